Background: an optimization exercise with open tools, aiming at small area, a short achievable clock period and few clock cycles. Do not read the settings as production practice. Where RTL was checked, it was by simulation tests only, not by an equivalence proof against the original. Runs are listed by start time; runs that overlapped did not see each other's results, and the first one shown may already differ from the original design. The series may have gaps, and a smaller design here may also do less where the tests do not look. No functional check of the RTL was part of runs 1, 3 to 5, 16, 17, 20 and 31. Power figures rest on the tool's default switching activity, not on a simulated workload.

===== design/flow/run.sh =====
#!/bin/bash
# synth_recipe.tcl (not shown) runs the flow's synth.tcl, then flattens the netlist and writes it again
# the make line also repeats each setting of config.mk as NAME=value (left out here)
make -C /OpenROAD-flow-scripts/flow DESIGN_CONFIG=/design/flow/config.mk WORK_HOME=/design/flow/orfs CLKGATE_MAP_FILE= SYNTH_SCRIPT=/design/flow/synth_recipe.tcl finish

===== design/flow/config.mk =====
export PLATFORM = sky130hd
export DESIGN_NAME = cpu_design
export DESIGN_NICKNAME = cpu_design
export VERILOG_FILES = /design/flow/design.v
export SDC_FILE = /design/flow/constraint.sdc
export NUM_CORES = 4
export LEC_CHECK = 0
export CAP_MARGIN = 20
export CORE_MARGIN = 2
export CORE_UTILIZATION = 40
export SLEW_MARGIN = 20

===== design/flow/constraint.sdc =====
create_clock -name core_clock -period 8.0 [get_ports {clock}]
set_input_delay 1.6000 -clock core_clock [delete_from_list [all_inputs] [get_ports {clock}]]
set_output_delay 1.6000 -clock core_clock [all_outputs]
set_load 0.01 [all_outputs]

===== design/flow/design.v =====
module cpu_design (reset, clock, write_read, M_address, M_data_in, M_data_out,overflow,status);
input reset,clock;
input[7:0] M_data_in;
output reg write_read,overflow;
output reg [7:0] M_data_out;
output reg[11:0] M_address;
reg[15:0] IR;
reg[7:0] MDR;
reg[11:0] MAR,PC;
reg [7:0]R0;
reg [7:0]R1;
reg [7:0]R2;
reg [7:0]R3;
reg [7:0]A;
reg [8:0]F;
output reg[2:0] status;
parameter idle=4'b0000, load=4'b0001, move=4'b0010, add=4'b0011, sub=4'b0100, AND=4'b0101;
parameter OR=4'b0110, XOR=4'b0111, shrp=4'b1000, shlp=4'b1001, swap=4'b1010, jmp=4'b1011;
parameter jz=4'b1100, read=4'b1101, write=4'b1110, stop=4'b1111; 
always@(*)  
begin
	if((reset==1)&&(status==3)&&(IR[15:12]==write)) 
		write_read=1'b1; 
	else
		write_read=1'b0; 
	M_address=MAR;
	M_data_out=MDR;
	overflow=F[8]^F[7];
 end
always @(negedge clock or negedge reset) 
begin
	if(reset==1'b0)
	begin
		MAR<=12'b000000000000;
		status<=3'b000; 
	end
	else  
		case (status)
			3'b000: begin
						status<=3'b001;
						MAR<=PC;
						case(IR[9:8])
							2'b00: A<=R0;
							2'b01: A<=R1;
							2'b10: A<=R2;
							2'b11: A<=R3;
						endcase
					end
			3'b001: begin
						if(IR[15:12]==stop)status<=1;
						else if (IR[15:12]==swap|| (IR[15:12]==jmp)|| IR[15:12]==jz || IR[15:12]==read || IR[15:12]==write) 
							status<=3'b010;
						else
							status<=3'b000;
					end
			3'b010:begin 
						if(IR[15:12]==swap)
							status <= 3'b000;
						else if ((IR[15:12]==jmp)||(IR[15:12]==read)||(IR[15:12]==write))
						begin
							MAR <= IR[11:0];
							status <= 3'b011;
						end
						else if((IR[15:12]==jz)&& (R0[7:0] == 8'b0000_0000)) 
						begin
							MAR <= IR[11:0];
							status <= 3'b011;
						end
						else
						begin
							MAR <= PC;
							status <= 3'b011;
						end
					end
			3'b011:begin
						if((IR[15:12]==write) || (IR[15:12]==read))
						begin
							MAR<=PC;
							status<=3'b100;
						end
						else
							status<=3'b000;
					 end
			3'b100:begin
						status<=3'b000;
					 end
			default:status<=3'b000;
		endcase
end
always@(posedge clock or negedge reset) 
begin
	if(reset==1'b0) 
	begin
		IR<=16'h0000;
		PC<=12'b000000000000;
		MDR<=8'b00000000;
		R0<=8'b00000000;
		R1<=8'b00000000;
		R2<=8'b00000000;
		F=9'b000000000;
		R3<=8'b00000000; 
	end
	else
	begin
		case (status)
			3'b000: begin
						IR[15:8]<=M_data_in;
						IR[7:0]<=8'b00000000; 
						PC<=PC+12'b000000000001; 
					end  
			3'b001: begin  
						case(IR[15:12]) 
							load: R0<={4'b0000,IR[11:8]}; 
							swap:begin
									case(IR[11:10])
										2'b00:begin
													case(IR[9:8])
														2'b00:R0<=R0;
														2'b01:R1<=R0;
														2'b10:R2<=R0;
														2'b11:R3<=R0;
													endcase
												end
										2'b01:begin
													case(IR[9:8])
														2'b00:R0<=R1;
														2'b01:R1<=R1;
														2'b10:R2<=R1;
														2'b11:R3<=R1;
													endcase
												end
										2'b10:begin
													case(IR[9:8])
														2'b00:R0<=R2;
														2'b01:R1<=R2;
														2'b10:R2<=R2;
														2'b11:R3<=R2;
													endcase
												end
										2'b11:begin
													case(IR[9:8])
														2'b00:R0<=R3;
														2'b01:R1<=R3;
														2'b10:R2<=R3;
														2'b11:R3<=R3;
													endcase
												end
									endcase
								  end
							shlp:begin 
									case(IR[11:10]) 
										2'b00:R0<=R0<<1;
										2'b01:R1<=R1<<1;
										2'b10:R2<=R2<<1;
										2'b11:R3<=R3<<1;
									endcase
								  end
							shrp:begin
									case(IR[11:10]) 
										2'b00:R0<=R0>>1;
										2'b01:R1<=R1>>1;
										2'b10:R2<=R2>>1;
										2'b11:R3<=R3>>1;
									endcase
								  end
							add:begin
									case(IR[11:10])
										2'b00:begin
													F=A+R0;
													R0<=F[7:0];
												end
										2'b01:begin
													F=A+R1;
													R1<=F[7:0];
												end
										2'b10:begin
													F=A+R2;
													R2<=F[7:0];
												end
										2'b11:begin
													F=A+R3;
													R3<=F[7:0];
												end
									endcase
								 end
							sub:begin
									case(IR[11:10])
										2'b00:begin
													F=R0-A;
													R0<=F[7:0];
												end
										2'b01:begin
													F=R1-A;
													R1<=F[7:0];
												end
										2'b10:begin
													F=R2-A;
													R2<=F[7:0];
												end
										2'b11:begin
													F=R3-A;
													R3<=F[7:0];
												end
									endcase
								 end
							move:begin
										case(IR[11:10])
											2'b00:R0<=A;
											2'b01:R1<=A;
											2'b10:R2<=A;
											2'b11:R3<=A;
										endcase
								  end
							AND:begin
									case(IR[11:10])
										2'b00:R0=R0 & A;
										2'b01:R1=R1 & A;
										2'b10:R2=R2 & A;
										2'b11:R3=R3 & A;
									endcase
								 end
							OR:begin
									case(IR[11:10])
										2'b00:R0=R0 | A;
										2'b01:R1=R1 | A;
										2'b10:R2=R2 | A;
										2'b11:R3=R3 | A;
									endcase
								end
							XOR:begin
									case(IR[11:10])
										2'b00:R0=R0 ^ A;
										2'b01:R1=R1 ^ A;
										2'b10:R2=R2 ^ A;
										2'b11:R3=R3 ^ A;
									endcase
								 end
							default:;
						endcase
					end 
			3'b010:begin
						case(IR[15:12])
							swap:begin
									case(IR[11:10])
										2'b00:R0<=A;
										2'b01:R1<=A;
										2'b10:R2<=A;
										2'b11:R3<=A;
									endcase
								  end
							read:begin
									IR[7:0]<=M_data_in;
									PC<=PC+12'b000000000001;
								  end
							write:begin
										IR[7:0]<=M_data_in;
										PC<=PC+12'b000000000001;
										MDR<=R0;
									end
							jmp:begin
									IR[7:0]<=M_data_in;
									PC<=PC+12'b000000000001;
								 end
							jz:begin
									IR[7:0]<=M_data_in;
									PC<=PC+12'b000000000001;
								end
						endcase
					 end
			3'b011:begin
						case(IR[15:12])
							jmp:begin
										PC<=IR[11:0];
									end
							jz:begin
									if(R0==8'b00000000)
										PC<=IR[11:0];
								end
							read:begin
									R0<=M_data_in;
								end
							default:;
						endcase
					 end
			3'b100:begin
					 end
			default:; 
		endcase
	end
end 
endmodule

==> results of run 1 <==
-- registers in the layout, summed over array words and instances (netlist names) --
| register | cells |
|---|---|
| status | 3 |
| A | 8 |
| IR | 16 |
| MDR | 8 |
| R3 | 8 |
| MAR | 12 |
| PC | 12 |
| F | 2 |
| R2 | 8 |
| R1 | 8 |
| R0 | 8 |
-- layout make-up --
class / count / area (um2) / share of cell area [%]
Inverter: 74 / 278 / 2.34
Clock inverter: 15 / 101 / 0.854
Tap cell: 341 / 427 / 3.59
Timing Repair Buffer: 81 / 691 / 5.82
Clock buffer: 9 / 225 / 1.90
Sequential cell: 93 / 2370 / 20.0
Multi-Input combinational cell: 1097 / 7780 / 65.5
-- metrics by stage --
step                area (um2)  instances
floorplan                10900       1375
global placement         11500       1687
detailed placement       11500       1687
CTS                      11900       1710
global route             11900       1710
finish                   11900       1710
-- path summary, 6_finish.rpt --
check	startpoint	endpoint	slack (ns)	cells past startpoint
max	status[1]	write_read	0.34	4
min	MAR[5]	MAR[5]	0.42	2
max reg2reg	A[3]	F[7]	0.71	8
min reg2reg	MAR[5]	MAR[5]	0.42	2
max in group asynchronous	reset	MAR[9]	1.74	2
min in group asynchronous	reset	R0[7]	1.20	1
-- cells in the mapped netlist (32+ instances only) --
master	count	area, um2
a21oi_1	140	701
buf_2	35	175
clkbuf_1	58	218
dfrtp_1	70	1750
ha_1	107	1340
inv_1	73	274
mux2i_1	62	621
nand2_1	135	507
nand3_1	32	160
nor2_1	99	372
o21ai_0	90	450
o22ai_1	35	219
-- cell families after synthesis --
| group | count (synthesis) |
|---|---|
| multiplexers | 84 |
| adder cells (fa/ha/maj) | 115 |
| AND/OR/NAND/NOR | 392 |
| flip-flops | 93 |
| XOR/XNOR | 25 |
| buffers and inverters | 185 |
| AO/OA/AOI/OAI | 481 |
-- worst min-delay path: stages, from the launching register on --
cell	delay (ns)
dfrtn_1	0.41
nand2_1	0.04
o21ai_0	0.06
-- routing by layer --
| layer | up-vias | GRT usage [%] |
|---|---|---|
| li1 | 5039 | - |
| met5 | - | 0 |
| met3 | 146 | 5.05 |
| met4 | 0 | 13.9 |
| met2 | 714 | 48.4 |
| met1 | 5408 | 40.4 |
==> metrics.csv, run 1 <==
metric,value,unit
class_of_the_most_critical_hold_timing_path,reg2reg,
route.antenna.remaining_nets,0,
cts.repair.resized,0,
cts_setup_buffers,0,
mappedNetlistArea,10900,um2
critPathRequiredTime,6.40,ns
mostFrequentLayoutCell,a21oi_1,
whs,0.424,ns
cp_data_arrival_time,6.06,ns
path_buf_inv,1,
clk_pin_slew,0.06,ns
place_congestion,0.985,
post_synth_and_or_nand_nor_area_fraction,17.1,%
place_hpwl,30800,um
synth-async-reset-ratio,91.4,%
endpoint_kind,output pin,
cts_buffers,9,
finalSetupViolCount,0,
num_rows,60,
crit_path_max_incr_delay,0.57,ns
cap_viol_max_count,0,
synthXorXnorAreaFrac,2.08,%
clk_path_buf_depth,2,
yosys.area_share.adder,13.8,%
fillers,2713,
grt_pass1_vias,10800,
number_of_enable_type_register_cells_in_the_synthesized_netlist,8,
grt_first_pass_wirelength,66300,um
finalCoreUtilization,44.2,%
die-height,169,um
finalWirelength,43900,um
average_footprint_of_a_synthesized_cell,7.92,um2
die_area,28600,um2
dieWidth,169,um
ys.flop_type,dfrtp_1,
dr.first_iter.drc_count,1396,
seq_area_frac_synth,21.7,%
grt_setup_unrepaired,false,
fraction_of_synthesized_area_in_multiplexers,8.80,%
routed_wire_length_per_instance,25.6,um
layout_common_cells,"a21oi_1 (140), nand2_1 (135), ha_1 (107)",
num_antenna_cells,0,
startpoint_type,register,
finalWorstSetupSlack,0.343,ns
port_buffers,34,
post-route-drc-count,0,
slew_headroom,22.2,%
grt_usage,30.4,%
pre_repair_dr_iteration_count,7,
cts_root_buffer,clkbuf_16,
actual_transition_at_the_worst_max_transition_pin,1.16,ns
max_slew_violation_count,0,
number_of_top_level_pins,35,
finalHoldViolCount,0,
ctsHtreeMaxLevel,3,
synth_compound_area_share,29.3,%
maxUsedRoutingLayer,met4,
detailroute.wirelength.met2,19700,um
outcome,no timing/DRC/antenna violations,
clock_latency_on_the_worst_skew_pair,0.43,ns
area_delta_synth_final,9.01,%
worst_path_dominant_cell_family,simple AND/OR/NAND/NOR gates,
dpl_worst_slack,0.738,ns
criticalPathCategory,reg2out,
vias,11300,
tritoncts_num_sinks,93,
cts_tree,built,
synth_top_family_by_area,compound AO/OA/AOI/OAI gates,
nets,1489,
number_of_antenna_violations_at_the_first_check_in_global_routing,0,
globalRoute.totalOverflow,0,
met3RoutedLength,4530,um
setup_tns,0,ns
finalClockSkew,0.0703,ns
initial_utilization,40.5,%
core_area,26900,um2
worstPathMaxFanout,10,
grt_start_max_net_pins,60,
synthCells,1375,
cts_hold_buf,0,
detail_route.wirelength.met1,17600,um
viasPerCell,6.61,
drive_gt1_share,8.77,%
timing.critical_path.cells,nand2b_1 > nor2_1 > and3_1 > clkdlybuf4s50_1,
synth_warnings,1,
netlist-cell-type-count,93,
yosys_register_bits,93,
critical-path-slowest-cell,dfrtn_1,
Power of run 1 is not shown: the default activity estimate is doubtful for this run.
==> run 2, diff against run 1 <==
==> design/flow/design.v (replaced) <==
module cpu_design (reset, clock, write_read, M_address, M_data_in, M_data_out, overflow, status);
input reset, clock;
input [7:0] M_data_in;
output write_read, overflow;
output [7:0] M_data_out;
output [11:0] M_address;
output [2:0] status;
reg [11:0] PC;
reg [7:0] IR, LO;
reg [7:0] R0, R1, R2, R3;
reg ovf;
reg st_e, st_t, st_h;
wire [3:0] op = IR[7:4];
wire [1:0] rd_i = IR[3:2];
wire [1:0] rs_i = IR[1:0];
wire op_ld   = op == 4'd1;
wire op_add  = op == 4'd3;
wire op_sub  = op == 4'd4;
wire op_swap = op == 4'd10;
wire op_jmp  = op == 4'd11;
wire op_jz   = op == 4'd12;
wire op_rd   = op == 4'd13;
wire op_wr   = op == 4'd14;
wire op_stop = op == 4'd15;
wire op_two  = op[3] & (op[2] | op[1] & op[0]) & ~op_stop;   
wire op_alu  = (op >= 4'd2) && (op <= 4'd10);
reg [7:0] rd, rs;
always @(*) begin
	case (rd_i)
		2'd0: rd = R0;
		2'd1: rd = R1;
		2'd2: rd = R2;
		default: rd = R3;
	endcase
	case (rs_i)
		2'd0: rs = R0;
		2'd1: rs = R1;
		2'd2: rs = R2;
		default: rs = R3;
	endcase
end
wire [8:0] sum = {1'b0, rd} + {1'b0, rs ^ {8{op_sub}}} + {8'd0, op_sub};
wire f8 = sum[8] ^ op_sub;
wire f7 = sum[7];
reg [7:0] res;
always @(*) begin
	case (op)
		4'd3, 4'd4: res = sum[7:0];
		4'd5: res = rd & rs;
		4'd6: res = rd | rs;
		4'd7: res = rd ^ rs;
		4'd8: res = {1'b0, rd[7:1]};
		4'd9: res = {rd[6:0], 1'b0};
		default: res = rs;   
	endcase
end
wire r0z = (R0 == 8'd0);
wire [11:0] tgt = {IR[3:0], LO};
wire [11:0] addr = st_t ? tgt : PC;
wire t_fetch = st_t & (op_jmp | op_jz);       
wire fetch = (~st_e & ~st_t & ~st_h) | (st_e & ~op_two & ~op_stop) | t_fetch;
assign M_address = addr;
assign M_data_out = R0;
assign write_read = st_t & op_wr;
assign overflow = ovf;
assign status = {1'b0, write_read, write_read | st_h};
wire ex = st_e;
wire wr_alu = ex & op_alu;
wire wr_sw  = ex & op_swap;
always @(posedge clock or negedge reset) begin
	if (!reset) begin
		PC <= 12'd0;
		st_e <= 1'b0;
		st_t <= 1'b0;
		st_h <= 1'b0;
		ovf <= 1'b0;
		R0 <= 8'd0;
		R1 <= 8'd0;
		R2 <= 8'd0;
		R3 <= 8'd0;
	end else begin
		if (fetch | (st_e & op_two))
			PC <= addr + 12'd1;
		st_e <= fetch;
		st_t <= st_e & op_two & ~(op_jz & ~r0z);
		if (st_e & op_stop)
			st_h <= 1'b1;
		if (ex & (op_add | op_sub))
			ovf <= f8 ^ f7;
		if (st_t & op_rd) R0 <= M_data_in;
		else if (ex & op_ld) R0 <= {4'd0, IR[3:0]};
		else if (wr_alu & (rd_i == 2'd0)) R0 <= res;
		else if (wr_sw & (rs_i == 2'd0)) R0 <= rd;
		if (wr_alu & (rd_i == 2'd1)) R1 <= res;
		else if (wr_sw & (rs_i == 2'd1)) R1 <= rd;
		if (wr_alu & (rd_i == 2'd2)) R2 <= res;
		else if (wr_sw & (rs_i == 2'd2)) R2 <= rd;
		if (wr_alu & (rd_i == 2'd3)) R3 <= res;
		else if (wr_sw & (rs_i == 2'd3)) R3 <= rd;
	end
end
always @(posedge clock) begin
	if (fetch)
		IR <= M_data_in;
	if (st_e & op_two)
		LO <= M_data_in;
end
endmodule
==> metrics.csv, run 2 <==
metric,value,unit,change
outcome,no timing/DRC/antenna violations,,
max_reg_flops,12,,-4
criticalPathCategory,reg2out,,
synth_warnings,1,,unchanged
mostFrequentLayoutCell,nand2_1,,
grt_first_pass_wirelength,23000,um,-65%
cts_tree,built,,
netlist-cell-type-count,71,,-24%
ys.flop_type,dfrtp_1,,
yosys_register_bits,64,,-31%
cts_hold_buf,0,,unchanged
actual_transition_at_the_worst_max_transition_pin,1.12,ns,-0.0415 ns
place_hpwl,10700,um,-65%
synthTopCellsByCount,"nand2_1 (58), dfrtp_1 (48), a21oi_1 (38)",,
mappedNetlistArea,5020,um2,-54%
ctsHtreeMaxLevel,3,,unchanged
average_footprint_of_a_synthesized_cell,9.31,um2,+18%
final_cell_count_no_fill,731,,-57%
yosys-top-cells-area,"dfrtp_1 (24%), edfxtp_1 (9.6%), mux4_2 (6.7%)",,
initial_utilization,41.4,%,+0.90 points
core_area,12100,um2,-55%
dr.first_iter.drc_count,394,,-72%
class_of_the_most_critical_hold_timing_path,reg2reg,,
layout_common_cells,"nand2_1 (58), dfrtp_1 (48), a21oi_1 (38)",,
post-synth-top-count-cell,nand2_1,,
cts_buffers,9,,unchanged
grt_pass1_vias,4162,,-62%
cts_root_buffer,clkbuf_16,,
num_antenna_cells,0,,unchanged
synthCells,539,,-61%
cp_data_arrival_time,2.68,ns,-3.38 ns
worstPathMaxFanout,31,,+21
critical-path-slowest-cell,edfxtp_1,,
fillers,1155,,-57%
cts.repair.resized,0,,unchanged
clk_path_buf_depth,2,,unchanged
number_of_top_level_pins,35,,unchanged
dieWidth,116,um,-31%
number_of_enable_type_register_cells_in_the_synthesized_netlist,16,,+8
num_rows,40,,-33%
place_congestion,0.937,,-4.9%
max_slew_violation_count,0,,unchanged
worst_path_dominant_cell_family,flip-flops,,
cap_viol_max_count,0,,unchanged
critPathRequiredTime,6.40,ns,about the same
seq_area_frac_synth,33.5,%,+12 points
vias,4378,,-61%
clk_pin_slew,0.05,ns,about the same
viasPerCell,5.99,,-9.4%
pre_repair_dr_iteration_count,6,,-1
number_of_antenna_violations_at_the_first_check_in_global_routing,0,,unchanged
cts_setup_buffers,0,,unchanged
globalRoute.totalOverflow,0,,unchanged
post-route-drc-count,0,,unchanged
post-place-cells,715,,-58%
die_area,13500,um2,-53%
min_period,4.28,ns,
setup_tns,0,ns,unchanged
grt_usage,22.8,%,-7.6 points
synthDominantCellAreaShare,23.9,%,+7.9 points
slew_headroom,25.4,%,+3.2 points
crit_path_max_incr_delay,0.98,ns,+0.41 ns
finalClockSkew,0.00787,ns,-0.0624 ns
route.antenna.remaining_nets,0,,unchanged
path_buf_inv,2,,+1
finalHoldViolCount,0,,unchanged
finalWirelength,14400,um,-67%
routed_wire_length_per_instance,19.7,um,-23%
achievable-frequency,234,MHz,
tritoncts_num_sinks,64,,-31%
layout_worst_path_cycle_share,53.5,%,
final-seq-area,1680,um2,-29%
area_used_by_multi_input_combinational_logic,3080,um2,-60%
timing.critical_path.cells,inv_1 > nor3_1 > or2_2 > clkdlybuf4s50_1,,
grt_start_max_net_pins,49,,-18%
nets,593,,-60%
endpoint_kind,output pin,,
clock_latency_on_the_worst_skew_pair,0.34,ns,-0.09 ns
finalSetupViolCount,0,,unchanged
grt_setup_unrepaired,false,,
synth_area_leader_cell,dfrtp_1,,
startpoint_type,register,,
area_delta_synth_final,15.1,%,
synth-async-reset-ratio,75.0,%,-16 points
regMostFlops,PC,,
die-height,116,um,-31%
drive_gt1_share,12.6,%,+3.8 points
port_buffers,33,,-2.9%
==> run 2: layer usage <==
metal  routed length, um  vias up  share of wire [%]  GRT usage [%]
met4                 272        0                1.9           8.41
met2                6490      177                 45           34.0
met5                   0        -                  0              0
met3                1020       26                7.1           5.39
li1                    -     2042                  -              -
met1                6640     2133                 46           32.4
==> run 2: metrics by stage <==
step | hold slack (ns) | util, % | instance area [um2] | setup slack (ns)
after CTS | 0.485 | 47.7 | 5770 | 3.72
after floorplan | 0.442 | - | 5020 | 4.71
final | 0.480 | 47.7 | 5770 | 3.72
after detailed placement | 0.470 | 45.0 | 5450 | 4.05
after global placement | 0.461 | 45.0 | 5450 | 4.14
after global routing | 0.528 | 47.7 | 5770 | 3.49
==> run 2: final timing paths <==
check / to / slack, ns / depth (start not counted) / from
min in group asynchronous: R0[6] / 1.38 / 2 / reset
min reg2reg: ovf / 0.48 / 2 / ovf
min: ovf / 0.48 / 2 / ovf
max reg2reg: R0[2] / 3.99 / 10 / IR[5]
max in group asynchronous: R3[3] / 6.18 / 2 / reset
max: status[0] / 3.72 / 4 / IR[5]
==> run 2: logic make-up after synthesis <==
family,synth area share (%)
fa+ha+maj,6.39
flops,33.5
xor+xnor,3.32
compound gates,19.5
buf+inv,5.16
mux,15.6
simple gates,16.5
other cells,0.0748
==> run 2: cell type report <==
class                      count  area share (%)
sequential                    64            29.1
timing repair buffer          41            6.68
inverter                      26            1.69
tap                          168            3.64
multi-input combinational    416            53.3
clock inverter                 7            1.67
clock buffer                   9            3.90
==> run 2: worst min-delay path, stage by stage, from the launching register on <==
cell	delay, ns
dfrtp_1	0.34
nand2_1	0.05
o21ai_1	0.06
Testbench counts for the RTL of run 2, summed over its fixed seeds: cycles 256,524.
Power of run 2 is not shown: the default activity estimate is doubtful for this run.
==> run 3, diff against run 2 <==
--- a/design/flow/design.v
+++ b/design/flow/design.v
@@ -5,11 +5,11 @@
 output [7:0] M_data_out;
 output [11:0] M_address;
 output [2:0] status;
-reg [11:0] PC;
-reg [7:0] IR, LO;
+reg [11:0] MAR, PC;
+reg [7:0] IR;
 reg [7:0] R0, R1, R2, R3;
 reg ovf;
-reg st_e, st_t, st_h;
+reg st_e, st_tj, st_tr, st_tw, st_h;
 wire [3:0] op = IR[7:4];
 wire [1:0] rd_i = IR[3:2];
 wire [1:0] rs_i = IR[1:0];
@@ -22,7 +22,7 @@
 wire op_rd   = op == 4'd13;
 wire op_wr   = op == 4'd14;
 wire op_stop = op == 4'd15;
-wire op_two  = op[3] & (op[2] | op[1] & op[0]) & ~op_stop;   
+wire op_two  = op_jmp | op_jz | op_rd | op_wr;
 wire op_alu  = (op >= 4'd2) && (op <= 4'd10);
 reg [7:0] rd, rs;
 always @(*) begin
@@ -55,23 +55,25 @@
 	endcase
 end
 wire r0z = (R0 == 8'd0);
-wire [11:0] tgt = {IR[3:0], LO};
-wire [11:0] addr = st_t ? tgt : PC;
-wire t_fetch = st_t & (op_jmp | op_jz);       
-wire fetch = (~st_e & ~st_t & ~st_h) | (st_e & ~op_two & ~op_stop) | t_fetch;
-assign M_address = addr;
+wire st_b = ~(st_e | st_tj | st_tr | st_tw | st_h);
+wire e_two = st_e & op_two;
+wire go_t = e_two & ~(op_jz & ~r0z);
+wire fetch = st_b | (st_e & ~op_two & ~op_stop) | st_tj;
+wire [11:0] mar_inc = MAR + 12'd1;
+assign M_address = MAR;
 assign M_data_out = R0;
-assign write_read = st_t & op_wr;
+assign write_read = st_tw;
 assign overflow = ovf;
-assign status = {1'b0, write_read, write_read | st_h};
-wire ex = st_e;
-wire wr_alu = ex & op_alu;
-wire wr_sw  = ex & op_swap;
+assign status = {1'b0, st_tw, st_tw | st_h};
+wire wr_alu = st_e & op_alu;
+wire wr_sw  = st_e & op_swap;
 always @(posedge clock or negedge reset) begin
 	if (!reset) begin
-		PC <= 12'd0;
+		MAR <= 12'd0;
 		st_e <= 1'b0;
-		st_t <= 1'b0;
+		st_tj <= 1'b0;
+		st_tr <= 1'b0;
+		st_tw <= 1'b0;
 		st_h <= 1'b0;
 		ovf <= 1'b0;
 		R0 <= 8'd0;
@@ -79,16 +81,22 @@
 		R2 <= 8'd0;
 		R3 <= 8'd0;
 	end else begin
-		if (fetch | (st_e & op_two))
-			PC <= addr + 12'd1;
+		if (go_t)
+			MAR <= {IR[3:0], M_data_in};
+		else if (st_tr | st_tw)
+			MAR <= PC;
+		else
+			MAR <= mar_inc;
 		st_e <= fetch;
-		st_t <= st_e & op_two & ~(op_jz & ~r0z);
+		st_tj <= go_t & (op_jmp | op_jz);
+		st_tr <= go_t & op_rd;
+		st_tw <= go_t & op_wr;
 		if (st_e & op_stop)
 			st_h <= 1'b1;
-		if (ex & (op_add | op_sub))
+		if (st_e & (op_add | op_sub))
 			ovf <= f8 ^ f7;
-		if (st_t & op_rd) R0 <= M_data_in;
-		else if (ex & op_ld) R0 <= {4'd0, IR[3:0]};
+		if (st_tr) R0 <= M_data_in;
+		else if (st_e & op_ld) R0 <= {4'd0, IR[3:0]};
 		else if (wr_alu & (rd_i == 2'd0)) R0 <= res;
 		else if (wr_sw & (rs_i == 2'd0)) R0 <= rd;
 		if (wr_alu & (rd_i == 2'd1)) R1 <= res;
@@ -100,9 +108,8 @@
 	end
 end
 always @(posedge clock) begin
-	if (fetch)
-		IR <= M_data_in;
-	if (st_e & op_two)
-		LO <= M_data_in;
+	IR <= M_data_in;
+	if (e_two)
+		PC <= mar_inc;
 end
 endmodule
==> metrics.csv, run 3 <==
metric,value,unit,change
cap_viol_max_count,0,,unchanged
pre_repair_dr_iteration_count,5,,-1
post-route-drc-count,0,,unchanged
viasPerCell,6.03,,+0.74%
area_delta_synth_final,14.8,%,
ff2ff_setup_slack,3.83,ns,-0.16 ns
yosys-top-cells-area,"dfrtp_1 (25%), edfxtp_1 (7.2%), mux4_2 (6.3%)",,
vias,4356,,-0.50%
drive_gt1_share,11.0,%,-1.6 points
core_area,12100,um2,unchanged
power_leakage,2.39,nW,
finalHoldViolCount,0,,unchanged
powerDensity,391,nW/um2,
timing.critical_path.from,IR[6],,
hold-path-cell-count,2,,unchanged
die_area,13400,um2,-0.16%
clk_path_buf_depth,2,,unchanged
critPathRequiredTime,8.27,ns,+1.87 ns
yosys_register_bits,70,,+9.4%
cts_buffers,9,,unchanged
routed_wire_length_per_instance,20.5,um,+3.9%
max_slew_violation_count,0,,unchanged
grt_first_pass_wirelength,23400,um,+1.8%
area_used_by_multi_input_combinational_logic,3000,um2,-2.4%
nets,584,,-1.5%
outcome,no timing/DRC/antenna violations,,
criticalPathCategory,reg2reg,,
place_hpwl,10200,um,-4.8%
fillers,1179,,+2.1%
ys.flop_type,dfrtp_1,,
finalWirelength,14800,um,+2.7%
final-seq-area,1770,um2,+5.4%
grt_pass1_vias,4103,,-1.4%
globalRoute.totalOverflow,0,,unchanged
cts.repair.resized,0,,unchanged
num_antenna_cells,0,,unchanged
synthTopCellsByCount,"dfrtp_1 (50), nor2_1 (49), nand2_1 (47)",,
startpoint_type,register,,
number_of_enable_type_register_cells_in_the_synthesized_netlist,12,,-4
max-vdd-ir-drop,0.142,mV,
dieWidth,116,um,about the same
min_to,st_e,,
clock_latency_on_the_worst_skew_pair,0.35,ns,about the same
clk_pin_slew,0.06,ns,about the same
synth-async-reset-ratio,71.4,%,-3.6 points
min_period,4.17,ns,-0.113 ns
seq_area_frac_synth,35.4,%,+1.9 points
layout_common_cells,"dfrtp_1 (50), nor2_1 (49), nand2_1 (47)",,
dr.first_iter.drc_count,379,,-3.8%
actual_transition_at_the_worst_max_transition_pin,1.10,ns,-0.0209 ns
finalClockSkew,0.0144,ns,+0.00656 ns
finalSetupViolCount,0,,unchanged
slew_headroom,26.5,%,+1.1 points
cts_tree,built,,
r2r.worst_path.cells,10,,unchanged
setup_tns,0,ns,unchanged
finalWorstSetupSlack,3.83,ns,+0.113 ns
rr_endpoint,R0[6],,
mostFrequentLayoutCell,dfrtp_1,,
synthDominantCellAreaShare,25.0,%,+1.0 points
cts_root_buffer,clkbuf_16,,
tritoncts_num_sinks,70,,+9.4%
cp_data_arrival_time,4.43,ns,+1.75 ns
dpl_worst_slack,3.94,ns,-0.107 ns
post-synth-top-count-cell,dfrtp_1,,
grt_usage,23.0,%,+0.25 points
port_buffers,33,,unchanged
num_rows,40,,unchanged
place_congestion,1.01,,+7.4%
route.antenna.remaining_nets,0,,unchanged
cts_setup_buffers,0,,unchanged
timing.rr.start,IR[6],,
initial_utilization,41.3,%,-0.072 points
synth_area_leader_cell,dfrtp_1,,
die-height,116,um,about the same
synth_warnings,1,,unchanged
synthCells,532,,-1.3%
hold_start,st_tj,,
reg_top3,"MAR: 12 flops, PC: 12 flops",,
number_of_top_level_pins,35,,unchanged
grt_setup_unrepaired,false,,
grt_start_max_net_pins,51,,+4.1%
class_of_the_most_critical_hold_timing_path,reg2reg,,
number_of_antenna_violations_at_the_first_check_in_global_routing,0,,unchanged
endpoint_kind,register,,
achievable-frequency,240,MHz,+2.7%
average_footprint_of_a_synthesized_cell,9.41,um2,+1.1%
layout_worst_path_cycle_share,52.1,%,-1.4 points
worstPathMaxFanout,22,,-29%
netlist-cell-type-count,70,,-1.4%
ctsHtreeMaxLevel,3,,unchanged
cts_hold_buf,0,,unchanged
mappedNetlistArea,5010,um2,-0.17%
run 3: cells by family (layout without fill, tap and decap cells):
logic type	Yosys count	in the layout	share of synthesized area, %
mux	48	48	14.4
flops	70	70	35.4
other cells	1	1	0.0749
xor+xnor	21	21	3.67
buf+inv	56	78	4.82
compound gates	144	144	18.8
fa+ha+maj	25	25	6.40
simple gates	167	167	16.5
run 3: power breakdown:
part	total (mW)	internal [mW]	switching, mW
sequential	0.646	0.507	0.139
clock	0.423	0.246	0.177
combinational	1.18	0.536	0.643
total	2.25	1.29	0.959
run 3: per-stage QoR:
| stage | hold slack, ns | total power [mW] | instance area, um2 | utilization, % | instances |
|---|---|---|---|---|---|
| after detailed placement | 0.433 | 1.81 | 5440 | 44.9 | 706 |
| after global routing | 0.468 | 2.41 | 5750 | 47.5 | 722 |
| after global placement | 0.428 | 1.78 | 5440 | 44.9 | 706 |
| after CTS | 0.449 | 2.24 | 5750 | 47.5 | 722 |
| final | 0.445 | 2.25 | 5750 | 47.5 | 722 |
| after floorplan | 0.416 | 1.43 | 5010 | - | 532 |
run 3: cell type report:
class	instances	area share (%)
clock buffer	9	3.92
multi-input combinational	406	52.2
tap	168	3.66
clock inverter	7	1.41
sequential	70	30.8
inverter	23	1.50
timing repair buffer	39	6.44
run 3: how the worst max path moves through the flow:
stage / slack (ns) / to / depth (start not counted)
detailed placement: 3.94 / R0[6] / 10
global route: 3.53 / R0[6] / 10
global placement: 4.11 / R0[6] / 10
CTS: 3.95 / R0[6] / 10
finish: 3.83 / R0[6] / 10
floorplan: 5.01 / R0[6] / 11
run 3: worst max-delay path, cell delays in order (launching register included):
cell       delay, ns
dfxtp_1         0.77
nor4b_4         1.01
xor2_1          0.25
inv_1           0.08
fa_1            0.43
nor2b_1         0.18
o2111ai_1       0.20
and3b_1         0.22
o32ai_1         0.59
a221oi_1        0.17
a21oi_1         0.18
run 3: per-layer routing:
layer	vias to the layer above	routed length, um	global-route usage [%]
li1	1988	-	-
met1	2151	6780	33.7
met2	193	6650	33.7
met3	24	1070	5.28
met4	0	312	7.78
met5	-	0	0
==> run 4, diff against run 3 <==
--- a/design/flow/design.v
+++ b/design/flow/design.v
@@ -39,7 +39,8 @@
 		default: rs = R3;
 	endcase
 end
-wire [8:0] sum = {1'b0, rd} + {1'b0, rs ^ {8{op_sub}}} + {8'd0, op_sub};
+wire [9:0] sum_c = {1'b0, rd, 1'b1} + {1'b0, rs ^ {8{op_sub}}, op_sub};
+wire [8:0] sum = sum_c[9:1];
 wire f8 = sum[8] ^ op_sub;
 wire f7 = sum[7];
 reg [7:0] res;
@@ -109,7 +110,6 @@
 end
 always @(posedge clock) begin
 	IR <= M_data_in;
-	if (e_two)
-		PC <= mar_inc;
+	PC <= mar_inc;   
 end
 endmodule
--- a/design/flow/config.mk
+++ b/design/flow/config.mk
@@ -5,7 +5,9 @@
 export SDC_FILE = /design/flow/constraint.sdc
 export NUM_CORES = 4
 export LEC_CHECK = 0
+export ABC_CLOCK_PERIOD_IN_PS = 2500
 export CAP_MARGIN = 20
 export CORE_MARGIN = 2
 export CORE_UTILIZATION = 40
+export SETUP_SLACK_MARGIN = 5
 export SLEW_MARGIN = 20
==> metrics.csv, run 4 <==
metric,value,unit,change
finalSetupViolCount,0,,unchanged
place_congestion,0.955,,-5.2%
final_cell_count_no_fill,787,,+9.0%
cts_tree,built,,
layout_common_cells,"nor2_1 (55), dfrtp_1 (45), a21oi_1 (43)",,
min_period,3.00,ns,-1.17 ns
yosys-top-cells-area,"dfrtp_1 (25%), dfxtp_1 (7.9%), mux2i_1 (7.5%)",,
clock_latency_on_the_worst_skew_pair,0.36,ns,about the same
post-place-cells,739,,+4.7%
seq_area_frac_synth,32.6,%,-2.8 points
synth_area_leader_cell,dfrtp_1,,
drive_gt1_share,20.5,%,+9.5 points
number_of_antenna_violations_at_the_first_check_in_global_routing,0,,unchanged
ctsHtreeMaxLevel,3,,unchanged
max_slew_violation_count,0,,unchanged
post_detailed_placement_cell_area,5510,um2,+1.3%
grt_setup_unrepaired,true,,
yosys_register_bits,70,,unchanged
globalRoute.totalOverflow,0,,unchanged
dpl_worst_slack,4.52,ns,+0.577 ns
whs,0.468,ns,+0.0229 ns
actual_transition_at_the_worst_max_transition_pin,0.923,ns,-0.175 ns
powerDensity,409,nW/um2,+4.6%
path_buf_inv,1,,unchanged
cts_buffers,9,,unchanged
synthCells,565,,+6.2%
dr.first_iter.drc_count,432,,+14%
number_of_enable_type_register_cells_in_the_synthesized_netlist,0,,-12
mappedNetlistArea,5070,um2,+1.3%
worstPathMaxFanout,5,,-77%
worst_path_dominant_cell_family,buffers and inverters,,
crit_path_max_incr_delay,0.58,ns,-0.43 ns
timing.critical_path.cells,clkdlybuf4s50_1,,
critical-path-slowest-cell,clkdlybuf4s50_1,,
clockPowerShare,16.1,%,-2.7 points
ys.flop_type,dfrtp_1,,
cts_root_buffer,clkbuf_16,,
grt_first_pass_wirelength,24000,um,+2.8%
dieWidth,117,um,+0.63%
number_of_top_level_pins,35,,unchanged
class_of_the_most_critical_hold_timing_path,reg2reg,,
nets,642,,+9.9%
clk_pin_slew,0.06,ns,about the same
place_hpwl,10900,um,+6.8%
reg_top3,"MAR: 12 flops, PC: 12 flops",,
synth-async-reset-ratio,71.4,%,unchanged
post-synth-top-count-cell,nor2_1,,
finalWirelength,15800,um,+6.4%
seq_power_share,25.7,%,-3.0 points
endpoint_kind,output pin,,
startpoint_type,register,,
setup_tns,0,ns,unchanged
post-route-drc-count,0,,unchanged
critPathRequiredTime,6.40,ns,-1.87 ns
power_leakage,2.78,nW,+16%
criticalPathCategory,reg2out,,
core_area,12500,um2,+3.3%
cp_data_arrival_time,1.40,ns,-3.03 ns
synth_warnings,1,,unchanged
path_depth,1,,-9
die-height,117,um,+0.63%
share_comb_of_total_power,58.2,%,+5.8 points
post-route-cell-area,6270,um2,+9.0%
clk_path_buf_depth,2,,unchanged
initial_utilization,40.5,%,-0.82 points
power.share.switching,42.6,%,-0.085 points
cts_hold_buf,0,,unchanged
synthTopCellsByCount,"nor2_1 (55), dfrtp_1 (50), a21oi_1 (45)",,
finalCoreUtilization,50.1,%,+2.6 points
grt_pass1_vias,4368,,+6.5%
tritoncts_num_sinks,70,,unchanged
pre_repair_dr_iteration_count,7,,+2
viasPerCell,5.98,,-0.95%
die_area,13600,um2,+1.3%
synthDominantCellAreaShare,24.7,%,-0.32 points
outcome,no timing/DRC/antenna violations,,
finalClockSkew,0.0123,ns,-0.00215 ns
hold-path-cell-count,1,,-1
average_footprint_of_a_synthesized_cell,8.98,um2,-4.6%
power,2.57,mW,+14%
layout_worst_path_cycle_share,37.5,%,-15 points
achievable-frequency,333,MHz,+39%
cap_viol_max_count,0,,unchanged
max-vdd-ir-drop,0.189,mV,+33%
finalWorstSetupSlack,5.00,ns,+1.17 ns
internal_power,1.47,mW,+14%
netlist-cell-type-count,66,,-5.7%
finalHoldViolCount,0,,unchanged
port_buffers,33,,unchanged
route.antenna.remaining_nets,0,,unchanged
num_antenna_cells,0,,unchanged
slew_headroom,38.3,%,+12 points
vias,4703,,+8.0%
switchingPower,1.09,mW,+14%
num_rows,41,,+2.5%
routed_wire_length_per_instance,20.0,um,-2.3%
r2r.worst_path.cells,11,,+1
area_delta_synth_final,23.5,%,
mostFrequentLayoutCell,nor2_1,,
grt_usage,23.3,%,+0.30 points
grt_start_max_net_pins,51,,unchanged
-- run 4: changes by cell type after synthesis, sizes merged, moves of 7 or more --
cell	before	now
mux2i	20	39
nand2b	9	2
edfxtp	12	0
mux2	12	3
a211oi	10	17
nor3	12	4
inv	23	37
dfxtp	8	20
nand2	48	37
o21ai	45	29
a31oi	0	11
-- run 4: routing by layer --
layer / up-vias / routed length (um) / part of all wire [%] / track usage, %
li1: 2158 / - / - / -
met1: 2281 / 6730 / 43 / 32.4
met2: 217 / 7210 / 46 / 36.0
met3: 47 / 1360 / 8.6 / 4.41
met4: 0 / 454 / 2.9 / 9.49
met5: - / 0 / 0 / 0
-- run 4: power groups by stage --
stage | clock [mW] | sequential, mW | combinational (mW)
after CTS | 0.416 | 0.656 | 1.34
after global routing | 0.428 | 0.679 | 1.63
after global placement | 0 | 0.657 | 1.24
after floorplan | 0 | 0.628 | 0.939
after detailed placement | 0 | 0.665 | 1.27
final | 0.413 | 0.660 | 1.49
-- run 4: what timing repair did --
item | in CTS | in global routing
setup endpoints to repair | 34 | 33
resized for setup | 21 | 24
setup buffers | 16 | 16
pin swaps | 4 | 9
-- run 4: area by class of cell --
type,count,area (um2)
Inverter,37,139
Clock inverter,5,57.6
Tap cell,172,215
Multi-Input combinational cell,422,3310
Sequential cell,70,1680
Fill cell,1176,6250
Timing Repair Buffer,70,619
Clock buffer,11,243
-- run 4: path summary, 6_finish.rpt --
check,from,to,slack (ns)
max,R0[7],M_data_out[7],5.00
min,st_tj,st_e,0.47
max reg2reg,IR[2],R0[0],5.00
min reg2reg,st_tj,st_e,0.47
max in group asynchronous,reset,MAR[3],6.11
min in group asynchronous,reset,R2[4],1.37
-- run 4: logic make-up after synthesis --
kind of cell | synth area share, %
simple gates | 16.1
compound gates | 20.4
buf+inv | 5.80
flops | 32.6
mux | 15.6
fa+ha+maj | 5.43
xor+xnor | 4.00
other cells | 0.0739
==> run 5, diff against run 4 <==
--- a/design/flow/config.mk
+++ b/design/flow/config.mk
@@ -5,7 +5,6 @@
 export SDC_FILE = /design/flow/constraint.sdc
 export NUM_CORES = 4
 export LEC_CHECK = 0
-export ABC_CLOCK_PERIOD_IN_PS = 2500
 export CAP_MARGIN = 20
 export CORE_MARGIN = 2
 export CORE_UTILIZATION = 40
==> metrics.csv, run 5 <==
metric,value,unit,change
outcome,no timing/DRC/antenna violations,,
grt_first_pass_wirelength,24000,um,unchanged
actual_transition_at_the_worst_max_transition_pin,0.923,ns,unchanged
grt_setup_unrepaired,true,,
place_congestion,0.955,,unchanged
mappedNetlistArea,5070,um2,unchanged
initial_utilization,40.5,%,unchanged
criticalPathCategory,reg2out,,
worstPathMaxFanout,5,,unchanged
vias,4703,,unchanged
port_buffers,33,,unchanged
finalHoldViolCount,0,,unchanged
number_of_top_level_pins,35,,unchanged
clk_path_buf_depth,2,,unchanged
path_buf_inv,1,,unchanged
post_detailed_placement_cell_area,5510,um2,unchanged
grt_start_max_net_pins,51,,unchanged
finalSetupViolCount,0,,unchanged
clock_latency_on_the_worst_skew_pair,0.36,ns,about the same
startpoint_type,register,,
critical-path-slowest-cell,clkdlybuf4s50_1,,
internal_power,1.47,mW,unchanged
critPathRequiredTime,6.40,ns,about the same
crit_path_max_incr_delay,0.58,ns,about the same
switchingPower,1.09,mW,unchanged
cts_hold_buf,0,,unchanged
ys.flop_type,dfrtp_1,,
finalCoreUtilization,50.1,%,unchanged
layout_worst_path_cycle_share,37.5,%,unchanged
dieWidth,117,um,unchanged
netlist-cell-type-count,66,,unchanged
pre_repair_dr_iteration_count,7,,unchanged
synthTopCellsByCount,"nor2_1 (55), dfrtp_1 (50), a21oi_1 (45)",,
synth-async-reset-ratio,71.4,%,unchanged
nets,642,,unchanged
number_of_antenna_violations_at_the_first_check_in_global_routing,0,,unchanged
dpl_worst_slack,4.52,ns,unchanged
core_area,12500,um2,unchanged
routed_wire_length_per_instance,20.0,um,unchanged
worst_path_dominant_cell_family,buffers and inverters,,
die-height,117,um,unchanged
num_rows,41,,unchanged
number_of_enable_type_register_cells_in_the_synthesized_netlist,0,,unchanged
post-route-drc-count,0,,unchanged
seq_power_share,25.7,%,about the same
synth_area_leader_cell,dfrtp_1,,
min_period,3.00,ns,unchanged
timing.rr.start,IR[2],,
reg_top3,"MAR: 12 flops, PC: 12 flops",,
area_delta_synth_final,23.5,%,unchanged
setup_tns,0,ns,unchanged
route.antenna.remaining_nets,0,,unchanged
post-synth-top-count-cell,nor2_1,,
layout_common_cells,"nor2_1 (55), dfrtp_1 (45), a21oi_1 (43)",,
grt_pass1_vias,4368,,unchanged
power.share.switching,42.6,%,unchanged
die_area,13600,um2,unchanged
ctsHtreeMaxLevel,3,,unchanged
seq_area_frac_synth,32.6,%,unchanged
timing.critical_path.cells,clkdlybuf4s50_1,,
finalWirelength,15800,um,unchanged
whs,0.468,ns,unchanged
cts_buffers,9,,unchanged
drive_gt1_share,20.5,%,unchanged
viasPerCell,5.98,,unchanged
max_slew_violation_count,0,,unchanged
finalClockSkew,0.0123,ns,unchanged
clk_pin_slew,0.06,ns,about the same
class_of_the_most_critical_hold_timing_path,reg2reg,,
powerDensity,409,nW/um2,unchanged
cts_tree,built,,
achievable-frequency,333,MHz,unchanged
cap_viol_max_count,0,,unchanged
hold_start,st_tj,,
max-vdd-ir-drop,0.189,mV,unchanged
yosys_register_bits,70,,unchanged
fillers,1176,,unchanged
average_footprint_of_a_synthesized_cell,8.98,um2,unchanged
power,2.57,mW,unchanged
mostFrequentLayoutCell,nor2_1,,
power_leakage,2.78,nW,unchanged
synth_warnings,1,,unchanged
cp_data_arrival_time,1.40,ns,about the same
tritoncts_num_sinks,70,,unchanged
share_comb_of_total_power,58.2,%,about the same
synthCells,565,,unchanged
post-place-cells,739,,unchanged
endpoint_kind,output pin,,
clockPowerShare,16.1,%,about the same
globalRoute.totalOverflow,0,,unchanged
timing.critical_path.from,R0[7],,
slew_headroom,38.3,%,unchanged
place_hpwl,10900,um,unchanged
grt_usage,23.3,%,unchanged
final_cell_count_no_fill,787,,unchanged
yosys-top-cells-area,"dfrtp_1 (25%), dfxtp_1 (7.9%), mux2i_1 (7.5%)",,
cts_root_buffer,clkbuf_16,,
post-route-cell-area,6270,um2,unchanged
dr.first_iter.drc_count,432,,unchanged
num_antenna_cells,0,,unchanged
synthDominantCellAreaShare,24.7,%,unchanged
finalWorstSetupSlack,5.00,ns,unchanged
-- run 5: cell counts in the layout (fill, tap and decap cells not counted) --
No cell type changed its count.
-- run 5: layout make-up --
cell class | count | area (um2) | area share, %
clock inverters | 5 | 57.6 | 0.919
repair buffers | 70 | 619 | 9.88
flip-flops and latches | 70 | 1680 | 26.9
well taps | 172 | 215 | 3.43
inverters | 37 | 139 | 2.22
clock buffers | 11 | 243 | 3.87
multi-input cells | 422 | 3310 | 52.8
-- run 5: final timing paths --
check	to	slack, ns	depth (start not counted)
setup / recovery	M_data_out[7]	5.00	1
min in group asynchronous	R2[4]	1.37	2
max in group asynchronous	MAR[3]	6.11	2
hold / removal	st_e	0.47	1
setup reg to reg	R0[0]	5.00	11
hold reg to reg	st_e	0.47	1
-- run 5: power by group through the flow --
stage / clock network (mW) / logic [mW] / registers [mW]
final: 0.413 / 1.49 / 0.660
after CTS: 0.416 / 1.34 / 0.656
after floorplan: 0 / 0.939 / 0.628
after global placement: 0 / 1.24 / 0.657
after detailed placement: 0 / 1.27 / 0.665
after global routing: 0.428 / 1.63 / 0.679
-- run 5: worst reg2reg max path, cell delays in order, from the launching register on --
cell	delay, ns
dfxtp_4	0.47
buf_4	0.16
mux4_2	0.64
inv_1	0.27
ha_1	0.29
nand2_1	0.07
nand3_1	0.07
a21oi_1	0.23
o211ai_1	0.16
a21oi_1	0.17
o31ai_1	0.11
a31o_2	0.25
-- run 5: logic make-up after synthesis --
group / Yosys count / synth area share (%)
fa+ha+maj: 22 / 5.43
xor+xnor: 21 / 4.00
flops: 70 / 32.6
compound gates: 154 / 20.4
buf+inv: 73 / 5.80
other cells: 1 / 0.0739
mux: 58 / 15.6
simple gates: 166 / 16.1
-- run 5: layer usage --
layer | track usage [%] | vias up | share of wire, %
li1 | - | 2158 | -
met1 | 32.4 | 2281 | 43
met2 | 36.0 | 217 | 46
met3 | 4.41 | 47 | 8.6
met4 | 9.49 | 0 | 2.9
met5 | 0 | - | 0
-- run 5: repair_timing --
item,CTS,global route
endpoints found under the setup margin,34,33
cloned,0,0
setup buffers,16,16
pin swaps,4,9
hold endpoints to repair,0,0
gates resized for setup,21,24
==> run 6, diff against run 5 <==
--- a/design/flow/design.v
+++ b/design/flow/design.v
@@ -60,7 +60,15 @@
 wire e_two = st_e & op_two;
 wire go_t = e_two & ~(op_jz & ~r0z);
 wire fetch = st_b | (st_e & ~op_two & ~op_stop) | st_tj;
-wire [11:0] mar_inc = MAR + 12'd1;
+wire wr0 = st_tr | st_e & (op_ld | op_alu & (rd_i == 2'd0) | op_swap & (rs_i == 2'd0));
+wire r0_nz_next = ~wr0 & ~r0z
+	| st_e & op_ld & (|IR[3:0])
+	| st_e & (op == 4'd8) & (rd_i == 2'd0) & (|R0[7:1])
+	| st_e & (op == 4'd9) & (rd_i == 2'd0) & (|R0[6:0]);
+wire skip = fetch & r0_nz_next & (M_data_in[7:4] == 4'd12);
+wire [10:0] mar_hi_inc = MAR[11:1] + 11'd1;
+wire [11:0] mar_inc = {MAR[0] ? mar_hi_inc : MAR[11:1], ~MAR[0]};
+wire [11:0] mar_next = {(MAR[0] | skip) ? mar_hi_inc : MAR[11:1], MAR[0] ^ ~skip};
 assign M_address = MAR;
 assign M_data_out = R0;
 assign write_read = st_tw;
@@ -87,8 +95,8 @@
 		else if (st_tr | st_tw)
 			MAR <= PC;
 		else
-			MAR <= mar_inc;
-		st_e <= fetch;
+			MAR <= mar_next;
+		st_e <= fetch & ~skip;
 		st_tj <= go_t & (op_jmp | op_jz);
 		st_tr <= go_t & op_rd;
 		st_tw <= go_t & op_wr;
==> metrics.csv, run 6 <==
metric,value,unit,change
cts_buffers,9,,unchanged
synthCells,560,,-0.88%
post-route-drc-count,0,,unchanged
pre_repair_dr_iteration_count,6,,-1
viasPerCell,5.80,,-3.0%
cts_root_buffer,clkbuf_16,,
finalWirelength,15300,um,-2.7%
clk_path_buf_depth,2,,unchanged
globalRoute.totalOverflow,0,,unchanged
number_of_top_level_pins,35,,unchanged
area_delta_synth_final,26.4,%,
average_footprint_of_a_synthesized_cell,8.98,um2,about the same
finalWorstSetupSlack,4.92,ns,-0.0836 ns
place_congestion,0.854,,-11%
num_rows,40,,-2.4%
cp_data_arrival_time,3.31,ns,+1.91 ns
synthDominantCellAreaShare,24.9,%,+0.20 points
layout_worst_path_cycle_share,38.5,%,+1.0 points
min_period,3.08,ns,+0.0836 ns
drive_gt1_share,27.7,%,+7.2 points
cts_hold_buf,0,,unchanged
synthTopCellsByCount,"nand2_1 (53), dfrtp_1 (50), a21oi_1 (40)",,
finalHoldViolCount,0,,unchanged
place_hpwl,9900,um,-9.2%
cts_tree,built,,
netlist-cell-type-count,63,,-4.5%
port_buffers,33,,unchanged
seq_area_frac_synth,32.8,%,+0.27 points
grt_start_max_net_pins,51,,unchanged
grt_pass1_vias,4275,,-2.1%
initial_utilization,41.4,%,+0.84 points
worstPathMaxFanout,6,,+1
post_detailed_placement_cell_area,5420,um2,-1.7%
mostFrequentLayoutCell,nand2_1,,
route.antenna.remaining_nets,0,,unchanged
endpoint_kind,register,,
outcome,no timing/DRC/antenna violations,,
dpl_worst_slack,4.24,ns,-0.282 ns
ys.flop_type,dfrtp_1,,
power_leakage,2.63,nW,-5.4%
max_slew_violation_count,0,,unchanged
routed_wire_length_per_instance,19.4,um,-3.1%
finalClockSkew,0.00643,ns,-0.00585 ns
core_area,12200,um2,-2.8%
die_area,13500,um2,-0.79%
number_of_antenna_violations_at_the_first_check_in_global_routing,0,,unchanged
fillers,1147,,-2.5%
synth_warnings,1,,unchanged
mappedNetlistArea,5030,um2,-0.81%
vias,4581,,-2.6%
grt_usage,23.3,%,-0.032 points
yosys_register_bits,70,,unchanged
powerDensity,433,nW/um2,+5.7%
post-synth-top-count-cell,nand2_1,,
critPathRequiredTime,8.23,ns,+1.83 ns
whs,0.516,ns,+0.0477 ns
setup_tns,0,ns,unchanged
num_antenna_cells,0,,unchanged
nets,650,,+1.2%
cap_viol_max_count,0,,unchanged
grt_setup_unrepaired,true,,
actual_transition_at_the_worst_max_transition_pin,0.815,ns,-0.108 ns
clock_latency_on_the_worst_skew_pair,0.35,ns,about the same
startpoint_type,register,,
max-vdd-ir-drop,0.178,mV,-5.6%
slew_headroom,45.6,%,+7.3 points
achievable-frequency,324,MHz,-2.7%
synth-async-reset-ratio,71.4,%,unchanged
dr.first_iter.drc_count,547,,+27%
criticalPathCategory,reg2reg,,
finalSetupViolCount,0,,unchanged
clk_pin_slew,0.06,ns,about the same
class_of_the_most_critical_hold_timing_path,reg2reg,,
layout_common_cells,"nand2_1 (52), buf_4 (50), dfrtp_1 (37)",,
dieWidth,116,um,-0.39%
grt_first_pass_wirelength,23800,um,-1.1%
ctsHtreeMaxLevel,3,,unchanged
number_of_enable_type_register_cells_in_the_synthesized_netlist,0,,unchanged
reg_top3,"MAR: 12 flops, PC: 12 flops",,
post-route-cell-area,6360,um2,+1.5%
synth_area_leader_cell,dfrtp_1,,
die-height,116,um,-0.39%
tritoncts_num_sinks,70,,unchanged
yosys-top-cells-area,"dfrtp_1 (25%), dfxtp_1 (8.0%), mux4_2 (7.2%)",,
-- run 6: changes by cell type after synthesis, moves of 12 or more --
cell | before | now
nand2_1 | 37 | 53
inv_1 | 37 | 24
mux2i_1 | 38 | 11
nor2b_1 | 4 | 26
o21ai_0 | 24 | 36
nor2_1 | 55 | 25
-- run 6: area by class of cell --
type / count / area (um2) / share of cell area [%]
clock buffer: 10 / 229 / 3.60
clock inverter: 6 / 71.3 / 1.12
inverter: 25 / 93.8 / 1.48
multi-input combinational: 422 / 3300 / 51.9
sequential: 70 / 1700 / 26.7
tap: 168 / 210 / 3.31
timing repair buffer: 89 / 756 / 11.9
-- run 6: metal layers --
layer / share of wire [%] / vias up / global-route usage (%)
met5: 0 / - / 0
met4: 1.6 / 0 / 7.06
met3: 8.3 / 17 / 5.97
met2: 46 / 186 / 34.7
met1: 44 / 2245 / 33.6
li1: - / 2133 / -
-- run 6: worst max-delay path: stages (launching register included) --
cell and delay (ns):
dfxtp_4 0.42, buf_6 0.16, mux4_2 0.58, inv_1 0.13
ha_1 0.24, a21o_1 0.19, a21oi_2 0.14, o21ai_0 0.09
a222oi_1 0.41, buf_4 0.20, a211oi_1 0.07, a211oi_1 0.23
o21ai_1 0.10
-- run 6: cell families after synthesis --
family,Yosys count,synth area share (%)
adders and majority gates,23,5.72
other,1,0.0745
muxes,39,12.0
DFF,70,32.8
buffers and inverters,68,5.67
and+or+nand+nor,160,16.4
xor gates and xnor gates,36,6.79
AOI/OAI and AO/OA,163,20.4
-- run 6: per-stage QoR --
| step | util, % | total power [mW] | std cells |
|---|---|---|---|
| floorplan | - | 1.62 | 560 |
| global placement | 44.6 | 1.97 | 722 |
| detailed placement | 44.6 | 2.00 | 722 |
| CTS | 49.8 | 2.57 | 770 |
| global route | 52.3 | 2.94 | 790 |
| finish | 52.3 | 2.75 | 790 |
-- run 6: worst paths after layout --
check	slack, ns	endpoint	cells past startpoint	startpoint
max in group asynchronous	6.12	R0[7]	2	reset
min in group asynchronous	1.37	MAR[2]	2	reset
worst max register to register	4.92	R0[0]	12	IR[2]
worst min register to register	0.52	MAR[1]	2	PC[1]
worst min-delay path	0.52	MAR[1]	2	PC[1]
worst max-delay path	4.92	R0[0]	12	IR[2]
-- run 6: report_power, final --
group	switching, mW	internal (mW)	leakage (nW)
registers	0.155	0.513	0.753
logic	0.828	0.847	1.73
clock network	0.165	0.243	0.139
-- run 6: timing repair --
action | in CTS | in global routing
setup buffers | 32 | 20
endpoints found under the setup margin | 52 | 46
endpoints found under the hold margin | 0 | 0
gates resized for setup | 53 | 39
pin swaps | 13 | 15
Testbench counts for the RTL of run 6, summed over its fixed seeds: cycles 245,097.
==> run 7, diff against run 6 <==
==> design/flow/flow/run.sh (new file) <==
#!/bin/bash
set -euo pipefail
here=$(cd "$(dirname "$0")" && pwd)
source "$here/params.sh"
bash standard.sh SETUP_SLACK_MARGIN=$MARGIN \
  "BUFFER_PORTS_ARGS=-buffer_cell $PORT_BUF" finish > make.log 2>&1
==> design/flow/flow/params.sh (new file) <==
MARGIN=6.2
PORT_BUF=sky130_fd_sc_hd__buf_2
==> design/flow/standard.sh (new file) <==
#!/bin/bash
# synth_recipe.tcl (not shown) runs the flow's synth.tcl, then flattens the netlist and writes it again
# the make line also repeats each setting of config.mk as NAME=value (left out here)
make -C /OpenROAD-flow-scripts/flow DESIGN_CONFIG=/design/flow/config.mk WORK_HOME=/design/flow/orfs CLKGATE_MAP_FILE= SYNTH_SCRIPT=/design/flow/synth_recipe.tcl "${@:-finish}"
removed: design/flow/run.sh
==> metrics.csv, run 7 <==
metric,value,unit,change
num_antenna_cells,0,,unchanged
area_delta_synth_final,33.6,%,
post-route-drc-count,0,,unchanged
slew_headroom,45.3,%,-0.27 points
core_area,12200,um2,unchanged
dr.first_iter.drc_count,537,,-1.8%
crit_path_max_incr_delay,0.53,ns,-0.05 ns
worstPathMaxFanout,5,,-1
routed_wire_length_per_instance,19.1,um,-1.4%
achievable-frequency,332,MHz,+2.4%
number_of_enable_type_register_cells_in_the_synthesized_netlist,0,,unchanged
average_footprint_of_a_synthesized_cell,8.98,um2,unchanged
die_area,13500,um2,unchanged
powerDensity,439,nW/um2,+1.4%
place_congestion,0.906,,+6.1%
clock_latency_on_the_worst_skew_pair,0.34,ns,about the same
number_of_top_level_pins,35,,unchanged
initial_utilization,41.4,%,unchanged
synthTopCellsByCount,"nand2_1 (53), dfrtp_1 (50), a21oi_1 (40)",,
grt_usage,24.0,%,+0.72 points
dieWidth,116,um,unchanged
mappedNetlistArea,5030,um2,unchanged
path_buf_inv,1,,-2
critical-path-slowest-cell,mux4_2,,
cap_viol_max_count,0,,unchanged
ys.flop_type,dfrtp_1,,
max-vdd-ir-drop,0.179,mV,+0.34%
mostFrequentLayoutCell,buf_4,,
grt_setup_unrepaired,true,,
cts_root_buffer,clkbuf_16,,
globalRoute.totalOverflow,0,,unchanged
cp_data_arrival_time,3.21,ns,-0.10 ns
layout_common_cells,"buf_4 (62), nand2_1 (52), dfrtp_1 (36)",,
timing.critical_path.cells,mux4_2 > xor2_1 > ha_1 > a21oi_2 > o21bai_1 > a21o_1 > or3_1 > and4b_4 > a21boi_4 > buf_4 > o21ai_1,,
clk_path_buf_depth,2,,unchanged
worst_path_dominant_cell_family,compound AO/OA/AOI/OAI gates,,
power_leakage,2.85,nW,+8.3%
place_hpwl,9820,um,-0.79%
grt_start_max_net_pins,51,,unchanged
grt_pass1_vias,4447,,+4.0%
nets,670,,+3.1%
synth-async-reset-ratio,71.4,%,unchanged
synth_area_leader_cell,dfrtp_1,,
number_of_antenna_violations_at_the_first_check_in_global_routing,0,,unchanged
post-synth-top-count-cell,nand2_1,,
finalHoldViolCount,0,,unchanged
actual_transition_at_the_worst_max_transition_pin,0.818,ns,+0.00260 ns
finalWorstSetupSlack,4.99,ns,+0.0722 ns
port_buffers,33,,unchanged
netlist-cell-type-count,63,,unchanged
die-height,116,um,unchanged
critPathRequiredTime,8.20,ns,-0.03 ns
dpl_worst_slack,4.22,ns,-0.0220 ns
cts_buffers,9,,unchanged
max_slew_violation_count,0,,unchanged
finalClockSkew,0.00986,ns,+0.00344 ns
seq_area_frac_synth,32.8,%,unchanged
num_rows,40,,unchanged
finalSetupViolCount,0,,unchanged
vias,4716,,+2.9%
yosys_register_bits,70,,unchanged
setup_tns,0,ns,unchanged
grt_first_pass_wirelength,24500,um,+3.1%
route.antenna.remaining_nets,0,,unchanged
endpoint_kind,register,,
synthDominantCellAreaShare,24.9,%,unchanged
layout_worst_path_cycle_share,37.6,%,-0.90 points
drive_gt1_share,38.3,%,+11 points
pre_repair_dr_iteration_count,8,,+2
finalWirelength,15500,um,+1.1%
clk_pin_slew,0.06,ns,about the same
min_period,3.01,ns,-0.0722 ns
tritoncts_num_sinks,70,,unchanged
viasPerCell,5.82,,+0.41%
startpoint_type,register,,
class_of_the_most_critical_hold_timing_path,reg2reg,,
synthCells,560,,unchanged
synth_warnings,1,,unchanged
cts_tree,built,,
outcome,no timing/DRC/antenna violations,,
yosys-top-cells-area,"dfrtp_1 (25%), dfxtp_1 (8.0%), mux4_2 (7.2%)",,
reg_top3,"MAR: 12 flops, PC: 12 flops",,
criticalPathCategory,reg2reg,,
cts_hold_buf,0,,unchanged
ctsHtreeMaxLevel,3,,unchanged
-- run 7: routing by layer --
layer	GRT usage (%)	vias up	part of all wire (%)
met4	7.54	0	1.9
met5	0	-	0
met3	3.89	25	7.0
li1	-	2179	-
met2	37.3	206	46
met1	34.7	2306	45
-- run 7: tightest hold or removal path: cells and delay by family (launching register included) --
kind,cells,cell delay (ns)
flops,1,0.30
compound gates,2,0.15
-- run 7: worst paths after layout --
kind	slack, ns	start	end	cells past startpoint
min	0.50	PC[0]	MAR[0]	2
max in group asynchronous	6.34	reset	MAR[5]	2
max reg2reg	4.99	R0[4]	R3[7]	11
max	4.99	R0[4]	R3[7]	11
min reg2reg	0.50	PC[0]	MAR[0]	2
min in group asynchronous	1.29	reset	MAR[2]	2
-- run 7: final cells by class --
class	instances	area, um2
multi-input cells	422	3500
fillers	1057	5440
well taps	168	210
clock buffers	11	243
repair buffers	109	913
clock inverters	5	58.8
flip-flops and latches	70	1700
inverters	25	96.3
-- run 7: timing repair --
action                     CTS  global route
resized for setup          108            30
setup endpoints to repair  121            73
setup buffers               65             7
pin swaps                   36            25
-- run 7: stage by stage --
stage          hold slack [ns]  area [um2]  utilization, %  instances  total power, mW
2_1_floorplan            0.468        5190               -        560             1.69
3_3_place_gp             0.490        5340            43.9        722             1.96
3_5_place_dp             0.502        5340            43.9        722             2.00
4_1_cts                  0.506        6550            53.8        803             2.83
5_1_grt                  0.539        6720            55.3        810             3.14
6_report                 0.498        6720            55.3        810             2.95
-- run 7: power breakdown --
part | leakage [nW] | internal, mW | switching (mW)
Sequential | 0.752 | 0.514 | 0.132
Clock | 0.142 | 0.250 | 0.155
Combinational | 1.95 | 0.965 | 0.933
-- run 7: logic make-up after synthesis --
group	count (synthesis)	share of synthesized area [%]
xor+xnor	36	6.79
buf+inv	68	5.67
simple gates	160	16.4
other cells	1	0.0745
flops	70	32.8
compound gates	163	20.4
mux	39	12.0
fa+ha+maj	23	5.72
==> run 8, diff against run 7 <==
==> design/flow/flow/params.sh (replaced) <==
MARGIN=5.6
PORT_BUF=sky130_fd_sc_hd__buf_2
==> metrics.csv, run 8 <==
metric,value,unit,change
vias,4787,,+1.5%
cts_hold_buf,0,,unchanged
achievable-frequency,327,MHz,-1.5%
worstPathMaxFanout,7,,+2
route.antenna.remaining_nets,0,,unchanged
hold-path-cell-count,2,,unchanged
class_of_the_most_critical_hold_timing_path,reg2reg,,
post-synth-top-count-cell,nand2_1,,
die-height,116,um,unchanged
criticalPathCategory,reg2reg,,
ctsHtreeMaxLevel,3,,unchanged
globalRoute.totalOverflow,0,,unchanged
yosys-top-cells-area,"dfrtp_1 (25%), dfxtp_1 (8.0%), mux4_2 (7.2%)",,
grt_setup_unrepaired,true,,
initial_utilization,41.4,%,unchanged
post_detailed_placement_cell_area,5330,um2,-0.14%
num_rows,40,,unchanged
endpoint_kind,register,,
setup_tns,0,ns,unchanged
core_area,12200,um2,unchanged
cts_root_buffer,clkbuf_16,,
synth_warnings,1,,unchanged
post-route-drc-count,0,,unchanged
startpoint_type,register,,
slew_headroom,45.2,%,-0.17 points
dr.first_iter.drc_count,546,,+1.7%
reg_top3,"MAR: 12 flops, PC: 12 flops",,
finalSetupViolCount,0,,unchanged
dieWidth,116,um,unchanged
cap_viol_max_count,0,,unchanged
average_footprint_of_a_synthesized_cell,8.98,um2,unchanged
viasPerCell,5.80,,-0.34%
netlist-cell-type-count,63,,unchanged
synthCells,560,,unchanged
number_of_enable_type_register_cells_in_the_synthesized_netlist,0,,unchanged
nets,685,,+2.2%
number_of_antenna_violations_at_the_first_check_in_global_routing,0,,unchanged
critPathRequiredTime,8.23,ns,+0.03 ns
cts_tree,built,,
grt_first_pass_wirelength,25600,um,+4.5%
grt_start_max_net_pins,51,,unchanged
drive_gt1_share,40.3,%,+2.0 points
final-seq-area,1700,um2,about the same
r2r.worst_path.cells,11,,unchanged
area_delta_synth_final,37.0,%,
place_hpwl,9760,um,-0.66%
mappedNetlistArea,5030,um2,unchanged
cp_data_arrival_time,3.28,ns,+0.07 ns
die_area,13500,um2,unchanged
clock_latency_on_the_worst_skew_pair,0.34,ns,about the same
routed_wire_length_per_instance,19.8,um,+3.3%
actual_transition_at_the_worst_max_transition_pin,0.821,ns,+0.00391 ns
powerDensity,441,nW/um2,+0.58%
synthTopCellsByCount,"nand2_1 (53), dfrtp_1 (50), a21oi_1 (40)",,
synth_area_leader_cell,dfrtp_1,,
mostFrequentLayoutCell,buf_4,,
grt_pass1_vias,4645,,+4.5%
power_leakage,2.95,nW,+3.6%
max_slew_violation_count,0,,unchanged
synthDominantCellAreaShare,24.9,%,unchanged
outcome,no timing/DRC/antenna violations,,
finalClockSkew,0.00365,ns,-0.00621 ns
area_used_by_multi_input_combinational_logic,3520,um2,+0.46%
layout_worst_path_cycle_share,38.2,%,+0.57 points
ys.flop_type,dfrtp_1,,
min_period,3.06,ns,+0.0454 ns
yosys_register_bits,70,,unchanged
max-vdd-ir-drop,0.169,mV,-5.6%
clk_pin_slew,0.06,ns,about the same
layout_common_cells,"buf_4 (76), nand2_1 (52), dfrtp_1 (37)",,
tritoncts_num_sinks,70,,unchanged
synth-async-reset-ratio,71.4,%,unchanged
num_antenna_cells,0,,unchanged
finalHoldViolCount,0,,unchanged
fillers,1023,,-3.2%
post-route-cell-area,6890,um2,+2.5%
cts_buffers,9,,unchanged
place_congestion,0.898,,-0.80%
finalWirelength,16300,um,+5.3%
pre_repair_dr_iteration_count,5,,-3
grt_usage,24.9,%,+0.84 points
port_buffers,33,,unchanged
clk_path_buf_depth,2,,unchanged
seq_area_frac_synth,32.8,%,unchanged
number_of_top_level_pins,35,,unchanged
## run 8: cell counts after synthesis
Identical to the previous run, type by type.
## run 8: area by class of cell
type,instances,share of cell area [%]
well taps,168,3.05
flip-flops and latches,70,24.6
multi-input cells,422,51.1
clock inverters,6,1.36
inverters,25,1.51
repair buffers,124,15.1
clock buffers,10,3.32
## run 8: repair_timing
| item | in CTS | in global routing |
|---|---|---|
| setup endpoints to repair | 70 | 69 |
| gates resized for setup | 116 | 36 |
| buffers inserted | 71 | 16 |
| endpoints found under the hold margin | 0 | 0 |
| cloned | 0 | 0 |
| pin swaps | 44 | 28 |
## run 8: layer usage
| metal | global-route usage [%] | wire length, um | share of wire, % | vias to the layer above |
|---|---|---|---|---|
| met5 | 0 | 0 | 0 | - |
| met4 | 8.33 | 311 | 1.9 | 0 |
| met3 | 5.50 | 1320 | 8.1 | 35 |
| met2 | 38.2 | 7470 | 46 | 238 |
| met1 | 35.0 | 7210 | 44 | 2308 |
| li1 | - | - | - | 2206 |
## run 8: report_power, final
| group | switching, mW | internal (mW) | total (mW) |
|---|---|---|---|
| logic | 0.960 | 0.995 | 1.96 |
| clock network | 0.165 | 0.275 | 0.440 |
| registers | 0.132 | 0.513 | 0.645 |
| total | 1.26 | 1.78 | 3.04 |
## run 8: cell families after synthesis
logic type / synth area share, %
XOR/XNOR: 6.79
flip-flops: 32.8
multiplexers: 12.0
other: 0.0745
AND/OR/NAND/NOR: 16.4
adder cells (fa/ha/maj): 5.72
buffers and inverters: 5.67
AO/OA/AOI/OAI: 20.4
## run 8: final timing paths
kind / endpoint / slack (ns) / from
setup / recovery: R0[7] / 4.94 / IR[0]
hold / removal: MAR[0] / 0.53 / PC[0]
setup reg to reg: R0[7] / 4.94 / IR[0]
hold reg to reg: MAR[0] / 0.53 / PC[0]
max in group asynchronous: MAR[5] / 6.08 / reset
min in group asynchronous: MAR[3] / 1.38 / reset
## run 8: worst max-delay path, cell delays in order, from the launching register on
cell and delay (ns):
dfxtp_4 0.43, mux4_2 0.60, xor2_1 0.17, ha_1 0.29, a21oi_2 0.20, o21bai_1 0.07, a21o_1 0.19, or3_1 0.32
and4b_4 0.23, a21boi_4 0.21, o211ai_1 0.11, o21a_1 0.11
## run 8: metrics by stage
step           hold WS [ns]  setup slack [ns]  std cells  power (mW)  utilization, %
2_1_floorplan         0.459              4.94        560        1.68               -
3_3_place_gp          0.489              4.38        722        1.95            43.8
3_5_place_dp          0.492              4.25        722        1.98            43.8
4_1_cts               0.518              4.96        809        2.86            54.3
5_1_grt               0.571              4.85        825        3.23            56.7
6_report              0.528              4.94        825        3.04            56.7
==> run 9, diff against run 8 <==
==> design/flow/run.sh (new file) <==
#!/bin/bash
# synth_recipe.tcl (not shown) runs the flow's synth.tcl, then flattens the netlist and writes it again
# the make line also repeats each setting of config.mk as NAME=value (left out here)
make -C /OpenROAD-flow-scripts/flow DESIGN_CONFIG=/design/flow/config.mk WORK_HOME=/design/flow/orfs CLKGATE_MAP_FILE= SYNTH_SCRIPT=/design/flow/synth_recipe.tcl finish
--- a/design/flow/config.mk
+++ b/design/flow/config.mk
@@ -8,5 +8,7 @@
 export CAP_MARGIN = 20
 export CORE_MARGIN = 2
 export CORE_UTILIZATION = 40
+export CTS_BUF_LIST = sky130_fd_sc_hd__clkbuf_8
+export CTS_CLUSTER_SIZE = 30
 export SETUP_SLACK_MARGIN = 5
 export SLEW_MARGIN = 20
removed: design/flow/flow/run.sh
removed: design/flow/flow/params.sh
removed: design/flow/standard.sh
==> metrics.csv, run 9 <==
metric,value,unit,change
power_leakage,2.57,nW,-13%
ctsHtreeMaxLevel,3,,unchanged
finalSetupViolCount,0,,unchanged
cap_viol_max_count,0,,unchanged
grt_start_max_net_pins,51,,unchanged
dr.first_iter.drc_count,460,,-16%
clk_path_buf_depth,2,,unchanged
dieWidth,116,um,unchanged
synth-async-reset-ratio,71.4,%,unchanged
criticalPathCategory,reg2reg,,
max_slew_violation_count,0,,unchanged
port_buffers,33,,unchanged
grt_usage,23.2,%,-1.6 points
nets,649,,-5.3%
layout_common_cells,"nand2_1 (52), buf_4 (50), dfrtp_1 (36)",,
ys.flop_type,dfrtp_1,,
ff2ff_setup_slack,4.98,ns,+0.03 ns
cts_buffers,9,,unchanged
crit_path_max_incr_delay,0.59,ns,about the same
post_detailed_placement_cell_area,5420,um2,+1.6%
worst_path_dominant_cell_family,multiplexers,,
finalWirelength,15200,um,-6.6%
actual_transition_at_the_worst_max_transition_pin,0.757,ns,-0.0640 ns
pre_repair_dr_iteration_count,6,,+1
critical_path.most_common_cell,xnor2_2,,
cp_data_arrival_time,3.25,ns,-0.03 ns
vias,4611,,-3.7%
switchingPower,1.12,mW,-11%
netlist-cell-type-count,63,,unchanged
initial_utilization,41.4,%,unchanged
rr_endpoint,ovf,,
synthTopCellsByCount,"nand2_1 (53), dfrtp_1 (50), a21oi_1 (40)",,
routed_wire_length_per_instance,19.3,um,-2.4%
setup_tns,0,ns,unchanged
post-route-drc-count,0,,unchanged
internal_power,1.48,mW,-17%
clk_pin_slew,0.08,ns,+0.02 ns
synthDominantCellAreaShare,24.9,%,unchanged
timing.critical_path.cells,buf_4 > mux4_2 > xor2_1 > ha_1 > a21o_1 > a41o_1 > nor4_1 > and4b_4 > xnor2_2 > xnor2_2 > a31oi_1,,
finalHoldViolCount,0,,unchanged
cts_tree,built,,
max-vdd-ir-drop,0.183,mV,+8.3%
num_rows,40,,unchanged
area_delta_synth_final,23.2,%,
worstPathMaxFanout,5,,-2
synth_area_leader_cell,dfrtp_1,,
mostFrequentLayoutCell,nand2_1,,
power.share.switching,43.1,%,+1.7 points
average_footprint_of_a_synthesized_cell,8.98,um2,unchanged
grt_setup_unrepaired,true,,
cts_root_buffer,clkbuf_8,,
powerDensity,418,nW/um2,-5.2%
whs,0.525,ns,-0.00356 ns
r2r.worst_path.cells,11,,unchanged
min_to,PC[3],,
achievable-frequency,331,MHz,+1.0%
timing.rr.start,IR[0],,
viasPerCell,5.84,,+0.72%
yosys_register_bits,70,,unchanged
hold_start,MAR[3],,
share_comb_of_total_power,63.4,%,-0.9 points
fillers,1160,,+13%
seq_power_share,25.2,%,+4.0 points
die-height,116,um,unchanged
critPathRequiredTime,8.23,ns,about the same
place_hpwl,9900,um,+1.5%
grt_pass1_vias,4266,,-8.2%
min_period,3.02,ns,-0.0313 ns
synth_warnings,1,,unchanged
path_buf_inv,1,,+1
number_of_top_level_pins,35,,unchanged
clock_latency_on_the_worst_skew_pair,0.37,ns,+0.03 ns
die_area,13500,um2,unchanged
class_of_the_most_critical_hold_timing_path,reg2reg,,
power,2.59,mW,-15%
reg_top3,"MAR: 12 flops, PC: 12 flops",,
mappedNetlistArea,5030,um2,unchanged
seq_area_frac_synth,32.8,%,unchanged
layout_worst_path_cycle_share,37.8,%,-0.39 points
startpoint_type,register,,
post-synth-top-count-cell,nand2_1,,
clockPowerShare,11.4,%,-3.1 points
yosys-top-cells-area,"dfrtp_1 (25%), dfxtp_1 (8.0%), mux4_2 (7.2%)",,
globalRoute.totalOverflow,0,,unchanged
post-route-cell-area,6200,um2,-10%
endpoint_kind,register,,
outcome,no timing/DRC/antenna violations,,
finalClockSkew,0.00973,ns,+0.00608 ns
final_cell_count_no_fill,789,,-4.4%
route.antenna.remaining_nets,0,,unchanged
slew_headroom,49.4,%,+4.3 points
synthCells,560,,unchanged
critical-path-slowest-cell,mux4_2,,
post-place-cells,722,,unchanged
drive_gt1_share,26.9,%,-13 points
tritoncts_num_sinks,70,,unchanged
number_of_antenna_violations_at_the_first_check_in_global_routing,0,,unchanged
core_area,12200,um2,unchanged
num_antenna_cells,0,,unchanged
grt_first_pass_wirelength,23700,um,-7.2%
hold-path-cell-count,1,,-1
number_of_enable_type_register_cells_in_the_synthesized_netlist,0,,unchanged
place_congestion,0.854,,-5.0%
run 9: timing repair:
action,in CTS,in global routing
setup endpoints to repair,61,47
pin swaps,11,14
hold buffers,0,0
buffers inserted,32,19
gates cloned,0,0
resized for setup,57,30
run 9: cell type report:
type,instances,area (um2),share of cell area (%)
clock buffers,9,124,2.00
flip-flops and latches,70,1700,27.4
repair buffers,88,746,12.0
multi-input cells,422,3250,52.5
inverters,25,93.8,1.51
clock inverters,7,75.1,1.21
well taps,168,210,3.39
run 9: kinds of logic after synthesis:
kind of cell / Yosys count / synth area share [%]
flip-flops: 70 / 32.8
AO/OA/AOI/OAI: 163 / 20.4
XOR/XNOR: 36 / 6.79
adder cells (fa/ha/maj): 23 / 5.72
other: 1 / 0.0745
buffers and inverters: 68 / 5.67
multiplexers: 39 / 12.0
AND/OR/NAND/NOR: 160 / 16.4
run 9: power groups by stage:
| stage | Sequential, mW | Combinational, mW | Clock (mW) |
|---|---|---|---|
| 2_1_floorplan | 0.632 | 0.983 | 0 |
| 3_3_place_gp | 0.671 | 1.30 | 0 |
| 3_5_place_dp | 0.679 | 1.32 | 0 |
| 4_1_cts | 0.659 | 1.50 | 0.299 |
| 5_1_grt | 0.678 | 1.78 | 0.313 |
| 6_report | 0.654 | 1.65 | 0.295 |
run 9: worst max-delay path by stage:
stage                     slack, ns  depth (start not counted)  endpoint    startpoint
final                          4.98                         11       ovf         IR[0]
after global routing           4.85                         11       ovf         IR[0]
after CTS                      4.94                         10       ovf         IR[0]
after detailed placement       4.24                         10     R0[0]         IR[2]
after global placement         4.24                         10     R0[0]         IR[2]
after floorplan                4.94                          9   MAR[10]  M_data_in[4]
run 9: per-layer routing:
layer / up-vias / global-route usage, % / wire length [um]
met5: - / 0 / 0
met4: 0 / 6.83 / 279
met3: 24 / 5.19 / 1220
met2: 220 / 34.6 / 7020
met1: 2239 / 34.0 / 6710
li1: 2128 / - / -
run 9: stage by stage:
stage	utilization [%]	setup slack, ns
3_3_place_gp	44.6	4.24
4_1_cts	49.0	4.94
6_report	51.0	4.98
2_1_floorplan	-	4.94
3_5_place_dp	44.6	4.24
5_1_grt	51.0	4.85
==> run 10, diff against run 9 <==
==> design/flow/flow/run.sh (new file) <==
#!/bin/bash
set -euo pipefail
here=$(cd "$(dirname "$0")" && pwd)
source "$here/params.sh"
bash standard.sh SETUP_SLACK_MARGIN=$MARGIN \
  "BUFFER_PORTS_ARGS=-buffer_cell $PORT_BUF" finish > make.log 2>&1
==> design/flow/flow/params.sh (new file) <==
MARGIN=5
PORT_BUF=sky130_fd_sc_hd__buf_1
==> design/flow/standard.sh (new file) <==
#!/bin/bash
# synth_recipe.tcl (not shown) runs the flow's synth.tcl, then flattens the netlist and writes it again
# the make line also repeats each setting of config.mk as NAME=value (left out here)
make -C /OpenROAD-flow-scripts/flow DESIGN_CONFIG=/design/flow/config.mk WORK_HOME=/design/flow/orfs CLKGATE_MAP_FILE= SYNTH_SCRIPT=/design/flow/synth_recipe.tcl "${@:-finish}"
--- a/design/flow/config.mk
+++ b/design/flow/config.mk
@@ -8,7 +8,5 @@
 export CAP_MARGIN = 20
 export CORE_MARGIN = 2
 export CORE_UTILIZATION = 40
-export CTS_BUF_LIST = sky130_fd_sc_hd__clkbuf_8
-export CTS_CLUSTER_SIZE = 30
 export SETUP_SLACK_MARGIN = 5
 export SLEW_MARGIN = 20
removed: design/flow/run.sh
==> metrics.csv, run 10 <==
metric,value,unit,change
initial_utilization,41.4,%,unchanged
power,2.57,mW,-1.0%
seq_power_share,26.5,%,+1.3 points
seq_area_frac_synth,32.8,%,unchanged
finalSetupViolCount,0,,unchanged
cts_buffers,9,,unchanged
switchingPower,1.11,mW,-0.99%
port_buffers,33,,unchanged
globalRoute.totalOverflow,0,,unchanged
yosys-top-cells-area,"dfrtp_1 (25%), dfxtp_1 (8.0%), mux4_2 (7.2%)",,
final_cell_count_no_fill,776,,-1.6%
pre_repair_dr_iteration_count,5,,-1
reg_top3,"MAR: 12 flops, PC: 12 flops",,
netlist-cell-type-count,63,,unchanged
finalWirelength,15000,um,-1.4%
grt_pass1_vias,4146,,-2.8%
vias,4563,,-1.0%
grt_setup_unrepaired,true,,
num_antenna_cells,0,,unchanged
timing.critical_path.cells,buf_4 > mux4_2 > xor2_1 > ha_1 > a31oi_1 > a21boi_1 > o41ai_2 > xnor2_1 > a21oi_2 > a21oi_1,,
startpoint_type,register,,
grt_usage,22.3,%,-0.95 points
max-vdd-ir-drop,0.153,mV,-16%
grt_start_max_net_pins,51,,unchanged
outcome,no timing/DRC/antenna violations,,
crit_path_max_incr_delay,0.57,ns,-0.02 ns
finalClockSkew,0.00769,ns,-0.00204 ns
share_comb_of_total_power,58.1,%,-5.3 points
core_area,12200,um2,unchanged
slew_headroom,50.4,%,+0.96 points
endpoint_kind,register,,
critPathRequiredTime,8.18,ns,-0.05 ns
min_period,3.02,ns,-0.00834 ns
max_slew_violation_count,0,,unchanged
setup_tns,0,ns,unchanged
place_hpwl,9890,um,about the same
area_delta_synth_final,20.1,%,
number_of_enable_type_register_cells_in_the_synthesized_netlist,0,,unchanged
timing.critical_path.from,IR[0],,
route.antenna.remaining_nets,0,,unchanged
achievable-frequency,332,MHz,+0.28%
cts_root_buffer,clkbuf_16,,
place_congestion,0.926,,+8.5%
synthTopCellsByCount,"nand2_1 (53), dfrtp_1 (50), a21oi_1 (40)",,
dieWidth,116,um,unchanged
power.share.switching,43.1,%,about the same
clockPowerShare,15.5,%,+4.1 points
actual_transition_at_the_worst_max_transition_pin,0.743,ns,-0.0143 ns
post_detailed_placement_cell_area,5220,um2,-3.7%
dpl_worst_slack,3.88,ns,-0.358 ns
power_leakage,2.47,nW,-4.2%
finalCoreUtilization,49.7,%,-1.3 points
finalWorstSetupSlack,4.98,ns,+0.00834 ns
clk_path_buf_depth,2,,unchanged
mostFrequentLayoutCell,nand2_1,,
whs,0.521,ns,-0.00385 ns
class_of_the_most_critical_hold_timing_path,reg2reg,,
ys.flop_type,dfrtp_1,,
nets,636,,-2.0%
finalHoldViolCount,0,,unchanged
tritoncts_num_sinks,70,,unchanged
synth-async-reset-ratio,71.4,%,unchanged
clk_pin_slew,0.06,ns,-0.02 ns
synth_warnings,1,,unchanged
hold_start,PC[1],,
synthDominantCellAreaShare,24.9,%,unchanged
drive_gt1_share,23.4,%,-3.5 points
cap_viol_max_count,0,,unchanged
mappedNetlistArea,5030,um2,unchanged
worstPathMaxFanout,6,,+1
layout_worst_path_cycle_share,37.7,%,-0.10 points
post-place-cells,722,,unchanged
die_area,13500,um2,unchanged
viasPerCell,5.88,,+0.62%
worst_path_dominant_cell_family,compound AO/OA/AOI/OAI gates,,
number_of_top_level_pins,35,,unchanged
layout_common_cells,"nand2_1 (52), dfrtp_1 (48), buf_4 (38)",,
cp_data_arrival_time,3.19,ns,-0.06 ns
grt_first_pass_wirelength,23000,um,-3.3%
yosys_register_bits,70,,unchanged
dr.first_iter.drc_count,376,,-18%
average_footprint_of_a_synthesized_cell,8.98,um2,unchanged
synth_area_leader_cell,dfrtp_1,,
critical-path-slowest-cell,mux4_2,,
routed_wire_length_per_instance,19.4,um,+0.25%
clock_latency_on_the_worst_skew_pair,0.34,ns,-0.03 ns
post-synth-top-count-cell,nand2_1,,
die-height,116,um,unchanged
ctsHtreeMaxLevel,3,,unchanged
criticalPathCategory,reg2reg,,
path_buf_inv,1,,unchanged
synthCells,560,,unchanged
timing.rr.start,IR[0],,
number_of_antenna_violations_at_the_first_check_in_global_routing,0,,unchanged
cts_tree,built,,
num_rows,40,,unchanged
powerDensity,425,nW/um2,+1.6%
post-route-drc-count,0,,unchanged
cts_hold_buf,0,,unchanged
internal_power,1.46,mW,-1.1%
post-route-cell-area,6040,um2,-2.6%
-- run 10: cell counts after synthesis --
No cell type changed its count.
-- run 10: repair_timing --
item,4_1_cts,5_1_grt
hold endpoints to repair,0,0
gates resized for setup,26,42
setup endpoints to repair,46,35
buffers inserted,15,23
pin swaps,2,14
-- run 10: worst paths after layout --
kind,to,slack (ns),cells past startpoint
setup / recovery,R1[6],4.98,10
hold / removal,MAR[1],0.52,2
setup reg to reg,R1[6],4.98,10
hold reg to reg,MAR[1],0.52,2
max in group asynchronous,R0[4],6.09,2
min in group asynchronous,MAR[3],1.37,2
-- run 10: power by group through the flow --
stage                     logic, mW  clock network [mW]  registers [mW]
after global routing           1.62               0.420           0.700
after CTS                      1.32               0.402           0.676
final                          1.49               0.398           0.679
after detailed placement       1.23                   0           0.683
after global placement         1.21                   0           0.672
after floorplan               0.983                   0           0.632
-- run 10: logic make-up after synthesis --
group                    synth area share (%)
flip-flops                               32.8
AO/OA/AOI/OAI                            20.4
buffers and inverters                    5.67
XOR/XNOR                                 6.79
other                                  0.0745
AND/OR/NAND/NOR                          16.4
multiplexers                             12.0
adder cells (fa/ha/maj)                  5.72
-- run 10: tightest hold or removal path, cell delays in order (launching register included) --
cell	delay, ns
dfxtp_1	0.30
a21oi_1	0.11
a21oi_1	0.07
-- run 10: area by class of cell --
class / instances / area, um2
clock buffers: 11 / 233
flip-flops and latches: 70 / 1680
clock inverters: 5 / 58.8
well taps: 168 / 210
repair buffers: 75 / 454
multi-input cells: 422 / 3310
fillers: 1117 / 6120
inverters: 25 / 93.8
-- run 10: per-layer routing --
metal	vias up	share of wire, %	GRT usage [%]
met5	-	0	0
met4	0	2.8	8.73
met3	29	7.1	4.15
met2	201	46	34.0
met1	2229	44	31.5
li1	2104	-	-
==> run 11, diff against run 10 <==
--- a/design/flow/config.mk
+++ b/design/flow/config.mk
@@ -8,5 +8,7 @@
 export CAP_MARGIN = 20
 export CORE_MARGIN = 2
 export CORE_UTILIZATION = 40
+export CTS_BUF_LIST = sky130_fd_sc_hd__clkbuf_8
+export CTS_CLUSTER_SIZE = 30
 export SETUP_SLACK_MARGIN = 5
 export SLEW_MARGIN = 20
==> metrics.csv, run 11 <==
metric,value,unit,change
layout_worst_path_cycle_share,37.5,%,-0.22 points
finalHoldViolCount,0,,unchanged
num_rows,40,,unchanged
tritoncts_num_sinks,70,,unchanged
post_detailed_placement_cell_area,5220,um2,unchanged
vias,4529,,-0.75%
cts_buffers,9,,unchanged
reg_top3,"MAR: 12 flops, PC: 12 flops",,
cts_tree,built,,
drive_gt1_share,22.9,%,-0.43 points
netlist-cell-type-count,63,,unchanged
cap_viol_max_count,0,,unchanged
finalWirelength,15000,um,-0.44%
place_congestion,0.926,,unchanged
finalSetupViolCount,0,,unchanged
critPathRequiredTime,8.26,ns,+0.08 ns
dieWidth,116,um,unchanged
ys.flop_type,dfrtp_1,,
yosys-top-cells-area,"dfrtp_1 (25%), dfxtp_1 (8.0%), mux4_2 (7.2%)",,
internal_power,1.37,mW,-6.4%
outcome,no timing/DRC/antenna violations,,
whs,0.521,ns,+0.000660 ns
layout_common_cells,"nand2_1 (52), dfrtp_1 (48), buf_4 (44)",,
worst_path_dominant_cell_family,compound AO/OA/AOI/OAI gates,,
setup_tns,0,ns,unchanged
number_of_antenna_violations_at_the_first_check_in_global_routing,0,,unchanged
yosys_register_bits,70,,unchanged
clk_path_buf_depth,2,,unchanged
max-vdd-ir-drop,0.151,mV,-1.5%
synth_area_leader_cell,dfrtp_1,,
viasPerCell,5.78,,-1.6%
area_delta_synth_final,18.4,%,
class_of_the_most_critical_hold_timing_path,reg2reg,,
grt_usage,22.1,%,-0.24 points
grt_first_pass_wirelength,22900,um,-0.48%
mostFrequentLayoutCell,nand2_1,,
seq_power_share,27.7,%,+1.2 points
post-place-cells,722,,unchanged
initial_utilization,41.4,%,unchanged
cp_data_arrival_time,3.26,ns,+0.07 ns
clk_pin_slew,0.08,ns,+0.02 ns
grt_setup_unrepaired,true,,
share_comb_of_total_power,60.6,%,+2.5 points
finalCoreUtilization,49.0,%,-0.71 points
synth_warnings,1,,unchanged
critical-path-slowest-cell,mux4_2,,
power.share.switching,44.3,%,+1.2 points
timing.rr.start,R0[4],,
die-height,116,um,unchanged
slew_headroom,49.4,%,-1.0 points
post-route-cell-area,5950,um2,-1.4%
ctsHtreeMaxLevel,3,,unchanged
nets,643,,+1.1%
pre_repair_dr_iteration_count,5,,unchanged
cts_root_buffer,clkbuf_8,,
die_area,13500,um2,unchanged
synthTopCellsByCount,"nand2_1 (53), dfrtp_1 (50), a21oi_1 (40)",,
actual_transition_at_the_worst_max_transition_pin,0.748,ns,+0.00516 ns
grt_start_max_net_pins,51,,unchanged
num_antenna_cells,0,,unchanged
number_of_top_level_pins,35,,unchanged
routed_wire_length_per_instance,19.1,um,-1.3%
worstPathMaxFanout,7,,+1
number_of_enable_type_register_cells_in_the_synthesized_netlist,0,,unchanged
synthCells,560,,unchanged
switchingPower,1.09,mW,-1.8%
port_buffers,33,,unchanged
seq_area_frac_synth,32.8,%,unchanged
average_footprint_of_a_synthesized_cell,8.98,um2,unchanged
grt_pass1_vias,4094,,-1.3%
endpoint_kind,register,,
clockPowerShare,11.7,%,-3.8 points
mappedNetlistArea,5030,um2,unchanged
startpoint_type,register,,
final_cell_count_no_fill,783,,+0.90%
timing.critical_path.from,R0[4],,
cts_hold_buf,0,,unchanged
power_leakage,2.46,nW,-0.39%
hold_start,PC[1],,
post-synth-top-count-cell,nand2_1,,
achievable-frequency,333,MHz,+0.58%
dr.first_iter.drc_count,398,,+5.9%
globalRoute.totalOverflow,0,,unchanged
synthDominantCellAreaShare,24.9,%,unchanged
min_period,3.00,ns,-0.0175 ns
finalClockSkew,0.0125,ns,+0.00479 ns
route.antenna.remaining_nets,0,,unchanged
synth-async-reset-ratio,71.4,%,unchanged
core_area,12200,um2,unchanged
max_slew_violation_count,0,,unchanged
post-route-drc-count,0,,unchanged
crit_path_max_incr_delay,0.54,ns,-0.03 ns
criticalPathCategory,reg2reg,,
powerDensity,412,nW/um2,-3.1%
timing.critical_path.cells,mux4_2 > xor2_2 > ha_4 > a21oi_4 > o21bai_1 > a21o_1 > or3_1 > and4b_4 > a21boi_4 > o211ai_1 > o21a_1,,
place_hpwl,9890,um,unchanged
clock_latency_on_the_worst_skew_pair,0.36,ns,+0.02 ns
path_buf_inv,0,,-1
[run 11: cell counts after synthesis]
No cell type changed its count.
[run 11: worst paths after layout]
path / endpoint / slack [ns] / cells past startpoint
worst max register to register: R0[7] / 5.00 / 11
worst min register to register: MAR[1] / 0.52 / 2
worst max-delay path: R0[7] / 5.00 / 11
min in group asynchronous: MAR[3] / 1.36 / 2
max in group asynchronous: R0[4] / 6.15 / 2
worst min-delay path: MAR[1] / 0.52 / 2
[run 11: layout make-up]
| type | count | area, um2 |
|---|---|---|
| Fill cell | 1130 | 6210 |
| Multi-Input combinational cell | 423 | 3290 |
| Sequential cell | 70 | 1680 |
| Timing Repair Buffer | 81 | 493 |
| Tap cell | 168 | 210 |
| Clock buffer | 9 | 124 |
| Inverter | 25 | 93.8 |
| Clock inverter | 7 | 66.3 |
[run 11: metrics by stage]
step	total power, mW	setup slack (ns)
global placement	1.89	3.88
CTS	2.28	5.00
global route	2.62	4.89
detailed placement	1.92	3.88
floorplan	1.62	4.94
finish	2.45	5.00
[run 11: cell families after synthesis]
| family | synth area share, % |
|---|---|
| muxes | 12.0 |
| other | 0.0745 |
| xor gates and xnor gates | 6.79 |
| AOI/OAI and AO/OA | 20.4 |
| and+or+nand+nor | 16.4 |
| DFF | 32.8 |
| buffers and inverters | 5.67 |
| adders and majority gates | 5.72 |
[run 11: what timing repair did]
item                                    4_1_cts  5_1_grt
pin swaps                                     2       11
gates cloned                                  0        1
endpoints found under the setup margin       46       32
resized for setup                            24       28
buffers inserted                             16       28
[run 11: worst register-to-register path: stages (launching register included)]
cell	delay, ns
dfrtp_2	0.46
mux4_2	0.54
xor2_2	0.21
ha_4	0.26
a21oi_4	0.17
o21bai_1	0.07
a21o_1	0.19
or3_1	0.32
and4b_4	0.24
a21boi_4	0.20
o211ai_1	0.12
o21a_1	0.11
[run 11: layer usage]
layer	share of wire, %	wire, um	vias up	GRT usage (%)
met4	2.3	337	0	6.90
met2	45	6790	175	33.9
met1	45	6790	2204	32.0
met3	6.9	1030	27	3.58
li1	-	-	2123	-
met5	0	0	-	0
[run 11: power by group through the flow]
stage	clock network (mW)	logic (mW)	registers (mW)
floorplan	0	0.983	0.632
global placement	0	1.21	0.672
detailed placement	0	1.23	0.683
CTS	0.289	1.31	0.674
global route	0.307	1.61	0.700
finish	0.287	1.49	0.680
==> run 12, diff against run 11 <==
--- a/design/flow/design.v
+++ b/design/flow/design.v
@@ -43,17 +43,26 @@
 wire [8:0] sum = sum_c[9:1];
 wire f8 = sum[8] ^ op_sub;
 wire f7 = sum[7];
-reg [7:0] res;
+reg [3:0] lut;
 always @(*) begin
 	case (op)
-		4'd3, 4'd4: res = sum[7:0];
-		4'd5: res = rd & rs;
-		4'd6: res = rd | rs;
-		4'd7: res = rd ^ rs;
-		4'd8: res = {1'b0, rd[7:1]};
-		4'd9: res = {rd[6:0], 1'b0};
-		default: res = rs;   
+		4'd5: lut = 4'b1000;
+		4'd6: lut = 4'b1110;
+		4'd7: lut = 4'b0110;
+		default: lut = 4'b1010;   
 	endcase
+end
+wire sel_sum = op_add | op_sub;
+wire sel_shr = op == 4'd8;
+wire sel_shl = op == 4'd9;
+reg [7:0] res;
+integer bi;
+always @(*) begin
+	for (bi = 0; bi < 8; bi = bi + 1)
+		res[bi] = lut[{rd[bi], rs[bi]}];
+	if (sel_shr) res = {1'b0, rd[7:1]};
+	if (sel_shl) res = {rd[6:0], 1'b0};
+	if (sel_sum) res = sum[7:0];
 end
 wire r0z = (R0 == 8'd0);
 wire st_b = ~(st_e | st_tj | st_tr | st_tw | st_h);
==> metrics.csv, run 12 <==
metric,value,unit,change
synthCells,536,,-4.3%
outcome,no timing/DRC/antenna violations,,
grt_first_pass_wirelength,23000,um,+0.52%
achievable-frequency,326,MHz,-2.3%
cp_data_arrival_time,3.32,ns,+0.06 ns
path_depth,9,,-2
nets,595,,-7.5%
reg_top3,"MAR: 12 flops, PC: 12 flops",,
finalHoldViolCount,0,,unchanged
die-height,115,um,-0.72%
synthTopCellsByCount,"dfrtp_1 (50), nand2_1 (47), nor2_1 (38)",,
slew_headroom,53.1,%,+3.7 points
number_of_antenna_violations_at_the_first_check_in_global_routing,0,,unchanged
yosys_register_bits,70,,unchanged
synth-async-reset-ratio,71.4,%,unchanged
die_area,13300,um2,-1.4%
worstPathMaxFanout,5,,-2
num_antenna_cells,0,,unchanged
synth_top_family_by_area,multiplexers,,
startpoint_type,register,,
routed_wire_length_per_instance,19.9,um,+4.3%
num_rows,40,,unchanged
number_of_top_level_pins,35,,unchanged
mostFrequentLayoutCell,dfrtp_1,,
dieWidth,115,um,-0.72%
worst_path_dominant_cell_family,multiplexers,,
setup_tns,0,ns,unchanged
clock_latency_on_the_worst_skew_pair,0.36,ns,about the same
powerDensity,404,nW/um2,-1.9%
place_hpwl,10000,um,+1.6%
ys.flop_type,dfrtp_1,,
synth_compound_area_share,16.4,%,-4.1 points
netlist-cell-type-count,71,,+13%
initial_utilization,41.1,%,-0.28 points
drive_gt1_share,25.2,%,+2.3 points
max-vdd-ir-drop,0.138,mV,-8.6%
dpl_worst_slack,4.40,ns,+0.517 ns
grt_usage,22.7,%,+0.66 points
grt_pass1_vias,4185,,+2.2%
hold-path-cell-count,2,,unchanged
post-route-drc-count,0,,unchanged
synthDominantCellAreaShare,25.2,%,+0.38 points
synth_area_leader_cell,dfrtp_1,,
average_footprint_of_a_synthesized_cell,9.25,um2,+2.9%
cap_viol_max_count,0,,unchanged
place_congestion,0.922,,-0.45%
finalWirelength,14900,um,-0.45%
area_delta_synth_final,17.3,%,
clk_pin_slew,0.08,ns,about the same
number_of_enable_type_register_cells_in_the_synthesized_netlist,0,,unchanged
finalSetupViolCount,0,,unchanged
seq_area_frac_synth,33.3,%,+0.50 points
cts_root_buffer,clkbuf_8,,
yosys.area_share.adder,2.93,%,-2.8 points
timing.critical_path.cells,mux4_2 > xnor2_1 > ha_1 > and3_1 > a221o_1 > a21oi_2 > o21ai_2 > xnor3_1 > mux2_2,,
layout_common_cells,"dfrtp_1 (49), nand2_1 (47), nor2_1 (35)",,
r2r.worst_path.cells,9,,-2
post-synth-top-count-cell,dfrtp_1,,
grt_setup_unrepaired,true,,
dr.first_iter.drc_count,431,,+8.3%
grt_start_max_net_pins,51,,unchanged
critPathRequiredTime,8.25,ns,about the same
viasPerCell,6.02,,+4.1%
fraction_of_synthesized_area_in_multiplexers,18.1,%,+6.0 points
fillers,1152,,+1.9%
ctsHtreeMaxLevel,3,,unchanged
critical-path-slowest-cell,mux4_2,,
path_buf_inv,0,,unchanged
min_period,3.07,ns,+0.0694 ns
finalWorstSetupSlack,4.93,ns,-0.0694 ns
max_slew_violation_count,0,,unchanged
class_of_the_most_critical_hold_timing_path,reg2reg,,
finalClockSkew,0.0175,ns,+0.00497 ns
route.antenna.remaining_nets,0,,unchanged
vias,4497,,-0.71%
globalRoute.totalOverflow,0,,unchanged
criticalPathCategory,reg2reg,,
actual_transition_at_the_worst_max_transition_pin,0.704,ns,-0.0448 ns
yosys-top-cells-area,"dfrtp_1 (25%), dfxtp_1 (8.1%), mux4_2 (7.3%)",,
power_leakage,2.29,nW,-6.7%
core_area,12100,um2,-0.82%
port_buffers,33,,unchanged
endpoint_kind,register,,
clk_path_buf_depth,2,,unchanged
crit_path_max_incr_delay,0.58,ns,+0.04 ns
cts_tree,built,,
cts_buffers,9,,unchanged
post_synth_and_or_nand_nor_area_fraction,17.4,%,+0.96 points
layout_worst_path_cycle_share,38.4,%,+0.87 points
tritoncts_num_sinks,70,,unchanged
pre_repair_dr_iteration_count,5,,unchanged
synth_warnings,1,,unchanged
cts_hold_buf,0,,unchanged
synthXorXnorAreaFrac,6.11,%,-0.68 points
mappedNetlistArea,4960,um2,-1.5%
[run 12: routing by layer]
| layer | vias to the layer above | part of all wire [%] | wire length, um | global-route usage, % |
|---|---|---|---|---|
| met5 | - | 0 | 0 | 0 |
| met4 | 0 | 2.8 | 424 | 8.92 |
| met3 | 39 | 6.8 | 1010 | 3.48 |
| met2 | 230 | 46 | 6920 | 34.9 |
| met1 | 2191 | 44 | 6530 | 32.3 |
| li1 | 2037 | - | - | - |
[run 12: cell type report]
cell class | instances | area [um2] | area share (%)
Multi-Input combinational cell | 410 | 3240 | 55.8
Clock inverter | 7 | 90.1 | 1.55
Inverter | 14 | 52.6 | 0.904
Timing Repair Buffer | 69 | 414 | 7.12
Tap cell | 168 | 210 | 3.62
Clock buffer | 9 | 124 | 2.13
Sequential cell | 70 | 1680 | 28.9
[run 12: repair_timing]
item / 4_1_cts / 5_1_grt
cloned: 1 / 0
resized for setup: 23 / 28
endpoints found under the setup margin: 39 / 26
buffers inserted: 17 / 17
pin swaps: 7 / 12
endpoints found under the hold margin: 0 / 0
[run 12: worst paths after layout]
check | from | endpoint | slack, ns
hold / removal | PC[1] | MAR[1] | 0.45
setup reg to reg | R0[2] | ovf | 4.93
max in group asynchronous | reset | R0[0] | 6.13
hold reg to reg | PC[1] | MAR[1] | 0.45
min in group asynchronous | reset | MAR[7] | 1.37
setup / recovery | R0[2] | ovf | 4.93
[run 12: logic make-up (layout without fill, tap and decap cells)]
| kind of cell | Yosys count | count (layout) |
|---|---|---|
| adder cells (fa/ha/maj) | 11 | 11 |
| AO/OA/AOI/OAI | 128 | 128 |
| XOR/XNOR | 33 | 33 |
| other | 1 | 1 |
| multiplexers | 66 | 66 |
| AND/OR/NAND/NOR | 170 | 171 |
| buffers and inverters | 57 | 99 |
| flip-flops | 70 | 70 |
[run 12: tightest hold or removal path: cells and delay by family (launching register included)]
family	cells	cell delay [ns]
AOI/OAI and AO/OA	1	0.07
DFF	1	0.30
and+or+nand+nor	1	0.05
[run 12: stage by stage]
stage               total power [mW]  hold slack [ns]  util [%]  cell area, um2  cells
detailed placement              1.82            0.450      42.6            5140    696
CTS                             2.22            0.461      46.1            5560    730
floorplan                       1.53            0.429         -            5040    536
global route                    2.50            0.505      48.2            5810    747
finish                          2.35            0.455      48.2            5810    747
global placement                1.78            0.435      42.6            5140    696
[run 12: power by group]
group	switching, mW	internal [mW]
clock	0.145	0.174
sequential	0.176	0.507
combinational	0.715	0.631
total	1.04	1.31
Testbench counts for the RTL of run 12, summed over its fixed seeds: cycles 245,097.
==> run 13, diff against run 12 <==
--- a/design/flow/config.mk
+++ b/design/flow/config.mk
@@ -7,7 +7,7 @@
 export LEC_CHECK = 0
 export CAP_MARGIN = 20
 export CORE_MARGIN = 2
-export CORE_UTILIZATION = 40
+export CORE_UTILIZATION = 65
 export CTS_BUF_LIST = sky130_fd_sc_hd__clkbuf_8
 export CTS_CLUSTER_SIZE = 30
 export SETUP_SLACK_MARGIN = 5
==> metrics.csv, run 13 <==
metric,value,unit,change
num_rows,31,,-23%
timing.rr.start,IR[7],,
viasPerCell,6.87,,+14%
grt_usage,37.2,%,+14 points
synthTopCellsByCount,"dfrtp_1 (50), nand2_1 (47), nor2_1 (38)",,
seq_power_share,29.3,%,+0.2 points
cts_tree,built,,
r2r.worst_path.cells,10,,+1
core_area,7330,um2,-39%
vias,4632,,+3.0%
place_congestion,0.983,,+6.6%
routed_wire_length_per_instance,21.9,um,+10%
clk_pin_slew,0.09,ns,about the same
cap_viol_max_count,0,,unchanged
globalRoute.totalOverflow,0,,unchanged
layout_common_cells,"dfrtp_1 (48), nand2_1 (47), nor2_1 (36)",,
synth_warnings,1,,unchanged
actual_transition_at_the_worst_max_transition_pin,0.775,ns,+0.0718 ns
worst_path_dominant_cell_family,simple AND/OR/NAND/NOR gates,,
yosys_register_bits,70,,unchanged
port_buffers,33,,unchanged
setup_tns,0,ns,unchanged
ys.flop_type,dfrtp_1,,
synthDominantCellAreaShare,25.2,%,unchanged
clockPowerShare,14.1,%,+0.5 points
synth-async-reset-ratio,71.4,%,unchanged
ff2ff_setup_slack,4.96,ns,+0.03 ns
startpoint_type,register,,
max_slew_violation_count,0,,unchanged
critical-path-slowest-cell,or4b_4,,
hold-path-cell-count,2,,unchanged
grt_start_max_net_pins,51,,unchanged
dpl_worst_slack,4.45,ns,+0.0535 ns
rr_endpoint,ovf,,
slew_headroom,48.2,%,-4.9 points
class_of_the_most_critical_hold_timing_path,reg2reg,,
outcome,no timing/DRC/antenna violations,,
dr.first_iter.drc_count,644,,+49%
clk_path_buf_depth,2,,unchanged
synthCells,536,,unchanged
post-route-drc-count,0,,unchanged
pre_repair_dr_iteration_count,5,,unchanged
number_of_antenna_violations_at_the_first_check_in_global_routing,0,,unchanged
yosys-top-cells-area,"dfrtp_1 (25%), dfxtp_1 (8.1%), mux4_2 (7.3%)",,
number_of_enable_type_register_cells_in_the_synthesized_netlist,0,,unchanged
finalWorstSetupSlack,4.96,ns,+0.0317 ns
seq_area_frac_synth,33.3,%,unchanged
clock_latency_on_the_worst_skew_pair,0.36,ns,about the same
path_buf_inv,1,,+1
power_leakage,2.28,nW,-0.63%
tritoncts_num_sinks,70,,unchanged
finalWirelength,14800,um,-0.69%
die_area,8340,um2,-37%
cts_hold_buf,0,,unchanged
grt_pass1_vias,4500,,+7.5%
route.antenna.remaining_nets,0,,unchanged
grt_first_pass_wirelength,24100,um,+5.0%
nets,591,,-0.67%
mostFrequentLayoutCell,dfrtp_1,,
synth_area_leader_cell,dfrtp_1,,
powerDensity,410,nW/um2,+1.5%
layout_worst_path_cycle_share,38.0,%,-0.40 points
num_antenna_cells,0,,unchanged
min_to,MAR[1],,
die-height,91.3,um,-21%
cts_root_buffer,clkbuf_8,,
area_delta_synth_final,14.6,%,
endpoint_kind,register,,
netlist-cell-type-count,71,,unchanged
timing.critical_path.cells,or4b_4 > buf_4 > xnor2_1 > ha_2 > or3_1 > a21oi_1 > o31a_1 > xnor2_2 > xnor3_1 > mux2_2,,
initial_utilization,67.6,%,+27 points
switchingPower,1.04,mW,+0.12%
critPathRequiredTime,8.25,ns,about the same
reg_top3,"MAR: 12 flops, PC: 12 flops",,
finalHoldViolCount,0,,unchanged
share_comb_of_total_power,56.5,%,-0.8 points
crit_path_max_incr_delay,0.63,ns,+0.05 ns
criticalPathCategory,reg2reg,,
worstPathMaxFanout,7,,+2
number_of_top_level_pins,35,,unchanged
power.share.switching,44.5,%,+0.40 points
internal_power,1.29,mW,-1.5%
achievable-frequency,329,MHz,+1.0%
min_period,3.04,ns,-0.0317 ns
hold_start,PC[1],,
ctsHtreeMaxLevel,3,,unchanged
dieWidth,91.3,um,-21%
mappedNetlistArea,4960,um2,unchanged
drive_gt1_share,25.0,%,-0.17 points
finalClockSkew,0.0135,ns,-0.00398 ns
cts_buffers,9,,unchanged
average_footprint_of_a_synthesized_cell,9.25,um2,unchanged
max-vdd-ir-drop,0.201,mV,+46%
grt_setup_unrepaired,true,,
place_hpwl,9530,um,-5.2%
post-synth-top-count-cell,dfrtp_1,,
cp_data_arrival_time,3.29,ns,-0.03 ns
finalSetupViolCount,0,,unchanged
-- run 13: cell counts after synthesis --
Identical to the previous run, type by type.
-- run 13: repair_timing --
item                       CTS  global route
buffers inserted            27             4
setup endpoints to repair   37            26
gates resized for setup     21            27
pin swaps                    5            10
gates cloned                 0             0
-- run 13: layer usage --
metal	track usage [%]	vias to the layer above	routed length, um
li1	-	2035	-
met1	53.4	2197	5970
met2	54.5	330	6610
met3	9.13	70	1630
met4	14.1	0	569
met5	0	-	0
-- run 13: how the worst max path moves through the flow --
stage	start	end	cells past startpoint
final	IR[7]	ovf	10
after global routing	IR[0]	ovf	10
after CTS	IR[4]	ovf	9
after detailed placement	IR[5]	MAR[8]	10
after global placement	IR[0]	ovf	9
after floorplan	M_data_in[4]	MAR[8]	8
-- run 13: final cells by class --
| cell class | count | area, um2 |
|---|---|---|
| clock inverters | 7 | 96.3 |
| fillers | 515 | 1650 |
| flip-flops and latches | 70 | 1680 |
| multi-input cells | 409 | 3220 |
| well taps | 99 | 124 |
| clock buffers | 9 | 124 |
| repair buffers | 66 | 389 |
| inverters | 14 | 52.6 |
-- run 13: per-stage QoR --
stage	power [mW]	std cells	instance area [um2]	hold slack [ns]	utilization [%]
finish	2.33	674	5680	0.464	77.5
global route	2.47	674	5680	0.515	77.5
CTS	2.22	670	5550	0.462	75.7
detailed placement	1.80	627	5050	0.442	68.9
global placement	1.76	627	5050	0.440	68.9
floorplan	1.53	536	5040	0.429	-
-- run 13: power groups by stage --
stage               Combinational, mW  Clock [mW]  Sequential, mW
floorplan                       0.898           0           0.636
global placement                 1.09           0           0.676
detailed placement               1.12           0           0.687
CTS                              1.21       0.331           0.675
global route                     1.41       0.346           0.704
finish                           1.32       0.329           0.684
-- run 13: logic make-up (layout without fill, tap and decap cells) --
| family | Yosys count | after routing | synth area share [%] |
|---|---|---|---|
| other | 1 | 1 | 0.0757 |
| adder cells (fa/ha/maj) | 11 | 11 | 2.93 |
| flip-flops | 70 | 70 | 33.3 |
| XOR/XNOR | 33 | 33 | 6.11 |
| AND/OR/NAND/NOR | 170 | 170 | 17.4 |
| AO/OA/AOI/OAI | 128 | 128 | 16.4 |
| multiplexers | 66 | 66 | 18.1 |
| buffers and inverters | 57 | 96 | 5.76 |
-- run 13: tightest hold or removal path, stage by stage, from the launching register on --
cell	delay, ns
dfxtp_1	0.30
nand2_1	0.05
a31oi_1	0.08
==> run 14, diff against run 13 <==
==> design/flow/flow/params.sh (replaced) <==
MARGIN=4.5
PORT_BUF=sky130_fd_sc_hd__buf_1
==> metrics.csv, run 14 <==
metric,value,unit,change
post_detailed_placement_cell_area,4980,um2,-1.4%
routed_wire_length_per_instance,20.8,um,-5.1%
number_of_antenna_violations_at_the_first_check_in_global_routing,0,,unchanged
cp_data_arrival_time,3.59,ns,+0.30 ns
core_area,7330,um2,unchanged
layout_worst_path_cycle_share,42.0,%,+4.0 points
timing.rr.start,IR[2],,
criticalPathCategory,reg2reg,,
synthDominantCellAreaShare,25.2,%,unchanged
finalHoldViolCount,0,,unchanged
finalWorstSetupSlack,4.64,ns,-0.323 ns
timing.critical_path.from,IR[2],,
clock_latency_on_the_worst_skew_pair,0.35,ns,about the same
power_leakage,2.06,nW,-9.5%
worstPathMaxFanout,14,,+7
grt_pass1_vias,4019,,-11%
route.antenna.remaining_nets,0,,unchanged
ctsHtreeMaxLevel,3,,unchanged
achievable-frequency,298,MHz,-9.6%
yosys_register_bits,70,,unchanged
post-route-drc-count,0,,unchanged
synth_area_leader_cell,dfrtp_1,,
max-vdd-ir-drop,0.246,mV,+22%
num_antenna_cells,0,,unchanged
globalRoute.totalOverflow,0,,unchanged
mostFrequentLayoutCell,dfrtp_1,,
seq_area_frac_synth,33.3,%,unchanged
synth_warnings,1,,unchanged
initial_utilization,67.6,%,unchanged
reg_top3,"MAR: 12 flops, PC: 12 flops",,
dpl_worst_slack,4.20,ns,-0.246 ns
finalClockSkew,0.0131,ns,-0.000338 ns
grt_usage,33.2,%,-4.0 points
min_period,3.36,ns,+0.323 ns
cts_tree,built,,
grt_setup_unrepaired,false,,
ys.flop_type,dfrtp_1,,
grt_start_max_net_pins,51,,unchanged
fillers,569,,+10%
place_congestion,0.980,,-0.29%
max_slew_violation_count,0,,unchanged
hold_start,PC[1],,
setup_tns,0,ns,unchanged
cts_hold_buf,0,,unchanged
layout_common_cells,"dfrtp_1 (50), nand2_1 (47), nor2_1 (38)",,
cts_root_buffer,clkbuf_8,,
mappedNetlistArea,4960,um2,unchanged
synthTopCellsByCount,"dfrtp_1 (50), nand2_1 (47), nor2_1 (38)",,
endpoint_kind,register,,
final_cell_count_no_fill,646,,-4.2%
place_hpwl,9410,um,-1.2%
pre_repair_dr_iteration_count,6,,+1
cap_viol_max_count,0,,unchanged
finalWirelength,13400,um,-9.1%
startpoint_type,register,,
post-place-cells,626,,-0.16%
post-route-cell-area,5260,um2,-7.5%
cts_buffers,9,,unchanged
outcome,no timing/DRC/antenna violations,,
dr.first_iter.drc_count,486,,-25%
die-height,91.3,um,unchanged
area_delta_synth_final,6.03,%,
grt_first_pass_wirelength,21600,um,-11%
synth-async-reset-ratio,71.4,%,unchanged
critPathRequiredTime,8.23,ns,-0.02 ns
drive_gt1_share,15.2,%,-9.9 points
class_of_the_most_critical_hold_timing_path,reg2reg,,
synthCells,536,,unchanged
port_buffers,33,,unchanged
die_area,8340,um2,unchanged
slew_headroom,52.3,%,+4.1 points
clk_path_buf_depth,2,,unchanged
actual_transition_at_the_worst_max_transition_pin,0.715,ns,-0.0599 ns
netlist-cell-type-count,71,,unchanged
viasPerCell,6.69,,-2.7%
post-synth-top-count-cell,dfrtp_1,,
number_of_top_level_pins,35,,unchanged
whs,0.458,ns,-0.00563 ns
nets,563,,-4.7%
number_of_enable_type_register_cells_in_the_synthesized_netlist,0,,unchanged
dieWidth,91.3,um,unchanged
powerDensity,407,nW/um2,-0.80%
clk_pin_slew,0.08,ns,about the same
tritoncts_num_sinks,70,,unchanged
ff2ff_setup_slack,4.64,ns,-0.32 ns
yosys-top-cells-area,"dfrtp_1 (25%), dfxtp_1 (8.1%), mux4_2 (7.3%)",,
vias,4320,,-6.7%
average_footprint_of_a_synthesized_cell,9.25,um2,unchanged
finalSetupViolCount,0,,unchanged
num_rows,31,,unchanged
## run 14: area by class of cell
type | instances | area, um2 | share of cell area [%]
Multi-Input combinational cell | 409 | 3030 | 57.6
Timing Repair Buffer | 38 | 163 | 3.10
Clock buffer | 10 | 138 | 2.62
Inverter | 14 | 52.6 | 1.00
Tap cell | 99 | 124 | 2.36
Sequential cell | 70 | 1670 | 31.7
Clock inverter | 6 | 86.3 | 1.64
## run 14: per-layer routing
layer / vias to the layer above / track usage (%) / wire length (um)
met5: - / 0 / 0
met4: 0 / 12.1 / 270
met3: 36 / 7.22 / 1400
met2: 225 / 47.4 / 6010
met1: 2087 / 49.8 / 5750
li1: 1972 / - / -
## run 14: through the flow
step	total power, mW	utilization (%)
2_1_floorplan	1.50	-
3_3_place_gp	1.75	67.9
3_5_place_dp	1.78	67.9
4_1_cts	2.11	71.2
5_1_grt	2.28	71.7
6_report	2.14	71.7
## run 14: final timing paths
check,end,cells past startpoint
max in group asynchronous,R2[5],2
hold / removal,MAR[1],2
setup reg to reg,ovf,8
min in group asynchronous,MAR[3],2
hold reg to reg,MAR[1],2
setup / recovery,ovf,8
## run 14: power by group
| part | switching, mW | internal (mW) | total, mW |
|---|---|---|---|
| sequential | 0.178 | 0.507 | 0.685 |
| combinational | 0.618 | 0.511 | 1.13 |
| clock | 0.140 | 0.184 | 0.325 |
## run 14: what timing repair did
action	CTS	global route
setup endpoints to repair	20	16
endpoints found under the hold margin	0	0
resized for setup	5	6
setup buffers	1	3
pin swaps	1	1
## run 14: critical path: stages, from the launching register on
cell and delay, ns:
dfxtp_2 0.57, mux4_2 0.70, fa_1 0.51, a211o_1 0.32
a21oi_1 0.15, o31a_1 0.15, xnor2_1 0.20, xnor3_1 0.38
mux2_2 0.26
## run 14: kinds of logic (layout without fill, tap and decap cells)
group / count (synthesis) / count (layout) / share of synthesized area [%]
and+or+nand+nor: 170 / 170 / 17.4
DFF: 70 / 70 / 33.3
other: 1 / 1 / 0.0757
muxes: 66 / 66 / 18.1
adders and majority gates: 11 / 11 / 2.93
xor gates and xnor gates: 33 / 33 / 6.11
buffers and inverters: 57 / 68 / 5.76
AOI/OAI and AO/OA: 128 / 128 / 16.4
==> run 15, diff against run 14 <==
==> design/flow/flow/params.sh (replaced) <==
MARGIN=5.4
PORT_BUF=sky130_fd_sc_hd__buf_1
==> metrics.csv, run 15 <==
metric,value,unit,change
cap_viol_max_count,0,,unchanged
number_of_antenna_violations_at_the_first_check_in_global_routing,0,,unchanged
cts_buffers,9,,unchanged
endpoint_kind,register,,
dr.first_iter.drc_count,1027,,+110%
drive_gt1_share,37.8,%,+23 points
power_leakage,2.55,nW,+24%
synth-async-reset-ratio,71.4,%,unchanged
setup_tns,0,ns,unchanged
seq_area_frac_synth,33.3,%,unchanged
die_area,8340,um2,unchanged
grt_setup_unrepaired,true,,
synth_area_leader_cell,dfrtp_1,,
mostFrequentLayoutCell,buf_4,,
cts_root_buffer,clkbuf_8,,
criticalPathCategory,reg2reg,,
hold-path-cell-count,2,,unchanged
synthDominantCellAreaShare,25.2,%,unchanged
dieWidth,91.3,um,unchanged
clock_latency_on_the_worst_skew_pair,0.37,ns,+0.02 ns
number_of_enable_type_register_cells_in_the_synthesized_netlist,0,,unchanged
cp_data_arrival_time,3.43,ns,-0.16 ns
startpoint_type,register,,
num_rows,31,,unchanged
rr_endpoint,ovf,,
layout_common_cells,"buf_4 (57), nand2_1 (45), nor2_1 (34)",,
ff2ff_setup_slack,4.83,ns,+0.19 ns
synthTopCellsByCount,"dfrtp_1 (50), nand2_1 (47), nor2_1 (38)",,
pre_repair_dr_iteration_count,8,,+2
max-vdd-ir-drop,0.234,mV,-5.0%
port_buffers,33,,unchanged
initial_utilization,67.6,%,unchanged
cts_tree,built,,
slew_headroom,50.6,%,-1.7 points
routed_wire_length_per_instance,24.7,um,+19%
timing.rr.start,IR[6],,
number_of_top_level_pins,35,,unchanged
hold_start,PC[1],,
grt_start_max_net_pins,51,,unchanged
powerDensity,438,nW/um2,+7.7%
yosys_register_bits,70,,unchanged
grt_first_pass_wirelength,25000,um,+16%
tritoncts_num_sinks,70,,unchanged
synth_warnings,1,,unchanged
power,2.77,mW,+30%
grt_usage,38.9,%,+5.7 points
synthCells,536,,unchanged
globalRoute.totalOverflow,0,,unchanged
route.antenna.remaining_nets,0,,unchanged
ctsHtreeMaxLevel,3,,unchanged
num_antenna_cells,0,,unchanged
dpl_worst_slack,4.36,ns,+0.150 ns
yosys-top-cells-area,"dfrtp_1 (25%), dfxtp_1 (8.1%), mux4_2 (7.3%)",,
place_hpwl,9470,um,+0.63%
average_footprint_of_a_synthesized_cell,9.25,um2,unchanged
max_slew_violation_count,0,,unchanged
actual_transition_at_the_worst_max_transition_pin,0.740,ns,+0.0250 ns
achievable-frequency,316,MHz,+6.0%
outcome,no timing/DRC/antenna violations,,
finalWirelength,17600,um,+31%
r2r.worst_path.cells,9,,+1
post-synth-top-count-cell,dfrtp_1,,
finalSetupViolCount,0,,unchanged
grt_pass1_vias,4531,,+13%
finalClockSkew,0.0244,ns,+0.0113 ns
place_congestion,0.990,,+0.98%
class_of_the_most_critical_hold_timing_path,reg2reg,,
netlist-cell-type-count,71,,unchanged
finalHoldViolCount,0,,unchanged
die-height,91.3,um,unchanged
reg_top3,"MAR: 12 flops, PC: 12 flops",,
ys.flop_type,dfrtp_1,,
worstPathMaxFanout,10,,-4
layout_worst_path_cycle_share,39.6,%,-2.4 points
core_area,7330,um2,unchanged
nets,629,,+12%
min_period,3.17,ns,-0.191 ns
vias,5092,,+18%
mappedNetlistArea,4960,um2,unchanged
fillers,364,,-36%
clk_path_buf_depth,2,,unchanged
clk_pin_slew,0.09,ns,about the same
area_delta_synth_final,27.6,%,
viasPerCell,7.15,,+6.9%
min_to,MAR[1],,
critPathRequiredTime,8.26,ns,+0.03 ns
finalWorstSetupSlack,4.83,ns,+0.191 ns
post-route-drc-count,0,,unchanged
-- run 15: power breakdown --
part	switching [mW]	internal [mW]	total [mW]
Clock	0.152	0.152	0.304
Sequential	0.154	0.515	0.669
Combinational	0.939	0.861	1.80
Total	1.24	1.53	2.77
-- run 15: worst max path at each step --
stage / from / to / slack (ns) / depth (start not counted)
floorplan: M_data_in[4] / MAR[8] / 4.93 / 8
global placement: IR[4] / MAR[8] / 4.36 / 10
detailed placement: IR[4] / MAR[8] / 4.36 / 10
CTS: IR[5] / R0[7] / 5.02 / 11
global route: IR[0] / ovf / 4.84 / 9
finish: IR[6] / ovf / 4.83 / 9
-- run 15: logic make-up after synthesis --
kind of cell             share of synthesized area, %
flip-flops                                       33.3
XOR/XNOR                                         6.11
buffers and inverters                            5.76
adder cells (fa/ha/maj)                          2.93
AND/OR/NAND/NOR                                  17.4
AO/OA/AOI/OAI                                    16.4
multiplexers                                     18.1
other                                          0.0757
-- run 15: metrics by stage --
stage          util (%)  instance area [um2]  hold slack (ns)  instances
6_report           86.3                 6320            0.459        712
5_1_grt            86.3                 6320            0.494        712
4_1_cts            81.0                 5940            0.457        689
3_5_place_dp       69.4                 5090            0.453        627
3_3_place_gp       69.4                 5090            0.441        627
2_1_floorplan         -                 5080            0.429        536
-- run 15: per-layer routing --
layer	global-route usage (%)	vias to the layer above	share of wire, %
met5	0	-	0
met4	15.2	0	5.6
met3	9.13	119	14
met2	57.8	488	43
met1	55.5	2382	37
li1	-	2103	-
-- run 15: repair_timing --
item	4_1_cts	5_1_grt
resized for setup	88	48
setup endpoints to repair	55	59
setup buffers	46	23
hold buffers	0	0
pin swaps	34	25
-- run 15: worst max-delay path, cell delays in order (launching register included) --
cell	delay (ns)
dfxtp_4	0.42
or4b_4	0.61
xnor2_4	0.19
ha_4	0.23
a21o_1	0.20
a221o_1	0.45
a21oi_2	0.27
o21ai_2	0.09
xnor3_1	0.33
mux2_2	0.27
-- run 15: layout make-up --
class / count / area [um2] / share of cell area [%]
multi-input combinational: 409 / 3470 / 54.8
sequential: 70 / 1700 / 26.9
tap: 99 / 124 / 1.96
timing repair buffer: 104 / 777 / 12.3
clock buffer: 10 / 138 / 2.18
inverter: 14 / 52.6 / 0.831
clock inverter: 6 / 63.8 / 1.01
==> run 16, diff against run 15 <==
--- a/design/flow/design.v
+++ b/design/flow/design.v
@@ -75,9 +75,9 @@
 	| st_e & (op == 4'd8) & (rd_i == 2'd0) & (|R0[7:1])
 	| st_e & (op == 4'd9) & (rd_i == 2'd0) & (|R0[6:0]);
 wire skip = fetch & r0_nz_next & (M_data_in[7:4] == 4'd12);
-wire [10:0] mar_hi_inc = MAR[11:1] + 11'd1;
-wire [11:0] mar_inc = {MAR[0] ? mar_hi_inc : MAR[11:1], ~MAR[0]};
-wire [11:0] mar_next = {(MAR[0] | skip) ? mar_hi_inc : MAR[11:1], MAR[0] ^ ~skip};
+wire [11:0] base = (st_tr | st_tw) ? PC : MAR;
+wire [10:0] base_hi_inc = base[11:1] + 11'd1;
+wire [11:0] seq_next = {(base[0] | skip) ? base_hi_inc : base[11:1], base[0] ^ ~skip};
 assign M_address = MAR;
 assign M_data_out = R0;
 assign write_read = st_tw;
@@ -101,10 +101,8 @@
 	end else begin
 		if (go_t)
 			MAR <= {IR[3:0], M_data_in};
-		else if (st_tr | st_tw)
-			MAR <= PC;
 		else
-			MAR <= mar_next;
+			MAR <= seq_next;
 		st_e <= fetch & ~skip;
 		st_tj <= go_t & (op_jmp | op_jz);
 		st_tr <= go_t & op_rd;
@@ -127,6 +125,6 @@
 end
 always @(posedge clock) begin
 	IR <= M_data_in;
-	PC <= mar_inc;   
+	PC <= MAR;   
 end
 endmodule
==> design/flow/flow/run.sh (replaced) <==
#!/bin/bash
set -euo pipefail
here=$(cd "$(dirname "$0")" && pwd)
source "$here/params.sh"
args=(SETUP_SLACK_MARGIN=$MARGIN "BUFFER_PORTS_ARGS=-buffer_cell $PORT_BUF")
if [[ -n "${CTS_ARGS:-}" ]]; then args+=("CTS_ARGS=$CTS_ARGS"); fi
bash standard.sh "${args[@]}" finish > make.log 2>&1
==> design/flow/flow/params.sh (replaced) <==
MARGIN=5
PORT_BUF=sky130_fd_sc_hd__buf_1
CTS_ARGS="-sink_clustering_enable -repair_clock_nets -sink_clustering_size 30 -buf_list sky130_fd_sc_hd__clkbuf_8 -dont_use_dummy_load"
==> metrics.csv, run 16 <==
metric,value,unit,change
routed_wire_length_per_instance,22.2,um,-10%
criticalPathCategory,reg2reg,,
num_rows,31,,unchanged
die-height,90.8,um,-0.56%
clk_pin_slew,0.08,ns,about the same
num_antenna_cells,0,,unchanged
drive_gt1_share,30.2,%,-7.7 points
seq_area_frac_synth,33.7,%,+0.39 points
final_cell_count_no_fill,669,,-6.0%
synth_area_leader_cell,dfrtp_1,,
number_of_enable_type_register_cells_in_the_synthesized_netlist,0,,unchanged
grt_setup_unrepaired,true,,
synthCells,509,,-5.0%
finalWirelength,14900,um,-16%
max_slew_violation_count,0,,unchanged
ff2ff_setup_slack,4.90,ns,+0.07 ns
cts_hold_buf,0,,unchanged
dr.first_iter.drc_count,613,,-40%
cp_data_arrival_time,3.33,ns,-0.10 ns
core_area,7290,um2,-0.53%
number_of_top_level_pins,35,,unchanged
power_leakage,2.48,nW,-2.8%
critPathRequiredTime,8.24,ns,-0.02 ns
max-vdd-ir-drop,0.188,mV,-20%
timing.critical_path.cells,mux4_2 > xor2_2 > ha_1 > and3_1 > a221o_1 > a2111o_1 > o211ai_1 > nor2_2 > o21ai_1,,
startpoint_type,register,,
finalClockSkew,0.0257,ns,+0.00129 ns
yosys-top-cells-area,"dfrtp_1 (26%), dfxtp_1 (8.2%), mux4_2 (7.4%)",,
synthTopCellsByCount,"dfrtp_1 (50), nor2_1 (50), a21oi_1 (35)",,
actual_transition_at_the_worst_max_transition_pin,1.03,ns,+0.292 ns
grt_start_max_net_pins,51,,unchanged
layout_worst_path_cycle_share,38.7,%,-0.91 points
pre_repair_dr_iteration_count,6,,-2
vias,4549,,-11%
worstPathMaxFanout,7,,-3
cts_tree,built,,
die_area,8250,um2,-1.1%
initial_utilization,67.2,%,-0.43 points
nets,593,,-5.7%
grt_first_pass_wirelength,23200,um,-7.2%
area_delta_synth_final,19.0,%,
netlist-cell-type-count,75,,+5.6%
viasPerCell,6.80,,-4.9%
reg_top3,"MAR: 12 flops, PC: 12 flops",,
outcome,no timing/DRC/antenna violations,,
route.antenna.remaining_nets,0,,unchanged
post-route-drc-count,0,,unchanged
average_footprint_of_a_synthesized_cell,9.62,um2,+4.1%
setup_tns,0,ns,unchanged
mappedNetlistArea,4900,um2,-1.2%
power,2.26,mW,-19%
critical-path-slowest-cell,mux4_2,,
post-place-cells,607,,-3.2%
cts_root_buffer,clkbuf_8,,
finalSetupViolCount,0,,unchanged
cap_viol_max_count,0,,unchanged
class_of_the_most_critical_hold_timing_path,reg2reg,,
clock_latency_on_the_worst_skew_pair,0.36,ns,about the same
grt_pass1_vias,4321,,-4.6%
grt_usage,36.3,%,-2.6 points
synth_warnings,1,,unchanged
achievable-frequency,323,MHz,+2.4%
synth-async-reset-ratio,71.4,%,unchanged
clk_path_buf_depth,2,,unchanged
slew_headroom,30.9,%,-20 points
crit_path_max_incr_delay,0.61,ns,about the same
tritoncts_num_sinks,70,,unchanged
layout_common_cells,"dfrtp_1 (48), buf_4 (48), nor2_1 (45)",,
globalRoute.totalOverflow,0,,unchanged
powerDensity,387,nW/um2,-12%
ctsHtreeMaxLevel,3,,unchanged
cts_buffers,9,,unchanged
number_of_antenna_violations_at_the_first_check_in_global_routing,0,,unchanged
min_period,3.10,ns,-0.0728 ns
synthDominantCellAreaShare,25.5,%,+0.30 points
port_buffers,33,,unchanged
dieWidth,90.8,um,-0.56%
endpoint_kind,register,,
finalHoldViolCount,0,,unchanged
yosys_register_bits,70,,unchanged
place_congestion,0.953,,-3.7%
place_hpwl,9400,um,-0.78%
ys.flop_type,dfrtp_1,,
run 16: cell types whose count changed after synthesis, sizes merged, moves of 8 or more:
cell and delta:
xnor2 -23, nand2 -19, xor2 +17, nor2 +11
inv -8
run 16: where the power goes:
group | switching (mW) | total [mW] | leakage [nW] | internal, mW
clock network | 0.120 | 0.221 | 0.0647 | 0.100
logic | 0.739 | 1.40 | 1.65 | 0.660
registers | 0.135 | 0.639 | 0.763 | 0.504
total | 0.994 | 2.26 | 2.48 | 1.26
run 16: worst paths after layout:
| check | start | to | cells after the start |
|---|---|---|---|
| max in group asynchronous | reset | st_tr | 2 |
| setup / recovery | R0[0] | R3[4] | 9 |
| min in group asynchronous | reset | R0[6] | 2 |
| hold reg to reg | MAR[10] | PC[10] | 0 |
| hold / removal | MAR[10] | PC[10] | 0 |
| setup reg to reg | R0[0] | R3[4] | 9 |
run 16: what timing repair did:
item / in CTS / in global routing
pin swaps: 21 / 21
hold endpoints to repair: 0 / 0
endpoints found under the setup margin: 43 / 27
resized for setup: 41 / 19
gates cloned: 1 / 0
setup buffers: 38 / 14
run 16: routing by layer:
layer / share of wire, % / up-vias / track usage [%]
met5: 0 / - / 0
met4: 3.2 / 0 / 10.7
met3: 11 / 61 / 12.0
met2: 45 / 299 / 54.2
met1: 41 / 2186 / 50.7
li1: - / 2003 / -
run 16: cell type report:
type	count	area, um2
clock buffer	9	124
fill	510	1460
inverter	6	22.5
multi-input combinational	395	3210
sequential	70	1680
tap	99	124
timing repair buffer	90	668
run 16: kinds of logic (layout without fill, tap and decap cells):
kind of cell | after synthesis | count (layout) | synth area share [%]
mux | 72 | 72 | 19.6
fa+ha+maj | 11 | 11 | 2.96
buf+inv | 44 | 105 | 4.55
xor+xnor | 26 | 26 | 4.65
simple gates | 157 | 157 | 16.8
other cells | 1 | 1 | 0.0766
flops | 70 | 70 | 33.7
compound gates | 128 | 128 | 17.7
run 16: through the flow:
| step | utilization, % | hold slack, ns | setup slack, ns | instance area (um2) |
|---|---|---|---|---|
| finish | 79.9 | 0.397 | 4.90 | 5830 |
| global route | 79.9 | 0.406 | 4.82 | 5830 |
| CTS | 77.4 | 0.399 | 4.90 | 5640 |
| detailed placement | 69.3 | 0.374 | 4.24 | 5050 |
| global placement | 69.3 | 0.369 | 4.32 | 5050 |
| floorplan | - | 0.428 | 4.88 | 4970 |
run 16: worst max-delay path, delay by kind of cell (launching register included):
kind            cells  cell delay [ns]
mux                 1             0.61
flops               1             0.47
simple gates        2             0.27
compound gates      4             1.14
fa+ha+maj           1             0.30
xor+xnor            1             0.20
==> run 17, diff against run 16 <==
--- a/design/flow/config.mk
+++ b/design/flow/config.mk
@@ -7,7 +7,7 @@
 export LEC_CHECK = 0
 export CAP_MARGIN = 20
 export CORE_MARGIN = 2
-export CORE_UTILIZATION = 65
+export CORE_UTILIZATION = 75
 export CTS_BUF_LIST = sky130_fd_sc_hd__clkbuf_8
 export CTS_CLUSTER_SIZE = 30
 export SETUP_SLACK_MARGIN = 5
==> metrics.csv, run 17 <==
metric,value,unit,change
outcome,no timing/DRC/antenna violations,,
place_congestion,0.950,,-0.34%
maxUsedRoutingLayer,met4,,
ff2ff_setup_slack,4.82,ns,-0.08 ns
final-seq-area,1680,um2,+0.30%
finalHoldViolCount,0,,unchanged
clk_path_buf_depth,2,,unchanged
cts_tree,built,,
actual_transition_at_the_worst_max_transition_pin,1.09,ns,+0.0584 ns
max-vdd-ir-drop,0.423,mV,+130%
critPathRequiredTime,8.18,ns,-0.06 ns
number_of_antenna_violations_at_the_first_check_in_global_routing,0,,unchanged
layout_common_cells,"dfrtp_1 (48), nor2_1 (47), buf_4 (47)",,
dr.first_iter.drc_count,763,,+24%
hold-path-cell-count,0,,unchanged
synth_area_leader_cell,dfrtp_1,,
cp_data_arrival_time,3.36,ns,+0.03 ns
globalRoute.totalOverflow,0,,unchanged
core_area,6350,um2,-13%
ys.flop_type,dfrtp_1,,
drive_gt1_share,29.0,%,-1.1 points
grt_start_max_net_pins,51,,unchanged
yosys-top-cells-area,"dfrtp_1 (26%), dfxtp_1 (8.2%), mux4_2 (7.4%)",,
synthDominantCellAreaShare,25.5,%,unchanged
timing.critical_path.from,IR[0],,
route.antenna.remaining_nets,0,,unchanged
mappedNetlistArea,4900,um2,unchanged
slew_headroom,27.0,%,-3.9 points
detailroute.wirelength.met2,7030,um,+5.9%
area_used_by_multi_input_combinational_logic,3200,um2,-0.31%
grt_setup_unrepaired,true,,
criticalPathCategory,reg2reg,,
grt_first_pass_wirelength,22800,um,-1.7%
max_slew_violation_count,0,,unchanged
mostFrequentLayoutCell,dfrtp_1,,
viasPerCell,7.70,,+13%
min_period,3.18,ns,+0.0796 ns
synthTopCellsByCount,"dfrtp_1 (50), nor2_1 (50), a21oi_1 (35)",,
clock_latency_on_the_worst_skew_pair,0.37,ns,about the same
layout_worst_path_cycle_share,39.7,%,+0.99 points
tritoncts_num_sinks,70,,unchanged
grt_usage,40.6,%,+4.3 points
startpoint_type,register,,
pre_repair_dr_iteration_count,7,,+1
powerDensity,392,nW/um2,+1.3%
met3RoutedLength,2230,um,+33%
post_detailed_placement_cell_area,5020,um2,-0.69%
endpoint_kind,register,,
num_antenna_cells,0,,unchanged
synth_warnings,1,,unchanged
power_leakage,2.41,nW,-2.6%
port_buffers,33,,unchanged
achievable-frequency,315,MHz,-2.5%
seq_area_frac_synth,33.7,%,unchanged
die_area,7190,um2,-13%
worstPathMaxFanout,7,,unchanged
post-route-cell-area,5680,um2,-2.6%
finalClockSkew,0.0342,ns,+0.00845 ns
place_hpwl,8980,um,-4.5%
setup_tns,0,ns,unchanged
number_of_enable_type_register_cells_in_the_synthesized_netlist,0,,unchanged
area_delta_synth_final,16.0,%,
reg_top3,"MAR: 12 flops, PC: 12 flops",,
dieWidth,84.8,um,-6.6%
netlist-cell-type-count,75,,unchanged
average_footprint_of_a_synthesized_cell,9.62,um2,unchanged
grt_pass1_vias,4399,,+1.8%
whs,0.378,ns,-0.0197 ns
cts_hold_buf,0,,unchanged
num_rows,29,,-6.5%
rr_endpoint,R2[5],,
finalWirelength,16200,um,+9.2%
cts_root_buffer,clkbuf_8,,
synth-async-reset-ratio,71.4,%,unchanged
class_of_the_most_critical_hold_timing_path,reg2reg,,
cp-endpoint,R2[5],,
post-route-drc-count,0,,unchanged
detail_route.wirelength.met1,5720,um,-5.6%
power,2.23,mW,-1.3%
fillers,279,,-45%
clk_pin_slew,0.08,ns,about the same
finalSetupViolCount,0,,unchanged
number_of_top_level_pins,35,,unchanged
vias,4945,,+8.7%
initial_utilization,77.1,%,+10 points
cts_buffers,9,,unchanged
yosys_register_bits,70,,unchanged
routed_wire_length_per_instance,25.3,um,+14%
dpl_worst_slack,4.23,ns,-0.0130 ns
nets,588,,-0.84%
finalWorstSetupSlack,4.82,ns,-0.0796 ns
die-height,84.8,um,-6.6%
timing.rr.start,IR[0],,
cap_viol_max_count,0,,unchanged
ctsHtreeMaxLevel,3,,unchanged
synthCells,509,,unchanged
r2r.worst_path.cells,11,,+2
-- run 17: routing by layer --
| metal | GRT usage [%] | vias to the layer above |
|---|---|---|
| li1 | - | 2004 |
| met1 | 58.1 | 2281 |
| met2 | 59.8 | 500 |
| met3 | 10.8 | 160 |
| met4 | 15.4 | 0 |
| met5 | 0 | - |
-- run 17: kinds of logic after synthesis --
kind of cell,after synthesis,share of synthesized area [%]
buf+inv,44,4.55
xor+xnor,26,4.65
simple gates,157,16.8
mux,72,19.6
other cells,1,0.0766
fa+ha+maj,11,2.96
compound gates,128,17.7
flops,70,33.7
-- run 17: repair_timing --
item	in CTS	in global routing
endpoints found under the setup margin	43	29
pin swaps	10	24
gates resized for setup	31	25
setup buffers	32	17
-- run 17: power by group --
part / switching [mW] / internal, mW / total, mW
Clock: 0.124 / 0.100 / 0.225
Sequential: 0.145 / 0.504 / 0.650
Combinational: 0.758 / 0.597 / 1.35
Total: 1.03 / 1.20 / 2.23
-- run 17: layout make-up --
type / count / area share (%)
multi-input cells: 395 / 56.4
flip-flops and latches: 70 / 29.6
repair buffers: 85 / 9.71
clock buffers: 9 / 2.18
well taps: 77 / 1.70
inverters: 6 / 0.396
-- run 17: worst min-delay path by stage --
stage	startpoint	endpoint	slack (ns)
2_1_floorplan	MAR[0]	PC[0]	0.43
3_3_place_gp	MAR[0]	PC[0]	0.37
3_5_place_dp	MAR[0]	PC[0]	0.38
4_1_cts	MAR[9]	PC[9]	0.37
5_1_grt	MAR[9]	PC[9]	0.38
6_report	MAR[9]	PC[9]	0.38
-- run 17: per-stage QoR --
step / std cells / util (%)
after global routing: 642 / 89.5
after global placement: 584 / 79.0
after detailed placement: 584 / 79.0
after CTS: 625 / 85.8
after floorplan: 509 / -
final: 642 / 89.5
-- run 17: worst max-delay path, stage by stage, from the launching register on --
cell      delay [ns]
dfxtp_4         0.40
buf_6           0.14
mux4_2          0.57
xor2_1          0.19
ha_2            0.42
o21ai_0         0.11
nor2_1          0.25
o22ai_1         0.16
xnor2_1         0.18
a221oi_2        0.32
buf_4           0.20
mux2i_1         0.07
==> run 18, diff against run 17 <==
--- a/design/flow/design.v
+++ b/design/flow/design.v
@@ -75,9 +75,9 @@
 	| st_e & (op == 4'd8) & (rd_i == 2'd0) & (|R0[7:1])
 	| st_e & (op == 4'd9) & (rd_i == 2'd0) & (|R0[6:0]);
 wire skip = fetch & r0_nz_next & (M_data_in[7:4] == 4'd12);
-wire [11:0] base = (st_tr | st_tw) ? PC : MAR;
-wire [10:0] base_hi_inc = base[11:1] + 11'd1;
-wire [11:0] seq_next = {(base[0] | skip) ? base_hi_inc : base[11:1], base[0] ^ ~skip};
+wire [10:0] mar_hi_inc = MAR[11:1] + 11'd1;
+wire [11:0] mar_inc = {MAR[0] ? mar_hi_inc : MAR[11:1], ~MAR[0]};
+wire [11:0] mar_next = {(MAR[0] | skip) ? mar_hi_inc : MAR[11:1], MAR[0] ^ ~skip};
 assign M_address = MAR;
 assign M_data_out = R0;
 assign write_read = st_tw;
@@ -101,8 +101,10 @@
 	end else begin
 		if (go_t)
 			MAR <= {IR[3:0], M_data_in};
+		else if (st_tr | st_tw)
+			MAR <= PC;
 		else
-			MAR <= seq_next;
+			MAR <= mar_next;
 		st_e <= fetch & ~skip;
 		st_tj <= go_t & (op_jmp | op_jz);
 		st_tr <= go_t & op_rd;
@@ -125,6 +127,6 @@
 end
 always @(posedge clock) begin
 	IR <= M_data_in;
-	PC <= MAR;   
+	PC <= mar_inc;   
 end
 endmodule
--- a/design/flow/config.mk
+++ b/design/flow/config.mk
@@ -7,7 +7,7 @@
 export LEC_CHECK = 0
 export CAP_MARGIN = 20
 export CORE_MARGIN = 2
-export CORE_UTILIZATION = 75
+export CORE_UTILIZATION = 65
 export CTS_BUF_LIST = sky130_fd_sc_hd__clkbuf_8
 export CTS_CLUSTER_SIZE = 30
 export SETUP_SLACK_MARGIN = 5
==> metrics.csv, run 18 <==
metric,value,unit,change
mostFrequentLayoutCell,dfrtp_1,,
dr.first_iter.drc_count,917,,+20%
layout_worst_path_cycle_share,38.2,%,-1.5 points
outcome,no timing/DRC/antenna violations,,
cts_root_buffer,clkbuf_8,,
clk_pin_slew,0.07,ns,about the same
post_detailed_placement_cell_area,5050,um2,+0.67%
grt_start_max_net_pins,51,,unchanged
final-seq-area,1680,um2,-0.30%
finalWirelength,14900,um,-8.2%
yosys_register_bits,70,,unchanged
port_buffers,33,,unchanged
cts_buffers,9,,unchanged
yosys-top-cells-area,"dfrtp_1 (25%), dfxtp_1 (8.1%), mux4_2 (7.3%)",,
endpoint_kind,register,,
viasPerCell,6.97,,-9.6%
cts_hold_buf,0,,unchanged
post-route-cell-area,5630,um2,-0.82%
synthCells,536,,+5.3%
setup_tns,0,ns,unchanged
synth_warnings,1,,unchanged
power_leakage,2.24,nW,-7.3%
synthDominantCellAreaShare,25.2,%,-0.30 points
post-synth-top-count-cell,dfrtp_1,,
r2r.worst_path.cells,9,,-2
place_hpwl,9530,um,+6.1%
drive_gt1_share,25.2,%,-3.8 points
hold-path-cell-count,2,,+2
startpoint_type,register,,
netlist-cell-type-count,71,,-5.3%
fillers,537,,+92%
globalRoute.totalOverflow,0,,unchanged
clk_path_buf_depth,2,,unchanged
initial_utilization,67.6,%,-9.5 points
grt_setup_unrepaired,true,,
area_delta_synth_final,13.7,%,
die_area,8340,um2,+16%
clock_latency_on_the_worst_skew_pair,0.37,ns,about the same
worstPathMaxFanout,6,,-1
reg_top3,"MAR: 12 flops, PC: 12 flops",,
max_slew_violation_count,0,,unchanged
synth-async-reset-ratio,71.4,%,unchanged
actual_transition_at_the_worst_max_transition_pin,0.791,ns,-0.299 ns
cp_data_arrival_time,3.29,ns,-0.07 ns
finalClockSkew,0.0212,ns,-0.0130 ns
number_of_enable_type_register_cells_in_the_synthesized_netlist,0,,unchanged
grt_pass1_vias,4336,,-1.4%
class_of_the_most_critical_hold_timing_path,reg2reg,,
number_of_antenna_violations_at_the_first_check_in_global_routing,0,,unchanged
pre_repair_dr_iteration_count,6,,-1
seq_area_frac_synth,33.3,%,-0.39 points
post-route-drc-count,0,,unchanged
die-height,91.3,um,+7.7%
dieWidth,91.3,um,+7.7%
route.antenna.remaining_nets,0,,unchanged
finalWorstSetupSlack,4.94,ns,+0.118 ns
finalHoldViolCount,0,,unchanged
achievable-frequency,327,MHz,+3.9%
mappedNetlistArea,4960,um2,+1.2%
place_congestion,0.983,,+3.5%
ctsHtreeMaxLevel,3,,unchanged
vias,4639,,-6.2%
average_footprint_of_a_synthesized_cell,9.25,um2,-3.9%
number_of_top_level_pins,35,,unchanged
core_area,7330,um2,+15%
routed_wire_length_per_instance,22.4,um,-11%
power,2.27,mW,+1.9%
synth_area_leader_cell,dfrtp_1,,
min_period,3.06,ns,-0.118 ns
slew_headroom,47.2,%,+20 points
ys.flop_type,dfrtp_1,,
num_antenna_cells,0,,unchanged
powerDensity,403,nW/um2,+2.8%
nets,590,,+0.34%
max-vdd-ir-drop,0.189,mV,-55%
criticalPathCategory,reg2reg,,
cts_tree,built,,
synthTopCellsByCount,"dfrtp_1 (50), nand2_1 (47), nor2_1 (38)",,
finalSetupViolCount,0,,unchanged
grt_first_pass_wirelength,23700,um,+3.6%
dpl_worst_slack,4.45,ns,+0.222 ns
critPathRequiredTime,8.23,ns,+0.05 ns
grt_usage,36.4,%,-4.2 points
tritoncts_num_sinks,70,,unchanged
num_rows,31,,+6.9%
cap_viol_max_count,0,,unchanged
area_used_by_multi_input_combinational_logic,3270,um2,+2.3%
layout_common_cells,"dfrtp_1 (48), nand2_1 (47), nor2_1 (35)",,
## run 18: cell types whose count changed in the layout (fill, tap and decap cells not counted), sizes merged, moves of 7 or more
cell | previous run | this run
a31oi | 12 | 5
nand2 | 28 | 47
xnor2 | 4 | 27
buf | 83 | 62
xor2 | 22 | 5
inv | 6 | 14
nor2 | 50 | 39
o21ai | 27 | 34
## run 18: final cells by class
cell class                 instances  area share (%)
sequential                        70            29.8
tap                               99            2.20
multi-input combinational        409            58.1
timing repair buffer              65            6.75
clock buffer                       9            2.20
inverter                          14           0.933
## run 18: per-stage QoR
step	cells	hold slack, ns	util [%]
2_1_floorplan	536	0.429	-
3_3_place_gp	627	0.440	68.9
3_5_place_dp	627	0.442	68.9
4_1_cts	658	0.461	73.7
5_1_grt	666	0.514	76.9
6_report	666	0.461	76.9
## run 18: final timing paths
check,slack [ns],from,end
setup / recovery,4.94,R0[0],ovf
hold / removal,0.46,PC[1],MAR[1]
setup reg to reg,4.94,R0[0],ovf
hold reg to reg,0.46,PC[1],MAR[1]
max in group asynchronous,6.15,reset,R0[0]
min in group asynchronous,1.37,reset,MAR[4]
## run 18: power breakdown
group          total, mW  leakage, nW  switching (mW)  internal [mW]
sequential         0.685        0.769           0.177          0.508
combinational       1.36         1.40           0.729          0.631
clock              0.227       0.0647           0.127          0.100
total               2.27         2.24            1.03           1.24
## run 18: worst max-delay path, stage by stage, from the launching register on
cell and delay, ns:
dfrtp_2 0.47, mux4_2 0.57, xnor2_4 0.19, ha_1 0.30
and3_1 0.18, a221o_1 0.34, a21oi_2 0.21, o21ai_2 0.08
xnor3_1 0.33, mux2_2 0.26
## run 18: kinds of logic (layout without fill, tap and decap cells)
family / count (synthesis) / count (layout) / share of synthesized area (%)
compound gates: 128 / 128 / 16.4
xor+xnor: 33 / 33 / 6.11
fa+ha+maj: 11 / 11 / 2.93
buf+inv: 57 / 88 / 5.76
flops: 70 / 70 / 33.3
mux: 66 / 66 / 18.1
other cells: 1 / 1 / 0.0757
simple gates: 170 / 170 / 17.4
## run 18: per-layer routing
metal  track usage (%)  part of all wire (%)  vias up
met3              7.47                    12       58
met2              53.5                    45      346
met5                 0                     0        -
li1                  -                     -     2028
met4              14.0                   3.0        0
met1              53.0                    40     2207
## run 18: repair_timing
item	CTS	global route
endpoints found under the setup margin	37	24
pin swaps	5	13
gates resized for setup	21	38
buffers inserted	22	8
Testbench counts for the RTL of run 18, summed over its fixed seeds: cycles 245,097.
==> run 19, diff against run 18 <==
--- a/design/flow/config.mk
+++ b/design/flow/config.mk
@@ -5,6 +5,7 @@
 export SDC_FILE = /design/flow/constraint.sdc
 export NUM_CORES = 4
 export LEC_CHECK = 0
+export ABC_AREA = 1
 export CAP_MARGIN = 20
 export CORE_MARGIN = 2
 export CORE_UTILIZATION = 65
==> metrics.csv, run 19 <==
metric,value,unit,change
cts_hold_buf,0,,unchanged
grt_first_pass_wirelength,24800,um,+4.8%
ff2ff_setup_slack,5.09,ns,+0.15 ns
number_of_enable_type_register_cells_in_the_synthesized_netlist,0,,unchanged
vias,5456,,+18%
critPathRequiredTime,8.23,ns,about the same
cap_viol_max_count,0,,unchanged
tritoncts_num_sinks,70,,unchanged
fillers,612,,+14%
seq_area_frac_synth,33.5,%,+0.14 points
hold-path-cell-count,2,,unchanged
rr_endpoint,R1[6],,
synthDominantCellAreaShare,25.3,%,+0.10 points
initial_utilization,67.7,%,+0.085 points
r2r.worst_path.cells,17,,+8
layout_common_cells,"nand2_1 (196), inv_1 (66), o21ai_0 (58)",,
slew_headroom,34.6,%,-13 points
core_area,7290,um2,-0.53%
share_comb_of_total_power,51.9,%,-7.9 points
powerDensity,342,nW/um2,-15%
worst_path_dominant_cell_family,simple AND/OR/NAND/NOR gates,,
clk_path_buf_depth,2,,unchanged
mostFrequentLayoutCell,nand2_1,,
synth_compound_area_share,20.7,%,+4.3 points
power_leakage,2.52,nW,+13%
clockPowerShare,11.9,%,+1.9 points
hold_start,st_h,,
timing.critical_path.cells,buf_4 > inv_2 > nand3_1 > nand3_1 > nand2_1 > xor2_1 > ha_1 > nand2_1 > o21ai_0 > nor2_1 > o21bai_1 > or2_2 > nand3_1 > nand2_1 > nand2_1 > nand2_1 > nand2_1,,
finalSetupViolCount,0,,unchanged
outcome,no timing/DRC/antenna violations,,
netlist-cell-type-count,46,,-35%
synth_top_family_by_area,simple AND/OR/NAND/NOR gates,,
num_rows,31,,unchanged
cts_tree,built,,
criticalPathCategory,reg2reg,,
synth_warnings,1,,unchanged
nets,793,,+34%
max-vdd-ir-drop,0.234,mV,+24%
finalCoreUtilization,74.3,%,-2.5 points
grt_start_max_net_pins,51,,unchanged
mappedNetlistArea,4940,um2,-0.40%
setup_tns,0,ns,unchanged
synthXorXnorAreaFrac,3.02,%,-3.1 points
power.share.switching,49.1,%,+3.6 points
dr.first_iter.drc_count,735,,-20%
ctsHtreeMaxLevel,3,,unchanged
critical_path.most_common_cell,nand2_1,,
number_of_top_level_pins,35,,unchanged
synth_area_leader_cell,dfrtp_1,,
area_delta_synth_final,9.78,%,
place_hpwl,11400,um,+20%
yosys_register_bits,70,,unchanged
layout_worst_path_cycle_share,36.4,%,-1.8 points
timing.rr.start,IR[1],,
startpoint_type,register,,
finalWirelength,15800,um,+5.9%
yosys-top-cells-area,"dfrtp_1 (25%), nand2_1 (15%), dfxtp_1 (8.1%)",,
critical-path-slowest-cell,dfxtp_4,,
synthTopCellsByCount,"nand2_1 (203), inv_1 (66), o21ai_0 (58)",,
post-place-cells,842,,+34%
grt_usage,37.8,%,+1.3 points
seq_power_share,36.2,%,+6.0 points
routed_wire_length_per_instance,18.2,um,-19%
globalRoute.totalOverflow,0,,unchanged
class_of_the_most_critical_hold_timing_path,reg2reg,,
cts_buffers,9,,unchanged
actual_transition_at_the_worst_max_transition_pin,0.977,ns,+0.186 ns
post-route-drc-count,0,,unchanged
min_period,2.91,ns,-0.147 ns
cts_root_buffer,clkbuf_8,,
ys.flop_type,dfrtp_1,,
port_buffers,33,,unchanged
number_of_antenna_violations_at_the_first_check_in_global_routing,0,,unchanged
die-height,91.1,um,-0.20%
grt_pass1_vias,4861,,+12%
achievable-frequency,344,MHz,+5.0%
synth-async-reset-ratio,71.4,%,unchanged
viasPerCell,6.28,,-9.9%
fraction_of_synthesized_area_in_multiplexers,0,%,-18 points
crit_path_max_incr_delay,0.41,ns,-0.16 ns
die_area,8310,um2,-0.39%
synthCells,729,,+36%
power,1.85,mW,-18%
place_congestion,1.03,,+5.0%
route.antenna.remaining_nets,0,,unchanged
finalHoldViolCount,0,,unchanged
dieWidth,91.1,um,-0.20%
reg_top3,"MAR: 12 flops, PC: 12 flops",,
max_slew_violation_count,0,,unchanged
post-synth-top-count-cell,nand2_1,,
worstPathMaxFanout,12,,+6
internal_power,0.944,mW,-24%
num_antenna_cells,0,,unchanged
clock_latency_on_the_worst_skew_pair,0.35,ns,-0.02 ns
post_synth_and_or_nand_nor_area_fraction,30.5,%,+13 points
min_to,st_h,,
endpoint_kind,register,,
clk_pin_slew,0.08,ns,about the same
cp_data_arrival_time,3.14,ns,-0.15 ns
grt_setup_unrepaired,true,,
yosys.area_share.adder,2.94,%,+0.012 points
finalClockSkew,0.0212,ns,-0.0000451 ns
average_footprint_of_a_synthesized_cell,6.77,um2,-27%
final_cell_count_no_fill,869,,+30%
switchingPower,0.910,mW,-12%
path_buf_inv,2,,+2
drive_gt1_share,13.1,%,-12 points
pre_repair_dr_iteration_count,6,,unchanged
## run 19: repair_timing
item / 4_1_cts / 5_1_grt
buffers inserted: 0 / 17
pin swaps: 0 / 6
cloned: 0 / 1
resized for setup: 10 / 19
setup endpoints to repair: 38 / 32
## run 19: cells by family after synthesis
kind of cell / after synthesis
compound gates: 173
flops: 70
other cells: 1
simple gates: 346
xor+xnor: 17
fa+ha+maj: 11
buf+inv: 111
## run 19: tightest hold or removal path, stage by stage, from the launching register on
cell and delay, ns:
dfrtp_1 0.37, inv_1 0.05, o31ai_1 0.06
## run 19: worst max-delay path by stage
stage | startpoint | end | slack (ns) | cells after the start
detailed placement | M_data_in[7] | MAR[9] | 4.65 | 10
floorplan | M_data_in[5] | MAR[6] | 5.33 | 9
finish | IR[1] | R1[6] | 5.09 | 17
global placement | M_data_in[7] | MAR[9] | 4.76 | 10
CTS | IR[1] | R1[6] | 5.00 | 15
global route | IR[5] | MAR[3] | 4.97 | 18
## run 19: layout make-up
class	instances	area [um2]	share of cell area [%]
flip-flops and latches	70	1670	30.8
inverters	90	338	6.23
clock buffers	9	124	2.29
repair buffers	52	263	4.85
multi-input cells	549	2900	53.5
well taps	99	124	2.29
## run 19: stage by stage
stage	hold slack [ns]	setup slack [ns]	instance area (um2)
after global placement	0.495	4.76	5080
final	0.510	5.09	5420
after floorplan	0.451	5.33	4940
after detailed placement	0.483	4.65	5080
after CTS	0.502	5.00	5220
after global routing	0.533	4.97	5420
## run 19: per-layer routing
layer	track usage (%)	vias to the layer above	wire length, um
met4	13.0	0	569
met3	8.96	69	1890
met1	53.1	2485	6410
li1	-	2508	-
met5	0	-	0
met2	57.2	394	6910
## run 19: power groups by stage
| stage | Sequential [mW] | Clock [mW] | Combinational [mW] |
|---|---|---|---|
| 4_1_cts | 0.660 | 0.221 | 0.893 |
| 6_report | 0.670 | 0.221 | 0.962 |
| 2_1_floorplan | 0.632 | 0 | 0.646 |
| 3_5_place_dp | 0.664 | 0 | 0.885 |
| 3_3_place_gp | 0.662 | 0 | 0.858 |
| 5_1_grt | 0.686 | 0.236 | 1.07 |
==> run 20, diff against run 19 <==
--- a/design/flow/design.v
+++ b/design/flow/design.v
@@ -39,10 +39,11 @@
 		default: rs = R3;
 	endcase
 end
-wire [9:0] sum_c = {1'b0, rd, 1'b1} + {1'b0, rs ^ {8{op_sub}}, op_sub};
-wire [8:0] sum = sum_c[9:1];
-wire f8 = sum[8] ^ op_sub;
-wire f7 = sum[7];
+wire [7:0] bb = rs ^ {8{op_sub}};
+wire [8:0] lo_c = {1'b0, rd[6:0], 1'b1} + {1'b0, bb[6:0], op_sub};
+wire c7 = lo_c[8];
+wire [7:0] sum = {rd[7] ^ bb[7] ^ c7, lo_c[7:1]};
+wire ovf_f = op_sub ^ (c7 ? ~(rd[7] & bb[7]) : (rd[7] | bb[7]));
 reg [3:0] lut;
 always @(*) begin
 	case (op)
@@ -75,9 +76,9 @@
 	| st_e & (op == 4'd8) & (rd_i == 2'd0) & (|R0[7:1])
 	| st_e & (op == 4'd9) & (rd_i == 2'd0) & (|R0[6:0]);
 wire skip = fetch & r0_nz_next & (M_data_in[7:4] == 4'd12);
-wire [10:0] mar_hi_inc = MAR[11:1] + 11'd1;
-wire [11:0] mar_inc = {MAR[0] ? mar_hi_inc : MAR[11:1], ~MAR[0]};
-wire [11:0] mar_next = {(MAR[0] | skip) ? mar_hi_inc : MAR[11:1], MAR[0] ^ ~skip};
+wire [11:0] base = (st_tr | st_tw) ? PC : MAR;
+wire [10:0] base_hi_inc = base[11:1] + 11'd1;
+wire [11:0] seq_next = {(base[0] | skip) ? base_hi_inc : base[11:1], base[0] ^ ~skip};
 assign M_address = MAR;
 assign M_data_out = R0;
 assign write_read = st_tw;
@@ -101,10 +102,8 @@
 	end else begin
 		if (go_t)
 			MAR <= {IR[3:0], M_data_in};
-		else if (st_tr | st_tw)
-			MAR <= PC;
 		else
-			MAR <= mar_next;
+			MAR <= seq_next;
 		st_e <= fetch & ~skip;
 		st_tj <= go_t & (op_jmp | op_jz);
 		st_tr <= go_t & op_rd;
@@ -112,7 +111,7 @@
 		if (st_e & op_stop)
 			st_h <= 1'b1;
 		if (st_e & (op_add | op_sub))
-			ovf <= f8 ^ f7;
+			ovf <= ovf_f;
 		if (st_tr) R0 <= M_data_in;
 		else if (st_e & op_ld) R0 <= {4'd0, IR[3:0]};
 		else if (wr_alu & (rd_i == 2'd0)) R0 <= res;
@@ -127,6 +126,6 @@
 end
 always @(posedge clock) begin
 	IR <= M_data_in;
-	PC <= mar_inc;   
+	PC <= MAR;   
 end
 endmodule
==> metrics.csv, run 20 <==
metric,value,unit,change
outcome,no timing/DRC/antenna violations,,
cts_root_buffer,clkbuf_8,,
grt_pass1_vias,4865,,+0.082%
clk_path_buf_depth,2,,unchanged
dr.first_iter.drc_count,856,,+16%
ctsHtreeMaxLevel,3,,unchanged
setup_tns,0,ns,unchanged
finalWorstSetupSlack,4.63,ns,-0.463 ns
reg_top3,"MAR: 12 flops, PC: 12 flops",,
power_leakage,2.67,nW,+6.1%
area_used_by_multi_input_combinational_logic,2870,um2,-0.99%
synth_warnings,1,,unchanged
critPathRequiredTime,8.22,ns,about the same
vias,5636,,+3.3%
grt_usage,43.5,%,+5.7 points
dpl_worst_slack,4.12,ns,-0.526 ns
post_detailed_placement_cell_area,4910,um2,-3.3%
cts_tree,built,,
tritoncts_num_sinks,70,,unchanged
grt_start_max_net_pins,51,,unchanged
finalWirelength,18600,um,+18%
place_hpwl,11700,um,+2.6%
netlist-cell-type-count,53,,+15%
place_congestion,1.07,,+3.5%
powerDensity,348,nW/um2,+1.6%
clock_latency_on_the_worst_skew_pair,0.36,ns,about the same
ys.flop_type,dfrtp_1,,
synth-async-reset-ratio,71.4,%,unchanged
mappedNetlistArea,4700,um2,-4.7%
r2r.worst_path.cells,20,,+3
achievable-frequency,296,MHz,-14%
startpoint_type,register,,
core_area,7140,um2,-2.1%
number_of_antenna_violations_at_the_first_check_in_global_routing,0,,unchanged
worstPathMaxFanout,7,,-5
synthTopCellsByCount,"nand2_1 (190), inv_1 (80), o21ai_0 (58)",,
pre_repair_dr_iteration_count,9,,+3
nets,768,,-3.2%
min_period,3.37,ns,+0.463 ns
number_of_top_level_pins,35,,unchanged
finalHoldViolCount,0,,unchanged
drive_gt1_share,17.5,%,+4.4 points
layout_worst_path_cycle_share,42.2,%,+5.8 points
slew_headroom,52.1,%,+17 points
route.antenna.remaining_nets,0,,unchanged
initial_utilization,65.9,%,-1.8 points
cts_buffers,9,,unchanged
synthDominantCellAreaShare,26.6,%,+1.3 points
max-vdd-ir-drop,0.170,mV,-27%
yosys_register_bits,70,,unchanged
finalClockSkew,0.0294,ns,+0.00828 ns
num_rows,31,,unchanged
grt_first_pass_wirelength,25400,um,+2.6%
cp_data_arrival_time,3.60,ns,+0.46 ns
post-route-cell-area,5570,um2,+2.8%
seq_area_frac_synth,35.1,%,+1.7 points
cap_viol_max_count,0,,unchanged
finalSetupViolCount,0,,unchanged
class_of_the_most_critical_hold_timing_path,reg2reg,,
whs,0.399,ns,-0.111 ns
clk_pin_slew,0.09,ns,about the same
port_buffers,33,,unchanged
synth_area_leader_cell,dfrtp_1,,
yosys-top-cells-area,"dfrtp_1 (27%), nand2_1 (15%), dfxtp_1 (8.5%)",,
fillers,505,,-17%
area_delta_synth_final,18.5,%,
layout_common_cells,"nand2_1 (184), inv_1 (72), nand3_1 (52)",,
endpoint_kind,register,,
die_area,7930,um2,-4.5%
mostFrequentLayoutCell,nand2_1,,
max_slew_violation_count,0,,unchanged
post-synth-top-count-cell,nand2_1,,
hold-path-cell-count,0,,-2
average_footprint_of_a_synthesized_cell,6.91,um2,+2.0%
viasPerCell,6.69,,+6.5%
cts_hold_buf,0,,unchanged
grt_setup_unrepaired,true,,
criticalPathCategory,reg2reg,,
number_of_enable_type_register_cells_in_the_synthesized_netlist,0,,unchanged
synthCells,681,,-6.6%
power,1.94,mW,+4.5%
actual_transition_at_the_worst_max_transition_pin,0.719,ns,-0.258 ns
post-route-drc-count,0,,unchanged
num_antenna_cells,0,,unchanged
final-seq-area,1680,um2,+0.37%
routed_wire_length_per_instance,22.1,um,+21%
globalRoute.totalOverflow,0,,unchanged
die-height,89.1,um,-2.3%
dieWidth,89.1,um,-2.3%
==> run 20: changes by cell type in the layout (fill, tap and decap cells not counted), moves of 6 or more <==
| cell | change |
|---|---|
| inv_1 | +6 |
| o211ai_1 | -18 |
| nor2_1 | -8 |
| buf_6 | +6 |
| o311ai_1 | -6 |
| inv_2 | -13 |
| xor2_1 | -7 |
| o21ai_0 | -9 |
| buf_4 | +14 |
| nor2_4 | +9 |
| nand2_1 | -12 |
| nor3_1 | -7 |
==> run 20: path summary, 6_finish.rpt <==
kind	to	startpoint	slack, ns
min in group asynchronous	MAR[0]	reset	1.36
min reg2reg	PC[7]	MAR[7]	0.40
min	PC[7]	MAR[7]	0.40
max	MAR[11]	IR[4]	4.63
max reg2reg	MAR[11]	IR[4]	4.63
max in group asynchronous	R2[0]	reset	6.12
==> run 20: power by group <==
group          internal (mW)  total [mW]  switching [mW]  leakage, nW
logic                  0.356        1.03           0.674         1.83
registers              0.505       0.678           0.174        0.778
clock network          0.101       0.229           0.129       0.0647
total                  0.961        1.94           0.976         2.67
==> run 20: logic make-up (layout without fill, tap and decap cells) <==
family	after synthesis	count (layout)	share of synthesized area [%]
other cells	1	1	0.0797
buf+inv	101	164	8.86
compound gates	147	147	18.5
simple gates	329	329	29.9
mux	7	7	1.57
xor+xnor	14	14	2.61
fa+ha+maj	12	12	3.35
flops	70	70	35.1
==> run 20: routing by layer <==
| metal | vias to the layer above | share of wire, % | GRT usage, % |
|---|---|---|---|
| li1 | 2390 | - | - |
| met4 | 0 | 9.3 | 28.5 |
| met1 | 2518 | 35 | 52.2 |
| met2 | 546 | 43 | 67.2 |
| met5 | - | 0 | 0 |
| met3 | 182 | 13 | 13.6 |
==> run 20: cell type report <==
type / count / area share (%)
Sequential cell: 70 / 30.1
Timing Repair Buffer: 70 / 8.15
Clock buffer: 9 / 2.22
Tap cell: 99 / 2.22
Inverter: 85 / 5.77
Multi-Input combinational cell: 510 / 51.5
==> run 20: worst max-delay path: stages (launching register included) <==
cell and delay [ns]:
dfxtp_4 0.40, nand2_2 0.09, inv_2 0.10, o21ai_1 0.08, nand2_1 0.15, nor2_4 0.07, nand2_2 0.14, nand2_2 0.11
nor2_4 0.13, inv_1 0.10, o21ai_1 0.27, nand3b_1 0.21, ha_4 0.23, nor2_2 0.08, o211ai_1 0.14, nor2_2 0.17
buf_4 0.14, buf_4 0.12, nand4_1 0.16, xnor2_1 0.23, a21oi_1 0.11
==> run 20: timing repair <==
| item | 4_1_cts | 5_1_grt |
|---|---|---|
| cloned | 0 | 0 |
| setup endpoints to repair | 36 | 31 |
| hold endpoints to repair | 0 | 0 |
| resized for setup | 42 | 51 |
| pin swaps | 9 | 15 |
| setup buffers | 10 | 24 |
==> run 20: per-stage QoR <==
step	instances	util, %
2_1_floorplan	681	-
3_3_place_gp	799	68.6
3_5_place_dp	800	68.8
4_1_cts	819	73.1
5_1_grt	843	78.1
6_report	843	78.1
==> run 21, diff against run 20 <==
--- a/design/flow/design.v
+++ b/design/flow/design.v
@@ -76,9 +76,9 @@
 	| st_e & (op == 4'd8) & (rd_i == 2'd0) & (|R0[7:1])
 	| st_e & (op == 4'd9) & (rd_i == 2'd0) & (|R0[6:0]);
 wire skip = fetch & r0_nz_next & (M_data_in[7:4] == 4'd12);
-wire [11:0] base = (st_tr | st_tw) ? PC : MAR;
-wire [10:0] base_hi_inc = base[11:1] + 11'd1;
-wire [11:0] seq_next = {(base[0] | skip) ? base_hi_inc : base[11:1], base[0] ^ ~skip};
+wire [10:0] mar_hi_inc = MAR[11:1] + 11'd1;
+wire [11:0] mar_inc = {MAR[0] ? mar_hi_inc : MAR[11:1], ~MAR[0]};
+wire [11:0] mar_next = {(MAR[0] | skip) ? mar_hi_inc : MAR[11:1], MAR[0] ^ ~skip};
 assign M_address = MAR;
 assign M_data_out = R0;
 assign write_read = st_tw;
@@ -102,8 +102,10 @@
 	end else begin
 		if (go_t)
 			MAR <= {IR[3:0], M_data_in};
+		else if (st_tr | st_tw)
+			MAR <= PC;
 		else
-			MAR <= seq_next;
+			MAR <= mar_next;
 		st_e <= fetch & ~skip;
 		st_tj <= go_t & (op_jmp | op_jz);
 		st_tr <= go_t & op_rd;
@@ -126,6 +128,6 @@
 end
 always @(posedge clock) begin
 	IR <= M_data_in;
-	PC <= MAR;   
+	PC <= mar_inc;   
 end
 endmodule
==> design/flow/flow/params.sh (replaced) <==
MARGIN=5.3
PORT_BUF=sky130_fd_sc_hd__buf_1
CTS_ARGS="-sink_clustering_enable -repair_clock_nets -sink_clustering_size 30 -buf_list sky130_fd_sc_hd__clkbuf_8 -dont_use_dummy_load"
==> metrics.csv, run 21 <==
metric,value,unit,change
cts_tree,built,,
power_leakage,2.77,nW,+3.6%
max-vdd-ir-drop,0.230,mV,+35%
finalCoreUtilization,82.0,%,+3.9 points
crit_path_max_incr_delay,0.46,ns,+0.06 ns
dr.first_iter.drc_count,952,,+11%
endpoint_kind,register,,
cts_buffers,9,,unchanged
fraction_of_synthesized_area_in_multiplexers,0,%,-1.6 points
yosys_register_bits,70,,unchanged
netlist-cell-type-count,49,,-7.5%
number_of_top_level_pins,35,,unchanged
achievable-frequency,353,MHz,+19%
port_buffers,33,,unchanged
max_slew_violation_count,0,,unchanged
initial_utilization,67.7,%,+1.8 points
grt_usage,39.3,%,-4.2 points
cts_hold_buf,0,,unchanged
finalHoldViolCount,0,,unchanged
post-synth-top-count-cell,nand2_1,,
dieWidth,91.2,um,+2.4%
actual_transition_at_the_worst_max_transition_pin,0.782,ns,+0.0630 ns
grt_setup_unrepaired,true,,
average_footprint_of_a_synthesized_cell,6.92,um2,+0.15%
layout_worst_path_cycle_share,35.5,%,-6.7 points
critical_path.most_common_cell,inv_1,,
finalClockSkew,0.0256,ns,-0.00381 ns
vias,5834,,+3.5%
area_delta_synth_final,21.1,%,
viasPerCell,6.64,,-0.73%
class_of_the_most_critical_hold_timing_path,reg2reg,,
setup_tns,0,ns,unchanged
worst_path_dominant_cell_family,simple AND/OR/NAND/NOR gates,,
layout_common_cells,"nand2_1 (188), nand3_1 (62), inv_1 (58)",,
num_antenna_cells,0,,unchanged
grt_first_pass_wirelength,26000,um,+2.4%
grt_pass1_vias,5257,,+8.1%
num_rows,31,,unchanged
reg_top3,"MAR: 12 flops, PC: 12 flops",,
synthDominantCellAreaShare,25.3,%,-1.3 points
grt_start_max_net_pins,51,,unchanged
synth_top_family_by_area,simple AND/OR/NAND/NOR gates,,
cap_viol_max_count,0,,unchanged
powerDensity,347,nW/um2,-0.20%
critPathRequiredTime,8.25,ns,+0.03 ns
synthXorXnorAreaFrac,3.37,%,+0.76 points
mostFrequentLayoutCell,nand2_1,,
clk_path_buf_depth,2,,unchanged
pre_repair_dr_iteration_count,10,,+1
finalSetupViolCount,0,,unchanged
ys.flop_type,dfrtp_1,,
clock_latency_on_the_worst_skew_pair,0.36,ns,about the same
synth_compound_area_share,18.3,%,-0.17 points
cts_root_buffer,clkbuf_8,,
yosys-top-cells-area,"dfrtp_1 (25%), nand2_1 (16%), dfxtp_1 (8.1%)",,
number_of_enable_type_register_cells_in_the_synthesized_netlist,0,,unchanged
core_area,7290,um2,+2.2%
drive_gt1_share,23.1,%,+5.6 points
die_area,8310,um2,+4.8%
worstPathMaxFanout,12,,+5
outcome,no timing/DRC/antenna violations,,
slew_headroom,47.7,%,-4.4 points
cp_data_arrival_time,3.09,ns,-0.51 ns
clk_pin_slew,0.08,ns,about the same
route.antenna.remaining_nets,0,,unchanged
finalWirelength,17800,um,-4.3%
min_period,2.84,ns,-0.536 ns
nets,804,,+4.7%
seq_area_frac_synth,33.4,%,-1.7 points
synth_warnings,1,,unchanged
die-height,91.2,um,+2.4%
tritoncts_num_sinks,70,,unchanged
globalRoute.totalOverflow,0,,unchanged
critical-path-slowest-cell,dfxtp_4,,
startpoint_type,register,,
place_congestion,0.982,,-8.1%
post_synth_and_or_nand_nor_area_fraction,33.2,%,+3.3 points
yosys.area_share.adder,3.19,%,-0.16 points
mappedNetlistArea,4940,um2,+5.0%
timing.critical_path.cells,inv_1 > nor2_4 > nand2_1 > nand3_1 > o21ai_2 > inv_1 > ha_1 > buf_6 > a21oi_4 > o311ai_2 > xor2_1 > nand2_1 > nand2_4 > buf_6 > o21ai_2 > inv_1,,
place_hpwl,11300,um,-3.8%
post-route-drc-count,0,,unchanged
criticalPathCategory,reg2reg,,
routed_wire_length_per_instance,20.3,um,-8.2%
ctsHtreeMaxLevel,3,,unchanged
synth_area_leader_cell,dfrtp_1,,
synth-async-reset-ratio,71.4,%,unchanged
number_of_antenna_violations_at_the_first_check_in_global_routing,0,,unchanged
synthTopCellsByCount,"nand2_1 (205), nand3_1 (70), inv_1 (63)",,
synthCells,714,,+4.8%
fillers,491,,-2.8%
path_buf_inv,5,,+1
run 21: tightest hold or removal path: cells and delay by family (launching register included):
family | cells | cell delay, ns
flops | 1 | 0.33
compound gates | 2 | 0.15
run 21: worst paths after layout:
kind / from / end / slack [ns] / cells past startpoint
setup / recovery: IR[2] / R2[6] / 5.16 / 16
hold / removal: st_tj / st_e / 0.51 / 2
setup reg to reg: IR[2] / R2[6] / 5.16 / 16
hold reg to reg: st_tj / st_e / 0.51 / 2
max in group asynchronous: reset / st_tr / 6.12 / 2
min in group asynchronous: reset / MAR[11] / 1.35 / 2
run 21: cells by family (layout without fill, tap and decap cells):
| family | after synthesis | in the layout |
|---|---|---|
| adders and majority gates | 12 | 12 |
| and+or+nand+nor | 365 | 367 |
| xor gates and xnor gates | 19 | 19 |
| AOI/OAI and AO/OA | 148 | 148 |
| buffers and inverters | 99 | 163 |
| other | 1 | 1 |
| DFF | 70 | 70 |
run 21: report_power, final:
group | leakage [nW] | switching [mW] | total [mW] | internal (mW)
clock | 0.0647 | 0.125 | 0.225 | 0.100
sequential | 0.778 | 0.183 | 0.687 | 0.504
combinational | 1.92 | 0.727 | 1.16 | 0.435
total | 2.77 | 1.04 | 2.07 | 1.04
run 21: stage by stage:
step / hold slack, ns / area (um2) / setup WS (ns) / power (mW) / std cells
after global routing: 0.531 / 5980 / 5.10 / 2.19 / 879
after detailed placement: 0.498 / 5080 / 4.54 / 1.55 / 827
after floorplan: 0.451 / 4940 / 5.33 / 1.28 / 714
final: 0.505 / 5980 / 5.16 / 2.07 / 879
after global placement: 0.485 / 5080 / 4.59 / 1.51 / 827
after CTS: 0.501 / 5430 / 5.26 / 1.82 / 848
run 21: timing repair:
| action | CTS | global route |
|---|---|---|
| setup endpoints to repair | 42 | 36 |
| pin swaps | 8 | 31 |
| gates cloned | 0 | 2 |
| gates resized for setup | 40 | 78 |
| buffers inserted | 12 | 29 |
run 21: final cells by class:
type	count	area, um2	share of cell area, %
multi-input cells	547	3260	54.5
flip-flops and latches	70	1680	28.0
well taps	99	124	2.07
repair buffers	76	498	8.33
clock buffers	9	124	2.07
inverters	78	299	5.00
run 21: routing by layer:
| metal | global-route usage (%) | wire length (um) | vias up |
|---|---|---|---|
| met2 | 59.3 | 7740 | 520 |
| met5 | 0 | 0 | - |
| met4 | 17.2 | 1320 | 0 |
| met1 | 54.6 | 6270 | 2624 |
| li1 | - | - | 2514 |
| met3 | 8.13 | 2470 | 176 |
Testbench counts for the RTL of run 21, summed over its fixed seeds: cycles 245,097.
==> run 22, diff against run 21 <==
==> design/flow/flow/params.sh (replaced) <==
MARGIN=5
PORT_BUF=sky130_fd_sc_hd__buf_1
CTS_ARGS="-sink_clustering_enable -repair_clock_nets -sink_clustering_size 30 -buf_list sky130_fd_sc_hd__clkbuf_8 -dont_use_dummy_load"
==> metrics.csv, run 22 <==
metric,value,unit,change
num_rows,31,,unchanged
average_footprint_of_a_synthesized_cell,6.92,um2,unchanged
tritoncts_num_sinks,70,,unchanged
dieWidth,91.2,um,unchanged
grt_first_pass_wirelength,24900,um,-4.4%
clock_latency_on_the_worst_skew_pair,0.35,ns,about the same
min_period,2.93,ns,+0.0912 ns
startpoint_type,register,,
power,1.83,mW,-12%
synth_warnings,1,,unchanged
viasPerCell,6.37,,-4.1%
synthCells,714,,unchanged
area_delta_synth_final,8.66,%,
cts_tree,built,,
place_hpwl,11300,um,unchanged
layout_common_cells,"nand2_1 (200), nand3_1 (68), inv_1 (63)",,
globalRoute.totalOverflow,0,,unchanged
worstPathMaxFanout,7,,-5
finalWorstSetupSlack,5.07,ns,-0.0912 ns
finalHoldViolCount,0,,unchanged
die_area,8310,um2,unchanged
slew_headroom,45.0,%,-2.6 points
cap_viol_max_count,0,,unchanged
finalWirelength,15100,um,-15%
route.antenna.remaining_nets,0,,unchanged
number_of_top_level_pins,35,,unchanged
class_of_the_most_critical_hold_timing_path,reg2reg,,
critPathRequiredTime,8.25,ns,about the same
port_buffers,33,,unchanged
cp_data_arrival_time,3.17,ns,+0.08 ns
number_of_enable_type_register_cells_in_the_synthesized_netlist,0,,unchanged
pre_repair_dr_iteration_count,6,,-4
achievable-frequency,342,MHz,-3.1%
netlist-cell-type-count,49,,unchanged
setup_tns,0,ns,unchanged
clk_path_buf_depth,2,,unchanged
layout_worst_path_cycle_share,36.6,%,+1.1 points
die-height,91.2,um,unchanged
ys.flop_type,dfrtp_1,,
initial_utilization,67.7,%,unchanged
vias,5373,,-7.9%
post-synth-top-count-cell,nand2_1,,
drive_gt1_share,12.5,%,-11 points
place_congestion,0.982,,unchanged
reg_top3,"MAR: 12 flops, PC: 12 flops",,
clk_pin_slew,0.07,ns,about the same
actual_transition_at_the_worst_max_transition_pin,0.823,ns,+0.0405 ns
yosys-top-cells-area,"dfrtp_1 (25%), nand2_1 (16%), dfxtp_1 (8.1%)",,
synth-async-reset-ratio,71.4,%,unchanged
post-route-drc-count,0,,unchanged
routed_wire_length_per_instance,17.8,um,-12%
yosys_register_bits,70,,unchanged
synthTopCellsByCount,"nand2_1 (205), nand3_1 (70), inv_1 (63)",,
ctsHtreeMaxLevel,3,,unchanged
grt_pass1_vias,5030,,-4.3%
cts_hold_buf,0,,unchanged
finalSetupViolCount,0,,unchanged
grt_usage,37.4,%,-1.9 points
synth_area_leader_cell,dfrtp_1,,
seq_area_frac_synth,33.4,%,unchanged
criticalPathCategory,reg2reg,,
nets,769,,-4.4%
dpl_worst_slack,4.54,ns,unchanged
cts_buffers,9,,unchanged
core_area,7290,um2,unchanged
cts_root_buffer,clkbuf_8,,
number_of_antenna_violations_at_the_first_check_in_global_routing,0,,unchanged
synthDominantCellAreaShare,25.3,%,unchanged
powerDensity,341,nW/um2,-1.7%
finalCoreUtilization,73.6,%,-8.4 points
grt_start_max_net_pins,51,,unchanged
finalClockSkew,0.0243,ns,-0.00133 ns
mostFrequentLayoutCell,nand2_1,,
grt_setup_unrepaired,true,,
max_slew_violation_count,0,,unchanged
mappedNetlistArea,4940,um2,unchanged
dr.first_iter.drc_count,700,,-26%
outcome,no timing/DRC/antenna violations,,
num_antenna_cells,0,,unchanged
max-vdd-ir-drop,0.223,mV,-3.2%
power_leakage,2.52,nW,-8.9%
endpoint_kind,register,,
run 22: cell count changes in the layout (fill, tap and decap cells not counted), sizes merged:
cell,change
buf,-33
clkinvlp,-1
inv,+1
nand2,-1
nand3,-1
run 22: cells by family after synthesis:
family / synth area share, %
other: 0.0759
AO/OA/AOI/OAI: 18.3
adder cells (fa/ha/maj): 3.19
buffers and inverters: 8.41
flip-flops: 33.4
AND/OR/NAND/NOR: 33.2
XOR/XNOR: 3.37
run 22: final timing paths:
path	startpoint	to	slack [ns]	depth (start not counted)
min in group asynchronous	reset	MAR[11]	1.36	2
hold / removal	st_tj	st_e	0.50	2
max in group asynchronous	reset	st_tr	6.14	2
setup reg to reg	IR[0]	R0[4]	5.07	16
setup / recovery	IR[0]	R0[4]	5.07	16
hold reg to reg	st_tj	st_e	0.50	2
run 22: area by class of cell:
cell class                 count  area (um2)
multi-input combinational    545        2960
sequential                    70        1670
clock buffer                   9         124
tap                           99         124
timing repair buffer          43         198
fill                         634        1930
inverter                      78         293
run 22: worst max-delay path: stages, from the launching register on:
cell	delay, ns
dfxtp_4	0.39
buf_4	0.16
o21ai_0	0.17
nand3_1	0.22
nand2_2	0.17
xor2_2	0.18
ha_1	0.29
a21oi_1	0.20
o21ai_2	0.11
nand2_1	0.07
nand2_1	0.05
a21oi_1	0.15
xor2_1	0.17
nand2_1	0.08
nand2_2	0.16
nand2_1	0.09
a21oi_1	0.18
run 22: power breakdown:
part	internal, mW	leakage (nW)	total [mW]	switching (mW)
clock network	0.100	0.0647	0.221	0.120
logic	0.328	1.68	0.936	0.609
registers	0.504	0.778	0.673	0.169
total	0.932	2.52	1.83	0.898
run 22: routing by layer:
layer / wire length [um] / track usage (%) / vias up / part of all wire (%)
li1: - / - / 2441 / -
met1: 6190 / 53.2 / 2499 / 41
met2: 6740 / 54.9 / 372 / 45
met3: 1620 / 7.80 / 61 / 11
met4: 505 / 16.3 / 0 / 3.4
met5: 0 / 0 / - / 0
run 22: timing repair:
item                                    4_1_cts  5_1_grt
pin swaps                                     0        6
resized for setup                            12       23
endpoints found under the setup margin       34       33
setup buffers                                 0        8
endpoints found under the hold margin         0        0
run 22: through the flow:
stage | instances | hold slack (ns) | cell area (um2)
final | 844 | 0.502 | 5370
after CTS | 836 | 0.501 | 5230
after global placement | 827 | 0.485 | 5080
after detailed placement | 827 | 0.498 | 5080
after global routing | 844 | 0.531 | 5370
after floorplan | 714 | 0.451 | 4940
==> run 23, diff against run 22 <==
==> design/flow/flow/params.sh (replaced) <==
MARGIN=5
PORT_BUF=sky130_fd_sc_hd__buf_1
CTS_ARGS="-sink_clustering_enable -repair_clock_nets -sink_clustering_size 64 -sink_clustering_max_diameter 120 -buf_list sky130_fd_sc_hd__clkbuf_8 -dont_use_dummy_load"
==> metrics.csv, run 23 <==
metric,value,unit,change
layout_common_cells,"nand2_1 (200), nand3_1 (68), inv_1 (63)",,
finalHoldViolCount,0,,unchanged
max-vdd-ir-drop,0.223,mV,unchanged
worst_path_dominant_cell_family,simple AND/OR/NAND/NOR gates,,
crit_path_max_incr_delay,0.39,ns,about the same
clk_pin_slew,0.07,ns,about the same
critPathRequiredTime,8.25,ns,about the same
cap_viol_max_count,0,,unchanged
post-route-drc-count,0,,unchanged
power.share.switching,49.1,%,unchanged
synth-async-reset-ratio,71.4,%,unchanged
mostFrequentLayoutCell,nand2_1,,
route.antenna.remaining_nets,0,,unchanged
yosys-top-cells-area,"dfrtp_1 (25%), nand2_1 (16%), dfxtp_1 (8.1%)",,
synthTopCellsByCount,"nand2_1 (205), nand3_1 (70), inv_1 (63)",,
dieWidth,91.2,um,unchanged
clockPowerShare,12.1,%,about the same
path_buf_inv,1,,unchanged
grt_busiest_layer,met2,,
area_delta_synth_final,8.66,%,unchanged
min_period,2.93,ns,unchanged
place_congestion,0.982,,unchanged
critical_path.most_common_cell,nand2_1,,
power_leakage,2.52,nW,unchanged
average_footprint_of_a_synthesized_cell,6.92,um2,unchanged
mappedNetlistArea,4940,um2,unchanged
share_comb_of_total_power,51.2,%,about the same
criticalPathCategory,reg2reg,,
synthDominantCellAreaShare,25.3,%,unchanged
globalRoute.totalOverflow,0,,unchanged
number_of_antenna_violations_at_the_first_check_in_global_routing,0,,unchanged
slew_headroom,45.0,%,unchanged
finalWirelength,15100,um,unchanged
cts_hold_buf,0,,unchanged
powerDensity,341,nW/um2,unchanged
max_slew_violation_count,0,,unchanged
cts_buffers,9,,unchanged
ctsHtreeMaxLevel,3,,unchanged
grtUsageMet1,53.2,%,unchanged
finalCoreUtilization,73.6,%,unchanged
grt_setup_unrepaired,true,,
outcome,no timing/DRC/antenna violations,,
num_antenna_cells,0,,unchanged
clock_latency_on_the_worst_skew_pair,0.35,ns,about the same
switchingPower,0.898,mW,unchanged
seq_power_share,36.8,%,about the same
startpoint_type,register,,
netlist-cell-type-count,49,,unchanged
die_area,8310,um2,unchanged
timing.critical_path.cells,buf_4 > o21ai_0 > nand3_1 > nand2_2 > xor2_2 > ha_1 > a21oi_1 > o21ai_2 > nand2_1 > nand2_1 > a21oi_1 > xor2_1 > nand2_1 > nand2_2 > nand2_1 > a21oi_1,,
nets,769,,unchanged
actual_transition_at_the_worst_max_transition_pin,0.823,ns,unchanged
num_rows,31,,unchanged
viasPerCell,6.37,,unchanged
internal_power,0.932,mW,unchanged
cts_root_buffer,clkbuf_8,,
synth_area_leader_cell,dfrtp_1,,
drive_gt1_share,12.5,%,unchanged
finalSetupViolCount,0,,unchanged
setup_tns,0,ns,unchanged
dr.first_iter.drc_count,700,,unchanged
number_of_top_level_pins,35,,unchanged
place_hpwl,11300,um,unchanged
achievable-frequency,342,MHz,unchanged
critical-path-slowest-cell,dfxtp_4,,
ys.flop_type,dfrtp_1,,
seq_area_frac_synth,33.4,%,unchanged
grt_usage,37.4,%,unchanged
vias,5373,,unchanged
synth_warnings,1,,unchanged
grt_first_pass_wirelength,24900,um,unchanged
port_buffers,33,,unchanged
worstPathMaxFanout,7,,unchanged
grt_start_max_net_pins,51,,unchanged
routed_wire_length_per_instance,17.8,um,unchanged
met2_use_gr,54.9,%,unchanged
yosys_register_bits,70,,unchanged
grt_pass1_vias,5030,,unchanged
fillers,634,,unchanged
clk_path_buf_depth,2,,unchanged
cts_tree,built,,
number_of_enable_type_register_cells_in_the_synthesized_netlist,0,,unchanged
tritoncts_num_sinks,70,,unchanged
pre_repair_dr_iteration_count,6,,unchanged
finalClockSkew,0.0243,ns,unchanged
reg_top3,"MAR: 12 flops, PC: 12 flops",,
post-synth-top-count-cell,nand2_1,,
use_met3,7.80,%,unchanged
endpoint_kind,register,,
core_area,7290,um2,unchanged
layout_worst_path_cycle_share,36.6,%,unchanged
synthCells,714,,unchanged
die-height,91.2,um,unchanged
class_of_the_most_critical_hold_timing_path,reg2reg,,
cp_data_arrival_time,3.17,ns,about the same
initial_utilization,67.7,%,unchanged
==> run 23: cell counts after synthesis <==
Identical to the previous run, type by type.
==> run 23: path summary, 6_finish.rpt <==
check	from	endpoint	slack [ns]	depth (start not counted)
setup / recovery	IR[0]	R0[4]	5.07	16
hold / removal	st_tj	st_e	0.50	2
setup reg to reg	IR[0]	R0[4]	5.07	16
hold reg to reg	st_tj	st_e	0.50	2
max in group asynchronous	reset	st_tr	6.14	2
min in group asynchronous	reset	MAR[11]	1.36	2
==> run 23: cell type report <==
type	instances	area, um2	share of cell area [%]
multi-input cells	545	2960	55.1
well taps	99	124	2.31
clock buffers	9	124	2.31
inverters	78	293	5.46
flip-flops and latches	70	1670	31.1
repair buffers	43	198	3.68
==> run 23: worst reg2reg max path, stage by stage (launching register included) <==
cell and delay, ns:
dfxtp_4 0.39, buf_4 0.16, o21ai_0 0.17, nand3_1 0.22, nand2_2 0.17, xor2_2 0.18, ha_1 0.29, a21oi_1 0.20
o21ai_2 0.11, nand2_1 0.07, nand2_1 0.05, a21oi_1 0.15, xor2_1 0.17, nand2_1 0.08, nand2_2 0.16, nand2_1 0.09
a21oi_1 0.18
==> run 23: repair_timing <==
action,4_1_cts,5_1_grt
pin swaps,0,6
endpoints found under the setup margin,34,33
buffers inserted,0,8
resized for setup,12,23
==> run 23: metal layers <==
metal  up-vias  routed length [um]
met5         -                   0
met4         0                 505
met3        61                1620
met2       372                6740
met1      2499                6190
li1       2441                   -
==> run 23: metrics by stage <==
stage | worst slack (ns) | hold WS (ns) | total power, mW | instances | cell area [um2]
2_1_floorplan | 5.33 | 0.451 | 1.28 | 714 | 4940
3_3_place_gp | 4.59 | 0.485 | 1.51 | 827 | 5080
3_5_place_dp | 4.54 | 0.498 | 1.55 | 827 | 5080
4_1_cts | 5.00 | 0.501 | 1.77 | 836 | 5230
5_1_grt | 4.98 | 0.531 | 1.97 | 844 | 5370
6_report | 5.07 | 0.502 | 1.83 | 844 | 5370
==> run 23: logic make-up (layout without fill, tap and decap cells) <==
logic type	Yosys count	count (layout)	share of synthesized area (%)
other	1	1	0.0759
adders and majority gates	12	12	3.19
buffers and inverters	99	130	8.41
xor gates and xnor gates	19	19	3.37
DFF	70	70	33.4
AOI/OAI and AO/OA	148	148	18.3
and+or+nand+nor	365	365	33.2
==> run 23: power by group through the flow <==
stage               registers [mW]  logic, mW  clock network [mW]
global placement             0.666      0.848                   0
detailed placement           0.672      0.880                   0
finish                       0.673      0.936               0.221
floorplan                    0.635      0.646                   0
global route                 0.692       1.05               0.230
CTS                          0.667      0.887               0.221
==> run 24, diff against run 23 <==
==> design/flow/flow/params.sh (replaced) <==
MARGIN=4.8
PORT_BUF=sky130_fd_sc_hd__buf_1
CTS_ARGS="-sink_clustering_enable -repair_clock_nets -sink_clustering_size 30 -buf_list sky130_fd_sc_hd__clkbuf_8 -dont_use_dummy_load"
==> metrics.csv, run 24 <==
metric,value,unit,change
outcome,no timing/DRC/antenna violations,,
clk_path_buf_depth,2,,unchanged
max_slew_violation_count,0,,unchanged
cts_root_buffer,clkbuf_8,,
area_delta_synth_final,7.12,%,
route.antenna.remaining_nets,0,,unchanged
number_of_top_level_pins,35,,unchanged
fillers,651,,+2.7%
mappedNetlistArea,4940,um2,unchanged
pre_repair_dr_iteration_count,6,,unchanged
vias,5267,,-2.0%
startpoint_type,register,,
achievable-frequency,338,MHz,-1.0%
grt_pass1_vias,5021,,-0.18%
rr_endpoint,R1[3],,
final_cell_count_no_fill,841,,-0.36%
cp_data_arrival_time,3.19,ns,+0.02 ns
max-vdd-ir-drop,0.223,mV,about the same
timing.critical_path.cells,inv_2 > nor2_4 > nand2_1 > nand3_1 > o21ai_1 > xor2_1 > fa_1 > nand2_1 > inv_1 > o21ai_0 > nand2_1 > o21ai_0 > nand2_1 > o21ai_1 > nand2_1,,
mostFrequentLayoutCell,nand2_1,,
worst_path_dominant_cell_family,simple AND/OR/NAND/NOR gates,,
synth_warnings,1,,unchanged
cts_buffers,9,,unchanged
clk_pin_slew,0.07,ns,about the same
hold_start,st_tj,,
r2r.worst_path.cells,15,,-1
slew_headroom,49.2,%,+4.2 points
initial_utilization,67.7,%,unchanged
actual_transition_at_the_worst_max_transition_pin,0.761,ns,-0.0621 ns
synth_area_leader_cell,dfrtp_1,,
path_buf_inv,2,,+1
synthTopCellsByCount,"nand2_1 (205), nand3_1 (70), inv_1 (63)",,
yosys-top-cells-area,"dfrtp_1 (25%), nand2_1 (16%), dfxtp_1 (8.1%)",,
port_buffers,33,,unchanged
area_used_by_multi_input_combinational_logic,2910,um2,-1.7%
nets,766,,-0.39%
powerDensity,341,nW/um2,+0.14%
netlist-cell-type-count,49,,unchanged
finalHoldViolCount,0,,unchanged
post-synth-top-count-cell,nand2_1,,
cts_tree,built,,
grt_start_max_net_pins,51,,unchanged
tritoncts_num_sinks,70,,unchanged
num_antenna_cells,0,,unchanged
routed_wire_length_per_instance,17.6,um,-1.5%
reg_top3,"MAR: 12 flops, PC: 12 flops",,
finalClockSkew,0.0226,ns,-0.00174 ns
class_of_the_most_critical_hold_timing_path,reg2reg,,
power_leakage,2.50,nW,-0.71%
critical-path-slowest-cell,dfxtp_4,,
finalWirelength,14800,um,-1.9%
synthDominantCellAreaShare,25.3,%,unchanged
grt_first_pass_wirelength,24900,um,about the same
ctsHtreeMaxLevel,3,,unchanged
clock_latency_on_the_worst_skew_pair,0.35,ns,about the same
worstPathMaxFanout,14,,+7
average_footprint_of_a_synthesized_cell,6.92,um2,unchanged
globalRoute.totalOverflow,0,,unchanged
seq_area_frac_synth,33.4,%,unchanged
dieWidth,91.2,um,unchanged
min_period,2.96,ns,+0.0298 ns
cp-endpoint,R1[3],,
ff2ff_setup_slack,5.04,ns,-0.03 ns
cts_hold_buf,0,,unchanged
setup_tns,0,ns,unchanged
final-seq-area,1660,um2,-0.38%
finalSetupViolCount,0,,unchanged
grt_setup_unrepaired,true,,
die-height,91.2,um,unchanged
criticalPathCategory,reg2reg,,
endpoint_kind,register,,
path_depth,15,,-1
layout_common_cells,"nand2_1 (203), nand3_1 (69), inv_1 (63)",,
number_of_antenna_violations_at_the_first_check_in_global_routing,0,,unchanged
critical_path.most_common_cell,nand2_1,,
crit_path_max_incr_delay,0.45,ns,+0.06 ns
timing.rr.start,IR[0],,
yosys_register_bits,70,,unchanged
drive_gt1_share,10.8,%,-1.7 points
number_of_enable_type_register_cells_in_the_synthesized_netlist,0,,unchanged
cap_viol_max_count,0,,unchanged
synth-async-reset-ratio,71.4,%,unchanged
timing.critical_path.from,IR[0],,
layout_worst_path_cycle_share,37.0,%,+0.37 points
place_congestion,0.982,,unchanged
post-place-cells,827,,unchanged
synthCells,714,,unchanged
dr.first_iter.drc_count,640,,-8.6%
num_rows,31,,unchanged
place_hpwl,11300,um,unchanged
ys.flop_type,dfrtp_1,,
post-route-drc-count,0,,unchanged
die_area,8310,um2,unchanged
viasPerCell,6.26,,-1.6%
grt_usage,37.4,%,about the same
critPathRequiredTime,8.23,ns,-0.02 ns
core_area,7290,um2,unchanged
## run 24: cell counts after synthesis
Identical to the previous run, type by type.
## run 24: power by group
group          internal [mW]  leakage [nW]  switching [mW]
clock network          0.100        0.0647           0.120
registers              0.504         0.779           0.169
logic                  0.318          1.66           0.595
total                  0.922          2.50           0.884
## run 24: kinds of logic after synthesis
group | share of synthesized area [%]
compound gates | 18.3
simple gates | 33.2
other cells | 0.0759
flops | 33.4
fa+ha+maj | 3.19
buf+inv | 8.41
xor+xnor | 3.37
## run 24: stage by stage
step	utilization, %	hold WS (ns)	power [mW]	cell area [um2]	setup slack, ns
CTS	71.6	0.501	1.77	5220	4.86
global placement	69.7	0.485	1.51	5080	4.59
floorplan	-	0.451	1.28	4940	5.33
detailed placement	69.7	0.498	1.55	5080	4.54
global route	72.5	0.531	1.95	5290	4.77
finish	72.5	0.500	1.81	5290	5.04
## run 24: area by class of cell
type	instances	area share, %
Clock buffer	9	2.34
Inverter	78	5.53
Multi-Input combinational cell	545	55.0
Sequential cell	70	31.4
Tap cell	99	2.34
Timing Repair Buffer	40	3.36
## run 24: worst min-delay path by stage
stage,depth (start not counted),end
floorplan,2,st_h
global placement,2,st_e
detailed placement,2,R1[3]
CTS,2,st_e
global route,2,st_e
finish,2,st_e
## run 24: repair_timing
item	4_1_cts	5_1_grt
endpoints found under the hold margin	0	0
cloned	0	0
gates resized for setup	6	11
setup buffers	0	5
pin swaps	0	2
endpoints found under the setup margin	19	32
## run 24: worst reg2reg max path: stages (launching register included)
cell     delay (ns)
dfxtp_4        0.45
inv_2          0.08
nor2_4         0.18
nand2_1        0.07
nand3_1        0.08
o21ai_1        0.13
xor2_1         0.20
fa_1           0.42
nand2_1        0.08
inv_1          0.05
o21ai_0        0.15
nand2_1        0.14
o21ai_0        0.38
nand2_1        0.21
o21ai_1        0.17
nand2_1        0.07
## run 24: routing by layer
| metal | routed length (um) | vias up | share of wire (%) | global-route usage [%] |
|---|---|---|---|---|
| li1 | - | 2436 | - | - |
| met1 | 6150 | 2419 | 42 | 53.3 |
| met2 | 6470 | 358 | 44 | 54.8 |
| met3 | 1670 | 54 | 11 | 7.80 |
| met4 | 498 | 0 | 3.4 | 16.3 |
| met5 | 0 | - | 0 | 0 |
==> run 25, diff against run 24 <==
==> design/flow/flow/run.sh (replaced) <==
#!/bin/bash
set -euo pipefail
here=$(cd "$(dirname "$0")" && pwd)
source "$here/params.sh"
export MY_ABC_SCRIPT="$here/abc_map.script"
args=(SYNTH_SCRIPT="$here/synth.tcl" SETUP_SLACK_MARGIN=$MARGIN "BUFFER_PORTS_ARGS=-buffer_cell $PORT_BUF")
if [[ -n "${CTS_ARGS:-}" ]]; then args+=("CTS_ARGS=$CTS_ARGS"); fi
bash standard.sh "${args[@]}" finish > make.log 2>&1
==> design/flow/flow/abc_map.script (new file) <==
strash
dch
map -a
topo
stime -c
buffer -c
upsize -c
dnsize -c
==> design/flow/flow/params.sh (replaced) <==
MARGIN=5
PORT_BUF=sky130_fd_sc_hd__buf_1
CTS_ARGS="-sink_clustering_enable -repair_clock_nets -sink_clustering_size 30 -buf_list sky130_fd_sc_hd__clkbuf_8 -dont_use_dummy_load"
==> design/flow/flow/synth.tcl (new file) <==
proc synth {args} { yosys synth -nofsm -noshare {*}$args }
proc abc {args} {
  set i [lsearch $args -script]
  if { $i >= 0 && [info exists ::env(MY_ABC_SCRIPT)] } { lset args [expr {$i + 1}] $::env(MY_ABC_SCRIPT) }
  yosys abc {*}$args
}
source $::env(SCRIPTS_DIR)/synth.tcl
# left out here: clear keep_hierarchy, flatten, clean up, hide names made inside functions, write 1_2_yosys.v
==> metrics.csv, run 25 <==
metric,value,unit,change
number_of_top_level_pins,35,,unchanged
core_area,6790,um2,-6.8%
cts_hold_buf,0,,unchanged
post-route-drc-count,0,,unchanged
num_antenna_cells,0,,unchanged
layout_common_cells,"nand2_1 (67), inv_1 (59), nor2_1 (53)",,
area_delta_synth_final,19.6,%,
globalRoute.totalOverflow,0,,unchanged
port_buffers,33,,unchanged
whs,0.489,ns,-0.0112 ns
dr.first_iter.drc_count,964,,+51%
synthTopCellsByCount,"nand2_1 (69), inv_1 (66), nor2_1 (59)",,
criticalPathCategory,reg2reg,,
area_used_by_multi_input_combinational_logic,2830,um2,-2.9%
hold-path-cell-count,2,,unchanged
r2r.worst_path.cells,22,,+7
cts_buffers,9,,unchanged
synth_warnings,1,,unchanged
reg_top3,"MAR: 12 flops, PC: 12 flops",,
seq_area_frac_synth,36.1,%,+2.6 points
nets,692,,-9.7%
critPathRequiredTime,8.22,ns,about the same
critical_path.most_common_cell,o21ai_1,,
clk_pin_slew,0.08,ns,about the same
place_congestion,1.09,,+11%
finalClockSkew,0.0208,ns,-0.00174 ns
worstPathMaxFanout,9,,-5
grt_setup_unrepaired,true,,
initial_utilization,67.4,%,-0.30 points
ys.flop_type,dfrtp_1,,
synth-async-reset-ratio,71.4,%,unchanged
mappedNetlistArea,4580,um2,-7.2%
routed_wire_length_per_instance,20.9,um,+19%
finalWirelength,16000,um,+8.1%
outcome,no timing/DRC/antenna violations,,
yosys-top-cells-area,"dfrtp_1 (27%), dfxtp_1 (8.7%), o21ai_0 (6.2%)",,
synth_area_leader_cell,dfrtp_1,,
post-synth-top-count-cell,nand2_1,,
netlist-cell-type-count,53,,+8.2%
path_buf_inv,4,,+2
cts_tree,built,,
max_slew_violation_count,0,,unchanged
number_of_enable_type_register_cells_in_the_synthesized_netlist,0,,unchanged
class_of_the_most_critical_hold_timing_path,reg2reg,,
viasPerCell,6.70,,+7.0%
crit_path_max_incr_delay,0.48,ns,+0.03 ns
dieWidth,87.9,um,-3.5%
actual_transition_at_the_worst_max_transition_pin,0.756,ns,-0.00464 ns
clockPowerShare,11.4,%,-0.8 points
drive_gt1_share,21.3,%,+10 points
layout_worst_path_cycle_share,41.3,%,+4.3 points
finalCoreUtilization,80.6,%,+8.1 points
switchingPower,0.955,mW,+8.1%
internal_power,1.02,mW,+11%
die-height,87.9,um,-3.5%
die_area,7730,um2,-6.9%
clk_path_buf_depth,2,,unchanged
min_period,3.30,ns,+0.347 ns
pre_repair_dr_iteration_count,6,,unchanged
grt_start_max_net_pins,51,,unchanged
slew_headroom,49.5,%,+0.31 points
endpoint_kind,register,,
power.share.switching,48.3,%,-0.60 points
tritoncts_num_sinks,70,,unchanged
cp_data_arrival_time,3.53,ns,+0.34 ns
cap_viol_max_count,0,,unchanged
place_hpwl,11000,um,-2.1%
route.antenna.remaining_nets,0,,unchanged
grt_pass1_vias,4585,,-8.7%
grt_usage,41.3,%,+3.9 points
yosys_register_bits,70,,unchanged
setup_tns,0,ns,unchanged
vias,5122,,-2.8%
grt_first_pass_wirelength,24000,um,-3.7%
powerDensity,361,nW/um2,+5.6%
mostFrequentLayoutCell,nand2_1,,
final-seq-area,1670,um2,+0.45%
finalHoldViolCount,0,,unchanged
cts_root_buffer,clkbuf_8,,
synthDominantCellAreaShare,27.3,%,+2.0 points
max-vdd-ir-drop,0.262,mV,+18%
average_footprint_of_a_synthesized_cell,7.55,um2,+9.1%
finalSetupViolCount,0,,unchanged
power_leakage,2.30,nW,-8.2%
number_of_antenna_violations_at_the_first_check_in_global_routing,0,,unchanged
startpoint_type,register,,
worst_path_dominant_cell_family,compound AO/OA/AOI/OAI gates,,
share_comb_of_total_power,55.4,%,+4.9 points
ctsHtreeMaxLevel,3,,unchanged
synthCells,607,,-15%
clock_latency_on_the_worst_skew_pair,0.35,ns,about the same
achievable-frequency,303,MHz,-11%
fillers,488,,-25%
num_rows,30,,-3.2%
critical-path-slowest-cell,dfxtp_2,,
seq_power_share,33.2,%,-4.1 points
path_depth,22,,+7
timing.critical_path.cells,nor2_4 > a221oi_1 > o21ai_1 > o21ai_4 > inv_2 > ha_1 > inv_1 > o31ai_4 > inv_1 > nor2_2 > o21ai_1 > nand2_1 > nand2_1 > inv_2 > o21a_1 > nor2_2 > xor2_1 > nand2_1 > nand2_2 > a21oi_2 > o21ai_1 > o21ai_1,,
## run 25: changes by cell type in the layout (fill, tap and decap cells not counted), sizes merged, moves of 7 or more
cell | before | now
o21ai | 65 | 80
nor2 | 49 | 71
o211ai | 13 | 6
buf | 39 | 65
o311ai | 9 | 2
inv | 77 | 88
nor3 | 14 | 25
nand3 | 70 | 16
nand2 | 216 | 69
a21oi | 43 | 52
a22oi | 0 | 9
o221ai | 1 | 12
## run 25: worst paths after layout
check	slack [ns]	end	from
worst min-delay path	0.49	st_h	st_h
worst min register to register	0.49	st_h	st_h
worst max register to register	4.70	R0[7]	IR[3]
min in group asynchronous	1.35	MAR[6]	reset
worst max-delay path	4.70	R0[7]	IR[3]
max in group asynchronous	6.16	R0[5]	reset
## run 25: cell families (layout without fill, tap and decap cells)
group	Yosys count	after routing	share of synthesized area [%]
XOR/XNOR	21	21	4.02
buffers and inverters	105	165	9.07
multiplexers	1	1	0.219
adder cells (fa/ha/maj)	12	12	3.44
other	1	1	0.0819
AND/OR/NAND/NOR	186	187	17.7
flip-flops	70	70	36.1
AO/OA/AOI/OAI	211	211	29.4
## run 25: repair_timing
item | CTS | global route
setup endpoints to repair | 36 | 36
resized for setup | 44 | 42
pin swaps | 27 | 16
setup buffers | 15 | 16
cloned | 0 | 1
## run 25: layout make-up
class                           count  area share [%]
Clock buffer                        9            2.26
Timing Repair Buffer               66            7.08
Sequential cell                    70            30.5
Tap cell                           96            2.19
Multi-Input combinational cell    433            51.6
Inverter                           90            6.42
## run 25: worst reg2reg max path, stage by stage, from the launching register on
cell and delay, ns:
dfxtp_2 0.48, nor2_4 0.10, a221oi_1 0.25, o21ai_1 0.16, o21ai_4 0.11, inv_2 0.08
ha_1 0.31, inv_1 0.10, o31ai_4 0.23, inv_1 0.09, nor2_2 0.14, o21ai_1 0.07
nand2_1 0.10, nand2_1 0.08, inv_2 0.08, o21a_1 0.16, nor2_2 0.06, xor2_1 0.14
nand2_1 0.08, nand2_2 0.12, a21oi_2 0.06, o21ai_1 0.12, o21ai_1 0.08
## run 25: power by group through the flow
stage | Clock [mW] | Sequential [mW] | Combinational (mW)
4_1_cts | 0.221 | 0.644 | 0.953
5_1_grt | 0.237 | 0.671 | 1.18
3_3_place_gp | 0 | 0.645 | 0.840
3_5_place_dp | 0 | 0.647 | 0.868
2_1_floorplan | 0 | 0.621 | 0.613
6_report | 0.225 | 0.657 | 1.09
## run 25: per-layer routing
layer  vias up  global-route usage, %  routed length, um
met1      2339                   56.8               6080
met2       453                   61.1               7030
li1       2236                      -                  -
met3        94                   11.3               2030
met5         -                      0                  0
met4         0                   18.3                828
## run 25: metrics by stage
step / cells / setup slack (ns) / power (mW) / cell area (um2)
final: 764 / 4.70 / 1.98 / 5480
after global routing: 764 / 4.51 / 2.09 / 5480
after CTS: 747 / 4.83 / 1.82 / 5190
after detailed placement: 723 / 4.26 / 1.52 / 4790
after global placement: 723 / 4.32 / 1.49 / 4790
after floorplan: 607 / 5.02 / 1.23 / 4610
==> run 26, diff against run 25 <==
==> design/flow/flow/abc_map.script (replaced) <==
strash
dc2
dch -f
map -a
topo
stime -c
buffer -c
upsize -c
dnsize -c
==> metrics.csv, run 26 <==
metric,value,unit,change
clock_latency_on_the_worst_skew_pair,0.36,ns,about the same
synthXorXnorAreaFrac,3.94,%,-0.072 points
vias,5155,,+0.64%
final_cell_count_no_fill,755,,-1.2%
min_period,3.00,ns,-0.302 ns
max_slew_violation_count,0,,unchanged
hold-path-cell-count,2,,unchanged
startpoint_type,register,,
number_of_antenna_violations_at_the_first_check_in_global_routing,0,,unchanged
finalHoldViolCount,0,,unchanged
reg_top3,"MAR: 12 flops, PC: 12 flops",,
num_rows,30,,unchanged
area_delta_synth_final,16.4,%,
routed_wire_length_per_instance,21.0,um,+0.37%
cts_hold_buf,0,,unchanged
die-height,88.7,um,+0.87%
core_area,6870,um2,+1.1%
num_antenna_cells,0,,unchanged
route.antenna.remaining_nets,0,,unchanged
grt_first_pass_wirelength,23800,um,-0.63%
pre_repair_dr_iteration_count,6,,unchanged
finalWorstSetupSlack,5.00,ns,+0.302 ns
yosys-top-cells-area,"dfrtp_1 (27%), dfxtp_1 (8.6%), o21ai_0 (6.1%)",,
viasPerCell,6.83,,+1.8%
grt_pass1_vias,4579,,-0.13%
layout_common_cells,"nand2_1 (63), nor2_1 (61), inv_1 (55)",,
power_leakage,2.23,nW,-2.9%
post_synth_and_or_nand_nor_area_fraction,17.9,%,+0.22 points
synth-async-reset-ratio,71.4,%,unchanged
ctsHtreeMaxLevel,3,,unchanged
die_area,7870,um2,+1.7%
synthCells,606,,-0.16%
yosys_register_bits,70,,unchanged
ff2ff_setup_slack,5.00,ns,+0.30 ns
dpl_worst_slack,4.25,ns,-0.00757 ns
crit_path_max_incr_delay,0.43,ns,-0.05 ns
nets,683,,-1.3%
finalClockSkew,0.0299,ns,+0.00912 ns
setup_tns,0,ns,unchanged
cts_tree,built,,
cp_data_arrival_time,3.25,ns,-0.28 ns
synth_top_family_by_area,compound AO/OA/AOI/OAI gates,,
place_congestion,1.07,,-1.7%
synth_area_leader_cell,dfrtp_1,,
finalSetupViolCount,0,,unchanged
post-synth-top-count-cell,nand2_1,,
whs,0.493,ns,+0.00381 ns
initial_utilization,67.9,%,+0.48 points
grt_setup_unrepaired,true,,
average_footprint_of_a_synthesized_cell,7.70,um2,+2.0%
critical-path-slowest-cell,o21ai_1,,
post_detailed_placement_cell_area,4840,um2,+0.99%
post-route-cell-area,5430,um2,-0.89%
max-vdd-ir-drop,0.273,mV,+4.2%
slew_headroom,30.7,%,-19 points
ys.flop_type,dfrtp_1,,
grt_start_max_net_pins,51,,unchanged
clk_pin_slew,0.08,ns,about the same
cap_viol_max_count,0,,unchanged
post-route-drc-count,0,,unchanged
synth_warnings,1,,unchanged
synth_compound_area_share,30.2,%,+0.73 points
critPathRequiredTime,8.25,ns,+0.03 ns
yosys.area_share.adder,3.38,%,-0.062 points
r2r.worst_path.cells,13,,-41%
globalRoute.totalOverflow,0,,unchanged
number_of_top_level_pins,35,,unchanged
place_hpwl,10900,um,-1.4%
fillers,503,,+3.1%
dr.first_iter.drc_count,924,,-4.1%
clk_path_buf_depth,2,,unchanged
seq_area_frac_synth,35.4,%,-0.65 points
grt_usage,40.4,%,-0.88 points
power,1.91,mW,-3.5%
netlist-cell-type-count,58,,+9.4%
port_buffers,33,,unchanged
cts_buffers,9,,unchanged
actual_transition_at_the_worst_max_transition_pin,1.03,ns,+0.279 ns
achievable-frequency,333,MHz,+10%
worstPathMaxFanout,7,,-2
mostFrequentLayoutCell,nand2_1,,
finalWirelength,15800,um,-0.81%
endpoint_kind,register,,
cts_root_buffer,clkbuf_8,,
mappedNetlistArea,4660,um2,+1.8%
post-place-cells,721,,-0.28%
layout_worst_path_cycle_share,37.5,%,-3.8 points
class_of_the_most_critical_hold_timing_path,reg2reg,,
criticalPathCategory,reg2reg,,
fraction_of_synthesized_area_in_multiplexers,0.215,%,-0.0039 points
synthDominantCellAreaShare,26.8,%,-0.49 points
outcome,no timing/DRC/antenna violations,,
tritoncts_num_sinks,70,,unchanged
timing.critical_path.cells,buf_4 > o21ai_0 > o221ai_1 > o21ai_1 > inv_1 > ha_1 > inv_1 > o21bai_2 > xor2_1 > nand2_1 > nand2_2 > nand2_2 > a22oi_2,,
synthTopCellsByCount,"nand2_1 (70), nor2_1 (67), inv_1 (60)",,
powerDensity,351,nW/um2,-2.6%
dieWidth,88.7,um,+0.87%
finalCoreUtilization,79.1,%,-1.6 points
drive_gt1_share,20.9,%,-0.32 points
number_of_enable_type_register_cells_in_the_synthesized_netlist,0,,unchanged
-- run 26: cell count changes after synthesis, moves of 6 or more --
| cell | change |
|---|---|
| inv_1 | -6 |
| nor2_1 | +8 |
| nor3_1 | -18 |
| o211ai_1 | +7 |
-- run 26: path summary, 6_finish.rpt --
check | startpoint | endpoint
min in group asynchronous | reset | MAR[10]
min reg2reg | st_h | st_h
min | st_h | st_h
max in group asynchronous | reset | R0[7]
max | IR[2] | R0[7]
max reg2reg | IR[2] | R0[7]
-- run 26: per-layer routing --
layer  vias up  GRT usage, %  routed length [um]
met2       437          60.7                6890
li1       2224             -                   -
met5         -             0                   0
met4         0          17.9                 940
met1      2371          53.8                5930
met3       123          12.6                2090
-- run 26: critical path, delay by kind of cell, from the launching register on --
kind / cells / cell delay (ns)
simple gates: 3 / 0.23
buf+inv: 3 / 0.52
flops: 1 / 0.38
compound gates: 5 / 1.23
xor+xnor: 1 / 0.16
fa+ha+maj: 1 / 0.38
-- run 26: kinds of logic (layout without fill, tap and decap cells) --
| kind of cell | after synthesis | count (layout) |
|---|---|---|
| AOI/OAI and AO/OA | 215 | 215 |
| xor gates and xnor gates | 21 | 21 |
| adders and majority gates | 12 | 12 |
| buffers and inverters | 101 | 152 |
| DFF | 70 | 70 |
| muxes | 1 | 1 |
| other | 1 | 1 |
| and+or+nand+nor | 185 | 187 |
-- run 26: where the power goes --
part | switching [mW] | internal (mW) | leakage, nW
sequential | 0.164 | 0.505 | 0.767
combinational | 0.647 | 0.367 | 1.40
clock | 0.124 | 0.100 | 0.0647
-- run 26: what timing repair did --
action                                  4_1_cts  5_1_grt
setup buffers                                 9       13
gates resized for setup                      30       54
gates cloned                                  0        3
pin swaps                                     2       22
endpoints found under the setup margin       38       28
-- run 26: cell type report --
class                      instances  area, um2  share of cell area [%]
timing repair inverter             1       5.00                  0.0922
clock buffer                       9        124                    2.28
multi-input combinational        437       2850                    52.4
tap                               96        120                    2.21
timing repair buffer              57        309                    5.69
sequential                        70       1670                    30.8
inverter                          85        355                    6.54
==> run 27, diff against run 26 <==
==> design/flow/flow/run.sh (replaced) <==
#!/bin/bash
set -euo pipefail
here=$(cd "$(dirname "$0")" && pwd)
source "$here/params.sh"
args=(SETUP_SLACK_MARGIN=$MARGIN "BUFFER_PORTS_ARGS=-buffer_cell $PORT_BUF")
if [[ -n "${CTS_ARGS:-}" ]]; then args+=("CTS_ARGS=$CTS_ARGS"); fi
bash standard.sh "${args[@]}" finish > make.log 2>&1
==> design/flow/flow/params.sh (replaced) <==
MARGIN=4.8
PORT_BUF=sky130_fd_sc_hd__buf_1
CTS_ARGS="-sink_clustering_enable -repair_clock_nets -sink_clustering_size 30 -buf_list sky130_fd_sc_hd__clkbuf_8 -dont_use_dummy_load"
--- a/design/flow/config.mk
+++ b/design/flow/config.mk
@@ -8,7 +8,7 @@
 export ABC_AREA = 1
 export CAP_MARGIN = 20
 export CORE_MARGIN = 2
-export CORE_UTILIZATION = 65
+export CORE_UTILIZATION = 55
 export CTS_BUF_LIST = sky130_fd_sc_hd__clkbuf_8
 export CTS_CLUSTER_SIZE = 30
 export SETUP_SLACK_MARGIN = 5
removed: design/flow/flow/abc_map.script
removed: design/flow/flow/synth.tcl
==> metrics.csv, run 27 <==
metric,value,unit,change
critPathRequiredTime,8.21,ns,-0.04 ns
mostFrequentLayoutCell,nand2_1,,
cts_tree,built,,
number_of_enable_type_register_cells_in_the_synthesized_netlist,0,,unchanged
clk_pin_slew,0.07,ns,about the same
place_congestion,0.960,,-10%
critical-path-slowest-cell,dfxtp_2,,
finalSetupViolCount,0,,unchanged
ctsHtreeMaxLevel,3,,unchanged
vias,5182,,+0.52%
synthCells,714,,+18%
yosys_register_bits,70,,unchanged
synthTopCellsByCount,"nand2_1 (205), nand3_1 (70), inv_1 (63)",,
class_of_the_most_critical_hold_timing_path,reg2reg,,
area_delta_synth_final,7.45,%,
timing.rr.start,IR[1],,
synth_warnings,1,,unchanged
finalHoldViolCount,0,,unchanged
grt_start_max_net_pins,51,,unchanged
powerDensity,344,nW/um2,-2.2%
post-route-drc-count,0,,unchanged
ff2ff_setup_slack,4.99,ns,about the same
pre_repair_dr_iteration_count,7,,+1
criticalPathCategory,reg2reg,,
max_slew_violation_count,0,,unchanged
cap_viol_max_count,0,,unchanged
place_hpwl,12200,um,+12%
path_depth,16,,+3
layout_worst_path_cycle_share,37.7,%,+0.14 points
timing.critical_path.cells,nor2_4 > nand2_1 > nand3_1 > o21ai_2 > xor2_1 > fa_1 > nand2_1 > inv_1 > o21ai_0 > nand2_1 > nand4_1 > nand2_1 > nand2_1 > nand3_1 > nand3_1 > a21oi_1,,
power_leakage,2.49,nW,+12%
rr_endpoint,R0[7],,
dieWidth,98.8,um,+11%
r2r.worst_path.cells,16,,+3
synth_area_leader_cell,dfrtp_1,,
min_period,3.01,ns,+0.0113 ns
die_area,9750,um2,+24%
cp-endpoint,R0[7],,
critical_path.most_common_cell,nand2_1,,
power,1.82,mW,-4.4%
num_rows,34,,+13%
worstPathMaxFanout,14,,+7
final_cell_count_no_fill,848,,+12%
startpoint_type,register,,
grt_pass1_vias,4823,,+5.3%
clk_path_buf_depth,2,,unchanged
average_footprint_of_a_synthesized_cell,6.92,um2,-10%
mappedNetlistArea,4940,um2,+5.9%
reg_top3,"MAR: 12 flops, PC: 12 flops",,
endpoint_kind,register,,
initial_utilization,56.6,%,-11 points
die-height,98.8,um,+11%
max-vdd-ir-drop,0.195,mV,-29%
outcome,no timing/DRC/antenna violations,,
setup_tns,0,ns,unchanged
hold-path-cell-count,2,,unchanged
ys.flop_type,dfrtp_1,,
nets,764,,+12%
number_of_antenna_violations_at_the_first_check_in_global_routing,0,,unchanged
crit_path_max_incr_delay,0.43,ns,about the same
finalWirelength,16300,um,+3.1%
synthDominantCellAreaShare,25.3,%,-1.5 points
netlist-cell-type-count,49,,-16%
yosys-top-cells-area,"dfrtp_1 (25%), nand2_1 (16%), dfxtp_1 (8.1%)",,
synth-async-reset-ratio,71.4,%,unchanged
grt_first_pass_wirelength,26200,um,+10%
actual_transition_at_the_worst_max_transition_pin,0.828,ns,-0.207 ns
cts_root_buffer,clkbuf_8,,
tritoncts_num_sinks,70,,unchanged
cp_data_arrival_time,3.23,ns,-0.02 ns
grt_setup_unrepaired,true,,
post-synth-top-count-cell,nand2_1,,
route.antenna.remaining_nets,0,,unchanged
seq_area_frac_synth,33.4,%,-2.0 points
routed_wire_length_per_instance,19.3,um,-8.2%
viasPerCell,6.11,,-11%
core_area,8720,um2,+27%
port_buffers,33,,unchanged
dr.first_iter.drc_count,468,,-49%
post-place-cells,835,,+16%
clock_latency_on_the_worst_skew_pair,0.35,ns,about the same
globalRoute.totalOverflow,0,,unchanged
path_buf_inv,1,,-2
slew_headroom,44.7,%,+14 points
whs,0.518,ns,+0.0252 ns
worst_path_dominant_cell_family,simple AND/OR/NAND/NOR gates,,
number_of_top_level_pins,35,,unchanged
layout_common_cells,"nand2_1 (202), nand3_1 (69), inv_1 (63)",,
finalClockSkew,0.0222,ns,-0.00774 ns
num_antenna_cells,0,,unchanged
cts_buffers,9,,unchanged
timing.critical_path.from,IR[1],,
drive_gt1_share,11.4,%,-9.6 points
cts_hold_buf,0,,unchanged
achievable-frequency,332,MHz,-0.37%
grt_usage,34.4,%,-6.0 points
[run 27: final cells by class]
type / instances / area, um2
fillers: 851 / 3410
multi-input cells: 545 / 2930
repair buffers: 38 / 163
inverters: 78 / 293
well taps: 108 / 135
flip-flops and latches: 70 / 1660
clock buffers: 9 / 124
[run 27: worst min-delay path by stage]
stage | slack [ns] | to | start
final | 0.52 | st_h | st_h
after floorplan | 0.45 | st_h | st_h
after global placement | 0.49 | st_e | st_tj
after detailed placement | 0.49 | st_h | st_h
after CTS | 0.52 | st_h | st_h
after global routing | 0.54 | st_e | st_tj
[run 27: cells by family (layout without fill, tap and decap cells)]
kind of cell,count (synthesis),in the layout,share of synthesized area (%)
simple gates,365,365,33.2
buf+inv,99,125,8.41
compound gates,148,148,18.3
fa+ha+maj,12,12,3.19
xor+xnor,19,19,3.37
flops,70,70,33.4
other cells,1,1,0.0759
[run 27: layer usage]
layer  track usage [%]  part of all wire (%)  routed length [um]
met1              48.0                    40                6530
met2              53.6                    47                7600
met3              5.82                   9.1                1490
met4              13.7                   4.3                 708
met5                 0                     0                   0
[run 27: power breakdown]
group          internal, mW  total [mW]  switching [mW]
registers             0.504       0.683           0.179
logic                 0.320       0.915           0.594
clock network         0.101       0.226           0.126
[run 27: through the flow]
stage	util, %	area [um2]	setup WS, ns
6_report	60.8	5310	4.99
5_1_grt	60.8	5310	4.79
4_1_cts	60.0	5230	4.83
3_5_place_dp	58.3	5080	4.22
3_3_place_gp	58.3	5080	4.26
2_1_floorplan	-	4940	5.33
[run 27: worst min-delay path: cells and delay by family (launching register included)]
family / cells / cell delay, ns
buffers and inverters: 1 / 0.05
flip-flops: 1 / 0.36
AO/OA/AOI/OAI: 1 / 0.07
[run 27: timing repair]
item | in CTS | in global routing
buffers inserted | 0 | 4
gates cloned | 0 | 0
pin swaps | 0 | 2
gates resized for setup | 10 | 13
setup endpoints to repair | 24 | 33
==> run 28, diff against run 27 <==
==> design/flow/flow/run.sh (replaced) <==
#!/bin/bash
set -euo pipefail
here=$(cd "$(dirname "$0")" && pwd)
source "$here/params.sh"
args=(SETUP_SLACK_MARGIN=$MARGIN "BUFFER_PORTS_ARGS=-buffer_cell $PORT_BUF")
if [[ -n "${CTS_ARGS:-}" ]]; then args+=("CTS_ARGS=$CTS_ARGS"); fi
if [[ -n "${EXTRA:-}" ]]; then args+=($EXTRA); fi
bash standard.sh "${args[@]}" finish > make.log 2>&1
==> design/flow/flow/params.sh (replaced) <==
MARGIN=4.8
PORT_BUF=sky130_fd_sc_hd__buf_1
CTS_ARGS="-sink_clustering_enable -repair_clock_nets -sink_clustering_size 30 -buf_list sky130_fd_sc_hd__clkbuf_8 -dont_use_dummy_load"
EXTRA="SKIP_GATE_CLONING=1"
--- a/design/flow/config.mk
+++ b/design/flow/config.mk
@@ -8,7 +8,7 @@
 export ABC_AREA = 1
 export CAP_MARGIN = 20
 export CORE_MARGIN = 2
-export CORE_UTILIZATION = 55
+export CORE_UTILIZATION = 65
 export CTS_BUF_LIST = sky130_fd_sc_hd__clkbuf_8
 export CTS_CLUSTER_SIZE = 30
 export SETUP_SLACK_MARGIN = 5
==> metrics.csv, run 28 <==
metric,value,unit,change
routed_wire_length_per_instance,17.6,um,-8.7%
synthDominantCellAreaShare,25.3,%,unchanged
synth_area_leader_cell,dfrtp_1,,
power.share.switching,48.9,%,-0.36 points
post-synth-top-count-cell,nand2_1,,
mappedNetlistArea,4940,um2,unchanged
synth-async-reset-ratio,71.4,%,unchanged
dpl_worst_slack,4.54,ns,+0.317 ns
finalWirelength,14800,um,-9.5%
share_comb_of_total_power,50.5,%,+0.4 points
vias,5267,,+1.6%
area_delta_synth_final,7.12,%,
ys.flop_type,dfrtp_1,,
die_area,8310,um2,-15%
clockPowerShare,12.2,%,-0.2 points
actual_transition_at_the_worst_max_transition_pin,0.761,ns,-0.0671 ns
slew_headroom,49.2,%,+4.5 points
netlist-cell-type-count,49,,unchanged
fillers,651,,-24%
layout_common_cells,"nand2_1 (203), nand3_1 (69), inv_1 (63)",,
powerDensity,341,nW/um2,-0.66%
critPathRequiredTime,8.23,ns,+0.02 ns
clk_pin_slew,0.07,ns,about the same
route.antenna.remaining_nets,0,,unchanged
max-vdd-ir-drop,0.223,mV,+15%
timing.rr.start,IR[0],,
num_antenna_cells,0,,unchanged
clk_path_buf_depth,2,,unchanged
grt_pass1_vias,5021,,+4.1%
place_hpwl,11300,um,-7.9%
ctsHtreeMaxLevel,3,,unchanged
port_buffers,33,,unchanged
dieWidth,91.2,um,-7.7%
num_rows,31,,-8.8%
switchingPower,0.884,mW,-1.7%
internal_power,0.922,mW,-0.27%
tritoncts_num_sinks,70,,unchanged
startpoint_type,register,,
finalWorstSetupSlack,5.04,ns,+0.0561 ns
timing.critical_path.from,IR[0],,
grt_usage,37.4,%,+2.9 points
outcome,no timing/DRC/antenna violations,,
average_footprint_of_a_synthesized_cell,6.92,um2,unchanged
initial_utilization,67.7,%,+11 points
cap_viol_max_count,0,,unchanged
worstPathMaxFanout,14,,unchanged
synthTopCellsByCount,"nand2_1 (205), nand3_1 (70), inv_1 (63)",,
core_area,7290,um2,-16%
synthCells,714,,unchanged
seq_area_frac_synth,33.4,%,unchanged
finalHoldViolCount,0,,unchanged
hold_start,st_tj,,
seq_power_share,37.3,%,-0.2 points
area_used_by_multi_input_combinational_logic,2910,um2,-0.73%
grt_setup_unrepaired,true,,
power_leakage,2.50,nW,+0.29%
pre_repair_dr_iteration_count,6,,-1
cts_buffers,9,,unchanged
grt_first_pass_wirelength,24900,um,-5.0%
nets,766,,+0.26%
reg_top3,"MAR: 12 flops, PC: 12 flops",,
cts_tree,built,,
clock_latency_on_the_worst_skew_pair,0.35,ns,about the same
post-route-drc-count,0,,unchanged
endpoint_kind,register,,
finalClockSkew,0.0226,ns,+0.000356 ns
class_of_the_most_critical_hold_timing_path,reg2reg,,
yosys-top-cells-area,"dfrtp_1 (25%), nand2_1 (16%), dfxtp_1 (8.1%)",,
final-seq-area,1660,um2,about the same
globalRoute.totalOverflow,0,,unchanged
mostFrequentLayoutCell,nand2_1,,
drive_gt1_share,10.8,%,-0.57 points
number_of_top_level_pins,35,,unchanged
number_of_enable_type_register_cells_in_the_synthesized_netlist,0,,unchanged
achievable-frequency,338,MHz,+1.9%
place_congestion,0.982,,+2.3%
criticalPathCategory,reg2reg,,
dr.first_iter.drc_count,640,,+37%
cp_data_arrival_time,3.19,ns,-0.04 ns
synth_warnings,1,,unchanged
max_slew_violation_count,0,,unchanged
setup_tns,0,ns,unchanged
grt_start_max_net_pins,51,,unchanged
layout_worst_path_cycle_share,37.0,%,-0.70 points
number_of_antenna_violations_at_the_first_check_in_global_routing,0,,unchanged
viasPerCell,6.26,,+2.5%
die-height,91.2,um,-7.7%
cts_root_buffer,clkbuf_8,,
yosys_register_bits,70,,unchanged
min_period,2.96,ns,-0.0561 ns
finalSetupViolCount,0,,unchanged
run 28: cell counts after synthesis:
No cell type changed its count.
run 28: layer usage:
layer | wire [um] | GRT usage, % | part of all wire, %
met5 | 0 | 0 | 0
met4 | 498 | 16.3 | 3.4
met1 | 6150 | 53.3 | 42
met2 | 6470 | 54.8 | 44
met3 | 1670 | 7.80 | 11
run 28: layout make-up:
cell class	instances	area share (%)
Clock buffer	9	2.34
Tap cell	99	2.34
Timing Repair Buffer	40	3.36
Inverter	78	5.53
Multi-Input combinational cell	545	55.0
Sequential cell	70	31.4
run 28: cell families after synthesis:
| group | synth area share (%) |
|---|---|
| flip-flops | 33.4 |
| adder cells (fa/ha/maj) | 3.19 |
| AND/OR/NAND/NOR | 33.2 |
| other | 0.0759 |
| buffers and inverters | 8.41 |
| AO/OA/AOI/OAI | 18.3 |
| XOR/XNOR | 3.37 |
run 28: power by group through the flow:
stage / Sequential [mW] / Combinational [mW] / Clock [mW]
after floorplan: 0.635 / 0.646 / 0
after CTS: 0.667 / 0.885 / 0.221
after global placement: 0.666 / 0.848 / 0
after global routing: 0.692 / 1.03 / 0.230
after detailed placement: 0.672 / 0.880 / 0
final: 0.673 / 0.913 / 0.220
run 28: per-stage QoR:
stage / hold slack [ns] / util (%) / power, mW / area [um2] / std cells
6_report: 0.500 / 72.5 / 1.81 / 5290 / 841
3_5_place_dp: 0.498 / 69.7 / 1.55 / 5080 / 827
4_1_cts: 0.501 / 71.6 / 1.77 / 5220 / 836
2_1_floorplan: 0.451 / - / 1.28 / 4940 / 714
5_1_grt: 0.531 / 72.5 / 1.95 / 5290 / 841
3_3_place_gp: 0.485 / 69.7 / 1.51 / 5080 / 827
run 28: final timing paths:
check / end / slack (ns) / cells past startpoint
max: R1[3] / 5.04 / 15
min: st_e / 0.50 / 2
max reg2reg: R1[3] / 5.04 / 15
min reg2reg: st_e / 0.50 / 2
max in group asynchronous: ovf / 6.18 / 2
min in group asynchronous: MAR[11] / 1.36 / 2
run 28: repair_timing:
item                       CTS  global route
resized for setup            6            11
setup endpoints to repair   19            32
buffers inserted             0             5
hold buffers                 0             0
gates cloned                 0             0
pin swaps                    0             2
run 28: critical path, cell delays in order (launching register included):
cell and delay (ns):
dfxtp_4 0.45, inv_2 0.08, nor2_4 0.18, nand2_1 0.07, nand3_1 0.08, o21ai_1 0.13, xor2_1 0.20, fa_1 0.42
nand2_1 0.08, inv_1 0.05, o21ai_0 0.15, nand2_1 0.14, o21ai_0 0.38, nand2_1 0.21, o21ai_1 0.17, nand2_1 0.07
==> run 29, diff against run 28 <==
==> design/flow/flow/run.sh (replaced) <==
#!/bin/bash
set -euo pipefail
here=$(cd "$(dirname "$0")" && pwd)
source "$here/params.sh"
args=(SETUP_SLACK_MARGIN=$MARGIN "BUFFER_PORTS_ARGS=-buffer_cell $PORT_BUF")
if [[ -n "${CTS_ARGS:-}" ]]; then args+=("CTS_ARGS=$CTS_ARGS"); fi
bash standard.sh "${args[@]}" finish > make.log 2>&1
==> design/flow/flow/params.sh (replaced) <==
MARGIN=4.6
PORT_BUF=sky130_fd_sc_hd__buf_1
CTS_ARGS="-sink_clustering_enable -repair_clock_nets -sink_clustering_size 30 -buf_list sky130_fd_sc_hd__clkbuf_8 -dont_use_dummy_load"
==> metrics.csv, run 29 <==
metric,value,unit,change
outcome,no timing/DRC/antenna violations,,
synth_area_leader_cell,dfrtp_1,,
cp_data_arrival_time,3.40,ns,+0.21 ns
viasPerCell,6.32,,+0.92%
synthDominantCellAreaShare,25.3,%,unchanged
cts_tree,built,,
synth-async-reset-ratio,71.4,%,unchanged
clock_latency_on_the_worst_skew_pair,0.35,ns,about the same
grt_pass1_vias,5023,,+0.040%
vias,5284,,+0.32%
max-vdd-ir-drop,0.224,mV,+0.64%
cts_root_buffer,clkbuf_8,,
number_of_enable_type_register_cells_in_the_synthesized_netlist,0,,unchanged
dieWidth,91.2,um,unchanged
ff2ff_setup_slack,4.86,ns,-0.18 ns
slew_headroom,47.7,%,-1.5 points
port_buffers,33,,unchanged
min_to,st_e,,
core_area,7290,um2,unchanged
cts_buffers,9,,unchanged
post-synth-top-count-cell,nand2_1,,
actual_transition_at_the_worst_max_transition_pin,0.783,ns,+0.0219 ns
min_period,3.14,ns,+0.181 ns
nets,761,,-0.65%
routed_wire_length_per_instance,17.7,um,+0.88%
max_slew_violation_count,0,,unchanged
post-route-drc-count,0,,unchanged
cap_viol_max_count,0,,unchanged
route.antenna.remaining_nets,0,,unchanged
powerDensity,345,nW/um2,+1.0%
setup_tns,0,ns,unchanged
netlist-cell-type-count,49,,unchanged
synthCells,714,,unchanged
worstPathMaxFanout,14,,unchanged
clk_path_buf_depth,2,,unchanged
r2r.worst_path.cells,15,,unchanged
num_rows,31,,unchanged
layout_worst_path_cycle_share,39.2,%,+2.3 points
drive_gt1_share,10.0,%,-0.74 points
layout_common_cells,"nand2_1 (204), nand3_1 (69), inv_1 (63)",,
class_of_the_most_critical_hold_timing_path,reg2reg,,
place_congestion,0.982,,unchanged
power_leakage,2.47,nW,-1.5%
critPathRequiredTime,8.26,ns,+0.03 ns
pre_repair_dr_iteration_count,8,,+2
globalRoute.totalOverflow,0,,unchanged
initial_utilization,67.7,%,unchanged
grt_setup_unrepaired,true,,
number_of_antenna_violations_at_the_first_check_in_global_routing,0,,unchanged
finalCoreUtilization,71.8,%,-0.79 points
ctsHtreeMaxLevel,3,,unchanged
seq_area_frac_synth,33.4,%,unchanged
mostFrequentLayoutCell,nand2_1,,
num_antenna_cells,0,,unchanged
synth_warnings,1,,unchanged
rr_endpoint,R0[5],,
clk_pin_slew,0.07,ns,about the same
place_hpwl,11300,um,unchanged
endpoint_kind,register,,
criticalPathCategory,reg2reg,,
finalWirelength,14800,um,+0.28%
yosys_register_bits,70,,unchanged
average_footprint_of_a_synthesized_cell,6.92,um2,unchanged
finalHoldViolCount,0,,unchanged
reg_top3,"MAR: 12 flops, PC: 12 flops",,
area_delta_synth_final,5.95,%,
finalClockSkew,0.0239,ns,+0.00133 ns
grt_start_max_net_pins,51,,unchanged
achievable-frequency,319,MHz,-5.8%
grt_usage,37.4,%,unchanged
yosys-top-cells-area,"dfrtp_1 (25%), nand2_1 (16%), dfxtp_1 (8.1%)",,
cts_hold_buf,0,,unchanged
die-height,91.2,um,unchanged
timing.rr.start,IR[1],,
startpoint_type,register,,
synthTopCellsByCount,"nand2_1 (205), nand3_1 (70), inv_1 (63)",,
die_area,8310,um2,unchanged
hold-path-cell-count,2,,unchanged
dr.first_iter.drc_count,687,,+7.3%
mappedNetlistArea,4940,um2,unchanged
grt_first_pass_wirelength,24900,um,about the same
number_of_top_level_pins,35,,unchanged
tritoncts_num_sinks,70,,unchanged
hold_start,st_tj,,
ys.flop_type,dfrtp_1,,
power,1.81,mW,about the same
finalSetupViolCount,0,,unchanged
-- run 29: final cells by class --
cell class / count / area, um2
timing repair buffer: 35 / 140
multi-input combinational: 545 / 2890
sequential: 70 / 1660
fill: 655 / 2060
clock buffer: 9 / 124
inverter: 78 / 293
tap: 99 / 124
-- run 29: how the worst max path moves through the flow --
stage	startpoint	endpoint	slack [ns]	depth (start not counted)
6_report	IR[1]	R0[5]	4.86	15
4_1_cts	IR[0]	R0[5]	4.60	18
5_1_grt	IR[3]	R0[5]	4.57	17
3_3_place_gp	M_data_in[6]	MAR[8]	4.59	9
3_5_place_dp	M_data_in[6]	MAR[8]	4.54	9
2_1_floorplan	M_data_in[5]	MAR[9]	5.33	7
-- run 29: critical path, stage by stage (launching register included) --
cell and delay (ns):
dfxtp_2 0.52, nand2_1 0.25, o21ai_1 0.33, xor2_1 0.16, fa_1 0.42, nand2_1 0.08
inv_1 0.05, o21ai_0 0.16, nand2_1 0.14, nand2_1 0.08, a21oi_1 0.07, o21ai_0 0.18
nand3_1 0.11, nand2_1 0.31, nand2_1 0.09, a21oi_1 0.13
-- run 29: cell families after synthesis --
group	synth area share, %
buffers and inverters	8.41
xor gates and xnor gates	3.37
AOI/OAI and AO/OA	18.3
adders and majority gates	3.19
other	0.0759
and+or+nand+nor	33.2
DFF	33.4
-- run 29: power breakdown --
group          switching [mW]  internal [mW]
clock network           0.120          0.100
registers               0.170          0.504
logic                   0.595          0.316
total                   0.885          0.920
-- run 29: stage by stage --
step / instances / hold WS, ns / setup WS [ns] / instance area, um2
5_1_grt: 836 / 0.531 / 4.57 / 5230
2_1_floorplan: 714 / 0.451 / 5.33 / 4940
4_1_cts: 836 / 0.501 / 4.60 / 5200
3_5_place_dp: 827 / 0.498 / 4.54 / 5080
3_3_place_gp: 827 / 0.485 / 4.59 / 5080
6_report: 836 / 0.504 / 4.86 / 5230
-- run 29: repair_timing --
item | in CTS | in global routing
gates resized for setup | 0 | 12
setup buffers | 0 | 0
setup endpoints to repair | 0 | 33
-- run 29: per-layer routing --
metal	wire length, um	GRT usage (%)
met5	0	0
met4	484	16.4
met3	1640	7.80
met2	6540	54.8
met1	6150	53.3
==> run 30, diff against run 29 <==
==> design/flow/flow/run.sh (replaced) <==
#!/bin/bash
set -euo pipefail
here=$(cd "$(dirname "$0")" && pwd)
source "$here/params.sh"
args=(SETUP_SLACK_MARGIN=$MARGIN "BUFFER_PORTS_ARGS=-buffer_cell $PORT_BUF")
if [[ -n "${CTS_ARGS:-}" ]]; then args+=("CTS_ARGS=$CTS_ARGS"); fi
if [[ -n "${EXTRA:-}" ]]; then args+=($EXTRA); fi
bash standard.sh "${args[@]}" finish > make.log 2>&1
==> design/flow/flow/params.sh (replaced) <==
MARGIN=4.8
PORT_BUF=sky130_fd_sc_hd__buf_1
CTS_ARGS="-sink_clustering_enable -repair_clock_nets -sink_clustering_size 30 -buf_list sky130_fd_sc_hd__clkbuf_8 -dont_use_dummy_load"
EXTRA="REMOVE_ABC_BUFFERS=1"
==> metrics.csv, run 30 <==
metric,value,unit,change
mostFrequentLayoutCell,nand2_1,,
critPathRequiredTime,8.23,ns,-0.03 ns
grt_start_max_net_pins,51,,unchanged
place_hpwl,11000,um,-2.7%
outcome,no timing/DRC/antenna violations,,
reg_top3,"MAR: 12 flops, PC: 12 flops",,
synth_area_leader_cell,dfrtp_1,,
netlist-cell-type-count,49,,unchanged
layout_worst_path_cycle_share,36.9,%,-2.3 points
critical-path-slowest-cell,dfxtp_4,,
routed_wire_length_per_instance,17.5,um,-1.5%
cts_hold_buf,0,,unchanged
post-route-cell-area,5250,um2,+0.33%
max_slew_violation_count,0,,unchanged
grt_first_pass_wirelength,24100,um,-3.2%
powerDensity,342,nW/um2,-0.74%
initial_utilization,67.7,%,unchanged
timing.critical_path.cells,nor2_4 > nand2_1 > nand3_1 > nand2_1 > xor2_1 > ha_1 > a21oi_1 > o21ai_2 > nand2_1 > o311ai_1 > xor2_1 > nand2_1 > nand2_1 > o21ai_1 > nand2_1,,
drive_gt1_share,10.0,%,unchanged
timing.rr.start,IR[1],,
path_buf_inv,0,,-1
die_area,8310,um2,unchanged
actual_transition_at_the_worst_max_transition_pin,0.775,ns,-0.00740 ns
num_rows,31,,unchanged
slew_headroom,48.1,%,+0.43 points
final-seq-area,1670,um2,+0.45%
post-route-drc-count,0,,unchanged
area_used_by_multi_input_combinational_logic,2900,um2,+0.35%
clk_pin_slew,0.07,ns,about the same
area_delta_synth_final,6.31,%,
finalSetupViolCount,0,,unchanged
yosys-top-cells-area,"dfrtp_1 (25%), nand2_1 (16%), dfxtp_1 (8.1%)",,
mappedNetlistArea,4940,um2,unchanged
number_of_enable_type_register_cells_in_the_synthesized_netlist,0,,unchanged
seq_area_frac_synth,33.4,%,unchanged
average_footprint_of_a_synthesized_cell,6.92,um2,unchanged
globalRoute.totalOverflow,0,,unchanged
viasPerCell,6.14,,-2.8%
min_period,2.95,ns,-0.185 ns
number_of_antenna_violations_at_the_first_check_in_global_routing,0,,unchanged
grt_pass1_vias,4735,,-5.7%
max-vdd-ir-drop,0.228,mV,+1.6%
pre_repair_dr_iteration_count,8,,unchanged
ctsHtreeMaxLevel,3,,unchanged
route.antenna.remaining_nets,0,,unchanged
criticalPathCategory,reg2reg,,
fillers,664,,+1.4%
critical_path.most_common_cell,nand2_1,,
dpl_worst_slack,4.58,ns,+0.0379 ns
synth_warnings,1,,unchanged
die-height,91.2,um,unchanged
dieWidth,91.2,um,unchanged
achievable-frequency,339,MHz,+6.3%
post_detailed_placement_cell_area,5080,um2,unchanged
power,1.80,mW,-0.40%
yosys_register_bits,70,,unchanged
ys.flop_type,dfrtp_1,,
r2r.worst_path.cells,15,,unchanged
worstPathMaxFanout,14,,unchanged
ff2ff_setup_slack,5.05,ns,+0.18 ns
cts_setup_buffers,0,,unchanged
tritoncts_num_sinks,70,,unchanged
nets,761,,unchanged
synthCells,714,,unchanged
number_of_top_level_pins,35,,unchanged
finalWorstSetupSlack,5.05,ns,+0.185 ns
cts_buffers,9,,unchanged
cts.repair.resized,4,,+4
cap_viol_max_count,0,,unchanged
class_of_the_most_critical_hold_timing_path,reg2reg,,
cts_root_buffer,clkbuf_8,,
cp_data_arrival_time,3.18,ns,-0.22 ns
cts_tree,built,,
crit_path_max_incr_delay,0.41,ns,-0.11 ns
power_leakage,2.47,nW,+0.10%
finalClockSkew,0.0218,ns,-0.00213 ns
clk_path_buf_depth,2,,unchanged
grt_usage,36.7,%,-0.67 points
finalWirelength,14600,um,-1.5%
num_antenna_cells,0,,unchanged
port_buffers,33,,unchanged
startpoint_type,register,,
core_area,7290,um2,unchanged
synthDominantCellAreaShare,25.3,%,unchanged
clock_latency_on_the_worst_skew_pair,0.35,ns,about the same
finalCoreUtilization,72.0,%,+0.24 points
endpoint_kind,register,,
layout_common_cells,"nand2_1 (204), nand3_1 (69), inv_1 (63)",,
hold_start,st_tj,,
grt_setup_unrepaired,false,,
synthTopCellsByCount,"nand2_1 (205), nand3_1 (70), inv_1 (63)",,
vias,5136,,-2.8%
finalHoldViolCount,0,,unchanged
worst_path_dominant_cell_family,simple AND/OR/NAND/NOR gates,,
dr.first_iter.drc_count,671,,-2.3%
setup_tns,0,ns,unchanged
post-synth-top-count-cell,nand2_1,,
hold-path-cell-count,2,,unchanged
place_congestion,0.988,,+0.65%
synth-async-reset-ratio,71.4,%,unchanged
rr_endpoint,R1[6],,
min_to,st_e,,
-- run 30: cell counts after synthesis --
No cell type changed its count.
-- run 30: how the worst max path moves through the flow --
| stage | startpoint | endpoint | slack (ns) | depth (start not counted) |
|---|---|---|---|---|
| 2_1_floorplan | M_data_in[5] | MAR[8] | 5.03 | 7 |
| 3_3_place_gp | M_data_in[7] | MAR[8] | 4.61 | 9 |
| 3_5_place_dp | M_data_in[7] | MAR[8] | 4.58 | 9 |
| 4_1_cts | IR[2] | R0[6] | 4.85 | 16 |
| 5_1_grt | st_tr | MAR[8] | 4.80 | 10 |
| 6_report | IR[1] | R1[6] | 5.05 | 15 |
-- run 30: cell families after synthesis --
kind of cell             synth area share, %
AO/OA/AOI/OAI                           18.3
flip-flops                              33.4
buffers and inverters                   8.41
XOR/XNOR                                3.37
AND/OR/NAND/NOR                         33.2
other                                 0.0759
adder cells (fa/ha/maj)                 3.19
-- run 30: metrics by stage --
stage	hold slack, ns	instances
after floorplan	0.451	693
after global placement	0.487	827
after detailed placement	0.496	827
after CTS	0.511	836
after global routing	0.549	836
final	0.509	836
-- run 30: worst reg2reg max path, stage by stage, from the launching register on --
cell	delay, ns
dfxtp_4	0.41
nor2_4	0.28
nand2_1	0.09
nand3_1	0.17
nand2_1	0.15
xor2_1	0.17
ha_1	0.33
a21oi_1	0.20
o21ai_2	0.10
nand2_1	0.08
o311ai_1	0.11
xor2_1	0.17
nand2_1	0.09
nand2_1	0.22
o21ai_1	0.22
nand2_1	0.06
-- run 30: cell type report --
type / instances / area share (%)
Clock buffer: 9 / 2.36
Multi-Input combinational cell: 545 / 55.3
Inverter: 78 / 5.58
Sequential cell: 70 / 31.8
Timing Repair Buffer: 35 / 2.67
Tap cell: 99 / 2.36
-- run 30: power breakdown --
part           total, mW  internal, mW  switching [mW]
clock              0.223         0.100           0.122
sequential         0.666         0.504           0.163
combinational      0.909         0.317           0.592
total               1.80         0.921           0.876
-- run 30: metal layers --
| metal | part of all wire, % | vias up | GRT usage (%) |
|---|---|---|---|
| li1 | - | 2426 | - |
| met1 | 43 | 2329 | 54.3 |
| met2 | 43 | 345 | 52.4 |
| met3 | 12 | 36 | 8.63 |
| met4 | 2.4 | 0 | 12.8 |
| met5 | 0 | - | 0 |
==> run 31, diff against run 30 <==
--- a/design/flow/design.v
+++ b/design/flow/design.v
@@ -86,6 +86,8 @@
 assign status = {1'b0, st_tw, st_tw | st_h};
 wire wr_alu = st_e & op_alu;
 wire wr_sw  = st_e & op_swap;
+wire [7:0] delta = rd ^ res;
+wire [3:0] upd = {4{wr_alu}} & (4'b0001 << rd_i) | {4{wr_sw}} & (4'b0001 << rs_i);
 always @(posedge clock or negedge reset) begin
 	if (!reset) begin
 		MAR <= 12'd0;
@@ -116,14 +118,10 @@
 			ovf <= ovf_f;
 		if (st_tr) R0 <= M_data_in;
 		else if (st_e & op_ld) R0 <= {4'd0, IR[3:0]};
-		else if (wr_alu & (rd_i == 2'd0)) R0 <= res;
-		else if (wr_sw & (rs_i == 2'd0)) R0 <= rd;
-		if (wr_alu & (rd_i == 2'd1)) R1 <= res;
-		else if (wr_sw & (rs_i == 2'd1)) R1 <= rd;
-		if (wr_alu & (rd_i == 2'd2)) R2 <= res;
-		else if (wr_sw & (rs_i == 2'd2)) R2 <= rd;
-		if (wr_alu & (rd_i == 2'd3)) R3 <= res;
-		else if (wr_sw & (rs_i == 2'd3)) R3 <= rd;
+		else R0 <= R0 ^ delta & {8{upd[0]}};
+		R1 <= R1 ^ delta & {8{upd[1]}};
+		R2 <= R2 ^ delta & {8{upd[2]}};
+		R3 <= R3 ^ delta & {8{upd[3]}};
 	end
 end
 always @(posedge clock) begin
==> metrics.csv, run 31 <==
metric,value,unit,change
post-synth-top-count-cell,nand2_1,,
clockPowerShare,11.6,%,-0.8 points
startpoint_type,register,,
synthDominantCellAreaShare,25.9,%,+0.56 points
cap_viol_max_count,0,,unchanged
switchingPower,0.933,mW,+6.5%
die-height,90.2,um,-1.0%
synth_warnings,1,,unchanged
synthTopCellsByCount,"nand2_1 (189), nand3_1 (69), inv_1 (64)",,
min_period,3.04,ns,+0.0895 ns
dieWidth,90.2,um,-1.0%
class_of_the_most_critical_hold_timing_path,reg2reg,,
seq_power_share,36.4,%,-0.7 points
ctsHtreeMaxLevel,3,,unchanged
mostFrequentLayoutCell,nand2_1,,
power_leakage,2.45,nW,-0.92%
endpoint_kind,register,,
power,1.88,mW,+4.7%
number_of_antenna_violations_at_the_first_check_in_global_routing,0,,unchanged
power.share.switching,49.6,%,+0.84 points
critical_path.most_common_cell,nand2_1,,
slew_headroom,54.8,%,+6.6 points
clk_path_buf_depth,2,,unchanged
grt_setup_unrepaired,true,,
whs,0.489,ns,-0.0195 ns
pre_repair_dr_iteration_count,7,,-1
max_slew_violation_count,0,,unchanged
post_detailed_placement_cell_area,5000,um2,-1.5%
place_congestion,0.976,,-1.2%
cts_tree,built,,
synthCells,696,,-2.5%
die_area,8140,um2,-2.1%
route.antenna.remaining_nets,0,,unchanged
port_buffers,33,,unchanged
initial_utilization,67.0,%,-0.75 points
grt_start_max_net_pins,51,,unchanged
dr.first_iter.drc_count,426,,-37%
finalWorstSetupSlack,4.96,ns,-0.0895 ns
post-route-drc-count,0,,unchanged
num_rows,31,,unchanged
r2r.worst_path.cells,18,,+3
finalHoldViolCount,0,,unchanged
yosys_register_bits,70,,unchanged
grt_pass1_vias,4824,,+1.9%
criticalPathCategory,reg2reg,,
tritoncts_num_sinks,70,,unchanged
dpl_worst_slack,4.46,ns,-0.121 ns
cts_hold_buf,0,,unchanged
path_buf_inv,1,,+1
rr_endpoint,R0[7],,
grt_usage,35.5,%,-1.2 points
layout_common_cells,"nand2_1 (188), nand3_1 (68), inv_1 (64)",,
drive_gt1_share,10.9,%,+0.81 points
setup_tns,0,ns,unchanged
powerDensity,359,nW/um2,+4.8%
worst_path_dominant_cell_family,simple AND/OR/NAND/NOR gates,,
vias,5023,,-2.2%
ys.flop_type,dfrtp_1,,
nets,750,,-1.4%
timing.critical_path.cells,nor2_4 > inv_1 > o211ai_1 > o21ai_2 > xor2_1 > ha_1 > a21oi_2 > o21bai_1 > a21oi_2 > nand2_2 > nand2_1 > nand3_1 > nand3_1 > nand2_2 > nand2_1 > nand2_1 > nand3_1 > nand2_1,,
area_delta_synth_final,8.49,%,
finalClockSkew,0.0244,ns,+0.00261 ns
number_of_top_level_pins,35,,unchanged
internal_power,0.949,mW,+2.9%
mappedNetlistArea,4830,um2,-2.2%
reg_top3,"MAR: 12 flops, PC: 12 flops",,
max-vdd-ir-drop,0.223,mV,-2.0%
actual_transition_at_the_worst_max_transition_pin,0.678,ns,-0.0974 ns
hold_start,st_h,,
clock_latency_on_the_worst_skew_pair,0.35,ns,about the same
outcome,no timing/DRC/antenna violations,,
timing.rr.start,IR[0],,
number_of_enable_type_register_cells_in_the_synthesized_netlist,0,,unchanged
synth_area_leader_cell,dfrtp_1,,
share_comb_of_total_power,52.0,%,+1.5 points
cts_buffers,9,,unchanged
globalRoute.totalOverflow,0,,unchanged
yosys-top-cells-area,"dfrtp_1 (26%), nand2_1 (15%), dfxtp_1 (8.3%)",,
finalWirelength,14500,um,-0.55%
num_antenna_cells,0,,unchanged
achievable-frequency,329,MHz,-2.9%
seq_area_frac_synth,34.2,%,+0.74 points
average_footprint_of_a_synthesized_cell,6.94,um2,+0.38%
ff2ff_setup_slack,4.96,ns,-0.09 ns
place_hpwl,10800,um,-1.8%
post-route-cell-area,5240,um2,-0.14%
critPathRequiredTime,8.22,ns,about the same
routed_wire_length_per_instance,17.6,um,+0.53%
critical-path-slowest-cell,dfxtp_4,,
grt_first_pass_wirelength,23100,um,-4.5%
netlist-cell-type-count,42,,-14%
worstPathMaxFanout,13,,-1
finalSetupViolCount,0,,unchanged
synth-async-reset-ratio,71.4,%,unchanged
layout_worst_path_cycle_share,38.0,%,+1.1 points
cts_root_buffer,clkbuf_8,,
min_to,st_h,,
clk_pin_slew,0.07,ns,about the same
viasPerCell,6.07,,-1.1%
hold-path-cell-count,2,,unchanged
cp_data_arrival_time,3.26,ns,+0.08 ns
core_area,7210,um2,-1.1%
crit_path_max_incr_delay,0.40,ns,about the same
==> run 31: changes by cell type after synthesis, sizes merged, moves of 4 or more <==
cell	before	now
nor3	14	8
a21oi	43	24
buf	17	9
o21ai	65	61
or2	5	1
xor2	18	31
o311ai	9	0
nand2	216	210
a211oi	5	0
xnor2	1	9
a22oi	0	4
nand4	5	10
o221ai	1	5
==> run 31: stage by stage <==
stage / instances / utilization (%)
finish: 827 / 72.7
global route: 827 / 72.7
floorplan: 680 / -
detailed placement: 814 / 69.4
global placement: 814 / 69.4
CTS: 823 / 71.3
==> run 31: kinds of logic (layout without fill, tap and decap cells) <==
kind of cell,after synthesis,count (layout),synth area share [%]
AOI/OAI and AO/OA,121,121,14.4
xor gates and xnor gates,40,40,7.25
adders and majority gates,10,10,2.59
buffers and inverters,94,126,7.98
DFF,70,70,34.2
muxes,1,1,0.207
other,1,1,0.0776
and+or+nand+nor,359,359,33.3
==> run 31: worst max path at each step <==
stage / from / endpoint / slack, ns / depth (start not counted)
floorplan: M_data_in[5] / MAR[2] / 5.13 / 7
global placement: IR[5] / MAR[2] / 4.69 / 12
detailed placement: IR[5] / MAR[4] / 4.46 / 12
CTS: IR[0] / R0[7] / 4.81 / 19
global route: IR[0] / R0[7] / 4.72 / 18
finish: IR[0] / R0[7] / 4.96 / 18
==> run 31: power groups by stage <==
stage / clock network (mW) / logic, mW / registers, mW
after floorplan: 0 / 0.658 / 0.658
after global placement: 0 / 0.880 / 0.675
after detailed placement: 0 / 0.923 / 0.679
after CTS: 0.219 / 0.934 / 0.675
after global routing: 0.232 / 1.09 / 0.702
final: 0.219 / 0.978 / 0.685
==> run 31: layer usage <==
| metal | part of all wire [%] | global-route usage, % |
|---|---|---|
| met1 | 41 | 47.8 |
| met2 | 45 | 55.6 |
| met3 | 10 | 7.96 |
| met4 | 3.5 | 15.0 |
| met5 | 0 | 0 |
==> run 31: repair_timing <==
action | CTS | global route
setup buffers | 0 | 4
resized for setup | 6 | 19
pin swaps | 0 | 5
cloned | 0 | 0
setup endpoints to repair | 20 | 35
==> run 31: worst reg2reg max path: cells and delay by family (launching register included) <==
| family | cells | cell delay (ns) |
|---|---|---|
| fa+ha+maj | 1 | 0.36 |
| xor+xnor | 1 | 0.17 |
| buf+inv | 1 | 0.13 |
| simple gates | 10 | 0.94 |
| flops | 1 | 0.40 |
| compound gates | 5 | 0.91 |
==> run 31: cell type report <==
type,instances,area [um2]
fill,614,1970
inverter,78,293
clock buffer,9,124
tap,99,124
timing repair buffer,39,170
sequential,70,1660
multi-input combinational,532,2870
==> run 32, diff against run 31 <==
--- a/design/flow/design.v
+++ b/design/flow/design.v
@@ -86,8 +86,6 @@
 assign status = {1'b0, st_tw, st_tw | st_h};
 wire wr_alu = st_e & op_alu;
 wire wr_sw  = st_e & op_swap;
-wire [7:0] delta = rd ^ res;
-wire [3:0] upd = {4{wr_alu}} & (4'b0001 << rd_i) | {4{wr_sw}} & (4'b0001 << rs_i);
 always @(posedge clock or negedge reset) begin
 	if (!reset) begin
 		MAR <= 12'd0;
@@ -118,10 +116,14 @@
 			ovf <= ovf_f;
 		if (st_tr) R0 <= M_data_in;
 		else if (st_e & op_ld) R0 <= {4'd0, IR[3:0]};
-		else R0 <= R0 ^ delta & {8{upd[0]}};
-		R1 <= R1 ^ delta & {8{upd[1]}};
-		R2 <= R2 ^ delta & {8{upd[2]}};
-		R3 <= R3 ^ delta & {8{upd[3]}};
+		else if (wr_alu & (rd_i == 2'd0)) R0 <= res;
+		else if (wr_sw & (rs_i == 2'd0)) R0 <= rd;
+		if (wr_alu & (rd_i == 2'd1)) R1 <= res;
+		else if (wr_sw & (rs_i == 2'd1)) R1 <= rd;
+		if (wr_alu & (rd_i == 2'd2)) R2 <= res;
+		else if (wr_sw & (rs_i == 2'd2)) R2 <= rd;
+		if (wr_alu & (rd_i == 2'd3)) R3 <= res;
+		else if (wr_sw & (rs_i == 2'd3)) R3 <= rd;
 	end
 end
 always @(posedge clock) begin
--- a/design/flow/config.mk
+++ b/design/flow/config.mk
@@ -8,7 +8,7 @@
 export ABC_AREA = 1
 export CAP_MARGIN = 20
 export CORE_MARGIN = 2
-export CORE_UTILIZATION = 65
+export CORE_UTILIZATION = 70
 export CTS_BUF_LIST = sky130_fd_sc_hd__clkbuf_8
 export CTS_CLUSTER_SIZE = 30
 export SETUP_SLACK_MARGIN = 5
==> metrics.csv, run 32 <==
metric,value,unit,change
number_of_antenna_violations_at_the_first_check_in_global_routing,0,,unchanged
number_of_enable_type_register_cells_in_the_synthesized_netlist,0,,unchanged
place_hpwl,11600,um,+7.9%
port_buffers,33,,unchanged
mostFrequentLayoutCell,nand2_1,,
yosys-top-cells-area,"dfrtp_1 (25%), nand2_1 (16%), dfxtp_1 (8.1%)",,
layout_worst_path_cycle_share,37.7,%,-0.31 points
cts_tree,built,,
critical_path.most_common_cell,nand2_1,,
nets,761,,+1.5%
grt_setup_unrepaired,true,,
clk_path_buf_depth,2,,unchanged
crit_path_max_incr_delay,0.52,ns,+0.12 ns
cp_data_arrival_time,3.28,ns,+0.02 ns
min_period,3.02,ns,-0.0251 ns
mappedNetlistArea,4940,um2,+2.2%
grt_usage,42.2,%,+6.7 points
netlist-cell-type-count,49,,+17%
synthCells,714,,+2.6%
cts_hold_buf,0,,unchanged
actual_transition_at_the_worst_max_transition_pin,0.772,ns,+0.0944 ns
max_slew_violation_count,0,,unchanged
average_footprint_of_a_synthesized_cell,6.92,um2,-0.38%
route.antenna.remaining_nets,0,,unchanged
setup_tns,0,ns,unchanged
pre_repair_dr_iteration_count,6,,-1
dr.first_iter.drc_count,777,,+82%
die-height,88.0,um,-2.5%
achievable-frequency,331,MHz,+0.83%
finalWorstSetupSlack,4.98,ns,+0.0251 ns
vias,5339,,+6.3%
number_of_top_level_pins,35,,unchanged
finalHoldViolCount,0,,unchanged
ctsHtreeMaxLevel,3,,unchanged
cap_viol_max_count,0,,unchanged
worstPathMaxFanout,13,,unchanged
critical-path-slowest-cell,dfxtp_2,,
synth-async-reset-ratio,71.4,%,unchanged
area_used_by_multi_input_combinational_logic,2910,um2,+1.3%
path_buf_inv,1,,unchanged
die_area,7740,um2,-4.9%
seq_power_share,36.9,%,+0.5 points
share_comb_of_total_power,50.9,%,-1.1 points
timing.critical_path.cells,nor2_4 > nand2_1 > nand3_1 > nand2_1 > inv_1 > ha_1 > nand2_1 > nor3_1 > nand2_1 > o311ai_1 > xor2_1 > nand2_1 > nand2_1 > nand2_1 > a21oi_1,,
grt_first_pass_wirelength,24800,um,+7.6%
ys.flop_type,dfrtp_1,,
power_leakage,2.46,nW,+0.54%
area_delta_synth_final,6.23,%,
routed_wire_length_per_instance,18.8,um,+6.8%
slew_headroom,48.4,%,-6.4 points
reg_top3,"MAR: 12 flops, PC: 12 flops",,
critPathRequiredTime,8.26,ns,+0.04 ns
cts_root_buffer,clkbuf_8,,
finalWirelength,15600,um,+7.6%
num_antenna_cells,0,,unchanged
clockPowerShare,12.2,%,+0.6 points
class_of_the_most_critical_hold_timing_path,reg2reg,,
internal_power,0.921,mW,-2.9%
num_rows,30,,-3.2%
finalSetupViolCount,0,,unchanged
fillers,507,,-17%
grt_start_max_net_pins,51,,unchanged
cts_setup_buffers,0,,unchanged
dpl_worst_slack,4.46,ns,+0.00601 ns
synthDominantCellAreaShare,25.3,%,-0.56 points
final-seq-area,1660,um2,-0.23%
core_area,6790,um2,-5.8%
switchingPower,0.905,mW,-3.0%
max-vdd-ir-drop,0.255,mV,+14%
cts.repair.resized,3,,-3
place_congestion,1.01,,+3.9%
dieWidth,88.0,um,-2.5%
outcome,no timing/DRC/antenna violations,,
clk_pin_slew,0.06,ns,about the same
yosys_register_bits,70,,unchanged
finalClockSkew,0.0202,ns,-0.00420 ns
power.share.switching,49.5,%,about the same
endpoint_kind,register,,
globalRoute.totalOverflow,0,,unchanged
cts_buffers,9,,unchanged
seq_area_frac_synth,33.4,%,-0.74 points
viasPerCell,6.41,,+5.5%
initial_utilization,72.7,%,+5.7 points
finalCoreUtilization,77.2,%,+4.6 points
drive_gt1_share,10.3,%,-0.54 points
startpoint_type,register,,
tritoncts_num_sinks,70,,unchanged
ff2ff_setup_slack,4.98,ns,+0.03 ns
grt_pass1_vias,4977,,+3.2%
powerDensity,348,nW/um2,-3.0%
post-route-drc-count,0,,unchanged
synthTopCellsByCount,"nand2_1 (205), nand3_1 (70), inv_1 (63)",,
worst_path_dominant_cell_family,simple AND/OR/NAND/NOR gates,,
clock_latency_on_the_worst_skew_pair,0.35,ns,about the same
synth_warnings,1,,unchanged
layout_common_cells,"nand2_1 (204), nand3_1 (69), inv_1 (62)",,
synth_area_leader_cell,dfrtp_1,,
criticalPathCategory,reg2reg,,
post-synth-top-count-cell,nand2_1,,
## run 32: changes by cell type after synthesis, sizes merged, moves of 5 or more
cell | before | now
xnor2 | 9 | 1
buf | 9 | 17
o311ai | 0 | 9
a21oi | 24 | 43
xor2 | 31 | 18
nor3 | 8 | 14
nand2 | 210 | 216
nand4 | 10 | 5
a211oi | 0 | 5
## run 32: per-layer routing
metal / share of wire [%] / wire length (um) / global-route usage, % / vias to the layer above
li1: - / - / - / 2425
met1: 38 / 5980 / 58.2 / 2424
met2: 44 / 6930 / 62.8 / 422
met3: 14 / 2220 / 12.4 / 68
met4: 3.1 / 480 / 16.4 / 0
met5: 0 / 0 / 0 / -
## run 32: kinds of logic after synthesis
logic type | Yosys count | share of synthesized area [%]
buffers and inverters | 99 | 8.41
AO/OA/AOI/OAI | 148 | 18.3
AND/OR/NAND/NOR | 365 | 33.2
XOR/XNOR | 19 | 3.37
adder cells (fa/ha/maj) | 12 | 3.19
flip-flops | 70 | 33.4
other | 1 | 0.0759
## run 32: layout make-up
cell class | instances | share of cell area (%)
timing repair buffer | 35 | 2.67
clock buffer | 9 | 2.36
tap | 96 | 2.29
sequential | 70 | 31.6
inverter | 78 | 5.65
multi-input combinational | 545 | 55.4
## run 32: worst paths after layout
| kind | to | cells after the start | start |
|---|---|---|---|
| worst max-delay path | R0[6] | 15 | IR[3] |
| min in group asynchronous | MAR[9] | 2 | reset |
| worst min-delay path | R2[5] | 2 | R2[5] |
| worst min register to register | R2[5] | 2 | R2[5] |
| max in group asynchronous | R3[6] | 2 | reset |
| worst max register to register | R0[6] | 15 | IR[3] |
## run 32: worst register-to-register path, cell delays in order, from the launching register on
cell and delay, ns:
dfxtp_2 0.52, nor2_4 0.15, nand2_1 0.08, nand3_1 0.09, nand2_1 0.32, inv_1 0.17, ha_1 0.44, nand2_1 0.09
nor3_1 0.15, nand2_1 0.07, o311ai_1 0.09, xor2_1 0.23, nand2_1 0.07, nand2_1 0.24, nand2_1 0.09, a21oi_1 0.13
## run 32: power groups by stage
stage / clock network [mW] / registers [mW] / logic [mW]
after floorplan: 0 / 0.642 / 0.623
after global placement: 0 / 0.662 / 0.859
after detailed placement: 0 / 0.666 / 0.891
after CTS: 0.217 / 0.662 / 0.894
after global routing: 0.230 / 0.686 / 1.03
final: 0.223 / 0.673 / 0.930
## run 32: stage by stage
step / cell area (um2) / power, mW / hold slack [ns] / cells
4_1_cts: 5200 / 1.77 / 0.521 / 833
3_5_place_dp: 5080 / 1.56 / 0.496 / 824
3_3_place_gp: 5080 / 1.52 / 0.481 / 824
2_1_floorplan: 4820 / 1.27 / 0.451 / 693
5_1_grt: 5250 / 1.94 / 0.560 / 833
6_report: 5250 / 1.83 / 0.520 / 833
Testbench counts for the RTL of run 32, summed over its fixed seeds: cycles 245,097.
==> run 33, diff against run 32 <==
==> design/flow/flow/params.sh (replaced) <==
MARGIN=4.9
PORT_BUF=sky130_fd_sc_hd__buf_1
CTS_ARGS="-sink_clustering_enable -repair_clock_nets -sink_clustering_size 30 -buf_list sky130_fd_sc_hd__clkbuf_8 -dont_use_dummy_load"
EXTRA="REMOVE_ABC_BUFFERS=1"
--- a/design/flow/config.mk
+++ b/design/flow/config.mk
@@ -8,7 +8,7 @@
 export ABC_AREA = 1
 export CAP_MARGIN = 20
 export CORE_MARGIN = 2
-export CORE_UTILIZATION = 70
+export CORE_UTILIZATION = 65
 export CTS_BUF_LIST = sky130_fd_sc_hd__clkbuf_8
 export CTS_CLUSTER_SIZE = 30
 export SETUP_SLACK_MARGIN = 5
==> metrics.csv, run 33 <==
metric,value,unit,change
mostFrequentLayoutCell,nand2_1,,
finalWirelength,14700,um,-5.7%
yosys-top-cells-area,"dfrtp_1 (25%), nand2_1 (16%), dfxtp_1 (8.1%)",,
initial_utilization,67.7,%,-5.0 points
place_hpwl,11000,um,-5.6%
yosys_register_bits,70,,unchanged
die_area,8310,um2,+7.3%
die-height,91.2,um,+3.6%
power_leakage,2.50,nW,+1.8%
routed_wire_length_per_instance,17.5,um,-6.9%
synth_warnings,1,,unchanged
dpl_worst_slack,4.58,ns,+0.115 ns
post-route-drc-count,0,,unchanged
core_area,7290,um2,+7.3%
post-place-cells,827,,+0.36%
actual_transition_at_the_worst_max_transition_pin,0.765,ns,-0.00699 ns
number_of_top_level_pins,35,,unchanged
clk_path_buf_depth,2,,unchanged
seq_area_frac_synth,33.4,%,unchanged
timing.critical_path.from,IR[0],,
timing.rr.start,IR[0],,
met3RoutedLength,1730,um,-22%
average_footprint_of_a_synthesized_cell,6.92,um2,unchanged
finalHoldViolCount,0,,unchanged
finalWorstSetupSlack,5.09,ns,+0.110 ns
cp_data_arrival_time,3.15,ns,-0.13 ns
worst_path_dominant_cell_family,simple AND/OR/NAND/NOR gates,,
clk_pin_slew,0.08,ns,+0.02 ns
achievable-frequency,344,MHz,+3.8%
critPathRequiredTime,8.24,ns,-0.02 ns
final_cell_count_no_fill,843,,+1.2%
grt_pass1_vias,4737,,-4.8%
detailroute.wirelength.met2,6190,um,-11%
tritoncts_num_sinks,70,,unchanged
path_buf_inv,2,,+1
grt_setup_unrepaired,true,,
reg_top3,"MAR: 12 flops, PC: 12 flops",,
critical_path.most_common_cell,nand2_1,,
cts_root_buffer,clkbuf_8,,
endpoint_kind,register,,
ff2ff_setup_slack,5.09,ns,+0.11 ns
post-synth-top-count-cell,nand2_1,,
synth-async-reset-ratio,71.4,%,unchanged
layout_worst_path_cycle_share,36.3,%,-1.4 points
grt_usage,36.8,%,-5.5 points
port_buffers,33,,unchanged
max-vdd-ir-drop,0.228,mV,-11%
synthCells,714,,unchanged
ctsHtreeMaxLevel,3,,unchanged
cts_buffers,9,,unchanged
finalCoreUtilization,72.8,%,-4.4 points
route.antenna.remaining_nets,0,,unchanged
hold_start,st_tj,,
finalSetupViolCount,0,,unchanged
criticalPathCategory,reg2reg,,
maxUsedRoutingLayer,met4,,
number_of_antenna_violations_at_the_first_check_in_global_routing,0,,unchanged
min_period,2.91,ns,-0.110 ns
powerDensity,340,nW/um2,-2.3%
globalRoute.totalOverflow,0,,unchanged
mappedNetlistArea,4940,um2,unchanged
grt_start_max_net_pins,51,,unchanged
drive_gt1_share,11.3,%,+0.98 points
viasPerCell,6.21,,-3.1%
cts_tree,built,,
slew_headroom,48.8,%,+0.40 points
number_of_enable_type_register_cells_in_the_synthesized_netlist,0,,unchanged
dieWidth,91.2,um,+3.6%
area_delta_synth_final,7.50,%,
dr.first_iter.drc_count,629,,-19%
vias,5234,,-2.0%
place_congestion,0.988,,-2.6%
cts_hold_buf,0,,unchanged
class_of_the_most_critical_hold_timing_path,reg2reg,,
critical-path-slowest-cell,dfxtp_4,,
netlist-cell-type-count,49,,unchanged
grt_first_pass_wirelength,24200,um,-2.6%
synthDominantCellAreaShare,25.3,%,unchanged
cap_viol_max_count,0,,unchanged
outcome,no timing/DRC/antenna violations,,
pre_repair_dr_iteration_count,7,,+1
nets,768,,+0.92%
whs,0.509,ns,-0.0112 ns
timing.critical_path.cells,inv_2 > nor2_4 > nand2_1 > nand3_1 > o21ai_1 > xor2_1 > fa_1 > nand2_1 > inv_1 > o21ai_0 > nand2_1 > nand4_1 > nand2_1 > nand2_1 > nand3_1 > nand3_1 > a21oi_1,,
crit_path_max_incr_delay,0.45,ns,-0.07 ns
num_rows,31,,+3.3%
layout_common_cells,"nand2_1 (202), nand3_1 (69), inv_1 (63)",,
worstPathMaxFanout,14,,+1
num_antenna_cells,0,,unchanged
finalClockSkew,0.0202,ns,-0.0000100 ns
setup_tns,0,ns,unchanged
startpoint_type,register,,
synth_area_leader_cell,dfrtp_1,,
clock_latency_on_the_worst_skew_pair,0.35,ns,about the same
max_slew_violation_count,0,,unchanged
ys.flop_type,dfrtp_1,,
synthTopCellsByCount,"nand2_1 (205), nand3_1 (70), inv_1 (63)",,
detail_route.wirelength.met1,6290,um,+5.2%
[run 33: routing by layer]
layer  track usage [%]  vias to the layer above
li1                  -                     2440
met1              54.5                     2377
met2              52.5                      360
met3              8.63                       57
met4              12.8                        0
met5                 0                        -
[run 33: cells by family (layout without fill, tap and decap cells)]
group	Yosys count	after routing	synth area share, %
simple gates	365	365	33.2
compound gates	148	148	18.3
buf+inv	99	129	8.41
flops	70	70	33.4
xor+xnor	19	19	3.37
fa+ha+maj	12	12	3.19
other cells	1	1	0.0759
[run 33: per-stage QoR]
stage	power, mW	cell area [um2]
2_1_floorplan	1.27	4820
3_3_place_gp	1.51	5080
3_5_place_dp	1.54	5080
4_1_cts	1.77	5220
5_1_grt	1.94	5310
6_report	1.80	5310
[run 33: tightest hold or removal path, cell delays in order (launching register included)]
cell and delay, ns:
dfrtp_1 0.32, a211oi_1 0.06, a21oi_2 0.09
[run 33: timing repair]
action | in CTS | in global routing
buffers inserted | 0 | 7
endpoints found under the setup margin | 35 | 32
pin swaps | 0 | 3
gates resized for setup | 8 | 12
gates cloned | 0 | 0
[run 33: worst paths after layout]
path	endpoint	depth (start not counted)
min reg2reg	st_e	2
max	R0[7]	17
min in group asynchronous	MAR[11]	2
max reg2reg	R0[7]	17
min	st_e	2
max in group asynchronous	st_tr	2
[run 33: final cells by class]
cell class / count / area (um2)
Multi-Input combinational cell: 545 / 2910
Fill cell: 652 / 1980
Sequential cell: 70 / 1670
Inverter: 78 / 293
Timing Repair Buffer: 42 / 193
Clock buffer: 9 / 124
Tap cell: 99 / 124
[run 33: power by group]
part,switching [mW],internal [mW],total [mW]
Combinational,0.595,0.320,0.915
Clock,0.122,0.100,0.223
Sequential,0.163,0.504,0.667
==> run 34, diff against run 33 <==
==> design/flow/run.sh (new file) <==
#!/bin/bash
# synth_recipe.tcl (not shown) runs the flow's synth.tcl, then flattens the netlist and writes it again
# the make line also repeats each setting of config.mk as NAME=value (left out here)
make -C /OpenROAD-flow-scripts/flow DESIGN_CONFIG=/design/flow/config.mk WORK_HOME=/design/flow/orfs CLKGATE_MAP_FILE= SYNTH_SCRIPT=/design/flow/synth_recipe.tcl finish
removed: design/flow/flow/run.sh
removed: design/flow/flow/params.sh
removed: design/flow/standard.sh
==> metrics.csv, run 34 <==
metric,value,unit,change
die_area,8310,um2,unchanged
endpoint_kind,output pin,,
critical-path-slowest-cell,clkdlybuf4s50_1,,
tritoncts_num_sinks,70,,unchanged
worstPathMaxFanout,5,,-9
worst_path_dominant_cell_family,buffers and inverters,,
finalHoldViolCount,0,,unchanged
criticalPathCategory,reg2out,,
area_delta_synth_final,17.2,%,
cts_hold_buf,0,,unchanged
post-synth-top-count-cell,nand2_1,,
grt_first_pass_wirelength,25000,um,+3.6%
finalCoreUtilization,79.3,%,+6.5 points
average_footprint_of_a_synthesized_cell,6.92,um2,unchanged
seq_area_frac_synth,33.4,%,unchanged
clk_pin_slew,0.08,ns,about the same
mostFrequentLayoutCell,nand2_1,,
drive_gt1_share,16.1,%,+4.9 points
synthCells,714,,unchanged
clk_path_buf_depth,2,,unchanged
globalRoute.totalOverflow,0,,unchanged
num_rows,31,,unchanged
post-route-drc-count,0,,unchanged
place_hpwl,11200,um,+2.5%
finalClockSkew,0.00957,ns,-0.0106 ns
ys.flop_type,dfrtp_1,,
reg_top3,"MAR: 12 flops, PC: 12 flops",,
synth_warnings,1,,unchanged
critPathRequiredTime,6.40,ns,-1.84 ns
cts_buffers,9,,unchanged
mappedNetlistArea,4940,um2,unchanged
place_congestion,0.971,,-1.8%
achievable-frequency,333,MHz,-3.0%
cp_data_arrival_time,1.40,ns,-1.75 ns
timing.critical_path.cells,clkdlybuf4s50_1,,
yosys_register_bits,70,,unchanged
yosys-top-cells-area,"dfrtp_1 (25%), nand2_1 (16%), dfxtp_1 (8.1%)",,
cts_tree,built,,
grt_pass1_vias,5038,,+6.4%
min_period,3.00,ns,+0.0906 ns
grt_usage,37.9,%,+1.1 points
ctsHtreeMaxLevel,3,,unchanged
core_area,7290,um2,unchanged
grt_setup_unrepaired,true,,
finalWirelength,15700,um,+6.9%
pre_repair_dr_iteration_count,9,,+2
dr.first_iter.drc_count,725,,+15%
port_buffers,33,,unchanged
actual_transition_at_the_worst_max_transition_pin,0.768,ns,+0.00324 ns
viasPerCell,6.33,,+1.9%
route.antenna.remaining_nets,0,,unchanged
slew_headroom,48.8,%,about the same
startpoint_type,register,,
whs,0.517,ns,+0.00855 ns
crit_path_max_incr_delay,0.58,ns,+0.13 ns
final_cell_count_no_fill,861,,+2.1%
vias,5446,,+4.1%
synth-async-reset-ratio,71.4,%,unchanged
post-route-cell-area,5790,um2,+9.0%
initial_utilization,67.7,%,unchanged
number_of_top_level_pins,35,,unchanged
post-place-cells,827,,unchanged
finalSetupViolCount,0,,unchanged
post_detailed_placement_cell_area,5300,um2,+4.3%
clock_latency_on_the_worst_skew_pair,0.35,ns,about the same
number_of_antenna_violations_at_the_first_check_in_global_routing,0,,unchanged
max-vdd-ir-drop,0.215,mV,-5.7%
number_of_enable_type_register_cells_in_the_synthesized_netlist,0,,unchanged
powerDensity,351,nW/um2,+3.3%
max_slew_violation_count,0,,unchanged
num_antenna_cells,0,,unchanged
class_of_the_most_critical_hold_timing_path,reg2reg,,
layout_common_cells,"nand2_1 (197), nand3_1 (68), inv_1 (63)",,
nets,779,,+1.4%
setup_tns,0,ns,unchanged
outcome,no timing/DRC/antenna violations,,
cts_root_buffer,clkbuf_8,,
synth_area_leader_cell,dfrtp_1,,
cap_viol_max_count,0,,unchanged
dieWidth,91.2,um,unchanged
netlist-cell-type-count,49,,unchanged
synthTopCellsByCount,"nand2_1 (205), nand3_1 (70), inv_1 (63)",,
layout_worst_path_cycle_share,37.5,%,+1.1 points
die-height,91.2,um,unchanged
synthDominantCellAreaShare,25.3,%,unchanged
power_leakage,2.73,nW,+9.1%
grt_start_max_net_pins,31,,-39%
path_buf_inv,1,,-1
routed_wire_length_per_instance,18.3,um,+4.6%
[run 34: worst reg2reg max path: stages, from the launching register on]
cell and delay (ns):
dfxtp_4 0.42, inv_2 0.07, nor2_4 0.20, nand2_1 0.07, nand3_1 0.09, o21ai_2 0.09
xor2_1 0.18, fa_1 0.40, nand2_1 0.07, inv_1 0.05, o21ai_1 0.13, nand2_1 0.13
nand2_1 0.09, a21oi_1 0.07, nor2_1 0.10, nand2_1 0.06, nand3_1 0.11, nand2_2 0.11
buf_4 0.17, nand2_1 0.06, nand2_1 0.05
[run 34: cells by family (layout without fill, tap and decap cells)]
| logic type | after synthesis | count (layout) | share of synthesized area (%) |
|---|---|---|---|
| AND/OR/NAND/NOR | 365 | 366 | 33.2 |
| other | 1 | 1 | 0.0759 |
| adder cells (fa/ha/maj) | 12 | 12 | 3.19 |
| AO/OA/AOI/OAI | 148 | 148 | 18.3 |
| flip-flops | 70 | 70 | 33.4 |
| XOR/XNOR | 19 | 19 | 3.37 |
| buffers and inverters | 99 | 146 | 8.41 |
[run 34: routing by layer]
metal | vias up | track usage [%] | share of wire [%]
li1 | 2481 | - | -
met1 | 2506 | 52.1 | 39
met2 | 397 | 57.2 | 45
met3 | 62 | 10.8 | 13
met4 | 0 | 13.8 | 2.9
met5 | - | 0 | 0
[run 34: repair_timing]
item                       4_1_cts  5_1_grt
pin swaps                        1        6
cloned                           1        0
buffers inserted                 3       14
setup endpoints to repair       41       40
gates resized for setup         21       33
[run 34: path summary, 6_finish.rpt]
kind | from | end | slack (ns) | cells after the start
setup / recovery | R0[6] | M_data_out[6] | 5.00 | 1
hold / removal | st_tj | st_e | 0.52 | 2
setup reg to reg | IR[0] | R1[5] | 5.16 | 20
hold reg to reg | st_tj | st_e | 0.52 | 2
max in group asynchronous | reset | R0[2] | 6.09 | 2
min in group asynchronous | reset | MAR[10] | 1.32 | 1
[run 34: through the flow]
stage	power [mW]	setup slack (ns)
3_3_place_gp	1.58	4.23
5_1_grt	2.16	4.97
6_report	2.03	5.00
4_1_cts	1.95	5.00
2_1_floorplan	1.28	5.33
3_5_place_dp	1.62	4.12
[run 34: area by class of cell]
| type | count | area (um2) |
|---|---|---|
| multi-input combinational | 546 | 2980 |
| tap | 99 | 124 |
| inverter | 78 | 293 |
| fill | 547 | 1510 |
| clock buffer | 9 | 124 |
| sequential | 70 | 1680 |
| clock inverter | 7 | 72.6 |
| timing repair buffer | 52 | 507 |
[run 34: where the power goes]
part / switching [mW] / internal (mW) / total (mW)
clock: 0.144 / 0.144 / 0.289
sequential: 0.163 / 0.509 / 0.672
combinational: 0.648 / 0.423 / 1.07
total: 0.955 / 1.08 / 2.03
==> run 35, diff against run 34 <==
==> design/flow/flow/run.sh (new file) <==
#!/bin/bash
set -euo pipefail
here=$(cd "$(dirname "$0")" && pwd)
source "$here/params.sh"
args=(SETUP_SLACK_MARGIN=$MARGIN "BUFFER_PORTS_ARGS=-buffer_cell $PORT_BUF")
if [[ -n "${CTS_ARGS:-}" ]]; then args+=("CTS_ARGS=$CTS_ARGS"); fi
if [[ -n "${EXTRA:-}" ]]; then args+=($EXTRA); fi
bash standard.sh "${args[@]}" finish > make.log 2>&1
==> design/flow/flow/params.sh (new file) <==
MARGIN=4.9
PORT_BUF=sky130_fd_sc_hd__buf_1
CTS_ARGS="-sink_clustering_enable -repair_clock_nets -sink_clustering_size 20 -root_buf sky130_fd_sc_hd__clkbuf_8 -buf_list sky130_fd_sc_hd__clkbuf_4 -sink_clustering_max_diameter 40 -dont_use_dummy_load"
EXTRA="REMOVE_ABC_BUFFERS=1"
==> design/flow/standard.sh (new file) <==
#!/bin/bash
# synth_recipe.tcl (not shown) runs the flow's synth.tcl, then flattens the netlist and writes it again
# the make line also repeats each setting of config.mk as NAME=value (left out here)
make -C /OpenROAD-flow-scripts/flow DESIGN_CONFIG=/design/flow/config.mk WORK_HOME=/design/flow/orfs CLKGATE_MAP_FILE= SYNTH_SCRIPT=/design/flow/synth_recipe.tcl "${@:-finish}"
--- a/design/flow/config.mk
+++ b/design/flow/config.mk
@@ -9,7 +9,7 @@
 export CAP_MARGIN = 20
 export CORE_MARGIN = 2
 export CORE_UTILIZATION = 65
-export CTS_BUF_LIST = sky130_fd_sc_hd__clkbuf_8
+export CTS_BUF_LIST = sky130_fd_sc_hd__clkbuf_4
 export CTS_CLUSTER_SIZE = 30
 export SETUP_SLACK_MARGIN = 5
 export SLEW_MARGIN = 20
removed: design/flow/run.sh
==> metrics.csv, run 35 <==
metric,value,unit,change
outcome,no timing/DRC/antenna violations,,
tritoncts_num_sinks,70,,unchanged
routed_wire_length_per_instance,17.5,um,-4.4%
min_period,2.91,ns,-0.0906 ns
finalClockSkew,0.0202,ns,+0.0106 ns
core_area,7290,um2,unchanged
mappedNetlistArea,4940,um2,unchanged
synth_area_leader_cell,dfrtp_1,,
number_of_enable_type_register_cells_in_the_synthesized_netlist,0,,unchanged
dr.first_iter.drc_count,629,,-13%
place_hpwl,11000,um,-2.4%
place_congestion,0.988,,+1.8%
whs,0.509,ns,-0.00855 ns
synth-async-reset-ratio,71.4,%,unchanged
worst_path_dominant_cell_family,simple AND/OR/NAND/NOR gates,,
critical-path-slowest-cell,dfxtp_4,,
area_delta_synth_final,7.50,%,
cap_viol_max_count,0,,unchanged
criticalPathCategory,reg2reg,,
ctsHtreeMaxLevel,3,,unchanged
yosys_register_bits,70,,unchanged
initial_utilization,67.7,%,unchanged
finalSetupViolCount,0,,unchanged
grt_start_max_net_pins,51,,+65%
num_antenna_cells,0,,unchanged
netlist-cell-type-count,49,,unchanged
cts_buffers,9,,unchanged
grt_first_pass_wirelength,24200,um,-3.5%
startpoint_type,register,,
layout_common_cells,"nand2_1 (202), nand3_1 (69), inv_1 (63)",,
power_leakage,2.50,nW,-8.3%
grt_setup_unrepaired,true,,
seq_area_frac_synth,33.4,%,unchanged
cts_tree,built,,
port_buffers,33,,unchanged
synthDominantCellAreaShare,25.3,%,unchanged
critical_path.most_common_cell,nand2_1,,
slew_headroom,48.8,%,about the same
vias,5234,,-3.9%
class_of_the_most_critical_hold_timing_path,reg2reg,,
drive_gt1_share,11.3,%,-4.9 points
worstPathMaxFanout,14,,+9
post-route-drc-count,0,,unchanged
synth_warnings,1,,unchanged
clk_pin_slew,0.08,ns,about the same
globalRoute.totalOverflow,0,,unchanged
powerDensity,340,nW/um2,-3.2%
actual_transition_at_the_worst_max_transition_pin,0.765,ns,-0.00324 ns
die_area,8310,um2,unchanged
layout_worst_path_cycle_share,36.3,%,-1.1 points
finalCoreUtilization,72.8,%,-6.5 points
endpoint_kind,register,,
number_of_top_level_pins,35,,unchanged
max-vdd-ir-drop,0.228,mV,+6.0%
finalWorstSetupSlack,5.09,ns,+0.0906 ns
die-height,91.2,um,unchanged
crit_path_max_incr_delay,0.45,ns,-0.13 ns
number_of_antenna_violations_at_the_first_check_in_global_routing,0,,unchanged
grt_usage,36.8,%,-1.1 points
num_rows,31,,unchanged
average_footprint_of_a_synthesized_cell,6.92,um2,unchanged
final_cell_count_no_fill,843,,-2.1%
synthTopCellsByCount,"nand2_1 (205), nand3_1 (70), inv_1 (63)",,
post-place-cells,827,,unchanged
viasPerCell,6.21,,-1.8%
mostFrequentLayoutCell,nand2_1,,
cp_data_arrival_time,3.15,ns,+1.75 ns
yosys-top-cells-area,"dfrtp_1 (25%), nand2_1 (16%), dfxtp_1 (8.1%)",,
reg_top3,"MAR: 12 flops, PC: 12 flops",,
cts_root_buffer,clkbuf_8,,
post-synth-top-count-cell,nand2_1,,
synthCells,714,,unchanged
clk_path_buf_depth,2,,unchanged
finalWirelength,14700,um,-6.4%
grt_pass1_vias,4737,,-6.0%
ys.flop_type,dfrtp_1,,
nets,768,,-1.4%
achievable-frequency,344,MHz,+3.1%
dpl_worst_slack,4.58,ns,+0.462 ns
route.antenna.remaining_nets,0,,unchanged
dieWidth,91.2,um,unchanged
critPathRequiredTime,8.24,ns,+1.84 ns
max_slew_violation_count,0,,unchanged
setup_tns,0,ns,unchanged
pre_repair_dr_iteration_count,7,,-2
clock_latency_on_the_worst_skew_pair,0.35,ns,about the same
path_buf_inv,2,,+1
timing.critical_path.cells,inv_2 > nor2_4 > nand2_1 > nand3_1 > o21ai_1 > xor2_1 > fa_1 > nand2_1 > inv_1 > o21ai_0 > nand2_1 > nand4_1 > nand2_1 > nand2_1 > nand3_1 > nand3_1 > a21oi_1,,
finalHoldViolCount,0,,unchanged
==> run 35: changes by cell type in the layout (fill, tap and decap cells not counted), moves of 4 or more <==
| cell | before | now |
|---|---|---|
| dfrtp_1 | 38 | 49 |
| dlymetal6s2s_1 | 4 | 0 |
| buf_1 | 0 | 32 |
| dfrtp_2 | 12 | 1 |
| nand2_1 | 197 | 202 |
| clkdlybuf4s50_1 | 27 | 0 |
| buf_4 | 16 | 9 |
==> run 35: cell type report <==
type,instances,area [um2]
inverter,78,293
fill,652,1980
sequential,70,1670
clock buffer,9,124
tap,99,124
multi-input combinational,545,2910
timing repair buffer,42,193
==> run 35: metrics by stage <==
| stage | total power [mW] | cell area (um2) |
|---|---|---|
| 5_1_grt | 1.94 | 5310 |
| 3_3_place_gp | 1.51 | 5080 |
| 6_report | 1.80 | 5310 |
| 4_1_cts | 1.77 | 5220 |
| 3_5_place_dp | 1.54 | 5080 |
| 2_1_floorplan | 1.27 | 4820 |
==> run 35: final timing paths <==
kind,endpoint,startpoint,cells after the start,slack [ns]
min in group asynchronous,MAR[11],reset,2,1.37
max in group asynchronous,st_tr,reset,2,6.14
hold reg to reg,st_e,st_tj,2,0.51
hold / removal,st_e,st_tj,2,0.51
setup reg to reg,R0[7],IR[0],17,5.09
setup / recovery,R0[7],IR[0],17,5.09
==> run 35: worst reg2reg max path: stages, from the launching register on <==
cell and delay, ns:
dfxtp_4 0.45, inv_2 0.08, nor2_4 0.16, nand2_1 0.08
nand3_1 0.08, o21ai_1 0.15, xor2_1 0.20, fa_1 0.40
nand2_1 0.07, inv_1 0.05, o21ai_0 0.14, nand2_1 0.13
nand4_1 0.13, nand2_1 0.08, nand2_1 0.06, nand3_1 0.24
nand3_1 0.24, a21oi_1 0.08
==> run 35: timing repair <==
action | 4_1_cts | 5_1_grt
setup buffers | 0 | 7
pin swaps | 0 | 3
hold buffers | 0 | 0
endpoints found under the setup margin | 35 | 32
gates resized for setup | 8 | 12
==> run 35: cells by family after synthesis <==
| family | Yosys count | share of synthesized area (%) |
|---|---|---|
| other | 1 | 0.0759 |
| AOI/OAI and AO/OA | 148 | 18.3 |
| adders and majority gates | 12 | 3.19 |
| xor gates and xnor gates | 19 | 3.37 |
| buffers and inverters | 99 | 8.41 |
| DFF | 70 | 33.4 |
| and+or+nand+nor | 365 | 33.2 |
==> run 35: layer usage <==
metal | part of all wire [%] | global-route usage [%] | vias up
met5 | 0 | 0 | -
met4 | 3.5 | 12.8 | 0
met3 | 12 | 8.63 | 57
met2 | 42 | 52.5 | 360
met1 | 43 | 54.5 | 2377
li1 | - | - | 2440
==> run 35: power by group <==
part	switching (mW)	leakage, nW	total (mW)	internal (mW)
Combinational	0.595	1.66	0.915	0.320
Clock	0.122	0.0647	0.223	0.100
Sequential	0.163	0.778	0.667	0.504
Total	0.880	2.50	1.80	0.925
==> run 36, diff against run 35 <==
==> design/flow/flow/params.sh (replaced) <==
MARGIN=4.9
PORT_BUF=sky130_fd_sc_hd__buf_1
CTS_ARGS="-sink_clustering_enable -repair_clock_nets -sink_clustering_size 30 -buf_list {sky130_fd_sc_hd__clkbuf_4 sky130_fd_sc_hd__clkbuf_8} -dont_use_dummy_load"
EXTRA="REMOVE_ABC_BUFFERS=1"
==> metrics.csv, run 36 <==
metric,value,unit,change
met2_use_gr,52.5,%,unchanged
power_leakage,2.50,nW,unchanged
yosys-top-cells-area,"dfrtp_1 (25%), nand2_1 (16%), dfxtp_1 (8.1%)",,
synth-async-reset-ratio,71.4,%,unchanged
rr_endpoint,R0[7],,
post-place-cells,827,,unchanged
dieWidth,91.2,um,unchanged
cp_data_arrival_time,3.15,ns,about the same
clockPowerShare,12.3,%,about the same
average_footprint_of_a_synthesized_cell,6.92,um2,unchanged
area_delta_synth_final,7.50,%,unchanged
post-route-drc-count,0,,unchanged
synth_warnings,1,,unchanged
share_comb_of_total_power,50.7,%,about the same
startpoint_type,register,,
cts_tree,built,,
route.antenna.remaining_nets,0,,unchanged
synthDominantCellAreaShare,25.3,%,unchanged
die_area,8310,um2,unchanged
yosys_register_bits,70,,unchanged
seq_area_frac_synth,33.4,%,unchanged
die-height,91.2,um,unchanged
grt_busiest_layer,met1,,
number_of_antenna_violations_at_the_first_check_in_global_routing,0,,unchanged
num_antenna_cells,0,,unchanged
switchingPower,0.880,mW,unchanged
drive_gt1_share,11.3,%,unchanged
finalWirelength,14700,um,unchanged
setup_tns,0,ns,unchanged
min_period,2.91,ns,unchanged
post-synth-top-count-cell,nand2_1,,
mappedNetlistArea,4940,um2,unchanged
mostFrequentLayoutCell,nand2_1,,
endpoint_kind,register,,
viasPerCell,6.21,,unchanged
tritoncts_num_sinks,70,,unchanged
finalSetupViolCount,0,,unchanged
hold-path-cell-count,2,,unchanged
dr.first_iter.drc_count,629,,unchanged
use_met3,8.63,%,unchanged
ys.flop_type,dfrtp_1,,
path_buf_inv,2,,unchanged
slew_headroom,48.8,%,unchanged
critical_path.most_common_cell,nand2_1,,
grt_setup_unrepaired,true,,
cap_viol_max_count,0,,unchanged
grt_start_max_net_pins,51,,unchanged
powerDensity,340,nW/um2,unchanged
initial_utilization,67.7,%,unchanged
grt_first_pass_wirelength,24200,um,unchanged
place_congestion,0.988,,unchanged
power,1.80,mW,unchanged
grt_usage,36.8,%,unchanged
core_area,7290,um2,unchanged
ctsHtreeMaxLevel,3,,unchanged
clk_path_buf_depth,2,,unchanged
layout_common_cells,"nand2_1 (202), nand3_1 (69), inv_1 (63)",,
max_slew_violation_count,0,,unchanged
fillers,652,,unchanged
pre_repair_dr_iteration_count,7,,unchanged
internal_power,0.925,mW,unchanged
cts_root_buffer,clkbuf_8,,
finalCoreUtilization,72.8,%,unchanged
layout_worst_path_cycle_share,36.3,%,unchanged
cts_buffers,9,,unchanged
globalRoute.totalOverflow,0,,unchanged
number_of_enable_type_register_cells_in_the_synthesized_netlist,0,,unchanged
class_of_the_most_critical_hold_timing_path,reg2reg,,
number_of_top_level_pins,35,,unchanged
critPathRequiredTime,8.24,ns,about the same
netlist-cell-type-count,49,,unchanged
synthTopCellsByCount,"nand2_1 (205), nand3_1 (70), inv_1 (63)",,
place_hpwl,11000,um,unchanged
grtUsageMet1,54.5,%,unchanged
criticalPathCategory,reg2reg,,
crit_path_max_incr_delay,0.45,ns,about the same
actual_transition_at_the_worst_max_transition_pin,0.765,ns,unchanged
finalClockSkew,0.0202,ns,unchanged
outcome,no timing/DRC/antenna violations,,
synthCells,714,,unchanged
clk_pin_slew,0.08,ns,about the same
achievable-frequency,344,MHz,unchanged
critical-path-slowest-cell,dfxtp_4,,
seq_power_share,37.0,%,about the same
max-vdd-ir-drop,0.228,mV,unchanged
finalHoldViolCount,0,,unchanged
port_buffers,33,,unchanged
worstPathMaxFanout,14,,unchanged
routed_wire_length_per_instance,17.5,um,unchanged
timing.rr.start,IR[0],,
synth_area_leader_cell,dfrtp_1,,
nets,768,,unchanged
post-route-cell-area,5310,um2,unchanged
grt_pass1_vias,4737,,unchanged
num_rows,31,,unchanged
reg_top3,"MAR: 12 flops, PC: 12 flops",,
timing.critical_path.cells,inv_2 > nor2_4 > nand2_1 > nand3_1 > o21ai_1 > xor2_1 > fa_1 > nand2_1 > inv_1 > o21ai_0 > nand2_1 > nand4_1 > nand2_1 > nand2_1 > nand3_1 > nand3_1 > a21oi_1,,
hold_start,st_tj,,
min_to,st_e,,
post_detailed_placement_cell_area,5080,um2,unchanged
vias,5234,,unchanged
clock_latency_on_the_worst_skew_pair,0.35,ns,about the same
power.share.switching,48.8,%,unchanged
ff2ff_setup_slack,5.09,ns,about the same
final_cell_count_no_fill,843,,unchanged
r2r.worst_path.cells,17,,unchanged
worst_path_dominant_cell_family,simple AND/OR/NAND/NOR gates,,
-- run 36: cell counts after synthesis --
No cell type changed its count.
-- run 36: layout make-up --
class	instances	area [um2]	share of cell area (%)
Sequential cell	70	1670	31.4
Clock buffer	9	124	2.33
Timing Repair Buffer	42	193	3.63
Inverter	78	293	5.51
Tap cell	99	124	2.33
Multi-Input combinational cell	545	2910	54.7
-- run 36: cells by family after synthesis --
group,share of synthesized area (%)
buf+inv,8.41
fa+ha+maj,3.19
simple gates,33.2
other cells,0.0759
flops,33.4
compound gates,18.3
xor+xnor,3.37
-- run 36: layer usage --
metal | routed length [um] | up-vias
met5 | 0 | -
met1 | 6290 | 2377
met3 | 1730 | 57
met2 | 6190 | 360
met4 | 508 | 0
li1 | - | 2440
-- run 36: how the worst max path moves through the flow --
stage	from	endpoint	slack [ns]	depth (start not counted)
floorplan	M_data_in[5]	MAR[8]	5.03	7
global placement	M_data_in[7]	MAR[8]	4.61	9
detailed placement	M_data_in[7]	MAR[8]	4.58	9
CTS	st_tr	MAR[1]	4.94	9
global route	IR[4]	MAR[8]	4.90	16
finish	IR[0]	R0[7]	5.09	17
-- run 36: what timing repair did --
action,CTS,global route
resized for setup,8,12
setup endpoints to repair,35,32
hold buffers,0,0
pin swaps,0,3
setup buffers,0,7
-- run 36: worst register-to-register path, cell delays in order (launching register included) --
cell and delay [ns]:
dfxtp_4 0.45, inv_2 0.08, nor2_4 0.16, nand2_1 0.08
nand3_1 0.08, o21ai_1 0.15, xor2_1 0.20, fa_1 0.40
nand2_1 0.07, inv_1 0.05, o21ai_0 0.14, nand2_1 0.13
nand4_1 0.13, nand2_1 0.08, nand2_1 0.06, nand3_1 0.24
nand3_1 0.24, a21oi_1 0.08
-- run 36: power by group through the flow --
stage                     combinational (mW)  sequential (mW)  clock, mW
after floorplan                        0.623            0.642          0
after global placement                 0.846            0.662          0
after detailed placement               0.878            0.667          0
after CTS                              0.884            0.662      0.224
after global routing                    1.02            0.686      0.234
final                                  0.915            0.667      0.223
-- run 36: through the flow --
step / hold slack [ns] / setup WS (ns)
after floorplan: 0.451 / 5.03
after global placement: 0.487 / 4.61
after detailed placement: 0.496 / 4.58
after CTS: 0.511 / 4.94
after global routing: 0.549 / 4.90
final: 0.509 / 5.09
==> run 37, diff against run 36 <==
==> design/flow/flow/params.sh (replaced) <==
MARGIN=4.9
PORT_BUF=sky130_fd_sc_hd__buf_1
CTS_ARGS="-sink_clustering_enable -repair_clock_nets -sink_clustering_size 30 -buf_list sky130_fd_sc_hd__clkbuf_8 -dont_use_dummy_load"
EXTRA="REMOVE_ABC_BUFFERS=1"
--- a/design/flow/config.mk
+++ b/design/flow/config.mk
@@ -9,7 +9,8 @@
 export CAP_MARGIN = 20
 export CORE_MARGIN = 2
 export CORE_UTILIZATION = 65
-export CTS_BUF_LIST = sky130_fd_sc_hd__clkbuf_4
+export CTS_BUF_LIST = sky130_fd_sc_hd__clkbuf_8
 export CTS_CLUSTER_SIZE = 30
+export PLACE_DENSITY = 0.75
 export SETUP_SLACK_MARGIN = 5
 export SLEW_MARGIN = 20
==> metrics.csv, run 37 <==
metric,value,unit,change
grt_usage,36.8,%,unchanged
layout_common_cells,"nand2_1 (202), nand3_1 (69), inv_1 (63)",,
post-synth-top-count-cell,nand2_1,,
area_delta_synth_final,7.50,%,unchanged
die_area,8310,um2,unchanged
endpoint_kind,register,,
place_hpwl,11000,um,unchanged
synth-async-reset-ratio,71.4,%,unchanged
die-height,91.2,um,unchanged
cp_data_arrival_time,3.15,ns,about the same
grt_pass1_vias,4737,,unchanged
post-route-drc-count,0,,unchanged
number_of_antenna_violations_at_the_first_check_in_global_routing,0,,unchanged
max_slew_violation_count,0,,unchanged
outcome,no timing/DRC/antenna violations,,
achievable-frequency,344,MHz,unchanged
reg_top3,"MAR: 12 flops, PC: 12 flops",,
synth_warnings,1,,unchanged
final-seq-area,1670,um2,unchanged
initial_utilization,67.7,%,unchanged
worstPathMaxFanout,14,,unchanged
cts_root_buffer,clkbuf_8,,
internal_power,0.925,mW,unchanged
route.antenna.remaining_nets,0,,unchanged
finalHoldViolCount,0,,unchanged
max-vdd-ir-drop,0.228,mV,unchanged
yosys_register_bits,70,,unchanged
average_footprint_of_a_synthesized_cell,6.92,um2,unchanged
synthDominantCellAreaShare,25.3,%,unchanged
class_of_the_most_critical_hold_timing_path,reg2reg,,
cap_viol_max_count,0,,unchanged
clk_path_buf_depth,2,,unchanged
finalClockSkew,0.0202,ns,unchanged
clockPowerShare,12.3,%,about the same
finalSetupViolCount,0,,unchanged
cts_hold_buf,0,,unchanged
power.share.switching,48.8,%,unchanged
layout_worst_path_cycle_share,36.3,%,unchanged
ctsHtreeMaxLevel,3,,unchanged
tritoncts_num_sinks,70,,unchanged
share_comb_of_total_power,50.7,%,about the same
drive_gt1_share,11.3,%,unchanged
vias,5234,,unchanged
place_congestion,0.988,,unchanged
number_of_top_level_pins,35,,unchanged
synthTopCellsByCount,"nand2_1 (205), nand3_1 (70), inv_1 (63)",,
power_leakage,2.50,nW,unchanged
core_area,7290,um2,unchanged
globalRoute.totalOverflow,0,,unchanged
critPathRequiredTime,8.24,ns,about the same
finalWirelength,14700,um,unchanged
routed_wire_length_per_instance,17.5,um,unchanged
actual_transition_at_the_worst_max_transition_pin,0.765,ns,unchanged
cts_buffers,9,,unchanged
min_period,2.91,ns,unchanged
seq_power_share,37.0,%,about the same
synth_area_leader_cell,dfrtp_1,,
mappedNetlistArea,4940,um2,unchanged
dr.first_iter.drc_count,629,,unchanged
cts_tree,built,,
setup_tns,0,ns,unchanged
whs,0.509,ns,unchanged
clk_pin_slew,0.08,ns,about the same
num_rows,31,,unchanged
slew_headroom,48.8,%,unchanged
synthCells,714,,unchanged
area_used_by_multi_input_combinational_logic,2910,um2,unchanged
port_buffers,33,,unchanged
clock_latency_on_the_worst_skew_pair,0.35,ns,about the same
seq_area_frac_synth,33.4,%,unchanged
dieWidth,91.2,um,unchanged
pre_repair_dr_iteration_count,7,,unchanged
number_of_enable_type_register_cells_in_the_synthesized_netlist,0,,unchanged
criticalPathCategory,reg2reg,,
fillers,652,,unchanged
nets,768,,unchanged
ys.flop_type,dfrtp_1,,
viasPerCell,6.21,,unchanged
grt_setup_unrepaired,true,,
num_antenna_cells,0,,unchanged
yosys-top-cells-area,"dfrtp_1 (25%), nand2_1 (16%), dfxtp_1 (8.1%)",,
netlist-cell-type-count,49,,unchanged
powerDensity,340,nW/um2,unchanged
grt_start_max_net_pins,51,,unchanged
switchingPower,0.880,mW,unchanged
startpoint_type,register,,
grt_first_pass_wirelength,24200,um,unchanged
mostFrequentLayoutCell,nand2_1,,
-- run 37: cell counts in the layout (fill, tap and decap cells not counted) --
Identical to the previous run, type by type.
-- run 37: final cells by class --
type | instances | share of cell area (%)
clock buffer | 9 | 2.33
sequential | 70 | 31.4
timing repair buffer | 42 | 3.63
inverter | 78 | 5.51
multi-input combinational | 545 | 54.7
tap | 99 | 2.33
-- run 37: power by group through the flow --
stage	Clock (mW)	Combinational, mW	Sequential, mW
final	0.223	0.915	0.667
after global routing	0.234	1.02	0.686
after CTS	0.224	0.884	0.662
after detailed placement	0	0.878	0.667
after global placement	0	0.846	0.662
after floorplan	0	0.623	0.642
-- run 37: metrics by stage --
stage	total power, mW	setup slack [ns]	util (%)	instances	area [um2]
global route	1.94	4.90	72.8	843	5310
CTS	1.77	4.94	71.6	836	5220
detailed placement	1.54	4.58	69.7	827	5080
finish	1.80	5.09	72.8	843	5310
global placement	1.51	4.61	69.7	827	5080
floorplan	1.27	5.03	-	693	4820
-- run 37: worst paths after layout --
path                        from  slack, ns       to  cells past startpoint
max in group asynchronous  reset       6.14    st_tr                      2
hold reg to reg            st_tj       0.51     st_e                      2
hold / removal             st_tj       0.51     st_e                      2
min in group asynchronous  reset       1.37  MAR[11]                      2
setup reg to reg           IR[0]       5.09    R0[7]                     17
setup / recovery           IR[0]       5.09    R0[7]                     17
-- run 37: logic make-up after synthesis --
logic type	after synthesis	share of synthesized area (%)
buffers and inverters	99	8.41
other	1	0.0759
AND/OR/NAND/NOR	365	33.2
AO/OA/AOI/OAI	148	18.3
adder cells (fa/ha/maj)	12	3.19
flip-flops	70	33.4
XOR/XNOR	19	3.37
-- run 37: what timing repair did --
item / in CTS / in global routing
pin swaps: 0 / 3
gates resized for setup: 8 / 12
buffers inserted: 0 / 7
endpoints found under the setup margin: 35 / 32
-- run 37: layer usage --
metal | global-route usage, % | share of wire [%] | vias to the layer above
met1 | 54.5 | 43 | 2377
li1 | - | - | 2440
met3 | 8.63 | 12 | 57
met2 | 52.5 | 42 | 360
met5 | 0 | 0 | -
met4 | 12.8 | 3.5 | 0
-- run 37: worst max-delay path, cell delays in order, from the launching register on --
cell,delay (ns)
dfxtp_4,0.45
inv_2,0.08
nor2_4,0.16
nand2_1,0.07
nand3_1,0.08
o21ai_1,0.15
xor2_1,0.20
fa_1,0.40
nand2_1,0.07
inv_1,0.05
o21ai_0,0.14
nand2_1,0.13
nand4_1,0.13
nand2_1,0.08
nand2_1,0.06
nand3_1,0.24
nand3_1,0.24
a21oi_1,0.08

[separate check: timing with driven ports]
The results above use ideal ports. As a check the final layouts listed here were re-extracted and re-timed, cells and wires unchanged.
Step 1 assumes that a clkbuf_16 drives the clock port and a buf_2 every other input.
Step 2 adds t to the input delays and takes it off the output delays; t is the mean of the earliest and latest rising clock arrival at the registers after step 1. Input paths then give back, and output paths get back, about the clock's delay inside the block.
a / b / c = no drivers / after step 1 / after step 2; a / b = the first two.
| run | t (ns) | slack for setup (ns) | worst setup path at the end | slew at the worst register clock pin (ns) | cell pins on the clock port's net |
|---|---|---|---|---|---|
| run 2 | 0.379 | 3.718 / 3.680 / 3.994 | register to register | 0.06 / 0.06 | 1 |
| run 3 | 0.378 | 3.831 / 3.831 / 3.831 | register to register | 0.07 / 0.07 | 1 |
| run 4 | 0.392 | 5.001 / 4.960 / 5.001 | register to register | 0.06 / 0.06 | 1 |
| run 5 | 0.392 | 5.001 / 4.960 / 5.001 | register to register | 0.06 / 0.06 | 1 |
| run 6 | 0.387 | 4.917 / 4.917 / 4.696 | input to register | 0.06 / 0.06 | 1 |
| run 7 | 0.372 | 4.989 / 4.989 / 4.715 | input to register | 0.06 / 0.06 | 1 |
| run 8 | 0.376 | 4.944 / 4.944 / 4.696 | input to register | 0.06 / 0.06 | 1 |
| run 9 | 0.404 | 4.975 / 4.975 / 4.677 | input to register | 0.08 / 0.08 | 1 |
| run 10 | 0.374 | 4.984 / 4.984 / 4.657 | input to register | 0.06 / 0.06 | 1 |
| run 11 | 0.389 | 5.001 / 5.001 / 4.630 | input to register | 0.08 / 0.08 | 1 |
| run 12 | 0.389 | 4.932 / 4.932 / 4.672 | input to register | 0.09 / 0.09 | 1 |
| run 13 | 0.388 | 4.963 / 4.963 / 4.599 | input to register | 0.09 / 0.09 | 1 |
| run 14 | 0.376 | 4.641 / 4.641 / 4.452 | input to register | 0.08 / 0.08 | 1 |
| run 15 | 0.391 | 4.832 / 4.832 / 4.603 | input to register | 0.10 / 0.10 | 1 |
| run 16 | 0.372 | 4.904 / 4.904 / 4.573 | input to register | 0.08 / 0.08 | 1 |
| run 17 | 0.384 | 4.825 / 4.825 / 4.464 | input to register | 0.09 / 0.09 | 1 |
| run 18 | 0.391 | 4.943 / 4.943 / 4.654 | input to register | 0.09 / 0.09 | 1 |
| run 19 | 0.376 | 5.090 / 5.090 / 4.911 | input to register | 0.08 / 0.08 | 1 |
| run 20 | 0.374 | 4.627 / 4.600 / 4.225 | input to register | 0.09 / 0.09 | 1 |
| run 21 | 0.378 | 5.164 / 5.164 / 4.961 | input to register | 0.08 / 0.08 | 1 |
| run 22 | 0.371 | 5.072 / 5.072 / 4.938 | input to register | 0.08 / 0.08 | 1 |
| run 23 | 0.371 | 5.072 / 5.072 / 4.938 | input to register | 0.08 / 0.08 | 1 |
| run 24 | 0.369 | 5.043 / 5.043 / 4.738 | input to register | 0.08 / 0.08 | 1 |
| run 25 | 0.370 | 4.695 / 4.695 / 4.695 | register to register | 0.08 / 0.08 | 1 |
| run 26 | 0.380 | 4.998 / 4.998 / 4.782 | input to register | 0.08 / 0.08 | 1 |
| run 27 | 0.368 | 4.986 / 4.986 / 4.772 | input to register | 0.08 / 0.08 | 1 |
| run 28 | 0.369 | 5.043 / 5.043 / 4.738 | input to register | 0.08 / 0.08 | 1 |
| run 29 | 0.372 | 4.861 / 4.861 / 4.776 | input to register | 0.08 / 0.08 | 1 |
| run 30 | 0.373 | 5.046 / 5.046 / 4.796 | input to register | 0.08 / 0.08 | 1 |
| run 31 | 0.374 | 4.957 / 4.957 / 4.698 | input to register | 0.08 / 0.08 | 1 |
| run 32 | 0.374 | 4.982 / 4.982 / 4.706 | input to register | 0.08 / 0.08 | 1 |
| run 33 | 0.374 | 5.092 / 5.092 / 4.795 | input to register | 0.08 / 0.08 | 1 |
| run 34 | 0.378 | 5.001 / 4.967 / 5.026 | input to register | 0.08 / 0.08 | 1 |
| run 35 | 0.374 | 5.092 / 5.092 / 4.795 | input to register | 0.08 / 0.08 | 1 |
| run 36 | 0.374 | 5.092 / 5.092 / 4.795 | input to register | 0.08 / 0.08 | 1 |
| run 37 | 0.374 | 5.092 / 5.092 / 4.795 | input to register | 0.08 / 0.08 | 1 |
After both steps every run listed still meets setup and hold. The setup slack of run 20, which loses most, moves by -0.027 ns with the drivers and by -0.402 ns with both steps.
